What follows belongs to an exercise in optimizing a design on an open flow for small area and a short achievable clock period; a production flow would make more cautious choices. At most, simulation tests tie the RTL to the original design; equivalence was not proved. The runs stand in the order in which they began. Some may have run side by side, so a run need not build on the results above it, and the first need not be the original design. Not every run is shown, and edits may drop behaviour that the tests do not exercise. The RTL of runs 2 to 9, 13 to 16, 18, 29 to 31 and 34 was laid out without a check of its function. In runs 29 to 38 the design's own scripts or RTL, not TritonCTS, make the clock network. The flow treats the clock pin as an ideal source. Dropping or thinning the clock tree relies on that and would not hold on a real chip. Power figures rest on the tool's default switching activity, not on a simulated workload.

<file path="run.sh">
#!/bin/bash
# synth_recipe.tcl (not shown) runs the flow's synth.tcl, then flattens the netlist and writes it again
# the make line also repeats each setting of config.mk as NAME=value (left out here)
make -C /OpenROAD-flow-scripts/flow DESIGN_CONFIG=/design/flow/config.mk WORK_HOME=/design/flow/orfs CLKGATE_MAP_FILE= SYNTH_SCRIPT=/design/flow/synth_recipe.tcl finish
</file>
<file path="config.mk">
export PLATFORM = sky130hd
export DESIGN_NAME = FFT64
export DESIGN_NICKNAME = FFT64
export VERILOG_FILES = /design/flow/design.v
export SDC_FILE = /design/flow/constraint.sdc
export NUM_CORES = 8
export LEC_CHECK = 0
export CAP_MARGIN = 20
export CORE_MARGIN = 2
export CORE_UTILIZATION = 40
export SLEW_MARGIN = 20
</file>
<file path="constraint.sdc">
create_clock -name core_clock -period 11.0 [get_ports {clk}]
set_input_delay 2.2000 -clock core_clock [delete_from_list [all_inputs] [get_ports {clk}]]
set_output_delay 2.2000 -clock core_clock [all_outputs]
set_load 0.01 [all_outputs]
</file>
<file path="design.v">
module butterfly #(
    parameter WIDTH = 16
) (
    input       signed [WIDTH-1:0] d0_re,
    input       signed [WIDTH-1:0] d0_img,
    input       signed [WIDTH-1:0] d1_re,
    input       signed [WIDTH-1:0] d1_img,
    output  reg signed [WIDTH-1:0] out0_re,
    output  reg signed [WIDTH-1:0] out0_img,
    output  reg signed [WIDTH-1:0] out1_re,
    output  reg signed [WIDTH-1:0] out1_img
);
    always @(*) begin
        out0_re = d1_re - d0_re;
        out0_img = d1_img - d0_img;
        out1_re = d1_re + d0_re;
        out1_img = d1_img + d0_img;
    end
endmodule
module delaybuffer#(
    parameter depth = 32,
               width = 16
) (
    input             clk,
    input [width-1:0] in_re,
    input [width-1:0] in_img,
    output [width-1:0] out_re,
    output [width-1:0] out_img
);
reg [width-1:0] shift_re [depth-1:0];
reg [width-1:0] shift_img [depth-1:0];
assign out_re = shift_re[depth-1];
assign out_img = shift_img[depth-1];
integer i;
always @(posedge clk) begin
    for(i = depth-1; i > 0; i = i -1) begin
        shift_re[i] <= shift_re[i-1];
        shift_img[i] <= shift_img[i-1];
    end
    shift_re[0] <= in_re;
    shift_img[0] <= in_img;
end
endmodule
module multiply#(
    parameter width = 16,
              scaling = 8
) (
    input signed [width-1:0] a_re,
    input signed [width-1:0] a_img,
    input signed [width-1:0] b_re,
    input signed [width-1:0] b_img,
    output signed [width-1:0] c_re,
    output signed [width-1:0] c_img
);
wire signed [width*2-1:0] temp1, temp2, temp3, temp4; 
wire signed [width-1:0] sc_temp1, sc_temp2, sc_temp3, sc_temp4;
assign temp1 = a_re * b_re;
assign temp2 = a_img * b_img;
assign temp3 = a_re * b_img;
assign temp4 = a_img * b_re;
assign sc_temp1 = temp1 >>> scaling;
assign sc_temp2 = temp2 >>> scaling;
assign sc_temp3 = temp3 >>> scaling;
assign sc_temp4 = temp4 >>> scaling;
assign c_re = sc_temp1 - sc_temp2;
assign c_img = sc_temp3 + sc_temp4;
endmodule
module twiddle (
    input [4:0] addr,
    output signed [15:0] tw_re,
    output signed [15:0] tw_img
);
wire  [15:0] wn_re [31:0];
wire  [15:0] wn_img [31:0];
assign tw_re = $signed(wn_re[addr]);
assign tw_img = $signed(wn_img[addr]);
assign wn_re[ 0] = 16'h0100;     assign wn_img[ 0] = 16'h0000;    
assign wn_re[ 1] = 16'h00FF;     assign wn_img[ 1] = 16'hFFE7;    
assign wn_re[ 2] = 16'h00FB;     assign wn_img[ 2] = 16'hFFCE;    
assign wn_re[ 3] = 16'h00F5;     assign wn_img[ 3] = 16'hFFB6;    
assign wn_re[ 4] = 16'h00ED;     assign wn_img[ 4] = 16'hFF9E;    
assign wn_re[ 5] = 16'h00E2;     assign wn_img[ 5] = 16'hFF87;    
assign wn_re[ 6] = 16'h00D5;     assign wn_img[ 6] = 16'hFF72;    
assign wn_re[ 7] = 16'h00C6;     assign wn_img[ 7] = 16'hFF5E;    
assign wn_re[ 8] = 16'h00B5;     assign wn_img[ 8] = 16'hFF4B;    
assign wn_re[ 9] = 16'h00A2;     assign wn_img[ 9] = 16'hFF3A;    
assign wn_re[10] = 16'h008E;     assign wn_img[10] = 16'hFF2B;    
assign wn_re[11] = 16'h0079;     assign wn_img[11] = 16'hFF1E;    
assign wn_re[12] = 16'h0062;     assign wn_img[12] = 16'hFF13;    
assign wn_re[13] = 16'h004A;     assign wn_img[13] = 16'hFF0B;    
assign wn_re[14] = 16'h0032;     assign wn_img[14] = 16'hFF05;    
assign wn_re[15] = 16'h0019;     assign wn_img[15] = 16'hFF01;    
assign wn_re[16] = 16'h0000;     assign wn_img[16] = 16'hFF00;    
assign wn_re[17] = 16'hFFE7;     assign wn_img[17] = 16'hFF01;    
assign wn_re[18] = 16'hFFCE;     assign wn_img[18] = 16'hFF05;    
assign wn_re[19] = 16'hFFB6;     assign wn_img[19] = 16'hFF0B;    
assign wn_re[20] = 16'hFF9E;     assign wn_img[20] = 16'hFF13;    
assign wn_re[21] = 16'hFF87;     assign wn_img[21] = 16'hFF1E;    
assign wn_re[22] = 16'hFF72;     assign wn_img[22] = 16'hFF2B;    
assign wn_re[23] = 16'hFF5E;     assign wn_img[23] = 16'hFF3A;    
assign wn_re[24] = 16'hFF4B;     assign wn_img[24] = 16'hFF4B;    
assign wn_re[25] = 16'hFF3A;     assign wn_img[25] = 16'hFF5E;    
assign wn_re[26] = 16'hFF2B;     assign wn_img[26] = 16'hFF72;    
assign wn_re[27] = 16'hFF1E;     assign wn_img[27] = 16'hFF87;    
assign wn_re[28] = 16'hFF13;     assign wn_img[28] = 16'hFF9E;    
assign wn_re[29] = 16'hFF0B;     assign wn_img[29] = 16'hFFB6;    
assign wn_re[30] = 16'hFF05;     assign wn_img[30] = 16'hFFCE;    
assign wn_re[31] = 16'hFF01;     assign wn_img[31] = 16'hFFE7;    
endmodule
module sdfunit #(
        parameter N = 64,
                  M = 1,
                  width = 16
) (
    input                           clk,
    input                           rst_n,
    input                           di_en,
    input       signed  [width-1:0] di_re,
    input       signed  [width-1:0] di_img,
    output reg                      sdf_out_en,
    output reg  signed  [width-1:0] sdf_out_re,
    output reg  signed  [width-1:0] sdf_out_img
);
function integer log2;
    input integer x;
    integer value;
    begin
        value = x-1;
        for (log2=0; value>0; log2=log2+1)
            value = value>>1;
    end
endfunction
localparam  LOG_N = log2(N);     
localparam IDLE = 2'b00,
           S1   = 2'b01,  
           S2   = 2'b10,  
           S3   = 2'b11;  
reg         [1:0]       state;
reg         [1:0]       n_state;
reg                     data_en;
wire        [4:0]       tw_addr;
wire                    tw_weight;
reg                     temp_en;
reg  signed [width-1:0] temp_re;
reg  signed [width-1:0] temp_img;
reg         [LOG_N-1:0] do_counter;
reg  signed [width-1:0] data_in_re;
reg  signed [width-1:0] data_in_img ;
reg         [LOG_N-1:0] di_count;  
reg  signed [width-1:0] db_in_re;  
reg  signed [width-1:0] db_in_img; 
reg  signed [width-1:0] bf_in0_re;  
reg  signed [width-1:0] bf_in0_img;
wire signed [width-1:0] bf_out0_re;  
wire signed [width-1:0] bf_out0_img;
reg  signed [width-1:0] bf_in1_re;  
reg  signed [width-1:0] bf_in1_img;
wire signed [width-1:0] bf_out1_re;  
wire signed [width-1:0] bf_out1_img;
reg  signed [width-1:0] mul_in0_re;
reg  signed [width-1:0] mul_in0_img;
wire signed [width-1:0] mul_in1_re;
wire signed [width-1:0] mul_in1_img;
wire signed [width-1:0] mul_out_re;
wire signed [width-1:0] mul_out_img;
wire signed [width-1:0] db_out_re;
wire signed [width-1:0] db_out_img;
butterfly u1(   
    .d0_re(bf_in0_re), 
    .d0_img(bf_in0_img), 
    .d1_re(bf_in1_re), 
    .d1_img(bf_in1_img), 
    .out0_re(bf_out0_re), 
    .out0_img(bf_out0_img), 
    .out1_re(bf_out1_re), 
    .out1_img(bf_out1_img)
);
delaybuffer #(.depth(N >> 1)) u2(
    .clk (clk),
    .in_re(db_in_re),
    .in_img(db_in_img),
    .out_re(db_out_re),
    .out_img(db_out_img)
);
multiply u3(
    .a_re  (mul_in0_re),
    .a_img (mul_in0_img),
    .b_re  (mul_in1_re),
    .b_img (mul_in1_img),
    .c_re  (mul_out_re),
    .c_img (mul_out_img)
);
twiddle u4(
    .addr   (tw_addr),
    .tw_re  (mul_in1_re),
    .tw_img (mul_in1_img)
);
always@(posedge clk or negedge rst_n) begin
    if(!rst_n) begin
        data_in_re <= {width{1'b0}};
        data_in_img <= {width{1'b0}};
    end
    else begin
        data_in_re <= di_re;
        data_in_img <= di_img;
    end
end
always @(posedge clk or negedge rst_n) begin
    if (!rst_n)
        data_en <= 1'b0;
    else
        data_en <= di_en;
end
always @(posedge clk or negedge rst_n) begin
    if(!rst_n)
        state <= IDLE;
    else
        state <= n_state;
end
always@(*) begin
    case(state)
        IDLE: if(di_en)
                n_state = S1;
              else
                n_state = IDLE;
        S1  : if(di_count == (N >> 1) - 1'b1)
                n_state = S2;
              else
                n_state = S1;
        S2  : if(di_count == {LOG_N{1'b1}})
                n_state = S3;
              else
                n_state = S2;
        S3  : if(di_count == (N >> 1) - 1'b1)
                n_state = S2;
              else
                n_state = S3;
        default: n_state = IDLE;
    endcase
end
always @(posedge clk or negedge rst_n) begin
    if(!rst_n) begin
        di_count <= {LOG_N{1'b0}};
    end
    else begin
        di_count <= (data_en || state == S3)? (di_count + 1'b1) : {LOG_N{1'b0}};
    end
end
always@(*) begin
    if(state == S1 || state == S3) begin
        db_in_re = data_in_re;
        db_in_img = data_in_img; 
    end
    else if(state == S2) begin
        db_in_re = bf_out0_re;
        db_in_img = bf_out0_img;
    end
    else begin
        db_in_re = {width{1'b0}};
        db_in_img = {width{1'b0}};
    end
end
always @(*) begin
    if(state == S2) begin
        bf_in0_re = data_in_re;
        bf_in0_img = data_in_img;
        bf_in1_re = db_out_re;
        bf_in1_img = db_out_img;
    end
    else begin
        bf_in0_re = {width{1'b0}};
        bf_in0_img = {width{1'b0}};
        bf_in1_re = {width{1'b0}};
        bf_in1_img = {width{1'b0}};
    end
end
always @(*) begin
    if (state == S3) begin
        mul_in0_re = db_out_re;
        mul_in0_img = db_out_img;
    end
    else begin
        mul_in0_re = {width{1'b0}};
        mul_in0_img = {width{1'b0}};
    end
end
assign tw_addr = di_count * M;  
always @(*) begin
    if(state == S2) begin
        temp_re = bf_out1_re;
        temp_img = bf_out1_img;
    end
    else if (state == S3 && tw_addr == 0) begin
        temp_re = db_out_re;
        temp_img = db_out_img;
    end
    else if (state == 3) begin
        temp_re = mul_out_re;
        temp_img = mul_out_img;        
    end
    else begin
        temp_re = {width{1'b0}};
        temp_img = {width{1'b0}};
    end
end
always @(*) begin
    if (state == S3 || state == S2) begin
        temp_en = 1'b1;
    end
    else begin
        temp_en = 1'b0;
    end
end
always @(posedge clk or negedge rst_n) begin
    if (!rst_n) begin
        sdf_out_re <= {width{1'b0}};
        sdf_out_img <= {width{1'b0}};
    end
    else begin
        sdf_out_re <= temp_re;
        sdf_out_img <= temp_img;
    end
end
always @(posedge clk or negedge rst_n) begin
    if (!rst_n) begin
        sdf_out_en <= 1'b0;
    end
    else begin
        sdf_out_en <= temp_en;
    end
end
endmodule
module FFT64 #(
    parameter width = 16
) (
    input                           clk,
    input                           rst_n,
    input                           di_en,
    input       signed  [width-1:0] di_re,
    input       signed  [width-1:0] di_img,
    output                          do_en,
    output  reg signed  [width-1:0] do_re,
    output  reg signed  [width-1:0] do_img
);
reg             [width-1:0]   fft_re [63:0];
reg             [width-1:0]   fft_img [63:0];
reg             [width-1:0]   temp_re [63:0];
reg             [width-1:0]   temp_img [63:0];
reg             [5:0]         i;
reg             [5:0]         j;
wire                          sdf1_out_en;
wire  signed    [width-1:0]   sdf1_out_re;
wire  signed    [width-1:0]   sdf1_out_img;
wire                          sdf2_out_en;
wire  signed    [width-1:0]   sdf2_out_re;
wire  signed    [width-1:0]   sdf2_out_img;
wire                          sdf3_out_en;
wire  signed    [width-1:0]   sdf3_out_re;
wire  signed    [width-1:0]   sdf3_out_img;
wire                          sdf4_out_en;
wire  signed    [width-1:0]   sdf4_out_re;
wire  signed    [width-1:0]   sdf4_out_img;
wire                          sdf5_out_en;
wire  signed    [width-1:0]   sdf5_out_re;
wire  signed    [width-1:0]   sdf5_out_img;
wire                          sdf6_out_en;
wire  signed    [width-1:0]   sdf6_out_re;
wire  signed    [width-1:0]   sdf6_out_img;
wire            [5:0]         order[63:0];
sdfunit #(.N(64), .M(1), .width(width)) u1(
    .clk            (clk),
    .rst_n          (rst_n),
    .di_en          (di_en),
    .di_re          (di_re),
    .di_img         (di_img),
    .sdf_out_en     (sdf1_out_en),
    .sdf_out_re     (sdf1_out_re),
    .sdf_out_img    (sdf1_out_img)
);
sdfunit #(.N(32), .M(2), .width(width)) u2(
    .clk            (clk),
    .rst_n          (rst_n),
    .di_en          (sdf1_out_en),
    .di_re          (sdf1_out_re),
    .di_img         (sdf1_out_img),
    .sdf_out_en     (sdf2_out_en),
    .sdf_out_re     (sdf2_out_re),
    .sdf_out_img    (sdf2_out_img)
);
sdfunit #(.N(16), .M(4), .width(width))u3(
    .clk            (clk),
    .rst_n          (rst_n),
    .di_en          (sdf2_out_en),
    .di_re          (sdf2_out_re),
    .di_img         (sdf2_out_img),
    .sdf_out_en     (sdf3_out_en),
    .sdf_out_re     (sdf3_out_re),
    .sdf_out_img    (sdf3_out_img)
);
sdfunit #(.N(8), .M(8), .width(width)) u4(
    .clk            (clk),
    .rst_n          (rst_n),
    .di_en          (sdf3_out_en),
    .di_re          (sdf3_out_re),
    .di_img         (sdf3_out_img),
    .sdf_out_en     (sdf4_out_en),
    .sdf_out_re     (sdf4_out_re),
    .sdf_out_img    (sdf4_out_img)
);
sdfunit #(.N(4), .M(16), .width(width)) u5(
    .clk            (clk),
    .rst_n          (rst_n),
    .di_en          (sdf4_out_en),
    .di_re          (sdf4_out_re),
    .di_img         (sdf4_out_img),
    .sdf_out_en     (sdf5_out_en),
    .sdf_out_re     (sdf5_out_re),
    .sdf_out_img    (sdf5_out_img)
);
sdfunit #(.N(2), .M(32), .width(width)) u6(
    .clk            (clk),
    .rst_n          (rst_n),
    .di_en          (sdf5_out_en),
    .di_re          (sdf5_out_re),
    .di_img         (sdf5_out_img),
    .sdf_out_en     (sdf6_out_en),
    .sdf_out_re     (sdf6_out_re),
    .sdf_out_img    (sdf6_out_img)
);
assign order[0] = 0;    assign order[1] = 32;   assign order[2] = 16;   assign order[3] = 48;
assign order[4] = 8;    assign order[5] = 40;   assign order[6] = 24;   assign order[7] = 56;
assign order[8] = 4;    assign order[9] = 36;   assign order[10] = 20;  assign order[11] = 52;
assign order[12] = 12;  assign order[13] = 44;  assign order[14] = 28;  assign order[15] = 60;
assign order[16] = 2;   assign order[17] = 34;  assign order[18] = 18;  assign order[19] = 50;
assign order[20] = 10;  assign order[21] = 42;  assign order[22] = 26;  assign order[23] = 58;
assign order[24] = 6;   assign order[25] = 38;  assign order[26] = 22;  assign order[27] = 54;
assign order[28] = 14;  assign order[29] = 46;  assign order[30] = 30;  assign order[31] = 62;
assign order[32] = 1;   assign order[33] = 33;  assign order[34] = 17;  assign order[35] = 49;
assign order[36] = 9;   assign order[37] = 41;  assign order[38] = 25;  assign order[39] = 57;
assign order[40] = 5;   assign order[41] = 37;  assign order[42] = 21;  assign order[43] = 53;
assign order[44] = 13;  assign order[45] = 45;  assign order[46] = 29;  assign order[47] = 61;
assign order[48] = 3;   assign order[49] = 35;  assign order[50] = 19;  assign order[51] = 51;
assign order[52] = 11;  assign order[53] = 43;  assign order[54] = 27;  assign order[55] = 59;
assign order[56] = 7;   assign order[57] = 39;  assign order[58] = 23;  assign order[59] = 55;
assign order[60] = 15;  assign order[61] = 47;  assign order[62] = 31;  assign order[63] = 63;
assign do_en = (j != 0)? 1'b1 : 1'b0;
always @(posedge clk or negedge rst_n) begin
    if (!rst_n)
        i <= 0;
    else if(sdf6_out_en)
        i <= i + 1;
    else
        i <= i;
end
always @(posedge clk) begin
    if(sdf6_out_en) begin
        fft_re[order[i]] <= sdf6_out_re;
        fft_img[order[i]] <= sdf6_out_img;
    end
    else begin
        fft_re[order[i]] <= {width{1'b0}};
        fft_img[order[i]] <= {width{1'b0}};
    end
end
always @(posedge clk or negedge rst_n) begin
    if (!rst_n)
        j <= 0;
    else
        j <= (i == 63 && j != 6'd63)? j + 1 : j;
end
integer k ;
always @(posedge clk) begin
    if (i == 63 && sdf6_out_en) begin
        for(k = 0; k < 64; k = k+1) begin
            temp_re[k] <= (k == 63) ? sdf6_out_re : fft_re[k];
            temp_img[k] <= (k == 63) ? sdf6_out_img : fft_img[k];
        end
    end
end
always @(*) begin
    if (do_en == 1 ) begin
        do_re = temp_re[i];
        do_img = temp_img[i];
    end
    else begin
        do_re = {width{1'b0}};
        do_img = {width{1'b0}};
    end
end
endmodule
</file>
==> impl_metrics.yaml, run 1 <==
detailed_routing:
  dr.pass1.iters: 6
  wl_per_cell_um: 26.7
  initialDrtViolationCount: 24757
  vias_per_cell: 5.33
  routed_wl_um: 1000000
  num_vias: 199551
  drc: 0
  antenna_left: 0
sta:
  rsz0062_at_grt: "false"
  setup_viol: 0
  timing.final.max_slew_violations: 0
  slew_headroom_pct: 16.0
  max_clock_freq_mhz: 98.2
  hold_violations: 0
  fin_crit_sh_pct: 92.6
  fin_crit_ps: 10180
  tns_ps: 0
  finalClockSkew_ps: 123
  worst_pin_slew_ps: 1260
layout:
  fillers: 73609
  regArea_um2: 173000
  multiInputGateArea_um2: 136000
  final_cell_mix: "inv_1 (4195), edfxtp_1 (4064), fa_1 (2907)"
  drive_above_1_share_pct: 7.78
  final_common_cell: "inv_1"
  layout.nets: 30893
  instances_no_fill: 37455
  syn_to_final_growth_pct: 12.1
setup_path:
  crit_start: "u2.di_count[0]"
  cpPeakStageDelay_ps: 560
  start_kind: "flip-flop"
  slowest_stage: "ha_1"
  critPathRequiredTime_ps: 11900
  reg2reg_from: "u2.di_count[0]"
  critPathMaxFanout: 16
  cp-end-kind: "flip-flop"
  critPathKind: "reg -> reg"
  arrival_ps: 11080
global_route:
  grt_pass1_vias: 200461
  antenna_found_initial: 71
  track_usage_pct: 23.9
  grt_pass1_wl_um: 1430000
  gr-total-overflow: 0
  grt_start_max_net_pins: 187
logic_synthesis:
  async_flop_share_pct: 6.76
  syn-cell-area_um2: 327000
  yosysSeqAreaShare_pct: 53.0
  synth_cells: 25393
  avgSynthCellArea_um2: 12.9
  synth_edf_count: 4064
  yosysTopAreaCellShare_pct: 37.3
  ys_types: 111
  synth_flop_cell: "edfxtp_1"
  synthTopCellsByArea: "edfxtp_1 (37%), fa_1 (18%), dfxtp_1 (12%)"
  synth_seq_cells: 6521
  yosysWarningCount: 29
  synth_top_area_cell: "edfxtp_1"
cts:
  clk_latency_ps: 1160
  post-cts-setup-buffers: 0
  cts_max_level: 6
  cts.clk_slew.worst_paths_ps: 60
  clock-sinks: 6521
  clockRootBuffer: "clkbuf_16"
  ctsResizeCount: 0
  ctsHoldBuffers: 0
  ctsLongestPathBuffers: 4
  numCtsBuffers: 629
  cts_tree: "done"
floorplanning:
  row_count: 332
  core-area_um2: 816000
  start_util_pct: 40.1
  dieHeight_um: 908
  die_area_um2: 825000
  io_pins: 68
  fp.dieW_um: 908
power:
  p_leak_nw: 140
  ir_drop_mv: 0.162
  cellPowerDensity_nw_per_um2: 132
outcome:
  outcome: "timing/DRC/antenna clean"
place:
  gp_congestion: 0.938
  portBuffers: 67
  dp_cells: 36283
  place_hpwl_um: 696000
run:
  max_cap_viol_count: 0
worst_hold_path:
  min_from: "u4.u2.shift_img[0][4]"
  hold_class: "reg -> reg"
cell type report:
class / count / share of cell area (%)
clock buffer: 823 / 4.70
tap: 10855 / 3.70
clock inverter: 327 / 0.941
inverter: 4201 / 4.30
timing repair buffer: 862 / 1.97
antenna: 21 / 0.0143
multi-input combinational: 13845 / 37.1
sequential: 6521 / 47.3
kinds of logic after synthesis:
kind of cell | after synthesis | share of synthesized area [%]
AO/OA/AOI/OAI | 3042 | 6.50
adder cells (fa/ha/maj) | 4798 | 25.0
AND/OR/NAND/NOR | 4994 | 6.91
flip-flops | 6521 | 53.0
other | 1 | 0.00115
buffers and inverters | 5027 | 5.79
XOR/XNOR | 979 | 2.64
multiplexers | 31 | 0.0995
routing by layer:
layer	track usage (%)	vias up	part of all wire [%]
li1	-	85794	-
met3	4.40	1975	9.9
met1	33.3	101974	40
met5	0	-	0.0092
met2	37.3	9792	45
met4	9.51	16	4.9
Yosys cell counts, types with 39 or more instances:
cell	count
dfrtp_1	441
a21o_1	141
and2_1	316
o21bai_1	131
a221oi_1	157
nor4_1	52
a211oi_1	64
dfxtp_1	2016
a31oi_1	39
o31ai_1	65
nand2_1	1609
nor2b_1	141
o211ai_1	64
or2_2	58
nand2b_1	113
or4_1	41
o211a_1	50
a22o_1	185
xor2_1	226
buf_1	90
nand4_1	215
a21oi_1	610
nor3_1	197
fa_1	2907
clkbuf_1	707
xnor2_1	748
and3_1	169
ha_1	1891
or3_1	52
o21a_1	90
inv_1	4195
nand3_1	223
nor2_1	1726
a22oi_1	710
o21ai_0	419
edfxtp_1	4064
critical path: cells and delay by family (launching register included):
family	cells	cell delay, ps
xor gates and xnor gates	3	1160
DFF	1	420
buffers and inverters	6	1210
adders and majority gates	9	3940
AOI/OAI and AO/OA	13	2270
and+or+nand+nor	4	1000
metrics by stage:
step | hold slack, ps | cell area, µm² | util, % | power (W) | setup WS, ps
floorplan | 310 | 327000 | - | 0.0268 | -20820
global placement | 310 | 345000 | 42.3 | 0.0273 | 765
detailed placement | 312 | 346000 | 42.4 | 0.0273 | 621
CTS | 276 | 367000 | 44.9 | 0.0486 | 576
global route | 299 | 367000 | 44.9 | 0.0496 | 203
finish | 253 | 367000 | 45.0 | 0.0483 | 819
final timing paths:
path / slack, ps / endpoint / cells after the start
max: 820 / u2.sdf_out_re[15] / 35
min: 250 / u4.u2.shift_img[1][4] / 0
max reg2reg: 820 / u2.sdf_out_re[15] / 35
min in group asynchronous: 1100 / u1.sdf_out_img[15] / 1
max in group asynchronous: 7490 / u3.state[0] / 3
min reg2reg: 250 / u4.u2.shift_img[1][4] / 0
flip-flops by register name (all words and copies together) (netlist names), 32 cells and up:
register,flops
u4.u2.shift_img,64
u1.u2.shift_re,512
u4.u2.shift_re,64
u5.u2.shift_re,32
temp_re,1024
u2.u2.shift_re,256
fft_img,1008
u3.u2.shift_img,128
u5.u2.shift_img,32
u2.u2.shift_img,256
u3.u2.shift_re,128
fft_re,1008
u1.u2.shift_img,512
temp_img,1024
where the power goes:
group          internal [W]  total, W  leakage, nW  switching [W]
combinational      0.000249  0.000754         82.1       0.000505
clock                0.0122    0.0216         10.1        0.00937
sequential           0.0259    0.0260         48.4      0.0000853
==> run 2, diff against run 1 <==
==> design.v (replaced) <==
module butterfly #(
    parameter WIDTH = 16
) (
    input  [WIDTH-1:0] d0_re,
    input  [WIDTH-1:0] d0_img,
    input  [WIDTH-1:0] d1_re,
    input  [WIDTH-1:0] d1_img,
    output [WIDTH-1:0] out0_re,
    output [WIDTH-1:0] out0_img,
    output [WIDTH-1:0] out1_re,
    output [WIDTH-1:0] out1_img
);
assign out0_re  = d1_re - d0_re;
assign out0_img = d1_img - d0_img;
assign out1_re  = d1_re + d0_re;
assign out1_img = d1_img + d0_img;
endmodule
module delaybuffer #(
    parameter depth = 32,
              width = 16,
              TAP   = 0
) (
    input              clk,
    input  [width-1:0] in_re,
    input  [width-1:0] in_img,
    output [width-1:0] out_re,
    output [width-1:0] out_img,
    output [width-1:0] tap_re,
    output [width-1:0] tap_img
);
reg [width-1:0] shift_re  [depth-1:0];
reg [width-1:0] shift_img [depth-1:0];
assign out_re  = shift_re[depth-1];
assign out_img = shift_img[depth-1];
assign tap_re  = shift_re[depth-1-TAP];
assign tap_img = shift_img[depth-1-TAP];
integer i;
always @(posedge clk) begin
    for (i = depth-1; i > 0; i = i-1) begin
        shift_re[i]  <= shift_re[i-1];
        shift_img[i] <= shift_img[i-1];
    end
    shift_re[0]  <= in_re;
    shift_img[0] <= in_img;
end
endmodule
module multiply (
    input                    clk,
    input             [4:0]  addr,
    input      signed [15:0] a_re,
    input      signed [15:0] a_img,
    output reg signed [15:0] c_re,
    output reg signed [15:0] c_img
);
wire signed [8:0] w_re, w_im;
twiddle u_tw(.addr(addr), .tw_re(w_re), .tw_img(w_im));
wire signed [24:0] p1 = a_re * w_re;
wire signed [24:0] p2 = a_img * w_im;
wire signed [24:0] p3 = a_re * w_im;
wire signed [24:0] p4 = a_img * w_re;
reg [15:0] q1, q2, q3, q4;
always @(posedge clk) begin
    q1 <= p1[23:8];
    q2 <= p2[23:8];
    q3 <= p3[23:8];
    q4 <= p4[23:8];
    c_re  <= q1 - q2;
    c_img <= q3 + q4;
end
endmodule
module twiddle (
    input      [4:0] addr,
    output reg [8:0] tw_re,
    output reg [8:0] tw_img
);
always @(*) begin
    case (addr)
        5'd0 : begin tw_re = 9'h000; tw_img = 9'h000; end  
        5'd1 : begin tw_re = 9'h0FF; tw_img = 9'h1E7; end
        5'd2 : begin tw_re = 9'h0FB; tw_img = 9'h1CE; end
        5'd3 : begin tw_re = 9'h0F5; tw_img = 9'h1B6; end
        5'd4 : begin tw_re = 9'h0ED; tw_img = 9'h19E; end
        5'd5 : begin tw_re = 9'h0E2; tw_img = 9'h187; end
        5'd6 : begin tw_re = 9'h0D5; tw_img = 9'h172; end
        5'd7 : begin tw_re = 9'h0C6; tw_img = 9'h15E; end
        5'd8 : begin tw_re = 9'h0B5; tw_img = 9'h14B; end
        5'd9 : begin tw_re = 9'h0A2; tw_img = 9'h13A; end
        5'd10: begin tw_re = 9'h08E; tw_img = 9'h12B; end
        5'd11: begin tw_re = 9'h079; tw_img = 9'h11E; end
        5'd12: begin tw_re = 9'h062; tw_img = 9'h113; end
        5'd13: begin tw_re = 9'h04A; tw_img = 9'h10B; end
        5'd14: begin tw_re = 9'h032; tw_img = 9'h105; end
        5'd15: begin tw_re = 9'h019; tw_img = 9'h101; end
        5'd16: begin tw_re = 9'h000; tw_img = 9'h100; end
        5'd17: begin tw_re = 9'h1E7; tw_img = 9'h101; end
        5'd18: begin tw_re = 9'h1CE; tw_img = 9'h105; end
        5'd19: begin tw_re = 9'h1B6; tw_img = 9'h10B; end
        5'd20: begin tw_re = 9'h19E; tw_img = 9'h113; end
        5'd21: begin tw_re = 9'h187; tw_img = 9'h11E; end
        5'd22: begin tw_re = 9'h172; tw_img = 9'h12B; end
        5'd23: begin tw_re = 9'h15E; tw_img = 9'h13A; end
        5'd24: begin tw_re = 9'h14B; tw_img = 9'h14B; end
        5'd25: begin tw_re = 9'h13A; tw_img = 9'h15E; end
        5'd26: begin tw_re = 9'h12B; tw_img = 9'h172; end
        5'd27: begin tw_re = 9'h11E; tw_img = 9'h187; end
        5'd28: begin tw_re = 9'h113; tw_img = 9'h19E; end
        5'd29: begin tw_re = 9'h10B; tw_img = 9'h1B6; end
        5'd30: begin tw_re = 9'h105; tw_img = 9'h1CE; end
        default: begin tw_re = 9'h101; tw_img = 9'h1E7; end
    endcase
end
endmodule
module sdfunit #(
    parameter D    = 32,
              LD   = 5,       
              M    = 1,       
              OFF  = 0,
              KIND = 0
) (
    input                    clk,
    input             [5:0]  cnt,
    input             [15:0] di_re,
    input             [15:0] di_img,
    output reg        [15:0] do_re,
    output reg        [15:0] do_img
);
wire [5:0]  u6 = cnt - OFF;
wire [LD:0] ph = u6[LD:0];
wire        p2 = ph[LD];
wire [15:0] db_re, db_img, tap_re, tap_img;
wire [15:0] dif_re, dif_img, sum_re, sum_img;
butterfly bf (
    .d0_re(di_re), .d0_img(di_img), .d1_re(db_re), .d1_img(db_img),
    .out0_re(dif_re), .out0_img(dif_img), .out1_re(sum_re), .out1_img(sum_img)
);
delaybuffer #(.depth(D), .width(16), .TAP(KIND == 0 ? 2 : 0)) dl (
    .clk(clk),
    .in_re (p2 ? dif_re  : di_re),
    .in_img(p2 ? dif_img : di_img),
    .out_re(db_re), .out_img(db_img),
    .tap_re(tap_re), .tap_img(tap_img)
);
wire [15:0] pr_re, pr_img;
generate
if (KIND == 0) begin : g_mul
    wire [LD:0] mt = ph + 2'd2;           
    wire [4:0]  addr = mt[LD-1:0] * M;
    wire [15:0] c_re, c_img;
    multiply mul (.clk(clk), .addr(addr), .a_re(tap_re), .a_img(tap_img),
                  .c_re(c_re), .c_img(c_img));
    wire m0 = (ph[LD-1:0] == 0);
    assign pr_re  = m0 ? db_re  : c_re;
    assign pr_img = m0 ? db_img : c_img;
end else if (KIND == 1) begin : g_j
    assign pr_re  = ph[0] ? db_img : db_re;
    assign pr_img = ph[0] ? (16'd0 - db_re) : db_img;
end else begin : g_none
    assign pr_re  = db_re;
    assign pr_img = db_img;
end
endgenerate
always @(posedge clk) begin
    do_re  <= p2 ? sum_re  : pr_re;
    do_img <= p2 ? sum_img : pr_img;
end
endmodule
module FFT64 #(
    parameter width = 16
) (
    input                           clk,
    input                           rst_n,
    input                           di_en,
    input       signed  [width-1:0] di_re,
    input       signed  [width-1:0] di_img,
    output reg                      do_en,
    output reg  signed  [width-1:0] do_re,
    output reg  signed  [width-1:0] do_img
);
localparam O1 = 0, O2 = O1 + 33, O3 = O2 + 17, O4 = O3 + 9, O5 = O4 + 5,
           O6 = O5 + 3, O7 = O6 + 2;           
localparam OA = O7, OB = OA + 31, OC = OB + 14, OD = OC + 4;  
localparam OUT0 = OD + 1;                      
reg        started, f1;
reg [5:0]  cnt;
always @(posedge clk or negedge rst_n) begin
    if (!rst_n) begin
        started <= 1'b0;
        cnt     <= 6'd0;
        f1      <= 1'b0;
        do_en   <= 1'b0;
    end else begin
        started <= started | di_en;
        if (started) cnt <= cnt + 6'd1;
        if (started && cnt == 6'd63) f1 <= 1'b1;
        if (f1 && cnt == (OUT0 - 65)) do_en <= 1'b1;
    end
end
reg [15:0] in_re, in_img;
always @(posedge clk) begin
    in_re  <= di_re;
    in_img <= di_img;
end
wire [15:0] s1_re, s1_im, s2_re, s2_im, s3_re, s3_im, s4_re, s4_im,
            s5_re, s5_im, s6_re, s6_im;
sdfunit #(.D(32), .LD(5), .M(1),  .OFF(O1), .KIND(0)) u1 (.clk(clk), .cnt(cnt),
    .di_re(in_re), .di_img(in_img), .do_re(s1_re), .do_img(s1_im));
sdfunit #(.D(16), .LD(4), .M(2),  .OFF(O2), .KIND(0)) u2 (.clk(clk), .cnt(cnt),
    .di_re(s1_re), .di_img(s1_im), .do_re(s2_re), .do_img(s2_im));
sdfunit #(.D(8),  .LD(3), .M(4),  .OFF(O3), .KIND(0)) u3 (.clk(clk), .cnt(cnt),
    .di_re(s2_re), .di_img(s2_im), .do_re(s3_re), .do_img(s3_im));
sdfunit #(.D(4),  .LD(2), .M(8),  .OFF(O4), .KIND(0)) u4 (.clk(clk), .cnt(cnt),
    .di_re(s3_re), .di_img(s3_im), .do_re(s4_re), .do_img(s4_im));
sdfunit #(.D(2),  .LD(1), .M(16), .OFF(O5), .KIND(1)) u5 (.clk(clk), .cnt(cnt),
    .di_re(s4_re), .di_img(s4_im), .do_re(s5_re), .do_img(s5_im));
sdfunit #(.D(1),  .LD(0), .M(32), .OFF(O6), .KIND(2)) u6 (.clk(clk), .cnt(cnt),
    .di_re(s5_re), .di_img(s5_im), .do_re(s6_re), .do_img(s6_im));
wire [5:0] ua = cnt - OA, ub = cnt - OB, uc = cnt - OC;
wire sa = ua[5] & ~ua[0];
wire sb = ub[4] & ~ub[1];
wire sc = uc[3] & ~uc[2];
wire [15:0] la_re, la_im, lb_re, lb_im, lc_re, lc_im, unused0, unused1;
wire [15:0] ra_re = sa ? s6_re : la_re;
wire [15:0] ra_im = sa ? s6_im : la_im;
wire [15:0] rb_re = sb ? ra_re : lb_re;
wire [15:0] rb_im = sb ? ra_im : lb_im;
wire [15:0] rc_re = sc ? rb_re : lc_re;
wire [15:0] rc_im = sc ? rb_im : lc_im;
delaybuffer #(.depth(31), .width(16)) dla (.clk(clk),
    .in_re(sa ? la_re : s6_re), .in_img(sa ? la_im : s6_im),
    .out_re(la_re), .out_img(la_im), .tap_re(), .tap_img());
delaybuffer #(.depth(14), .width(16)) dlb (.clk(clk),
    .in_re(sb ? lb_re : ra_re), .in_img(sb ? lb_im : ra_im),
    .out_re(lb_re), .out_img(lb_im), .tap_re(), .tap_img());
delaybuffer #(.depth(4), .width(16)) dlc (.clk(clk),
    .in_re(sc ? lc_re : rb_re), .in_img(sc ? lc_im : rb_im),
    .out_re(lc_re), .out_img(lc_im), .tap_re(), .tap_img());
always @(posedge clk) begin
    do_re  <= rc_re;
    do_img <= rc_im;
end
endmodule
==> impl_metrics.yaml, run 2 <==
logic_synthesis:
  synth_flop_cell: "dfxtp_1"
  yosysSeqAreaShare_pct: 46.5
  synth_edf_count: 0
  async_flop_share_pct: 0.213
  yosysWarningCount: 36
  ys_types: 89
  synthTopCellsByArea: "dfxtp_1 (46%), fa_1 (18%), ha_1 (9.1%)"
  synth_cells: 16316
  yosysTopAreaCellShare_pct: 46.3
  synthTopCellsByCount: "dfxtp_1 (4224), inv_1 (2163), fa_1 (1673)"
  avgSynthCellArea_um2: 11.2
  synth_seq_cells: 4233
  synth_top_area_cell: "dfxtp_1"
  syn-cell-area_um2: 182000
  synth.most_common_cell: "dfxtp_1"
cts:
  clock-sinks: 4233
  ctsLongestPathBuffers: 4
  numCtsBuffers: 408
  clockRootBuffer: "clkbuf_16"
  ctsHoldBuffers: 0
  cts_tree: "done"
  cts_max_level: 5
  clk_latency_ps: 1030
  ctsResizeCount: 0
  post-cts-setup-buffers: 0
  cts.clk_slew.worst_paths_ps: 60
global_route:
  grt_pass1_wl_um: 609000
  antenna_found_initial: 25
  gr-total-overflow: 0
  grt_pass1_vias: 108154
  grt_start_max_net_pins: 77
  track_usage_pct: 16.7
detailed_routing:
  antenna_left: 0
  routed_wl_um: 382000
  wl_per_cell_um: 16.7
  vias_per_cell: 4.64
  dr.pass1.iters: 6
  drc: 0
  num_vias: 105980
  initialDrtViolationCount: 5867
sta:
  slew_headroom_pct: -2.23
  fin_crit_ps: 9530
  tns_ps: 0
  setup_viol: 0
  max_clock_freq_mhz: 105
  hold_violations: 0
  fin_crit_sh_pct: 86.7
  finalClockSkew_ps: 87.3
  timing.final.max_slew_violations: 2
  worst_pin_slew_ps: 1520
  setup_slack_ps: 1470
  hold-worst-slack_ps: 248
  rsz0062_at_grt: "false"
floorplanning:
  dieHeight_um: 679
  io_pins: 68
  die_area_um2: 462000
  start_util_pct: 40.1
  fp.dieW_um: 679
  core-area_um2: 455000
  row_count: 248
setup_path:
  arrival_ps: 10390
  slowest_stage: "o21ai_2"
  start_kind: "flip-flop"
  cpPeakStageDelay_ps: 820
  critPathKind: "reg -> reg"
  critPathRequiredTime_ps: 11860
  cp-end-kind: "flip-flop"
  critPathMaxFanout: 48
place:
  portBuffers: 67
  place_ws_ps: 1500
  place_hpwl_um: 283000
  gp_congestion: 0.846
  dp_cells: 22051
layout:
  top_regs: "u1.dl.shift_img (512), u1.dl.shift_re (512)"
  syn_to_final_growth_pct: 12.4
  layout.nets: 19498
  final_common_cell: "dfxtp_1"
  instances_no_fill: 22826
  drive_above_1_share_pct: 6.62
  final_cell_mix: "dfxtp_1 (4224), inv_1 (2162), fa_1 (1673)"
run:
  max_cap_viol_count: 1
outcome:
  outcome: "failed layout checks"
  so.violations: "max-capacitance violations, max-slew violations"
worst_hold_path:
  hold_class: "reg -> reg"
-- run 2: worst max-delay path, delay by kind of cell (launching register included) --
family,cells,cell delay [ps]
adder cells (fa/ha/maj),8,3830
XOR/XNOR,2,570
buffers and inverters,6,760
flip-flops,1,800
AND/OR/NAND/NOR,6,1430
AO/OA/AOI/OAI,7,2030
-- run 2: path summary, 6_finish.rpt --
| kind | slack (ps) | from | to | cells past startpoint |
|---|---|---|---|---|
| setup / recovery | 1470 | cnt[0] | u2.g_mul.mul.q1[15] | 29 |
| hold / removal | 250 | dla.shift_re[9][4] | dla.shift_re[10][4] | 0 |
| setup reg to reg | 1470 | cnt[0] | u2.g_mul.mul.q1[15] | 29 |
| hold reg to reg | 250 | dla.shift_re[9][4] | dla.shift_re[10][4] | 0 |
| max in group asynchronous | 8830 | rst_n | cnt[0] | 1 |
| min in group asynchronous | 1660 | rst_n | cnt[1] | 1 |
-- run 2: layer usage --
metal  vias up  share of wire, %  GRT usage, %
met1     51753                45          22.2
met5         -            0.0034             0
met2      1908                47          28.0
met3       596               4.1          2.23
met4         2               3.5          5.70
li1      51721                 -             -
-- run 2: cell families after synthesis --
kind of cell	Yosys count	synth area share (%)
AO/OA/AOI/OAI	1790	6.07
flip-flops	4233	46.5
AND/OR/NAND/NOR	3656	9.60
other	2	0.00412
multiplexers	266	1.52
adder cells (fa/ha/maj)	3001	27.5
XOR/XNOR	699	3.37
buffers and inverters	2669	5.52
-- run 2: cell type report --
type	count	area, µm²
tap	6000	7510
inverter	2169	8140
clock inverter	219	3240
multi-input combinational	9421	88000
timing repair buffer	229	1890
clock buffer	535	11600
fill	42162	250000
antenna	20	50.0
sequential	4233	84800
-- run 2: stage by stage --
stage          area [µm²]  util [%]
5_1_grt            205000      45.1
4_1_cts            205000      45.1
6_report           205000      45.1
3_3_place_gp       190000      41.8
3_5_place_dp       190000      41.8
2_1_floorplan      182000         -
Power of run 2 is left out: the tool's default activity adds up to more than one toggle a clock period on the data nets, which glitch-free logic cannot reach.
==> run 3, diff against run 2 <==
==> design.v (replaced) <==
module butterfly #(
    parameter WIDTH = 16
) (
    input  [WIDTH-1:0] d0_re,
    input  [WIDTH-1:0] d0_img,
    input  [WIDTH-1:0] d1_re,
    input  [WIDTH-1:0] d1_img,
    output [WIDTH-1:0] out0_re,
    output [WIDTH-1:0] out0_img,
    output [WIDTH-1:0] out1_re,
    output [WIDTH-1:0] out1_img
);
assign out0_re  = d1_re - d0_re;
assign out0_img = d1_img - d0_img;
assign out1_re  = d1_re + d0_re;
assign out1_img = d1_img + d0_img;
endmodule
module delaybuffer #(
    parameter depth = 32,
              width = 16,
              INS   = 0,       
              TAP   = 0
) (
    input              clk,
    input  [width-1:0] in_re,
    input  [width-1:0] in_img,
    input              ins,
    input  [width-1:0] ins_re,
    input  [width-1:0] ins_img,
    output [width-1:0] out_re,
    output [width-1:0] out_img,
    output [width-1:0] tap_re,
    output [width-1:0] tap_img
);
reg [width-1:0] shift_re  [depth-1:0];
reg [width-1:0] shift_img [depth-1:0];
assign out_re  = shift_re[depth-1];
assign out_img = shift_img[depth-1];
assign tap_re  = shift_re[TAP];
assign tap_img = shift_img[TAP];
integer i;
always @(posedge clk) begin
    for (i = depth-1; i > 0; i = i-1) begin
        if (INS != 0 && i == INS && ins) begin
            shift_re[i]  <= ins_re;
            shift_img[i] <= ins_img;
        end else begin
            shift_re[i]  <= shift_re[i-1];
            shift_img[i] <= shift_img[i-1];
        end
    end
    shift_re[0]  <= in_re;
    shift_img[0] <= in_img;
end
endmodule
module multiply (
    input         clk,
    input  [15:0] A,
    input  [15:0] B,
    input  [8:0]  R,
    input  [8:0]  I,
    output [15:0] c_re,
    output [15:0] c_img
);
wire s1, c2;
fa us1 (.a(~(A[0] & R[2])), .b(~(A[1] & R[1])), .ci(~(A[2] & R[0])), .s(s1), .co(c2));
wire s3, c4;
fa us3 (.a(~(A[0] & R[3])), .b(~(A[1] & R[2])), .ci(~(A[2] & R[1])), .s(s3), .co(c4));
wire s5, c6;
fa us5 (.a(~(A[3] & R[0])), .b(c2), .ci(s3), .s(s5), .co(c6));
wire s7, c8;
fa us7 (.a(~(A[0] & R[4])), .b(~(A[1] & R[3])), .ci(~(A[2] & R[2])), .s(s7), .co(c8));
wire s9, c10;
fa us9 (.a(~(A[3] & R[1])), .b(~(A[4] & R[0])), .ci(c4), .s(s9), .co(c10));
wire s11, c12;
fa us11 (.a(s7), .b(c6), .ci(s9), .s(s11), .co(c12));
wire s13, c14;
fa us13 (.a(~(A[0] & R[5])), .b(~(A[1] & R[4])), .ci(~(A[2] & R[3])), .s(s13), .co(c14));
wire s15, c16;
fa us15 (.a(~(A[3] & R[2])), .b(~(A[4] & R[1])), .ci(~(A[5] & R[0])), .s(s15), .co(c16));
wire s17, c18;
fa us17 (.a(c8), .b(s13), .ci(s15), .s(s17), .co(c18));
wire s19, c20;
fa us19 (.a(c10), .b(s17), .ci(c12), .s(s19), .co(c20));
wire s21, c22;
fa us21 (.a(~(A[0] & R[6])), .b(~(A[1] & R[5])), .ci(~(A[2] & R[4])), .s(s21), .co(c22));
wire s23, c24;
fa us23 (.a(~(A[3] & R[3])), .b(~(A[4] & R[2])), .ci(~(A[5] & R[1])), .s(s23), .co(c24));
wire s25, c26;
fa us25 (.a(~(A[6] & R[0])), .b(c14), .ci(c16), .s(s25), .co(c26));
wire s27, c28;
fa us27 (.a(s21), .b(s23), .ci(c18), .s(s27), .co(c28));
wire s29, c30;
fa us29 (.a(s25), .b(s27), .ci(c20), .s(s29), .co(c30));
wire s31, c32;
fa us31 (.a(~(A[0] & R[7])), .b(~(A[1] & R[6])), .ci(~(A[2] & R[5])), .s(s31), .co(c32));
wire s33, c34;
fa us33 (.a(~(A[3] & R[4])), .b(~(A[4] & R[3])), .ci(~(A[5] & R[2])), .s(s33), .co(c34));
wire s35, c36;
fa us35 (.a(~(A[6] & R[1])), .b(~(A[7] & R[0])), .ci(c22), .s(s35), .co(c36));
wire s37, c38;
fa us37 (.a(c24), .b(s31), .ci(s33), .s(s37), .co(c38));
wire s39, c40;
fa us39 (.a(c26), .b(s35), .ci(s37), .s(s39), .co(c40));
wire s41, c42;
fa us41 (.a(c28), .b(s39), .ci(c30), .s(s41), .co(c42));
wire [8:0] lo43 = {1'b0, {~s41, ~s29, ~s19, ~s11, ~s5, ~s1, (A[0] & R[1]), (A[0] & R[0])}} + {1'b0, {1'b0, 1'b0, 1'b0, 1'b0, 1'b0, 1'b0, (A[1] & R[0]), 1'b0}};
wire s44, c45;
fa us44 (.a(~(B[0] & I[2])), .b(~(B[1] & I[1])), .ci(~(B[2] & I[0])), .s(s44), .co(c45));
wire s46, c47;
fa us46 (.a(~(B[0] & I[3])), .b(~(B[1] & I[2])), .ci(~(B[2] & I[1])), .s(s46), .co(c47));
wire s48, c49;
fa us48 (.a(~(B[3] & I[0])), .b(c45), .ci(s46), .s(s48), .co(c49));
wire s50, c51;
fa us50 (.a(~(B[0] & I[4])), .b(~(B[1] & I[3])), .ci(~(B[2] & I[2])), .s(s50), .co(c51));
wire s52, c53;
fa us52 (.a(~(B[3] & I[1])), .b(~(B[4] & I[0])), .ci(c47), .s(s52), .co(c53));
wire s54, c55;
fa us54 (.a(s50), .b(c49), .ci(s52), .s(s54), .co(c55));
wire s56, c57;
fa us56 (.a(~(B[0] & I[5])), .b(~(B[1] & I[4])), .ci(~(B[2] & I[3])), .s(s56), .co(c57));
wire s58, c59;
fa us58 (.a(~(B[3] & I[2])), .b(~(B[4] & I[1])), .ci(~(B[5] & I[0])), .s(s58), .co(c59));
wire s60, c61;
fa us60 (.a(c51), .b(s56), .ci(s58), .s(s60), .co(c61));
wire s62, c63;
fa us62 (.a(c53), .b(s60), .ci(c55), .s(s62), .co(c63));
wire s64, c65;
fa us64 (.a(~(B[0] & I[6])), .b(~(B[1] & I[5])), .ci(~(B[2] & I[4])), .s(s64), .co(c65));
wire s66, c67;
fa us66 (.a(~(B[3] & I[3])), .b(~(B[4] & I[2])), .ci(~(B[5] & I[1])), .s(s66), .co(c67));
wire s68, c69;
fa us68 (.a(~(B[6] & I[0])), .b(c57), .ci(c59), .s(s68), .co(c69));
wire s70, c71;
fa us70 (.a(s64), .b(s66), .ci(c61), .s(s70), .co(c71));
wire s72, c73;
fa us72 (.a(s68), .b(s70), .ci(c63), .s(s72), .co(c73));
wire s74, c75;
fa us74 (.a(~(B[0] & I[7])), .b(~(B[1] & I[6])), .ci(~(B[2] & I[5])), .s(s74), .co(c75));
wire s76, c77;
fa us76 (.a(~(B[3] & I[4])), .b(~(B[4] & I[3])), .ci(~(B[5] & I[2])), .s(s76), .co(c77));
wire s78, c79;
fa us78 (.a(~(B[6] & I[1])), .b(~(B[7] & I[0])), .ci(c65), .s(s78), .co(c79));
wire s80, c81;
fa us80 (.a(c67), .b(s74), .ci(s76), .s(s80), .co(c81));
wire s82, c83;
fa us82 (.a(c69), .b(s78), .ci(s80), .s(s82), .co(c83));
wire s84, c85;
fa us84 (.a(c71), .b(s82), .ci(c73), .s(s84), .co(c85));
wire [8:0] lo86 = {1'b0, {~s84, ~s72, ~s62, ~s54, ~s48, ~s44, (B[0] & I[1]), (B[0] & I[0])}} + {1'b0, {1'b0, 1'b0, 1'b0, 1'b0, 1'b0, 1'b0, (B[1] & I[0]), 1'b0}};
wire s87, c88;
fa us87 (.a((A[0] & R[8])), .b(~(A[1] & R[7])), .ci(~(A[2] & R[6])), .s(s87), .co(c88));
wire s89, c90;
fa us89 (.a(~(A[3] & R[5])), .b(~(A[4] & R[4])), .ci(~(A[5] & R[3])), .s(s89), .co(c90));
wire s91, c92;
fa us91 (.a(~(A[6] & R[2])), .b(~(A[7] & R[1])), .ci(~(A[8] & R[0])), .s(s91), .co(c92));
wire s93, c94;
fa us93 (.a(~(B[0] & I[8])), .b((B[1] & I[7])), .ci((B[2] & I[6])), .s(s93), .co(c94));
wire s95, c96;
fa us95 (.a((B[3] & I[5])), .b((B[4] & I[4])), .ci((B[5] & I[3])), .s(s95), .co(c96));
wire s97, c98;
fa us97 (.a((B[6] & I[2])), .b((B[7] & I[1])), .ci((B[8] & I[0])), .s(s97), .co(c98));
wire s99, c100;
fa us99 (.a(c32), .b(c34), .ci(~c75), .s(s99), .co(c100));
wire s101, c102;
fa us101 (.a(~c77), .b(s87), .ci(s89), .s(s101), .co(c102));
wire s103, c104;
fa us103 (.a(s91), .b(s93), .ci(s95), .s(s103), .co(c104));
wire s105, c106;
fa us105 (.a(s97), .b(c36), .ci(c38), .s(s105), .co(c106));
wire s107, c108;
fa us107 (.a(~c79), .b(~c81), .ci(s99), .s(s107), .co(c108));
wire s109, c110;
fa us109 (.a(s101), .b(s103), .ci(c40), .s(s109), .co(c110));
wire s111, c112;
fa us111 (.a(~c83), .b(s105), .ci(s107), .s(s111), .co(c112));
wire s113, c114;
fa us113 (.a(s109), .b(s111), .ci(c42), .s(s113), .co(c114));
wire s115, c116;
fa us115 (.a(~c85), .b(s113), .ci(~lo43[8]), .s(s115), .co(c116));
wire s117, c118;
fa us117 (.a((A[1] & R[8])), .b(~(A[2] & R[7])), .ci(~(A[3] & R[6])), .s(s117), .co(c118));
wire s119, c120;
fa us119 (.a(~(A[4] & R[5])), .b(~(A[5] & R[4])), .ci(~(A[6] & R[3])), .s(s119), .co(c120));
wire s121, c122;
fa us121 (.a(~(A[7] & R[2])), .b(~(A[8] & R[1])), .ci(~(A[9] & R[0])), .s(s121), .co(c122));
wire s123, c124;
fa us123 (.a(~(B[1] & I[8])), .b((B[2] & I[7])), .ci((B[3] & I[6])), .s(s123), .co(c124));
wire s125, c126;
fa us125 (.a((B[4] & I[5])), .b((B[5] & I[4])), .ci((B[6] & I[3])), .s(s125), .co(c126));
wire s127, c128;
fa us127 (.a((B[7] & I[2])), .b((B[8] & I[1])), .ci((B[9] & I[0])), .s(s127), .co(c128));
wire s129 = 1'b0 ^ c88 ^ c90;
wire c130 = (1'b0 & c88) | (1'b0 & c90) | (c88 & c90);
wire s131, c132;
fa us131 (.a(c92), .b(c94), .ci(c96), .s(s131), .co(c132));
wire s133, c134;
fa us133 (.a(c98), .b(s117), .ci(s119), .s(s133), .co(c134));
wire s135, c136;
fa us135 (.a(s121), .b(s123), .ci(s125), .s(s135), .co(c136));
wire s137, c138;
fa us137 (.a(s127), .b(c100), .ci(c102), .s(s137), .co(c138));
wire s139, c140;
fa us139 (.a(c104), .b(s129), .ci(s131), .s(s139), .co(c140));
wire s141, c142;
fa us141 (.a(s133), .b(s135), .ci(c106), .s(s141), .co(c142));
wire s143, c144;
fa us143 (.a(c108), .b(s137), .ci(s139), .s(s143), .co(c144));
wire s145, c146;
fa us145 (.a(c110), .b(c112), .ci(s141), .s(s145), .co(c146));
wire s147, c148;
fa us147 (.a(s143), .b(s145), .ci(c114), .s(s147), .co(c148));
wire s149, c150;
fa us149 (.a((A[2] & R[8])), .b(~(A[3] & R[7])), .ci(~(A[4] & R[6])), .s(s149), .co(c150));
wire s151, c152;
fa us151 (.a(~(A[5] & R[5])), .b(~(A[6] & R[4])), .ci(~(A[7] & R[3])), .s(s151), .co(c152));
wire s153, c154;
fa us153 (.a(~(A[8] & R[2])), .b(~(A[9] & R[1])), .ci(~(A[10] & R[0])), .s(s153), .co(c154));
wire s155, c156;
fa us155 (.a(~(B[2] & I[8])), .b((B[3] & I[7])), .ci((B[4] & I[6])), .s(s155), .co(c156));
wire s157, c158;
fa us157 (.a((B[5] & I[5])), .b((B[6] & I[4])), .ci((B[7] & I[3])), .s(s157), .co(c158));
wire s159, c160;
fa us159 (.a((B[8] & I[2])), .b((B[9] & I[1])), .ci((B[10] & I[0])), .s(s159), .co(c160));
wire s161, c162;
fa us161 (.a(c118), .b(c120), .ci(c122), .s(s161), .co(c162));
wire s163, c164;
fa us163 (.a(c124), .b(c126), .ci(c128), .s(s163), .co(c164));
wire s165, c166;
fa us165 (.a(s149), .b(s151), .ci(s153), .s(s165), .co(c166));
wire s167, c168;
fa us167 (.a(s155), .b(s157), .ci(s159), .s(s167), .co(c168));
wire s169, c170;
fa us169 (.a(c130), .b(c132), .ci(c134), .s(s169), .co(c170));
wire s171, c172;
fa us171 (.a(c136), .b(s161), .ci(s163), .s(s171), .co(c172));
wire s173, c174;
fa us173 (.a(s165), .b(s167), .ci(c138), .s(s173), .co(c174));
wire s175, c176;
fa us175 (.a(c140), .b(s169), .ci(s171), .s(s175), .co(c176));
wire s177, c178;
fa us177 (.a(c142), .b(c144), .ci(s173), .s(s177), .co(c178));
wire s179, c180;
fa us179 (.a(s175), .b(c146), .ci(s177), .s(s179), .co(c180));
wire s181, c182;
fa us181 (.a((A[3] & R[8])), .b(~(A[4] & R[7])), .ci(~(A[5] & R[6])), .s(s181), .co(c182));
wire s183, c184;
fa us183 (.a(~(A[6] & R[5])), .b(~(A[7] & R[4])), .ci(~(A[8] & R[3])), .s(s183), .co(c184));
wire s185, c186;
fa us185 (.a(~(A[9] & R[2])), .b(~(A[10] & R[1])), .ci(~(A[11] & R[0])), .s(s185), .co(c186));
wire s187, c188;
fa us187 (.a(~(B[3] & I[8])), .b((B[4] & I[7])), .ci((B[5] & I[6])), .s(s187), .co(c188));
wire s189, c190;
fa us189 (.a((B[6] & I[5])), .b((B[7] & I[4])), .ci((B[8] & I[3])), .s(s189), .co(c190));
wire s191, c192;
fa us191 (.a((B[9] & I[2])), .b((B[10] & I[1])), .ci((B[11] & I[0])), .s(s191), .co(c192));
wire s193, c194;
fa us193 (.a(c150), .b(c152), .ci(c154), .s(s193), .co(c194));
wire s195, c196;
fa us195 (.a(c156), .b(c158), .ci(c160), .s(s195), .co(c196));
wire s197, c198;
fa us197 (.a(s181), .b(s183), .ci(s185), .s(s197), .co(c198));
wire s199, c200;
fa us199 (.a(s187), .b(s189), .ci(s191), .s(s199), .co(c200));
wire s201, c202;
fa us201 (.a(c162), .b(c164), .ci(c166), .s(s201), .co(c202));
wire s203, c204;
fa us203 (.a(c168), .b(s193), .ci(s195), .s(s203), .co(c204));
wire s205, c206;
fa us205 (.a(s197), .b(s199), .ci(c170), .s(s205), .co(c206));
wire s207, c208;
fa us207 (.a(c172), .b(s201), .ci(s203), .s(s207), .co(c208));
wire s209, c210;
fa us209 (.a(c174), .b(c176), .ci(s205), .s(s209), .co(c210));
wire s211, c212;
fa us211 (.a(s207), .b(c178), .ci(s209), .s(s211), .co(c212));
wire s213, c214;
fa us213 (.a((A[4] & R[8])), .b(~(A[5] & R[7])), .ci(~(A[6] & R[6])), .s(s213), .co(c214));
wire s215, c216;
fa us215 (.a(~(A[7] & R[5])), .b(~(A[8] & R[4])), .ci(~(A[9] & R[3])), .s(s215), .co(c216));
wire s217, c218;
fa us217 (.a(~(A[10] & R[2])), .b(~(A[11] & R[1])), .ci(~(A[12] & R[0])), .s(s217), .co(c218));
wire s219, c220;
fa us219 (.a(~(B[4] & I[8])), .b((B[5] & I[7])), .ci((B[6] & I[6])), .s(s219), .co(c220));
wire s221, c222;
fa us221 (.a((B[7] & I[5])), .b((B[8] & I[4])), .ci((B[9] & I[3])), .s(s221), .co(c222));
wire s223, c224;
fa us223 (.a((B[10] & I[2])), .b((B[11] & I[1])), .ci((B[12] & I[0])), .s(s223), .co(c224));
wire s225, c226;
fa us225 (.a(c182), .b(c184), .ci(c186), .s(s225), .co(c226));
wire s227, c228;
fa us227 (.a(c188), .b(c190), .ci(c192), .s(s227), .co(c228));
wire s229, c230;
fa us229 (.a(s213), .b(s215), .ci(s217), .s(s229), .co(c230));
wire s231, c232;
fa us231 (.a(s219), .b(s221), .ci(s223), .s(s231), .co(c232));
wire s233, c234;
fa us233 (.a(c194), .b(c196), .ci(c198), .s(s233), .co(c234));
wire s235, c236;
fa us235 (.a(c200), .b(s225), .ci(s227), .s(s235), .co(c236));
wire s237, c238;
fa us237 (.a(s229), .b(s231), .ci(c202), .s(s237), .co(c238));
wire s239, c240;
fa us239 (.a(c204), .b(s233), .ci(s235), .s(s239), .co(c240));
wire s241, c242;
fa us241 (.a(c206), .b(c208), .ci(s237), .s(s241), .co(c242));
wire s243, c244;
fa us243 (.a(s239), .b(c210), .ci(s241), .s(s243), .co(c244));
wire s245, c246;
fa us245 (.a((A[5] & R[8])), .b(~(A[6] & R[7])), .ci(~(A[7] & R[6])), .s(s245), .co(c246));
wire s247, c248;
fa us247 (.a(~(A[8] & R[5])), .b(~(A[9] & R[4])), .ci(~(A[10] & R[3])), .s(s247), .co(c248));
wire s249, c250;
fa us249 (.a(~(A[11] & R[2])), .b(~(A[12] & R[1])), .ci(~(A[13] & R[0])), .s(s249), .co(c250));
wire s251, c252;
fa us251 (.a(~(B[5] & I[8])), .b((B[6] & I[7])), .ci((B[7] & I[6])), .s(s251), .co(c252));
wire s253, c254;
fa us253 (.a((B[8] & I[5])), .b((B[9] & I[4])), .ci((B[10] & I[3])), .s(s253), .co(c254));
wire s255, c256;
fa us255 (.a((B[11] & I[2])), .b((B[12] & I[1])), .ci((B[13] & I[0])), .s(s255), .co(c256));
wire s257, c258;
fa us257 (.a(c214), .b(c216), .ci(c218), .s(s257), .co(c258));
wire s259, c260;
fa us259 (.a(c220), .b(c222), .ci(c224), .s(s259), .co(c260));
wire s261, c262;
fa us261 (.a(s245), .b(s247), .ci(s249), .s(s261), .co(c262));
wire s263, c264;
fa us263 (.a(s251), .b(s253), .ci(s255), .s(s263), .co(c264));
wire s265, c266;
fa us265 (.a(c226), .b(c228), .ci(c230), .s(s265), .co(c266));
wire s267, c268;
fa us267 (.a(c232), .b(s257), .ci(s259), .s(s267), .co(c268));
wire s269, c270;
fa us269 (.a(s261), .b(s263), .ci(c234), .s(s269), .co(c270));
wire s271, c272;
fa us271 (.a(c236), .b(s265), .ci(s267), .s(s271), .co(c272));
wire s273, c274;
fa us273 (.a(c238), .b(c240), .ci(s269), .s(s273), .co(c274));
wire s275, c276;
fa us275 (.a(s271), .b(c242), .ci(s273), .s(s275), .co(c276));
wire s277, c278;
fa us277 (.a((A[6] & R[8])), .b(~(A[7] & R[7])), .ci(~(A[8] & R[6])), .s(s277), .co(c278));
wire s279, c280;
fa us279 (.a(~(A[9] & R[5])), .b(~(A[10] & R[4])), .ci(~(A[11] & R[3])), .s(s279), .co(c280));
wire s281, c282;
fa us281 (.a(~(A[12] & R[2])), .b(~(A[13] & R[1])), .ci(~(A[14] & R[0])), .s(s281), .co(c282));
wire s283, c284;
fa us283 (.a(~(B[6] & I[8])), .b((B[7] & I[7])), .ci((B[8] & I[6])), .s(s283), .co(c284));
wire s285, c286;
fa us285 (.a((B[9] & I[5])), .b((B[10] & I[4])), .ci((B[11] & I[3])), .s(s285), .co(c286));
wire s287, c288;
fa us287 (.a((B[12] & I[2])), .b((B[13] & I[1])), .ci((B[14] & I[0])), .s(s287), .co(c288));
wire s289, c290;
fa us289 (.a(c246), .b(c248), .ci(c250), .s(s289), .co(c290));
wire s291, c292;
fa us291 (.a(c252), .b(c254), .ci(c256), .s(s291), .co(c292));
wire s293, c294;
fa us293 (.a(s277), .b(s279), .ci(s281), .s(s293), .co(c294));
wire s295, c296;
fa us295 (.a(s283), .b(s285), .ci(s287), .s(s295), .co(c296));
wire s297, c298;
fa us297 (.a(c258), .b(c260), .ci(c262), .s(s297), .co(c298));
wire s299, c300;
fa us299 (.a(c264), .b(s289), .ci(s291), .s(s299), .co(c300));
wire s301, c302;
fa us301 (.a(s293), .b(s295), .ci(c266), .s(s301), .co(c302));
wire s303, c304;
fa us303 (.a(c268), .b(s297), .ci(s299), .s(s303), .co(c304));
wire s305, c306;
fa us305 (.a(c270), .b(c272), .ci(s301), .s(s305), .co(c306));
wire s307, c308;
fa us307 (.a(s303), .b(c274), .ci(s305), .s(s307), .co(c308));
wire s309, c310;
fa us309 (.a((A[7] & R[8])), .b(~(A[8] & R[7])), .ci(~(A[9] & R[6])), .s(s309), .co(c310));
wire s311, c312;
fa us311 (.a(~(A[10] & R[5])), .b(~(A[11] & R[4])), .ci(~(A[12] & R[3])), .s(s311), .co(c312));
wire s313, c314;
fa us313 (.a(~(A[13] & R[2])), .b(~(A[14] & R[1])), .ci((A[15] & R[0])), .s(s313), .co(c314));
wire s315, c316;
fa us315 (.a(~(B[7] & I[8])), .b((B[8] & I[7])), .ci((B[9] & I[6])), .s(s315), .co(c316));
wire s317, c318;
fa us317 (.a((B[10] & I[5])), .b((B[11] & I[4])), .ci((B[12] & I[3])), .s(s317), .co(c318));
wire s319, c320;
fa us319 (.a((B[13] & I[2])), .b((B[14] & I[1])), .ci(~(B[15] & I[0])), .s(s319), .co(c320));
wire s321, c322;
fa us321 (.a(c278), .b(c280), .ci(c282), .s(s321), .co(c322));
wire s323, c324;
fa us323 (.a(c284), .b(c286), .ci(c288), .s(s323), .co(c324));
wire s325, c326;
fa us325 (.a(s309), .b(s311), .ci(s313), .s(s325), .co(c326));
wire s327, c328;
fa us327 (.a(s315), .b(s317), .ci(s319), .s(s327), .co(c328));
wire s329, c330;
fa us329 (.a(c290), .b(c292), .ci(c294), .s(s329), .co(c330));
wire s331, c332;
fa us331 (.a(c296), .b(s321), .ci(s323), .s(s331), .co(c332));
wire s333, c334;
fa us333 (.a(s325), .b(s327), .ci(c298), .s(s333), .co(c334));
wire s335, c336;
fa us335 (.a(c300), .b(s329), .ci(s331), .s(s335), .co(c336));
wire s337, c338;
fa us337 (.a(c302), .b(c304), .ci(s333), .s(s337), .co(c338));
wire s339, c340;
fa us339 (.a(s335), .b(c306), .ci(s337), .s(s339), .co(c340));
wire s341, c342;
fa us341 (.a((A[8] & R[8])), .b(~(A[9] & R[7])), .ci(~(A[10] & R[6])), .s(s341), .co(c342));
wire s343, c344;
fa us343 (.a(~(A[11] & R[5])), .b(~(A[12] & R[4])), .ci(~(A[13] & R[3])), .s(s343), .co(c344));
wire s345, c346;
fa us345 (.a(~(A[14] & R[2])), .b((A[15] & R[1])), .ci(~(B[8] & I[8])), .s(s345), .co(c346));
wire s347, c348;
fa us347 (.a((B[9] & I[7])), .b((B[10] & I[6])), .ci((B[11] & I[5])), .s(s347), .co(c348));
wire s349, c350;
fa us349 (.a((B[12] & I[4])), .b((B[13] & I[3])), .ci((B[14] & I[2])), .s(s349), .co(c350));
wire s351 = ~(B[15] & I[1]) ^ 1'b0 ^ c310;
wire c352 = (~(B[15] & I[1]) & 1'b0) | (~(B[15] & I[1]) & c310) | (1'b0 & c310);
wire s353, c354;
fa us353 (.a(c312), .b(c314), .ci(c316), .s(s353), .co(c354));
wire s355, c356;
fa us355 (.a(c318), .b(c320), .ci(s341), .s(s355), .co(c356));
wire s357, c358;
fa us357 (.a(s343), .b(s345), .ci(s347), .s(s357), .co(c358));
wire s359, c360;
fa us359 (.a(s349), .b(c322), .ci(c324), .s(s359), .co(c360));
wire s361, c362;
fa us361 (.a(c326), .b(c328), .ci(s351), .s(s361), .co(c362));
wire s363, c364;
fa us363 (.a(s353), .b(s355), .ci(s357), .s(s363), .co(c364));
wire s365, c366;
fa us365 (.a(c330), .b(c332), .ci(s359), .s(s365), .co(c366));
wire s367, c368;
fa us367 (.a(s361), .b(s363), .ci(c334), .s(s367), .co(c368));
wire s369, c370;
fa us369 (.a(c336), .b(s365), .ci(c338), .s(s369), .co(c370));
wire s371, c372;
fa us371 (.a(s367), .b(c340), .ci(s369), .s(s371), .co(c372));
wire s373, c374;
fa us373 (.a((A[9] & R[8])), .b(~(A[10] & R[7])), .ci(~(A[11] & R[6])), .s(s373), .co(c374));
wire s375, c376;
fa us375 (.a(~(A[12] & R[5])), .b(~(A[13] & R[4])), .ci(~(A[14] & R[3])), .s(s375), .co(c376));
wire s377, c378;
fa us377 (.a((A[15] & R[2])), .b(~(B[9] & I[8])), .ci((B[10] & I[7])), .s(s377), .co(c378));
wire s379, c380;
fa us379 (.a((B[11] & I[6])), .b((B[12] & I[5])), .ci((B[13] & I[4])), .s(s379), .co(c380));
wire s381, c382;
fa us381 (.a((B[14] & I[3])), .b(~(B[15] & I[2])), .ci(c342), .s(s381), .co(c382));
wire s383, c384;
fa us383 (.a(c344), .b(c346), .ci(c348), .s(s383), .co(c384));
wire s385, c386;
fa us385 (.a(c350), .b(s373), .ci(s375), .s(s385), .co(c386));
wire s387, c388;
fa us387 (.a(s377), .b(s379), .ci(c352), .s(s387), .co(c388));
wire s389, c390;
fa us389 (.a(c354), .b(c356), .ci(c358), .s(s389), .co(c390));
wire s391, c392;
fa us391 (.a(s381), .b(s383), .ci(s385), .s(s391), .co(c392));
wire s393, c394;
fa us393 (.a(c360), .b(c362), .ci(c364), .s(s393), .co(c394));
wire s395, c396;
fa us395 (.a(s387), .b(s389), .ci(s391), .s(s395), .co(c396));
wire s397, c398;
fa us397 (.a(c366), .b(s393), .ci(s395), .s(s397), .co(c398));
wire s399, c400;
fa us399 (.a(c368), .b(s397), .ci(c370), .s(s399), .co(c400));
wire s401, c402;
fa us401 (.a((A[10] & R[8])), .b(~(A[11] & R[7])), .ci(~(A[12] & R[6])), .s(s401), .co(c402));
wire s403, c404;
fa us403 (.a(~(A[13] & R[5])), .b(~(A[14] & R[4])), .ci((A[15] & R[3])), .s(s403), .co(c404));
wire s405, c406;
fa us405 (.a(~(B[10] & I[8])), .b((B[11] & I[7])), .ci((B[12] & I[6])), .s(s405), .co(c406));
wire s407, c408;
fa us407 (.a((B[13] & I[5])), .b((B[14] & I[4])), .ci(~(B[15] & I[3])), .s(s407), .co(c408));
wire s409, c410;
fa us409 (.a(c374), .b(c376), .ci(c378), .s(s409), .co(c410));
wire s411, c412;
fa us411 (.a(c380), .b(s401), .ci(s403), .s(s411), .co(c412));
wire s413, c414;
fa us413 (.a(s405), .b(s407), .ci(c382), .s(s413), .co(c414));
wire s415, c416;
fa us415 (.a(c384), .b(c386), .ci(s409), .s(s415), .co(c416));
wire s417, c418;
fa us417 (.a(s411), .b(c388), .ci(c390), .s(s417), .co(c418));
wire s419, c420;
fa us419 (.a(c392), .b(s413), .ci(s415), .s(s419), .co(c420));
wire s421, c422;
fa us421 (.a(c394), .b(c396), .ci(s417), .s(s421), .co(c422));
wire s423, c424;
fa us423 (.a(s419), .b(c398), .ci(s421), .s(s423), .co(c424));
wire s425, c426;
fa us425 (.a((A[11] & R[8])), .b(~(A[12] & R[7])), .ci(~(A[13] & R[6])), .s(s425), .co(c426));
wire s427, c428;
fa us427 (.a(~(A[14] & R[5])), .b((A[15] & R[4])), .ci(~(B[11] & I[8])), .s(s427), .co(c428));
wire s429, c430;
fa us429 (.a((B[12] & I[7])), .b((B[13] & I[6])), .ci((B[14] & I[5])), .s(s429), .co(c430));
wire s431, c432;
fa us431 (.a(~(B[15] & I[4])), .b(c402), .ci(c404), .s(s431), .co(c432));
wire s433, c434;
fa us433 (.a(c406), .b(c408), .ci(s425), .s(s433), .co(c434));
wire s435, c436;
fa us435 (.a(s427), .b(s429), .ci(c410), .s(s435), .co(c436));
wire s437, c438;
fa us437 (.a(c412), .b(s431), .ci(s433), .s(s437), .co(c438));
wire s439, c440;
fa us439 (.a(c414), .b(c416), .ci(s435), .s(s439), .co(c440));
wire s441, c442;
fa us441 (.a(s437), .b(c418), .ci(c420), .s(s441), .co(c442));
wire s443, c444;
fa us443 (.a(s439), .b(c422), .ci(s441), .s(s443), .co(c444));
wire s445, c446;
fa us445 (.a((A[12] & R[8])), .b(~(A[13] & R[7])), .ci(~(A[14] & R[6])), .s(s445), .co(c446));
wire s447, c448;
fa us447 (.a((A[15] & R[5])), .b(~(B[12] & I[8])), .ci((B[13] & I[7])), .s(s447), .co(c448));
wire s449, c450;
fa us449 (.a((B[14] & I[6])), .b(~(B[15] & I[5])), .ci(c426), .s(s449), .co(c450));
wire s451, c452;
fa us451 (.a(c428), .b(c430), .ci(s445), .s(s451), .co(c452));
wire s453, c454;
fa us453 (.a(s447), .b(c432), .ci(c434), .s(s453), .co(c454));
wire s455, c456;
fa us455 (.a(s449), .b(s451), .ci(c436), .s(s455), .co(c456));
wire s457, c458;
fa us457 (.a(c438), .b(s453), .ci(c440), .s(s457), .co(c458));
wire s459, c460;
fa us459 (.a(s455), .b(c442), .ci(s457), .s(s459), .co(c460));
wire s461, c462;
fa us461 (.a((A[13] & R[8])), .b(~(A[14] & R[7])), .ci((A[15] & R[6])), .s(s461), .co(c462));
wire s463, c464;
fa us463 (.a(~(B[13] & I[8])), .b((B[14] & I[7])), .ci(~(B[15] & I[6])), .s(s463), .co(c464));
wire s465, c466;
fa us465 (.a(c446), .b(c448), .ci(s461), .s(s465), .co(c466));
wire s467, c468;
fa us467 (.a(s463), .b(c450), .ci(c452), .s(s467), .co(c468));
wire s469, c470;
fa us469 (.a(s465), .b(c454), .ci(s467), .s(s469), .co(c470));
wire s471, c472;
fa us471 (.a(c456), .b(s469), .ci(c458), .s(s471), .co(c472));
wire s473, c474;
fa us473 (.a((A[14] & R[8])), .b((A[15] & R[7])), .ci(~(B[14] & I[8])), .s(s473), .co(c474));
wire s475, c476;
fa us475 (.a(~(B[15] & I[7])), .b(c462), .ci(c464), .s(s475), .co(c476));
wire s477, c478;
fa us477 (.a(s473), .b(c466), .ci(s475), .s(s477), .co(c478));
wire s479, c480;
fa us479 (.a(c468), .b(s477), .ci(c470), .s(s479), .co(c480));
wire s481, c482;
fa us481 (.a(~(A[15] & R[8])), .b((B[15] & I[8])), .ci(c474), .s(s481), .co(c482));
wire s483, c484;
fa us483 (.a(c476), .b(s481), .ci(c478), .s(s483), .co(c484));
wire s485, c486;
fa us485 (.a(~(A[0] & I[2])), .b(~(A[1] & I[1])), .ci(~(A[2] & I[0])), .s(s485), .co(c486));
wire s487, c488;
fa us487 (.a(~(A[0] & I[3])), .b(~(A[1] & I[2])), .ci(~(A[2] & I[1])), .s(s487), .co(c488));
wire s489, c490;
fa us489 (.a(~(A[3] & I[0])), .b(c486), .ci(s487), .s(s489), .co(c490));
wire s491, c492;
fa us491 (.a(~(A[0] & I[4])), .b(~(A[1] & I[3])), .ci(~(A[2] & I[2])), .s(s491), .co(c492));
wire s493, c494;
fa us493 (.a(~(A[3] & I[1])), .b(~(A[4] & I[0])), .ci(c488), .s(s493), .co(c494));
wire s495, c496;
fa us495 (.a(s491), .b(c490), .ci(s493), .s(s495), .co(c496));
wire s497, c498;
fa us497 (.a(~(A[0] & I[5])), .b(~(A[1] & I[4])), .ci(~(A[2] & I[3])), .s(s497), .co(c498));
wire s499, c500;
fa us499 (.a(~(A[3] & I[2])), .b(~(A[4] & I[1])), .ci(~(A[5] & I[0])), .s(s499), .co(c500));
wire s501, c502;
fa us501 (.a(c492), .b(s497), .ci(s499), .s(s501), .co(c502));
wire s503, c504;
fa us503 (.a(c494), .b(s501), .ci(c496), .s(s503), .co(c504));
wire s505, c506;
fa us505 (.a(~(A[0] & I[6])), .b(~(A[1] & I[5])), .ci(~(A[2] & I[4])), .s(s505), .co(c506));
wire s507, c508;
fa us507 (.a(~(A[3] & I[3])), .b(~(A[4] & I[2])), .ci(~(A[5] & I[1])), .s(s507), .co(c508));
wire s509, c510;
fa us509 (.a(~(A[6] & I[0])), .b(c498), .ci(c500), .s(s509), .co(c510));
wire s511, c512;
fa us511 (.a(s505), .b(s507), .ci(c502), .s(s511), .co(c512));
wire s513, c514;
fa us513 (.a(s509), .b(s511), .ci(c504), .s(s513), .co(c514));
wire s515, c516;
fa us515 (.a(~(A[0] & I[7])), .b(~(A[1] & I[6])), .ci(~(A[2] & I[5])), .s(s515), .co(c516));
wire s517, c518;
fa us517 (.a(~(A[3] & I[4])), .b(~(A[4] & I[3])), .ci(~(A[5] & I[2])), .s(s517), .co(c518));
wire s519, c520;
fa us519 (.a(~(A[6] & I[1])), .b(~(A[7] & I[0])), .ci(c506), .s(s519), .co(c520));
wire s521, c522;
fa us521 (.a(c508), .b(s515), .ci(s517), .s(s521), .co(c522));
wire s523, c524;
fa us523 (.a(c510), .b(s519), .ci(s521), .s(s523), .co(c524));
wire s525, c526;
fa us525 (.a(c512), .b(s523), .ci(c514), .s(s525), .co(c526));
wire [8:0] lo527 = {1'b0, {~s525, ~s513, ~s503, ~s495, ~s489, ~s485, (A[0] & I[1]), (A[0] & I[0])}} + {1'b0, {1'b0, 1'b0, 1'b0, 1'b0, 1'b0, 1'b0, (A[1] & I[0]), 1'b0}};
wire s528, c529;
fa us528 (.a(~(B[0] & R[2])), .b(~(B[1] & R[1])), .ci(~(B[2] & R[0])), .s(s528), .co(c529));
wire s530, c531;
fa us530 (.a(~(B[0] & R[3])), .b(~(B[1] & R[2])), .ci(~(B[2] & R[1])), .s(s530), .co(c531));
wire s532, c533;
fa us532 (.a(~(B[3] & R[0])), .b(c529), .ci(s530), .s(s532), .co(c533));
wire s534, c535;
fa us534 (.a(~(B[0] & R[4])), .b(~(B[1] & R[3])), .ci(~(B[2] & R[2])), .s(s534), .co(c535));
wire s536, c537;
fa us536 (.a(~(B[3] & R[1])), .b(~(B[4] & R[0])), .ci(c531), .s(s536), .co(c537));
wire s538, c539;
fa us538 (.a(s534), .b(c533), .ci(s536), .s(s538), .co(c539));
wire s540, c541;
fa us540 (.a(~(B[0] & R[5])), .b(~(B[1] & R[4])), .ci(~(B[2] & R[3])), .s(s540), .co(c541));
wire s542, c543;
fa us542 (.a(~(B[3] & R[2])), .b(~(B[4] & R[1])), .ci(~(B[5] & R[0])), .s(s542), .co(c543));
wire s544, c545;
fa us544 (.a(c535), .b(s540), .ci(s542), .s(s544), .co(c545));
wire s546, c547;
fa us546 (.a(c537), .b(s544), .ci(c539), .s(s546), .co(c547));
wire s548, c549;
fa us548 (.a(~(B[0] & R[6])), .b(~(B[1] & R[5])), .ci(~(B[2] & R[4])), .s(s548), .co(c549));
wire s550, c551;
fa us550 (.a(~(B[3] & R[3])), .b(~(B[4] & R[2])), .ci(~(B[5] & R[1])), .s(s550), .co(c551));
wire s552, c553;
fa us552 (.a(~(B[6] & R[0])), .b(c541), .ci(c543), .s(s552), .co(c553));
wire s554, c555;
fa us554 (.a(s548), .b(s550), .ci(c545), .s(s554), .co(c555));
wire s556, c557;
fa us556 (.a(s552), .b(s554), .ci(c547), .s(s556), .co(c557));
wire s558, c559;
fa us558 (.a(~(B[0] & R[7])), .b(~(B[1] & R[6])), .ci(~(B[2] & R[5])), .s(s558), .co(c559));
wire s560, c561;
fa us560 (.a(~(B[3] & R[4])), .b(~(B[4] & R[3])), .ci(~(B[5] & R[2])), .s(s560), .co(c561));
wire s562, c563;
fa us562 (.a(~(B[6] & R[1])), .b(~(B[7] & R[0])), .ci(c549), .s(s562), .co(c563));
wire s564, c565;
fa us564 (.a(c551), .b(s558), .ci(s560), .s(s564), .co(c565));
wire s566, c567;
fa us566 (.a(c553), .b(s562), .ci(s564), .s(s566), .co(c567));
wire s568, c569;
fa us568 (.a(c555), .b(s566), .ci(c557), .s(s568), .co(c569));
wire [8:0] lo570 = {1'b0, {~s568, ~s556, ~s546, ~s538, ~s532, ~s528, (B[0] & R[1]), (B[0] & R[0])}} + {1'b0, {1'b0, 1'b0, 1'b0, 1'b0, 1'b0, 1'b0, (B[1] & R[0]), 1'b0}};
wire s571, c572;
fa us571 (.a((A[0] & I[8])), .b(~(A[1] & I[7])), .ci(~(A[2] & I[6])), .s(s571), .co(c572));
wire s573, c574;
fa us573 (.a(~(A[3] & I[5])), .b(~(A[4] & I[4])), .ci(~(A[5] & I[3])), .s(s573), .co(c574));
wire s575, c576;
fa us575 (.a(~(A[6] & I[2])), .b(~(A[7] & I[1])), .ci(~(A[8] & I[0])), .s(s575), .co(c576));
wire s577, c578;
fa us577 (.a((B[0] & R[8])), .b(~(B[1] & R[7])), .ci(~(B[2] & R[6])), .s(s577), .co(c578));
wire s579, c580;
fa us579 (.a(~(B[3] & R[5])), .b(~(B[4] & R[4])), .ci(~(B[5] & R[3])), .s(s579), .co(c580));
wire s581, c582;
fa us581 (.a(~(B[6] & R[2])), .b(~(B[7] & R[1])), .ci(~(B[8] & R[0])), .s(s581), .co(c582));
wire s583, c584;
fa us583 (.a(c516), .b(c518), .ci(c559), .s(s583), .co(c584));
wire s585, c586;
fa us585 (.a(c561), .b(s571), .ci(s573), .s(s585), .co(c586));
wire s587, c588;
fa us587 (.a(s575), .b(s577), .ci(s579), .s(s587), .co(c588));
wire s589, c590;
fa us589 (.a(s581), .b(c520), .ci(c522), .s(s589), .co(c590));
wire s591, c592;
fa us591 (.a(c563), .b(c565), .ci(s583), .s(s591), .co(c592));
wire s593, c594;
fa us593 (.a(s585), .b(s587), .ci(c524), .s(s593), .co(c594));
wire s595, c596;
fa us595 (.a(c567), .b(s589), .ci(s591), .s(s595), .co(c596));
wire s597, c598;
fa us597 (.a(s593), .b(s595), .ci(c526), .s(s597), .co(c598));
wire s599, c600;
fa us599 (.a(c569), .b(s597), .ci(~lo527[8]), .s(s599), .co(c600));
wire s601, c602;
fa us601 (.a((A[1] & I[8])), .b(~(A[2] & I[7])), .ci(~(A[3] & I[6])), .s(s601), .co(c602));
wire s603, c604;
fa us603 (.a(~(A[4] & I[5])), .b(~(A[5] & I[4])), .ci(~(A[6] & I[3])), .s(s603), .co(c604));
wire s605, c606;
fa us605 (.a(~(A[7] & I[2])), .b(~(A[8] & I[1])), .ci(~(A[9] & I[0])), .s(s605), .co(c606));
wire s607, c608;
fa us607 (.a((B[1] & R[8])), .b(~(B[2] & R[7])), .ci(~(B[3] & R[6])), .s(s607), .co(c608));
wire s609, c610;
fa us609 (.a(~(B[4] & R[5])), .b(~(B[5] & R[4])), .ci(~(B[6] & R[3])), .s(s609), .co(c610));
wire s611, c612;
fa us611 (.a(~(B[7] & R[2])), .b(~(B[8] & R[1])), .ci(~(B[9] & R[0])), .s(s611), .co(c612));
wire s613 = 1'b0 ^ c572 ^ c574;
wire c614 = (1'b0 & c572) | (1'b0 & c574) | (c572 & c574);
wire s615, c616;
fa us615 (.a(c576), .b(c578), .ci(c580), .s(s615), .co(c616));
wire s617, c618;
fa us617 (.a(c582), .b(s601), .ci(s603), .s(s617), .co(c618));
wire s619, c620;
fa us619 (.a(s605), .b(s607), .ci(s609), .s(s619), .co(c620));
wire s621, c622;
fa us621 (.a(s611), .b(c584), .ci(c586), .s(s621), .co(c622));
wire s623, c624;
fa us623 (.a(c588), .b(s613), .ci(s615), .s(s623), .co(c624));
wire s625, c626;
fa us625 (.a(s617), .b(s619), .ci(c590), .s(s625), .co(c626));
wire s627, c628;
fa us627 (.a(c592), .b(s621), .ci(s623), .s(s627), .co(c628));
wire s629, c630;
fa us629 (.a(c594), .b(c596), .ci(s625), .s(s629), .co(c630));
wire s631, c632;
fa us631 (.a(s627), .b(s629), .ci(c598), .s(s631), .co(c632));
wire s633, c634;
fa us633 (.a((A[2] & I[8])), .b(~(A[3] & I[7])), .ci(~(A[4] & I[6])), .s(s633), .co(c634));
wire s635, c636;
fa us635 (.a(~(A[5] & I[5])), .b(~(A[6] & I[4])), .ci(~(A[7] & I[3])), .s(s635), .co(c636));
wire s637, c638;
fa us637 (.a(~(A[8] & I[2])), .b(~(A[9] & I[1])), .ci(~(A[10] & I[0])), .s(s637), .co(c638));
wire s639, c640;
fa us639 (.a((B[2] & R[8])), .b(~(B[3] & R[7])), .ci(~(B[4] & R[6])), .s(s639), .co(c640));
wire s641, c642;
fa us641 (.a(~(B[5] & R[5])), .b(~(B[6] & R[4])), .ci(~(B[7] & R[3])), .s(s641), .co(c642));
wire s643, c644;
fa us643 (.a(~(B[8] & R[2])), .b(~(B[9] & R[1])), .ci(~(B[10] & R[0])), .s(s643), .co(c644));
wire s645, c646;
fa us645 (.a(c602), .b(c604), .ci(c606), .s(s645), .co(c646));
wire s647, c648;
fa us647 (.a(c608), .b(c610), .ci(c612), .s(s647), .co(c648));
wire s649, c650;
fa us649 (.a(s633), .b(s635), .ci(s637), .s(s649), .co(c650));
wire s651, c652;
fa us651 (.a(s639), .b(s641), .ci(s643), .s(s651), .co(c652));
wire s653, c654;
fa us653 (.a(c614), .b(c616), .ci(c618), .s(s653), .co(c654));
wire s655, c656;
fa us655 (.a(c620), .b(s645), .ci(s647), .s(s655), .co(c656));
wire s657, c658;
fa us657 (.a(s649), .b(s651), .ci(c622), .s(s657), .co(c658));
wire s659, c660;
fa us659 (.a(c624), .b(s653), .ci(s655), .s(s659), .co(c660));
wire s661, c662;
fa us661 (.a(c626), .b(c628), .ci(s657), .s(s661), .co(c662));
wire s663, c664;
fa us663 (.a(s659), .b(c630), .ci(s661), .s(s663), .co(c664));
wire s665, c666;
fa us665 (.a((A[3] & I[8])), .b(~(A[4] & I[7])), .ci(~(A[5] & I[6])), .s(s665), .co(c666));
wire s667, c668;
fa us667 (.a(~(A[6] & I[5])), .b(~(A[7] & I[4])), .ci(~(A[8] & I[3])), .s(s667), .co(c668));
wire s669, c670;
fa us669 (.a(~(A[9] & I[2])), .b(~(A[10] & I[1])), .ci(~(A[11] & I[0])), .s(s669), .co(c670));
wire s671, c672;
fa us671 (.a((B[3] & R[8])), .b(~(B[4] & R[7])), .ci(~(B[5] & R[6])), .s(s671), .co(c672));
wire s673, c674;
fa us673 (.a(~(B[6] & R[5])), .b(~(B[7] & R[4])), .ci(~(B[8] & R[3])), .s(s673), .co(c674));
wire s675, c676;
fa us675 (.a(~(B[9] & R[2])), .b(~(B[10] & R[1])), .ci(~(B[11] & R[0])), .s(s675), .co(c676));
wire s677, c678;
fa us677 (.a(c634), .b(c636), .ci(c638), .s(s677), .co(c678));
wire s679, c680;
fa us679 (.a(c640), .b(c642), .ci(c644), .s(s679), .co(c680));
wire s681, c682;
fa us681 (.a(s665), .b(s667), .ci(s669), .s(s681), .co(c682));
wire s683, c684;
fa us683 (.a(s671), .b(s673), .ci(s675), .s(s683), .co(c684));
wire s685, c686;
fa us685 (.a(c646), .b(c648), .ci(c650), .s(s685), .co(c686));
wire s687, c688;
fa us687 (.a(c652), .b(s677), .ci(s679), .s(s687), .co(c688));
wire s689, c690;
fa us689 (.a(s681), .b(s683), .ci(c654), .s(s689), .co(c690));
wire s691, c692;
fa us691 (.a(c656), .b(s685), .ci(s687), .s(s691), .co(c692));
wire s693, c694;
fa us693 (.a(c658), .b(c660), .ci(s689), .s(s693), .co(c694));
wire s695, c696;
fa us695 (.a(s691), .b(c662), .ci(s693), .s(s695), .co(c696));
wire s697, c698;
fa us697 (.a((A[4] & I[8])), .b(~(A[5] & I[7])), .ci(~(A[6] & I[6])), .s(s697), .co(c698));
wire s699, c700;
fa us699 (.a(~(A[7] & I[5])), .b(~(A[8] & I[4])), .ci(~(A[9] & I[3])), .s(s699), .co(c700));
wire s701, c702;
fa us701 (.a(~(A[10] & I[2])), .b(~(A[11] & I[1])), .ci(~(A[12] & I[0])), .s(s701), .co(c702));
wire s703, c704;
fa us703 (.a((B[4] & R[8])), .b(~(B[5] & R[7])), .ci(~(B[6] & R[6])), .s(s703), .co(c704));
wire s705, c706;
fa us705 (.a(~(B[7] & R[5])), .b(~(B[8] & R[4])), .ci(~(B[9] & R[3])), .s(s705), .co(c706));
wire s707, c708;
fa us707 (.a(~(B[10] & R[2])), .b(~(B[11] & R[1])), .ci(~(B[12] & R[0])), .s(s707), .co(c708));
wire s709, c710;
fa us709 (.a(c666), .b(c668), .ci(c670), .s(s709), .co(c710));
wire s711, c712;
fa us711 (.a(c672), .b(c674), .ci(c676), .s(s711), .co(c712));
wire s713, c714;
fa us713 (.a(s697), .b(s699), .ci(s701), .s(s713), .co(c714));
wire s715, c716;
fa us715 (.a(s703), .b(s705), .ci(s707), .s(s715), .co(c716));
wire s717, c718;
fa us717 (.a(c678), .b(c680), .ci(c682), .s(s717), .co(c718));
wire s719, c720;
fa us719 (.a(c684), .b(s709), .ci(s711), .s(s719), .co(c720));
wire s721, c722;
fa us721 (.a(s713), .b(s715), .ci(c686), .s(s721), .co(c722));
wire s723, c724;
fa us723 (.a(c688), .b(s717), .ci(s719), .s(s723), .co(c724));
wire s725, c726;
fa us725 (.a(c690), .b(c692), .ci(s721), .s(s725), .co(c726));
wire s727, c728;
fa us727 (.a(s723), .b(c694), .ci(s725), .s(s727), .co(c728));
wire s729, c730;
fa us729 (.a((A[5] & I[8])), .b(~(A[6] & I[7])), .ci(~(A[7] & I[6])), .s(s729), .co(c730));
wire s731, c732;
fa us731 (.a(~(A[8] & I[5])), .b(~(A[9] & I[4])), .ci(~(A[10] & I[3])), .s(s731), .co(c732));
wire s733, c734;
fa us733 (.a(~(A[11] & I[2])), .b(~(A[12] & I[1])), .ci(~(A[13] & I[0])), .s(s733), .co(c734));
wire s735, c736;
fa us735 (.a((B[5] & R[8])), .b(~(B[6] & R[7])), .ci(~(B[7] & R[6])), .s(s735), .co(c736));
wire s737, c738;
fa us737 (.a(~(B[8] & R[5])), .b(~(B[9] & R[4])), .ci(~(B[10] & R[3])), .s(s737), .co(c738));
wire s739, c740;
fa us739 (.a(~(B[11] & R[2])), .b(~(B[12] & R[1])), .ci(~(B[13] & R[0])), .s(s739), .co(c740));
wire s741, c742;
fa us741 (.a(c698), .b(c700), .ci(c702), .s(s741), .co(c742));
wire s743, c744;
fa us743 (.a(c704), .b(c706), .ci(c708), .s(s743), .co(c744));
wire s745, c746;
fa us745 (.a(s729), .b(s731), .ci(s733), .s(s745), .co(c746));
wire s747, c748;
fa us747 (.a(s735), .b(s737), .ci(s739), .s(s747), .co(c748));
wire s749, c750;
fa us749 (.a(c710), .b(c712), .ci(c714), .s(s749), .co(c750));
wire s751, c752;
fa us751 (.a(c716), .b(s741), .ci(s743), .s(s751), .co(c752));
wire s753, c754;
fa us753 (.a(s745), .b(s747), .ci(c718), .s(s753), .co(c754));
wire s755, c756;
fa us755 (.a(c720), .b(s749), .ci(s751), .s(s755), .co(c756));
wire s757, c758;
fa us757 (.a(c722), .b(c724), .ci(s753), .s(s757), .co(c758));
wire s759, c760;
fa us759 (.a(s755), .b(c726), .ci(s757), .s(s759), .co(c760));
wire s761, c762;
fa us761 (.a((A[6] & I[8])), .b(~(A[7] & I[7])), .ci(~(A[8] & I[6])), .s(s761), .co(c762));
wire s763, c764;
fa us763 (.a(~(A[9] & I[5])), .b(~(A[10] & I[4])), .ci(~(A[11] & I[3])), .s(s763), .co(c764));
wire s765, c766;
fa us765 (.a(~(A[12] & I[2])), .b(~(A[13] & I[1])), .ci(~(A[14] & I[0])), .s(s765), .co(c766));
wire s767, c768;
fa us767 (.a((B[6] & R[8])), .b(~(B[7] & R[7])), .ci(~(B[8] & R[6])), .s(s767), .co(c768));
wire s769, c770;
fa us769 (.a(~(B[9] & R[5])), .b(~(B[10] & R[4])), .ci(~(B[11] & R[3])), .s(s769), .co(c770));
wire s771, c772;
fa us771 (.a(~(B[12] & R[2])), .b(~(B[13] & R[1])), .ci(~(B[14] & R[0])), .s(s771), .co(c772));
wire s773, c774;
fa us773 (.a(c730), .b(c732), .ci(c734), .s(s773), .co(c774));
wire s775, c776;
fa us775 (.a(c736), .b(c738), .ci(c740), .s(s775), .co(c776));
wire s777, c778;
fa us777 (.a(s761), .b(s763), .ci(s765), .s(s777), .co(c778));
wire s779, c780;
fa us779 (.a(s767), .b(s769), .ci(s771), .s(s779), .co(c780));
wire s781, c782;
fa us781 (.a(c742), .b(c744), .ci(c746), .s(s781), .co(c782));
wire s783, c784;
fa us783 (.a(c748), .b(s773), .ci(s775), .s(s783), .co(c784));
wire s785, c786;
fa us785 (.a(s777), .b(s779), .ci(c750), .s(s785), .co(c786));
wire s787, c788;
fa us787 (.a(c752), .b(s781), .ci(s783), .s(s787), .co(c788));
wire s789, c790;
fa us789 (.a(c754), .b(c756), .ci(s785), .s(s789), .co(c790));
wire s791, c792;
fa us791 (.a(s787), .b(c758), .ci(s789), .s(s791), .co(c792));
wire s793, c794;
fa us793 (.a((A[7] & I[8])), .b(~(A[8] & I[7])), .ci(~(A[9] & I[6])), .s(s793), .co(c794));
wire s795, c796;
fa us795 (.a(~(A[10] & I[5])), .b(~(A[11] & I[4])), .ci(~(A[12] & I[3])), .s(s795), .co(c796));
wire s797, c798;
fa us797 (.a(~(A[13] & I[2])), .b(~(A[14] & I[1])), .ci((A[15] & I[0])), .s(s797), .co(c798));
wire s799, c800;
fa us799 (.a((B[7] & R[8])), .b(~(B[8] & R[7])), .ci(~(B[9] & R[6])), .s(s799), .co(c800));
wire s801, c802;
fa us801 (.a(~(B[10] & R[5])), .b(~(B[11] & R[4])), .ci(~(B[12] & R[3])), .s(s801), .co(c802));
wire s803, c804;
fa us803 (.a(~(B[13] & R[2])), .b(~(B[14] & R[1])), .ci((B[15] & R[0])), .s(s803), .co(c804));
wire s805, c806;
fa us805 (.a(c762), .b(c764), .ci(c766), .s(s805), .co(c806));
wire s807, c808;
fa us807 (.a(c768), .b(c770), .ci(c772), .s(s807), .co(c808));
wire s809, c810;
fa us809 (.a(s793), .b(s795), .ci(s797), .s(s809), .co(c810));
wire s811, c812;
fa us811 (.a(s799), .b(s801), .ci(s803), .s(s811), .co(c812));
wire s813, c814;
fa us813 (.a(c774), .b(c776), .ci(c778), .s(s813), .co(c814));
wire s815, c816;
fa us815 (.a(c780), .b(s805), .ci(s807), .s(s815), .co(c816));
wire s817, c818;
fa us817 (.a(s809), .b(s811), .ci(c782), .s(s817), .co(c818));
wire s819, c820;
fa us819 (.a(c784), .b(s813), .ci(s815), .s(s819), .co(c820));
wire s821, c822;
fa us821 (.a(c786), .b(c788), .ci(s817), .s(s821), .co(c822));
wire s823, c824;
fa us823 (.a(s819), .b(c790), .ci(s821), .s(s823), .co(c824));
wire s825, c826;
fa us825 (.a((A[8] & I[8])), .b(~(A[9] & I[7])), .ci(~(A[10] & I[6])), .s(s825), .co(c826));
wire s827, c828;
fa us827 (.a(~(A[11] & I[5])), .b(~(A[12] & I[4])), .ci(~(A[13] & I[3])), .s(s827), .co(c828));
wire s829, c830;
fa us829 (.a(~(A[14] & I[2])), .b((A[15] & I[1])), .ci((B[8] & R[8])), .s(s829), .co(c830));
wire s831, c832;
fa us831 (.a(~(B[9] & R[7])), .b(~(B[10] & R[6])), .ci(~(B[11] & R[5])), .s(s831), .co(c832));
wire s833, c834;
fa us833 (.a(~(B[12] & R[4])), .b(~(B[13] & R[3])), .ci(~(B[14] & R[2])), .s(s833), .co(c834));
wire s835 = (B[15] & R[1]) ^ 1'b0 ^ c794;
wire c836 = ((B[15] & R[1]) & 1'b0) | ((B[15] & R[1]) & c794) | (1'b0 & c794);
wire s837, c838;
fa us837 (.a(c796), .b(c798), .ci(c800), .s(s837), .co(c838));
wire s839, c840;
fa us839 (.a(c802), .b(c804), .ci(s825), .s(s839), .co(c840));
wire s841, c842;
fa us841 (.a(s827), .b(s829), .ci(s831), .s(s841), .co(c842));
wire s843, c844;
fa us843 (.a(s833), .b(c806), .ci(c808), .s(s843), .co(c844));
wire s845, c846;
fa us845 (.a(c810), .b(c812), .ci(s835), .s(s845), .co(c846));
wire s847, c848;
fa us847 (.a(s837), .b(s839), .ci(s841), .s(s847), .co(c848));
wire s849, c850;
fa us849 (.a(c814), .b(c816), .ci(s843), .s(s849), .co(c850));
wire s851, c852;
fa us851 (.a(s845), .b(s847), .ci(c818), .s(s851), .co(c852));
wire s853, c854;
fa us853 (.a(c820), .b(s849), .ci(c822), .s(s853), .co(c854));
wire s855, c856;
fa us855 (.a(s851), .b(c824), .ci(s853), .s(s855), .co(c856));
wire s857, c858;
fa us857 (.a((A[9] & I[8])), .b(~(A[10] & I[7])), .ci(~(A[11] & I[6])), .s(s857), .co(c858));
wire s859, c860;
fa us859 (.a(~(A[12] & I[5])), .b(~(A[13] & I[4])), .ci(~(A[14] & I[3])), .s(s859), .co(c860));
wire s861, c862;
fa us861 (.a((A[15] & I[2])), .b((B[9] & R[8])), .ci(~(B[10] & R[7])), .s(s861), .co(c862));
wire s863, c864;
fa us863 (.a(~(B[11] & R[6])), .b(~(B[12] & R[5])), .ci(~(B[13] & R[4])), .s(s863), .co(c864));
wire s865, c866;
fa us865 (.a(~(B[14] & R[3])), .b((B[15] & R[2])), .ci(c826), .s(s865), .co(c866));
wire s867, c868;
fa us867 (.a(c828), .b(c830), .ci(c832), .s(s867), .co(c868));
wire s869, c870;
fa us869 (.a(c834), .b(s857), .ci(s859), .s(s869), .co(c870));
wire s871, c872;
fa us871 (.a(s861), .b(s863), .ci(c836), .s(s871), .co(c872));
wire s873, c874;
fa us873 (.a(c838), .b(c840), .ci(c842), .s(s873), .co(c874));
wire s875, c876;
fa us875 (.a(s865), .b(s867), .ci(s869), .s(s875), .co(c876));
wire s877, c878;
fa us877 (.a(c844), .b(c846), .ci(c848), .s(s877), .co(c878));
wire s879, c880;
fa us879 (.a(s871), .b(s873), .ci(s875), .s(s879), .co(c880));
wire s881, c882;
fa us881 (.a(c850), .b(s877), .ci(s879), .s(s881), .co(c882));
wire s883, c884;
fa us883 (.a(c852), .b(s881), .ci(c854), .s(s883), .co(c884));
wire s885, c886;
fa us885 (.a((A[10] & I[8])), .b(~(A[11] & I[7])), .ci(~(A[12] & I[6])), .s(s885), .co(c886));
wire s887, c888;
fa us887 (.a(~(A[13] & I[5])), .b(~(A[14] & I[4])), .ci((A[15] & I[3])), .s(s887), .co(c888));
wire s889, c890;
fa us889 (.a((B[10] & R[8])), .b(~(B[11] & R[7])), .ci(~(B[12] & R[6])), .s(s889), .co(c890));
wire s891, c892;
fa us891 (.a(~(B[13] & R[5])), .b(~(B[14] & R[4])), .ci((B[15] & R[3])), .s(s891), .co(c892));
wire s893, c894;
fa us893 (.a(c858), .b(c860), .ci(c862), .s(s893), .co(c894));
wire s895, c896;
fa us895 (.a(c864), .b(s885), .ci(s887), .s(s895), .co(c896));
wire s897, c898;
fa us897 (.a(s889), .b(s891), .ci(c866), .s(s897), .co(c898));
wire s899, c900;
fa us899 (.a(c868), .b(c870), .ci(s893), .s(s899), .co(c900));
wire s901, c902;
fa us901 (.a(s895), .b(c872), .ci(c874), .s(s901), .co(c902));
wire s903, c904;
fa us903 (.a(c876), .b(s897), .ci(s899), .s(s903), .co(c904));
wire s905, c906;
fa us905 (.a(c878), .b(c880), .ci(s901), .s(s905), .co(c906));
wire s907, c908;
fa us907 (.a(s903), .b(c882), .ci(s905), .s(s907), .co(c908));
wire s909, c910;
fa us909 (.a((A[11] & I[8])), .b(~(A[12] & I[7])), .ci(~(A[13] & I[6])), .s(s909), .co(c910));
wire s911, c912;
fa us911 (.a(~(A[14] & I[5])), .b((A[15] & I[4])), .ci((B[11] & R[8])), .s(s911), .co(c912));
wire s913, c914;
fa us913 (.a(~(B[12] & R[7])), .b(~(B[13] & R[6])), .ci(~(B[14] & R[5])), .s(s913), .co(c914));
wire s915, c916;
fa us915 (.a((B[15] & R[4])), .b(c886), .ci(c888), .s(s915), .co(c916));
wire s917, c918;
fa us917 (.a(c890), .b(c892), .ci(s909), .s(s917), .co(c918));
wire s919, c920;
fa us919 (.a(s911), .b(s913), .ci(c894), .s(s919), .co(c920));
wire s921, c922;
fa us921 (.a(c896), .b(s915), .ci(s917), .s(s921), .co(c922));
wire s923, c924;
fa us923 (.a(c898), .b(c900), .ci(s919), .s(s923), .co(c924));
wire s925, c926;
fa us925 (.a(s921), .b(c902), .ci(c904), .s(s925), .co(c926));
wire s927, c928;
fa us927 (.a(s923), .b(c906), .ci(s925), .s(s927), .co(c928));
wire s929, c930;
fa us929 (.a((A[12] & I[8])), .b(~(A[13] & I[7])), .ci(~(A[14] & I[6])), .s(s929), .co(c930));
wire s931, c932;
fa us931 (.a((A[15] & I[5])), .b((B[12] & R[8])), .ci(~(B[13] & R[7])), .s(s931), .co(c932));
wire s933, c934;
fa us933 (.a(~(B[14] & R[6])), .b((B[15] & R[5])), .ci(c910), .s(s933), .co(c934));
wire s935, c936;
fa us935 (.a(c912), .b(c914), .ci(s929), .s(s935), .co(c936));
wire s937, c938;
fa us937 (.a(s931), .b(c916), .ci(c918), .s(s937), .co(c938));
wire s939, c940;
fa us939 (.a(s933), .b(s935), .ci(c920), .s(s939), .co(c940));
wire s941, c942;
fa us941 (.a(c922), .b(s937), .ci(c924), .s(s941), .co(c942));
wire s943, c944;
fa us943 (.a(s939), .b(c926), .ci(s941), .s(s943), .co(c944));
wire s945, c946;
fa us945 (.a((A[13] & I[8])), .b(~(A[14] & I[7])), .ci((A[15] & I[6])), .s(s945), .co(c946));
wire s947, c948;
fa us947 (.a((B[13] & R[8])), .b(~(B[14] & R[7])), .ci((B[15] & R[6])), .s(s947), .co(c948));
wire s949, c950;
fa us949 (.a(c930), .b(c932), .ci(s945), .s(s949), .co(c950));
wire s951, c952;
fa us951 (.a(s947), .b(c934), .ci(c936), .s(s951), .co(c952));
wire s953, c954;
fa us953 (.a(s949), .b(c938), .ci(s951), .s(s953), .co(c954));
wire s955, c956;
fa us955 (.a(c940), .b(s953), .ci(c942), .s(s955), .co(c956));
wire s957, c958;
fa us957 (.a((A[14] & I[8])), .b((A[15] & I[7])), .ci((B[14] & R[8])), .s(s957), .co(c958));
wire s959, c960;
fa us959 (.a((B[15] & R[7])), .b(c946), .ci(c948), .s(s959), .co(c960));
wire s961, c962;
fa us961 (.a(s957), .b(c950), .ci(s959), .s(s961), .co(c962));
wire s963, c964;
fa us963 (.a(c952), .b(s961), .ci(c954), .s(s963), .co(c964));
wire s965, c966;
fa us965 (.a(~(A[15] & I[8])), .b(~(B[15] & R[8])), .ci(c958), .s(s965), .co(c966));
wire s967, c968;
fa us967 (.a(c960), .b(s965), .ci(c962), .s(s967), .co(c968));
wire [15:0] re_a = {c480, c472, c460, c444, c424, c400, c372, s371, c308, c276, c244, c212, c180, c148, c116, lo86[8]};
wire [15:0] re_b = {s483, s479, s471, s459, s443, s423, s399, 1'b1, s339, s307, s275, s243, s211, s179, s147, s115};
wire [15:0] im_a = {c964, c956, c944, c928, c908, c884, c856, s855, c792, c760, c728, c696, c664, c632, c600, ~lo570[8]};
wire [15:0] im_b = {s967, s963, s955, s943, s927, s907, s883, 1'b1, s823, s791, s759, s727, s695, s663, s631, s599};
reg  [15:0] re_a_q, re_b_q, im_a_q, im_b_q;
always @(posedge clk) begin
    re_a_q <= re_a;
    re_b_q <= re_b;
    im_a_q <= im_a;
    im_b_q <= im_b;
end
assign c_re  = (~re_a_q) + (~re_b_q);
assign c_img = (~im_a_q) + (~im_b_q);
endmodule
module fa (
    input  a,
    input  b,
    input  ci,
    output s,
    output co
);
assign s  = a ^ b ^ ci;
assign co = (a & b) | (a & ci) | (b & ci);
endmodule
module twiddle (
    input      [4:0] addr,
    output reg [8:0] tw_re,
    output reg [8:0] tw_img
);
always @(*) begin
    case (addr)
        5'd1 : begin tw_re = 9'h0FF; tw_img = 9'h1E7; end
        5'd2 : begin tw_re = 9'h0FB; tw_img = 9'h1CE; end
        5'd3 : begin tw_re = 9'h0F5; tw_img = 9'h1B6; end
        5'd4 : begin tw_re = 9'h0ED; tw_img = 9'h19E; end
        5'd5 : begin tw_re = 9'h0E2; tw_img = 9'h187; end
        5'd6 : begin tw_re = 9'h0D5; tw_img = 9'h172; end
        5'd7 : begin tw_re = 9'h0C6; tw_img = 9'h15E; end
        5'd8 : begin tw_re = 9'h0B5; tw_img = 9'h14B; end
        5'd9 : begin tw_re = 9'h0A2; tw_img = 9'h13A; end
        5'd10: begin tw_re = 9'h08E; tw_img = 9'h12B; end
        5'd11: begin tw_re = 9'h079; tw_img = 9'h11E; end
        5'd12: begin tw_re = 9'h062; tw_img = 9'h113; end
        5'd13: begin tw_re = 9'h04A; tw_img = 9'h10B; end
        5'd14: begin tw_re = 9'h032; tw_img = 9'h105; end
        5'd15: begin tw_re = 9'h019; tw_img = 9'h101; end
        5'd16: begin tw_re = 9'h000; tw_img = 9'h100; end
        5'd17: begin tw_re = 9'h1E7; tw_img = 9'h101; end
        5'd18: begin tw_re = 9'h1CE; tw_img = 9'h105; end
        5'd19: begin tw_re = 9'h1B6; tw_img = 9'h10B; end
        5'd20: begin tw_re = 9'h19E; tw_img = 9'h113; end
        5'd21: begin tw_re = 9'h187; tw_img = 9'h11E; end
        5'd22: begin tw_re = 9'h172; tw_img = 9'h12B; end
        5'd23: begin tw_re = 9'h15E; tw_img = 9'h13A; end
        5'd24: begin tw_re = 9'h14B; tw_img = 9'h14B; end
        5'd25: begin tw_re = 9'h13A; tw_img = 9'h15E; end
        5'd26: begin tw_re = 9'h12B; tw_img = 9'h172; end
        5'd27: begin tw_re = 9'h11E; tw_img = 9'h187; end
        5'd28: begin tw_re = 9'h113; tw_img = 9'h19E; end
        5'd29: begin tw_re = 9'h10B; tw_img = 9'h1B6; end
        5'd30: begin tw_re = 9'h105; tw_img = 9'h1CE; end
        5'd31: begin tw_re = 9'h101; tw_img = 9'h1E7; end
        default: begin tw_re = 9'h000; tw_img = 9'h000; end
    endcase
end
endmodule
module sdfunit #(
    parameter D    = 32,
              INS  = 0,
              TAP  = 0,
              KIND = 0
) (
    input         clk,
    input         p2,
    input         ins,
    input         post,
    input         jrot,
    input  [15:0] di_re,
    input  [15:0] di_img,
    input  [15:0] ins_re,
    input  [15:0] ins_img,
    input  [15:0] post_re,
    input  [15:0] post_img,
    output [15:0] dif_re,
    output [15:0] dif_img,
    output [15:0] tap_re,
    output [15:0] tap_img,
    output reg [15:0] do_re,
    output reg [15:0] do_img
);
wire [15:0] db_re, db_img, sum_re, sum_img;
butterfly bf (
    .d0_re(di_re), .d0_img(di_img), .d1_re(db_re), .d1_img(db_img),
    .out0_re(dif_re), .out0_img(dif_img), .out1_re(sum_re), .out1_img(sum_img)
);
delaybuffer #(.depth(D), .width(16), .INS(INS), .TAP(TAP)) dl (
    .clk(clk),
    .in_re (p2 ? dif_re  : di_re),
    .in_img(p2 ? dif_img : di_img),
    .ins(ins), .ins_re(ins_re), .ins_img(ins_img),
    .out_re(db_re), .out_img(db_img),
    .tap_re(tap_re), .tap_img(tap_img)
);
wire [15:0] w_re, w_img;
generate
if (KIND == 1) begin : g_j
    assign w_re  = jrot ? db_img : db_re;
    assign w_img = jrot ? (16'd0 - db_re) : db_img;
end else begin : g_n
    assign w_re  = post ? post_re  : db_re;
    assign w_img = post ? post_img : db_img;
end
endgenerate
always @(posedge clk) begin
    do_re  <= p2 ? sum_re  : w_re;
    do_img <= p2 ? sum_img : w_img;
end
endmodule
module FFT64 #(
    parameter width = 16
) (
    input                           clk,
    input                           rst_n,
    input                           di_en,
    input       signed  [width-1:0] di_re,
    input       signed  [width-1:0] di_img,
    output reg                      do_en,
    output reg  signed  [width-1:0] do_re,
    output reg  signed  [width-1:0] do_img
);
localparam O1 = 0, O2 = O1 + 33, O3 = O2 + 17, O4 = O3 + 9, O5 = O4 + 5,
           O6 = O5 + 3, O7 = O6 + 2;
localparam OA = O7, OB = OA + 31, OC = OB + 14, OUT0 = OC + 4 + 1;
reg        started, f1;
reg [5:0]  cnt;
always @(posedge clk or negedge rst_n) begin
    if (!rst_n) begin
        started <= 1'b0;
        cnt     <= 6'd0;
        f1      <= 1'b0;
        do_en   <= 1'b0;
    end else begin
        started <= started | di_en;
        if (started) cnt <= cnt + 6'd1;
        if (started && cnt == 6'd63) f1 <= 1'b1;
        if (f1 && cnt == OUT0 - 65) do_en <= 1'b1;
    end
end
reg [15:0] in_re, in_img;
always @(posedge clk) begin
    in_re  <= di_re;
    in_img <= di_img;
end
wire [5:0] ph1 = cnt - O1, ph2 = cnt - O2, ph3 = cnt - O3, ph4 = cnt - O4,
           ph5 = cnt - O5, ph6 = cnt - O6;
wire p2_1 = ph1[5], p2_2 = ph2[4], p2_3 = ph3[3], p2_4 = ph4[2], p2_5 = ph5[1],
     p2_6 = ph6[0];
wire [5:0] n   = cnt + 6'd1;
wire [5:0] n18 = n - 6'd18;
wire [5:0] n33 = n - 6'd33;
wire [3:0] n11 = n[3:0] - 4'd11;
wire [3:0] n2  = n[3:0] - 4'd2;
wire [3:0] n8  = n[3:0] - 4'd8;
wire x1  = (n >= 6'd34) || (n == 6'd0);
wire x2e = (n >= 6'd1)  && (n <= 6'd15);
wire x2o = (n >= 6'd19) && (n <= 6'd33);
wire [4:0] kx = x1 ? n33[4:0] : x2e ? {n[3:0], 1'b0} : {n18[3:0], 1'b0};
wire y3  = (n11 >= 4'd1) && (n11 <= 4'd7);
wire y4e = (n2  >= 4'd1) && (n2  <= 4'd3);
wire y4o = (n8  >= 4'd1) && (n8  <= 4'd3);
wire [4:0] ky = y3 ? {n11[2:0], 2'b00} : y4e ? {n2[1:0], 3'b000} : {n8[1:0], 3'b000};
wire [8:0] wrx, wix, wry, wiy;
twiddle twx (.addr(kx), .tw_re(wrx), .tw_img(wix));
twiddle twy (.addr(ky), .tw_re(wry), .tw_img(wiy));
wire [15:0] s1_re, s1_im, s2_re, s2_im, s3_re, s3_im, s4_re, s4_im,
            s5_re, s5_im, s6_re, s6_im;
wire [15:0] d1_re, d1_im, d2_re, d2_im, d3_re, d3_im, d4_re, d4_im;
wire [15:0] t2_re, t2_im, t4_re, t4_im;
wire [15:0] mx_re, mx_im, my_re, my_im;
reg [15:0] ax_re, ax_im, ay_re, ay_im;      
reg [8:0]  rx, ix, ry, iy;                  
reg        x1_q, x2e_q, x2o_q, y3_q, y4e_q, y4o_q;
reg        x1_qq, x2e_qq, x2o_qq, y3_qq, y4e_qq, y4o_qq;
always @(posedge clk) begin
    ax_re <= x1 ? d1_re : x2e ? t2_re : d2_re;
    ax_im <= x1 ? d1_im : x2e ? t2_im : d2_im;
    ay_re <= y3 ? d3_re : y4e ? t4_re : d4_re;
    ay_im <= y3 ? d3_im : y4e ? t4_im : d4_im;
    rx <= wrx; ix <= wix; ry <= wry; iy <= wiy;
    x1_q <= x1; x2e_q <= x2e; x2o_q <= x2o;
    y3_q <= y3; y4e_q <= y4e; y4o_q <= y4o;
    x1_qq <= x1_q; x2e_qq <= x2e_q; x2o_qq <= x2o_q;
    y3_qq <= y3_q; y4e_qq <= y4e_q; y4o_qq <= y4o_q;
end
multiply mulx (.clk(clk), .A(ax_re), .B(ax_im), .R(rx), .I(ix),
               .c_re(mx_re), .c_img(mx_im));
multiply muly (.clk(clk), .A(ay_re), .B(ay_im), .R(ry), .I(iy),
               .c_re(my_re), .c_img(my_im));
sdfunit #(.D(32), .INS(2)) u1 (.clk(clk), .p2(p2_1),
    .ins(x1_qq), .post(1'b0), .jrot(1'b0),
    .di_re(in_re), .di_img(in_img), .ins_re(mx_re), .ins_img(mx_im),
    .post_re(16'd0), .post_img(16'd0),
    .dif_re(d1_re), .dif_img(d1_im), .tap_re(), .tap_img(),
    .do_re(s1_re), .do_img(s1_im));
sdfunit #(.D(16), .INS(2), .TAP(13)) u2 (.clk(clk), .p2(p2_2),
    .ins(x2o_qq), .post(x2e_qq), .jrot(1'b0),
    .di_re(s1_re), .di_img(s1_im), .ins_re(mx_re), .ins_img(mx_im),
    .post_re(mx_re), .post_img(mx_im),
    .dif_re(d2_re), .dif_img(d2_im), .tap_re(t2_re), .tap_img(t2_im),
    .do_re(s2_re), .do_img(s2_im));
sdfunit #(.D(8), .INS(2)) u3 (.clk(clk), .p2(p2_3),
    .ins(y3_qq), .post(1'b0), .jrot(1'b0),
    .di_re(s2_re), .di_img(s2_im), .ins_re(my_re), .ins_img(my_im),
    .post_re(16'd0), .post_img(16'd0),
    .dif_re(d3_re), .dif_img(d3_im), .tap_re(), .tap_img(),
    .do_re(s3_re), .do_img(s3_im));
sdfunit #(.D(4), .INS(2), .TAP(1)) u4 (.clk(clk), .p2(p2_4),
    .ins(y4o_qq), .post(y4e_qq), .jrot(1'b0),
    .di_re(s3_re), .di_img(s3_im), .ins_re(my_re), .ins_img(my_im),
    .post_re(my_re), .post_img(my_im),
    .dif_re(d4_re), .dif_img(d4_im), .tap_re(t4_re), .tap_img(t4_im),
    .do_re(s4_re), .do_img(s4_im));
sdfunit #(.D(2), .KIND(1)) u5 (.clk(clk), .p2(p2_5),
    .ins(1'b0), .post(1'b0), .jrot(~ph5[1] & ph5[0]),
    .di_re(s4_re), .di_img(s4_im), .ins_re(16'd0), .ins_img(16'd0),
    .post_re(16'd0), .post_img(16'd0),
    .dif_re(), .dif_img(), .tap_re(), .tap_img(),
    .do_re(s5_re), .do_img(s5_im));
sdfunit #(.D(1)) u6 (.clk(clk), .p2(p2_6),
    .ins(1'b0), .post(1'b0), .jrot(1'b0),
    .di_re(s5_re), .di_img(s5_im), .ins_re(16'd0), .ins_img(16'd0),
    .post_re(16'd0), .post_img(16'd0),
    .dif_re(), .dif_img(), .tap_re(), .tap_img(),
    .do_re(s6_re), .do_img(s6_im));
wire [5:0] ua = cnt - OA, ub = cnt - OB, uc = cnt - OC;
wire sa = ua[5] & ~ua[0];
wire sb = ub[4] & ~ub[1];
wire sc = uc[3] & ~uc[2];
wire [15:0] la_re, la_im, lb_re, lb_im, lc_re, lc_im;
wire [15:0] ra_re = sa ? s6_re : la_re;
wire [15:0] ra_im = sa ? s6_im : la_im;
wire [15:0] rb_re = sb ? ra_re : lb_re;
wire [15:0] rb_im = sb ? ra_im : lb_im;
wire [15:0] rc_re = sc ? rb_re : lc_re;
wire [15:0] rc_im = sc ? rb_im : lc_im;
delaybuffer #(.depth(31), .width(16)) dla (.clk(clk),
    .in_re(sa ? la_re : s6_re), .in_img(sa ? la_im : s6_im),
    .ins(1'b0), .ins_re(16'd0), .ins_img(16'd0),
    .out_re(la_re), .out_img(la_im), .tap_re(), .tap_img());
delaybuffer #(.depth(14), .width(16)) dlb (.clk(clk),
    .in_re(sb ? lb_re : ra_re), .in_img(sb ? lb_im : ra_im),
    .ins(1'b0), .ins_re(16'd0), .ins_img(16'd0),
    .out_re(lb_re), .out_img(lb_im), .tap_re(), .tap_img());
delaybuffer #(.depth(4), .width(16)) dlc (.clk(clk),
    .in_re(sc ? lc_re : rb_re), .in_img(sc ? lc_im : rb_im),
    .ins(1'b0), .ins_re(16'd0), .ins_img(16'd0),
    .out_re(lc_re), .out_img(lc_im), .tap_re(), .tap_img());
always @(posedge clk) begin
    do_re  <= rc_re;
    do_img <= rc_im;
end
endmodule
--- a/config.mk
+++ b/config.mk
@@ -11 +11,3 @@
 export SLEW_MARGIN = 20
+export SYNTH_HIERARCHICAL = 1
+export SYNTH_MINIMUM_KEEP_SIZE = 0
==> impl_metrics.yaml, run 3 <==
place:
  gp_congestion: 0.864
  place_ws_ps: 5850
  place_hpwl_um: 195000
  portBuffers: 67
global_route:
  antenna_found_initial: 12
  grt_pass1_wl_um: 458000
  grt_pass1_vias: 79698
  grt_start_max_net_pins: 78
  track_usage_pct: 15.8
  gr-total-overflow: 0
cts:
  cts_tree: "done"
  clockRootBuffer: "clkbuf_16"
  clock-sinks: 4085
  ctsHoldBuffers: 0
  ctsLongestPathBuffers: 4
  post-cts-setup-buffers: 0
  cts.clk_slew.worst_paths_ps: 70
  ctsResizeCount: 0
  clk_latency_ps: 940
  numCtsBuffers: 374
  cts_max_level: 5
detailed_routing:
  drc: 0
  vias_per_cell: 4.67
  antenna_left: 0
  dr.pass1.iters: 6
  num_vias: 77934
  routed_wl_um: 289000
  initialDrtViolationCount: 4766
  wl_per_cell_um: 17.3
setup_path:
  critPathKind: "reg -> reg"
  cpPeakStageDelay_ps: 860
  start_kind: "flip-flop"
  arrival_ps: 6040
  cp_cell_sequence: "ha_1, xor2_1, inv_1, ha_1, nand2b_1, a211oi_1, o32ai_4, buf_4, o221ai_1, nand4_1, buf_4, inv_2, or4_1, o211ai_1"
  path_depth: 14
  path_delay_family: "buffers and inverters"
  critPathMaxFanout: 68
  slowest_stage: "dfrtp_1"
  critPathRequiredTime_ps: 11840
  critPathBufInv: 4
  cp-end-kind: "flip-flop"
  rr_worst_depth: 14
worst_hold_path:
  min_path_cells: 0
  hold_class: "reg -> reg"
sta:
  setup_slack_ps: 5800
  timing.final.max_slew_violations: 0
  fin_crit_sh_pct: 47.3
  worst_pin_slew_ps: 1260
  max_clock_freq_mhz: 192
  rsz0062_at_grt: "false"
  finalClockSkew_ps: 74.0
  setup_viol: 0
  fin_crit_ps: 5200
  slew_headroom_pct: 15.4
  hold_violations: 0
  tns_ps: 0
layout:
  final_cell_mix: "dfxtp_1 (4057), nand2_1 (1225), fa_1 (984)"
  regArea_um2: 81900
  final_common_cell: "dfxtp_1"
  top_regs: "u1.dl.shift_img (512), u1.dl.shift_re (512)"
  syn_to_final_growth_pct: 12.2
  multiInputGateArea_um2: 58600
  layout.nets: 13058
  drive_above_1_share_pct: 10.9
  fillers: 32750
logic_synthesis:
  avgSynthCellArea_um2: 12.6
  syn-cell-area_um2: 145000
  yosysWarningCount: 42
  synth_cells: 11497
floorplanning:
  fp.dieW_um: 606
  die_area_um2: 367000
  row_count: 221
  core-area_um2: 362000
  start_util_pct: 40.1
  io_pins: 68
  dieHeight_um: 606
run:
  max_cap_viol_count: 0
outcome:
  outcome: "timing/DRC/antenna clean"
## run 3: changes by cell type in the layout (fill, tap and decap cells not counted), moves of 254 or more
cell / delta
and2_1: -380
fa_1: -689
ha_1: -872
inv_1: -1643
mux2_4: +332
nor2_1: -426
o21ai_0: -301
xnor2_1: -254
## run 3: path summary, 6_finish.rpt
kind                                        end            startpoint  slack (ps)
setup / recovery                          iy[4]                cnt[0]        5800
hold / removal             dla.shift_re[16][14]  dla.shift_re[15][14]         280
setup reg to reg                          iy[4]                cnt[0]        5800
hold reg to reg            dla.shift_re[16][14]  dla.shift_re[15][14]         280
max in group asynchronous                cnt[1]                 rst_n        9030
min in group asynchronous                cnt[5]                 rst_n        1610
## run 3: stage by stage
stage	hold WS [ps]	cell area, µm²	utilization, %	cells
2_1_floorplan	310	145000	-	11613
3_3_place_gp	310	150000	41.4	16005
3_5_place_dp	312	150000	41.4	16006
4_1_cts	276	163000	45.0	16694
5_1_grt	284	163000	45.0	16696
6_report	278	163000	45.0	16702
## run 3: layer usage
| metal | track usage [%] | vias up | part of all wire (%) |
|---|---|---|---|
| li1 | - | 37526 | - |
| met1 | 22.0 | 38153 | 47 |
| met2 | 25.2 | 1733 | 45 |
| met3 | 2.18 | 522 | 4.5 |
| met4 | 5.06 | 0 | 2.9 |
| met5 | 0 | - | 0 |
## run 3: area by class of cell
| class | count | area share [%] |
|---|---|---|
| diodes | 8 | 0.0123 |
| clock buffers | 524 | 6.61 |
| clock inverters | 164 | 1.42 |
| inverters | 525 | 1.21 |
| multi-input cells | 6462 | 36.0 |
| flip-flops and latches | 4085 | 50.3 |
| well taps | 4794 | 3.69 |
| repair buffers | 140 | 0.749 |
Power of run 3 is left out for the same reason.
--- run 4: outline of the changes from run 3 ---
design.v: 1294 -> 4452 lines; modules unchanged: 1
  FFT64: edited, 144 -> 4442 lines, not shown
  removed: butterfly, delaybuffer, multiply, twiddle, sdfunit
==> impl_metrics.yaml, run 4 <==
global_route:
  grt_start_max_net_pins: 87
  track_usage_pct: 16.9
  antenna_found_initial: 13
  grt_pass1_wl_um: 460000
  grt_pass1_vias: 78248
  gr-total-overflow: 0
cts:
  ctsResizeCount: 0
  post-cts-setup-buffers: 0
  cts_tree: "done"
  cts.clk_slew.worst_paths_ps: 70
  clockRootBuffer: "clkbuf_16"
  clock-sinks: 4091
  clk_latency_ps: 960
  cts_max_level: 5
  numCtsBuffers: 382
  ctsHoldBuffers: 0
  ctsLongestPathBuffers: 4
worst_hold_path:
  min_from: "l2_im[11][14]"
  hold_class: "reg -> reg"
  min_path_cells: 0
  hold-path-endpoint: "l2_im[12][14]"
detailed_routing:
  wl_per_cell_um: 18.6
  antenna_left: 0
  vias_per_cell: 4.66
  num_vias: 73316
  initialDrtViolationCount: 4119
  dr.pass1.iters: 6
  routed_wl_um: 293000
  drc: 0
place:
  portBuffers: 67
  gp_congestion: 0.861
  place_ws_ps: 6380
  place_hpwl_um: 204000
setup_path:
  cpPeakStageDelay_ps: 860
  critPathRequiredTime_ps: 11770
  critPathMaxFanout: 14
  path_delay_family: "adder cells"
  r2r-end: "my_im_c8_0"
  rr_worst_depth: 8
  cp-end-kind: "flip-flop"
  cp_cell_sequence: "nand2_1, fa_1, fa_1, fa_1, fa_1, fa_1, fa_1, fa_1"
  critPathBufInv: 0
  reg2reg_from: "ay_im[5]"
  cpMostUsedCell: "fa_1"
  start_kind: "flip-flop"
  rrSetupSlack_ps: 6370
  critPathKind: "reg -> reg"
  slowest_stage: "dfxtp_1"
  arrival_ps: 5400
logic_synthesis:
  synthTopCellsByArea: "dfxtp_1 (59%), fa_1 (17%), ha_1 (4.1%)"
  synth_cells: 10743
  syn-cell-area_um2: 138000
  yosysWarningCount: 33
  synth.most_common_cell: "dfxtp_1"
  synthTopCellsByCount: "dfxtp_1 (4082), nand2_1 (1190), fa_1 (1152)"
  synth_flop_cell: "dfxtp_1"
  yosysTopAreaCellShare_pct: 59.3
  synth_top_area_cell: "dfxtp_1"
  synth_fa_ha_area_share_pct: 20.8
  ys_types: 95
  avgSynthCellArea_um2: 12.8
  synth_compound_area_share_pct: 5.27
  async_flop_share_pct: 0.220
  synthSimpleGateAreaFrac_pct: 7.20
  synth_top_family_by_area: "adder cells"
  yosysSeqAreaShare_pct: 59.5
  synth.area.mux_share_pct: 2.69
  synth_xor_area_share_pct: 1.56
  synth_seq_cells: 4091
  synth_edf_count: 0
floorplanning:
  dieHeight_um: 591
  start_util_pct: 40.2
  row_count: 215
  io_pins: 68
  die_area_um2: 349000
  core-area_um2: 343000
  fp.dieW_um: 591
layout:
  drive_above_1_share_pct: 8.15
  final_cell_mix: "dfxtp_1 (4064), nand2_1 (1189), fa_1 (1152)"
  syn_to_final_growth_pct: 13.5
  layout.nets: 12507
  final_common_cell: "dfxtp_1"
  top_regs: "l1_im (512), l1_re (512)"
  fillers: 30411
sta:
  setup_viol: 0
  fin_crit_ps: 4630
  finalClockSkew_ps: 93.4
  max_clock_freq_mhz: 216
  setup_slack_ps: 6370
  tns_ps: 0
  fin_crit_sh_pct: 42.1
  slew_headroom_pct: 28.4
  worst_pin_slew_ps: 1070
  timing.final.max_slew_violations: 0
  rsz0062_at_grt: "false"
  hold_violations: 0
outcome:
  outcome: "timing/DRC/antenna clean"
run:
  max_cap_viol_count: 0
[run 4: worst max path at each step]
stage          cells after the start  startpoint         end
2_1_floorplan                     11    ax_re[1]  mx_re_c0_1
3_3_place_gp                      10       ry[7]  my_re_c0_1
3_5_place_dp                      11       iy[7]  my_im_c0_1
4_1_cts                            8   ay_im[10]  my_im_c8_0
5_1_grt                           11       iy[7]  my_im_c0_1
6_report                           8    ay_im[5]  my_im_c8_0
[run 4: modules after synthesis, one instance, submodules excluded]
| module | flip-flops and latches | cells inside | copies in the design | cell area, µm² |
|---|---|---|---|---|
| FFT64 | 4091 | 9787 | 1 | 119000 |
| fa | 0 | 1 | 956 | 20.0 |
[run 4: layout make-up]
type	instances	area (µm²)	area share (%)
inverters	606	2280	1.46
diodes	5	12.5	0.00800
clock inverters	150	2210	1.41
flip-flops and latches	4091	82000	52.4
repair buffers	152	1310	0.837
clock buffers	541	11000	7.02
well taps	4557	5700	3.65
multi-input cells	5636	51900	33.2
[run 4: through the flow]
step / hold slack [ps] / std cells / area [µm²] / utilization, %
final: 249 / 15738 / 156000 / 45.6
after global routing: 251 / 15734 / 156000 / 45.6
after floorplan: 310 / 10773 / 138000 / -
after global placement: 310 / 15042 / 143000 / 41.8
after CTS: 240 / 15733 / 156000 / 45.6
after detailed placement: 312 / 15042 / 143000 / 41.8
[run 4: kinds of logic (layout without fill, tap and decap cells)]
family	count (synthesis)	in the layout
AOI/OAI and AO/OA	1202	1202
xor gates and xnor gates	244	244
adders and majority gates	1603	1603
buffers and inverters	1046	1449
DFF	4091	4091
muxes	350	350
other	2	37
and+or+nand+nor	2205	2205
[run 4: per-layer routing]
metal	global-route usage, %	up-vias	share of wire (%)
li1	-	34498	-
met3	2.69	539	4.7
met2	28.1	1760	47
met5	0	-	0.0048
met4	5.97	2	3.5
met1	22.3	36517	45
Power of run 4 is left out for the same reason.
## Run 5: large edit since run 4, in outline
design.v: 4452 -> 3865 lines; modules unchanged: 1
  FFT64: edited, 4442 -> 3855 lines, shown in part
==> module FFT64, changes in run 5, first 50 of 7141 lines <==
@@ -56,4 +56,13 @@
 end
-wire [5:0] cnx = started ? cnt + 6'd1 : 6'd0;    
-wire [5:0] cnx2 = cnx + 6'd1;
+reg [5:0] c1, c2;
+always @(posedge clk or negedge rst_n) begin
+    if (!rst_n) begin
+        c1 <= 6'd0;
+        c2 <= 6'd1;
+    end else begin
+        c1 <= (started | di_en) ? c1 + 6'd1 : 6'd0;
+        c2 <= started ? c2 + 6'd1 : (di_en ? 6'd2 : 6'd1);
+    end
+end
+wire [5:0] cnx = c1;
 wire [5:0] phn1 = cnx - 6'd0;
@@ -76,5 +85,10 @@
 reg [1:0] selnx;
-reg [8:0] wrx, wix;
+reg [4:0] wrx_one;
+reg [4:0] wrx_two;
+reg [4:0] wrx_neg;
+reg [4:0] wix_one;
+reg [4:0] wix_two;
+reg [4:0] wix_neg;
 always @(*) begin
-    case (cnx2)
+    case (c2)
         6'd0: selnx = 2'd1;   
@@ -144,65 +158,65 @@
 always @(*) begin
-    case (cnx)
-        6'd0: begin wrx = 9'h101; wix = 9'h1e7; end   
-        6'd1: begin wrx = 9'h0fb; wix = 9'h1ce; end   
-        6'd2: begin wrx = 9'h0ed; wix = 9'h19e; end   
-        6'd3: begin wrx = 9'h0d5; wix = 9'h172; end   
-        6'd4: begin wrx = 9'h0b5; wix = 9'h14b; end   
-        6'd5: begin wrx = 9'h08e; wix = 9'h12b; end   
-        6'd6: begin wrx = 9'h062; wix = 9'h113; end   
-        6'd7: begin wrx = 9'h032; wix = 9'h105; end   
-        6'd8: begin wrx = 9'h000; wix = 9'h100; end   
-        6'd9: begin wrx = 9'h1ce; wix = 9'h105; end   
-        6'd10: begin wrx = 9'h19e; wix = 9'h113; end   
-        6'd11: begin wrx = 9'h172; wix = 9'h12b; end   
-        6'd12: begin wrx = 9'h14b; wix = 9'h14b; end   
-        6'd13: begin wrx = 9'h12b; wix = 9'h172; end   
-        6'd14: begin wrx = 9'h113; wix = 9'h19e; end   
-        6'd15: begin wrx = 9'h105; wix = 9'h1ce; end   
-        6'd19: begin wrx = 9'h0fb; wix = 9'h1ce; end   
-        6'd20: begin wrx = 9'h0ed; wix = 9'h19e; end   
==> impl_metrics.yaml, run 5 <==
outcome:
  outcome: "timing/DRC/antenna clean"
cts:
  clk_latency_ps: 950
  clock-sinks: 4123
  ctsHoldBuffers: 0
  clockRootBuffer: "clkbuf_16"
  post-cts-setup-buffers: 0
  ctsLongestPathBuffers: 4
  cts.clk_slew.worst_paths_ps: 70
  cts_max_level: 5
  ctsResizeCount: 0
  numCtsBuffers: 384
  cts_tree: "done"
logic_synthesis:
  synthTopCellsByArea: "dfxtp_1 (60%), fa_1 (9.8%), ha_1 (5.7%)"
  synthTopCellsByCount: "dfxtp_1 (4102), inv_1 (803), fa_1 (664)"
  synth_cells: 10918
  synth_top_area_cell: "dfxtp_1"
  async_flop_share_pct: 0.509
  yosysSeqAreaShare_pct: 60.8
  synth_flop_cell: "dfxtp_1"
  avgSynthCellArea_um2: 12.5
  synth_seq_cells: 4123
  yosysWarningCount: 43
  syn-cell-area_um2: 136000
  synth_edf_count: 0
  synth.most_common_cell: "dfxtp_1"
  yosysTopAreaCellShare_pct: 60.4
  ys_types: 83
global_route:
  grt_pass1_wl_um: 448000
  gr-total-overflow: 0
  antenna_found_initial: 12
  track_usage_pct: 16.4
  grt_start_max_net_pins: 96
  grt_pass1_vias: 77459
place:
  place_ws_ps: 6650
  dp_cells: 15098
  place_hpwl_um: 192000
  portBuffers: 67
  gp_congestion: 0.869
run:
  max_cap_viol_count: 0
setup_path:
  cp-end-kind: "flip-flop"
  start_kind: "flip-flop"
  reg2reg_from: "ix_neg[3]"
  rrSetupSlack_ps: 6600
  arrival_ps: 5180
  rr_worst_depth: 8
  r2r-end: "mx_im_b3"
  critPathRequiredTime_ps: 11780
  critPathMaxFanout: 23
  critPathKind: "reg -> reg"
sta:
  rsz0062_at_grt: "false"
  tns_ps: 0
  setup_slack_ps: 6600
  hold_violations: 0
  worst_pin_slew_ps: 1150
  hold-worst-slack_ps: 272
  fin_crit_ps: 4400
  fin_crit_sh_pct: 40.0
  slew_headroom_pct: 23.2
  timing.final.max_slew_violations: 0
  max_clock_freq_mhz: 227
  finalClockSkew_ps: 66.4
  setup_viol: 0
detailed_routing:
  antenna_left: 0
  drc: 0
  wl_per_cell_um: 17.9
  vias_per_cell: 4.68
  routed_wl_um: 284000
  initialDrtViolationCount: 4264
  num_vias: 74052
  dr.pass1.iters: 8
floorplanning:
  dieHeight_um: 587
  io_pins: 68
  fp.dieW_um: 587
  row_count: 214
  start_util_pct: 40.1
  die_area_um2: 345000
  core-area_um2: 339000
worst_hold_path:
  hold_class: "reg -> reg"
  min_path_cells: 0
  min_from: "l1_re[27][11]"
  hold-path-endpoint: "l1_re[28][11]"
layout:
  final_cell_mix: "dfxtp_1 (4075), inv_1 (803), fa_1 (664)"
  drive_above_1_share_pct: 8.50
  layout.nets: 12263
  top_regs: "l1_im (512), l1_re (512)"
  syn_to_final_growth_pct: 13.6
  instances_no_fill: 15818
  final_common_cell: "dfxtp_1"
  fillers: 30432
run 5: kinds of logic (layout without fill, tap and decap cells):
group / after synthesis / after routing / synth area share, %
AND/OR/NAND/NOR: 1477 / 1477 / 4.77
flip-flops: 4123 / 4123 / 60.8
adder cells (fa/ha/maj): 1281 / 1281 / 15.4
buffers and inverters: 1319 / 1672 / 3.64
AO/OA/AOI/OAI: 1559 / 1559 / 7.38
other: 1 / 12 / 0.00276
multiplexers: 376 / 376 / 2.94
XOR/XNOR: 782 / 782 / 5.06
run 5: through the flow:
stage | util (%) | area [µm²]
2_1_floorplan | - | 136000
3_3_place_gp | 41.6 | 141000
3_5_place_dp | 41.6 | 141000
4_1_cts | 45.5 | 154000
5_1_grt | 45.5 | 155000
6_report | 45.6 | 155000
run 5: Yosys stat by module (local to each module, per instance):
module  cells  flops+latches  area, µm²
FFT64   10458           4123     127000
fa          1              0       20.0
run 5: critical path, cell delays in order, from the launching register on:
cell and delay (ps):
dfxtp_1 320, buf_4 380, clkinv_1 800, xnor2_1 500, fa_1 460, fa_1 470, fa_1 400, fa_1 510
fa_1 420
run 5: final cells by class:
| cell class | instances | area (µm²) | share of cell area (%) |
|---|---|---|---|
| Antenna cell | 10 | 25.0 | 0.0162 |
| Clock buffer | 529 | 10900 | 7.03 |
| Clock inverter | 180 | 2460 | 1.59 |
| Inverter | 815 | 3060 | 1.98 |
| Multi-Input combinational cell | 5477 | 48500 | 31.4 |
| Sequential cell | 4123 | 82700 | 53.5 |
| Tap cell | 4536 | 5680 | 3.67 |
| Timing Repair Buffer | 148 | 1290 | 0.836 |
run 5: worst max-delay path by stage:
stage | from | end | slack [ps] | cells after the start
final | ix_neg[3] | mx_im_b3 | 6600 | 8
after global routing | iy_neg[3] | my_im_b3 | 6410 | 9
after CTS | ix_neg[3] | mx_im_b3 | 6630 | 8
after detailed placement | iy_neg[3] | my_im_b3 | 6650 | 9
after global placement | my_im_a1 | o4_im[14] | 6260 | 14
after floorplan | ry_neg[3] | my_re_b3 | 7150 | 9
run 5: routing by layer:
| layer | global-route usage, % | wire length (µm) | vias to the layer above |
|---|---|---|---|
| li1 | - | - | 35506 |
| met1 | 21.7 | 128000 | 36308 |
| met2 | 27.0 | 133000 | 1686 |
| met3 | 2.43 | 13300 | 548 |
| met4 | 6.13 | 9930 | 4 |
| met5 | 0 | 21 | - |
Power of run 5 is left out for the same reason.
==> run 6, diff against run 5 <==
--- a/design.v
+++ b/design.v
@@ -53,3 +53,2 @@
         f1      <= 1'b0;
-        do_en   <= 1'b0;
     end else begin
@@ -58,5 +57,7 @@
         if (started && cnt == 6'd63) f1 <= 1'b1;
-        if (f1 && cnt == 6'd54) do_en <= 1'b1;
     end
 end
+always @(posedge clk) begin
+    do_en <= rst_n & (do_en | (f1 && cnt == 6'd54));
+end
 reg [15:0] in_re, in_img;
==> flow/run.sh (new file) <==
#!/bin/bash
# Standard ORFS flow (standard.sh) with a tighter timing-repair target
# and plain buffers on the ports. Each tool's output is logged in this folder.
bash standard.sh SETUP_SLACK_MARGIN=7.3 "BUFFER_PORTS_ARGS=-buffer_cell sky130_fd_sc_hd__buf_2" finish > standard.log 2>&1
==> standard.sh (new file) <==
#!/bin/bash
# synth_recipe.tcl (not shown) runs the flow's synth.tcl, then flattens the netlist and writes it again
# the make line also repeats each setting of config.mk as NAME=value (left out here)
make -C /OpenROAD-flow-scripts/flow DESIGN_CONFIG=/design/flow/config.mk WORK_HOME=/design/flow/orfs CLKGATE_MAP_FILE= SYNTH_SCRIPT=/design/flow/synth_recipe.tcl "${@:-finish}"
removed: run.sh
==> impl_metrics.yaml, run 6 <==
sta:
  setup_viol: 0
  worst_pin_slew_ps: 1160
  tns_ps: 0
  max_clock_freq_mhz: 275
  rsz0062_at_grt: "true"
  hold_violations: 0
  timing.final.max_slew_violations: 0
  fin_crit_sh_pct: 33.0
  fin_crit_ps: 3630
  slew_headroom_pct: 22.4
  finalClockSkew_ps: 59.5
global_route:
  antenna_found_initial: 9
  use_met1_pct: 21.8
  gr-total-overflow: 0
  busiest_layer: "met2"
  met3_usage_pct: 2.51
  grt_start_max_net_pins: 87
  grt_pass1_wl_um: 449000
  track_usage_pct: 16.4
  grt_pass1_vias: 77551
  met2_usage_pct: 27.2
worst_hold_path:
  min_path_cells: 0
  hold_class: "reg -> reg"
  hold-path-endpoint: "l1_re[10][3]"
  min_from: "l1_re[9][3]"
setup_path:
  critPathRequiredTime_ps: 11800
  critPathKind: "reg -> reg"
  rrSetupSlack_ps: 7370
  reg2reg_from: "ax_re[13]"
  arrival_ps: 4430
  crit_start: "ax_re[13]"
  rr_worst_depth: 7
  start_kind: "flip-flop"
  r2r-end: "mx_im_b6"
  cp-end-kind: "flip-flop"
  critPathMaxFanout: 18
layout:
  layout.nets: 12300
  syn_to_final_growth_pct: 14.2
  multiInputGateArea_um2: 48700
  top_regs: "l1_im (512), l1_re (512)"
  final_common_cell: "dfxtp_1"
  regArea_um2: 82800
  fillers: 30167
  final_cell_mix: "dfxtp_1 (4022), inv_1 (806), fa_1 (658)"
  drive_above_1_share_pct: 10.3
cts:
  ctsHoldBuffers: 0
  clockRootBuffer: "clkbuf_16"
  ctsLongestPathBuffers: 4
  clk_latency_ps: 960
  cts_tree: "done"
  cts_max_level: 5
  clock-sinks: 4123
  cts.clk_slew.worst_paths_ps: 60
  numCtsBuffers: 385
logic_synthesis:
  synth_cells: 10923
  synth.most_common_cell: "dfxtp_1"
  synthTopCellsByArea: "dfxtp_1 (60%), fa_1 (9.8%), ha_1 (5.7%)"
  syn-cell-area_um2: 136000
  yosysTopAreaCellShare_pct: 60.4
  synth_edf_count: 0
  ys_types: 82
  synth_top_area_cell: "dfxtp_1"
  synth_seq_cells: 4123
  yosysSeqAreaShare_pct: 60.7
  async_flop_share_pct: 0.485
  synth_flop_cell: "dfxtp_1"
  synthTopCellsByCount: "dfxtp_1 (4103), inv_1 (810), fa_1 (664)"
  avgSynthCellArea_um2: 12.5
  yosysWarningCount: 43
floorplanning:
  io_pins: 68
  row_count: 214
  die_area_um2: 345000
  fp.dieW_um: 587
  core-area_um2: 339000
  start_util_pct: 40.1
  dieHeight_um: 587
outcome:
  outcome: "timing/DRC/antenna clean"
place:
  portBuffers: 67
  place_hpwl_um: 192000
  gp_congestion: 0.860
detailed_routing:
  drc: 0
  vias_per_cell: 4.68
  antenna_left: 0
  num_vias: 74113
  initialDrtViolationCount: 4506
  wl_per_cell_um: 18.1
  routed_wl_um: 287000
  dr.pass1.iters: 8
run:
  max_cap_viol_count: 0
-- run 6: cell types whose count changed after synthesis, sizes merged, moves of 5 or more --
cell	delta
nand2	-5
clkbuf	+12
inv	+6
buf	-7
nor2	-5
-- run 6: critical path, cell delays in order (launching register included) --
cell and delay (ps):
dfxtp_2 680, a22oi_1 190, xor2_1 190, fa_1 610, fa_1 460, fa_1 400
fa_1 520, fa_1 410
-- run 6: kinds of logic after synthesis --
family | count (synthesis) | synth area share [%]
adder cells (fa/ha/maj) | 1279 | 15.4
AO/OA/AOI/OAI | 1568 | 7.43
other | 1 | 0.00276
flip-flops | 4123 | 60.7
XOR/XNOR | 783 | 5.06
buffers and inverters | 1329 | 3.67
multiplexers | 375 | 2.93
AND/OR/NAND/NOR | 1465 | 4.73
-- run 6: cell type report --
cell class | count | area share [%]
repair buffers | 182 | 0.952
flip-flops and latches | 4123 | 53.3
diodes | 4 | 0.00644
multi-input cells | 5472 | 31.4
well taps | 4536 | 3.65
inverters | 820 | 2.00
repair inverters | 2 | 0.00806
clock buffers | 538 | 7.14
clock inverters | 171 | 1.58
-- run 6: worst max-delay path by stage --
stage,endpoint,slack [ps]
floorplan,my_re_b3,7260
global placement,o4_im[14],6420
detailed placement,my_re_b3,6680
CTS,my_re_b3,7280
global route,o4_im[14],7220
finish,mx_im_b6,7370
-- run 6: per-stage QoR --
step | setup WS, ps | utilization, % | instances | hold WS, ps | instance area [µm²]
after floorplan | 7260 | - | 10924 | 310 | 136000
after detailed placement | 6680 | 41.5 | 15104 | 312 | 141000
after global placement | 6420 | 41.5 | 15104 | 309 | 141000
after CTS | 7280 | 45.6 | 15824 | 284 | 155000
final | 7370 | 45.8 | 15848 | 283 | 155000
after global routing | 7220 | 45.8 | 15845 | 282 | 155000
-- run 6: metal layers --
layer	wire (µm)	share of wire [%]
met4	9000	3.1
met2	134000	47
met1	130000	45
met3	13400	4.7
met5	0	0
-- run 6: timing repair --
item	4_1_cts	5_1_grt
gates cloned	2	5
buffers inserted	9	15
hold endpoints to repair	0	0
resized for setup	100	71
endpoints found under the setup margin	183	87
pin swaps	7	28
-- run 6: Yosys stat by module (local to each module, per instance) --
| module | area [µm²] | copies in the design | cells inside | flops+latches |
|---|---|---|---|---|
| FFT64 | 127000 | 1 | 10463 | 4123 |
| fa | 20.0 | 460 | 1 | 0 |
Power of run 6 is left out for the same reason.
==> run 7, diff against run 6 <==
==> flow/run.sh (replaced) <==
#!/bin/bash
# Standard ORFS flow (standard.sh) with a tighter timing-repair target,
# plain buffers on the ports and larger clock-tree sink clusters.
bash standard.sh SETUP_SLACK_MARGIN=7.3 "BUFFER_PORTS_ARGS=-buffer_cell sky130_fd_sc_hd__buf_2" CTS_CLUSTER_SIZE=24 CTS_CLUSTER_DIAMETER=100 finish > standard.log 2>&1
--- a/config.mk
+++ b/config.mk
@@ -9,3 +9,3 @@
 export CORE_MARGIN = 2
-export CORE_UTILIZATION = 40
+export CORE_UTILIZATION = 55
 export SLEW_MARGIN = 20
==> impl_metrics.yaml, run 7 <==
layout:
  top_regs: "l1_im (512), l1_re (512)"
  layout.nets: 12125
  final_cell_mix: "dfxtp_1 (4029), inv_1 (808), fa_1 (657)"
  drive_above_1_share_pct: 7.11
  syn_to_final_growth_pct: 7.29
  final_common_cell: "dfxtp_1"
  fillers: 19740
setup_path:
  critPathRequiredTime_ps: 11700
  critPathMaxFanout: 18
  cp-end-kind: "flip-flop"
  path_delay_family: "adder cells"
  slowest_stage: "dfxtp_1"
  start_kind: "flip-flop"
  cpPeakStageDelay_ps: 970
  critPathBufInv: 0
  arrival_ps: 4320
  cpMostUsedCell: "fa_1"
  cp_cell_sequence: "a22oi_1, xnor2_1, fa_1, fa_1, fa_1, fa_1"
  critPathKind: "reg -> reg"
run:
  max_cap_viol_count: 0
floorplanning:
  die_area_um2: 251000
  start_util_pct: 55.3
  row_count: 182
  core-area_um2: 246000
  dieHeight_um: 501
  io_pins: 68
  fp.dieW_um: 501
cts:
  clock-sinks: 4123
  cts_max_level: 4
  cts_tree: "done"
  ctsLongestPathBuffers: 3
  clk_latency_ps: 920
  numCtsBuffers: 198
  ctsHoldBuffers: 0
  cts.clk_slew.worst_paths_ps: 90
  clockRootBuffer: "clkbuf_16"
global_route:
  gr-total-overflow: 0
  grt_pass1_wl_um: 429000
  antenna_found_initial: 11
  track_usage_pct: 21.8
  grt_pass1_vias: 73980
  grt_start_max_net_pins: 91
logic_synthesis:
  synth_edf_count: 0
  async_flop_share_pct: 0.485
  synthTopCellsByCount: "dfxtp_1 (4103), inv_1 (810), fa_1 (664)"
  yosysSeqAreaShare_pct: 60.7
  synth_top_family_by_area: "adder cells"
  avgSynthCellArea_um2: 12.5
  synth_cells: 10923
  synth_xor_area_share_pct: 5.06
  synth.most_common_cell: "dfxtp_1"
  yosysWarningCount: 43
  synthTopCellsByArea: "dfxtp_1 (60%), fa_1 (9.8%), ha_1 (5.7%)"
  yosysTopAreaCellShare_pct: 60.4
  synth_fa_ha_area_share_pct: 15.4
  synth_top_area_cell: "dfxtp_1"
  ys_types: 82
  syn-cell-area_um2: 136000
  synth_flop_cell: "dfxtp_1"
  synth_compound_area_share_pct: 7.43
  synth.area.mux_share_pct: 2.93
  synth_seq_cells: 4123
  synthSimpleGateAreaFrac_pct: 4.73
detailed_routing:
  initialDrtViolationCount: 4515
  wl_per_cell_um: 19.6
  antenna_left: 0
  drc: 0
  routed_wl_um: 276000
  dr.pass1.iters: 9
  vias_per_cell: 5.15
  num_vias: 72525
sta:
  rsz0062_at_grt: "true"
  fin_crit_sh_pct: 32.9
  setup_viol: 0
  hold_violations: 0
  max_clock_freq_mhz: 276
  finalClockSkew_ps: 108
  tns_ps: 0
  slew_headroom_pct: 22.6
  fin_crit_ps: 3620
  timing.final.max_slew_violations: 0
  worst_pin_slew_ps: 1150
worst_hold_path:
  hold_class: "reg -> reg"
outcome:
  outcome: "timing/DRC/antenna clean"
place:
  gp_congestion: 0.884
  place_hpwl_um: 190000
  portBuffers: 67
==> run 7: cell types whose count changed in the layout (fill, tap and decap cells not counted), sizes merged, moves of 3 or more <==
| cell | before | now |
|---|---|---|
| inv | 833 | 830 |
| buf | 176 | 188 |
| clkinv | 93 | 20 |
| clkbuf | 544 | 210 |
| bufinv | 39 | 1 |
| clkinvlp | 28 | 3 |
==> run 7: kinds of logic (layout without fill, tap and decap cells) <==
logic type,count (synthesis),in the layout
mux,375,375
other cells,1,8
fa+ha+maj,1279,1279
buf+inv,1329,1254
simple gates,1465,1465
xor+xnor,783,783
flops,4123,4123
compound gates,1568,1568
==> run 7: timing repair <==
action,CTS,global route
setup buffers,9,20
resized for setup,73,93
gates cloned,2,5
endpoints found under the setup margin,152,82
pin swaps,4,28
==> run 7: final cells by class <==
class	count	area, µm²	share of cell area [%]
repair buffers	196	1620	1.11
inverters	820	3100	2.12
flip-flops and latches	4123	82800	56.7
clock buffers	204	4990	3.42
well taps	3220	4030	2.76
clock inverters	34	709	0.486
diodes	6	15.0	0.0103
multi-input cells	5472	48700	33.4
==> run 7: per-module statistics from Yosys (local to each module, per instance) <==
module  area [µm²]  copies in the design  cells  flops+latches
FFT64       127000                     1  10463           4123
fa            20.0                   460      1              0
==> run 7: worst paths after layout <==
| path | from | end | slack, ps | cells after the start |
|---|---|---|---|---|
| max | ax_im[14] | mx_re_b9 | 7380 | 6 |
| min | l1_re[0][11] | l1_re[1][11] | 250 | 0 |
| max reg2reg | ax_im[14] | mx_re_b9 | 7380 | 6 |
| min reg2reg | l1_re[0][11] | l1_re[1][11] | 250 | 0 |
| max in group asynchronous | rst_n | c1[4] | 9330 | 1 |
| min in group asynchronous | rst_n | f1 | 1290 | 1 |
==> run 7: stage by stage <==
stage	hold slack [ps]	std cells	area (µm²)	util, %	worst slack, ps
floorplan	310	10924	136000	-	7260
global placement	310	13795	139000	56.6	6590
detailed placement	312	13795	139000	56.6	6620
CTS	250	14044	145000	59.1	7250
global route	258	14071	146000	59.3	7270
finish	246	14075	146000	59.3	7380
==> run 7: metal layers <==
layer  global-route usage, %  wire length [µm]  vias to the layer above
li1                        -                 -                    34921
met1                    30.8            130000                    35717
met2                    35.3            126000                     1491
met3                    2.60             11600                      394
met4                    6.71              8550                        2
met5                       0                13                        -
Power of run 7 is left out for the same reason.
==> run 8, diff against run 7 <==
==> flow/run.sh (replaced) <==
#!/bin/bash
# Standard ORFS flow (standard.sh) with a tighter timing-repair target,
# plain buffers on the ports and larger clock-tree sink clusters.
bash standard.sh SETUP_SLACK_MARGIN=7.3 "BUFFER_PORTS_ARGS=-buffer_cell sky130_fd_sc_hd__buf_2" CTS_CLUSTER_SIZE=20 CTS_CLUSTER_DIAMETER=80 finish > standard.log 2>&1
--- a/config.mk
+++ b/config.mk
@@ -9,3 +9,3 @@
 export CORE_MARGIN = 2
-export CORE_UTILIZATION = 55
+export CORE_UTILIZATION = 40
 export SLEW_MARGIN = 20
==> impl_metrics.yaml, run 8 <==
logic_synthesis:
  yosysTopAreaCellShare_pct: 60.4
  synth_cells: 10923
  synth_seq_cells: 4123
  synth_edf_count: 0
  synth_flop_cell: "dfxtp_1"
  avgSynthCellArea_um2: 12.5
  syn-cell-area_um2: 136000
  async_flop_share_pct: 0.485
  yosysWarningCount: 43
  ys_types: 82
  synthTopCellsByCount: "dfxtp_1 (4103), inv_1 (810), fa_1 (664)"
  synth_top_area_cell: "dfxtp_1"
  yosysSeqAreaShare_pct: 60.7
  synth.most_common_cell: "dfxtp_1"
  synthTopCellsByArea: "dfxtp_1 (60%), fa_1 (9.8%), ha_1 (5.7%)"
layout:
  top_regs: "l1_im (512), l1_re (512)"
  drive_above_1_share_pct: 7.45
  final_cell_mix: "dfxtp_1 (4021), inv_1 (805), fa_1 (658)"
  final_common_cell: "dfxtp_1"
  syn_to_final_growth_pct: 9.21
  layout.nets: 12158
setup_path:
  r2r-end: "mx_re_b3"
  critPathKind: "reg -> reg"
  rr_worst_depth: 7
  worstSetupEndpoint: "mx_re_b3"
  arrival_ps: 4380
  reg2reg_from: "ax_re[2]"
  critPathMaxFanout: 18
  critPathRequiredTime_ps: 11770
  cp-end-kind: "flip-flop"
  rrSetupSlack_ps: 7380
  crit_start: "ax_re[2]"
  start_kind: "flip-flop"
worst_hold_path:
  hold_class: "reg -> reg"
  min_from: "l4_im[0][11]"
floorplanning:
  fp.dieW_um: 587
  start_util_pct: 40.1
  row_count: 214
  io_pins: 68
  core-area_um2: 339000
  die_area_um2: 345000
  dieHeight_um: 587
global_route:
  antenna_found_initial: 11
  grt_pass1_wl_um: 442000
  grt_pass1_vias: 75808
  grt_start_max_net_pins: 87
  gr-total-overflow: 0
  track_usage_pct: 16.1
cts:
  clockRootBuffer: "clkbuf_16"
  clock-sinks: 4123
  numCtsBuffers: 242
  cts_tree: "done"
  cts_max_level: 4
  clk_latency_ps: 940
  cts.clk_slew.worst_paths_ps: 90
  ctsLongestPathBuffers: 4
sta:
  fin_crit_sh_pct: 32.9
  hold_violations: 0
  fin_crit_ps: 3620
  max_clock_freq_mhz: 277
  slew_headroom_pct: 23.1
  setup_viol: 0
  tns_ps: 0
  timing.final.max_slew_violations: 0
  rsz0062_at_grt: "true"
  finalClockSkew_ps: 84.1
  worst_pin_slew_ps: 1150
detailed_routing:
  num_vias: 72792
  drc: 0
  antenna_left: 0
  vias_per_cell: 4.72
  dr.pass1.iters: 6
  initialDrtViolationCount: 4849
  routed_wl_um: 282000
  wl_per_cell_um: 18.3
outcome:
  outcome: "timing/DRC/antenna clean"
place:
  place_hpwl_um: 192000
  portBuffers: 67
  gp_congestion: 0.860
run:
  max_cap_viol_count: 0
run 8: changes by cell type in the layout (fill, tap and decap cells not counted), sizes merged:
| cell | before | now |
|---|---|---|
| buf | 188 | 178 |
| bufbuf | 2 | 1 |
| clkbuf | 210 | 262 |
| clkinv | 20 | 23 |
| clkinvlp | 3 | 6 |
| diode | 6 | 4 |
| inv | 830 | 831 |
run 8: how the worst min path moves through the flow:
stage	cells past startpoint	endpoint	slack [ps]
after floorplan	0	ba_im[10][0]	310
after global placement	0	l1_im[16][3]	310
after detailed placement	0	ba_im[10][7]	310
after CTS	0	l2_re[1][2]	280
after global routing	0	l1_re[12][0]	290
final	0	l4_im[1][11]	280
run 8: per-module statistics from Yosys (local to each module, per instance):
module / cells inside / copies in the design / area [µm²]
FFT64: 10463 / 1 / 127000
fa: 1 / 460 / 20.0
run 8: cells by family after synthesis:
group	after synthesis	synth area share, %
simple gates	1465	4.73
fa+ha+maj	1279	15.4
compound gates	1568	7.43
buf+inv	1329	3.67
mux	375	2.93
flops	4123	60.7
xor+xnor	783	5.06
other cells	1	0.00276
run 8: per-layer routing:
metal | track usage, % | share of wire [%]
met1 | 21.7 | 46
met4 | 5.12 | 3.0
met5 | 0 | 0.0046
met3 | 2.18 | 4.4
met2 | 26.9 | 47
run 8: cell type report:
type | instances | area, µm²
fillers | 30824 | 191000
flip-flops and latches | 4123 | 82800
multi-input cells | 5472 | 48700
clock buffers | 258 | 6160
well taps | 4536 | 5680
inverters | 820 | 3100
repair buffers | 183 | 1490
clock inverters | 39 | 619
repair inverters | 2 | 12.5
diodes | 4 | 10.0
run 8: worst max-delay path, cell delays in order, from the launching register on:
cell and delay, ps:
dfxtp_2 710, a22oi_1 200, xnor2_1 190, fa_1 490
fa_1 470, fa_1 450, fa_1 510, fa_1 410
run 8: through the flow:
step	hold slack [ps]	cell area, µm²	utilization (%)	setup WS (ps)	cells
6_report	275	149000	43.8	7380	15437
5_1_grt	292	149000	43.8	7250	15434
4_1_cts	282	148000	43.6	7280	15413
3_5_place_dp	312	141000	41.5	6680	15104
3_3_place_gp	309	141000	41.5	6420	15104
2_1_floorplan	310	136000	-	7260	10924
run 8: repair_timing:
| item | CTS | global route |
|---|---|---|
| setup endpoints to repair | 186 | 75 |
| pin swaps | 8 | 29 |
| hold buffers | 0 | 0 |
| buffers inserted | 9 | 16 |
| gates cloned | 3 | 4 |
| resized for setup | 100 | 67 |
Power of run 8 is left out for the same reason.
==> run 9, diff against run 8 <==
==> flow/run.sh (replaced) <==
#!/bin/bash
# Standard ORFS flow (standard.sh) with a tighter timing-repair target,
# plain buffers on the ports and larger clock-tree sink clusters.
bash standard.sh SETUP_SLACK_MARGIN=7.3 "BUFFER_PORTS_ARGS=-buffer_cell sky130_fd_sc_hd__buf_2" CTS_CLUSTER_SIZE=32 CTS_CLUSTER_DIAMETER=60 finish > standard.log 2>&1
==> impl_metrics.yaml, run 9 <==
sta:
  fin_crit_ps: 3670
  slew_headroom_pct: 23.2
  hold_violations: 0
  setup_slack_ps: 7330
  tns_ps: 0
  max_clock_freq_mhz: 273
  timing.final.max_slew_violations: 0
  finalClockSkew_ps: 79.3
  fin_crit_sh_pct: 33.3
  rsz0062_at_grt: "true"
  setup_viol: 0
  worst_pin_slew_ps: 1150
setup_path:
  reg2reg_from: "my_im_b1"
  arrival_ps: 4400
  critPathKind: "reg -> reg"
  critPathRequiredTime_ps: 11740
  cp-end-kind: "flip-flop"
  rrSetupSlack_ps: 7330
  critPathMaxFanout: 3
  start_kind: "flip-flop"
  crit_start: "my_im_b1"
floorplanning:
  fp.dieW_um: 587
  core-area_um2: 339000
  die_area_um2: 345000
  dieHeight_um: 587
  io_pins: 68
  row_count: 214
  start_util_pct: 40.1
place:
  place_hpwl_um: 192000
  place_ws_ps: 6680
  dp_cells: 15104
  gp_congestion: 0.860
  portBuffers: 67
logic_synthesis:
  synth_seq_cells: 4123
  synth.most_common_cell: "dfxtp_1"
  syn-cell-area_um2: 136000
  yosysTopAreaCellShare_pct: 60.4
  synth_edf_count: 0
  synthTopCellsByArea: "dfxtp_1 (60%), fa_1 (9.8%), ha_1 (5.7%)"
  avgSynthCellArea_um2: 12.5
  async_flop_share_pct: 0.485
  synth_flop_cell: "dfxtp_1"
  synth_cells: 10923
  yosysSeqAreaShare_pct: 60.7
  synthTopCellsByCount: "dfxtp_1 (4103), inv_1 (810), fa_1 (664)"
  synth_top_area_cell: "dfxtp_1"
  ys_types: 82
  yosysWarningCount: 43
detailed_routing:
  antenna_left: 0
  dr.pass1.iters: 6
  initialDrtViolationCount: 4642
  num_vias: 73273
  drc: 0
  routed_wl_um: 284000
  vias_per_cell: 4.69
  wl_per_cell_um: 18.2
layout:
  final_common_cell: "dfxtp_1"
  layout.nets: 12180
  final_cell_mix: "dfxtp_1 (4019), inv_1 (806), fa_1 (657)"
  top_regs: "l1_im (512), l1_re (512)"
  fillers: 30499
  instances_no_fill: 15622
  drive_above_1_share_pct: 9.05
  syn_to_final_growth_pct: 11.6
cts:
  numCtsBuffers: 266
  cts.clk_slew.worst_paths_ps: 100
  clock-sinks: 4123
  cts_tree: "done"
  cts_max_level: 5
  clk_latency_ps: 930
  ctsHoldBuffers: 0
  clockRootBuffer: "clkbuf_16"
  ctsLongestPathBuffers: 4
run:
  max_cap_viol_count: 0
global_route:
  grt_pass1_vias: 76017
  grt_start_max_net_pins: 87
  antenna_found_initial: 10
  track_usage_pct: 16.2
  gr-total-overflow: 0
  grt_pass1_wl_um: 444000
outcome:
  outcome: "timing/DRC/antenna clean"
worst_hold_path:
  hold_class: "reg -> reg"
  min_from: "ba_re[0][8]"
[run 9: cell count changes in the layout (fill, tap and decap cells not counted), sizes merged]
cell	change
buf	-3
bufbuf	-1
bufinv	+8
clkbuf	+30
clkinv	+56
clkinvlp	+1
diode	+6
inv	+88
[run 9: final timing paths]
check,endpoint,cells after the start
setup / recovery,o4_im[6],12
hold / removal,ba_re[1][8],0
setup reg to reg,o4_im[6],12
hold reg to reg,ba_re[1][8],0
max in group asynchronous,c1[2],1
min in group asynchronous,cnt[4],1
[run 9: layout make-up]
class	count	area, µm²	share of cell area (%)
multi-input combinational	5472	48700	32.1
inverter	820	3100	2.04
clock buffer	286	6900	4.54
timing repair inverter	2	12.5	0.00824
clock inverter	192	3120	2.05
timing repair buffer	181	1510	0.991
tap	4536	5680	3.74
antenna	10	25.0	0.0165
sequential	4123	82800	54.5
[run 9: stage by stage]
| stage | hold WS, ps | utilization, % | cell area (µm²) |
|---|---|---|---|
| 2_1_floorplan | 310 | - | 136000 |
| 3_3_place_gp | 309 | 41.5 | 141000 |
| 3_5_place_dp | 312 | 41.5 | 141000 |
| 4_1_cts | 256 | 44.6 | 151000 |
| 5_1_grt | 256 | 44.8 | 152000 |
| 6_report | 262 | 44.8 | 152000 |
[run 9: worst max-delay path: stages, from the launching register on]
cell	delay, ps
dfxtp_2	320
inv_1	50
fa_1	460
ha_2	200
fa_2	420
buf_4	150
a21o_1	150
a21o_1	180
fa_1	410
xnor2_2	300
nor2_1	150
a21oi_1	50
o21ai_0	660
[run 9: timing repair]
| action | 4_1_cts | 5_1_grt |
|---|---|---|
| endpoints found under the setup margin | 188 | 75 |
| cloned | 2 | 6 |
| buffers inserted | 9 | 13 |
| pin swaps | 8 | 33 |
| resized for setup | 105 | 77 |
[run 9: logic make-up (layout without fill, tap and decap cells)]
| logic type | count (synthesis) | count (layout) | synth area share, % |
|---|---|---|---|
| flops | 4123 | 4123 | 60.7 |
| compound gates | 1568 | 1568 | 7.43 |
| simple gates | 1465 | 1465 | 4.73 |
| buf+inv | 1329 | 1481 | 3.67 |
| fa+ha+maj | 1279 | 1279 | 15.4 |
| xor+xnor | 783 | 783 | 5.06 |
| mux | 375 | 375 | 2.93 |
| other cells | 1 | 12 | 0.00276 |
[run 9: Yosys stat by module, one instance, submodules excluded]
module  flip-flops and latches  cells  times used
fa                           0      1         460
FFT64                     4123  10463           1
[run 9: routing by layer]
metal	track usage [%]	part of all wire, %	vias to the layer above
met5	0	0.0046	-
met4	5.47	3.3	2
met3	2.43	4.6	510
met2	26.8	46	1567
met1	21.7	46	35925
li1	-	-	35269
Power of run 9 is left out for the same reason.
## Run 10: large edit since run 9, in outline
design.v: 3866 -> 3846 lines; modules unchanged: 0
  csa_fa: new, 10 lines
  FFT64: edited, 3856 -> 3836 lines, not shown
  removed: fa
==> module csa_fa as of run 10 <==
module csa_fa (
    input  a,
    input  b,
    input  ci,
    output s,
    output co
);
assign s  = a ^ b ^ ci;
assign co = (a & b) | (a & ci) | (b & ci);
endmodule
==> flow/run.sh (replaced) <==
#!/bin/bash
# Layout flow: the standard ORFS flow (standard.sh, unchanged synthesis)
# with these changes to how the layout is made:
#  - timing repair aims at 7.3 ns of setup slack (the clock stays 11 ns),
#  - the port buffers are plain buf_2 cells,
#  - clock-tree sinks are clustered in groups of up to 24 within 100 um.
# The whole output of the flow goes to standard.log in this folder.
bash standard.sh SETUP_SLACK_MARGIN=7.3 \
  "BUFFER_PORTS_ARGS=-buffer_cell sky130_fd_sc_hd__buf_2" \
  CTS_CLUSTER_SIZE=24 CTS_CLUSTER_DIAMETER=100 \
  finish > standard.log 2>&1
--- a/config.mk
+++ b/config.mk
@@ -9,3 +9,3 @@
 export CORE_MARGIN = 2
-export CORE_UTILIZATION = 40
+export CORE_UTILIZATION = 55
 export SLEW_MARGIN = 20
==> impl_metrics.yaml, run 10 <==
outcome:
  outcome: "timing/DRC/antenna clean"
floorplanning:
  core-area_um2: 245000
  io_pins: 68
  fp.dieW_um: 501
  dieHeight_um: 501
  die_area_um2: 251000
  start_util_pct: 55.3
  row_count: 182
layout:
  regArea_um2: 82800
  syn_to_final_growth_pct: 6.86
  top_regs: "l1_im (512), l1_re (512)"
  drive_above_1_share_pct: 7.11
  multiInputGateArea_um2: 48300
  fillers: 19990
  final_common_cell: "dfxtp_1"
  final_cell_mix: "dfxtp_1 (4029), inv_1 (777), nand2_1 (656)"
  layout.nets: 12096
sta:
  setup_viol: 0
  worst_pin_slew_ps: 1180
  setup_slack_ps: 7340
  fin_crit_sh_pct: 33.2
  tns_ps: 0
  hold_violations: 0
  max_clock_freq_mhz: 274
  rsz0062_at_grt: "true"
  finalClockSkew_ps: 79.2
  timing.final.max_slew_violations: 0
  fin_crit_ps: 3660
  slew_headroom_pct: 21.2
global_route:
  met3_usage_pct: 2.98
  busiest_layer: "met2"
  met2_usage_pct: 39.7
  track_usage_pct: 22.8
  gr-total-overflow: 0
  grt_start_max_net_pins: 114
  use_met1_pct: 29.1
  grt_pass1_vias: 74659
  antenna_found_initial: 11
  grt_pass1_wl_um: 441000
cts:
  clockRootBuffer: "clkbuf_16"
  cts_max_level: 4
  clock-sinks: 4123
  ctsHoldBuffers: 0
  ctsLongestPathBuffers: 3
  clk_latency_ps: 880
  numCtsBuffers: 195
  cts.clk_slew.worst_paths_ps: 90
  cts_tree: "done"
setup_path:
  critPathKind: "reg -> reg"
  critPathMaxFanout: 12
  rr_worst_depth: 7
  cp-end-kind: "flip-flop"
  crit_start: "ay_re[3]"
  r2r-end: "my_re_b3"
  rrSetupSlack_ps: 7340
  reg2reg_from: "ay_re[3]"
  critPathRequiredTime_ps: 11740
  worstSetupEndpoint: "my_re_b3"
  arrival_ps: 4400
  start_kind: "flip-flop"
logic_synthesis:
  syn-cell-area_um2: 136000
  ys_types: 106
  synth_cells: 11118
  yosysSeqAreaShare_pct: 60.9
  async_flop_share_pct: 0.485
  synth_flop_cell: "dfxtp_1"
  yosysWarningCount: 43
  synth_top_area_cell: "dfxtp_1"
  synthTopCellsByArea: "dfxtp_1 (61%), fa_1 (8.5%), ha_1 (5.0%)"
  synthTopCellsByCount: "dfxtp_1 (4103), inv_1 (780), xnor2_1 (660)"
  synth_seq_cells: 4123
  yosysTopAreaCellShare_pct: 60.6
  synth.most_common_cell: "dfxtp_1"
  avgSynthCellArea_um2: 12.2
  synth_edf_count: 0
detailed_routing:
  dr.pass1.iters: 6
  drc: 0
  antenna_left: 0
  initialDrtViolationCount: 4614
  num_vias: 73086
  vias_per_cell: 5.14
  routed_wl_um: 286000
  wl_per_cell_um: 20.1
run:
  max_cap_viol_count: 0
place:
  gp_congestion: 0.873
  portBuffers: 67
  place_ws_ps: 6630
  place_hpwl_um: 198000
worst_hold_path:
  min_from: "l2_im[9][4]"
  hold_class: "reg -> reg"
[run 10: cell types whose count changed in the layout (fill, tap and decap cells not counted), sizes merged, moves of 58 or more]
cell and delta:
clkbuf -82, xnor2 +58, inv -125, a21oi +110
nor2 +106, fa -88, ha -76
[run 10: per-module statistics from Yosys (local to each module, per instance)]
module  area, µm²  cells  flip-flops and latches  times used
FFT64      126000  10658                    4123           1
csa_fa       20.0      1                       0         460
[run 10: what timing repair did]
action | in CTS | in global routing
buffers inserted | 4 | 8
gates resized for setup | 93 | 57
setup endpoints to repair | 171 | 90
pin swaps | 4 | 15
gates cloned | 2 | 2
[run 10: worst max-delay path, cell delays in order, from the launching register on]
cell and delay (ps):
dfxtp_1 800, a22oi_1 220, xnor2_1 180, fa_1 580, fa_1 430, fa_1 410
fa_1 510, fa_1 400
[run 10: final cells by class]
type	count	share of cell area (%)
clock inverter	28	0.388
sequential	4123	57.1
antenna	4	0.00691
tap	3220	2.78
clock buffer	208	3.42
timing repair buffer	163	0.891
multi-input combinational	5672	33.3
inverter	791	2.06
[run 10: metrics by stage]
step | cells | instance area [µm²] | util [%] | hold slack (ps)
final | 14209 | 145000 | 59.0 | 276
after global routing | 14207 | 145000 | 59.0 | 279
after CTS | 14194 | 145000 | 58.9 | 272
after detailed placement | 13952 | 139000 | 56.5 | 312
after global placement | 13952 | 139000 | 56.5 | 310
after floorplan | 11119 | 136000 | - | 310
[run 10: logic make-up (layout without fill, tap and decap cells)]
kind of cell	count (synthesis)	in the layout	synth area share [%]
flip-flops	4123	4123	60.9
XOR/XNOR	866	866	5.62
other	1	6	0.00276
buffers and inverters	1324	1190	3.70
AO/OA/AOI/OAI	1646	1646	7.74
AND/OR/NAND/NOR	1659	1659	5.49
multiplexers	370	370	2.94
adder cells (fa/ha/maj)	1129	1129	13.6
[run 10: worst min path at each step]
stage	endpoint	slack, ps	depth (start not counted)
2_1_floorplan	ba_im[10][0]	310	0
3_3_place_gp	l5_im[1][0]	310	0
3_5_place_dp	ba_im[23][10]	310	0
4_1_cts	l2_im[10][4]	270	0
5_1_grt	l2_im[10][4]	280	0
6_report	l2_im[10][4]	280	0
[run 10: layer usage]
layer / vias up / wire, µm
met2: 1462 / 140000
met1: 35765 / 124000
met5: - / 39
li1: 35433 / -
met3: 420 / 11400
met4: 6 / 10400
Power of run 10 is left out for the same reason.
==> run 11, diff against run 10 <==
==> flow/run.sh (replaced) <==
#!/bin/bash
bash standard.sh SETUP_SLACK_MARGIN=7.3 "BUFFER_PORTS_ARGS=-buffer_cell sky130_fd_sc_hd__buf_2" CTS_CLUSTER_SIZE=32 CTS_CLUSTER_DIAMETER=60 finish > standard.log 2>&1
==> impl_metrics.yaml, run 11 <==
outcome:
  outcome: "timing/DRC/antenna clean"
global_route:
  grt_start_max_net_pins: 114
  gr-total-overflow: 0
  track_usage_pct: 22.7
  antenna_found_initial: 13
  grt_pass1_vias: 74367
  grt_pass1_wl_um: 440000
floorplanning:
  core-area_um2: 245000
  start_util_pct: 55.3
  dieHeight_um: 501
  die_area_um2: 251000
  io_pins: 68
  fp.dieW_um: 501
  row_count: 182
logic_synthesis:
  yosysSeqAreaShare_pct: 60.9
  synthTopCellsByArea: "dfxtp_1 (61%), fa_1 (8.5%), ha_1 (5.0%)"
  synth_edf_count: 0
  synth_seq_cells: 4123
  async_flop_share_pct: 0.485
  synth_cells: 11118
  synth.most_common_cell: "dfxtp_1"
  avgSynthCellArea_um2: 12.2
  synthTopCellsByCount: "dfxtp_1 (4103), inv_1 (780), xnor2_1 (660)"
  yosysTopAreaCellShare_pct: 60.6
  syn-cell-area_um2: 136000
  ys_types: 106
  synth_top_area_cell: "dfxtp_1"
  yosysWarningCount: 43
  synth_flop_cell: "dfxtp_1"
sta:
  max_clock_freq_mhz: 276
  worst_pin_slew_ps: 1230
  slew_headroom_pct: 18.3
  tns_ps: 0
  fin_crit_ps: 3620
  timing.final.max_slew_violations: 0
  rsz0062_at_grt: "true"
  hold_violations: 0
  hold-worst-slack_ps: 281
  finalClockSkew_ps: 70.7
  setup_viol: 0
  fin_crit_sh_pct: 32.9
layout:
  fillers: 19858
  drive_above_1_share_pct: 7.81
  layout.nets: 12094
  final_cell_mix: "dfxtp_1 (4027), inv_1 (778), nand2_1 (656)"
  multiInputGateArea_um2: 48300
  syn_to_final_growth_pct: 7.88
  final_common_cell: "dfxtp_1"
  top_regs: "l1_im (512), l1_re (512)"
  instances_no_fill: 14296
  regArea_um2: 82800
detailed_routing:
  vias_per_cell: 5.11
  antenna_left: 0
  routed_wl_um: 285000
  dr.pass1.iters: 8
  num_vias: 73076
  drc: 0
  initialDrtViolationCount: 4298
  wl_per_cell_um: 20.0
cts:
  clock-sinks: 4123
  cts.clk_slew.worst_paths_ps: 110
  cts_tree: "done"
  numCtsBuffers: 195
  clockRootBuffer: "clkbuf_16"
  clk_latency_ps: 880
  ctsLongestPathBuffers: 3
  cts_max_level: 4
setup_path:
  critPathKind: "reg -> reg"
  start_kind: "flip-flop"
  critPathBufInv: 0
  slowest_stage: "dfxtp_1"
  cp_cell_sequence: "a22oi_1, xor2_1, fa_1, fa_1, fa_1, fa_1, fa_1"
  cpPeakStageDelay_ps: 740
  critPathRequiredTime_ps: 11710
  critPathMaxFanout: 11
  cpMostUsedCell: "fa_1"
  path_delay_family: "adder cells"
  arrival_ps: 4340
  cp-end-kind: "flip-flop"
place:
  dp_cells: 13952
  portBuffers: 67
  place_hpwl_um: 198000
  gp_congestion: 0.873
run:
  max_cap_viol_count: 0
worst_hold_path:
  hold_class: "reg -> reg"
run 11: cell count changes in the layout (fill, tap and decap cells not counted), sizes merged:
cell | previous run | this run
clkbuf | 210 | 219
bufinv | 0 | 6
clkinvlp | 3 | 7
clkinv | 22 | 53
inv | 794 | 834
buf | 159 | 155
diode | 4 | 5
run 11: timing repair:
action                                  4_1_cts  5_1_grt
hold buffers                                  0        0
endpoints found under the setup margin      167      111
pin swaps                                     2        5
resized for setup                            88       63
setup buffers                                 4        5
cloned                                        2        3
run 11: logic make-up after synthesis:
group,after synthesis,share of synthesized area [%]
adders and majority gates,1129,13.6
other,1,0.00276
DFF,4123,60.9
AOI/OAI and AO/OA,1646,7.74
buffers and inverters,1324,3.70
xor gates and xnor gates,866,5.62
and+or+nand+nor,1659,5.49
muxes,370,2.94
run 11: area by class of cell:
cell class,count,area share [%]
Antenna cell,5,0.00855
Clock buffer,215,3.48
Clock inverter,109,1.24
Inverter,791,2.05
Multi-Input combinational cell,5672,33.0
Sequential cell,4123,56.6
Tap cell,3220,2.75
Timing Repair Buffer,161,0.891
run 11: through the flow:
stage / utilization [%] / instance area, µm² / setup slack, ps
2_1_floorplan: - / 136000 / 7260
3_3_place_gp: 56.5 / 139000 / 6580
3_5_place_dp: 56.5 / 139000 / 6630
4_1_cts: 59.4 / 146000 / 7260
5_1_grt: 59.6 / 146000 / 7290
6_report: 59.6 / 146000 / 7380
run 11: worst paths after layout:
check                                to  slack (ps)          from  cells past startpoint
max                            my_im_b3        7380      ay_im[8]                      7
min                        l3_im[7][15]         280  l3_im[6][15]                      0
max reg2reg                    my_im_b3        7380      ay_im[8]                      7
min reg2reg                l3_im[7][15]         280  l3_im[6][15]                      0
max in group asynchronous         c2[0]        9390         rst_n                      1
min in group asynchronous        cnt[1]        1250         rst_n                      1
run 11: layer usage:
layer / GRT usage [%] / vias to the layer above / share of wire [%]
li1: - / 35548 / -
met1: 29.0 / 35664 / 43
met2: 39.6 / 1413 / 49
met3: 2.96 / 447 / 3.9
met4: 7.85 / 4 / 3.6
met5: 0 / - / 0.0091
run 11: per-module statistics from Yosys (local to each module, per instance):
module	flip-flops and latches	cells	cell area, µm²	copies in the design
FFT64	4123	10658	126000	1
csa_fa	0	1	20.0	460
Power of run 11 is left out for the same reason.
==> run 12, diff against run 11 <==
==> flow/run.sh (replaced) <==
#!/bin/bash
bash standard.sh SETUP_SLACK_MARGIN=7.3 "BUFFER_PORTS_ARGS=-buffer_cell sky130_fd_sc_hd__buf_2" CTS_CLUSTER_SIZE=36 CTS_CLUSTER_DIAMETER=50 finish > standard.log 2>&1
--- a/config.mk
+++ b/config.mk
@@ -9,3 +9,3 @@
 export CORE_MARGIN = 2
-export CORE_UTILIZATION = 55
+export CORE_UTILIZATION = 60
 export SLEW_MARGIN = 20
==> impl_metrics.yaml, run 12 <==
place:
  portBuffers: 67
  gp_congestion: 0.887
  place_hpwl_um: 196000
logic_synthesis:
  synthSimpleGateAreaFrac_pct: 5.49
  syn-cell-area_um2: 136000
  synth.area.mux_share_pct: 2.94
  yosysTopAreaCellShare_pct: 60.6
  synth_fa_ha_area_share_pct: 13.6
  synth_xor_area_share_pct: 5.62
  synth_compound_area_share_pct: 7.74
  async_flop_share_pct: 0.485
  synth_flop_cell: "dfxtp_1"
  yosysSeqAreaShare_pct: 60.9
  avgSynthCellArea_um2: 12.2
  synthTopCellsByCount: "dfxtp_1 (4103), inv_1 (780), xnor2_1 (660)"
  synth_cells: 11118
  ys_types: 106
  synth_seq_cells: 4123
  synth_top_area_cell: "dfxtp_1"
  synth_top_family_by_area: "adder cells"
  synth.most_common_cell: "dfxtp_1"
  synthTopCellsByArea: "dfxtp_1 (61%), fa_1 (8.5%), ha_1 (5.0%)"
  synth_edf_count: 0
  yosysWarningCount: 43
setup_path:
  arrival_ps: 4410
  critPathKind: "reg -> reg"
  critPathMaxFanout: 32
  critPathRequiredTime_ps: 11770
  cp-end-kind: "flip-flop"
  start_kind: "flip-flop"
sta:
  max_clock_freq_mhz: 274
  slew_headroom_pct: 28.0
  fin_crit_ps: 3640
  hold_violations: 0
  setup_viol: 0
  rsz0062_at_grt: "true"
  timing.final.max_slew_violations: 0
  worst_pin_slew_ps: 1050
  fin_crit_sh_pct: 33.1
  finalClockSkew_ps: 92.7
  tns_ps: 0
layout:
  syn_to_final_growth_pct: 10.6
  drive_above_1_share_pct: 9.49
  final_cell_mix: "dfxtp_1 (4028), inv_1 (777), nand2_1 (656)"
  layout.nets: 12200
  top_regs: "l1_im (512), l1_re (512)"
  final_common_cell: "dfxtp_1"
outcome:
  outcome: "timing/DRC/antenna clean"
floorplanning:
  core-area_um2: 225000
  die_area_um2: 230000
  start_util_pct: 60.4
  dieHeight_um: 479
  io_pins: 68
  fp.dieW_um: 479
  row_count: 174
detailed_routing:
  initialDrtViolationCount: 4926
  dr.pass1.iters: 6
  wl_per_cell_um: 20.1
  routed_wl_um: 287000
  drc: 0
  num_vias: 74480
  antenna_left: 0
  vias_per_cell: 5.22
cts:
  cts.clk_slew.worst_paths_ps: 110
  ctsLongestPathBuffers: 4
  clk_latency_ps: 970
  cts_max_level: 5
  clock-sinks: 4123
  clockRootBuffer: "clkbuf_16"
  numCtsBuffers: 291
  cts_tree: "done"
worst_hold_path:
  hold_class: "reg -> reg"
global_route:
  antenna_found_initial: 10
  grt_pass1_wl_um: 442000
  track_usage_pct: 24.9
  grt_start_max_net_pins: 106
  grt_pass1_vias: 75452
  gr-total-overflow: 0
run:
  max_cap_viol_count: 0
run 12: final timing paths:
check	startpoint	endpoint	slack (ps)	cells past startpoint
min in group asynchronous	rst_n	f1	1180	1
worst min-delay path	l1_re[23][12]	l1_re[24][12]	280	0
worst max-delay path	iy_neg[3]	my_im_b7	7360	9
worst min register to register	l1_re[23][12]	l1_re[24][12]	280	0
worst max register to register	iy_neg[3]	my_im_b7	7360	9
max in group asynchronous	rst_n	c2[0]	9420	1
run 12: cell families after synthesis:
kind of cell,count (synthesis)
mux,370
other cells,1
xor+xnor,866
flops,4123
fa+ha+maj,1129
compound gates,1646
buf+inv,1324
simple gates,1659
run 12: critical path: stages, from the launching register on:
cell	delay, ps
dfxtp_2	330
buf_8	210
buf_16	250
a22oi_2	110
xor2_1	210
fa_1	590
fa_1	430
fa_1	420
fa_1	520
fa_1	430
run 12: repair_timing:
action / 4_1_cts / 5_1_grt
gates resized for setup: 87 / 65
endpoints found under the setup margin: 146 / 87
cloned: 1 / 2
hold buffers: 0 / 0
pin swaps: 1 / 5
endpoints found under the hold margin: 0 / 0
buffers inserted: 12 / 3
run 12: cell type report:
cell class | instances | area (µm²)
clock buffers | 315 | 7630
clock inverters | 199 | 3200
flip-flops and latches | 4123 | 82800
well taps | 2992 | 3740
fillers | 16644 | 74600
diodes | 15 | 37.5
inverters | 791 | 2990
multi-input cells | 5672 | 48300
repair buffers | 171 | 1340
run 12: metal layers:
layer  track usage, %  vias up  part of all wire [%]
met5                0        -                     0
met4             10.1        0                   4.1
met3             2.91      606                   4.2
met2             42.4     1851                    49
met1             32.3    36119                    43
li1                 -    35904                     -
run 12: Yosys stat by module, one instance, submodules excluded:
module	cell area (µm²)	cells
FFT64	126000	10658
csa_fa	20.0	1
run 12: through the flow:
step	setup slack (ps)	cell area (µm²)	cells	hold WS, ps	utilization (%)
after floorplan	7260	136000	11119	310	-
after global placement	6570	138000	13730	310	61.6
after detailed placement	6690	138000	13730	312	61.6
after CTS	7270	150000	14257	279	66.6
after global routing	7260	150000	14271	275	66.8
final	7360	150000	14278	281	66.8
Power of run 12 is left out for the same reason.
==> run 13: too many edits to list; what changed since run 12 <==
design.v: 3846 -> 4095 lines; modules unchanged: 1
  csa_ha: new, 9 lines
  FFT64: edited, 3836 -> 4076 lines, not shown
==> module csa_ha as of run 13 <==
module csa_ha (
    input  a,
    input  b,
    output s,
    output co
);
assign s  = a ^ b;
assign co = a & b;
endmodule
==> flow/run.sh (replaced) <==
#!/bin/bash
# Layout flow: the standard ORFS flow (standard.sh, unchanged synthesis)
# with these changes to how the layout is made:
#  - timing repair aims at 7.3 ns of setup slack (the clock stays 11 ns),
#  - the port buffers are plain buf_2 cells,
#  - clock-tree sinks are clustered in groups of up to 24 within 100 um.
# The whole output of the flow goes to standard.log in this folder.
bash standard.sh SETUP_SLACK_MARGIN=7.3 \
  "BUFFER_PORTS_ARGS=-buffer_cell sky130_fd_sc_hd__buf_2" \
  CTS_CLUSTER_SIZE=24 CTS_CLUSTER_DIAMETER=100 \
  finish > standard.log 2>&1
--- a/config.mk
+++ b/config.mk
@@ -9,3 +9,3 @@
 export CORE_MARGIN = 2
-export CORE_UTILIZATION = 60
+export CORE_UTILIZATION = 55
 export SLEW_MARGIN = 20
==> impl_metrics.yaml, run 13 <==
logic_synthesis:
  synth.area.mux_share_pct: 3.97
  synth_fa_ha_area_share_pct: 12.7
  synthTopCellsByArea: "dfxtp_1 (62%), fa_1 (7.1%), ha_1 (5.4%)"
  yosysSeqAreaShare_pct: 62.8
  synth_flop_cell: "dfxtp_1"
  yosysTopAreaCellShare_pct: 62.4
  synthSimpleGateAreaFrac_pct: 5.52
  avgSynthCellArea_um2: 12.6
  yosysWarningCount: 61
  synth_edf_count: 0
  synth_xor_area_share_pct: 5.24
  synth_top_area_cell: "dfxtp_1"
  synth.most_common_cell: "dfxtp_1"
  synth_top_family_by_area: "adder cells"
  synth_seq_cells: 4123
  synth_compound_area_share_pct: 7.64
  async_flop_share_pct: 0.485
  ys_types: 75
  synthTopCellsByCount: "dfxtp_1 (4103), nand2_1 (720), xnor2_1 (598)"
  syn-cell-area_um2: 132000
  synth_cells: 10402
setup_path:
  critPathKind: "reg -> reg"
  critPathMaxFanout: 19
  start_kind: "flip-flop"
  arrival_ps: 4380
  cp-end-kind: "flip-flop"
  critPathRequiredTime_ps: 11710
cts:
  clk_latency_ps: 880
  cts.clk_slew.worst_paths_ps: 90
  ctsLongestPathBuffers: 3
  clock-sinks: 4123
  ctsHoldBuffers: 0
  numCtsBuffers: 200
  cts_max_level: 4
  clockRootBuffer: "clkbuf_16"
  cts_tree: "done"
floorplanning:
  dieHeight_um: 493
  row_count: 179
  start_util_pct: 55.3
  fp.dieW_um: 493
  core-area_um2: 238000
  io_pins: 68
  die_area_um2: 243000
sta:
  fin_crit_sh_pct: 33.4
  timing.final.max_slew_violations: 0
  rsz0062_at_grt: "false"
  max_clock_freq_mhz: 272
  finalClockSkew_ps: 61.2
  fin_crit_ps: 3680
  slew_headroom_pct: 27.9
  setup_viol: 0
  tns_ps: 0
  worst_pin_slew_ps: 1080
  hold_violations: 0
layout:
  top_regs: "l1_im (512), l1_re (512)"
  final_common_cell: "dfxtp_1"
  drive_above_1_share_pct: 8.33
  layout.nets: 11352
  syn_to_final_growth_pct: 7.39
  final_cell_mix: "dfxtp_1 (4035), nand2_1 (720), xnor2_1 (597)"
detailed_routing:
  wl_per_cell_um: 20.7
  routed_wl_um: 279000
  antenna_left: 0
  initialDrtViolationCount: 4271
  dr.pass1.iters: 24
  num_vias: 70785
  drc: 0
  vias_per_cell: 5.25
global_route:
  grt_pass1_vias: 71692
  antenna_found_initial: 11
  grt_start_max_net_pins: 97
  grt_pass1_wl_um: 428000
  gr-total-overflow: 0
  track_usage_pct: 22.7
outcome:
  outcome: "timing/DRC/antenna clean"
place:
  gp_congestion: 0.876
  portBuffers: 67
  place_hpwl_um: 190000
worst_hold_path:
  hold_class: "reg -> reg"
run:
  max_cap_viol_count: 0
==> run 13: cell types whose count changed after synthesis, sizes merged, moves of 62 or more <==
cell | previous run | this run
xnor2 | 660 | 598
a21oi | 406 | 291
o21ai | 491 | 429
mux2 | 169 | 267
inv | 788 | 217
fa | 576 | 468
nand2 | 657 | 720
==> run 13: per-module statistics from Yosys, one instance, submodules excluded <==
module	cells inside	area [µm²]
FFT64	9522	117000
csa_fa	1	20.0
csa_ha	1	12.5
==> run 13: logic make-up after synthesis <==
logic type,after synthesis
and+or+nand+nor,1661
buffers and inverters,744
AOI/OAI and AO/OA,1541
other,1
muxes,488
xor gates and xnor gates,787
adders and majority gates,1057
DFF,4123
==> run 13: cell type report <==
cell class,count,area [µm²]
antenna,6,15.0
clock buffer,206,5030
clock inverter,36,686
fill,18993,96600
inverter,220,838
multi-input combinational,5536,46300
sequential,4123,82800
tap,3167,3960
timing repair buffer,197,1640
==> run 13: per-layer routing <==
layer	part of all wire, %	track usage, %	vias to the layer above
met2	47	37.5	1609
met1	45	30.9	34570
met5	0.0093	0	-
met4	3.9	8.26	4
li1	-	-	34136
met3	3.9	2.57	466
==> run 13: through the flow <==
stage	worst slack, ps	cells	hold slack [ps]	area (µm²)	utilization, %
after CTS	7290	13463	283	141000	59.2
final	7320	13491	288	141000	59.4
after detailed placement	6630	13207	312	135000	56.6
after floorplan	7300	10403	310	132000	-
after global placement	6620	13206	310	135000	56.6
after global routing	7270	13489	298	141000	59.4
==> run 13: path summary, 6_finish.rpt <==
path / from / endpoint / slack, ps / cells past startpoint
setup / recovery: rx_two[0] / mx_im_b3 / 7320 / 8
hold / removal: ba_im[15][0] / ba_im[16][0] / 290 / 0
setup reg to reg: rx_two[0] / mx_im_b3 / 7320 / 8
hold reg to reg: ba_im[15][0] / ba_im[16][0] / 290 / 0
max in group asynchronous: rst_n / c1[3] / 9340 / 1
min in group asynchronous: rst_n / c1[5] / 1290 / 1
==> run 13: worst max-delay path: stages, from the launching register on <==
cell and delay, ps:
dfxtp_2 540, buf_6 290, a22oi_1 150, xnor2_1 290, fa_1 490, fa_1 450
fa_1 390, fa_1 500, fa_1 410
==> run 13: repair_timing <==
| item | CTS | global route |
|---|---|---|
| cloned | 1 | 7 |
| endpoints found under the setup margin | 112 | 99 |
| resized for setup | 55 | 83 |
| setup buffers | 13 | 14 |
| pin swaps | 2 | 9 |
Power of run 13 is left out for the same reason.
==> run 14, diff against run 13 <==
--- a/design.v
+++ b/design.v
@@ -48,3 +48,3 @@
 reg  [15:0] l6_im [0:0];
-reg  [15:0] o6_re, o6_im;
+wire [15:0] o6_re, o6_im;
 reg  [15:0] ba_re [0:30];
@@ -69,3 +69,3 @@
 always @(posedge clk) begin
-    do_en <= rst_n & (do_en | (f1 && cnt == 6'd54));
+    do_en <= rst_n & (do_en | (f1 && cnt == 6'd53));
 end
@@ -4052,9 +4052,9 @@
     l6_re[0] <= p2_6 ? dif6_re : o5_re;
-    o6_re <= p2_6 ? sum6_re : l6_re[0];
     l6_im[0] <= p2_6 ? dif6_im : o5_im;
-    o6_im <= p2_6 ? sum6_im : l6_im[0];
 end
-wire [5:0] ua = cnx - 6'd5;
-wire [5:0] ub = cnx - 6'd36;
-wire [5:0] uc = cnx - 6'd50;
+assign o6_re = p2_6 ? sum6_re : l6_re[0];
+assign o6_im = p2_6 ? sum6_im : l6_im[0];
+wire [5:0] ua = cnx - 6'd4;
+wire [5:0] ub = cnx - 6'd35;
+wire [5:0] uc = cnx - 6'd49;
 reg sa, sb, sc;
==> impl_metrics.yaml, run 14 <==
setup_path:
  cp_cell_sequence: "fa_2, ha_4, ha_2, o211ai_1, a21boi_2, o31a_1, o41ai_4, o21bai_1, ha_1, mux2i_1, o21ai_0"
  critPathBufInv: 0
  cpPeakStageDelay_ps: 700
  arrival_ps: 4380
  critPathRequiredTime_ps: 11680
  slowest_stage: "o21ai_0"
  critPathKind: "reg -> reg"
  path_delay_family: "compound AO/OA/AOI/OAI gates"
  cp-end-kind: "flip-flop"
  critPathMaxFanout: 3
  start_kind: "flip-flop"
logic_synthesis:
  synthTopCellsByCount: "dfxtp_1 (4071), xnor2_1 (600), nand2_1 (573)"
  synth_top_area_cell: "dfxtp_1"
  synth_seq_cells: 4091
  synth.most_common_cell: "dfxtp_1"
  yosysWarningCount: 61
  yosysSeqAreaShare_pct: 62.7
  synth_edf_count: 0
  async_flop_share_pct: 0.489
  avgSynthCellArea_um2: 12.7
  synth_cells: 10277
  ys_types: 91
  syn-cell-area_um2: 131000
  yosysTopAreaCellShare_pct: 62.3
  synthTopCellsByArea: "dfxtp_1 (62%), fa_1 (7.2%), ha_1 (5.4%)"
  synth_flop_cell: "dfxtp_1"
cts:
  ctsLongestPathBuffers: 3
  cts_max_level: 4
  cts_tree: "done"
  clockRootBuffer: "clkbuf_16"
  cts.clk_slew.worst_paths_ps: 90
  ctsHoldBuffers: 0
  clk_latency_ps: 900
  numCtsBuffers: 193
  clock-sinks: 4091
sta:
  hold_violations: 0
  timing.final.max_slew_violations: 0
  rsz0062_at_grt: "true"
  setup_viol: 0
  slew_headroom_pct: 23.7
  tns_ps: 0
  finalClockSkew_ps: 73.1
  worst_pin_slew_ps: 1130
  fin_crit_ps: 3710
  max_clock_freq_mhz: 270
  fin_crit_sh_pct: 33.7
run:
  max_cap_viol_count: 0
place:
  gp_congestion: 0.880
  place_hpwl_um: 185000
  portBuffers: 67
global_route:
  gr-total-overflow: 0
  grt_pass1_wl_um: 419000
  grt_start_max_net_pins: 92
  antenna_found_initial: 12
  track_usage_pct: 22.3
  grt_pass1_vias: 70690
detailed_routing:
  num_vias: 69794
  antenna_left: 0
  initialDrtViolationCount: 4135
  dr.pass1.iters: 6
  routed_wl_um: 272000
  drc: 0
  wl_per_cell_um: 20.4
  vias_per_cell: 5.23
layout:
  final_common_cell: "dfxtp_1"
  layout.nets: 11215
  final_cell_mix: "dfxtp_1 (3986), xnor2_1 (597), nand2_1 (572)"
  fillers: 18892
  syn_to_final_growth_pct: 7.44
  top_regs: "l1_im (512), l1_re (512)"
  drive_above_1_share_pct: 9.85
floorplanning:
  core-area_um2: 237000
  start_util_pct: 55.1
  fp.dieW_um: 492
  row_count: 179
  io_pins: 68
  die_area_um2: 242000
  dieHeight_um: 492
outcome:
  outcome: "timing/DRC/antenna clean"
worst_hold_path:
  hold_class: "reg -> reg"
run 14: changes by cell type after synthesis, moves of 35 or more:
| cell | before | now |
|---|---|---|
| o21ai_0 | 429 | 359 |
| a21oi_1 | 291 | 353 |
| mux2_2 | 267 | 336 |
| nor2_1 | 503 | 552 |
| nand2_1 | 720 | 573 |
| inv_1 | 215 | 180 |
| mux2i_1 | 221 | 176 |
run 14: layout make-up:
| class | instances | area, µm² | share of cell area [%] |
|---|---|---|---|
| clock inverters | 27 | 539 | 0.384 |
| clock buffers | 204 | 4920 | 3.50 |
| inverters | 185 | 704 | 0.501 |
| flip-flops and latches | 4091 | 82200 | 58.5 |
| well taps | 3167 | 3960 | 2.82 |
| repair buffers | 205 | 1680 | 1.19 |
| multi-input cells | 5468 | 46500 | 33.1 |
| diodes | 9 | 22.5 | 0.0160 |
run 14: kinds of logic after synthesis:
| group | share of synthesized area, % |
|---|---|
| multiplexers | 4.29 |
| flip-flops | 62.7 |
| XOR/XNOR | 5.27 |
| other | 0.00287 |
| AND/OR/NAND/NOR | 5.44 |
| AO/OA/AOI/OAI | 7.60 |
| adder cells (fa/ha/maj) | 12.6 |
| buffers and inverters | 2.08 |
run 14: final timing paths:
check | slack, ps | end | start | cells after the start
worst max register to register | 7290 | o2_re[11] | mx_re_a1 | 11
min in group asynchronous | 1280 | cnt[1] | rst_n | 1
worst max-delay path | 7290 | o2_re[11] | mx_re_a1 | 11
worst min register to register | 300 | l5_im[1][1] | l5_im[0][1] | 0
worst min-delay path | 300 | l5_im[1][1] | l5_im[0][1] | 0
max in group asynchronous | 9380 | c1[2] | rst_n | 1
run 14: stage by stage:
step | util [%] | hold WS, ps | std cells | cell area, µm² | setup slack (ps)
after floorplan | - | 310 | 10278 | 131000 | 7300
after global placement | 56.4 | 310 | 13063 | 134000 | 6250
after detailed placement | 56.4 | 312 | 13064 | 134000 | 6330
after CTS | 59.0 | 290 | 13329 | 140000 | 7200
after global routing | 59.2 | 300 | 13350 | 141000 | 7230
final | 59.3 | 299 | 13356 | 141000 | 7290
run 14: metal layers:
layer | share of wire [%] | GRT usage, % | vias up
li1 | - | - | 33808
met1 | 45 | 29.7 | 34150
met2 | 48 | 37.9 | 1407
met3 | 3.8 | 2.75 | 427
met4 | 3.3 | 7.27 | 2
met5 | 0.0048 | 0 | -
run 14: Yosys stat by module, one instance, submodules excluded:
module	cells	flops+latches	copies in the design
FFT64	9397	4091	1
csa_fa	1	0	468
csa_ha	1	0	412
run 14: timing repair:
| action | CTS | global route |
|---|---|---|
| setup endpoints to repair | 160 | 68 |
| buffers inserted | 34 | 12 |
| pin swaps | 26 | 40 |
| cloned | 0 | 6 |
| gates resized for setup | 102 | 94 |
Power of run 14 is left out for the same reason.
==> run 15: too many edits to list; what changed since run 14 <==
design.v: 4095 -> 4155 lines; modules unchanged: 2
  FFT64: edited, 4076 -> 4136 lines, shown in part
==> module FFT64, changes in run 15, first 34 of 1004 lines <==
@@ -710,69 +710,53 @@
 csa_fa u_fs317 (.a((((rx_one[4] & ax_re[15]) | (rx_two[4] & ax_re[14])) ^ rx_neg[4])), .b(~(((ix_one[4] & ax_im[15]) | (ix_two[4] & ax_im[14])) ^ ix_neg[4])), .ci(hc286), .s(fs317), .co(fc318));
-wire hs319, hc320;
-csa_ha u_hs319 (.a(~fc78), .b(hs287), .s(hs319), .co(hc320));
-wire fs321, fc322;
-csa_fa u_fs321 (.a(hc288), .b(fs231), .ci(fs289), .s(fs321), .co(fc322));
-wire fs323, fc324;
-csa_fa u_fs323 (.a(fs237), .b(fc290), .ci(fs291), .s(fs323), .co(fc324));
-wire fs325, fc326;
-csa_fa u_fs325 (.a(fs241), .b(fc292), .ci(fs293), .s(fs325), .co(fc326));
-wire fs327, fc328;
-csa_fa u_fs327 (.a(fs245), .b(fc294), .ci(fs295), .s(fs327), .co(fc328));
-wire fs329, fc330;
-csa_fa u_fs329 (.a(fs249), .b(fc296), .ci(fs297), .s(fs329), .co(fc330));
-wire fs331, fc332;
-csa_fa u_fs331 (.a(fs253), .b(fc298), .ci(fs299), .s(fs331), .co(fc332));
-wire fs333, fc334;
-csa_fa u_fs333 (.a(fs257), .b(fc300), .ci(fs301), .s(fs333), .co(fc334));
-wire fs335, fc336;
-csa_fa u_fs335 (.a(fs261), .b(fc302), .ci(fs303), .s(fs335), .co(fc336));
-wire fs337, fc338;
-csa_fa u_fs337 (.a(fs265), .b(fc304), .ci(fs305), .s(fs337), .co(fc338));
-wire fs339, fc340;
-csa_fa u_fs339 (.a(fs269), .b(fc306), .ci(fs307), .s(fs339), .co(fc340));
-wire fs341, fc342;
-csa_fa u_fs341 (.a(fc270), .b(fc308), .ci(fs309), .s(fs341), .co(fc342));
-wire fs343, fc344;
-csa_fa u_fs343 (.a(fc274), .b(fs311), .ci(fc310), .s(fs343), .co(fc344));
-wire fs345, fc346;
-csa_fa u_fs345 (.a(fs281), .b(fc312), .ci(fs313), .s(fs345), .co(fc346));
-wire fs347, fc348;
-csa_fa u_fs347 (.a(fc282), .b(fs315), .ci(fc314), .s(fs347), .co(fc348));
-wire fs349, fc350;
-csa_fa u_fs349 (.a(fc284), .b(fs317), .ci(fc316), .s(fs349), .co(fc350));
==> impl_metrics.yaml, run 15 <==
layout:
  fillers: 19215
  final_common_cell: "dfxtp_1"
  layout.nets: 11280
  syn_to_final_growth_pct: 7.12
  multiInputGateArea_um2: 46800
  regArea_um2: 83400
  drive_above_1_share_pct: 9.06
  final_cell_mix: "dfxtp_1 (4083), xnor2_1 (603), nand2_1 (575)"
  top_regs: "l1_im (512), l1_re (512)"
setup_path:
  crit_start: "my_im_a1"
  arrival_ps: 4450
  rr_worst_depth: 16
  start_kind: "flip-flop"
  cpMostUsedCell: "fa_1"
  reg2reg_from: "my_im_a1"
  cpPeakStageDelay_ps: 550
  critPathKind: "reg -> reg"
  cp-end-kind: "flip-flop"
  slowest_stage: "fa_1"
  critPathRequiredTime_ps: 11730
  cp_cell_sequence: "fa_1, fa_1, ha_4, a21o_1, a21oi_4, o21ai_1, a31o_2, a41o_1, a41oi_2, nand2b_1, ha_2, nor2_2, xor2_1, nor2_1, a211oi_1, a21oi_1"
  critPathMaxFanout: 3
logic_synthesis:
  synth_seq_cells: 4155
  avgSynthCellArea_um2: 12.8
  yosysWarningCount: 61
  syn-cell-area_um2: 133000
  synthTopCellsByArea: "dfxtp_1 (62%), fa_1 (7.0%), ha_1 (5.4%)"
  synth_cells: 10353
  ys_types: 86
  synth_flop_cell: "dfxtp_1"
  yosysSeqAreaShare_pct: 62.8
  synth.most_common_cell: "dfxtp_1"
  yosysTopAreaCellShare_pct: 62.5
  async_flop_share_pct: 0.481
  synthTopCellsByCount: "dfxtp_1 (4135), xnor2_1 (603), ha_1 (576), nand2_1 (576), nor2_1 (482)"
  synth_edf_count: 0
  synth_top_area_cell: "dfxtp_1"
detailed_routing:
  routed_wl_um: 276000
  initialDrtViolationCount: 4584
  vias_per_cell: 5.28
  dr.pass1.iters: 6
  antenna_left: 0
  wl_per_cell_um: 20.6
  num_vias: 70815
  drc: 0
floorplanning:
  die_area_um2: 245000
  io_pins: 68
  row_count: 180
  core-area_um2: 240000
  dieHeight_um: 495
  start_util_pct: 55.2
  fp.dieW_um: 495
sta:
  fin_crit_ps: 3720
  slew_headroom_pct: 18.3
  finalClockSkew_ps: 65.9
  hold_violations: 0
  rsz0062_at_grt: "true"
  tns_ps: 0
  timing.final.max_slew_violations: 0
  setup_viol: 0
  fin_crit_sh_pct: 33.8
  max_clock_freq_mhz: 269
  worst_pin_slew_ps: 1220
cts:
  cts.clk_slew.worst_paths_ps: 90
  ctsHoldBuffers: 0
  numCtsBuffers: 196
  clock-sinks: 4155
  ctsLongestPathBuffers: 3
  cts_max_level: 4
  cts_tree: "done"
  clk_latency_ps: 890
  clockRootBuffer: "clkbuf_16"
global_route:
  grt_pass1_wl_um: 428000
  gr-total-overflow: 0
  track_usage_pct: 22.5
  grt_start_max_net_pins: 85
  grt_pass1_vias: 72318
  antenna_found_initial: 15
outcome:
  outcome: "timing/DRC/antenna clean"
place:
  portBuffers: 67
  gp_congestion: 0.851
  place_hpwl_um: 188000
worst_hold_path:
  hold_class: "reg -> reg"
  min_path_cells: 0
  min_from: "l1_re[0][10]"
run:
  max_cap_viol_count: 0
-- run 15: per-module statistics from Yosys, one instance, submodules excluded --
module | flops+latches | copies in the design | cell area (µm²) | cells inside
FFT64 | 4155 | 1 | 118000 | 9469
csa_fa | 0 | 464 | 20.0 | 1
csa_ha | 0 | 420 | 12.5 | 1
-- run 15: final timing paths --
kind                       slack, ps            to
max                             7280     o4_im[14]
min                              290  l1_re[1][10]
max reg2reg                     7280     o4_im[14]
min reg2reg                      290  l1_re[1][10]
max in group asynchronous       9340         c1[4]
min in group asynchronous       1270        cnt[2]
-- run 15: what timing repair did --
item                                    CTS  global route
pin swaps                                34            35
endpoints found under the setup margin   97            86
buffers inserted                         17            15
gates cloned                              0             3
gates resized for setup                  41            91
-- run 15: logic make-up (layout without fill, tap and decap cells) --
| logic type | count (synthesis) | in the layout | synth area share, % |
|---|---|---|---|
| AOI/OAI and AO/OA | 1566 | 1566 | 7.94 |
| buffers and inverters | 761 | 644 | 2.16 |
| adders and majority gates | 1058 | 1058 | 12.6 |
| muxes | 515 | 515 | 4.24 |
| other | 1 | 3 | 0.00283 |
| xor gates and xnor gates | 777 | 777 | 5.14 |
| and+or+nand+nor | 1520 | 1520 | 5.09 |
| DFF | 4155 | 4155 | 62.8 |
-- run 15: final cells by class --
cell class / instances / area share (%)
sequential: 4155 / 58.7
multi-input combinational: 5438 / 33.0
clock buffer: 206 / 3.53
tap: 3185 / 2.81
timing repair buffer: 180 / 0.923
inverter: 234 / 0.623
clock inverter: 24 / 0.376
antenna: 1 / 0.00176
-- run 15: metrics by stage --
stage	worst slack (ps)	utilization (%)	cells	area [µm²]	hold WS, ps
CTS	7230	58.9	13404	141000	277
global placement	6670	56.5	13157	136000	310
detailed placement	6710	56.5	13157	136000	312
floorplan	7300	-	10354	133000	310
global route	7080	59.1	13423	142000	283
finish	7280	59.1	13423	142000	288
-- run 15: worst max-delay path, delay by kind of cell, from the launching register on --
family / cells / cell delay [ps]
adders and majority gates: 4 / 1400
xor gates and xnor gates: 1 / 220
AOI/OAI and AO/OA: 8 / 1380
and+or+nand+nor: 3 / 240
DFF: 1 / 330
-- run 15: layer usage --
layer / wire (µm) / track usage (%) / vias up
met5: 13 / 0 / -
met4: 9600 / 7.50 / 2
met3: 12300 / 3.20 / 499
met2: 130000 / 37.3 / 1610
met1: 124000 / 30.5 / 34595
li1: - / - / 34109
Power of run 15 is left out for the same reason.
==> run 16, diff against run 15 <==
--- a/flow/run.sh
+++ b/flow/run.sh
@@ -3,3 +3,3 @@
 # with these changes to how the layout is made:
-#  - timing repair aims at 7.3 ns of setup slack (the clock stays 11 ns),
+#  - timing repair aims at 7.5 ns of setup slack (the clock stays 11 ns),
 #  - the port buffers are plain buf_2 cells,
@@ -7,3 +7,3 @@
 # The whole output of the flow goes to standard.log in this folder.
-bash standard.sh SETUP_SLACK_MARGIN=7.3 \
+bash standard.sh SETUP_SLACK_MARGIN=7.5 \
   "BUFFER_PORTS_ARGS=-buffer_cell sky130_fd_sc_hd__buf_2" \
==> impl_metrics.yaml, run 16 <==
outcome:
  outcome: "timing/DRC/antenna clean"
floorplanning:
  io_pins: 68
  row_count: 180
  dieHeight_um: 495
  start_util_pct: 55.2
  fp.dieW_um: 495
  core-area_um2: 240000
  die_area_um2: 245000
setup_path:
  reg2reg_from: "my_re_a1"
  slowest_stage: "fa_1"
  cpMostUsedCell: "fa_1"
  arrival_ps: 4480
  crit_start: "my_re_a1"
  critPathKind: "reg -> reg"
  cpPeakStageDelay_ps: 570
  start_kind: "flip-flop"
  critPathBufInv: 0
  path_depth: 16
  rr_worst_depth: 16
  critPathMaxFanout: 3
  cp-end-kind: "flip-flop"
  cp_cell_sequence: "fa_1, fa_1, ha_4, a21o_1, a21oi_4, o21ai_2, a31o_4, a41o_1, a41oi_2, nand2b_1, ha_2, nor2_4, xor2_2, nor2_1, a211oi_1, a21oi_1"
  critPathRequiredTime_ps: 11720
  path_delay_family: "adder cells"
logic_synthesis:
  yosysTopAreaCellShare_pct: 62.5
  ys_types: 86
  async_flop_share_pct: 0.481
  synthTopCellsByCount: "dfxtp_1 (4135), xnor2_1 (603), ha_1 (576), nand2_1 (576), nor2_1 (482)"
  synth_seq_cells: 4155
  yosysWarningCount: 61
  synth_edf_count: 0
  synthTopCellsByArea: "dfxtp_1 (62%), fa_1 (7.0%), ha_1 (5.4%)"
  synth_top_area_cell: "dfxtp_1"
  yosysSeqAreaShare_pct: 62.8
  synth.most_common_cell: "dfxtp_1"
  syn-cell-area_um2: 133000
  avgSynthCellArea_um2: 12.8
  synth_cells: 10353
  synth_flop_cell: "dfxtp_1"
detailed_routing:
  vias_per_cell: 5.27
  drc: 0
  num_vias: 70871
  dr.pass1.iters: 8
  antenna_left: 0
  initialDrtViolationCount: 4195
  wl_per_cell_um: 20.7
  routed_wl_um: 279000
sta:
  finalClockSkew_ps: 59.3
  slew_headroom_pct: 29.6
  max_clock_freq_mhz: 266
  timing.final.max_slew_violations: 0
  tns_ps: 0
  setup_viol: 0
  rsz0062_at_grt: "true"
  fin_crit_sh_pct: 34.2
  hold_violations: 0
  setup_slack_ps: 7230
  fin_crit_ps: 3770
  hold-worst-slack_ps: 288
  worst_pin_slew_ps: 1050
global_route:
  busiest_layer: "met2"
  met3_usage_pct: 2.98
  antenna_found_initial: 7
  use_met1_pct: 30.5
  met2_usage_pct: 37.9
  track_usage_pct: 22.7
  grt_pass1_vias: 72479
  grt_start_max_net_pins: 96
  grt_pass1_wl_um: 431000
  gr-total-overflow: 0
layout:
  drive_above_1_share_pct: 10.4
  final_cell_mix: "dfxtp_1 (4033), xnor2_1 (601), nand2_1 (574)"
  top_regs: "l1_im (512), l1_re (512)"
  instances_no_fill: 13460
  syn_to_final_growth_pct: 7.86
  layout.nets: 11308
  final_common_cell: "dfxtp_1"
cts:
  cts_max_level: 4
  ctsLongestPathBuffers: 3
  ctsHoldBuffers: 0
  clockRootBuffer: "clkbuf_16"
  numCtsBuffers: 195
  cts_tree: "done"
  clock-sinks: 4155
  clk_latency_ps: 870
  cts.clk_slew.worst_paths_ps: 100
place:
  portBuffers: 67
  dp_cells: 13159
  gp_congestion: 0.871
  place_hpwl_um: 190000
  place_ws_ps: 7040
worst_hold_path:
  min_from: "l3_im[6][15]"
  hold_class: "reg -> reg"
  min_path_cells: 0
run:
  max_cap_viol_count: 0
run 16: cells by family (layout without fill, tap and decap cells):
group | Yosys count | after routing | share of synthesized area, %
DFF | 4155 | 4155 | 62.8
muxes | 515 | 515 | 4.24
and+or+nand+nor | 1520 | 1520 | 5.09
AOI/OAI and AO/OA | 1566 | 1566 | 7.94
adders and majority gates | 1058 | 1058 | 12.6
other | 1 | 6 | 0.00283
buffers and inverters | 761 | 678 | 2.16
xor gates and xnor gates | 777 | 777 | 5.14
run 16: what timing repair did:
item	4_1_cts	5_1_grt
cloned	2	2
endpoints found under the setup margin	192	209
buffers inserted	35	23
resized for setup	179	169
pin swaps	61	60
run 16: area by class of cell:
cell class,instances,area (µm²)
clock inverter,27,527
sequential,4155,83500
multi-input combinational,5438,47300
antenna,4,10.0
tap,3185,3990
inverter,234,887
timing repair buffer,209,1790
fill,19172,97200
clock buffer,208,4950
run 16: path summary, 6_finish.rpt:
| kind | end | slack (ps) |
|---|---|---|
| max in group asynchronous | c1[4] | 9340 |
| setup / recovery | o4_re[14] | 7230 |
| min in group asynchronous | c2[2] | 1280 |
| hold / removal | l3_im[7][15] | 290 |
| hold reg to reg | l3_im[7][15] | 290 |
| setup reg to reg | o4_re[14] | 7230 |
run 16: routing by layer:
metal / routed length [µm] / part of all wire [%]
met2: 132000 / 47
met3: 11000 / 4.0
met4: 9870 / 3.5
met5: 20 / 0.0072
met1: 126000 / 45
run 16: Yosys stat by module (local to each module, per instance):
module / cells / flops+latches / area [µm²]
FFT64: 9469 / 4155 / 118000
csa_fa: 1 / 0 / 20.0
csa_ha: 1 / 0 / 12.5
run 16: per-stage QoR:
stage | util, % | instance area, µm²
2_1_floorplan | - | 133000
3_3_place_gp | 56.5 | 136000
3_5_place_dp | 56.5 | 136000
4_1_cts | 59.2 | 142000
6_report | 59.5 | 143000
5_1_grt | 59.5 | 143000
Power of run 16 is left out for the same reason.
## Run 17: large edit since run 16, in outline
design.v: 4155 -> 4095 lines; modules unchanged: 2
  FFT64: edited, 4136 -> 4076 lines, shown in part
==> module FFT64, changes in run 17, first 45 of 1414 lines <==
@@ -29,3 +29,3 @@
 reg  [15:0] l6_im [0:0];
-wire [15:0] o6_re, o6_im;
+reg  [15:0] o6_re, o6_im;
 reg  [15:0] ba_re [0:30];
@@ -50,3 +50,3 @@
 always @(posedge clk) begin
-    do_en <= rst_n & (do_en | (f1 && cnt == 6'd53));
+    do_en <= rst_n & (do_en | (f1 && cnt == 6'd54));
 end
@@ -95,3 +95,3 @@
         6'd0: selnx = 2'd1;   
-        6'd1: selnx = 2'd2;   
+        6'd1: selnx = 2'd1;   
         6'd2: selnx = 2'd2;   
@@ -110,34 +110,34 @@
         6'd15: selnx = 2'd2;   
-        6'd19: selnx = 2'd3;   
-        6'd20: selnx = 2'd3;   
-        6'd21: selnx = 2'd3;   
-        6'd22: selnx = 2'd3;   
-        6'd23: selnx = 2'd3;   
-        6'd24: selnx = 2'd3;   
-        6'd25: selnx = 2'd3;   
-        6'd26: selnx = 2'd3;   
-        6'd27: selnx = 2'd3;   
-        6'd28: selnx = 2'd3;   
-        6'd29: selnx = 2'd3;   
-        6'd30: selnx = 2'd3;   
-        6'd31: selnx = 2'd3;   
-        6'd32: selnx = 2'd3;   
-        6'd33: selnx = 2'd3;   
-        6'd34: selnx = 2'd1;   
-        6'd35: selnx = 2'd1;   
-        6'd36: selnx = 2'd1;   
-        6'd37: selnx = 2'd1;   
-        6'd38: selnx = 2'd1;   
-        6'd39: selnx = 2'd1;   
-        6'd40: selnx = 2'd1;   
-        6'd41: selnx = 2'd1;   
-        6'd42: selnx = 2'd1;   
-        6'd43: selnx = 2'd1;   
-        6'd44: selnx = 2'd1;   
-        6'd45: selnx = 2'd1;   
-        6'd46: selnx = 2'd1;   
--- a/flow/run.sh
+++ b/flow/run.sh
@@ -3,3 +3,3 @@
 # with these changes to how the layout is made:
-#  - timing repair aims at 7.5 ns of setup slack (the clock stays 11 ns),
+#  - timing repair aims at 7.3 ns of setup slack (the clock stays 11 ns),
 #  - the port buffers are plain buf_2 cells,
@@ -7,3 +7,3 @@
 # The whole output of the flow goes to standard.log in this folder.
-bash standard.sh SETUP_SLACK_MARGIN=7.5 \
+bash standard.sh SETUP_SLACK_MARGIN=7.3 \
   "BUFFER_PORTS_ARGS=-buffer_cell sky130_fd_sc_hd__buf_2" \
==> impl_metrics.yaml, run 17 <==
sta:
  finalClockSkew_ps: 55.5
  max_clock_freq_mhz: 275
  fin_crit_sh_pct: 33.1
  slew_headroom_pct: 25.1
  timing.final.max_slew_violations: 0
  setup_viol: 0
  hold_violations: 0
  tns_ps: 0
  worst_pin_slew_ps: 1110
  rsz0062_at_grt: "true"
  hold-worst-slack_ps: 289
  fin_crit_ps: 3640
  setup_slack_ps: 7360
global_route:
  grt_pass1_wl_um: 415000
  gr-total-overflow: 0
  track_usage_pct: 22.0
  grt_start_max_net_pins: 80
  grt_pass1_vias: 70451
  antenna_found_initial: 13
run:
  max_cap_viol_count: 0
logic_synthesis:
  synth_fa_ha_area_share_pct: 12.7
  synth_seq_cells: 4123
  syn-cell-area_um2: 132000
  synth.most_common_cell: "dfxtp_1"
  synth_xor_area_share_pct: 5.16
  yosysSeqAreaShare_pct: 62.8
  synth_flop_cell: "dfxtp_1"
  synth_cells: 10306
  avgSynthCellArea_um2: 12.8
  synthTopCellsByCount: "dfxtp_1 (4103), nand2_1 (623), xnor2_1 (613)"
  yosysTopAreaCellShare_pct: 62.4
  yosysWarningCount: 61
  synthTopCellsByArea: "dfxtp_1 (62%), fa_1 (7.1%), ha_1 (5.4%)"
  synth_top_family_by_area: "adder cells"
  synth_compound_area_share_pct: 7.52
  synthSimpleGateAreaFrac_pct: 5.21
  ys_types: 79
  synth_top_area_cell: "dfxtp_1"
  synth.area.mux_share_pct: 4.42
  async_flop_share_pct: 0.485
  synth_edf_count: 0
setup_path:
  critPathRequiredTime_ps: 11740
  cpMostUsedCell: "fa_1"
  cpPeakStageDelay_ps: 610
  arrival_ps: 4380
  path_delay_family: "adder cells"
  r2r-end: "my_re_b5"
  rrSetupSlack_ps: 7360
  cp_cell_sequence: "buf_4, xnor2_1, fa_1, fa_1, fa_1, fa_1, fa_1"
  slowest_stage: "fa_1"
  reg2reg_from: "ry_neg[0]"
  critPathKind: "reg -> reg"
  start_kind: "flip-flop"
  critPathBufInv: 1
  cp-end-kind: "flip-flop"
  critPathMaxFanout: 33
  rr_worst_depth: 7
cts:
  ctsLongestPathBuffers: 3
  clockRootBuffer: "clkbuf_16"
  cts_tree: "done"
  numCtsBuffers: 195
  clock-sinks: 4123
  cts_max_level: 4
  clk_latency_ps: 890
  cts.clk_slew.worst_paths_ps: 90
layout:
  fin_util_pct: 59.2
  syn_to_final_growth_pct: 6.95
  final_cell_mix: "dfxtp_1 (4033), nand2_1 (621), xnor2_1 (611)"
  drive_above_1_share_pct: 9.37
  layout.nets: 11214
  final_common_cell: "dfxtp_1"
  top_regs: "l1_im (512), l1_re (512)"
  fillers: 19047
floorplanning:
  core-area_um2: 238000
  row_count: 179
  start_util_pct: 55.4
  fp.dieW_um: 493
  dieHeight_um: 493
  io_pins: 68
  die_area_um2: 243000
place:
  gp_congestion: 0.856
  portBuffers: 67
  place_hpwl_um: 183000
  place_ws_ps: 6710
detailed_routing:
  routed_wl_um: 268000
  drc: 0
  initialDrtViolationCount: 4558
  wl_per_cell_um: 20.1
  dr.pass1.iters: 6
  vias_per_cell: 5.21
  antenna_left: 0
  num_vias: 69583
worst_hold_path:
  hold_class: "reg -> reg"
  min_path_cells: 0
  min_from: "l1_im[26][6]"
  hold-path-endpoint: "l1_im[27][6]"
outcome:
  outcome: "timing/DRC/antenna clean"
-- run 17: cell types whose count changed after synthesis, moves of 15 or more --
cell,change
nor2_1,-27
mux2_2,+26
dfxtp_1,-32
a31oi_1,-17
a211oi_1,-46
inv_1,+18
nor3_1,-54
or3_1,+26
buf_2,+15
nor2b_1,-16
a21o_1,-62
or2_2,+15
o21ai_0,+108
nand2_1,+47
-- run 17: final cells by class --
type | count | area, µm² | area share (%)
flip-flops and latches | 4123 | 82800 | 58.8
multi-input cells | 5406 | 46300 | 32.9
clock buffers | 207 | 4980 | 3.53
well taps | 3167 | 3960 | 2.81
repair buffers | 165 | 1350 | 0.960
inverters | 250 | 945 | 0.671
clock inverters | 26 | 527 | 0.374
diodes | 4 | 10.0 | 0.00711
-- run 17: stage by stage --
step           area, µm²  std cells
4_1_cts           141000      13340
3_5_place_dp      135000      13096
6_report          141000      13348
2_1_floorplan     132000      10307
5_1_grt           141000      13347
3_3_place_gp      135000      13096
-- run 17: worst max-delay path by stage --
stage	cells after the start	slack, ps	endpoint	from
global route	15	7280	l2_im[2][14]	mx_im_a1
finish	7	7360	my_re_b5	ry_neg[0]
detailed placement	14	6710	l1_re[2][14]	mx_re_a1
floorplan	11	7330	my_im_b3	iy_neg[1]
CTS	10	7300	l1_re[2][6]	mx_re_a1
global placement	14	6650	l4_im[2][14]	my_im_a1
-- run 17: worst register-to-register path, delay by kind of cell, from the launching register on --
kind       cells  cell delay [ps]
fa+ha+maj      5             2400
xor+xnor       1              300
buf+inv        1              490
flops          1              320
-- run 17: per-layer routing --
layer | global-route usage [%] | share of wire [%] | vias up
met3 | 2.79 | 3.8 | 464
met2 | 36.6 | 47 | 1455
met4 | 8.14 | 3.8 | 0
met1 | 29.3 | 45 | 33977
met5 | 0 | 0 | -
li1 | - | - | 33687
-- run 17: modules after synthesis, one instance, submodules excluded --
module | flops+latches | area, µm² | copies in the design
csa_ha | 0 | 12.5 | 412
FFT64 | 4123 | 117000 | 1
csa_fa | 0 | 20.0 | 468
-- run 17: cells by family (layout without fill, tap and decap cells) --
kind of cell / count (synthesis) / after routing
compound gates: 1503 / 1503
fa+ha+maj: 1056 / 1056
buf+inv: 778 / 648
mux: 537 / 537
other cells: 1 / 6
flops: 4123 / 4123
xor+xnor: 776 / 776
simple gates: 1532 / 1532
-- run 17: what timing repair did --
action / in CTS / in global routing
resized for setup: 78 / 47
hold buffers: 0 / 0
endpoints found under the setup margin: 152 / 71
pin swaps: 9 / 14
buffers inserted: 9 / 1
gates cloned: 2 / 3
Power of run 17 is left out for the same reason.
==> run 18, diff against run 17 <==
--- a/design.v
+++ b/design.v
@@ -48,3 +48,3 @@
 reg  [15:0] l6_im [0:0];
-reg  [15:0] o6_re, o6_im;
+wire [15:0] o6_re, o6_im;
 reg  [15:0] ba_re [0:30];
@@ -69,3 +69,3 @@
 always @(posedge clk) begin
-    do_en <= rst_n & (do_en | (f1 && cnt == 6'd54));
+    do_en <= rst_n & (do_en | (f1 && cnt == 6'd53));
 end
@@ -4052,9 +4052,9 @@
     l6_re[0] <= p2_6 ? dif6_re : o5_re;
-    o6_re <= p2_6 ? sum6_re : l6_re[0];
     l6_im[0] <= p2_6 ? dif6_im : o5_im;
-    o6_im <= p2_6 ? sum6_im : l6_im[0];
 end
-wire [5:0] ua = cnx - 6'd5;
-wire [5:0] ub = cnx - 6'd36;
-wire [5:0] uc = cnx - 6'd50;
+assign o6_re = p2_6 ? sum6_re : l6_re[0];
+assign o6_im = p2_6 ? sum6_im : l6_im[0];
+wire [5:0] ua = cnx - 6'd4;
+wire [5:0] ub = cnx - 6'd35;
+wire [5:0] uc = cnx - 6'd49;
 reg sa, sb, sc;
==> impl_metrics.yaml, run 18 <==
logic_synthesis:
  synth_top_area_cell: "dfxtp_1"
  syn-cell-area_um2: 131000
  ys_types: 90
  synth_seq_cells: 4091
  yosysWarningCount: 61
  yosysTopAreaCellShare_pct: 62.2
  synth_flop_cell: "dfxtp_1"
  synth_edf_count: 0
  synth_cells: 10166
  synthTopCellsByCount: "dfxtp_1 (4071), xnor2_1 (644), ha_1 (569)"
  avgSynthCellArea_um2: 12.9
  synth.most_common_cell: "dfxtp_1"
  async_flop_share_pct: 0.489
  synthTopCellsByArea: "dfxtp_1 (62%), fa_1 (7.2%), ha_1 (5.4%)"
  yosysSeqAreaShare_pct: 62.6
detailed_routing:
  antenna_left: 0
  wl_per_cell_um: 20.5
  drc: 0
  num_vias: 69049
  routed_wl_um: 270000
  vias_per_cell: 5.22
  initialDrtViolationCount: 3960
  dr.pass1.iters: 6
setup_path:
  path_delay_family: "adder cells"
  cpPeakStageDelay_ps: 590
  start_kind: "flip-flop"
  cp_cell_sequence: "buf_4, xnor2_1, fa_1, fa_1, fa_1, fa_1, fa_1"
  critPathKind: "reg -> reg"
  slowest_stage: "buf_4"
  cpMostUsedCell: "fa_1"
  rrSetupSlack_ps: 7340
  critPathBufInv: 1
  arrival_ps: 4380
  critPathMaxFanout: 36
  cp-end-kind: "flip-flop"
  critPathRequiredTime_ps: 11720
place:
  gp_congestion: 0.853
  portBuffers: 67
  place_hpwl_um: 185000
cts:
  ctsLongestPathBuffers: 3
  cts_tree: "done"
  clock-sinks: 4091
  ctsHoldBuffers: 0
  numCtsBuffers: 193
  cts_max_level: 4
  clk_latency_ps: 900
  clockRootBuffer: "clkbuf_16"
  cts.clk_slew.worst_paths_ps: 100
sta:
  fin_crit_sh_pct: 33.3
  setup_viol: 0
  finalClockSkew_ps: 70.6
  worst_pin_slew_ps: 1160
  tns_ps: 0
  max_clock_freq_mhz: 273
  fin_crit_ps: 3660
  hold_violations: 0
  rsz0062_at_grt: "true"
  slew_headroom_pct: 22.3
  timing.final.max_slew_violations: 0
global_route:
  grt_pass1_vias: 70481
  track_usage_pct: 22.2
  grt_pass1_wl_um: 417000
  gr-total-overflow: 0
  grt_start_max_net_pins: 99
  antenna_found_initial: 23
floorplanning:
  dieHeight_um: 492
  fp.dieW_um: 492
  start_util_pct: 55.2
  die_area_um2: 242000
  core-area_um2: 237000
  row_count: 179
  io_pins: 68
layout:
  drive_above_1_share_pct: 10.2
  syn_to_final_growth_pct: 7.15
  final_cell_mix: "dfxtp_1 (3994), xnor2_1 (642), nand2_1 (563), ha_1 (563), fa_1 (468)"
  layout.nets: 11089
  final_common_cell: "dfxtp_1"
  top_regs: "l1_im (512), l1_re (512)"
run:
  max_cap_viol_count: 0
worst_hold_path:
  hold_class: "reg -> reg"
outcome:
  outcome: "timing/DRC/antenna clean"
## run 18: cell count changes after synthesis, moves of 23 or more
cell and change:
o21ai_0 -81, mux2_2 +70, inv_1 -59, nand2_1 -59, dfxtp_1 -32, xnor2_1 +31
a21oi_1 +29, a211oi_1 +28, mux2i_1 -26, clkbuf_1 +23
## run 18: layer usage
layer	track usage, %	up-vias	wire (µm)
li1	-	33380	-
met1	29.3	33889	121000
met2	38.0	1340	131000
met3	2.65	440	9330
met4	7.30	0	9450
met5	0	-	0
## run 18: cell type report
cell class                 count  area, µm²
fill                       19023      97100
sequential                  4091      82100
multi-input combinational   5359      46500
clock buffer                 201       4880
tap                         3167       3960
timing repair buffer         179       1500
inverter                     193        738
clock inverter                27        537
antenna                        5       12.5
## run 18: stage by stage
step	cell area, µm²	util [%]	std cells	setup slack [ps]	hold slack, ps
global route	140000	59.1	13219	7290	288
detailed placement	134000	56.4	12956	6720	312
finish	140000	59.1	13222	7340	288
CTS	140000	58.9	13199	7300	283
floorplan	131000	-	10167	7300	310
global placement	134000	56.4	12956	6700	310
## run 18: path summary, 6_finish.rpt
path,startpoint,cells past startpoint,endpoint
max,ry_neg[2],7,my_re_b8
min reg2reg,ba_im[8][2],0,ba_im[9][2]
min in group asynchronous,rst_n,1,c2[3]
max in group asynchronous,rst_n,1,c2[0]
min,ba_im[8][2],0,ba_im[9][2]
max reg2reg,ry_neg[2],7,my_re_b8
## run 18: timing repair
action / CTS / global route
endpoints found under the setup margin: 148 / 93
gates resized for setup: 65 / 74
cloned: 3 / 5
pin swaps: 5 / 17
buffers inserted: 12 / 13
## run 18: per-module statistics from Yosys, one instance, submodules excluded
module / cells inside / area [µm²] / times used / flip-flops and latches
csa_fa: 1 / 20.0 / 468 / 0
csa_ha: 1 / 12.5 / 412 / 0
FFT64: 9286 / 116000 / 1 / 4091
## run 18: cells by family after synthesis
family                   share of synthesized area, %
AO/OA/AOI/OAI                                    7.33
other                                         0.00286
adder cells (fa/ha/maj)                          12.6
XOR/XNOR                                         5.40
multiplexers                                     4.85
buffers and inverters                            2.07
flip-flops                                       62.6
AND/OR/NAND/NOR                                  5.09
## run 18: worst reg2reg max path, cell delays in order, from the launching register on
cell and delay (ps):
dfxtp_2 320, buf_4 590, xnor2_1 300, fa_1 510
fa_1 410, fa_1 440, fa_1 520, fa_1 410
Power of run 18 is left out for the same reason.
==> run 19, diff against run 18 <==
--- a/design.v
+++ b/design.v
@@ -48,3 +48,3 @@
 reg  [15:0] l6_im [0:0];
-wire [15:0] o6_re, o6_im;
+reg  [15:0] o6_re, o6_im;
 reg  [15:0] ba_re [0:30];
@@ -69,3 +69,3 @@
 always @(posedge clk) begin
-    do_en <= rst_n & (do_en | (f1 && cnt == 6'd53));
+    do_en <= rst_n & (do_en | (f1 && cnt == 6'd54));
 end
@@ -4052,9 +4052,9 @@
     l6_re[0] <= p2_6 ? dif6_re : o5_re;
+    o6_re <= p2_6 ? sum6_re : l6_re[0];
     l6_im[0] <= p2_6 ? dif6_im : o5_im;
+    o6_im <= p2_6 ? sum6_im : l6_im[0];
 end
-assign o6_re = p2_6 ? sum6_re : l6_re[0];
-assign o6_im = p2_6 ? sum6_im : l6_im[0];
-wire [5:0] ua = cnx - 6'd4;
-wire [5:0] ub = cnx - 6'd35;
-wire [5:0] uc = cnx - 6'd49;
+wire [5:0] ua = cnx - 6'd5;
+wire [5:0] ub = cnx - 6'd36;
+wire [5:0] uc = cnx - 6'd50;
 reg sa, sb, sc;
==> flow/run.sh (replaced) <==
#!/bin/bash
bash standard.sh SETUP_SLACK_MARGIN=7.3 "BUFFER_PORTS_ARGS=-buffer_cell sky130_fd_sc_hd__buf_2" "CTS_BUF_LIST=sky130_fd_sc_hd__clkbuf_8" CTS_CLUSTER_SIZE=16 CTS_CLUSTER_DIAMETER=80 finish > standard.log 2>&1
==> impl_metrics.yaml, run 19 <==
detailed_routing:
  wl_per_cell_um: 20.0
  vias_per_cell: 5.21
  met1_length_um: 121000
  wl_met2_um: 127000
  num_vias: 70159
  dr.pass1.iters: 5
  antenna_left: 0
  initialDrtViolationCount: 4324
  drc: 0
  top_layer: "met5"
  routed_wl_um: 269000
  met3_length_um: 10400
logic_synthesis:
  synth_flop_cell: "dfxtp_1"
  synth.most_common_cell: "dfxtp_1"
  avgSynthCellArea_um2: 12.8
  syn-cell-area_um2: 132000
  synth_cells: 10306
  yosysTopAreaCellShare_pct: 62.4
  ys_types: 79
  synth_top_area_cell: "dfxtp_1"
  async_flop_share_pct: 0.485
  synthTopCellsByCount: "dfxtp_1 (4103), nand2_1 (623), xnor2_1 (613)"
  yosysWarningCount: 61
  synthTopCellsByArea: "dfxtp_1 (62%), fa_1 (7.1%), ha_1 (5.4%)"
  synth_edf_count: 0
  yosysSeqAreaShare_pct: 62.8
  synth_seq_cells: 4123
place:
  gp_congestion: 0.856
  place_hpwl_um: 183000
  place_ws_ps: 6710
  placed_area_um2: 135000
  portBuffers: 67
floorplanning:
  io_pins: 68
  die_area_um2: 243000
  row_count: 179
  dieHeight_um: 493
  core-area_um2: 238000
  fp.dieW_um: 493
  start_util_pct: 55.4
sta:
  rsz0062_at_grt: "true"
  setup_slack_ps: 7280
  timing.final.max_slew_violations: 0
  finalClockSkew_ps: 93.7
  hold_violations: 0
  fin_crit_ps: 3720
  slew_headroom_pct: 27.1
  tns_ps: 0
  setup_viol: 0
  fin_crit_sh_pct: 33.8
  worst_pin_slew_ps: 1080
  max_clock_freq_mhz: 269
  hold-worst-slack_ps: 261
layout:
  syn_to_final_growth_pct: 6.52
  layout.nets: 11335
  fillers: 19153
  top_regs: "l1_im (512), l1_re (512)"
  drive_above_1_share_pct: 10.7
  final_common_cell: "dfxtp_1"
  final_area_um2: 140000
  final_cell_mix: "dfxtp_1 (4014), nand2_1 (621), xnor2_1 (612)"
cts:
  cts_tree: "done"
  clockRootBuffer: "clkbuf_8"
  clk_latency_ps: 1070
  ctsLongestPathBuffers: 4
  clock-sinks: 4123
  numCtsBuffers: 317
  cts_max_level: 5
  cts.clk_slew.worst_paths_ps: 90
  ctsHoldBuffers: 0
global_route:
  grt_pass1_vias: 71269
  grt_start_max_net_pins: 80
  antenna_found_initial: 16
  track_usage_pct: 22.0
  grt_pass1_wl_um: 417000
  gr-total-overflow: 0
setup_path:
  rrSetupSlack_ps: 7370
  critPathKind: "reg -> out"
  cpPeakStageDelay_ps: 340
  cp-end-kind: "output pin"
  cp_cell_sequence: "buf_6"
  slowest_stage: "dfxtp_2"
  worstSetupEndpoint: "do_re[14]"
  path_delay_family: "flip-flops"
  r2r-end: "my_re_b3"
  reg2reg_from: "iy_neg[3]"
  critPathRequiredTime_ps: 8800
  path_depth: 1
  arrival_ps: 1520
  critPathMaxFanout: 1
  critPathBufInv: 1
  rr_worst_depth: 9
  crit_start: "do_re[14]"
  start_kind: "flip-flop"
run:
  max_cap_viol_count: 0
worst_hold_path:
  hold_class: "reg -> reg"
outcome:
  outcome: "timing/DRC/antenna clean"
[run 19: layout make-up]
class | count | area [µm²] | area share, %
clock inverter | 41 | 404 | 0.288
timing repair buffer | 164 | 1430 | 1.02
multi-input combinational | 5406 | 46300 | 33.0
inverter | 250 | 945 | 0.674
antenna | 5 | 12.5 | 0.00892
clock buffer | 322 | 4430 | 3.16
sequential | 4123 | 82800 | 59.0
tap | 3167 | 3960 | 2.83
[run 19: worst min-delay path by stage]
stage	from	endpoint	slack (ps)	cells after the start
after floorplan	ba_im[9][0]	ba_im[10][0]	310	0
after global placement	bb_im[12][10]	bb_im[13][10]	310	0
after detailed placement	ba_re[19][10]	ba_re[20][10]	310	0
after CTS	l1_im[26][6]	l1_im[27][6]	250	0
after global routing	l1_im[26][6]	l1_im[27][6]	270	0
final	l1_im[10][6]	l1_im[11][6]	260	0
[run 19: cell families after synthesis]
family,share of synthesized area [%]
DFF,62.8
and+or+nand+nor,5.21
AOI/OAI and AO/OA,7.52
adders and majority gates,12.7
buffers and inverters,2.24
xor gates and xnor gates,5.16
muxes,4.42
other,0.00285
[run 19: what timing repair did]
item | 4_1_cts | 5_1_grt
pin swaps | 8 | 14
cloned | 0 | 5
setup buffers | 7 | 2
endpoints found under the setup margin | 183 | 115
gates resized for setup | 96 | 65
[run 19: layer usage]
metal  vias to the layer above  GRT usage, %
li1                      33898             -
met1                     34216          29.3
met2                      1530          36.7
met3                       513          2.93
met4                         2          8.26
met5                         -             0
[run 19: per-module statistics from Yosys (local to each module, per instance)]
module	copies in the design	cells inside
csa_ha	412	1
FFT64	1	9426
csa_fa	468	1
[run 19: metrics by stage]
step | util (%) | cells
2_1_floorplan | - | 10307
3_3_place_gp | 56.6 | 13096
3_5_place_dp | 56.6 | 13096
4_1_cts | 58.8 | 13466
5_1_grt | 59.0 | 13476
6_report | 59.0 | 13478
Power of run 19 is left out for the same reason.
==> run 20, diff against run 19 <==
==> flow/run.sh (replaced) <==
#!/bin/bash
bash standard.sh SETUP_SLACK_MARGIN=7.3 "BUFFER_PORTS_ARGS=-buffer_cell sky130_fd_sc_hd__buf_2" "CTS_ARGS=-sink_clustering_enable -repair_clock_nets -sink_clustering_size 20 -sink_clustering_max_diameter 80 -sink_clustering_buffer sky130_fd_sc_hd__clkbuf_8" finish > standard.log 2>&1
==> impl_metrics.yaml, run 20 <==
sta:
  fin_crit_sh_pct: 33.3
  max_clock_freq_mhz: 273
  hold_violations: 0
  fin_crit_ps: 3660
  setup_viol: 0
  finalClockSkew_ps: 37.9
  timing.final.max_slew_violations: 0
  tns_ps: 0
  worst_pin_slew_ps: 1100
  setup_slack_ps: 7340
  slew_headroom_pct: 26.2
  rsz0062_at_grt: "true"
setup_path:
  reg2reg_from: "iy_neg[3]"
  rr_worst_depth: 9
  path_depth: 9
  r2r-end: "my_re_b3"
  critPathMaxFanout: 19
  critPathRequiredTime_ps: 11730
  start_kind: "flip-flop"
  rrSetupSlack_ps: 7340
  critPathBufInv: 2
  cpMostUsedCell: "fa_1"
  crit_start: "iy_neg[3]"
  cpPeakStageDelay_ps: 500
  critPathKind: "reg -> reg"
  path_delay_family: "adder cells"
  cp-end-kind: "flip-flop"
  slowest_stage: "fa_1"
  cp_cell_sequence: "buf_12, buf_16, a22oi_1, xnor2_1, fa_1, fa_1, fa_1, fa_1, fa_1"
  worstSetupEndpoint: "my_re_b3"
  arrival_ps: 4390
place:
  gp_congestion: 0.856
  place_ws_ps: 6710
  portBuffers: 67
  place_hpwl_um: 183000
layout:
  layout.nets: 11253
  regArea_um2: 82800
  fin_util_pct: 58.5
  syn_to_final_growth_pct: 5.75
  multiInputGateArea_um2: 46300
  fillers: 19242
  drive_above_1_share_pct: 9.78
  top_regs: "l1_im (512), l1_re (512)"
  final_cell_mix: "dfxtp_1 (4032), nand2_1 (621), xnor2_1 (610)"
  final_common_cell: "dfxtp_1"
detailed_routing:
  drc: 0
  antenna_left: 0
  initialDrtViolationCount: 4416
  vias_per_cell: 5.20
  routed_wl_um: 268000
  dr.pass1.iters: 6
  num_vias: 69683
  wl_per_cell_um: 20.0
logic_synthesis:
  yosysSeqAreaShare_pct: 62.8
  synthTopCellsByArea: "dfxtp_1 (62%), fa_1 (7.1%), ha_1 (5.4%)"
  synth_top_area_cell: "dfxtp_1"
  synth_cells: 10306
  synth_seq_cells: 4123
  ys_types: 79
  synth_flop_cell: "dfxtp_1"
  synth_edf_count: 0
  yosysTopAreaCellShare_pct: 62.4
  avgSynthCellArea_um2: 12.8
  syn-cell-area_um2: 132000
  async_flop_share_pct: 0.485
  synthTopCellsByCount: "dfxtp_1 (4103), nand2_1 (623), xnor2_1 (613)"
  yosysWarningCount: 61
  synth.most_common_cell: "dfxtp_1"
global_route:
  grt_pass1_vias: 70478
  gr-total-overflow: 0
  grt_start_max_net_pins: 80
  track_usage_pct: 21.9
  grt_pass1_wl_um: 414000
  antenna_found_initial: 18
cts:
  clockRootBuffer: "clkbuf_16"
  clk_latency_ps: 850
  ctsLongestPathBuffers: 3
  cts_tree: "done"
  numCtsBuffers: 231
  cts_max_level: 4
  clock-sinks: 4123
  cts.clk_slew.worst_paths_ps: 120
run:
  max_cap_viol_count: 0
floorplanning:
  start_util_pct: 55.4
  io_pins: 68
  dieHeight_um: 493
  fp.dieW_um: 493
  row_count: 179
  core-area_um2: 238000
  die_area_um2: 243000
outcome:
  outcome: "timing/DRC/antenna clean"
worst_hold_path:
  hold_class: "reg -> reg"
-- run 20: cell count changes in the layout (fill, tap and decap cells not counted), moves of 7 or more --
cell       delta
buf_2        +19
buf_6        -21
clkbuf_1     +10
clkbuf_16    +20
clkbuf_8    -106
dfxtp_1      +18
dfxtp_2      -18
inv_1        -10
inv_16        +7
inv_6         -8
-- run 20: how the worst min path moves through the flow --
stage,slack [ps],cells after the start,from,to
after global routing,310,0,bb_im[4][4],bb_im[5][4]
after CTS,310,0,bb_re[4][7],bb_re[5][7]
after detailed placement,310,0,ba_re[19][10],ba_re[20][10]
final,310,0,l2_re[5][13],l2_re[6][13]
after global placement,310,0,bb_im[12][10],bb_im[13][10]
after floorplan,310,0,ba_im[9][0],ba_im[10][0]
-- run 20: layout make-up --
cell class                 instances  area share [%]
sequential                      4123            59.5
antenna                            3         0.00539
clock buffer                     245            2.50
timing repair buffer             168           0.972
tap                             3167            2.85
multi-input combinational       5406            33.2
inverter                         250           0.679
clock inverter                    27           0.296
-- run 20: per-layer routing --
metal	up-vias	share of wire (%)	global-route usage (%)
met5	-	0.0052	0
met3	488	4.1	3.02
met4	2	3.7	7.58
li1	33734	-	-
met2	1526	47	36.6
met1	33933	45	29.1
-- run 20: cell families (layout without fill, tap and decap cells) --
logic type                 Yosys count  count (layout)  synth area share, %
AOI/OAI and AO/OA                 1503            1503                 7.52
xor gates and xnor gates           776             776                 5.16
adders and majority gates         1056            1056                 12.7
buffers and inverters              778             690                 2.24
DFF                               4123            4123                 62.8
muxes                              537             537                 4.42
other                                1               5              0.00285
and+or+nand+nor                   1532            1532                 5.21
-- run 20: timing repair --
item / 4_1_cts / 5_1_grt
resized for setup: 73 / 50
setup buffers: 10 / 2
gates cloned: 0 / 6
hold buffers: 0 / 0
setup endpoints to repair: 155 / 85
pin swaps: 8 / 16
-- run 20: Yosys stat by module (local to each module, per instance) --
module  flops+latches  times used  area (µm²)  cells
FFT64            4123           1      117000   9426
csa_ha              0         412        12.5      1
csa_fa              0         468        20.0      1
-- run 20: stage by stage --
step / cells / area, µm² / hold slack, ps
6_report: 13389 / 139000 / 312
5_1_grt: 13387 / 139000 / 306
4_1_cts: 13378 / 139000 / 312
3_5_place_dp: 13096 / 135000 / 312
3_3_place_gp: 13096 / 135000 / 310
2_1_floorplan: 10307 / 132000 / 310
Power of run 20 is left out for the same reason.
==> run 21, diff against run 20 <==
==> flow/run.sh (replaced) <==
#!/bin/bash
# Layout flow: the standard ORFS flow (standard.sh, unchanged synthesis)
# with these changes to how the layout is made:
#  - timing repair aims at 7.3 ns of setup slack (the clock stays 11 ns),
#  - the port buffers are plain buf_2 cells,
#  - the clock tree is built from clkbuf_8 cells, sinks clustered in groups
#    of up to 16 within 80 um.
# The whole output of the flow goes to standard.log in this folder.
bash standard.sh SETUP_SLACK_MARGIN=7.3 \
  "BUFFER_PORTS_ARGS=-buffer_cell sky130_fd_sc_hd__buf_2" \
  "CTS_BUF_LIST=sky130_fd_sc_hd__clkbuf_8" \
  CTS_CLUSTER_SIZE=16 CTS_CLUSTER_DIAMETER=80 \
  finish > standard.log 2>&1
==> impl_metrics.yaml, run 21 <==
layout:
  syn_to_final_growth_pct: 6.52
  layout.nets: 11335
  fillers: 19153
  top_regs: "l1_im (512), l1_re (512)"
  final_common_cell: "dfxtp_1"
  fin_util_pct: 59.0
  drive_above_1_share_pct: 10.7
  final_cell_mix: "dfxtp_1 (4014), nand2_1 (621), xnor2_1 (612)"
detailed_routing:
  routed_wl_um: 269000
  met1_length_um: 121000
  dr.pass1.iters: 5
  wl_met2_um: 127000
  wl_per_cell_um: 20.0
  drc: 0
  num_vias: 70159
  antenna_left: 0
  initialDrtViolationCount: 4324
  top_layer: "met5"
  vias_per_cell: 5.21
  met3_length_um: 10400
run:
  max_cap_viol_count: 0
worst_hold_path:
  hold_class: "reg -> reg"
  min_path_cells: 0
setup_path:
  arrival_ps: 1520
  critPathBufInv: 1
  start_kind: "flip-flop"
  critPathKind: "reg -> out"
  cp_cell_sequence: "buf_6"
  critPathRequiredTime_ps: 8800
  path_depth: 1
  worstSetupEndpoint: "do_re[14]"
  critPathMaxFanout: 1
  rr_worst_depth: 9
  cp-end-kind: "output pin"
  path_delay_family: "flip-flops"
  reg2reg_from: "iy_neg[3]"
  cpPeakStageDelay_ps: 340
  r2r-end: "my_re_b3"
  rrSetupSlack_ps: 7370
  slowest_stage: "dfxtp_2"
  crit_start: "do_re[14]"
global_route:
  grt_pass1_vias: 71269
  gr-total-overflow: 0
  grt_pass1_wl_um: 417000
  antenna_found_initial: 16
  grt_start_max_net_pins: 80
  track_usage_pct: 22.0
floorplanning:
  start_util_pct: 55.4
  fp.dieW_um: 493
  core-area_um2: 238000
  row_count: 179
  dieHeight_um: 493
  io_pins: 68
  die_area_um2: 243000
logic_synthesis:
  synth_edf_count: 0
  synth.most_common_cell: "dfxtp_1"
  async_flop_share_pct: 0.485
  synth_cells: 10306
  synth_top_area_cell: "dfxtp_1"
  syn-cell-area_um2: 132000
  avgSynthCellArea_um2: 12.8
  synth_seq_cells: 4123
  yosysTopAreaCellShare_pct: 62.4
  synthTopCellsByArea: "dfxtp_1 (62%), fa_1 (7.1%), ha_1 (5.4%)"
  synth_flop_cell: "dfxtp_1"
  synthTopCellsByCount: "dfxtp_1 (4103), nand2_1 (623), xnor2_1 (613)"
  yosysWarningCount: 61
  ys_types: 79
  yosysSeqAreaShare_pct: 62.8
sta:
  tns_ps: 0
  rsz0062_at_grt: "true"
  worst_pin_slew_ps: 1080
  hold_violations: 0
  max_clock_freq_mhz: 269
  timing.final.max_slew_violations: 0
  setup_viol: 0
  slew_headroom_pct: 27.1
  fin_crit_ps: 3720
  fin_crit_sh_pct: 33.8
  hold-worst-slack_ps: 261
  finalClockSkew_ps: 93.7
cts:
  cts_max_level: 5
  clockRootBuffer: "clkbuf_8"
  numCtsBuffers: 317
  clk_latency_ps: 1070
  clock-sinks: 4123
  ctsLongestPathBuffers: 4
  ctsHoldBuffers: 0
  cts.clk_slew.worst_paths_ps: 90
  cts_tree: "done"
place:
  place_hpwl_um: 183000
  gp_congestion: 0.856
  portBuffers: 67
outcome:
  outcome: "timing/DRC/antenna clean"
## run 21: cell families after synthesis
logic type / Yosys count / share of synthesized area [%]
DFF: 4123 / 62.8
muxes: 537 / 4.42
buffers and inverters: 778 / 2.24
other: 1 / 0.00285
xor gates and xnor gates: 776 / 5.16
adders and majority gates: 1056 / 12.7
AOI/OAI and AO/OA: 1503 / 7.52
and+or+nand+nor: 1532 / 5.21
## run 21: worst min-delay path by stage
stage                    endpoint     startpoint  slack [ps]
finish               l1_im[11][6]   l1_im[10][6]         260
global route         l1_im[27][6]   l1_im[26][6]         270
CTS                  l1_im[27][6]   l1_im[26][6]         250
detailed placement  ba_re[20][10]  ba_re[19][10]         310
global placement    bb_im[13][10]  bb_im[12][10]         310
floorplan            ba_im[10][0]    ba_im[9][0]         310
## run 21: worst reg2reg max path, cell delays in order, from the launching register on
cell and delay [ps]:
dfxtp_4 410, buf_12 180, buf_16 190, a22oi_1 290, xnor2_1 210, fa_1 490
fa_1 480, fa_1 390, fa_1 500, fa_1 400
## run 21: metrics by stage
step	area (µm²)	setup slack, ps	instances
2_1_floorplan	132000	7330	10307
3_3_place_gp	135000	6650	13096
3_5_place_dp	135000	6710	13096
4_1_cts	140000	7150	13466
5_1_grt	140000	7170	13476
6_report	140000	7280	13478
## run 21: timing repair
action                     4_1_cts  5_1_grt
pin swaps                        8       14
buffers inserted                 7        2
resized for setup               96       65
gates cloned                     0        5
setup endpoints to repair      183      115
## run 21: area by class of cell
class                           count  area, µm²  share of cell area [%]
Sequential cell                  4123      82800                    59.0
Tap cell                         3167       3960                    2.83
Inverter                          250        945                   0.674
Clock buffer                      322       4430                    3.16
Timing Repair Buffer              164       1430                    1.02
Antenna cell                        5       12.5                 0.00892
Multi-Input combinational cell   5406      46300                    33.0
Clock inverter                     41        404                   0.288
## run 21: modules after synthesis, one instance, submodules excluded
module	cell area [µm²]	times used	cells	flip-flops and latches
FFT64	117000	1	9426	4123
csa_ha	12.5	412	1	0
csa_fa	20.0	468	1	0
## run 21: metal layers
metal | GRT usage, % | up-vias
met4 | 8.26 | 2
met5 | 0 | -
met1 | 29.3 | 34216
met3 | 2.93 | 513
li1 | - | 33898
met2 | 36.7 | 1530
Power of run 21 is left out for the same reason.
==> run 22, diff against run 21 <==
==> flow/run.sh (replaced) <==
#!/bin/bash
bash standard.sh SETUP_SLACK_MARGIN=7.3 "BUFFER_PORTS_ARGS=-buffer_cell sky130_fd_sc_hd__buf_2" "CTS_ARGS=-sink_clustering_enable -repair_clock_nets -sink_clustering_size 16 -sink_clustering_max_diameter 70 -sink_clustering_buffer sky130_fd_sc_hd__clkbuf_8" finish > standard.log 2>&1
==> impl_metrics.yaml, run 22 <==
logic_synthesis:
  synthTopCellsByCount: "dfxtp_1 (4103), nand2_1 (623), xnor2_1 (613)"
  avgSynthCellArea_um2: 12.8
  syn-cell-area_um2: 132000
  synth_cells: 10306
  synthTopCellsByArea: "dfxtp_1 (62%), fa_1 (7.1%), ha_1 (5.4%)"
  synth_edf_count: 0
  ys_types: 79
  synth_seq_cells: 4123
  synth.most_common_cell: "dfxtp_1"
  async_flop_share_pct: 0.485
  yosysTopAreaCellShare_pct: 62.4
  yosysWarningCount: 61
  synth_flop_cell: "dfxtp_1"
  synth_top_area_cell: "dfxtp_1"
  yosysSeqAreaShare_pct: 62.8
cts:
  cts_max_level: 5
  clk_latency_ps: 920
  cts_tree: "done"
  clock-sinks: 4123
  clockRootBuffer: "clkbuf_16"
  ctsLongestPathBuffers: 4
  cts.clk_slew.worst_paths_ps: 100
  numCtsBuffers: 317
sta:
  hold_violations: 0
  slew_headroom_pct: 26.4
  rsz0062_at_grt: "false"
  worst_pin_slew_ps: 1090
  fin_crit_ps: 3610
  fin_crit_sh_pct: 32.8
  max_clock_freq_mhz: 277
  tns_ps: 0
  timing.final.max_slew_violations: 0
  hold-worst-slack_ps: 287
  setup_viol: 0
  finalClockSkew_ps: 57.9
floorplanning:
  die_area_um2: 243000
  fp.dieW_um: 493
  io_pins: 68
  dieHeight_um: 493
  row_count: 179
  start_util_pct: 55.4
  core-area_um2: 238000
global_route:
  grt_start_max_net_pins: 80
  gr-total-overflow: 0
  antenna_found_initial: 15
  grt_pass1_vias: 71474
  track_usage_pct: 22.0
  grt_pass1_wl_um: 418000
detailed_routing:
  num_vias: 70279
  routed_wl_um: 269000
  initialDrtViolationCount: 4277
  drc: 0
  antenna_left: 0
  dr.pass1.iters: 6
  wl_per_cell_um: 20.0
  vias_per_cell: 5.21
run:
  max_cap_viol_count: 0
layout:
  final_common_cell: "dfxtp_1"
  instances_no_fill: 13478
  drive_above_1_share_pct: 10.5
  final_cell_mix: "dfxtp_1 (4033), nand2_1 (621), xnor2_1 (611)"
  final_area_um2: 141000
  fillers: 19083
  syn_to_final_growth_pct: 6.91
  top_regs: "l1_im (512), l1_re (512)"
  layout.nets: 11336
place:
  dp_cells: 13096
  place_hpwl_um: 183000
  gp_congestion: 0.856
  placed_area_um2: 135000
  portBuffers: 67
setup_path:
  rr_worst_depth: 8
  rrSetupSlack_ps: 7390
  critPathMaxFanout: 32
  critPathKind: "reg -> reg"
  arrival_ps: 4380
  start_kind: "flip-flop"
  reg2reg_from: "ix_two[2]"
  critPathRequiredTime_ps: 11770
  worstSetupEndpoint: "mx_im_b7"
  cp-end-kind: "flip-flop"
  r2r-end: "mx_im_b7"
  crit_start: "ix_two[2]"
outcome:
  outcome: "timing/DRC/antenna clean"
worst_hold_path:
  hold_class: "reg -> reg"
run 22: cell types whose count changed in the layout (fill, tap and decap cells not counted), sizes merged:
cell | before | now
inv | 277 | 262
clkbuf | 327 | 338
clkinv | 4 | 12
clkinvlp | 7 | 3
run 22: worst max-delay path, stage by stage, from the launching register on:
cell and delay (ps):
dfxtp_1 320, buf_4 390, a22oi_1 190, xnor2_1 270, fa_1 480, fa_1 470
fa_1 400, fa_1 510, fa_1 430
run 22: logic make-up after synthesis:
kind of cell             after synthesis  share of synthesized area, %
AND/OR/NAND/NOR                     1532                          5.21
adder cells (fa/ha/maj)             1056                          12.7
AO/OA/AOI/OAI                       1503                          7.52
XOR/XNOR                             776                          5.16
other                                  1                       0.00285
multiplexers                         537                          4.42
buffers and inverters                778                          2.24
flip-flops                          4123                          62.8
run 22: worst min path at each step:
stage                             start            end  slack (ps)  cells past startpoint
after floorplan             ba_im[9][0]   ba_im[10][0]         310                      0
after global placement    bb_im[12][10]  bb_im[13][10]         310                      0
after detailed placement  ba_re[19][10]  ba_re[20][10]         310                      0
after CTS                  l1_im[10][6]   l1_im[11][6]         290                      0
after global routing       bb_re[7][13]   bb_re[8][13]         300                      0
final                      l1_im[10][6]   l1_im[11][6]         290                      0
run 22: layer usage:
layer | GRT usage, % | share of wire, % | vias up | wire length [µm]
met4 | 8.55 | 3.9 | 2 | 10400
met5 | 0 | 0.0052 | - | 14
li1 | - | - | 33931 | -
met3 | 3.14 | 4.0 | 543 | 10900
met1 | 29.2 | 45 | 34266 | 121000
met2 | 36.6 | 47 | 1537 | 127000
run 22: cell type report:
cell class / count / area, µm² / area share, %
diodes: 5 / 12.5 / 0.00889
clock buffers: 332 / 5100 / 3.62
clock inverters: 30 / 357 / 0.253
inverters: 250 / 945 / 0.671
multi-input cells: 5406 / 46300 / 32.9
flip-flops and latches: 4123 / 82800 / 58.8
well taps: 3167 / 3960 / 2.82
repair buffers: 165 / 1340 / 0.955
run 22: stage by stage:
stage | worst slack, ps | utilization (%)
floorplan | 7330 | -
global placement | 6650 | 56.6
detailed placement | 6710 | 56.6
CTS | 7290 | 59.0
global route | 7300 | 59.2
finish | 7390 | 59.2
run 22: repair_timing:
action,CTS,global route
pin swaps,7,14
setup buffers,7,2
endpoints found under the setup margin,151,72
hold buffers,0,0
gates cloned,0,6
gates resized for setup,73,48
run 22: Yosys stat by module, one instance, submodules excluded:
| module | times used | cells | flip-flops and latches |
|---|---|---|---|
| csa_ha | 412 | 1 | 0 |
| csa_fa | 468 | 1 | 0 |
| FFT64 | 1 | 9426 | 4123 |
Power of run 22 is left out for the same reason.
==> run 23, diff against run 22 <==
==> flow/run.sh (replaced) <==
#!/bin/bash
# Layout flow: the standard ORFS flow (standard.sh, unchanged synthesis)
# with these changes to how the layout is made:
#  - timing repair aims at 7.3 ns of setup slack (the clock stays 11 ns),
#  - the port buffers are plain buf_2 cells,
#  - the clock tree is built from clkbuf_8 cells, sinks clustered in groups
#    of up to 16 within 80 um.
# The whole output of the flow goes to standard.log in this folder.
bash standard.sh SETUP_SLACK_MARGIN=7.45 \
  "BUFFER_PORTS_ARGS=-buffer_cell sky130_fd_sc_hd__buf_2" \
  "CTS_BUF_LIST=sky130_fd_sc_hd__clkbuf_8" \
  CTS_CLUSTER_SIZE=16 CTS_CLUSTER_DIAMETER=80 \
  finish > standard.log 2>&1
==> impl_metrics.yaml, run 23 <==
layout:
  regArea_um2: 82900
  layout.nets: 11375
  final_common_cell: "dfxtp_1"
  final_cell_mix: "dfxtp_1 (3997), nand2_1 (622), xnor2_1 (610)"
  drive_above_1_share_pct: 11.6
  multiInputGateArea_um2: 46500
  top_regs: "l1_im (512), l1_re (512)"
  fillers: 19058
  syn_to_final_growth_pct: 7.21
  final_area_um2: 141000
cts:
  clock-sinks: 4123
  clockRootBuffer: "clkbuf_8"
  cts_max_level: 5
  clk_latency_ps: 1080
  cts.clk_slew.worst_paths_ps: 90
  cts_tree: "done"
  ctsLongestPathBuffers: 4
  numCtsBuffers: 316
  ctsHoldBuffers: 0
sta:
  timing.final.max_slew_violations: 0
  worst_pin_slew_ps: 1060
  hold_violations: 0
  setup_viol: 0
  finalClockSkew_ps: 99.1
  fin_crit_sh_pct: 33.7
  slew_headroom_pct: 29.4
  tns_ps: 0
  fin_crit_ps: 3700
  rsz0062_at_grt: "true"
  max_clock_freq_mhz: 270
place:
  portBuffers: 67
  placed_area_um2: 135000
  gp_congestion: 0.842
  place_hpwl_um: 182000
floorplanning:
  start_util_pct: 55.4
  io_pins: 68
  die_area_um2: 243000
  dieHeight_um: 493
  core-area_um2: 238000
  row_count: 179
  fp.dieW_um: 493
logic_synthesis:
  yosysSeqAreaShare_pct: 62.8
  yosysWarningCount: 61
  synth.most_common_cell: "dfxtp_1"
  synth_seq_cells: 4123
  synth_flop_cell: "dfxtp_1"
  syn-cell-area_um2: 132000
  synthTopCellsByArea: "dfxtp_1 (62%), fa_1 (7.1%), ha_1 (5.4%)"
  synth_cells: 10306
  yosysTopAreaCellShare_pct: 62.4
  async_flop_share_pct: 0.485
  synth_edf_count: 0
  synth_top_area_cell: "dfxtp_1"
  synthTopCellsByCount: "dfxtp_1 (4103), nand2_1 (623), xnor2_1 (613)"
  avgSynthCellArea_um2: 12.8
  ys_types: 79
setup_path:
  cp-end-kind: "output pin"
  critPathBufInv: 1
  cpPeakStageDelay_ps: 330
  critPathRequiredTime_ps: 8800
  critPathMaxFanout: 1
  cp_cell_sequence: "buf_6"
  slowest_stage: "dfxtp_2"
  start_kind: "flip-flop"
  arrival_ps: 1500
  critPathKind: "reg -> out"
  path_delay_family: "flip-flops"
detailed_routing:
  wl_per_cell_um: 19.9
  antenna_left: 0
  vias_per_cell: 5.20
  dr.pass1.iters: 5
  drc: 0
  initialDrtViolationCount: 3785
  routed_wl_um: 269000
  num_vias: 70265
global_route:
  gr-total-overflow: 0
  grt_start_max_net_pins: 112
  antenna_found_initial: 11
  track_usage_pct: 22.1
  grt_pass1_wl_um: 420000
  grt_pass1_vias: 71917
outcome:
  outcome: "timing/DRC/antenna clean"
run:
  max_cap_viol_count: 0
worst_hold_path:
  hold_class: "reg -> reg"
run 23: kinds of logic (layout without fill, tap and decap cells):
kind of cell / count (synthesis) / after routing / share of synthesized area [%]
DFF: 4123 / 4123 / 62.8
xor gates and xnor gates: 776 / 776 / 5.16
buffers and inverters: 778 / 818 / 2.24
muxes: 537 / 537 / 4.42
adders and majority gates: 1056 / 1056 / 12.7
other: 1 / 9 / 0.00285
and+or+nand+nor: 1532 / 1532 / 5.21
AOI/OAI and AO/OA: 1503 / 1503 / 7.52
run 23: stage by stage:
| step | setup slack [ps] | cells | hold slack [ps] | util (%) |
|---|---|---|---|---|
| floorplan | 7410 | 10307 | 310 | - |
| global placement | 6540 | 13097 | 310 | 56.6 |
| detailed placement | 6540 | 13097 | 312 | 56.6 |
| CTS | 7170 | 13484 | 257 | 59.0 |
| global route | 7180 | 13518 | 263 | 59.3 |
| finish | 7300 | 13521 | 280 | 59.3 |
run 23: worst paths after layout:
kind	startpoint	to	slack (ps)	cells after the start
worst max register to register	ay_re[6]	my_re_b3	7500	7
worst max-delay path	do_img[1]	do_img[1]	7300	1
min in group asynchronous	rst_n	c2[1]	1100	1
max in group asynchronous	rst_n	cnt[0]	9480	1
worst min-delay path	ba_re[1][10]	ba_re[2][10]	280	0
worst min register to register	ba_re[1][10]	ba_re[2][10]	280	0
run 23: repair_timing:
action	CTS	global route
setup buffers	20	25
gates cloned	4	5
gates resized for setup	169	129
pin swaps	28	32
endpoints found under the setup margin	204	146
run 23: cell type report:
| class | count | share of cell area, % |
|---|---|---|
| Inverter | 250 | 0.676 |
| Antenna cell | 7 | 0.0124 |
| Multi-Input combinational cell | 5406 | 32.9 |
| Clock buffer | 323 | 3.15 |
| Tap cell | 3167 | 2.81 |
| Timing Repair Buffer | 205 | 1.42 |
| Clock inverter | 40 | 0.276 |
| Sequential cell | 4123 | 58.7 |
run 23: per-layer routing:
layer  routed length (µm)  GRT usage (%)
met1               121000           29.5
met5                    0         0.0978
met2               128000           36.8
met4                 9650           8.04
met3                11000           3.13
run 23: modules after synthesis, one instance, submodules excluded:
module	cells	times used	area [µm²]
FFT64	9426	1	117000
csa_fa	1	468	20.0
csa_ha	1	412	12.5
Power of run 23 is left out for the same reason.
==> run 24, diff against run 23 <==
--- a/flow/run.sh
+++ b/flow/run.sh
@@ -8,3 +8,3 @@
 # The whole output of the flow goes to standard.log in this folder.
-bash standard.sh SETUP_SLACK_MARGIN=7.45 \
+bash standard.sh SETUP_SLACK_MARGIN=7.3 PLACE_DENSITY=0.72 \
   "BUFFER_PORTS_ARGS=-buffer_cell sky130_fd_sc_hd__buf_2" \
==> impl_metrics.yaml, run 24 <==
run:
  max_cap_viol_count: 0
detailed_routing:
  routed_wl_um: 277000
  antenna_left: 0
  wl_per_cell_um: 20.5
  drc: 0
  initialDrtViolationCount: 4806
  num_vias: 71251
  dr.pass1.iters: 7
  vias_per_cell: 5.29
sta:
  max_clock_freq_mhz: 267
  fin_crit_ps: 3740
  finalClockSkew_ps: 106
  setup_viol: 0
  hold-worst-slack_ps: 263
  slew_headroom_pct: 27.1
  timing.final.max_slew_violations: 0
  rsz0062_at_grt: "true"
  worst_pin_slew_ps: 1090
  hold_violations: 0
  fin_crit_sh_pct: 34.0
  tns_ps: 0
cts:
  clk_latency_ps: 1090
  numCtsBuffers: 315
  ctsHoldBuffers: 0
  clockRootBuffer: "clkbuf_8"
  ctsLongestPathBuffers: 4
  cts.clk_slew.worst_paths_ps: 100
  cts_tree: "done"
  cts_max_level: 5
  clock-sinks: 4123
layout:
  syn_to_final_growth_pct: 6.62
  drive_above_1_share_pct: 10.9
  layout.nets: 11339
  final_cell_mix: "dfxtp_1 (4006), nand2_1 (622), xnor2_1 (609)"
  top_regs: "l1_im (512), l1_re (512)"
  final_common_cell: "dfxtp_1"
  instances_no_fill: 13479
worst_hold_path:
  hold_class: "reg -> reg"
setup_path:
  cpPeakStageDelay_ps: 370
  arrival_ps: 1540
  cp_cell_sequence: "buf_6"
  path_delay_family: "flip-flops"
  critPathRequiredTime_ps: 8800
  critPathMaxFanout: 1
  slowest_stage: "dfxtp_4"
  critPathBufInv: 1
  critPathKind: "reg -> out"
  cp-end-kind: "output pin"
  start_kind: "flip-flop"
logic_synthesis:
  synth_top_area_cell: "dfxtp_1"
  synthSimpleGateAreaFrac_pct: 5.21
  synth_seq_cells: 4123
  yosysTopAreaCellShare_pct: 62.4
  synth_compound_area_share_pct: 7.52
  yosysSeqAreaShare_pct: 62.8
  synth_xor_area_share_pct: 5.16
  synth_edf_count: 0
  synth_top_family_by_area: "adder cells"
  syn-cell-area_um2: 132000
  synth.most_common_cell: "dfxtp_1"
  synth_flop_cell: "dfxtp_1"
  yosysWarningCount: 61
  synth_cells: 10306
  async_flop_share_pct: 0.485
  synth.area.mux_share_pct: 4.42
  synth_fa_ha_area_share_pct: 12.7
  ys_types: 79
  synthTopCellsByCount: "dfxtp_1 (4103), nand2_1 (623), xnor2_1 (613)"
  synthTopCellsByArea: "dfxtp_1 (62%), fa_1 (7.1%), ha_1 (5.4%)"
  avgSynthCellArea_um2: 12.8
outcome:
  outcome: "timing/DRC/antenna clean"
place:
  gp_congestion: 0.894
  place_hpwl_um: 184000
  dp_cells: 13095
  portBuffers: 67
global_route:
  grt_pass1_vias: 73039
  use_met1_pct: 29.6
  grt_pass1_wl_um: 424000
  met2_usage_pct: 37.2
  gr-total-overflow: 0
  track_usage_pct: 22.6
  met3_usage_pct: 3.29
  grt_start_max_net_pins: 99
  antenna_found_initial: 9
  busiest_layer: "met2"
floorplanning:
  row_count: 179
  dieHeight_um: 493
  start_util_pct: 55.4
  core-area_um2: 238000
  die_area_um2: 243000
  io_pins: 68
  fp.dieW_um: 493
==> run 24: cell types whose count changed in the layout (fill, tap and decap cells not counted), moves of 9 or more <==
cell / delta
a22oi_1: +14
a22oi_2: -14
buf_4: -19
dfxtp_1: +9
dfxtp_4: -17
o21ai_0: +10
o21ai_1: -9
==> run 24: cell type report <==
class / instances / area (µm²)
multi-input cells: 5406 / 46400
repair buffers: 170 / 1560
flip-flops and latches: 4123 / 82800
clock buffers: 321 / 4420
inverters: 250 / 948
clock inverters: 34 / 293
diodes: 8 / 20.0
fillers: 18673 / 97500
well taps: 3167 / 3960
==> run 24: what timing repair did <==
action                     in CTS  in global routing
pin swaps                      11                 17
gates resized for setup       119                 78
cloned                          2                  3
buffers inserted               13                  3
setup endpoints to repair     194                115
==> run 24: final timing paths <==
kind | from | endpoint | slack, ps | depth (start not counted)
min reg2reg | l1_re[12][1] | l1_re[13][1] | 260 | 0
min | l1_re[12][1] | l1_re[13][1] | 260 | 0
max in group asynchronous | rst_n | c2[0] | 9540 | 1
min in group asynchronous | rst_n | cnt[5] | 1120 | 1
max | do_img[13] | do_img[13] | 7260 | 1
max reg2reg | rx_neg[2] | mx_re_b8 | 7340 | 7
==> run 24: worst register-to-register path, delay by kind of cell, from the launching register on <==
family / cells / cell delay, ps
xor gates and xnor gates: 1 / 250
adders and majority gates: 5 / 2350
buffers and inverters: 1 / 620
DFF: 1 / 320
==> run 24: metrics by stage <==
| step | util (%) | instance area, µm² | setup slack (ps) |
|---|---|---|---|
| floorplan | - | 132000 | 7330 |
| global route | 59.0 | 140000 | 7160 |
| finish | 59.0 | 140000 | 7260 |
| detailed placement | 56.6 | 135000 | 6520 |
| CTS | 58.8 | 140000 | 7140 |
| global placement | 56.6 | 135000 | 5900 |
==> run 24: cells by family (layout without fill, tap and decap cells) <==
| family | after synthesis | in the layout |
|---|---|---|
| AO/OA/AOI/OAI | 1503 | 1503 |
| XOR/XNOR | 776 | 776 |
| adder cells (fa/ha/maj) | 1056 | 1056 |
| buffers and inverters | 778 | 775 |
| flip-flops | 4123 | 4123 |
| multiplexers | 537 | 537 |
| other | 1 | 10 |
| AND/OR/NAND/NOR | 1532 | 1532 |
==> run 24: modules after synthesis, one instance, submodules excluded <==
module | times used | area (µm²)
csa_fa | 468 | 20.0
FFT64 | 1 | 117000
csa_ha | 412 | 12.5
==> run 24: per-layer routing <==
layer | share of wire (%) | wire (µm)
met3 | 4.9 | 13600
met2 | 47 | 130000
met1 | 44 | 121000
met5 | 0 | 0
met4 | 4.5 | 12500
Power of run 24 is left out for the same reason.
==> run 25, diff against run 24 <==
--- a/design.v
+++ b/design.v
@@ -48,3 +48,3 @@
 reg  [15:0] l6_im [0:0];
-reg  [15:0] o6_re, o6_im;
+wire [15:0] o6_re, o6_im;
 reg  [15:0] ba_re [0:30];
@@ -69,3 +69,3 @@
 always @(posedge clk) begin
-    do_en <= rst_n & (do_en | (f1 && cnt == 6'd54));
+    do_en <= rst_n & (do_en | (f1 && cnt == 6'd53));
 end
@@ -177,65 +177,105 @@
 end
+reg [4:0] knx, kx;
 always @(*) begin
-    case (c1)
-        6'd0: begin wrx_one = 5'h17; wrx_two = 5'h0; wrx_neg = 5'h11; wix_one = 5'h0; wix_two = 5'hd; wix_neg = 5'h9; end   
-        6'd1: begin wrx_one = 5'h13; wrx_two = 5'h0; wrx_neg = 5'h10; wix_one = 5'hc; wix_two = 5'h1; wix_neg = 5'h9; end   
-        6'd2: begin wrx_one = 5'h0; wrx_two = 5'h0; wrx_neg = 5'h0; wix_one = 5'h10; wix_two = 5'h0; wix_neg = 5'h10; end   
-        6'd3: begin wrx_one = 5'h1; wrx_two = 5'h6; wrx_neg = 5'h5; wix_one = 5'h11; wix_two = 5'h0; wix_neg = 5'h10; end   
-        6'd4: begin wrx_one = 5'hc; wrx_two = 5'h1; wrx_neg = 5'h9; wix_one = 5'h13; wix_two = 5'h0; wix_neg = 5'h10; end   
-        6'd5: begin wrx_one = 5'hc; wrx_two = 5'h3; wrx_neg = 5'hd; wix_one = 5'h17; wix_two = 5'h0; wix_neg = 5'h13; end   
-        6'd6: begin wrx_one = 5'h0; wrx_two = 5'hd; wrx_neg = 5'h9; wix_one = 5'h17; wix_two = 5'h0; wix_neg = 5'h11; end   
-        6'd7: begin wrx_one = 5'h1; wrx_two = 5'ha; wrx_neg = 5'h9; wix_one = 5'h10; wix_two = 5'h5; wix_neg = 5'h11; end   
-        6'd8: begin wrx_one = 5'h16; wrx_two = 5'h9; wrx_neg = 5'h15; wix_one = 5'h1f; wix_two = 5'h0; wix_neg = 5'h17; end   
-        6'd9: begin wrx_one = 5'h18; wrx_two = 5'h5; wrx_neg = 5'h11; wix_one = 5'h1a; wix_two = 5'h1; wix_neg = 5'h13; end   
-        6'd10: begin wrx_one = 5'h1f; wrx_two = 5'h0; wrx_neg = 5'h13; wix_one = 5'h1f; wix_two = 5'h0; wix_neg = 5'h13; end   
-        6'd11: begin wrx_one = 5'h1a; wrx_two = 5'h1; wrx_neg = 5'h13; wix_one = 5'h18; wix_two = 5'h5; wix_neg = 5'h11; end   
-        6'd12: begin wrx_one = 5'h1f; wrx_two = 5'h0; wrx_neg = 5'h17; wix_one = 5'h16; wix_two = 5'h9; wix_neg = 5'h15; end   
-        6'd13: begin wrx_one = 5'h10; wrx_two = 5'h5; wrx_neg = 5'h11; wix_one = 5'h1; wix_two = 5'ha; wix_neg = 5'h9; end   
-        6'd14: begin wrx_one = 5'h17; wrx_two = 5'h0; wrx_neg = 5'h11; wix_one = 5'h0; wix_two = 5'hd; wix_neg = 5'h9; end   
-        6'd15: begin wrx_one = 5'h17; wrx_two = 5'h0; wrx_neg = 5'h13; wix_one = 5'hc; wix_two = 5'h3; wix_neg = 5'hd; end   
-        6'd16: begin wrx_one = 5'h13; wrx_two = 5'h0; wrx_neg = 5'h10; wix_one = 5'hc; wix_two = 5'h1; wix_neg = 5'h9; end   
-        6'd17: begin wrx_one = 5'h11; wrx_two = 5'h0; wrx_neg = 5'h10; wix_one = 5'h1; wix_two = 5'h6; wix_neg = 5'h5; end   
-        6'd19: begin wrx_one = 5'h13; wrx_two = 5'h0; wrx_neg = 5'h3; wix_one = 5'hc; wix_two = 5'h1; wix_neg = 5'h9; end   
-        6'd20: begin wrx_one = 5'h17; wrx_two = 5'h0; wrx_neg = 5'h6; wix_one = 5'h0; wix_two = 5'hd; wix_neg = 5'h9; end   
-        6'd21: begin wrx_one = 5'h1f; wrx_two = 5'h0; wrx_neg = 5'h8; wix_one = 5'h16; wix_two = 5'h9; wix_neg = 5'h15; end   
-        6'd22: begin wrx_one = 5'h1f; wrx_two = 5'h0; wrx_neg = 5'hc; wix_one = 5'h1f; wix_two = 5'h0; wix_neg = 5'h13; end   
-        6'd23: begin wrx_one = 5'h14; wrx_two = 5'h9; wrx_neg = 5'h9; wix_one = 5'h1f; wix_two = 5'h0; wix_neg = 5'h17; end   
-        6'd24: begin wrx_one = 5'h2; wrx_two = 5'hd; wrx_neg = 5'h5; wix_one = 5'h17; wix_two = 5'h0; wix_neg = 5'h11; end   
-        6'd25: begin wrx_one = 5'he; wrx_two = 5'h1; wrx_neg = 5'h5; wix_one = 5'h13; wix_two = 5'h0; wix_neg = 5'h10; end   
-        6'd26: begin wrx_one = 5'h0; wrx_two = 5'h0; wrx_neg = 5'h0; wix_one = 5'h10; wix_two = 5'h0; wix_neg = 5'h10; end   
-        6'd27: begin wrx_one = 5'hc; wrx_two = 5'h1; wrx_neg = 5'h9; wix_one = 5'h13; wix_two = 5'h0; wix_neg = 5'h10; end   
-        6'd28: begin wrx_one = 5'h0; wrx_two = 5'hd; wrx_neg = 5'h9; wix_one = 5'h17; wix_two = 5'h0; wix_neg = 5'h11; end   
-        6'd29: begin wrx_one = 5'h16; wrx_two = 5'h9; wrx_neg = 5'h15; wix_one = 5'h1f; wix_two = 5'h0; wix_neg = 5'h17; end   
-        6'd30: begin wrx_one = 5'h1f; wrx_two = 5'h0; wrx_neg = 5'h13; wix_one = 5'h1f; wix_two = 5'h0; wix_neg = 5'h13; end   
-        6'd31: begin wrx_one = 5'h1f; wrx_two = 5'h0; wrx_neg = 5'h17; wix_one = 5'h16; wix_two = 5'h9; wix_neg = 5'h15; end   
-        6'd32: begin wrx_one = 5'h17; wrx_two = 5'h0; wrx_neg = 5'h11; wix_one = 5'h0; wix_two = 5'hd; wix_neg = 5'h9; end   
-        6'd33: begin wrx_one = 5'h13; wrx_two = 5'h0; wrx_neg = 5'h10; wix_one = 5'hc; wix_two = 5'h1; wix_neg = 5'h9; end   
-        6'd34: begin wrx_one = 5'h11; wrx_two = 5'h0; wrx_neg = 5'h1; wix_one = 5'h1; wix_two = 5'h6; wix_neg = 5'h5; end   
-        6'd35: begin wrx_one = 5'h13; wrx_two = 5'h0; wrx_neg = 5'h3; wix_one = 5'hc; wix_two = 5'h1; wix_neg = 5'h9; end   
-        6'd36: begin wrx_one = 5'h17; wrx_two = 5'h0; wrx_neg = 5'h4; wix_one = 5'hc; wix_two = 5'h3; wix_neg = 5'hd; end   
-        6'd37: begin wrx_one = 5'h17; wrx_two = 5'h0; wrx_neg = 5'h6; wix_one = 5'h0; wix_two = 5'hd; wix_neg = 5'h9; end   
-        6'd38: begin wrx_one = 5'h12; wrx_two = 5'h5; wrx_neg = 5'h5; wix_one = 5'h1; wix_two = 5'ha; wix_neg = 5'h9; end   
-        6'd39: begin wrx_one = 5'h1f; wrx_two = 5'h0; wrx_neg = 5'h8; wix_one = 5'h16; wix_two = 5'h9; wix_neg = 5'h15; end   
-        6'd40: begin wrx_one = 5'h18; wrx_two = 5'h3; wrx_neg = 5'h9; wix_one = 5'h18; wix_two = 5'h5; wix_neg = 5'h11; end   
-        6'd41: begin wrx_one = 5'h1f; wrx_two = 5'h0; wrx_neg = 5'hc; wix_one = 5'h1f; wix_two = 5'h0; wix_neg = 5'h13; end   
-        6'd42: begin wrx_one = 5'h1a; wrx_two = 5'h5; wrx_neg = 5'hd; wix_one = 5'h1a; wix_two = 5'h1; wix_neg = 5'h13; end   
-        6'd43: begin wrx_one = 5'h14; wrx_two = 5'h9; wrx_neg = 5'h9; wix_one = 5'h1f; wix_two = 5'h0; wix_neg = 5'h17; end   
-        6'd44: begin wrx_one = 5'h1; wrx_two = 5'ha; wrx_neg = 5'h2; wix_one = 5'h10; wix_two = 5'h5; wix_neg = 5'h11; end   
-        6'd45: begin wrx_one = 5'h2; wrx_two = 5'hd; wrx_neg = 5'h5; wix_one = 5'h17; wix_two = 5'h0; wix_neg = 5'h11; end   
-        6'd46: begin wrx_one = 5'he; wrx_two = 5'h1; wrx_neg = 5'h3; wix_one = 5'h17; wix_two = 5'h0; wix_neg = 5'h13; end   
-        6'd47: begin wrx_one = 5'he; wrx_two = 5'h1; wrx_neg = 5'h5; wix_one = 5'h13; wix_two = 5'h0; wix_neg = 5'h10; end   
-        6'd48: begin wrx_one = 5'h1; wrx_two = 5'h6; wrx_neg = 5'h2; wix_one = 5'h11; wix_two = 5'h0; wix_neg = 5'h10; end   
-        6'd51: begin wrx_one = 5'h13; wrx_two = 5'h0; wrx_neg = 5'h3; wix_one = 5'hc; wix_two = 5'h1; wix_neg = 5'h9; end   
-        6'd52: begin wrx_one = 5'h17; wrx_two = 5'h0; wrx_neg = 5'h6; wix_one = 5'h0; wix_two = 5'hd; wix_neg = 5'h9; end   
-        6'd53: begin wrx_one = 5'h1f; wrx_two = 5'h0; wrx_neg = 5'h8; wix_one = 5'h16; wix_two = 5'h9; wix_neg = 5'h15; end   
-        6'd54: begin wrx_one = 5'h1f; wrx_two = 5'h0; wrx_neg = 5'hc; wix_one = 5'h1f; wix_two = 5'h0; wix_neg = 5'h13; end   
-        6'd55: begin wrx_one = 5'h14; wrx_two = 5'h9; wrx_neg = 5'h9; wix_one = 5'h1f; wix_two = 5'h0; wix_neg = 5'h17; end   
-        6'd56: begin wrx_one = 5'h2; wrx_two = 5'hd; wrx_neg = 5'h5; wix_one = 5'h17; wix_two = 5'h0; wix_neg = 5'h11; end   
-        6'd57: begin wrx_one = 5'he; wrx_two = 5'h1; wrx_neg = 5'h5; wix_one = 5'h13; wix_two = 5'h0; wix_neg = 5'h10; end   
-        6'd58: begin wrx_one = 5'h0; wrx_two = 5'h0; wrx_neg = 5'h0; wix_one = 5'h10; wix_two = 5'h0; wix_neg = 5'h10; end   
-        6'd59: begin wrx_one = 5'hc; wrx_two = 5'h1; wrx_neg = 5'h9; wix_one = 5'h13; wix_two = 5'h0; wix_neg = 5'h10; end   
-        6'd60: begin wrx_one = 5'h0; wrx_two = 5'hd; wrx_neg = 5'h9; wix_one = 5'h17; wix_two = 5'h0; wix_neg = 5'h11; end   
-        6'd61: begin wrx_one = 5'h16; wrx_two = 5'h9; wrx_neg = 5'h15; wix_one = 5'h1f; wix_two = 5'h0; wix_neg = 5'h17; end   
-        6'd62: begin wrx_one = 5'h1f; wrx_two = 5'h0; wrx_neg = 5'h13; wix_one = 5'h1f; wix_two = 5'h0; wix_neg = 5'h13; end   
-        6'd63: begin wrx_one = 5'h1f; wrx_two = 5'h0; wrx_neg = 5'h17; wix_one = 5'h16; wix_two = 5'h9; wix_neg = 5'h15; end   
+    case (c2)
+        6'd0: knx = 5'd28;
+        6'd1: knx = 5'd30;
+        6'd2: knx = 5'd16;
+        6'd3: knx = 5'd17;
+        6'd4: knx = 5'd18;
+        6'd5: knx = 5'd19;
+        6'd6: knx = 5'd20;
+        6'd7: knx = 5'd21;
+        6'd8: knx = 5'd22;
+        6'd9: knx = 5'd23;
+        6'd10: knx = 5'd24;
+        6'd11: knx = 5'd25;
+        6'd12: knx = 5'd26;
+        6'd13: knx = 5'd27;
+        6'd14: knx = 5'd28;
+        6'd15: knx = 5'd29;
+        6'd16: knx = 5'd30;
+        6'd17: knx = 5'd31;
+        6'd19: knx = 5'd2;
+        6'd20: knx = 5'd4;
+        6'd21: knx = 5'd6;
+        6'd22: knx = 5'd8;
+        6'd23: knx = 5'd10;
+        6'd24: knx = 5'd12;
+        6'd25: knx = 5'd14;
+        6'd26: knx = 5'd16;
+        6'd27: knx = 5'd18;
+        6'd28: knx = 5'd20;
+        6'd29: knx = 5'd22;
+        6'd30: knx = 5'd24;
+        6'd31: knx = 5'd26;
+        6'd32: knx = 5'd28;
+        6'd33: knx = 5'd30;
+        6'd34: knx = 5'd1;
+        6'd35: knx = 5'd2;
+        6'd36: knx = 5'd3;
+        6'd37: knx = 5'd4;
+        6'd38: knx = 5'd5;
+        6'd39: knx = 5'd6;
+        6'd40: knx = 5'd7;
+        6'd41: knx = 5'd8;
+        6'd42: knx = 5'd9;
+        6'd43: knx = 5'd10;
+        6'd44: knx = 5'd11;
+        6'd45: knx = 5'd12;
+        6'd46: knx = 5'd13;
+        6'd47: knx = 5'd14;
+        6'd48: knx = 5'd15;
+        6'd51: knx = 5'd2;
+        6'd52: knx = 5'd4;
+        6'd53: knx = 5'd6;
+        6'd54: knx = 5'd8;
+        6'd55: knx = 5'd10;
+        6'd56: knx = 5'd12;
+        6'd57: knx = 5'd14;
+        6'd58: knx = 5'd16;
+        6'd59: knx = 5'd18;
+        6'd60: knx = 5'd20;
+        6'd61: knx = 5'd22;
+        6'd62: knx = 5'd24;
+        6'd63: knx = 5'd26;
+        default: knx = 5'd0;
+    endcase
+end
+always @(posedge clk) begin
+    kx <= knx;
+end
+always @(*) begin
+    case (kx)
+        5'd1: begin wrx_one = 5'h11; wrx_two = 5'h0; wrx_neg = 5'h1; wix_one = 5'h1; wix_two = 5'h6; wix_neg = 5'h5; end
+        5'd2: begin wrx_one = 5'h13; wrx_two = 5'h0; wrx_neg = 5'h3; wix_one = 5'hc; wix_two = 5'h1; wix_neg = 5'h9; end
+        5'd3: begin wrx_one = 5'h17; wrx_two = 5'h0; wrx_neg = 5'h4; wix_one = 5'hc; wix_two = 5'h3; wix_neg = 5'hd; end
+        5'd4: begin wrx_one = 5'h17; wrx_two = 5'h0; wrx_neg = 5'h6; wix_one = 5'h0; wix_two = 5'hd; wix_neg = 5'h9; end
+        5'd5: begin wrx_one = 5'h12; wrx_two = 5'h5; wrx_neg = 5'h5; wix_one = 5'h1; wix_two = 5'ha; wix_neg = 5'h9; end
+        5'd6: begin wrx_one = 5'h1f; wrx_two = 5'h0; wrx_neg = 5'h8; wix_one = 5'h16; wix_two = 5'h9; wix_neg = 5'h15; end
+        5'd7: begin wrx_one = 5'h18; wrx_two = 5'h3; wrx_neg = 5'h9; wix_one = 5'h18; wix_two = 5'h5; wix_neg = 5'h11; end
+        5'd8: begin wrx_one = 5'h1f; wrx_two = 5'h0; wrx_neg = 5'hc; wix_one = 5'h1f; wix_two = 5'h0; wix_neg = 5'h13; end
+        5'd9: begin wrx_one = 5'h1a; wrx_two = 5'h5; wrx_neg = 5'hd; wix_one = 5'h1a; wix_two = 5'h1; wix_neg = 5'h13; end
+        5'd10: begin wrx_one = 5'h14; wrx_two = 5'h9; wrx_neg = 5'h9; wix_one = 5'h1f; wix_two = 5'h0; wix_neg = 5'h17; end
+        5'd11: begin wrx_one = 5'h1; wrx_two = 5'ha; wrx_neg = 5'h2; wix_one = 5'h10; wix_two = 5'h5; wix_neg = 5'h11; end
+        5'd12: begin wrx_one = 5'h2; wrx_two = 5'hd; wrx_neg = 5'h5; wix_one = 5'h17; wix_two = 5'h0; wix_neg = 5'h11; end
+        5'd13: begin wrx_one = 5'he; wrx_two = 5'h1; wrx_neg = 5'h3; wix_one = 5'h17; wix_two = 5'h0; wix_neg = 5'h13; end
+        5'd14: begin wrx_one = 5'he; wrx_two = 5'h1; wrx_neg = 5'h5; wix_one = 5'h13; wix_two = 5'h0; wix_neg = 5'h10; end
+        5'd15: begin wrx_one = 5'h1; wrx_two = 5'h6; wrx_neg = 5'h2; wix_one = 5'h11; wix_two = 5'h0; wix_neg = 5'h10; end
+        5'd16: begin wrx_one = 5'h0; wrx_two = 5'h0; wrx_neg = 5'h0; wix_one = 5'h10; wix_two = 5'h0; wix_neg = 5'h10; end
+        5'd17: begin wrx_one = 5'h1; wrx_two = 5'h6; wrx_neg = 5'h5; wix_one = 5'h11; wix_two = 5'h0; wix_neg = 5'h10; end
+        5'd18: begin wrx_one = 5'hc; wrx_two = 5'h1; wrx_neg = 5'h9; wix_one = 5'h13; wix_two = 5'h0; wix_neg = 5'h10; end
+        5'd19: begin wrx_one = 5'hc; wrx_two = 5'h3; wrx_neg = 5'hd; wix_one = 5'h17; wix_two = 5'h0; wix_neg = 5'h13; end
+        5'd20: begin wrx_one = 5'h0; wrx_two = 5'hd; wrx_neg = 5'h9; wix_one = 5'h17; wix_two = 5'h0; wix_neg = 5'h11; end
+        5'd21: begin wrx_one = 5'h1; wrx_two = 5'ha; wrx_neg = 5'h9; wix_one = 5'h10; wix_two = 5'h5; wix_neg = 5'h11; end
+        5'd22: begin wrx_one = 5'h16; wrx_two = 5'h9; wrx_neg = 5'h15; wix_one = 5'h1f; wix_two = 5'h0; wix_neg = 5'h17; end
+        5'd23: begin wrx_one = 5'h18; wrx_two = 5'h5; wrx_neg = 5'h11; wix_one = 5'h1a; wix_two = 5'h1; wix_neg = 5'h13; end
+        5'd24: begin wrx_one = 5'h1f; wrx_two = 5'h0; wrx_neg = 5'h13; wix_one = 5'h1f; wix_two = 5'h0; wix_neg = 5'h13; end
+        5'd25: begin wrx_one = 5'h1a; wrx_two = 5'h1; wrx_neg = 5'h13; wix_one = 5'h18; wix_two = 5'h5; wix_neg = 5'h11; end
+        5'd26: begin wrx_one = 5'h1f; wrx_two = 5'h0; wrx_neg = 5'h17; wix_one = 5'h16; wix_two = 5'h9; wix_neg = 5'h15; end
+        5'd27: begin wrx_one = 5'h10; wrx_two = 5'h5; wrx_neg = 5'h11; wix_one = 5'h1; wix_two = 5'ha; wix_neg = 5'h9; end
+        5'd28: begin wrx_one = 5'h17; wrx_two = 5'h0; wrx_neg = 5'h11; wix_one = 5'h0; wix_two = 5'hd; wix_neg = 5'h9; end
+        5'd29: begin wrx_one = 5'h17; wrx_two = 5'h0; wrx_neg = 5'h13; wix_one = 5'hc; wix_two = 5'h3; wix_neg = 5'hd; end
+        5'd30: begin wrx_one = 5'h13; wrx_two = 5'h0; wrx_neg = 5'h10; wix_one = 5'hc; wix_two = 5'h1; wix_neg = 5'h9; end
+        5'd31: begin wrx_one = 5'h11; wrx_two = 5'h0; wrx_neg = 5'h10; wix_one = 5'h1; wix_two = 5'h6; wix_neg = 5'h5; end
         default: begin wrx_one = 5'h0; wrx_two = 5'h0; wrx_neg = 5'h0; wix_one = 5'h0; wix_two = 5'h0; wix_neg = 5'h0; end
@@ -311,56 +351,72 @@
 end
+reg [4:0] kny, ky;
+always @(*) begin
+    case (c2)
+        6'd1: kny = 5'd8;
+        6'd2: kny = 5'd16;
+        6'd3: kny = 5'd24;
+        6'd4: kny = 5'd16;
+        6'd5: kny = 5'd20;
+        6'd6: kny = 5'd24;
+        6'd7: kny = 5'd28;
+        6'd9: kny = 5'd8;
+        6'd10: kny = 5'd16;
+        6'd11: kny = 5'd24;
+        6'd12: kny = 5'd4;
+        6'd13: kny = 5'd8;
+        6'd14: kny = 5'd12;
+        6'd17: kny = 5'd8;
+        6'd18: kny = 5'd16;
+        6'd19: kny = 5'd24;
+        6'd20: kny = 5'd16;
+        6'd21: kny = 5'd20;
+        6'd22: kny = 5'd24;
+        6'd23: kny = 5'd28;
+        6'd25: kny = 5'd8;
+        6'd26: kny = 5'd16;
+        6'd27: kny = 5'd24;
+        6'd28: kny = 5'd4;
+        6'd29: kny = 5'd8;
+        6'd30: kny = 5'd12;
+        6'd33: kny = 5'd8;
+        6'd34: kny = 5'd16;
+        6'd35: kny = 5'd24;
+        6'd36: kny = 5'd16;
+        6'd37: kny = 5'd20;
+        6'd38: kny = 5'd24;
+        6'd39: kny = 5'd28;
+        6'd41: kny = 5'd8;
+        6'd42: kny = 5'd16;
+        6'd43: kny = 5'd24;
+        6'd44: kny = 5'd4;
+        6'd45: kny = 5'd8;
+        6'd46: kny = 5'd12;
+        6'd49: kny = 5'd8;
+        6'd50: kny = 5'd16;
+        6'd51: kny = 5'd24;
+        6'd52: kny = 5'd16;
+        6'd53: kny = 5'd20;
+        6'd54: kny = 5'd24;
+        6'd55: kny = 5'd28;
+        6'd57: kny = 5'd8;
+        6'd58: kny = 5'd16;
+        6'd59: kny = 5'd24;
+        6'd60: kny = 5'd4;
+        6'd61: kny = 5'd8;
+        6'd62: kny = 5'd12;
+        default: kny = 5'd0;
+    endcase
+end
+always @(posedge clk) begin
+    ky <= kny;
+end
 always @(*) begin
-    case (c1)
-        6'd1: begin wry_one = 5'h1f; wry_two = 5'h0; wry_neg = 5'hc; wiy_one = 5'h1f; wiy_two = 5'h0; wiy_neg = 5'h13; end   
-        6'd2: begin wry_one = 5'h0; wry_two = 5'h0; wry_neg = 5'h0; wiy_one = 5'h10; wiy_two = 5'h0; wiy_neg = 5'h10; end   
-        6'd3: begin wry_one = 5'h1f; wry_two = 5'h0; wry_neg = 5'h13; wiy_one = 5'h1f; wiy_two = 5'h0; wiy_neg = 5'h13; end   
-        6'd4: begin wry_one = 5'h0; wry_two = 5'h0; wry_neg = 5'h0; wiy_one = 5'h10; wiy_two = 5'h0; wiy_neg = 5'h10; end   
-        6'd5: begin wry_one = 5'h0; wry_two = 5'hd; wry_neg = 5'h9; wiy_one = 5'h17; wiy_two = 5'h0; wiy_neg = 5'h11; end   
-        6'd6: begin wry_one = 5'h1f; wry_two = 5'h0; wry_neg = 5'h13; wiy_one = 5'h1f; wiy_two = 5'h0; wiy_neg = 5'h13; end   
-        6'd7: begin wry_one = 5'h17; wry_two = 5'h0; wry_neg = 5'h11; wiy_one = 5'h0; wiy_two = 5'hd; wiy_neg = 5'h9; end   
-        6'd9: begin wry_one = 5'h1f; wry_two = 5'h0; wry_neg = 5'hc; wiy_one = 5'h1f; wiy_two = 5'h0; wiy_neg = 5'h13; end   
-        6'd10: begin wry_one = 5'h0; wry_two = 5'h0; wry_neg = 5'h0; wiy_one = 5'h10; wiy_two = 5'h0; wiy_neg = 5'h10; end   
-        6'd11: begin wry_one = 5'h1f; wry_two = 5'h0; wry_neg = 5'h13; wiy_one = 5'h1f; wiy_two = 5'h0; wiy_neg = 5'h13; end   
-        6'd12: begin wry_one = 5'h17; wry_two = 5'h0; wry_neg = 5'h6; wiy_one = 5'h0; wiy_two = 5'hd; wiy_neg = 5'h9; end   
-        6'd13: begin wry_one = 5'h1f; wry_two = 5'h0; wry_neg = 5'hc; wiy_one = 5'h1f; wiy_two = 5'h0; wiy_neg = 5'h13; end   
-        6'd14: begin wry_one = 5'h2; wry_two = 5'hd; wry_neg = 5'h5; wiy_one = 5'h17; wiy_two = 5'h0; wiy_neg = 5'h11; end   
-        6'd17: begin wry_one = 5'h1f; wry_two = 5'h0; wry_neg = 5'hc; wiy_one = 5'h1f; wiy_two = 5'h0; wiy_neg = 5'h13; end   
-        6'd18: begin wry_one = 5'h0; wry_two = 5'h0; wry_neg = 5'h0; wiy_one = 5'h10; wiy_two = 5'h0; wiy_neg = 5'h10; end   
-        6'd19: begin wry_one = 5'h1f; wry_two = 5'h0; wry_neg = 5'h13; wiy_one = 5'h1f; wiy_two = 5'h0; wiy_neg = 5'h13; end   
-        6'd20: begin wry_one = 5'h0; wry_two = 5'h0; wry_neg = 5'h0; wiy_one = 5'h10; wiy_two = 5'h0; wiy_neg = 5'h10; end   
-        6'd21: begin wry_one = 5'h0; wry_two = 5'hd; wry_neg = 5'h9; wiy_one = 5'h17; wiy_two = 5'h0; wiy_neg = 5'h11; end   
-        6'd22: begin wry_one = 5'h1f; wry_two = 5'h0; wry_neg = 5'h13; wiy_one = 5'h1f; wiy_two = 5'h0; wiy_neg = 5'h13; end   
-        6'd23: begin wry_one = 5'h17; wry_two = 5'h0; wry_neg = 5'h11; wiy_one = 5'h0; wiy_two = 5'hd; wiy_neg = 5'h9; end   
-        6'd25: begin wry_one = 5'h1f; wry_two = 5'h0; wry_neg = 5'hc; wiy_one = 5'h1f; wiy_two = 5'h0; wiy_neg = 5'h13; end   
-        6'd26: begin wry_one = 5'h0; wry_two = 5'h0; wry_neg = 5'h0; wiy_one = 5'h10; wiy_two = 5'h0; wiy_neg = 5'h10; end   
-        6'd27: begin wry_one = 5'h1f; wry_two = 5'h0; wry_neg = 5'h13; wiy_one = 5'h1f; wiy_two = 5'h0; wiy_neg = 5'h13; end   
-        6'd28: begin wry_one = 5'h17; wry_two = 5'h0; wry_neg = 5'h6; wiy_one = 5'h0; wiy_two = 5'hd; wiy_neg = 5'h9; end   
-        6'd29: begin wry_one = 5'h1f; wry_two = 5'h0; wry_neg = 5'hc; wiy_one = 5'h1f; wiy_two = 5'h0; wiy_neg = 5'h13; end   
-        6'd30: begin wry_one = 5'h2; wry_two = 5'hd; wry_neg = 5'h5; wiy_one = 5'h17; wiy_two = 5'h0; wiy_neg = 5'h11; end   
-        6'd33: begin wry_one = 5'h1f; wry_two = 5'h0; wry_neg = 5'hc; wiy_one = 5'h1f; wiy_two = 5'h0; wiy_neg = 5'h13; end   
-        6'd34: begin wry_one = 5'h0; wry_two = 5'h0; wry_neg = 5'h0; wiy_one = 5'h10; wiy_two = 5'h0; wiy_neg = 5'h10; end   
-        6'd35: begin wry_one = 5'h1f; wry_two = 5'h0; wry_neg = 5'h13; wiy_one = 5'h1f; wiy_two = 5'h0; wiy_neg = 5'h13; end   
-        6'd36: begin wry_one = 5'h0; wry_two = 5'h0; wry_neg = 5'h0; wiy_one = 5'h10; wiy_two = 5'h0; wiy_neg = 5'h10; end   
-        6'd37: begin wry_one = 5'h0; wry_two = 5'hd; wry_neg = 5'h9; wiy_one = 5'h17; wiy_two = 5'h0; wiy_neg = 5'h11; end   
-        6'd38: begin wry_one = 5'h1f; wry_two = 5'h0; wry_neg = 5'h13; wiy_one = 5'h1f; wiy_two = 5'h0; wiy_neg = 5'h13; end   
-        6'd39: begin wry_one = 5'h17; wry_two = 5'h0; wry_neg = 5'h11; wiy_one = 5'h0; wiy_two = 5'hd; wiy_neg = 5'h9; end   
-        6'd41: begin wry_one = 5'h1f; wry_two = 5'h0; wry_neg = 5'hc; wiy_one = 5'h1f; wiy_two = 5'h0; wiy_neg = 5'h13; end   
-        6'd42: begin wry_one = 5'h0; wry_two = 5'h0; wry_neg = 5'h0; wiy_one = 5'h10; wiy_two = 5'h0; wiy_neg = 5'h10; end   
-        6'd43: begin wry_one = 5'h1f; wry_two = 5'h0; wry_neg = 5'h13; wiy_one = 5'h1f; wiy_two = 5'h0; wiy_neg = 5'h13; end   
-        6'd44: begin wry_one = 5'h17; wry_two = 5'h0; wry_neg = 5'h6; wiy_one = 5'h0; wiy_two = 5'hd; wiy_neg = 5'h9; end   
-        6'd45: begin wry_one = 5'h1f; wry_two = 5'h0; wry_neg = 5'hc; wiy_one = 5'h1f; wiy_two = 5'h0; wiy_neg = 5'h13; end   
-        6'd46: begin wry_one = 5'h2; wry_two = 5'hd; wry_neg = 5'h5; wiy_one = 5'h17; wiy_two = 5'h0; wiy_neg = 5'h11; end   
-        6'd49: begin wry_one = 5'h1f; wry_two = 5'h0; wry_neg = 5'hc; wiy_one = 5'h1f; wiy_two = 5'h0; wiy_neg = 5'h13; end   
-        6'd50: begin wry_one = 5'h0; wry_two = 5'h0; wry_neg = 5'h0; wiy_one = 5'h10; wiy_two = 5'h0; wiy_neg = 5'h10; end   
-        6'd51: begin wry_one = 5'h1f; wry_two = 5'h0; wry_neg = 5'h13; wiy_one = 5'h1f; wiy_two = 5'h0; wiy_neg = 5'h13; end   
-        6'd52: begin wry_one = 5'h0; wry_two = 5'h0; wry_neg = 5'h0; wiy_one = 5'h10; wiy_two = 5'h0; wiy_neg = 5'h10; end   
-        6'd53: begin wry_one = 5'h0; wry_two = 5'hd; wry_neg = 5'h9; wiy_one = 5'h17; wiy_two = 5'h0; wiy_neg = 5'h11; end   
-        6'd54: begin wry_one = 5'h1f; wry_two = 5'h0; wry_neg = 5'h13; wiy_one = 5'h1f; wiy_two = 5'h0; wiy_neg = 5'h13; end   
-        6'd55: begin wry_one = 5'h17; wry_two = 5'h0; wry_neg = 5'h11; wiy_one = 5'h0; wiy_two = 5'hd; wiy_neg = 5'h9; end   
-        6'd57: begin wry_one = 5'h1f; wry_two = 5'h0; wry_neg = 5'hc; wiy_one = 5'h1f; wiy_two = 5'h0; wiy_neg = 5'h13; end   
-        6'd58: begin wry_one = 5'h0; wry_two = 5'h0; wry_neg = 5'h0; wiy_one = 5'h10; wiy_two = 5'h0; wiy_neg = 5'h10; end   
-        6'd59: begin wry_one = 5'h1f; wry_two = 5'h0; wry_neg = 5'h13; wiy_one = 5'h1f; wiy_two = 5'h0; wiy_neg = 5'h13; end   
-        6'd60: begin wry_one = 5'h17; wry_two = 5'h0; wry_neg = 5'h6; wiy_one = 5'h0; wiy_two = 5'hd; wiy_neg = 5'h9; end   
-        6'd61: begin wry_one = 5'h1f; wry_two = 5'h0; wry_neg = 5'hc; wiy_one = 5'h1f; wiy_two = 5'h0; wiy_neg = 5'h13; end   
-        6'd62: begin wry_one = 5'h2; wry_two = 5'hd; wry_neg = 5'h5; wiy_one = 5'h17; wiy_two = 5'h0; wiy_neg = 5'h11; end   
+    case (ky)
+        5'd4: begin wry_one = 5'h17; wry_two = 5'h0; wry_neg = 5'h6; wiy_one = 5'h0; wiy_two = 5'hd; wiy_neg = 5'h9; end
+        5'd8: begin wry_one = 5'h1f; wry_two = 5'h0; wry_neg = 5'hc; wiy_one = 5'h1f; wiy_two = 5'h0; wiy_neg = 5'h13; end
+        5'd12: begin wry_one = 5'h2; wry_two = 5'hd; wry_neg = 5'h5; wiy_one = 5'h17; wiy_two = 5'h0; wiy_neg = 5'h11; end
+        5'd16: begin wry_one = 5'h0; wry_two = 5'h0; wry_neg = 5'h0; wiy_one = 5'h10; wiy_two = 5'h0; wiy_neg = 5'h10; end
+        5'd20: begin wry_one = 5'h0; wry_two = 5'hd; wry_neg = 5'h9; wiy_one = 5'h17; wiy_two = 5'h0; wiy_neg = 5'h11; end
+        5'd24: begin wry_one = 5'h1f; wry_two = 5'h0; wry_neg = 5'h13; wiy_one = 5'h1f; wiy_two = 5'h0; wiy_neg = 5'h13; end
+        5'd28: begin wry_one = 5'h17; wry_two = 5'h0; wry_neg = 5'h11; wiy_one = 5'h0; wiy_two = 5'hd; wiy_neg = 5'h9; end
         default: begin wry_one = 5'h0; wry_two = 5'h0; wry_neg = 5'h0; wiy_one = 5'h0; wiy_two = 5'h0; wiy_neg = 5'h0; end
@@ -4052,9 +4108,9 @@
     l6_re[0] <= p2_6 ? dif6_re : o5_re;
-    o6_re <= p2_6 ? sum6_re : l6_re[0];
     l6_im[0] <= p2_6 ? dif6_im : o5_im;
-    o6_im <= p2_6 ? sum6_im : l6_im[0];
 end
-wire [5:0] ua = cnx - 6'd5;
-wire [5:0] ub = cnx - 6'd36;
-wire [5:0] uc = cnx - 6'd50;
+assign o6_re = p2_6 ? sum6_re : l6_re[0];
+assign o6_im = p2_6 ? sum6_im : l6_im[0];
+wire [5:0] ua = cnx - 6'd4;
+wire [5:0] ub = cnx - 6'd35;
+wire [5:0] uc = cnx - 6'd49;
 reg sa, sb, sc;
--- a/flow/run.sh
+++ b/flow/run.sh
@@ -8,3 +8,3 @@
 # The whole output of the flow goes to standard.log in this folder.
-bash standard.sh SETUP_SLACK_MARGIN=7.3 PLACE_DENSITY=0.72 \
+bash standard.sh SETUP_SLACK_MARGIN=7.3 \
   "BUFFER_PORTS_ARGS=-buffer_cell sky130_fd_sc_hd__buf_2" \
==> impl_metrics.yaml, run 25 <==
outcome:
  outcome: "timing/DRC/antenna clean"
floorplanning:
  die_area_um2: 242000
  core-area_um2: 237000
  io_pins: 68
  row_count: 179
  start_util_pct: 55.2
  fp.dieW_um: 492
  dieHeight_um: 492
setup_path:
  cp-end-kind: "output pin"
  cpPeakStageDelay_ps: 370
  critPathMaxFanout: 1
  arrival_ps: 1530
  start_kind: "flip-flop"
  critPathKind: "reg -> out"
  cp_cell_sequence: "buf_6"
  path_delay_family: "flip-flops"
  critPathBufInv: 1
  critPathRequiredTime_ps: 8800
  slowest_stage: "dfxtp_2"
cts:
  clock-sinks: 4103
  clockRootBuffer: "clkbuf_8"
  cts_tree: "done"
  cts.clk_slew.worst_paths_ps: 100
  ctsLongestPathBuffers: 4
  numCtsBuffers: 313
  ctsHoldBuffers: 0
  clk_latency_ps: 1070
  cts_max_level: 5
layout:
  final_cell_mix: "dfxtp_1 (3991), xnor2_1 (694), ha_1 (575)"
  drive_above_1_share_pct: 11.3
  fillers: 19147
  syn_to_final_growth_pct: 6.53
  top_regs: "l1_im (512), l1_re (512)"
  regArea_um2: 82400
  final_common_cell: "dfxtp_1"
  layout.nets: 11161
  multiInputGateArea_um2: 46500
sta:
  setup_viol: 0
  timing.final.max_slew_violations: 0
  slew_headroom_pct: 28.8
  worst_pin_slew_ps: 1070
  tns_ps: 0
  fin_crit_ps: 3730
  finalClockSkew_ps: 85.5
  max_clock_freq_mhz: 268
  rsz0062_at_grt: "true"
  hold_violations: 0
  fin_crit_sh_pct: 33.9
global_route:
  grt_pass1_vias: 70949
  grt_pass1_wl_um: 418000
  antenna_found_initial: 22
  track_usage_pct: 22.2
  grt_start_max_net_pins: 115
  gr-total-overflow: 0
logic_synthesis:
  synth_xor_area_share_pct: 5.82
  async_flop_share_pct: 0.487
  synth_top_family_by_area: "adder cells"
  yosysWarningCount: 54
  synthSimpleGateAreaFrac_pct: 4.77
  synth_edf_count: 0
  synth_seq_cells: 4103
  synth_compound_area_share_pct: 7.08
  ys_types: 88
  synth.most_common_cell: "dfxtp_1"
  yosysSeqAreaShare_pct: 62.7
  synth.area.mux_share_pct: 4.86
  yosysTopAreaCellShare_pct: 62.4
  avgSynthCellArea_um2: 13.0
  synthTopCellsByCount: "dfxtp_1 (4083), xnor2_1 (696), ha_1 (578)"
  synth_flop_cell: "dfxtp_1"
  synth_fa_ha_area_share_pct: 12.7
  synth_cells: 10105
  synth_top_area_cell: "dfxtp_1"
  syn-cell-area_um2: 131000
  synthTopCellsByArea: "dfxtp_1 (62%), fa_1 (7.1%), ha_1 (5.5%)"
place:
  place_hpwl_um: 183000
  portBuffers: 67
  gp_congestion: 0.853
detailed_routing:
  vias_per_cell: 5.17
  num_vias: 68844
  drc: 0
  initialDrtViolationCount: 3729
  dr.pass1.iters: 6
  antenna_left: 0
  routed_wl_um: 268000
  wl_per_cell_um: 20.1
worst_hold_path:
  hold_class: "reg -> reg"
run:
  max_cap_viol_count: 0
-- run 25: through the flow --
stage | hold WS (ps) | utilization (%) | area (µm²) | instances | worst slack (ps)
6_report | 270 | 58.8 | 140000 | 13309 | 7270
5_1_grt | 275 | 58.8 | 140000 | 13303 | 7170
4_1_cts | 247 | 58.6 | 139000 | 13279 | 7160
3_5_place_dp | 312 | 56.5 | 134000 | 12920 | 6900
3_3_place_gp | 309 | 56.5 | 134000 | 12920 | 6910
2_1_floorplan | 310 | - | 131000 | 10106 | 7310
-- run 25: cells by family (layout without fill, tap and decap cells) --
group                    count (synthesis)  after routing
flip-flops                            4103           4103
AO/OA/AOI/OAI                         1404           1404
AND/OR/NAND/NOR                       1391           1391
adder cells (fa/ha/maj)               1050           1050
XOR/XNOR                               871            871
buffers and inverters                  701            716
multiplexers                           584            584
other                                    1             23
-- run 25: final timing paths --
path / from / end / slack [ps] / depth (start not counted)
max: do_re[3] / do_re[3] / 7270 / 1
min: l2_re[9][10] / l2_re[10][10] / 270 / 0
max reg2reg: ry_one[3] / my_re_b3 / 7360 / 8
min reg2reg: l2_re[9][10] / l2_re[10][10] / 270 / 0
max in group asynchronous: rst_n / c2[1] / 9310 / 1
min in group asynchronous: rst_n / c1[1] / 1210 / 1
-- run 25: layout make-up --
class / count / area share [%]
repair buffers: 164 / 0.953
inverters: 196 / 0.533
clock inverters: 40 / 0.256
flip-flops and latches: 4103 / 59.0
clock buffers: 316 / 3.11
diodes: 21 / 0.0376
multi-input cells: 5302 / 33.3
well taps: 3167 / 2.84
-- run 25: modules after synthesis (local to each module, per instance) --
| module | cells | cell area, µm² | flops+latches |
|---|---|---|---|
| csa_ha | 1 | 12.5 | 0 |
| csa_fa | 1 | 20.0 | 0 |
| FFT64 | 9225 | 117000 | 4103 |
-- run 25: what timing repair did --
item,4_1_cts,5_1_grt
setup buffers,3,8
pin swaps,2,17
setup endpoints to repair,143,128
cloned,0,0
gates resized for setup,86,80
-- run 25: layer usage --
layer,global-route usage (%),part of all wire [%],vias to the layer above
met2,37.2,48,1280
met4,8.74,4.1,0
li1,-,-,33373
met3,2.84,3.4,539
met1,29.2,45,33652
met5,0,0,-
Power of run 25 is left out for the same reason.
==> run 26, diff against run 25 <==
==> flow/run.sh (replaced) <==
#!/bin/bash
bash standard.sh SETUP_SLACK_MARGIN=7.45 "BUFFER_PORTS_ARGS=-buffer_cell sky130_fd_sc_hd__buf_2" CTS_CLUSTER_SIZE=24 CTS_CLUSTER_DIAMETER=100 finish > standard.log 2>&1
==> impl_metrics.yaml, run 26 <==
sta:
  hold-worst-slack_ps: 290
  slew_headroom_pct: 29.6
  timing.final.max_slew_violations: 0
  hold_violations: 0
  max_clock_freq_mhz: 281
  fin_crit_sh_pct: 32.3
  fin_crit_ps: 3560
  setup_viol: 0
  worst_pin_slew_ps: 1050
  tns_ps: 0
  finalClockSkew_ps: 62.6
  rsz0062_at_grt: "true"
detailed_routing:
  num_vias: 68535
  wl_per_cell_um: 20.6
  routed_wl_um: 272000
  vias_per_cell: 5.19
  drc: 0
  antenna_left: 0
  dr.pass1.iters: 6
  initialDrtViolationCount: 3718
outcome:
  outcome: "timing/DRC/antenna clean"
cts:
  ctsHoldBuffers: 0
  numCtsBuffers: 193
  clk_latency_ps: 880
  clockRootBuffer: "clkbuf_16"
  cts_tree: "done"
  cts_max_level: 4
  cts.clk_slew.worst_paths_ps: 90
  ctsLongestPathBuffers: 3
  clock-sinks: 4103
layout:
  final_cell_mix: "dfxtp_1 (3969), xnor2_1 (691), ha_1 (570)"
  drive_above_1_share_pct: 11.2
  syn_to_final_growth_pct: 7.70
  final_common_cell: "dfxtp_1"
  layout.nets: 11060
  fillers: 18939
  instances_no_fill: 13195
  top_regs: "l1_im (512), l1_re (512)"
logic_synthesis:
  yosysTopAreaCellShare_pct: 62.4
  synth_cells: 10105
  synth_edf_count: 0
  synthTopCellsByArea: "dfxtp_1 (62%), fa_1 (7.1%), ha_1 (5.5%)"
  synth_top_area_cell: "dfxtp_1"
  syn-cell-area_um2: 131000
  synth.most_common_cell: "dfxtp_1"
  ys_types: 88
  synthTopCellsByCount: "dfxtp_1 (4083), xnor2_1 (696), ha_1 (578)"
  synth_flop_cell: "dfxtp_1"
  avgSynthCellArea_um2: 13.0
  yosysSeqAreaShare_pct: 62.7
  yosysWarningCount: 54
  async_flop_share_pct: 0.487
  synth_seq_cells: 4103
setup_path:
  cpPeakStageDelay_ps: 370
  critPathBufInv: 1
  rrSetupSlack_ps: 7470
  start_kind: "flip-flop"
  reg2reg_from: "o5_im[1]"
  slowest_stage: "dfxtp_4"
  cp-end-kind: "output pin"
  cp_cell_sequence: "buf_6"
  r2r-end: "bc_im[0][14]"
  path_depth: 1
  crit_start: "do_re[3]"
  critPathMaxFanout: 1
  critPathKind: "reg -> out"
  arrival_ps: 1360
  rr_worst_depth: 16
  critPathRequiredTime_ps: 8800
  worstSetupEndpoint: "do_re[3]"
  path_delay_family: "flip-flops"
global_route:
  track_usage_pct: 22.2
  antenna_found_initial: 21
  grt_pass1_vias: 69429
  grt_pass1_wl_um: 418000
  grt_start_max_net_pins: 72
  gr-total-overflow: 0
floorplanning:
  row_count: 179
  core-area_um2: 237000
  io_pins: 68
  dieHeight_um: 492
  die_area_um2: 242000
  fp.dieW_um: 492
  start_util_pct: 55.2
run:
  max_cap_viol_count: 0
place:
  portBuffers: 67
  dp_cells: 12923
  gp_congestion: 0.860
  place_hpwl_um: 186000
worst_hold_path:
  hold_class: "reg -> reg"
## run 26: cell type report
cell class / instances / area (µm²) / share of cell area [%]
Antenna cell: 10 / 25.0 / 0.0177
Timing Repair Buffer: 183 / 1770 / 1.25
Clock buffer: 207 / 4930 / 3.50
Sequential cell: 4103 / 82500 / 58.4
Multi-Input combinational cell: 5302 / 46800 / 33.1
Tap cell: 3167 / 3960 / 2.81
Clock inverter: 27 / 505 / 0.358
Inverter: 196 / 747 / 0.529
## run 26: cells by family (layout without fill, tap and decap cells)
logic type      after synthesis  in the layout  synth area share [%]
compound gates             1404           1404                  7.08
xor+xnor                    871            871                  5.82
fa+ha+maj                  1050           1050                  12.7
buf+inv                     701            613                  2.02
flops                      4103           4103                  62.7
mux                         584            584                  4.86
other cells                   1             12               0.00286
simple gates               1391           1391                  4.77
## run 26: how the worst min path moves through the flow
stage	start	end	slack, ps	cells past startpoint
CTS	l4_im[2][11]	l4_im[3][11]	270	0
detailed placement	ba_im[18][10]	ba_im[19][10]	310	0
floorplan	ba_im[9][0]	ba_im[10][0]	310	0
finish	l4_im[2][11]	l4_im[3][11]	290	0
global route	l4_im[2][11]	l4_im[3][11]	280	0
global placement	l3_im[5][12]	l3_im[6][12]	310	0
## run 26: what timing repair did
item | CTS | global route
endpoints found under the setup margin | 188 | 167
setup buffers | 14 | 9
gates cloned | 0 | 5
gates resized for setup | 158 | 171
pin swaps | 17 | 30
## run 26: stage by stage
step           util, %  area (µm²)  worst slack (ps)
6_report          59.5      141000              7440
5_1_grt           59.5      141000              7300
4_1_cts           59.1      140000              7370
3_5_place_dp      56.5      134000              6820
3_3_place_gp      56.5      134000              6870
2_1_floorplan        -      131000              7420
## run 26: Yosys stat by module (local to each module, per instance)
module	flip-flops and latches	cell area, µm²
FFT64	4103	117000
csa_fa	0	20.0
csa_ha	0	12.5
## run 26: routing by layer
layer  GRT usage [%]  up-vias  share of wire [%]  routed length (µm)
met5               0        -             0.0048                  13
met4            7.88        2                3.7               10200
li1                -    33189                  -                   -
met1            29.5    33655                 44              121000
met3            2.82      428                3.6                9700
met2            37.6     1261                 48              131000
Power of run 26 is left out for the same reason.
==> run 27, diff against run 26 <==
==> flow/run.sh (replaced) <==
#!/bin/bash
bash standard.sh SETUP_SLACK_MARGIN=7.45 "BUFFER_PORTS_ARGS=-buffer_cell sky130_fd_sc_hd__buf_2" "CTS_ARGS=-sink_clustering_enable -repair_clock_nets -sink_clustering_size 16 -sink_clustering_max_diameter 70 -sink_clustering_buffer sky130_fd_sc_hd__clkbuf_8" finish > standard.log 2>&1
==> impl_metrics.yaml, run 27 <==
logic_synthesis:
  yosysWarningCount: 54
  yosysTopAreaCellShare_pct: 62.4
  synth_edf_count: 0
  yosysSeqAreaShare_pct: 62.7
  synthTopCellsByCount: "dfxtp_1 (4083), xnor2_1 (696), ha_1 (578)"
  synth_top_area_cell: "dfxtp_1"
  syn-cell-area_um2: 131000
  synth_seq_cells: 4103
  synth_cells: 10105
  synth_flop_cell: "dfxtp_1"
  synthTopCellsByArea: "dfxtp_1 (62%), fa_1 (7.1%), ha_1 (5.5%)"
  avgSynthCellArea_um2: 13.0
  ys_types: 88
  synth.most_common_cell: "dfxtp_1"
  async_flop_share_pct: 0.487
place:
  portBuffers: 67
  gp_congestion: 0.860
  place_hpwl_um: 186000
setup_path:
  path_delay_family: "flip-flops"
  path_depth: 1
  critPathBufInv: 1
  critPathKind: "reg -> out"
  arrival_ps: 1400
  critPathRequiredTime_ps: 8800
  cp_cell_sequence: "buf_6"
  start_kind: "flip-flop"
  cp-end-kind: "output pin"
  rr_worst_depth: 16
  cpPeakStageDelay_ps: 370
  critPathMaxFanout: 1
  slowest_stage: "dfxtp_4"
cts:
  ctsHoldBuffers: 0
  cts.clk_slew.worst_paths_ps: 100
  clk_latency_ps: 930
  clockRootBuffer: "clkbuf_16"
  cts_max_level: 5
  ctsLongestPathBuffers: 4
  clock-sinks: 4103
  cts_tree: "done"
  numCtsBuffers: 319
sta:
  fin_crit_ps: 3600
  timing.final.max_slew_violations: 0
  tns_ps: 0
  finalClockSkew_ps: 63.9
  hold-worst-slack_ps: 277
  worst_pin_slew_ps: 1040
  slew_headroom_pct: 29.8
  fin_crit_sh_pct: 32.7
  max_clock_freq_mhz: 278
  hold_violations: 0
  setup_viol: 0
  rsz0062_at_grt: "true"
layout:
  final_cell_mix: "dfxtp_1 (3968), xnor2_1 (690), ha_1 (571)"
  syn_to_final_growth_pct: 7.97
  drive_above_1_share_pct: 12.5
  final_common_cell: "dfxtp_1"
  fin_util_pct: 59.6
  top_regs: "l1_im (512), l1_re (512)"
  layout.nets: 11192
floorplanning:
  dieHeight_um: 492
  core-area_um2: 237000
  start_util_pct: 55.2
  fp.dieW_um: 492
  row_count: 179
  die_area_um2: 242000
  io_pins: 68
global_route:
  grt_start_max_net_pins: 72
  grt_pass1_wl_um: 422000
  antenna_found_initial: 23
  gr-total-overflow: 0
  track_usage_pct: 22.5
  grt_pass1_vias: 70748
detailed_routing:
  num_vias: 69311
  dr.pass1.iters: 6
  routed_wl_um: 274000
  vias_per_cell: 5.19
  wl_per_cell_um: 20.6
  initialDrtViolationCount: 3714
  drc: 0
  antenna_left: 0
worst_hold_path:
  min_path_cells: 0
  hold_class: "reg -> reg"
run:
  max_cap_viol_count: 0
outcome:
  outcome: "timing/DRC/antenna clean"
[run 27: cell families after synthesis]
| kind of cell | after synthesis | share of synthesized area, % |
|---|---|---|
| AO/OA/AOI/OAI | 1404 | 7.08 |
| XOR/XNOR | 871 | 5.82 |
| adder cells (fa/ha/maj) | 1050 | 12.7 |
| buffers and inverters | 701 | 2.02 |
| flip-flops | 4103 | 62.7 |
| multiplexers | 584 | 4.86 |
| other | 1 | 0.00286 |
| AND/OR/NAND/NOR | 1391 | 4.77 |
[run 27: final timing paths]
path | end | startpoint | slack (ps)
worst min-delay path | l2_re[5][13] | l2_re[4][13] | 280
max in group asynchronous | c2[0] | rst_n | 9400
worst max register to register | bc_im[0][14] | o5_im[1] | 7490
worst max-delay path | do_re[3] | do_re[3] | 7400
worst min register to register | l2_re[5][13] | l2_re[4][13] | 280
min in group asynchronous | cnt[2] | rst_n | 1250
[run 27: Yosys stat by module, one instance, submodules excluded]
| module | cells inside | flip-flops and latches | area (µm²) |
|---|---|---|---|
| csa_fa | 1 | 0 | 20.0 |
| FFT64 | 9225 | 4103 | 117000 |
| csa_ha | 1 | 0 | 12.5 |
[run 27: per-stage QoR]
step / std cells / cell area [µm²] / setup WS [ps]
floorplan: 10106 / 131000 / 7420
global placement: 12921 / 134000 / 6870
detailed placement: 12923 / 134000 / 6820
CTS: 13315 / 141000 / 7320
global route: 13341 / 142000 / 7320
finish: 13344 / 142000 / 7400
[run 27: area by class of cell]
class                           count  area (µm²)
Clock buffer                      341        5240
Clock inverter                     36         458
Tap cell                         3167        3960
Antenna cell                       10        25.0
Inverter                          196         747
Fill cell                       18947       95900
Multi-Input combinational cell   5302       46800
Sequential cell                  4103       82500
Timing Repair Buffer              189        1830
[run 27: per-layer routing]
layer  track usage [%]  wire length [µm]  vias up
li1                  -                 -    33447
met1              29.5            121000    33912
met2              37.7            131000     1427
met3              2.96             10300      519
met4              9.17             11600        6
met5                 0                41        -
[run 27: repair_timing]
action	in CTS	in global routing
gates cloned	0	7
setup buffers	15	12
pin swaps	14	43
endpoints found under the hold margin	0	0
resized for setup	162	177
endpoints found under the setup margin	196	167
Power of run 27 is left out for the same reason.
==> run 28, diff against run 27 <==
==> flow/run.sh (replaced) <==
#!/bin/bash
# Layout flow: the standard ORFS flow (standard.sh, unchanged synthesis)
# with these changes to how the layout is made:
#  - timing repair aims at 7.45 ns of setup slack (the clock stays 11 ns),
#  - the port buffers are plain buf_2 cells,
#  - clock-tree sinks are clustered in groups of up to 24 within 100 um.
# The whole output of the flow goes to standard.log in this folder.
bash standard.sh SETUP_SLACK_MARGIN=7.45 \
  "BUFFER_PORTS_ARGS=-buffer_cell sky130_fd_sc_hd__buf_2" \
  CTS_CLUSTER_SIZE=24 CTS_CLUSTER_DIAMETER=100 \
  finish > standard.log 2>&1
==> impl_metrics.yaml, run 28 <==
detailed_routing:
  dr.pass1.iters: 6
  initialDrtViolationCount: 3718
  drc: 0
  antenna_left: 0
  wl_per_cell_um: 20.6
  num_vias: 68535
  routed_wl_um: 272000
  vias_per_cell: 5.19
logic_synthesis:
  avgSynthCellArea_um2: 13.0
  yosysSeqAreaShare_pct: 62.7
  ys_types: 88
  synth_top_area_cell: "dfxtp_1"
  yosysTopAreaCellShare_pct: 62.4
  synthTopCellsByArea: "dfxtp_1 (62%), fa_1 (7.1%), ha_1 (5.5%)"
  syn-cell-area_um2: 131000
  synthTopCellsByCount: "dfxtp_1 (4083), xnor2_1 (696), ha_1 (578)"
  yosysWarningCount: 54
  synth_edf_count: 0
  synth.most_common_cell: "dfxtp_1"
  async_flop_share_pct: 0.487
  synth_flop_cell: "dfxtp_1"
  synth_seq_cells: 4103
  synth_cells: 10105
floorplanning:
  io_pins: 68
  row_count: 179
  die_area_um2: 242000
  dieHeight_um: 492
  core-area_um2: 237000
  start_util_pct: 55.2
  fp.dieW_um: 492
worst_hold_path:
  min_from: "l4_im[2][11]"
  hold_class: "reg -> reg"
cts:
  clk_latency_ps: 880
  ctsLongestPathBuffers: 3
  cts_max_level: 4
  clock-sinks: 4103
  cts_tree: "done"
  clockRootBuffer: "clkbuf_16"
  ctsHoldBuffers: 0
  numCtsBuffers: 193
  cts.clk_slew.worst_paths_ps: 90
layout:
  syn_to_final_growth_pct: 7.70
  final_common_cell: "dfxtp_1"
  fin_util_pct: 59.5
  drive_above_1_share_pct: 11.2
  top_regs: "l1_im (512), l1_re (512)"
  final_cell_mix: "dfxtp_1 (3969), xnor2_1 (691), ha_1 (570)"
  layout.nets: 11060
global_route:
  grt_pass1_wl_um: 418000
  grt_start_max_net_pins: 72
  met2_usage_pct: 37.6
  antenna_found_initial: 21
  track_usage_pct: 22.2
  use_met1_pct: 29.5
  grt_pass1_vias: 69429
  busiest_layer: "met2"
  gr-total-overflow: 0
  met3_usage_pct: 2.82
sta:
  finalClockSkew_ps: 62.6
  timing.final.max_slew_violations: 0
  slew_headroom_pct: 29.6
  max_clock_freq_mhz: 281
  fin_crit_ps: 3560
  rsz0062_at_grt: "true"
  setup_viol: 0
  hold_violations: 0
  worst_pin_slew_ps: 1050
  fin_crit_sh_pct: 32.3
  tns_ps: 0
place:
  gp_congestion: 0.860
  portBuffers: 67
  place_hpwl_um: 186000
setup_path:
  crit_start: "do_re[3]"
  critPathRequiredTime_ps: 8800
  critPathBufInv: 1
  cpPeakStageDelay_ps: 370
  critPathKind: "reg -> out"
  reg2reg_from: "o5_im[1]"
  critPathMaxFanout: 1
  start_kind: "flip-flop"
  cp-end-kind: "output pin"
  path_delay_family: "flip-flops"
  slowest_stage: "dfxtp_4"
  cp_cell_sequence: "buf_6"
  arrival_ps: 1360
run:
  max_cap_viol_count: 0
outcome:
  outcome: "timing/DRC/antenna clean"
## run 28: cell counts after synthesis
No cell type changed its count.
## run 28: path summary, 6_finish.rpt
path	endpoint	slack (ps)	cells past startpoint
setup / recovery	do_re[3]	7440	1
hold / removal	l4_im[3][11]	290	0
setup reg to reg	bc_im[0][14]	7470	16
hold reg to reg	l4_im[3][11]	290	0
max in group asynchronous	c2[0]	9360	1
min in group asynchronous	cnt[0]	1300	1
## run 28: worst reg2reg max path, stage by stage, from the launching register on
cell	delay, ps
dfxtp_4	360
ha_4	250
a21o_1	160
a21o_1	200
a2111o_1	450
nand3_2	120
a21oi_2	50
or2_4	240
a21o_1	160
a21o_1	170
ha_2	170
nor2_2	120
xnor2_1	70
mux2i_1	240
a21oi_2	110
mux2_4	300
mux2_2	260
## run 28: through the flow
| stage | hold WS (ps) | std cells | setup WS [ps] | cell area [µm²] |
|---|---|---|---|---|
| detailed placement | 312 | 12923 | 6820 | 134000 |
| global route | 281 | 13192 | 7300 | 141000 |
| global placement | 310 | 12921 | 6870 | 134000 |
| finish | 290 | 13195 | 7440 | 141000 |
| floorplan | 310 | 10106 | 7420 | 131000 |
| CTS | 269 | 13171 | 7370 | 140000 |
## run 28: cell families after synthesis
logic type / share of synthesized area (%)
DFF: 62.7
AOI/OAI and AO/OA: 7.08
and+or+nand+nor: 4.77
adders and majority gates: 12.7
xor gates and xnor gates: 5.82
buffers and inverters: 2.02
muxes: 4.86
other: 0.00286
## run 28: area by class of cell
| cell class | instances | area [µm²] |
|---|---|---|
| Clock buffer | 207 | 4930 |
| Sequential cell | 4103 | 82500 |
| Inverter | 196 | 747 |
| Fill cell | 18939 | 96200 |
| Tap cell | 3167 | 3960 |
| Clock inverter | 27 | 505 |
| Timing Repair Buffer | 183 | 1770 |
| Multi-Input combinational cell | 5302 | 46800 |
| Antenna cell | 10 | 25.0 |
## run 28: routing by layer
metal | routed length [µm] | up-vias
li1 | - | 33189
met1 | 121000 | 33655
met2 | 131000 | 1261
met3 | 9700 | 428
met4 | 10200 | 2
met5 | 13 | -
## run 28: modules after synthesis (local to each module, per instance)
module	times used	cell area (µm²)	cells inside
csa_ha	412	12.5	1
csa_fa	468	20.0	1
FFT64	1	117000	9225
## run 28: what timing repair did
| action | 4_1_cts | 5_1_grt |
|---|---|---|
| endpoints found under the setup margin | 188 | 167 |
| setup buffers | 14 | 9 |
| resized for setup | 158 | 171 |
| endpoints found under the hold margin | 0 | 0 |
| pin swaps | 17 | 30 |
| cloned | 0 | 5 |
Power of run 28 is left out for the same reason.
==> run 29, diff against run 28 <==
--- a/design.v
+++ b/design.v
@@ -48,3 +48,3 @@
 reg  [15:0] l6_im [0:0];
-wire [15:0] o6_re, o6_im;
+reg  [15:0] o6_re, o6_im;
 reg  [15:0] ba_re [0:30];
@@ -69,3 +69,3 @@
 always @(posedge clk) begin
-    do_en <= rst_n & (do_en | (f1 && cnt == 6'd53));
+    do_en <= rst_n & (do_en | (f1 && cnt == 6'd54));
 end
@@ -4108,9 +4108,9 @@
     l6_re[0] <= p2_6 ? dif6_re : o5_re;
+    o6_re <= p2_6 ? sum6_re : l6_re[0];
     l6_im[0] <= p2_6 ? dif6_im : o5_im;
+    o6_im <= p2_6 ? sum6_im : l6_im[0];
 end
-assign o6_re = p2_6 ? sum6_re : l6_re[0];
-assign o6_im = p2_6 ? sum6_im : l6_im[0];
-wire [5:0] ua = cnx - 6'd4;
-wire [5:0] ub = cnx - 6'd35;
-wire [5:0] uc = cnx - 6'd49;
+wire [5:0] ua = cnx - 6'd5;
+wire [5:0] ub = cnx - 6'd36;
+wire [5:0] uc = cnx - 6'd50;
 reg sa, sb, sc;
==> flow/run.sh (replaced) <==
#!/bin/bash
# Layout flow: the standard ORFS flow (standard.sh, unchanged synthesis)
# with these changes to how the layout is made:
#  - timing repair aims at 7.65 ns of setup slack (the clock stays 11 ns),
#  - the port buffers are plain buf_2 cells,
#  - the clock tree is the balanced three-level tree of flow/cts_tree.tcl
#    (hooked in by flow/cts_hook.tcl) instead of TritonCTS's.
# The whole output of the flow goes to standard.log in this folder.
bash standard.sh SETUP_SLACK_MARGIN=7.65 \
  "BUFFER_PORTS_ARGS=-buffer_cell sky130_fd_sc_hd__buf_2" \
  "PRE_CTS_TCL=$PWD/flow/cts_hook.tcl" \
  finish > standard.log 2>&1
==> flow/cts_hook.tcl (new file) <==
# Sourced by ORFS's cts.tcl before clock tree synthesis (PRE_CTS_TCL).
# Replaces TritonCTS with the tree of cts_tree.tcl: the clock port drives
# 4 clkbuf_16 roots, each drives 8 clkbuf_16, each of those 8 leaf clkbuf_16
# buffers; the 256 leaves share the flip-flops equally (recursive median
# cuts of their placement). Every flip-flop sees three buffers. The rest of
# cts.tcl (legalisation, timing repair) runs as usual.
source [file join [file dirname [info script]] cts_tree.tcl]
rename clock_tree_synthesis tritoncts_clock_tree_synthesis
proc clock_tree_synthesis {args} {
  cts_build {4 8 8} sky130_fd_sc_hd__clkbuf_16
}
==> flow/cts_tree.tcl (new file) <==

proc cts_split {pts n} {
  # split pts (list of {obj x y}) into n groups of (nearly) equal size by
  # recursive cuts along the wider dimension
  if {$n <= 1} { return [list $pts] }
  set xs [lmap p $pts {lindex $p 1}]
  set ys [lmap p $pts {lindex $p 2}]
  set dx [expr {[tcl::mathfunc::max {*}$xs] - [tcl::mathfunc::min {*}$xs]}]
  set dy [expr {[tcl::mathfunc::max {*}$ys] - [tcl::mathfunc::min {*}$ys]}]
  set k [expr {$dx >= $dy ? 1 : 2}]
  set s [lsort -integer -index $k $pts]
  set n1 [expr {$n / 2}]
  set n2 [expr {$n - $n1}]
  set h [expr {([llength $s] * $n1 + $n / 2) / $n}]
  set a [lrange $s 0 [expr {$h - 1}]]
  set b [lrange $s $h end]
  return [concat [cts_split $a $n1] [cts_split $b $n2]]
}

proc cts_centroid {pts} {
  set sx 0; set sy 0
  foreach p $pts { set sx [expr {$sx + [lindex $p 1]}]; set sy [expr {$sy + [lindex $p 2]}] }
  set n [llength $pts]
  return [list [expr {$sx / $n}] [expr {$sy / $n}]]
}

proc cts_build {fanouts bufname {leafbuf ""}} {
  set db [ord::get_db]
  set block [ord::get_db_block]
  set master [$db findMaster $bufname]
  if {$leafbuf eq ""} { set leafbuf $bufname }
  set leafmaster [$db findMaster $leafbuf]
  set clk [$block findNet clk]
  set sinks {}
  foreach it [$clk getITerms] {
    set inst [$it getInst]
    set bb [$inst getBBox]
    lappend sinks [list $it [expr {([$bb xMin] + [$bb xMax]) / 2}] [expr {([$bb yMin] + [$bb yMax]) / 2}]]
  }
  set nleaf 1
  foreach f $fanouts { set nleaf [expr {$nleaf * $f}] }
  # groups of sinks per leaf, in bisection order
  set groups [cts_split $sinks $nleaf]
  set level [llength $fanouts]
  set count 0
  # build from the leaves up: children = list of {iterm x y}
  set children {}
  foreach g $groups { lappend children $g }
  for {set l [expr {$level - 1}]} {$l >= 0} {incr l -1} {
    set next {}
    set idx 0
    foreach g $children {
      lassign [cts_centroid $g] cx cy
      set name "cts_L${l}_${idx}"
      set inst [odb::dbInst_create $block [expr {$l == $level - 1 ? $leafmaster : $master}] $name]
      $inst setLocation [expr {int($cx)}] [expr {int($cy)}]
      $inst setPlacementStatus PLACED
      set net [odb::dbNet_create $block "clknet_L${l}_${idx}"]
      $net setSigType CLOCK
      [$inst findITerm X] connect $net
      foreach p $g {
        set it [lindex $p 0]
        $it disconnect
        $it connect $net
      }
      lappend next [list [$inst findITerm A] $cx $cy]
      incr idx
      incr count
    }
    # group the new buffers for the level above
    if {$l > 0} {
      set f [lindex $fanouts $l]
      set ng [expr {[llength $next] / $f}]
      set children {}
      for {set i 0} {$i < [llength $next]} {incr i $f} {
        lappend children [lrange $next $i [expr {$i + $f - 1}]]
      }
    } else {
      foreach p $next { [lindex $p 0] connect $clk }
    }
  }
  puts "my_cts: built [llength $fanouts] levels, $count buffers, $nleaf leaves for [llength $sinks] sinks"
}
==> impl_metrics.yaml, run 29 <==
logic_synthesis:
  synth_fa_ha_area_share_pct: 12.7
  yosysWarningCount: 54
  ys_types: 84
  synth_xor_area_share_pct: 5.77
  syn-cell-area_um2: 132000
  synthTopCellsByCount: "dfxtp_1 (4115), xnor2_1 (692), nand2_1 (616)"
  async_flop_share_pct: 0.484
  synth.area.mux_share_pct: 4.54
  synth_flop_cell: "dfxtp_1"
  synth.most_common_cell: "dfxtp_1"
  synth_top_family_by_area: "adder cells"
  synth_top_area_cell: "dfxtp_1"
  synth_cells: 10181
  synth_compound_area_share_pct: 7.11
  avgSynthCellArea_um2: 12.9
  synthSimpleGateAreaFrac_pct: 4.81
  synthTopCellsByArea: "dfxtp_1 (63%), fa_1 (7.1%), ha_1 (5.5%)"
  yosysTopAreaCellShare_pct: 62.6
  synth_seq_cells: 4135
  yosysSeqAreaShare_pct: 63.0
  synth_edf_count: 0
detailed_routing:
  top_layer: "met5"
  routed_wl_um: 272000
  wl_met2_um: 128000
  vias_per_cell: 5.21
  met1_length_um: 123000
  wl_per_cell_um: 20.3
  drc: 0
  initialDrtViolationCount: 3804
  antenna_left: 0
  met3_length_um: 10700
  dr.pass1.iters: 17
  num_vias: 70026
global_route:
  grt_start_max_net_pins: 115
  track_usage_pct: 21.9
  grt_pass1_wl_um: 418000
  grt_pass1_vias: 71301
  antenna_found_initial: 22
  gr-total-overflow: 0
setup_path:
  rr_worst_depth: 8
  cpPeakStageDelay_ps: 540
  worstSetupEndpoint: "my_re_b7"
  critPathRequiredTime_ps: 11530
  start_kind: "flip-flop"
  rrSetupSlack_ps: 7550
  arrival_ps: 3970
  slowest_stage: "fa_2"
  cp-end-kind: "flip-flop"
  cpMostUsedCell: "fa_2"
  critPathKind: "reg -> reg"
  critPathMaxFanout: 8
  cp_cell_sequence: "buf_12, a22oi_2, xnor2_1, fa_1, fa_1, fa_2, fa_2, fa_2"
  crit_start: "ry_two[2]"
  r2r-end: "my_re_b7"
  reg2reg_from: "ry_two[2]"
outcome:
  outcome: "timing/DRC/antenna clean"
sta:
  tns_ps: 0
  fin_crit_ps: 3450
  worst_pin_slew_ps: 1110
  max_clock_freq_mhz: 290
  rsz0062_at_grt: "true"
  hold_violations: 0
  fin_crit_sh_pct: 31.4
  timing.final.max_slew_violations: 0
  finalClockSkew_ps: 124
  slew_headroom_pct: 25.3
  setup_viol: 0
cts:
  clk_latency_ps: 710
  ctsHoldBuffers: 0
  cts.clk_slew.worst_paths_ps: 70
floorplanning:
  core-area_um2: 238000
  io_pins: 68
  dieHeight_um: 493
  fp.dieW_um: 493
  row_count: 179
  die_area_um2: 243000
  start_util_pct: 55.3
layout:
  fillers: 18495
  syn_to_final_growth_pct: 11.3
  top_regs: "l1_im (512), l1_re (512)"
  final_common_cell: "dfxtp_1"
  drive_above_1_share_pct: 14.3
  layout.nets: 11337
  final_cell_mix: "dfxtp_1 (3988), xnor2_1 (653), nand2_1 (597)"
worst_hold_path:
  hold_class: "reg -> reg"
place:
  gp_congestion: 0.869
  place_hpwl_um: 177000
  portBuffers: 67
run:
  max_cap_viol_count: 0
[run 29: cell types whose count changed after synthesis, moves of 29 or more]
cell     before   now
a21oi_1     310   274
mux2i_1     160   189
nand2_1     550   616
mux2_2      424   362
dfxtp_1    4083  4115
nor2_1      409   380
o21ai_0     327   388
[run 29: how the worst min path moves through the flow]
stage	startpoint	endpoint	slack [ps]	cells after the start
after floorplan	ba_im[9][0]	ba_im[10][0]	310	0
after global placement	l5_re[0][1]	l5_re[1][1]	310	0
after detailed placement	ba_im[20][6]	ba_im[21][6]	310	0
after CTS	ba_im[10][4]	ba_im[11][4]	310	0
after global routing	ba_im[17][9]	ba_im[18][9]	280	0
final	ba_im[17][9]	ba_im[18][9]	260	0
[run 29: kinds of logic (layout without fill, tap and decap cells)]
| group | Yosys count | in the layout |
|---|---|---|
| flops | 4135 | 4135 |
| mux | 551 | 551 |
| buf+inv | 730 | 799 |
| compound gates | 1424 | 1424 |
| fa+ha+maj | 1053 | 1053 |
| xor+xnor | 867 | 867 |
| simple gates | 1420 | 1420 |
| other cells | 1 | 17 |
[run 29: critical path: cells and delay by family, from the launching register on]
family	cells	cell delay, ps
XOR/XNOR	1	180
adder cells (fa/ha/maj)	5	2270
flip-flops	1	410
buffers and inverters	1	170
AO/OA/AOI/OAI	1	250
[run 29: what timing repair did]
action	4_1_cts	5_1_grt
gates resized for setup	344	315
pin swaps	69	147
setup endpoints to repair	186	205
gates cloned	26	11
buffers inserted	40	55
[run 29: stage by stage]
step | hold WS [ps] | utilization, % | setup slack, ps | cells | instance area (µm²)
after floorplan | 310 | - | 7610 | 10182 | 132000
after global placement | 310 | 56.6 | 6790 | 12993 | 135000
after detailed placement | 312 | 56.6 | 6720 | 12994 | 135000
after CTS | 312 | 60.7 | 7560 | 13352 | 144000
after global routing | 284 | 61.6 | 7480 | 13430 | 146000
final | 264 | 61.6 | 7550 | 13433 | 146000
[run 29: per-module statistics from Yosys, one instance, submodules excluded]
module	copies in the design	cells	cell area, µm²
FFT64	1	9301	117000
csa_fa	468	1	20.0
csa_ha	412	1	12.5
[run 29: cell type report]
class	instances	area [µm²]	area share, %
repair buffers	284	3420	2.34
well taps	3167	3960	2.71
inverters	223	851	0.581
flip-flops and latches	4135	83200	56.8
diodes	15	37.5	0.0256
multi-input cells	5317	47700	32.6
plain buffers	292	7310	4.99
[run 29: layer usage]
layer	track usage (%)	up-vias
met3	2.23	510
li1	-	33759
met5	0	-
met2	36.8	1439
met1	29.5	34312
met4	7.58	6
Power of run 29 is left out for the same reason.
==> run 30, diff against run 29 <==
==> flow/cts_hook.tcl (replaced) <==
# Sourced by ORFS's cts.tcl before clock tree synthesis (PRE_CTS_TCL).
# Replaces TritonCTS with the tree of cts_tree.tcl (cts_build2): the
# flip-flops are cut recursively at the median of their placement into leaf
# groups of at most 32 within 80 um half-perimeter, each driven by a
# clkbuf_16; the leaves are grouped the same way under mid-level clkbuf_16s
# (8 leaves each), and those under 4 root clkbuf_16s that the clock port
# drives. Every flip-flop sees three buffers. The rest of cts.tcl
# (legalisation, timing repair) runs as usual.
source [file join [file dirname [info script]] cts_tree.tcl]
rename clock_tree_synthesis tritoncts_clock_tree_synthesis
proc clock_tree_synthesis {args} {
  cts_build2 4 8 32 80 sky130_fd_sc_hd__clkbuf_16
}
--- a/flow/cts_tree.tcl
+++ b/flow/cts_tree.tcl
@@ -83 +83,63 @@
 }
+
+proc cts_hp {pts} {
+  set xs [lmap p $pts {lindex $p 1}]
+  set ys [lmap p $pts {lindex $p 2}]
+  return [expr {[tcl::mathfunc::max {*}$xs] - [tcl::mathfunc::min {*}$xs] + [tcl::mathfunc::max {*}$ys] - [tcl::mathfunc::min {*}$ys]}]
+}
+
+proc cts_leaves {pts maxn maxhp} {
+  # bisect until every group has at most maxn sinks and a bounding box
+  # half-perimeter of at most maxhp (database units)
+  if {[llength $pts] <= $maxn && [cts_hp $pts] <= $maxhp} { return [list $pts] }
+  set parts [cts_split $pts 2]
+  return [concat [cts_leaves [lindex $parts 0] $maxn $maxhp] [cts_leaves [lindex $parts 1] $maxn $maxhp]]
+}
+
+proc cts_level {block master prefix groups} {
+  # one buffer per group at its centroid, driving the group's pins;
+  # returns the buffers' input pins as {iterm x y}
+  set out {}
+  set idx 0
+  foreach g $groups {
+    lassign [cts_centroid $g] cx cy
+    set inst [odb::dbInst_create $block $master "${prefix}_${idx}"]
+    $inst setLocation [expr {int($cx)}] [expr {int($cy)}]
+    $inst setPlacementStatus PLACED
+    set net [odb::dbNet_create $block "clknet_${prefix}_${idx}"]
+    $net setSigType CLOCK
+    [$inst findITerm X] connect $net
+    foreach p $g {
+      set it [lindex $p 0]
+      $it disconnect
+      $it connect $net
+    }
+    lappend out [list [$inst findITerm A] $cx $cy]
+    incr idx
+  }
+  return $out
+}
+
+proc cts_build2 {nroots midfan maxn maxhp_um bufname} {
+  # leaves: groups of at most maxn flip-flops within maxhp_um half-perimeter;
+  # mids: midfan leaves each; roots: nroots, driven by the clock port
+  set db [ord::get_db]
+  set block [ord::get_db_block]
+  set master [$db findMaster $bufname]
+  set clk [$block findNet clk]
+  set dbu [$block getDbUnitsPerMicron]
+  set sinks {}
+  foreach it [$clk getITerms] {
+    set inst [$it getInst]
+    set bb [$inst getBBox]
+    lappend sinks [list $it [expr {([$bb xMin] + [$bb xMax]) / 2}] [expr {([$bb yMin] + [$bb yMax]) / 2}]]
+  }
+  set leaves [cts_leaves $sinks $maxn [expr {int($maxhp_um * $dbu)}]]
+  set lb [cts_level $block $master cts_leaf $leaves]
+  set nmid [expr {int(ceil(double([llength $lb]) / $midfan))}]
+  set nmid [expr {int(ceil(double($nmid) / $nroots)) * $nroots}]
+  set mb [cts_level $block $master cts_mid [cts_split $lb $nmid]]
+  set rb [cts_level $block $master cts_root [cts_split $mb $nroots]]
+  foreach p $rb { [lindex $p 0] connect $clk }
+  puts "my_cts: [llength $sinks] sinks, [llength $leaves] leaves, $nmid mids, $nroots roots"
+}
==> impl_metrics.yaml, run 30 <==
global_route:
  antenna_found_initial: 22
  grt_start_max_net_pins: 115
  grt_pass1_wl_um: 417000
  gr-total-overflow: 0
  grt_pass1_vias: 70951
  track_usage_pct: 21.8
place:
  gp_congestion: 0.869
  place_hpwl_um: 177000
  portBuffers: 67
setup_path:
  slowest_stage: "fa_2"
  cpMostUsedCell: "fa_2"
  critPathKind: "reg -> reg"
  critPathMaxFanout: 36
  cp-end-kind: "flip-flop"
  arrival_ps: 3890
  critPathRequiredTime_ps: 11470
  start_kind: "flip-flop"
  critPathBufInv: 1
  cpPeakStageDelay_ps: 610
  path_delay_family: "adder cells"
  cp_cell_sequence: "buf_6, xnor2_1, fa_2, fa_2, fa_2, fa_1, fa_1"
sta:
  max_clock_freq_mhz: 292
  fin_crit_sh_pct: 31.1
  rsz0062_at_grt: "true"
  timing.final.max_slew_violations: 0
  fin_crit_ps: 3430
  hold_violations: 0
  finalClockSkew_ps: 75.6
  slew_headroom_pct: 28.2
  setup_viol: 0
  tns_ps: 0
  worst_pin_slew_ps: 1080
cts:
  clk_latency_ps: 640
  ctsHoldBuffers: 0
  cts.clk_slew.worst_paths_ps: 110
run:
  max_cap_viol_count: 0
layout:
  drive_above_1_share_pct: 13.7
  final_cell_mix: "dfxtp_1 (3990), xnor2_1 (660), nand2_1 (600)"
  top_regs: "l1_im (512), l1_re (512)"
  syn_to_final_growth_pct: 10.4
  final_common_cell: "dfxtp_1"
  layout.nets: 11283
detailed_routing:
  dr.pass1.iters: 17
  wl_per_cell_um: 20.4
  antenna_left: 0
  vias_per_cell: 5.21
  num_vias: 69613
  drc: 0
  initialDrtViolationCount: 3752
  routed_wl_um: 272000
floorplanning:
  start_util_pct: 55.3
  io_pins: 68
  fp.dieW_um: 493
  row_count: 179
  die_area_um2: 243000
  core-area_um2: 238000
  dieHeight_um: 493
logic_synthesis:
  synth_seq_cells: 4135
  synth.area.mux_share_pct: 4.54
  synth_xor_area_share_pct: 5.77
  ys_types: 84
  yosysTopAreaCellShare_pct: 62.6
  synth_top_area_cell: "dfxtp_1"
  avgSynthCellArea_um2: 12.9
  synth_cells: 10181
  syn-cell-area_um2: 132000
  synth_edf_count: 0
  synthTopCellsByArea: "dfxtp_1 (63%), fa_1 (7.1%), ha_1 (5.5%)"
  synth_compound_area_share_pct: 7.11
  async_flop_share_pct: 0.484
  synth.most_common_cell: "dfxtp_1"
  synth_flop_cell: "dfxtp_1"
  yosysSeqAreaShare_pct: 63.0
  synth_top_family_by_area: "adder cells"
  synthTopCellsByCount: "dfxtp_1 (4115), xnor2_1 (692), nand2_1 (616)"
  synthSimpleGateAreaFrac_pct: 4.81
  yosysWarningCount: 54
  synth_fa_ha_area_share_pct: 12.7
worst_hold_path:
  hold_class: "reg -> reg"
outcome:
  outcome: "timing/DRC/antenna clean"
-- run 30: cells by family after synthesis --
group,after synthesis
flip-flops,4135
AO/OA/AOI/OAI,1424
AND/OR/NAND/NOR,1420
adder cells (fa/ha/maj),1053
XOR/XNOR,867
buffers and inverters,730
multiplexers,551
other,1
-- run 30: per-module statistics from Yosys, one instance, submodules excluded --
module | times used | flops+latches | cell area [µm²]
FFT64 | 1 | 4135 | 117000
csa_fa | 468 | 0 | 20.0
csa_ha | 412 | 0 | 12.5
-- run 30: layout make-up --
class	instances	area, µm²
fill	18643	92700
sequential	4135	83200
multi-input combinational	5317	47500
buffer	254	6360
tap	3167	3960
timing repair buffer	268	3320
inverter	223	848
antenna	8	20.0
-- run 30: repair_timing --
action,4_1_cts,5_1_grt
endpoints found under the hold margin,0,0
endpoints found under the setup margin,186,201
resized for setup,344,280
buffers inserted,39,40
pin swaps,69,120
gates cloned,26,11
-- run 30: per-layer routing --
metal,part of all wire [%],track usage (%),vias up,wire (µm)
met5,0.020,0,-,54
met4,3.6,7.03,8,9880
met3,4.5,2.64,505,12200
met2,47,36.8,1411,129000
met1,45,29.3,34056,121000
li1,-,-,33633,-
-- run 30: path summary, 6_finish.rpt --
path                         startpoint           end  slack, ps  depth (start not counted)
max                           ry_neg[1]      my_re_b4       7570                          7
min                        l3_im[2][12]  l3_im[3][12]        260                          0
max reg2reg                   ry_neg[1]      my_re_b4       7570                          7
min reg2reg                l3_im[2][12]  l3_im[3][12]        260                          0
max in group asynchronous         rst_n         c2[0]       9120                          1
min in group asynchronous         rst_n        cnt[5]       1520                          1
-- run 30: through the flow --
step | cells | util (%) | area [µm²] | worst slack (ps) | hold WS (ps)
6_report | 13372 | 61.0 | 145000 | 7570 | 257
4_1_cts | 13313 | 60.3 | 143000 | 7560 | 312
2_1_floorplan | 10182 | - | 132000 | 7610 | 310
5_1_grt | 13369 | 61.0 | 145000 | 7500 | 244
3_3_place_gp | 12993 | 56.6 | 135000 | 6790 | 310
3_5_place_dp | 12994 | 56.6 | 135000 | 6720 | 312
Power of run 30 is left out for the same reason.
--- run 31: outline of the changes from run 30 ---
design.v: 4151 -> 4211 lines; modules unchanged: 2
  FFT64: edited, 4132 -> 4192 lines, shown in part
==> module FFT64, changes in run 31, first 34 of 1004 lines <==
@@ -766,69 +766,53 @@
 csa_fa u_fs317 (.a((((rx_one[4] & ax_re[15]) | (rx_two[4] & ax_re[14])) ^ rx_neg[4])), .b(~(((ix_one[4] & ax_im[15]) | (ix_two[4] & ax_im[14])) ^ ix_neg[4])), .ci(hc286), .s(fs317), .co(fc318));
-wire hs319, hc320;
-csa_ha u_hs319 (.a(~fc78), .b(hs287), .s(hs319), .co(hc320));
-wire fs321, fc322;
-csa_fa u_fs321 (.a(hc288), .b(fs231), .ci(fs289), .s(fs321), .co(fc322));
-wire fs323, fc324;
-csa_fa u_fs323 (.a(fs237), .b(fc290), .ci(fs291), .s(fs323), .co(fc324));
-wire fs325, fc326;
-csa_fa u_fs325 (.a(fs241), .b(fc292), .ci(fs293), .s(fs325), .co(fc326));
-wire fs327, fc328;
-csa_fa u_fs327 (.a(fs245), .b(fc294), .ci(fs295), .s(fs327), .co(fc328));
-wire fs329, fc330;
-csa_fa u_fs329 (.a(fs249), .b(fc296), .ci(fs297), .s(fs329), .co(fc330));
-wire fs331, fc332;
-csa_fa u_fs331 (.a(fs253), .b(fc298), .ci(fs299), .s(fs331), .co(fc332));
-wire fs333, fc334;
-csa_fa u_fs333 (.a(fs257), .b(fc300), .ci(fs301), .s(fs333), .co(fc334));
-wire fs335, fc336;
-csa_fa u_fs335 (.a(fs261), .b(fc302), .ci(fs303), .s(fs335), .co(fc336));
-wire fs337, fc338;
-csa_fa u_fs337 (.a(fs265), .b(fc304), .ci(fs305), .s(fs337), .co(fc338));
-wire fs339, fc340;
-csa_fa u_fs339 (.a(fs269), .b(fc306), .ci(fs307), .s(fs339), .co(fc340));
-wire fs341, fc342;
-csa_fa u_fs341 (.a(fc270), .b(fc308), .ci(fs309), .s(fs341), .co(fc342));
-wire fs343, fc344;
-csa_fa u_fs343 (.a(fc274), .b(fs311), .ci(fc310), .s(fs343), .co(fc344));
-wire fs345, fc346;
-csa_fa u_fs345 (.a(fs281), .b(fc312), .ci(fs313), .s(fs345), .co(fc346));
-wire fs347, fc348;
-csa_fa u_fs347 (.a(fc282), .b(fs315), .ci(fc314), .s(fs347), .co(fc348));
-wire fs349, fc350;
-csa_fa u_fs349 (.a(fc284), .b(fs317), .ci(fc316), .s(fs349), .co(fc350));
==> impl_metrics.yaml, run 31 <==
outcome:
  outcome: "timing/DRC/antenna clean"
logic_synthesis:
  synth.most_common_cell: "dfxtp_1"
  yosysSeqAreaShare_pct: 63.4
  synth.area.mux_share_pct: 4.61
  async_flop_share_pct: 0.476
  synth_seq_cells: 4199
  synth_fa_ha_area_share_pct: 12.7
  synth_edf_count: 0
  syn-cell-area_um2: 133000
  synth_cells: 10240
  synthTopCellsByCount: "dfxtp_1 (4179), xnor2_1 (708), ha_1 (589)"
  ys_types: 84
  synth_top_family_by_area: "adder cells"
  synth_xor_area_share_pct: 5.76
  synth_compound_area_share_pct: 6.96
  synthSimpleGateAreaFrac_pct: 4.57
  yosysWarningCount: 54
  avgSynthCellArea_um2: 13.0
  synth_top_area_cell: "dfxtp_1"
  synthTopCellsByArea: "dfxtp_1 (63%), fa_1 (7.0%), ha_1 (5.5%)"
  synth_flop_cell: "dfxtp_1"
  yosysTopAreaCellShare_pct: 63.0
layout:
  syn_to_final_growth_pct: 8.85
  final_common_cell: "dfxtp_1"
  final_cell_mix: "dfxtp_1 (4081), xnor2_1 (707), nand2_1 (586)"
  drive_above_1_share_pct: 10.8
  layout.nets: 11290
  top_regs: "l1_im (512), l1_re (512)"
detailed_routing:
  drc: 0
  num_vias: 69121
  wl_per_cell_um: 19.6
  routed_wl_um: 262000
  antenna_left: 0
  initialDrtViolationCount: 3967
  vias_per_cell: 5.16
  dr.pass1.iters: 6
sta:
  hold_violations: 0
  worst_pin_slew_ps: 1040
  slew_headroom_pct: 29.9
  max_clock_freq_mhz: 270
  rsz0062_at_grt: "true"
  finalClockSkew_ps: 65.7
  setup_viol: 0
  tns_ps: 0
  fin_crit_ps: 3700
  timing.final.max_slew_violations: 0
  fin_crit_sh_pct: 33.7
setup_path:
  cp-end-kind: "flip-flop"
  rrSetupSlack_ps: 7300
  critPathKind: "reg -> reg"
  reg2reg_from: "my_im_a1"
  path_depth: 15
  cp_cell_sequence: "fa_1, fa_1, ha_4, a21o_1, a211oi_2, o21a_2, o31ai_4, a211oi_2, nor2_1, o21ai_1, nand2b_1, ha_4, nor2_4, xor2_2, o21ai_1"
  critPathMaxFanout: 3
  path_delay_family: "adder cells"
  critPathBufInv: 0
  critPathRequiredTime_ps: 11480
  arrival_ps: 4190
  crit_start: "my_im_a1"
  cpPeakStageDelay_ps: 550
  start_kind: "flip-flop"
  rr_worst_depth: 15
  slowest_stage: "fa_1"
floorplanning:
  fp.dieW_um: 495
  die_area_um2: 245000
  io_pins: 68
  row_count: 180
  start_util_pct: 55.3
  dieHeight_um: 495
  core-area_um2: 240000
global_route:
  grt_start_max_net_pins: 119
  track_usage_pct: 21.1
  gr-total-overflow: 0
  grt_pass1_vias: 71392
  grt_pass1_wl_um: 410000
  antenna_found_initial: 9
place:
  gp_congestion: 0.854
  place_hpwl_um: 175000
  portBuffers: 67
run:
  max_cap_viol_count: 0
worst_hold_path:
  min_path_cells: 0
  hold_class: "reg -> reg"
  min_from: "ba_re[25][7]"
cts:
  clk_latency_ps: 670
  cts.clk_slew.worst_paths_ps: 70
run 31: changes by cell type in the layout (fill, tap and decap cells not counted), moves of 34 or more:
cell	delta
dfxtp_1	+91
fa_2	-87
fa_1	+83
a22oi_2	-81
a22oi_1	+76
nor2_1	+52
o21ai_1	+49
xnor2_1	+47
buf_12	-38
clkbuf_16	+34
run 31: worst paths after layout:
kind / endpoint
setup / recovery: l3_im[2][14]
hold / removal: ba_re[26][7]
setup reg to reg: l3_im[2][14]
hold reg to reg: ba_re[26][7]
max in group asynchronous: c2[0]
min in group asynchronous: c1[1]
run 31: logic make-up after synthesis:
logic type / Yosys count
xor gates and xnor gates: 873
buffers and inverters: 720
adders and majority gates: 1071
AOI/OAI and AO/OA: 1431
other: 1
and+or+nand+nor: 1378
muxes: 567
DFF: 4199
run 31: final cells by class:
cell class                 count  area, µm²
inverter                     219        828
timing repair buffer         163       1250
buffer                       297       7430
tap                         3185       3990
fill                       19028      95700
multi-input combinational   5322      46800
sequential                  4199      84300
antenna                        1       2.50
run 31: what timing repair did:
action / in CTS / in global routing
hold endpoints to repair: 0 / 0
buffers inserted: 18 / 10
gates cloned: 0 / 2
pin swaps: 78 / 49
hold buffers: 0 / 0
resized for setup: 154 / 129
endpoints found under the setup margin: 147 / 217
run 31: Yosys stat by module (local to each module, per instance):
module,cells inside,copies in the design,flip-flops and latches,area (µm²)
FFT64,9356,1,4199,118000
csa_fa,1,464,0,20.0
csa_ha,1,420,0,12.5
run 31: per-layer routing:
layer	global-route usage, %	vias to the layer above	share of wire [%]	wire (µm)
met1	29.1	33777	46	120000
met3	2.30	430	3.9	10300
met5	0	-	0.012	32
li1	-	33632	-	-
met2	35.4	1278	47	124000
met4	5.95	4	3.0	7970
run 31: through the flow:
step	utilization, %	std cells	hold slack, ps	setup slack [ps]	cell area [µm²]
2_1_floorplan	-	10241	310	7650	133000
3_3_place_gp	56.5	13057	310	6660	136000
3_5_place_dp	56.5	13057	312	6720	136000
4_1_cts	59.9	13372	312	7250	144000
5_1_grt	60.2	13385	274	7220	145000
6_report	60.2	13386	277	7300	145000
Power of run 31 is left out for the same reason.
## Run 32: large edit since run 31, in outline
design.v: 4211 -> 4095 lines; modules unchanged: 2
  FFT64: edited, 4192 -> 4076 lines, not shown
==> impl_metrics.yaml, run 32 <==
logic_synthesis:
  synth_cells: 10212
  synth_xor_area_share_pct: 5.79
  yosysTopAreaCellShare_pct: 63.3
  synth_compound_area_share_pct: 6.92
  synthTopCellsByCount: "dfxtp_1 (4171), xnor2_1 (692), nand2_1 (594)"
  synth_fa_ha_area_share_pct: 12.3
  synth_top_family_by_area: "adder cells"
  ys_types: 76
  synth_seq_cells: 4191
  yosysSeqAreaShare_pct: 63.7
  synth_top_area_cell: "dfxtp_1"
  avgSynthCellArea_um2: 12.9
  syn-cell-area_um2: 132000
  synth_edf_count: 0
  synthSimpleGateAreaFrac_pct: 4.75
  synth_flop_cell: "dfxtp_1"
  synthTopCellsByArea: "dfxtp_1 (63%), fa_1 (7.1%), ha_1 (5.0%)"
  synth.area.mux_share_pct: 4.57
  async_flop_share_pct: 0.477
  yosysWarningCount: 54
  synth.most_common_cell: "dfxtp_1"
sta:
  tns_ps: 0
  timing.final.max_slew_violations: 0
  rsz0062_at_grt: "true"
  finalClockSkew_ps: 83.4
  max_clock_freq_mhz: 302
  setup_viol: 0
  fin_crit_ps: 3310
  fin_crit_sh_pct: 30.1
  worst_pin_slew_ps: 1230
  hold_violations: 0
  slew_headroom_pct: 17.3
  setup_slack_ps: 7690
outcome:
  outcome: "timing/DRC/antenna clean"
setup_path:
  critPathMaxFanout: 1
  path_delay_family: "flip-flops"
  rr_worst_depth: 13
  cp_cell_sequence: "buf_6"
  slowest_stage: "dfxtp_2"
  critPathKind: "reg -> out"
  r2r-end: "l3_im[7][14]"
  rrSetupSlack_ps: 7730
  critPathBufInv: 1
  start_kind: "flip-flop"
  worstSetupEndpoint: "do_img[11]"
  arrival_ps: 1110
  path_depth: 1
  reg2reg_from: "my_im_c1"
  cp-end-kind: "output pin"
  crit_start: "do_img[11]"
  cpPeakStageDelay_ps: 340
  critPathRequiredTime_ps: 8800
layout:
  final_cell_mix: "dfxtp_1 (4092), xnor2_1 (692), nand2_1 (593)"
  final_common_cell: "dfxtp_1"
  drive_above_1_share_pct: 9.90
  syn_to_final_growth_pct: 8.54
  fillers: 18951
  final_area_um2: 143000
  layout.nets: 11201
  top_regs: "l1_im (512), l1_re (512)"
floorplanning:
  row_count: 179
  dieHeight_um: 494
  core-area_um2: 238000
  die_area_um2: 244000
  fp.dieW_um: 494
  start_util_pct: 55.4
  io_pins: 68
detailed_routing:
  routed_wl_um: 259000
  drc: 0
  antenna_left: 0
  dr.pass1.iters: 5
  wl_per_cell_um: 19.4
  num_vias: 68636
  initialDrtViolationCount: 3667
  vias_per_cell: 5.15
worst_hold_path:
  hold_class: "reg -> reg"
  min_from: "l1_im[15][15]"
global_route:
  grt_pass1_wl_um: 404000
  track_usage_pct: 21.0
  grt_pass1_vias: 70093
  grt_start_max_net_pins: 117
  gr-total-overflow: 0
  antenna_found_initial: 12
place:
  place_ws_ps: 7180
  placed_area_um2: 135000
  place_hpwl_um: 174000
  portBuffers: 67
  gp_congestion: 0.837
cts:
  cts.clk_slew.worst_paths_ps: 110
  clk_latency_ps: 680
run:
  max_cap_viol_count: 0
## run 32: changes by cell type after synthesis, sizes merged, moves of 9 or more
cell,before,now
o21bai,28,15
nand2b,66,48
buf,96,84
nor2,440,476
and2,34,44
a21o,77,86
xor2,165,180
ha,589,529
o211ai,10,19
xnor2,708,692
mux2,361,350
nor2b,43,54
o21a,36,17
o21ai,445,410
## run 32: cells by family (layout without fill, tap and decap cells)
kind of cell	Yosys count	count (layout)
AND/OR/NAND/NOR	1443	1443
other	1	8
XOR/XNOR	872	872
multiplexers	559	559
AO/OA/AOI/OAI	1409	1409
adder cells (fa/ha/maj)	1017	1017
buffers and inverters	720	674
flip-flops	4191	4191
## run 32: worst min-delay path by stage
stage                     to  slack, ps  cells past startpoint
3_5_place_dp    ba_im[12][9]        310                      0
3_3_place_gp    ba_im[12][0]        310                      0
2_1_floorplan   ba_im[10][0]        310                      0
6_report       l1_im[16][15]        270                      0
5_1_grt         ba_re[9][12]        280                      0
4_1_cts         ba_im[11][8]        310                      0
## run 32: per-layer routing
| layer | up-vias | share of wire, % | global-route usage (%) | wire (µm) |
|---|---|---|---|---|
| met5 | - | 0.0046 | 0 | 12 |
| met4 | 2 | 3.4 | 6.39 | 8790 |
| met3 | 407 | 4.1 | 2.36 | 10600 |
| met2 | 1352 | 47 | 35.0 | 121000 |
| met1 | 33335 | 46 | 28.8 | 119000 |
| li1 | 33540 | - | - | - |
## run 32: per-module statistics from Yosys, one instance, submodules excluded
| module | copies in the design | flip-flops and latches |
|---|---|---|
| csa_fa | 468 | 0 |
| csa_ha | 364 | 0 |
| FFT64 | 1 | 4191 |
## run 32: what timing repair did
action,in CTS,in global routing
pin swaps,6,30
gates cloned,0,0
hold buffers,0,0
setup buffers,2,6
endpoints found under the setup margin,124,183
resized for setup,55,136
## run 32: through the flow
step	hold slack [ps]	std cells	util, %
2_1_floorplan	310	10213	-
3_3_place_gp	310	13026	56.7
3_5_place_dp	312	13027	56.7
4_1_cts	312	13327	59.9
5_1_grt	280	13337	60.1
6_report	270	13340	60.1
## run 32: layout make-up
type / instances / area (µm²) / area share (%)
Sequential cell: 4191 / 84100 / 58.7
Multi-Input combinational cell: 5302 / 45700 / 31.9
Buffer: 298 / 7460 / 5.21
Tap cell: 3167 / 3960 / 2.77
Timing Repair Buffer: 152 / 1090 / 0.764
Inverter: 224 / 850 / 0.593
Antenna cell: 6 / 15.0 / 0.0105
Power of run 32 is left out for the same reason.
==> run 33, diff against run 32 <==
--- a/flow/cts_hook.tcl
+++ b/flow/cts_hook.tcl
@@ -3,3 +3,3 @@
 # flip-flops are cut recursively at the median of their placement into leaf
-# groups of at most 32 within 80 um half-perimeter, each driven by a
+# groups of at most 40 within 90 um half-perimeter, each driven by a
 # clkbuf_16; the leaves are grouped the same way under mid-level clkbuf_16s
@@ -11,3 +11,3 @@
 proc clock_tree_synthesis {args} {
-  cts_build2 4 8 32 80 sky130_fd_sc_hd__clkbuf_16
+  cts_build2 4 8 40 90 sky130_fd_sc_hd__clkbuf_16
 }
==> impl_metrics.yaml, run 33 <==
logic_synthesis:
  avgSynthCellArea_um2: 12.9
  yosysTopAreaCellShare_pct: 63.3
  yosysSeqAreaShare_pct: 63.7
  synth_flop_cell: "dfxtp_1"
  synthTopCellsByCount: "dfxtp_1 (4171), xnor2_1 (692), nand2_1 (594)"
  ys_types: 76
  syn-cell-area_um2: 132000
  synth_top_area_cell: "dfxtp_1"
  synth_edf_count: 0
  async_flop_share_pct: 0.477
  synth_cells: 10212
  synthTopCellsByArea: "dfxtp_1 (63%), fa_1 (7.1%), ha_1 (5.0%)"
  synth.most_common_cell: "dfxtp_1"
  yosysWarningCount: 54
  synth_seq_cells: 4191
floorplanning:
  fp.dieW_um: 494
  dieHeight_um: 494
  start_util_pct: 55.4
  die_area_um2: 244000
  row_count: 179
  core-area_um2: 238000
  io_pins: 68
layout:
  syn_to_final_growth_pct: 6.83
  top_regs: "l1_im (512), l1_re (512)"
  final_cell_mix: "dfxtp_1 (4087), xnor2_1 (692), nand2_1 (593)"
  drive_above_1_share_pct: 9.12
  fillers: 19158
  layout.nets: 11110
  final_common_cell: "dfxtp_1"
sta:
  hold_violations: 0
  slew_headroom_pct: 23.5
  timing.final.max_slew_violations: 0
  max_clock_freq_mhz: 302
  tns_ps: 0
  finalClockSkew_ps: 95.0
  worst_pin_slew_ps: 1140
  hold-worst-slack_ps: 234
  fin_crit_sh_pct: 30.1
  fin_crit_ps: 3310
  setup_viol: 0
  rsz0062_at_grt: "true"
worst_hold_path:
  hold_class: "reg -> reg"
  hold-path-endpoint: "ba_im[15][11]"
  min_path_cells: 0
  min_from: "ba_im[14][11]"
detailed_routing:
  top_layer: "met5"
  met1_length_um: 119000
  dr.pass1.iters: 6
  routed_wl_um: 257000
  met3_length_um: 9760
  wl_per_cell_um: 19.4
  wl_met2_um: 121000
  initialDrtViolationCount: 3787
  antenna_left: 0
  vias_per_cell: 5.14
  num_vias: 68093
  drc: 0
place:
  place_hpwl_um: 174000
  gp_congestion: 0.837
  portBuffers: 67
setup_path:
  reg2reg_from: "my_im_c1"
  critPathBufInv: 1
  rrSetupSlack_ps: 7720
  critPathKind: "reg -> out"
  cp_cell_sequence: "buf_6"
  start_kind: "flip-flop"
  critPathRequiredTime_ps: 8800
  slowest_stage: "dfxtp_4"
  critPathMaxFanout: 1
  cp-end-kind: "output pin"
  path_delay_family: "flip-flops"
  r2r-end: "l3_im[2][14]"
  arrival_ps: 1110
  rr_worst_depth: 13
  cpPeakStageDelay_ps: 370
run:
  max_cap_viol_count: 0
global_route:
  grt_pass1_vias: 68961
  track_usage_pct: 20.8
  antenna_found_initial: 10
  grt_start_max_net_pins: 117
  gr-total-overflow: 0
  grt_pass1_wl_um: 400000
cts:
  clk_latency_ps: 640
  ctsHoldBuffers: 0
  cts.clk_slew.worst_paths_ps: 110
outcome:
  outcome: "timing/DRC/antenna clean"
-- run 33: cell type report --
type                            count  area [µm²]  share of cell area (%)
Timing Repair Buffer              153        1110                   0.785
Tap cell                         3167        3960                    2.81
Sequential cell                  4191       84100                    59.7
Antenna cell                        6        15.0                  0.0107
Buffer                            206        5150                    3.66
Inverter                          224         850                   0.603
Multi-Input combinational cell   5302       45800                    32.5
-- run 33: worst max-delay path by stage --
stage,end,start,depth (start not counted)
floorplan,mx_re_c1,rx_neg[2],7
global placement,l3_im[7][14],my_im_a1,13
detailed placement,l3_im[7][14],my_im_a1,13
CTS,l3_im[7][14],my_im_a1,13
global route,l3_re[7][14],my_re_a1,13
finish,do_re[5],do_re[5],1
-- run 33: stage by stage --
stage          util (%)  cell area (µm²)  cells  setup slack, ps
5_1_grt            59.2           141000  13246             7600
4_1_cts            58.9           140000  13235             7630
2_1_floorplan         -           132000  10213             7670
3_5_place_dp       56.7           135000  13027             7180
6_report           59.2           141000  13249             7690
3_3_place_gp       56.7           135000  13026             7160
-- run 33: Yosys stat by module (local to each module, per instance) --
module	cells	flip-flops and latches	area (µm²)
FFT64	9380	4191	118000
csa_ha	1	0	12.5
csa_fa	1	0	20.0
-- run 33: kinds of logic (layout without fill, tap and decap cells) --
family	after synthesis	in the layout	synth area share, %
AOI/OAI and AO/OA	1409	1409	6.92
xor gates and xnor gates	872	872	5.79
adders and majority gates	1017	1017	12.3
buffers and inverters	720	583	2.05
DFF	4191	4191	63.7
muxes	559	559	4.57
other	1	8	0.00284
and+or+nand+nor	1443	1443	4.75
-- run 33: layer usage --
| layer | vias to the layer above | GRT usage, % |
|---|---|---|
| li1 | 33355 | - |
| met3 | 372 | 1.96 |
| met5 | - | 0 |
| met4 | 2 | 6.17 |
| met2 | 1301 | 34.8 |
| met1 | 33063 | 28.7 |
-- run 33: repair_timing --
action,CTS,global route
pin swaps,6,26
setup buffers,2,7
endpoints found under the setup margin,125,193
resized for setup,55,148
Power of run 33 is left out for the same reason.
==> run 34, diff against run 33 <==
--- a/design.v
+++ b/design.v
@@ -427,3 +427,2 @@
 end
-reg [15:0] ax_re, ax_im;
 reg [4:0] rx_one;
@@ -436,4 +435,2 @@
 always @(posedge clk) begin
-    ax_re <= (selx == 2'd1) ? dif2_re : (selx == 2'd2) ? l1_re[16] : dif1_re;
-    ax_im <= (selx == 2'd1) ? dif2_im : (selx == 2'd2) ? l1_im[16] : dif1_im;
     rx_one <= wrx_one;
@@ -447,3 +444,2 @@
 end
-reg [15:0] ay_re, ay_im;
 reg [4:0] ry_one;
@@ -456,4 +452,2 @@
 always @(posedge clk) begin
-    ay_re <= (sely == 2'd1) ? dif4_re : (sely == 2'd2) ? l3_re[4] : dif3_re;
-    ay_im <= (sely == 2'd1) ? dif4_im : (sely == 2'd2) ? l3_im[4] : dif3_im;
     ry_one <= wry_one;
@@ -467,2 +461,6 @@
 end
+wire [15:0] ax_re = (selx_q == 2'd1) ? l2_re[0] : (selx_q == 2'd2) ? l1_re[17] : l1_re[0];
+wire [15:0] ax_im = (selx_q == 2'd1) ? l2_im[0] : (selx_q == 2'd2) ? l1_im[17] : l1_im[0];
+wire [15:0] ay_re = (sely_q == 2'd1) ? l4_re[0] : (sely_q == 2'd2) ? l3_re[5] : l3_re[0];
+wire [15:0] ay_im = (sely_q == 2'd1) ? l4_im[0] : (sely_q == 2'd2) ? l3_im[5] : l3_im[0];
 wire hs1, hc2;
==> impl_metrics.yaml, run 34 <==
setup_path:
  path_depth: 13
  critPathMaxFanout: 5
  r2r-end: "mx_re_c4"
  rrSetupSlack_ps: 7170
  rr_worst_depth: 13
  crit_start: "selx_q[1]"
  slowest_stage: "fa_1"
  critPathRequiredTime_ps: 11530
  path_delay_family: "adder cells"
  critPathKind: "reg -> reg"
  reg2reg_from: "selx_q[1]"
  cp_cell_sequence: "buf_12, buf_8, buf_16, nor2b_4, a211oi_4, a21oi_4, clkbuf_16, a22oi_2, xnor2_1, fa_1, fa_2, fa_2, fa_2"
  worstSetupEndpoint: "mx_re_c4"
  cpMostUsedCell: "fa_2"
  cpPeakStageDelay_ps: 570
  cp-end-kind: "flip-flop"
  start_kind: "flip-flop"
  critPathBufInv: 4
  arrival_ps: 4360
sta:
  slew_headroom_pct: 21.2
  fin_crit_sh_pct: 34.8
  worst_pin_slew_ps: 1180
  max_clock_freq_mhz: 261
  finalClockSkew_ps: 68.2
  tns_ps: 0
  setup_viol: 0
  fin_crit_ps: 3830
  timing.final.max_slew_violations: 0
  rsz0062_at_grt: "true"
  hold_violations: 0
floorplanning:
  io_pins: 68
  dieHeight_um: 493
  fp.dieW_um: 493
  core-area_um2: 238000
  die_area_um2: 243000
  row_count: 179
  start_util_pct: 55.3
global_route:
  track_usage_pct: 23.0
  gr-total-overflow: 0
  grt_pass1_wl_um: 435000
  grt_start_max_net_pins: 85
  antenna_found_initial: 18
  grt_pass1_vias: 71914
cts:
  ctsHoldBuffers: 0
  clk_latency_ps: 650
  cts.clk_slew.worst_paths_ps: 110
detailed_routing:
  drc: 0
  vias_per_cell: 5.24
  wl_per_cell_um: 21.1
  antenna_left: 0
  dr.pass1.iters: 6
  num_vias: 71337
  routed_wl_um: 287000
  initialDrtViolationCount: 4528
outcome:
  outcome: "timing/DRC/antenna clean"
logic_synthesis:
  syn-cell-area_um2: 132000
  yosysTopAreaCellShare_pct: 62.4
  synth_cells: 10276
  ys_types: 76
  synth_seq_cells: 4127
  synth.most_common_cell: "dfxtp_1"
  synth_flop_cell: "dfxtp_1"
  async_flop_share_pct: 0.485
  synth_top_area_cell: "dfxtp_1"
  synthTopCellsByArea: "dfxtp_1 (62%), fa_1 (7.1%), ha_1 (5.0%)"
  yosysSeqAreaShare_pct: 62.8
  yosysWarningCount: 54
  synth_edf_count: 0
  avgSynthCellArea_um2: 12.8
  synthTopCellsByCount: "dfxtp_1 (4107), xnor2_1 (647), nand2_1 (608)"
layout:
  syn_to_final_growth_pct: 12.3
  final_cell_mix: "dfxtp_1 (4033), xnor2_1 (592), nand2_1 (577)"
  drive_above_1_share_pct: 18.0
  layout.nets: 11476
  final_common_cell: "dfxtp_1"
  top_regs: "l1_im (512), l1_re (512)"
  fillers: 18370
place:
  gp_congestion: 0.838
  portBuffers: 67
  place_hpwl_um: 187000
worst_hold_path:
  hold_class: "reg -> reg"
run:
  max_cap_viol_count: 0
-- run 34: cell type report --
class,count,area (µm²),share of cell area [%]
Buffer,197,4930,3.33
Antenna cell,9,22.5,0.0152
Timing Repair Buffer,451,4780,3.24
Multi-Input combinational cell,5437,50500,34.1
Inverter,230,868,0.587
Tap cell,3167,3960,2.68
Sequential cell,4127,82900,56.0
-- run 34: per-module statistics from Yosys (local to each module, per instance) --
module  cells  flip-flops and latches
csa_fa      1                       0
csa_ha      1                       0
FFT64    9444                    4127
-- run 34: worst min path at each step --
stage	from	to	slack [ps]	cells after the start
after floorplan	selx[1]	selx_q[1]	310	0
after global placement	l1_im[8][13]	l1_im[9][13]	310	0
after detailed placement	ba_im[14][0]	ba_im[15][0]	310	0
after CTS	ba_im[13][11]	ba_im[14][11]	310	0
after global routing	l3_im[4][6]	l3_im[5][6]	260	0
final	l3_im[4][6]	l3_im[5][6]	270	0
-- run 34: through the flow --
stage	cells	hold slack, ps	setup WS (ps)	utilization, %	cell area [µm²]
after CTS	13520	312	7280	61.1	146000
after floorplan	10277	310	7360	-	133000
final	13618	273	7170	62.1	148000
after global routing	13610	259	7120	62.1	148000
after detailed placement	13119	312	5870	57.1	136000
after global placement	13119	309	5750	57.1	136000
-- run 34: worst register-to-register path, cell delays in order, from the launching register on --
cell       delay (ps)
dfxtp_4           380
buf_12            170
buf_8             150
buf_16            160
nor2b_4           140
a211oi_4           50
a21oi_4           270
clkbuf_16         220
a22oi_2            60
xnor2_1           210
fa_1              570
fa_2              460
fa_2              380
fa_2              540
-- run 34: kinds of logic after synthesis --
logic type / Yosys count / synth area share (%)
compound gates: 1537 / 7.76
xor+xnor: 821 / 5.46
fa+ha+maj: 1009 / 12.2
buf+inv: 714 / 2.08
flops: 4127 / 62.8
mux: 535 / 4.38
other cells: 1 / 0.00285
simple gates: 1532 / 5.30
-- run 34: timing repair --
action / CTS / global route
setup endpoints to repair: 298 / 260
gates cloned: 21 / 6
pin swaps: 186 / 206
setup buffers: 183 / 83
gates resized for setup: 470 / 351
-- run 34: per-layer routing --
metal | vias up | global-route usage (%) | part of all wire, %
met5 | - | 0 | 0.012
met4 | 4 | 7.06 | 3.3
met3 | 437 | 2.61 | 4.6
met2 | 1533 | 36.8 | 45
met1 | 34865 | 32.7 | 47
li1 | 34498 | - | -
Power of run 34 is left out for the same reason.
==> run 35, diff against run 34 <==
--- a/design.v
+++ b/design.v
@@ -427,2 +427,3 @@
 end
+reg [15:0] ax_re, ax_im;
 reg [4:0] rx_one;
@@ -435,2 +436,4 @@
 always @(posedge clk) begin
+    ax_re <= (selx == 2'd1) ? dif2_re : (selx == 2'd2) ? l1_re[16] : dif1_re;
+    ax_im <= (selx == 2'd1) ? dif2_im : (selx == 2'd2) ? l1_im[16] : dif1_im;
     rx_one <= wrx_one;
@@ -444,2 +447,3 @@
 end
+reg [15:0] ay_re, ay_im;
 reg [4:0] ry_one;
@@ -452,2 +456,4 @@
 always @(posedge clk) begin
+    ay_re <= (sely == 2'd1) ? dif4_re : (sely == 2'd2) ? l3_re[4] : dif3_re;
+    ay_im <= (sely == 2'd1) ? dif4_im : (sely == 2'd2) ? l3_im[4] : dif3_im;
     ry_one <= wry_one;
@@ -461,6 +467,2 @@
 end
-wire [15:0] ax_re = (selx_q == 2'd1) ? l2_re[0] : (selx_q == 2'd2) ? l1_re[17] : l1_re[0];
-wire [15:0] ax_im = (selx_q == 2'd1) ? l2_im[0] : (selx_q == 2'd2) ? l1_im[17] : l1_im[0];
-wire [15:0] ay_re = (sely_q == 2'd1) ? l4_re[0] : (sely_q == 2'd2) ? l3_re[5] : l3_re[0];
-wire [15:0] ay_im = (sely_q == 2'd1) ? l4_im[0] : (sely_q == 2'd2) ? l3_im[5] : l3_im[0];
 wire hs1, hc2;
--- a/flow/run.sh
+++ b/flow/run.sh
@@ -8,3 +8,3 @@
 # The whole output of the flow goes to standard.log in this folder.
-bash standard.sh SETUP_SLACK_MARGIN=7.65 \
+bash standard.sh SETUP_SLACK_MARGIN=7.75 \
   "BUFFER_PORTS_ARGS=-buffer_cell sky130_fd_sc_hd__buf_2" \
==> impl_metrics.yaml, run 35 <==
detailed_routing:
  vias_per_cell: 5.15
  initialDrtViolationCount: 3596
  antenna_left: 0
  dr.pass1.iters: 5
  routed_wl_um: 258000
  num_vias: 68301
  drc: 0
  wl_per_cell_um: 19.5
logic_synthesis:
  avgSynthCellArea_um2: 12.9
  synth_edf_count: 0
  synth.most_common_cell: "dfxtp_1"
  synth_compound_area_share_pct: 6.92
  syn-cell-area_um2: 132000
  yosysWarningCount: 54
  synth.area.mux_share_pct: 4.57
  synth_cells: 10212
  yosysTopAreaCellShare_pct: 63.3
  synthTopCellsByArea: "dfxtp_1 (63%), fa_1 (7.1%), ha_1 (5.0%)"
  synth_flop_cell: "dfxtp_1"
  synth_top_area_cell: "dfxtp_1"
  synth_fa_ha_area_share_pct: 12.3
  synthSimpleGateAreaFrac_pct: 4.75
  async_flop_share_pct: 0.477
  synth_top_family_by_area: "adder cells"
  synth_xor_area_share_pct: 5.79
  synth_seq_cells: 4191
  ys_types: 76
  yosysSeqAreaShare_pct: 63.7
  synthTopCellsByCount: "dfxtp_1 (4171), xnor2_1 (692), nand2_1 (594)"
setup_path:
  start_kind: "flip-flop"
  path_delay_family: "flip-flops"
  cp_cell_sequence: "buf_6"
  arrival_ps: 1080
  reg2reg_from: "my_im_c1"
  critPathRequiredTime_ps: 8800
  critPathKind: "reg -> out"
  critPathMaxFanout: 1
  cpPeakStageDelay_ps: 340
  cp-end-kind: "output pin"
  rr_worst_depth: 13
  r2r-end: "l4_im[2][14]"
  slowest_stage: "dfxtp_2"
  rrSetupSlack_ps: 7800
  critPathBufInv: 1
sta:
  finalClockSkew_ps: 110
  setup_viol: 0
  fin_crit_sh_pct: 29.8
  fin_crit_ps: 3280
  worst_pin_slew_ps: 1230
  hold_violations: 0
  slew_headroom_pct: 16.8
  max_clock_freq_mhz: 305
  tns_ps: 0
  rsz0062_at_grt: "true"
  timing.final.max_slew_violations: 0
global_route:
  grt_pass1_wl_um: 401000
  gr-total-overflow: 0
  track_usage_pct: 20.8
  grt_pass1_vias: 69378
  grt_start_max_net_pins: 117
  antenna_found_initial: 15
worst_hold_path:
  min_from: "l1_im[30][15]"
  min_path_cells: 0
  hold-path-endpoint: "l1_im[31][15]"
  hold_class: "reg -> reg"
cts:
  clk_latency_ps: 670
  ctsHoldBuffers: 0
  cts.clk_slew.worst_paths_ps: 110
floorplanning:
  row_count: 179
  core-area_um2: 238000
  fp.dieW_um: 494
  io_pins: 68
  die_area_um2: 244000
  start_util_pct: 55.4
  dieHeight_um: 494
place:
  portBuffers: 67
  gp_congestion: 0.844
  place_hpwl_um: 173000
layout:
  final_cell_mix: "dfxtp_1 (4071), xnor2_1 (692), nand2_1 (592)"
  syn_to_final_growth_pct: 7.26
  layout.nets: 11125
  drive_above_1_share_pct: 9.91
  top_regs: "l1_im (512), l1_re (512)"
  fillers: 19084
  final_common_cell: "dfxtp_1"
run:
  max_cap_viol_count: 0
outcome:
  outcome: "timing/DRC/antenna clean"
[run 35: worst max path at each step]
stage,slack [ps],depth (start not counted),to,from
6_report,7720,1,do_re[11],do_re[11]
5_1_grt,7660,14,l3_im[7][10],my_im_c1
4_1_cts,7710,13,l3_im[7][14],my_im_a1
3_5_place_dp,7140,13,l3_im[7][14],my_im_a1
3_3_place_gp,7130,13,l3_im[2][14],my_im_a1
2_1_floorplan,7750,7,mx_re_c1,ix_neg[2]
[run 35: per-module statistics from Yosys, one instance, submodules excluded]
| module | cells inside | area [µm²] | times used | flip-flops and latches |
|---|---|---|---|---|
| csa_ha | 1 | 12.5 | 364 | 0 |
| csa_fa | 1 | 20.0 | 468 | 0 |
| FFT64 | 9380 | 118000 | 1 | 4191 |
[run 35: layout make-up]
cell class	count	area, µm²	area share [%]
inverters	224	850	0.600
repair buffers	173	1390	0.979
flip-flops and latches	4191	84200	59.5
multi-input cells	5302	46100	32.6
well taps	3167	3960	2.80
diodes	6	15.0	0.0106
plain buffers	201	5030	3.55
[run 35: per-stage QoR]
stage	area, µm²	util [%]	setup WS [ps]	std cells	hold WS (ps)
after CTS	141000	59.0	7710	13235	312
after detailed placement	135000	56.7	7140	13026	312
after floorplan	132000	-	7750	10213	310
after global routing	142000	59.4	7660	13259	245
after global placement	135000	56.7	7130	13026	310
final	142000	59.4	7720	13264	236
[run 35: cells by family after synthesis]
logic type | count (synthesis)
DFF | 4191
and+or+nand+nor | 1443
AOI/OAI and AO/OA | 1409
adders and majority gates | 1017
xor gates and xnor gates | 872
buffers and inverters | 720
muxes | 559
other | 1
[run 35: routing by layer]
layer	vias to the layer above	track usage (%)	part of all wire (%)
li1	33386	-	-
met1	33351	28.7	46
met2	1183	34.8	47
met3	381	2.14	3.8
met4	0	6.09	3.4
met5	-	0	0
[run 35: repair_timing]
action | in CTS | in global routing
buffers inserted | 8 | 21
gates cloned | 0 | 1
pin swaps | 14 | 82
setup endpoints to repair | 207 | 204
resized for setup | 118 | 210
Power of run 35 is left out for the same reason.
==> run 36, diff against run 35 <==
--- a/flow/run.sh
+++ b/flow/run.sh
@@ -8,3 +8,3 @@
 # The whole output of the flow goes to standard.log in this folder.
-bash standard.sh SETUP_SLACK_MARGIN=7.75 \
+bash standard.sh SETUP_SLACK_MARGIN=7.55 \
   "BUFFER_PORTS_ARGS=-buffer_cell sky130_fd_sc_hd__buf_2" \
==> impl_metrics.yaml, run 36 <==
floorplanning:
  dieHeight_um: 494
  fp.dieW_um: 494
  row_count: 179
  core-area_um2: 238000
  start_util_pct: 55.4
  die_area_um2: 244000
  io_pins: 68
logic_synthesis:
  synth_edf_count: 0
  synth_seq_cells: 4191
  synthTopCellsByCount: "dfxtp_1 (4171), xnor2_1 (692), nand2_1 (594)"
  avgSynthCellArea_um2: 12.9
  synth_flop_cell: "dfxtp_1"
  yosysWarningCount: 54
  syn-cell-area_um2: 132000
  synth.most_common_cell: "dfxtp_1"
  synthTopCellsByArea: "dfxtp_1 (63%), fa_1 (7.1%), ha_1 (5.0%)"
  async_flop_share_pct: 0.477
  synth_cells: 10212
  yosysSeqAreaShare_pct: 63.7
  yosysTopAreaCellShare_pct: 63.3
  ys_types: 76
  synth_top_area_cell: "dfxtp_1"
detailed_routing:
  routed_wl_um: 257000
  drc: 0
  dr.pass1.iters: 6
  antenna_left: 0
  initialDrtViolationCount: 3909
  num_vias: 68029
  wl_per_cell_um: 19.4
  vias_per_cell: 5.14
worst_hold_path:
  hold_class: "reg -> reg"
global_route:
  antenna_found_initial: 10
  gr-total-overflow: 0
  grt_pass1_vias: 68933
  track_usage_pct: 20.8
  grt_start_max_net_pins: 117
  grt_pass1_wl_um: 400000
setup_path:
  critPathBufInv: 0
  arrival_ps: 3860
  slowest_stage: "dfxtp_1"
  critPathKind: "reg -> reg"
  path_delay_family: "adder cells"
  critPathMaxFanout: 12
  critPathRequiredTime_ps: 11480
  cp-end-kind: "flip-flop"
  start_kind: "flip-flop"
  cpPeakStageDelay_ps: 810
  cp_cell_sequence: "a22oi_1, xnor2_1, fa_1, fa_1, fa_1, fa_1"
  cpMostUsedCell: "fa_1"
layout:
  final_cell_mix: "dfxtp_1 (4109), xnor2_1 (692), nand2_1 (593)"
  layout.nets: 11103
  top_regs: "l1_im (512), l1_re (512)"
  drive_above_1_share_pct: 8.57
  final_common_cell: "dfxtp_1"
  fin_util_pct: 59.0
  syn_to_final_growth_pct: 6.57
place:
  gp_congestion: 0.837
  portBuffers: 67
  place_hpwl_um: 174000
run:
  max_cap_viol_count: 0
cts:
  ctsHoldBuffers: 0
  clk_latency_ps: 640
  cts.clk_slew.worst_paths_ps: 110
sta:
  tns_ps: 0
  slew_headroom_pct: 25.4
  fin_crit_ps: 3380
  finalClockSkew_ps: 95.3
  hold_violations: 0
  worst_pin_slew_ps: 1110
  timing.final.max_slew_violations: 0
  max_clock_freq_mhz: 296
  rsz0062_at_grt: "false"
  fin_crit_sh_pct: 30.7
  setup_viol: 0
outcome:
  outcome: "timing/DRC/antenna clean"
run 36: per-stage QoR:
step,setup WS (ps),instances,instance area (µm²),hold WS (ps)
after floorplan,7670,10213,132000,310
after global placement,7160,13026,135000,310
after CTS,7550,13234,140000,312
after detailed placement,7180,13027,135000,312
final,7620,13241,141000,234
after global routing,7550,13239,141000,237
run 36: logic make-up (layout without fill, tap and decap cells):
| group | Yosys count | in the layout | synth area share, % |
|---|---|---|---|
| mux | 559 | 559 | 4.57 |
| xor+xnor | 872 | 872 | 5.79 |
| buf+inv | 720 | 576 | 2.05 |
| fa+ha+maj | 1017 | 1017 | 12.3 |
| simple gates | 1443 | 1443 | 4.75 |
| flops | 4191 | 4191 | 63.7 |
| compound gates | 1409 | 1409 | 6.92 |
| other cells | 1 | 7 | 0.00284 |
run 36: modules after synthesis, one instance, submodules excluded:
module / flops+latches / area [µm²] / times used
csa_fa: 0 / 20.0 / 468
FFT64: 4191 / 118000 / 1
csa_ha: 0 / 12.5 / 364
run 36: final cells by class:
type	count	area, µm²
timing repair buffer	146	982
fill	19157	97700
inverter	224	843
antenna	5	12.5
buffer	206	5150
sequential	4191	84100
tap	3167	3960
multi-input combinational	5302	45600
run 36: what timing repair did:
item,CTS,global route
setup endpoints to repair,67,151
gates resized for setup,22,93
hold endpoints to repair,0,0
pin swaps,2,8
setup buffers,1,1
run 36: layer usage:
| layer | global-route usage (%) | wire (µm) | part of all wire, % | vias up |
|---|---|---|---|---|
| met4 | 6.17 | 8870 | 3.4 | 2 |
| met2 | 34.8 | 120000 | 47 | 1256 |
| li1 | - | - | - | 33344 |
| met3 | 1.95 | 9700 | 3.8 | 389 |
| met1 | 28.7 | 118000 | 46 | 33038 |
| met5 | 0 | 13 | 0.0051 | - |
run 36: final timing paths:
check	startpoint	to	slack, ps	depth (start not counted)
worst max-delay path	ay_re[13]	my_re_c6	7620	6
worst min register to register	ba_im[14][11]	ba_im[15][11]	230	0
worst max register to register	ay_re[13]	my_re_c6	7620	6
min in group asynchronous	rst_n	c1[1]	1620	1
worst min-delay path	ba_im[14][11]	ba_im[15][11]	230	0
max in group asynchronous	rst_n	c1[4]	8900	1
Power of run 36 is left out for the same reason.
==> run 37, diff against run 36 <==
--- a/flow/run.sh
+++ b/flow/run.sh
@@ -3,3 +3,3 @@
 # with these changes to how the layout is made:
-#  - timing repair aims at 7.65 ns of setup slack (the clock stays 11 ns),
+#  - timing repair aims at 7.75 ns of setup slack (the clock stays 11 ns),
 #  - the port buffers are plain buf_2 cells,
@@ -8,3 +8,3 @@
 # The whole output of the flow goes to standard.log in this folder.
-bash standard.sh SETUP_SLACK_MARGIN=7.55 \
+bash standard.sh SETUP_SLACK_MARGIN=7.75 \
   "BUFFER_PORTS_ARGS=-buffer_cell sky130_fd_sc_hd__buf_2" \
==> impl_metrics.yaml, run 37 <==
outcome:
  outcome: "timing/DRC/antenna clean"
detailed_routing:
  routed_wl_um: 258000
  num_vias: 68301
  wl_per_cell_um: 19.5
  drc: 0
  dr.pass1.iters: 5
  vias_per_cell: 5.15
  antenna_left: 0
  initialDrtViolationCount: 3596
sta:
  fin_crit_sh_pct: 29.8
  setup_viol: 0
  timing.final.max_slew_violations: 0
  fin_crit_ps: 3280
  max_clock_freq_mhz: 305
  worst_pin_slew_ps: 1230
  tns_ps: 0
  setup_slack_ps: 7720
  rsz0062_at_grt: "true"
  finalClockSkew_ps: 110
  hold_violations: 0
  hold-worst-slack_ps: 236
  slew_headroom_pct: 16.8
floorplanning:
  die_area_um2: 244000
  start_util_pct: 55.4
  core-area_um2: 238000
  dieHeight_um: 494
  fp.dieW_um: 494
  io_pins: 68
  row_count: 179
setup_path:
  critPathRequiredTime_ps: 8800
  critPathBufInv: 1
  slowest_stage: "dfxtp_2"
  rrSetupSlack_ps: 7800
  rr_worst_depth: 13
  cp-end-kind: "output pin"
  cpPeakStageDelay_ps: 340
  critPathMaxFanout: 1
  path_delay_family: "flip-flops"
  critPathKind: "reg -> out"
  reg2reg_from: "my_im_c1"
  r2r-end: "l4_im[2][14]"
  arrival_ps: 1080
  cp_cell_sequence: "buf_6"
  start_kind: "flip-flop"
logic_synthesis:
  synth_edf_count: 0
  synth_seq_cells: 4191
  avgSynthCellArea_um2: 12.9
  synthTopCellsByCount: "dfxtp_1 (4171), xnor2_1 (692), nand2_1 (594)"
  syn-cell-area_um2: 132000
  yosysSeqAreaShare_pct: 63.7
  ys_types: 76
  synth_flop_cell: "dfxtp_1"
  synth.most_common_cell: "dfxtp_1"
  synth_cells: 10212
  async_flop_share_pct: 0.477
  yosysTopAreaCellShare_pct: 63.3
  synthTopCellsByArea: "dfxtp_1 (63%), fa_1 (7.1%), ha_1 (5.0%)"
  yosysWarningCount: 54
  synth_top_area_cell: "dfxtp_1"
layout:
  syn_to_final_growth_pct: 7.26
  top_regs: "l1_im (512), l1_re (512)"
  layout.nets: 11125
  fillers: 19084
  instances_no_fill: 13264
  final_cell_mix: "dfxtp_1 (4071), xnor2_1 (692), nand2_1 (592)"
  final_common_cell: "dfxtp_1"
  drive_above_1_share_pct: 9.91
place:
  gp_congestion: 0.844
  place_hpwl_um: 173000
  dp_cells: 13026
  place_ws_ps: 7140
  portBuffers: 67
cts:
  clk_latency_ps: 670
  cts.clk_slew.worst_paths_ps: 110
global_route:
  grt_start_max_net_pins: 117
  antenna_found_initial: 15
  grt_pass1_wl_um: 401000
  gr-total-overflow: 0
  track_usage_pct: 20.8
  grt_pass1_vias: 69378
worst_hold_path:
  hold_class: "reg -> reg"
  hold-path-endpoint: "l1_im[31][15]"
  min_path_cells: 0
  min_from: "l1_im[30][15]"
run:
  max_cap_viol_count: 0
-- run 37: cell counts after synthesis --
No cell type changed its count.
-- run 37: per-stage QoR --
step                      cell area [µm²]  utilization, %
final                              142000            59.4
after global routing               142000            59.4
after CTS                          141000            59.0
after detailed placement           135000            56.7
after global placement             135000            56.7
after floorplan                    132000               -
-- run 37: logic make-up after synthesis --
kind of cell	count (synthesis)	share of synthesized area, %
flops	4191	63.7
mux	559	4.57
fa+ha+maj	1017	12.3
simple gates	1443	4.75
compound gates	1409	6.92
other cells	1	0.00284
xor+xnor	872	5.79
buf+inv	720	2.05
-- run 37: how the worst max path moves through the flow --
stage,slack [ps],start,end,cells past startpoint
2_1_floorplan,7750,ix_neg[2],mx_re_c1,7
3_3_place_gp,7130,my_im_a1,l3_im[2][14],13
3_5_place_dp,7140,my_im_a1,l3_im[7][14],13
4_1_cts,7710,my_im_a1,l3_im[7][14],13
5_1_grt,7660,my_im_c1,l3_im[7][10],14
6_report,7720,do_re[11],do_re[11],1
-- run 37: repair_timing --
| item | 4_1_cts | 5_1_grt |
|---|---|---|
| pin swaps | 14 | 82 |
| resized for setup | 118 | 210 |
| hold buffers | 0 | 0 |
| cloned | 0 | 1 |
| setup buffers | 8 | 21 |
| endpoints found under the setup margin | 207 | 204 |
-- run 37: per-module statistics from Yosys (local to each module, per instance) --
module / area [µm²] / cells / times used / flip-flops and latches
csa_ha: 12.5 / 1 / 364 / 0
FFT64: 118000 / 9380 / 1 / 4191
csa_fa: 20.0 / 1 / 468 / 0
-- run 37: final cells by class --
type                       instances  area, µm²  share of cell area (%)
inverter                         224        850                   0.600
buffer                           201       5030                    3.55
timing repair buffer             173       1390                   0.979
antenna                            6       15.0                  0.0106
tap                             3167       3960                    2.80
sequential                      4191      84200                    59.5
multi-input combinational       5302      46100                    32.6
-- run 37: metal layers --
layer  share of wire (%)  vias to the layer above  wire [µm]  global-route usage (%)
met4                 3.4                        0       8840                    6.09
met1                  46                    33351     119000                    28.7
li1                    -                    33386          -                       -
met5                   0                        -          0                       0
met2                  47                     1183     121000                    34.8
met3                 3.8                      381       9700                    2.14
Power of run 37 is left out for the same reason.
==> run 38, diff against run 37 <==
--- a/config.mk
+++ b/config.mk
@@ -9,3 +9,3 @@
 export CORE_MARGIN = 2
-export CORE_UTILIZATION = 55
+export CORE_UTILIZATION = 50
 export SLEW_MARGIN = 20
==> impl_metrics.yaml, run 38 <==
sta:
  hold_violations: 0
  finalClockSkew_ps: 92.3
  tns_ps: 0
  timing.final.max_slew_violations: 0
  hold-worst-slack_ps: 261
  fin_crit_ps: 3290
  setup_slack_ps: 7710
  rsz0062_at_grt: "true"
  worst_pin_slew_ps: 1130
  slew_headroom_pct: 24.6
  max_clock_freq_mhz: 304
  fin_crit_sh_pct: 29.9
  setup_viol: 0
floorplanning:
  core-area_um2: 263000
  start_util_pct: 50.3
  dieHeight_um: 518
  fp.dieW_um: 518
  die_area_um2: 268000
  row_count: 188
  io_pins: 68
place:
  place_ws_ps: 7160
  dp_cells: 13370
  gp_congestion: 0.836
  portBuffers: 67
  place_hpwl_um: 173000
layout:
  final_common_cell: "dfxtp_1"
  top_regs: "l1_im (512), l1_re (512)"
  multiInputGateArea_um2: 46100
  drive_above_1_share_pct: 9.76
  fillers: 22030
  syn_to_final_growth_pct: 7.56
  layout.nets: 11110
  final_cell_mix: "dfxtp_1 (4068), xnor2_1 (692), nand2_1 (590)"
  regArea_um2: 84200
  instances_no_fill: 13595
run:
  max_cap_viol_count: 0
setup_path:
  slowest_stage: "dfxtp_2"
  critPathBufInv: 1
  path_delay_family: "flip-flops"
  critPathKind: "reg -> out"
  cp-end-kind: "output pin"
  start_kind: "flip-flop"
  critPathRequiredTime_ps: 8800
  arrival_ps: 1090
  cpPeakStageDelay_ps: 350
  critPathMaxFanout: 1
  cp_cell_sequence: "buf_6"
logic_synthesis:
  ys_types: 76
  synth.most_common_cell: "dfxtp_1"
  synth_top_family_by_area: "adder cells"
  synth_seq_cells: 4191
  synth_cells: 10212
  synth_top_area_cell: "dfxtp_1"
  synth_flop_cell: "dfxtp_1"
  avgSynthCellArea_um2: 12.9
  synth_xor_area_share_pct: 5.79
  synth_edf_count: 0
  syn-cell-area_um2: 132000
  synth_compound_area_share_pct: 6.92
  synthTopCellsByCount: "dfxtp_1 (4171), xnor2_1 (692), nand2_1 (594)"
  synth.area.mux_share_pct: 4.57
  yosysWarningCount: 54
  synthSimpleGateAreaFrac_pct: 4.75
  async_flop_share_pct: 0.477
  synth_fa_ha_area_share_pct: 12.3
  yosysTopAreaCellShare_pct: 63.3
  synthTopCellsByArea: "dfxtp_1 (63%), fa_1 (7.1%), ha_1 (5.0%)"
  yosysSeqAreaShare_pct: 63.7
global_route:
  gr-total-overflow: 0
  grt_pass1_vias: 69830
  grt_pass1_wl_um: 404000
  track_usage_pct: 18.9
  grt_start_max_net_pins: 117
  antenna_found_initial: 14
cts:
  clk_latency_ps: 660
  cts.clk_slew.worst_paths_ps: 110
detailed_routing:
  wl_per_cell_um: 19.2
  dr.pass1.iters: 7
  routed_wl_um: 262000
  vias_per_cell: 5.04
  initialDrtViolationCount: 4037
  drc: 0
  num_vias: 68570
  antenna_left: 0
outcome:
  outcome: "timing/DRC/antenna clean"
worst_hold_path:
  hold_class: "reg -> reg"
[run 38: worst paths after layout]
| check | startpoint | end | slack (ps) | depth (start not counted) |
|---|---|---|---|---|
| worst min register to register | l3_re[3][8] | l3_re[4][8] | 260 | 0 |
| max in group asynchronous | rst_n | c2[1] | 8900 | 1 |
| worst max-delay path | do_re[10] | do_re[10] | 7710 | 1 |
| worst max register to register | ry_one[2] | my_im_c3 | 7830 | 7 |
| min in group asynchronous | rst_n | c1[3] | 1650 | 1 |
| worst min-delay path | l3_re[3][8] | l3_re[4][8] | 260 | 0 |
[run 38: area by class of cell]
| type | count | share of cell area [%] |
|---|---|---|
| sequential | 4191 | 59.3 |
| multi-input combinational | 5302 | 32.5 |
| buffer | 203 | 3.58 |
| tap | 3515 | 3.10 |
| timing repair buffer | 156 | 0.948 |
| inverter | 224 | 0.599 |
| antenna | 4 | 0.00705 |
[run 38: per-module statistics from Yosys, one instance, submodules excluded]
module | cells inside | times used
FFT64 | 9380 | 1
csa_fa | 1 | 468
csa_ha | 1 | 364
[run 38: logic make-up (layout without fill, tap and decap cells)]
logic type                 after synthesis  after routing
muxes                                  559            559
DFF                                   4191           4191
buffers and inverters                  720            583
and+or+nand+nor                       1443           1443
AOI/OAI and AO/OA                     1409           1409
adders and majority gates             1017           1017
other                                    1              6
xor gates and xnor gates               872            872
[run 38: layer usage]
metal	up-vias	share of wire, %	routed length, µm	global-route usage, %
met1	33467	46	120000	26.1
met5	-	0.0046	12	0
met2	1379	46	121000	31.5
met4	2	3.6	9400	5.60
li1	33343	-	-	-
met3	379	4.1	10700	1.82
[run 38: timing repair]
action	CTS	global route
hold buffers	0	0
buffers inserted	4	8
gates cloned	0	5
gates resized for setup	136	192
setup endpoints to repair	206	195
endpoints found under the hold margin	0	0
pin swaps	17	61
[run 38: metrics by stage]
stage / utilization, % / instance area [µm²]
detailed placement: 51.6 / 135000
CTS: 53.7 / 141000
global placement: 51.6 / 135000
global route: 54.1 / 142000
finish: 54.1 / 142000
floorplan: - / 132000
Power of run 38 is left out for the same reason.

## static timing again, ports no longer ideal
No port has a modelled driver above. Below, the same layouts with a new extraction and two added sets of constraints. Step 1 sets driving cells, clkbuf_16 on the clock port and buf_2 on the other inputs (assumed; they add their load-dependent delay and slew). Step 2 also shifts input and output timing later by t, the mid clock arrival at the registers, as if the neighbouring blocks saw the same clock. Slacks: ideal ports / drivers / drivers and shift; pairs: ideal ports / drivers.
| run | t (ns) | setup WS [ns] | clock arrival spread, ns | slew at the worst register clock pin (ns) | cell pins on the clock port's net |
|---|---|---|---|---|---|
| run 1 | 1.197 | 0.819 / 0.798 / 0.819 | 0.138 / 0.138 | 0.09 / 0.09 | 1 |
| run 2 | 1.068 | 1.468 / 1.468 / 1.468 | 0.147 / 0.146 | 0.08 / 0.08 | 1 |
| run 3 | 1.008 | 5.800 / 5.800 / 5.800 | 0.080 / 0.081 | 0.08 / 0.08 | 1 |
| run 4 | 1.012 | 6.367 / 6.367 / 6.367 | 0.097 / 0.097 | 0.07 / 0.07 | 1 |
| run 5 | 1.028 | 6.599 / 6.599 / 6.599 | 0.085 / 0.085 | 0.07 / 0.07 | 1 |
| run 6 | 1.022 | 7.369 / 7.288 / 7.369 | 0.072 / 0.073 | 0.08 / 0.08 | 1 |
| run 7 | 0.954 | 7.380 / 7.315 / 7.380 | 0.116 / 0.116 | 0.10 / 0.10 | 1 |
| run 8 | 1.004 | 7.385 / 7.292 / 7.385 | 0.121 / 0.121 | 0.09 / 0.09 | 1 |
| run 9 | 1.004 | 7.334 / 7.272 / 7.334 | 0.114 / 0.114 | 0.11 / 0.11 | 1 |
| run 10 | 0.940 | 7.345 / 7.311 / 7.345 | 0.086 / 0.086 | 0.10 / 0.10 | 1 |
| run 11 | 0.938 | 7.380 / 7.309 / 7.380 | 0.077 / 0.077 | 0.11 / 0.11 | 1 |
| run 12 | 1.004 | 7.355 / 7.287 / 7.355 | 0.117 / 0.116 | 0.12 / 0.12 | 1 |
| run 13 | 0.940 | 7.323 / 7.323 / 7.323 | 0.065 / 0.066 | 0.10 / 0.10 | 1 |
| run 14 | 0.954 | 7.295 / 7.295 / 7.295 | 0.074 / 0.074 | 0.10 / 0.10 | 1 |
| run 15 | 0.954 | 7.281 / 7.281 / 7.281 | 0.066 / 0.066 | 0.10 / 0.10 | 1 |
| run 16 | 0.937 | 7.235 / 7.235 / 7.235 | 0.062 / 0.062 | 0.10 / 0.10 | 1 |
| run 17 | 0.960 | 7.362 / 7.323 / 7.362 | 0.057 / 0.057 | 0.10 / 0.10 | 1 |
| run 18 | 0.955 | 7.341 / 7.300 / 7.341 | 0.077 / 0.077 | 0.11 / 0.11 | 1 |
| run 19 | 1.119 | 7.282 / 7.189 / 7.370 | 0.098 / 0.097 | 0.10 / 0.10 | 1 |
| run 20 | 0.925 | 7.340 / 7.340 / 7.340 | 0.039 / 0.039 | 0.12 / 0.12 | 1 |
| run 21 | 1.119 | 7.282 / 7.189 / 7.370 | 0.098 / 0.097 | 0.10 / 0.10 | 1 |
| run 22 | 0.986 | 7.390 / 7.308 / 7.390 | 0.064 / 0.064 | 0.10 / 0.10 | 1 |
| run 23 | 1.119 | 7.295 / 7.206 / 7.498 | 0.103 / 0.103 | 0.11 / 0.11 | 1 |
| run 24 | 1.124 | 7.261 / 7.175 / 7.344 | 0.106 / 0.106 | 0.11 / 0.11 | 1 |
| run 25 | 1.126 | 7.269 / 7.169 / 7.363 | 0.100 / 0.099 | 0.12 / 0.12 | 1 |
| run 26 | 0.940 | 7.443 / 7.352 / 7.469 | 0.068 / 0.067 | 0.10 / 0.10 | 1 |
| run 27 | 0.986 | 7.398 / 7.299 / 7.489 | 0.089 / 0.088 | 0.11 / 0.11 | 1 |
| run 28 | 0.940 | 7.443 / 7.352 / 7.469 | 0.068 / 0.067 | 0.10 / 0.10 | 1 |
| run 29 | 0.856 | 7.551 / 7.449 / 7.551 | 0.132 / 0.132 | 0.10 / 0.10 | 4 |
| run 30 | 0.832 | 7.574 / 7.477 / 7.574 | 0.099 / 0.099 | 0.11 / 0.11 | 4 |
| run 31 | 0.833 | 7.297 / 7.297 / 7.297 | 0.080 / 0.080 | 0.11 / 0.11 | 4 |
| run 32 | 0.836 | 7.693 / 7.491 / 7.726 | 0.087 / 0.088 | 0.11 / 0.11 | 4 |
| run 33 | 0.787 | 7.693 / 7.497 / 7.719 | 0.098 / 0.097 | 0.12 / 0.12 | 4 |
| run 34 | 0.821 | 7.169 / 7.169 / 7.169 | 0.073 / 0.073 | 0.12 / 0.12 | 4 |
| run 35 | 0.799 | 7.724 / 7.527 / 7.804 | 0.133 / 0.133 | 0.12 / 0.12 | 4 |
| run 36 | 0.787 | 7.618 / 7.487 / 7.618 | 0.096 / 0.096 | 0.12 / 0.12 | 4 |
| run 37 | 0.799 | 7.724 / 7.527 / 7.804 | 0.133 / 0.133 | 0.12 / 0.12 | 4 |
| run 38 | 0.813 | 7.714 / 7.508 / 7.807 | 0.104 / 0.104 | 0.12 / 0.12 | 4 |
